This is an optimization exercise on Yosys and OpenROAD, whose aim is small area, a short achievable clock period and few clock cycles per item, not a production implementation.
In this exercise RTL edits were held to simulation tests only and were not proved equivalent to the original.
The runs stand in the order in which they began. Some may have run side by side, so a run need not build on the results above it, and the first need not be the original design.
Not every run is shown, and edits may drop behaviour that the tests do not exercise.

--- flow/design.v ---
module JAM (
    input CLK,
    input RST,
    output reg [2:0] W,
    output reg [2:0] J,
    input [6:0] Cost,
    output reg [3:0] MatchCount,
    output reg [9:0] MinCost,
    output reg Valid );
reg [2:0]order[0:7];
reg [2:0]cs, ns;
reg [9:0]temp_min_cost;
reg [2:0]change_point;
reg [2:0]change_num;
reg [2:0]change_min_pointer;
reg [2:0]change_min_point;
reg [2:0]change_min_num;
reg [15:0]counter;
integer i;
parameter IDLE = 3'd0,
          GET_DATA = 3'd1,
          COMPARE = 3'd2,
          CHANGE = 3'd3,
          INVERSE = 3'd4;
always@(posedge CLK or posedge RST)begin
  if(RST)begin
    cs <= IDLE;
  end
  else begin
    cs <= ns;
  end
end
always@(*)begin
  case(cs)
    IDLE: ns = GET_DATA;
    GET_DATA: begin
      if(W < 3'd7)begin
        ns = GET_DATA;
      end
      else begin
        ns = COMPARE;
      end
    end
    COMPARE: begin
      if(change_min_pointer == 3'd7)begin
        ns = CHANGE;
      end
      else begin
        ns = COMPARE;
      end
    end
    CHANGE: ns = INVERSE;
    INVERSE: ns = GET_DATA;
    default: ns = IDLE;
  endcase
end
always@(posedge CLK or posedge RST)begin
  if(RST)begin
    for(i=0;i<8;i=i+1)begin
      order[i] <= i;
    end
  end
  else if(cs == CHANGE)begin
    order[change_point] <= change_min_num;
    order[change_min_point] <= change_num;
  end
  else if(cs == INVERSE)begin
    case(change_point)
      3'd5: begin
        order[6] <= order[7];
        order[7] <= order[6];
      end
      3'd4: begin
        order[5] <= order[7];
        order[7] <= order[5];
      end
      3'd3: begin
        order[4] <= order[7];
        order[7] <= order[4];
        order[5] <= order[6];
        order[6] <= order[5];
      end
      3'd2: begin
        order[3] <= order[7];
        order[7] <= order[3];
        order[4] <= order[6];
        order[6] <= order[4];
      end
      3'd1 :begin
        order[2] <= order[7];
        order[7] <= order[2];
        order[3] <= order[6];
        order[6] <= order[3];
        order[5] <= order[4];
        order[4] <= order[5];
      end
      3'd0: begin
        order[1] <= order[7];
        order[7] <= order[1];
        order[2] <= order[6];
        order[6] <= order[2];
        order[5] <= order[3];
        order[3] <= order[5];
      end
    endcase
  end
end
always@(posedge CLK or posedge RST)begin
  if(RST)begin
    W <= 3'd0;
  end
  else if(cs == GET_DATA)begin
    W <= W + 3'd1;
  end
end
always@(*)begin
  J = order[W];
end
always@(posedge CLK or posedge RST)begin
  if(RST)begin
    temp_min_cost <= 10'd0; 
  end
  else if(cs == GET_DATA)begin
    temp_min_cost <= temp_min_cost + {3'd0, Cost}; 
  end
  else if(cs == INVERSE)begin
    temp_min_cost <= 10'd0;
  end
end
always@(posedge CLK or posedge RST)begin
  if(RST)begin
    MatchCount <= 4'd0;
  end
  else if(cs == CHANGE && temp_min_cost < MinCost)begin
    MatchCount <= 4'd1;
  end
  else if(cs == CHANGE && temp_min_cost == MinCost)begin
    MatchCount <= MatchCount + 4'd1;
  end
end
always@(posedge CLK or posedge RST)begin
  if(RST)begin
    counter <= 16'd0;
  end
  else if(cs == INVERSE) begin
    counter <= counter + 16'd1;
  end
end
always@(posedge CLK or posedge RST)begin
  if(RST)begin
    MinCost <= 10'd1023; 
  end
  else if(cs == CHANGE && temp_min_cost < MinCost)begin
    MinCost <= temp_min_cost;
  end
end
always@(posedge CLK or posedge RST)begin
  if(RST)begin
    change_point <= 3'd0;
  end
  else if(cs == GET_DATA && W <= 3'd6 && order[W] < order[W+1])begin
    change_point <= W; 
  end
end
always@(posedge CLK or posedge RST)begin
  if(RST)begin
    change_num <= 3'd0;
    change_min_pointer <= 3'd0; 
  end	
  else if(W == 3'd7)begin
    change_num <= order[change_point];
    change_min_pointer <= change_point + 3'd1;
  end
  else if(cs == COMPARE && change_min_pointer < 3'd7)begin				
    change_min_pointer <= change_min_pointer + 3'd1;
  end
  else if(cs == INVERSE)begin
    change_min_pointer <= 3'd0;
  end
end
always@(posedge CLK or posedge RST)begin
  if(RST)begin
    change_min_point <= 3'd0;
    change_min_num <= 3'd7;
  end
  else if(cs == COMPARE && order[change_min_pointer] > change_num && order[change_min_pointer] <= change_min_num)begin
    change_min_point <= change_min_pointer;
    change_min_num <= order[change_min_pointer]; 
  end
  else if(cs == INVERSE)begin
    change_min_num <= 3'd7;
  end
end
always@(*)begin
  if(counter == 16'd40320)begin
    Valid = 1'b1;
  end
  else begin
    Valid = 1'b0;
  end
end
endmodule
--- flow/run.sh ---
#!/bin/bash
# synth_recipe.tcl (not shown) runs the flow's synth.tcl, then flattens the netlist and writes it again
# the make line also repeats each setting of config.mk as NAME=value (left out here)
make -C /OpenROAD-flow-scripts/flow DESIGN_CONFIG=/design/flow/config.mk WORK_HOME=/design/flow/orfs CLKGATE_MAP_FILE= SYNTH_SCRIPT=/design/flow/synth_recipe.tcl finish
--- flow/config.mk ---
export PLATFORM = sky130hd
export DESIGN_NAME = JAM
export DESIGN_NICKNAME = JAM
export VERILOG_FILES = /design/flow/design.v
export SDC_FILE = /design/flow/constraint.sdc
export NUM_CORES = 4
export LEC_CHECK = 0
export CAP_MARGIN = 20
export CORE_MARGIN = 2
export CORE_UTILIZATION = 40
export SLEW_MARGIN = 20
--- flow/constraint.sdc ---
create_clock -name core_clock -period 4.0 [get_ports {CLK}]
set_input_delay 0.8000 -clock core_clock [delete_from_list [all_inputs] [get_ports {CLK}]]
set_output_delay 0.8000 -clock core_clock [all_outputs]
set_load 0.01 [all_outputs]
==> notes.md, run 1 <==
Synthesized Nets 732; Fillers 1,451; DP HPWL between 10,000 and 15,000 um; PortBufs 29; Design Area, Final 6850 um^2; critical path class flop to output pin; final WL 18,200 um; Syn Area/Cell 9.10 um^2; Final period util between 80% and 90%; DR WL/cell 21.0 um; clock latency (worst-skew pair) roughly 0.35 ns; Hold Path Origin counter[12]$_DFFE_PP0P_; final clock skew 0.00719 ns; area of placed instances 6560 um^2; Post-Syn Instances 676; largest net degree at the start of global routing 39; Worst Path Max Fanout 16; residual DRC count 0; Final setup viols 0; setup TNS 0 ns; deepest clock path buffer count 2; initial core utilization 40.8%; Vias ~5,400; Critical R2R Capture change_min_point[0]$_DFFE_PP0P_; Slew HR 37.2%; slew of the pin with the lowest slew margin 0.942 ns; GP Congestion 0.917; DR iter-0 viols 511; RSZ-0062 raised after global routing no; Die W 128 um; Worst-path clk slew about 0.070 ns; clock buffer count from CTS 9; initial antenna violation count 0; mapped cell area 6150 um^2; Final Net Count 732; largest cells by area after synthesis dfrtp_1, dfstp_2, ha_1, mux2_2, a21oi_1; Critical Path Source Type flop; synth unique cells 58; register area share after synthesis about a third; Die Y 128 um; vias in the first global route 5,291; area grow syn2layout 11.4%; first-pass detailed-route iteration total 6; Register Area 2160 um^2; Critical Path Sink Type output pin; Synth area leader dfrtp_1; Final Hold Viols 0; EDFF count, synth 0; Overflow after GRT 0; final max-slew violation count 0; most frequent cell after synthesis dfrtp_1; Fmax roughly 280 MHz; first-pass GRT wire length 29,000 um; ys flop type dfrtp_1; worst endpoint required time roughly 3.2 ns; Setup Buffers After CTS 0; Reg2Reg Depth 11; hold depth 1; die area around 16,000 um^2; type of the worst min-delay path flop to flop; clock root buffer clkbuf_16; H-tree depth 3; area share of the largest cell type after synthesis 24.4%; # IOs 30; Placement Rows 45; Total GRT Usage 23.1%; status timing/DRC/antenna clean; post-route antenna net violation count 0; vias per std cell 6.25; Hold Buf Count CTS 0; CTS sink cnt 85; TritonCTS clock tree done; Yosys warnings 2; post-synthesis async set-or-reset flop share 100%; ratio of cells with drive above 1 in the final layout around 15%; r2r setup slk about 0.6 ns; arrival time at the worst endpoint 2.80 ns; Hold Crit Endpoint counter[12]$_DFFE_PP0P_; Commonest cells post-synth dfrtp_1, a21oi_1, nand2_1, nor2_1, ha_1; Antenna Cells 0; Synth Register Bits 85; Max Cap Violations 0; min Tclk post-route ~3.6 ns; core area 15,100 um^2; multi-input combinational cell area 3670 um^2; RR Startpoint change_min_pointer[1]$_DFFE_PP0P_; post-CTS sizing 0
## worst max path at each step
| stage | cells after the start | to | from |
|---|---|---|---|
| finish | 5 | J[0] | W[2]$_DFFE_PP0P_ |
| global route | 5 | J[0] | W[2]$_DFFE_PP0P_ |
| CTS | 5 | J[0] | W[2]$_DFFE_PP0P_ |
| detailed placement | 11 | change_min_point[0]$_DFFE_PP0P_ | change_min_pointer[1]$_DFFE_PP0P_ |
| global placement | 11 | change_point[0]$_DFFE_PP0P_ | W[2]$_DFFE_PP0P_ |
| floorplan | 13 | change_point[0]$_DFFE_PP0P_ | W[2]$_DFFE_PP0P_ |
## critical path: stages, from the launching register on
cell	delay [ns]
dfrtp_1	0.63
ha_1	0.63
a21oi_1	0.12
nand2_1	0.20
a2bb2oi_1	0.28
clkdlybuf4s50_1	0.59
## logic make-up after synthesis
kind of cell             synth area share (%)
AO/OA/AOI/OAI                            23.8
AND/OR/NAND/NOR                          13.9
buffers and inverters                    5.27
flip-flops                               35.1
multiplexers                             9.03
adder cells (fa/ha/maj)                  9.68
XOR/XNOR                                 3.27
## sequential cells by signal (all words and copies together) (netlist names)
register and cells:
MatchCount 4, MinCost 10, W 3, change_min_num 3
change_min_point 3, change_min_pointer 3, change_num 3, change_point 3
counter 16, cs 3, order 24, temp_min_cost 10
## cell type report
type	count	area share, %
clock buffer	9	3.29
clock inverter	7	1.08
inverter	37	2.04
multi-input combinational	506	53.6
sequential	85	31.5
tap	188	3.43
timing repair buffer	37	5.11
## layer usage
metal	global-route usage, %	routed length [um]
met1	30.3	7820
met2	35.5	8090
met3	5.18	1410
met4	12.8	920
met5	0	0
## stage by stage
| step | utilization [%] | hold WS (ns) | setup WS, ns | cells |
|---|---|---|---|---|
| final | 45.4 | 0.486 | 0.401 | 869 |
| after global placement | 43.4 | 0.463 | 0.687 | 853 |
| after floorplan | - | 0.441 | 0.802 | 676 |
| after CTS | 45.4 | 0.494 | 0.401 | 869 |
| after detailed placement | 43.4 | 0.481 | 0.618 | 853 |
| after global routing | 45.4 | 0.498 | 0.205 | 869 |
## cell usage in the layout (no fill, tap or decap), drive strengths merged, types with 6 or more instances in the layout
master / netlist / final
clkbuf: 43 / 9
nand2: 48 / 48
xor2: 9 / 9
clkinv: 2 / 7
inv: 35 / 35
a22oi: 18 / 18
mux2i: 15 / 15
dfstp: 25 / 25
a222oi: 13 / 13
o22ai: 6 / 6
nand2b: 7 / 7
a211oi: 11 / 11
o211ai: 9 / 9
nand3: 11 / 11
nand3b: 7 / 7
nor2b: 9 / 9
nor2: 48 / 48
nor3: 10 / 10
dfrtp: 60 / 60
a22o: 14 / 14
a21oi: 57 / 57
a21o: 6 / 6
buf: 5 / 8
o21ai: 37 / 37
ha: 46 / 46
mux2: 36 / 36
xnor2: 14 / 14
nand4: 10 / 10
a221oi: 12 / 12
clkdlybuf4s50: 0 / 29
Testbench counts, summed over its fixed seeds: cycles 8,504,568, tables 18.
Power of run 1 is not shown: the default activity estimate is doubtful for this run.
==> run 2: changes to the inputs <==
==> flow/design.v (replaced) <==
module JAM (
    input CLK,
    input RST,
    output reg [2:0] W,
    output reg [2:0] J,
    input [6:0] Cost,
    output reg [3:0] MatchCount,
    output reg [9:0] MinCost,
    output reg Valid );
localparam [2:0] S_SCAN = 3'd0,   
                 S_WAIT = 3'd1,   
                 S_DEC  = 3'd2,   
                 S_A0   = 3'd3,   
                 S_AUG  = 3'd4,   
                 S_ADJ  = 3'd5,   
                 S_DFS  = 3'd6,   
                 S_DONE = 3'd7;
localparam [1:0] T_NONE = 2'd0, T_A0 = 2'd1, T_SCAN = 2'd2, T_ADJ = 2'd3;
reg [2:0] cs;
reg [9:0]  wv   [0:7];    
reg [7:0]  mv   [0:7];    
reg [3:0]  way  [0:7];    
reg [2:0]  p    [0:7];    
reg [7:0]  mt;            
reg [7:0]  used;
reg [2:0]  row;           
reg [2:0]  i0;
reg [3:0]  j0;            
reg [6:0]  dl;            
reg [11:0] K;
reg [7:0]  best;
reg [2:0]  j1;
reg [2:0]  jj;            
reg [6:0]  creg;
reg [1:0]  ctag;
reg [2:0]  ccol;
reg        cend;          
reg [2:0]  crow;
reg        adj_end;
reg [7:0]  A [0:7];
reg [10:0] rmin;
reg [7:0]  arow;
reg [2:0]  lvl;
reg [7:0]  dused;
reg [3:0]  lb;
reg [2:0]  cst [0:4];
integer q;
function [3:0] next_free;
  input [7:0] u;
  input [3:0] from;
  integer n;
  begin
    next_free = 4'd8;
    for (n = 7; n >= 0; n = n - 1)
      if (!u[n] && n >= from) next_free = n;
  end
endfunction
function [3:0] lowest;
  input [7:0] m;
  integer n;
  begin
    lowest = 4'd8;
    for (n = 7; n >= 0; n = n - 1)
      if (m[n]) lowest = n;
  end
endfunction
function [2:0] perm3;
  input [7:0] r5, r6, r7, f;
  reg [7:0] e1, e3, e2;
  reg a1, a2, a3, b1, b2, b3, c1, c2, c3;
  integer n;
  begin
    e1 = f & (~f + 8'd1);
    e3 = 8'd0;
    for (n = 0; n < 8; n = n + 1)
      if (f[n]) e3 = 8'd1 << n;
    e2 = f & ~e1 & ~e3;
    a1 = |(r5 & e1); a2 = |(r5 & e2); a3 = |(r5 & e3);
    b1 = |(r6 & e1); b2 = |(r6 & e2); b3 = |(r6 & e3);
    c1 = |(r7 & e1); c2 = |(r7 & e2); c3 = |(r7 & e3);
    perm3 = {2'b00, a1 & b2 & c3} + {2'b00, a1 & b3 & c2} + {2'b00, a2 & b1 & c3}
          + {2'b00, a2 & b3 & c1} + {2'b00, a3 & b1 & c2} + {2'b00, a3 & b2 & c1};
  end
endfunction
wire [3:0]  nf_scan  = next_free(used, {1'b0, J} + 4'd1);
wire [3:0]  nf_first = next_free(used, 4'd0);
wire [3:0]  nf_after = next_free(used | (8'd1 << j1), 4'd0);
wire [11:0] xs   = {5'd0, creg} + K + {2'd0, wv[ccol]};
wire [7:0]  xsat = (|xs[10:7]) ? 8'hff : {1'b0, xs[6:0]};
wire        xlt  = xsat < mv[ccol];
wire [7:0]  nmv  = xlt ? xsat : mv[ccol];
wire        blt  = nmv < best;
wire [10:0] xa   = {4'd0, creg} + {1'b0, wv[ccol]};
wire [7:0]  cand  = A[lvl] & ~dused & (8'hff << lb);
wire [3:0]  cj    = lowest(cand);
wire [2:0]  pm3   = perm3(A[5], A[6], A[7], ~dused);
always @(posedge CLK or posedge RST) begin
  if (RST) begin
    cs <= S_SCAN;
    W <= 3'd0;
    J <= 3'd0;
    row <= 3'd0;
    i0 <= 3'd0;
    j0 <= 4'd8;
    used <= 8'd0;
    mt <= 8'd0;
    dl <= 7'd0;
    K <= 12'd0;
    best <= 8'hff;
    ctag <= T_NONE;
    adj_end <= 1'b0;
    MinCost <= 10'd0;
    MatchCount <= 4'd0;
    Valid <= 1'b0;
    for (q = 0; q < 8; q = q + 1) begin
      wv[q] <= 10'd0;
      mv[q] <= 8'hff;
    end
  end else begin
    case (ctag)
      T_A0: K <= {5'd0, dl} - {5'd0, creg} - {2'd0, wv[j0[2:0]]};
      T_SCAN: begin
        if (xlt) begin
          mv[ccol] <= xsat;
          way[ccol] <= j0;
        end
        if (blt) begin
          best <= nmv;
          j1 <= ccol;
        end
      end
      T_ADJ: begin
        if (ccol == 3'd0 || xa < rmin) begin
          rmin <= xa;
          arow <= 8'd1 << ccol;
        end else if (xa == rmin)
          arow <= arow | (8'd1 << ccol);
        if (cend)
          A[crow] <= (xa < rmin) ? (8'd1 << ccol) :
                         (xa == rmin) ? (arow | (8'd1 << ccol)) : arow;
      end
      default: ;
    endcase
    creg <= Cost;
    ccol <= J;
    crow <= W;
    cend <= (J == 3'd7);
    ctag <= T_NONE;
    case (cs)
      S_SCAN: begin
        ctag <= T_SCAN;
        if (nf_scan[3]) cs <= S_WAIT;
        else J <= nf_scan[2:0];
      end
      S_WAIT: begin
        if (adj_end) begin
          lvl <= 3'd0;
          dused <= 8'd0;
          lb <= 4'd0;
          MatchCount <= 4'd0;
          cs <= S_DFS;
        end else
          cs <= S_DEC;
      end
      S_DEC: begin
        dl <= best[6:0];
        used <= used | (8'd1 << j1);
        best <= 8'hff;
        if (mt[j1]) begin
          i0 <= p[j1];
          j0 <= {1'b0, j1};
          W <= p[j1];
          J <= j1;
          cs <= S_A0;
        end else begin
          MinCost <= MinCost + {3'd0, best[6:0]};
          for (q = 0; q < 8; q = q + 1) begin
            if (used[q]) wv[q] <= wv[q] + {3'd0, best[6:0]} - {3'd0, mv[q][6:0]};
            mv[q] <= 8'hff;
          end
          jj <= j1;
          mt[j1] <= 1'b1;
          cs <= S_AUG;
        end
      end
      S_A0: begin
        ctag <= T_A0;
        J <= nf_first[2:0];
        cs <= S_SCAN;
      end
      S_AUG: begin
        if (way[jj][3]) begin
          p[jj] <= row;
          used <= 8'd0;
          dl <= 7'd0;
          K <= 12'd0;
          j0 <= 4'd8;
          J <= 3'd0;
          if (row == 3'd7) begin
            W <= 3'd0;
            cs <= S_ADJ;
          end else begin
            row <= row + 3'd1;
            i0 <= row + 3'd1;
            W <= row + 3'd1;
            cs <= S_SCAN;
          end
        end else begin
          p[jj] <= p[way[jj][2:0]];
          jj <= way[jj][2:0];
        end
      end
      S_ADJ: begin
        ctag <= T_ADJ;
        J <= J + 3'd1;
        if (J == 3'd7) begin
          W <= W + 3'd1;
          if (W == 3'd7) begin
            adj_end <= 1'b1;
            cs <= S_WAIT;
          end
        end
      end
      S_DFS: begin
        if (lvl != 3'd5 && !cj[3]) begin
          cst[lvl] <= cj[2:0];
          dused <= dused | (8'd1 << cj[2:0]);
          lvl <= lvl + 3'd1;
          lb <= 4'd0;
        end else begin
          if (lvl == 3'd5) MatchCount <= MatchCount + {1'b0, pm3};
          if (lvl == 3'd0) begin
            Valid <= 1'b1;
            cs <= S_DONE;
          end else begin
            lvl <= lvl - 3'd1;
            dused <= dused & ~(8'd1 << cst[lvl - 3'd1]);
            lb <= {1'b0, cst[lvl - 3'd1]} + 4'd1;
          end
        end
      end
      default: ;
    endcase
  end
end
endmodule
==> run 2 against run 1 <==
  * Now fails the layout checks on negative setup slack
  * Cell count grew to 4.8 times the previous value
  * Global-route usage is 1.7 points higher
  * Synthesized cell count grew to 4.1 times the previous value
  * First-iteration DRC count grew to 3.8 times the previous value
  * Utilization is 4.8 points higher
  * Fmax is 54% lower
  * Area after synthesis grew to 4.5 times the previous value
  * Critical path type is now flop to flop
==> notes.md, run 2 <==
Synthesized Nets a little over 3,000; Crit-path slowest cell edfxtp_1; DR WL/cell 21.2 um; TritonCTS clock tree done; first-pass detailed-route iteration total 5; Total GRT Usage 24.8%; Final Hold Viols 0; Synth Register Bits 409; CTS sink cnt around 400; # IOs 30; core area roughly 68,000 um^2; biggest regs wv: 80 flops, A: 64 flops, mv: 64 flops; Die W 266 um; min Tclk post-route 7.79 ns; die area 70,700 um^2; Fillers just over 6,000; CP peak stage delay between 0.4 and 0.5 ns; cell mode on critical path buf_4; final clock skew 0.0253 ns; Final WS setup -3.79 ns; Overflow after GRT 0; Worst Path Max Fanout 5; most common cell after layout, fill and taps aside buf_4; Synth area leader edfxtp_1; clock root buffer clkbuf_16; Critical Path Sink Type flop; clock buffer count from CTS 48; Worst-path clk slew about 0.060 ns; ratio of cells with drive above 1 in the final layout 25.2%; largest cells by area after synthesis edfxtp_1, dfrtp_1, ha_1, dfstp_2, fa_1; Slew HR 34.2%; largest net degree at the start of global routing roughly 120; post-route antenna net violation count 0; Commonest cells post-synth inv_1, nand2_1, nor2_1, edfxtp_1, ha_1; Fail Reasons negative setup slack; synth unique cells 85; Register Area 11,300 um^2; Placement Rows 96; vias per std cell 5.61; Final Net Count 3,482; deepest clock path buffer count 3; Final period util 195%; H-tree depth 2; type of the worst min-delay path flop to flop; Max Cap Violations 0; DP HPWL 68,500 um; final WL 87,700 um; slew of the pin with the lowest slew margin 0.985 ns; GP Congestion 0.939; EDFF count, synth 189; mapped cell area 27,400 um^2; DR iter-0 viols 1,932; clock latency (worst-skew pair) around 0.60 ns; register area share after synthesis 41.1%; first-pass GRT wire length 135,000 um; area grow syn2layout 24.9%; critical path class flop to flop; residual DRC count 0; Final Core Density 50.2%; status failed layout checks; max FFs per register 80; initial core utilization 40.2%; Post-Syn Instances roughly 2,800; CP top delay family buffers and inverters; final max-slew violation count 0; vias in the first global route 23,395; Hold Buf Count CTS 0; most frequent cells in the layout buf_4, inv_1, nand2_1; Final setup viols 198; arrival time at the worst endpoint 8.10 ns; worst endpoint required time 4.31 ns; post-synthesis async set-or-reset flop share 53.8%; RSZ-0062 raised after global routing yes; area share of the largest cell type after synthesis about a fifth; Yosys warnings 7; PortBufs 29; Fmax 128 MHz; ys flop type edfxtp_1; multi-input combinational cell area 14,900 um^2; largest reg by FF count wv; most frequent cell after synthesis inv_1; Syn Area/Cell 9.83 um^2; Antenna Cells 0; Worst Path Buf+Inv 30; initial antenna violation count 2; Vias between 20,000 and 25,000; Critical Path Source Type flop; Die Y 266 um
## run 2: area by class of cell
type / count / share of cell area, %
Multi-Input combinational cell: 1901 / 43.6
Sequential cell: 409 / 32.9
Timing Repair Buffer: 506 / 12.0
Inverter: 351 / 3.86
Clock buffer: 64 / 3.80
Tap cell: 882 / 3.22
Clock inverter: 25 / 0.665
## run 2: repair_timing
item	in CTS	in global routing
pin swaps	39	30
setup buffers	45	11
gates cloned	1	1
hold endpoints to repair	0	0
setup endpoints to repair	192	201
resized for setup	78	37
## run 2: path summary, 6_finish.rpt
| check | from | to | slack (ns) | cells after the start |
|---|---|---|---|---|
| setup / recovery | ccol[0]$_DFFE_PN_ | rmin[8]$_DFFE_PP_ | -3.79 | 50 |
| setup reg to reg | ccol[0]$_DFFE_PN_ | rmin[8]$_DFFE_PP_ | -3.79 | 50 |
| hold / removal | mt[7]$_DFFE_PP0P_ | mt[7]$_DFFE_PP0P_ | 0.45 | 1 |
| max in group asynchronous | RST | used[4]$_DFFE_PP0P_ | 1.90 | 4 |
| hold reg to reg | mt[7]$_DFFE_PP0P_ | mt[7]$_DFFE_PP0P_ | 0.45 | 1 |
| min in group asynchronous | RST | Valid$_DFFE_PP0P_ | 0.81 | 3 |
## run 2: logic make-up after synthesis
| group | after synthesis | share of synthesized area, % |
|---|---|---|
| simple gates | 731 | 12.5 |
| compound gates | 678 | 16.3 |
| buf+inv | 480 | 6.66 |
| flops | 409 | 41.1 |
| fa+ha+maj | 256 | 13.6 |
| mux | 172 | 7.73 |
| xor+xnor | 64 | 2.04 |
## run 2: stage by stage
stage / setup TNS [ns] / setup slack (ns) / instances / hold slack [ns] / area (um^2)
4_1_cts: -558.35 / -3.84 / 4129 / 0.457 / 34000
3_3_place_gp: -389.81 / -4.11 / 3995 / 0.444 / 31800
5_1_grt: -638.97 / -4.05 / 4138 / 0.473 / 34300
2_1_floorplan: -433.26 / -4.03 / 2790 / 0.423 / 27800
3_5_place_dp: -414.33 / -4.32 / 3995 / 0.444 / 31800
6_report: -591.36 / -3.79 / 4138 / 0.452 / 34300
## run 2: routing by layer
layer / routed length (um) / track usage (%) / up-vias
met5: 11 / 0 / -
met4: 2450 / 7.21 / 2
met3: 6790 / 5.27 / 142
met2: 40800 / 40.6 / 814
met1: 37600 / 33.1 / 11502
li1: - / - / 10767
Testbench counts for the RTL of run 2, summed over its fixed seeds: cycles 5,697, tables 18.
Power of run 2 is not shown: the default activity estimate is doubtful for this run.
==> run 3: changes to the inputs <==
==> flow/design.v (replaced) <==
module JAM (
    input CLK,
    input RST,
    output reg [2:0] W,
    output reg [2:0] J,
    input [6:0] Cost,
    output reg [3:0] MatchCount,
    output reg [9:0] MinCost,
    output reg Valid );
localparam [2:0] S_SCAN = 3'd0,   
                 S_W1   = 3'd1,   
                 S_DEC  = 3'd2,   
                 S_A0   = 3'd3,   
                 S_AUG  = 3'd4,   
                 S_ADJ  = 3'd5,   
                 S_DFS  = 3'd6,   
                 S_DONE = 3'd7;
localparam [1:0] T_NONE = 2'd0, T_SCAN = 2'd1, T_ADJ = 2'd2;
reg [2:0]  cs;
reg        adj_end;
reg [7:0]  wv   [0:7];    
reg [7:0]  mv   [0:7];    
reg [3:0]  way  [0:7];    
reg [2:0]  p    [0:7];    
reg [7:0]  mt;            
reg [7:0]  used;
reg [2:0]  row;           
reg [3:0]  j0;            
reg [6:0]  dl;            
reg [9:0]  base;          
reg [7:0]  best;
reg [2:0]  j1;
reg [2:0]  jj;            
reg [1:0]  ctag;
reg [6:0]  creg;
reg [9:0]  kw;
reg [7:0]  msel;
reg [2:0]  ccol;
reg [2:0]  crow;
reg        nval;
reg [7:0]  nmv;
reg [2:0]  ncol;
reg [9:0]  rmin;
reg [7:0]  arow;
reg [2:0]  lvl;
reg [7:0]  dused;
reg [7:0]  rem;
reg [2:0]  cst [0:4];
reg [2:0]  pm;
reg        pmv;
integer q;
function [3:0] next_free;
  input [7:0] u;
  input [3:0] from;
  integer n;
  begin
    next_free = 4'd8;
    for (n = 7; n >= 0; n = n - 1)
      if (!u[n] && n >= from) next_free = n;
  end
endfunction
function [2:0] lowest;
  input [7:0] m;
  integer n;
  begin
    lowest = 3'd0;
    for (n = 7; n >= 0; n = n - 1)
      if (m[n]) lowest = n;
  end
endfunction
function [2:0] perm3;
  input [7:0] r5, r6, r7, f;
  reg [7:0] e1, e3, e2;
  reg a1, a2, a3, b1, b2, b3, c1, c2, c3;
  integer n;
  begin
    e1 = f & (~f + 8'd1);
    e3 = 8'd0;
    for (n = 0; n < 8; n = n + 1)
      if (f[n]) e3 = 8'd1 << n;
    e2 = f & ~e1 & ~e3;
    a1 = |(r5 & e1); a2 = |(r5 & e2); a3 = |(r5 & e3);
    b1 = |(r6 & e1); b2 = |(r6 & e2); b3 = |(r6 & e3);
    c1 = |(r7 & e1); c2 = |(r7 & e2); c3 = |(r7 & e3);
    perm3 = {2'b00, a1 & b2 & c3} + {2'b00, a1 & b3 & c2} + {2'b00, a2 & b1 & c3}
          + {2'b00, a2 & b3 & c1} + {2'b00, a3 & b1 & c2} + {2'b00, a3 & b2 & c1};
  end
endfunction
wire [3:0]  nf_scan  = next_free(used, {1'b0, J} + 4'd1);
wire [3:0]  nf_first = next_free(used, 4'd0);
wire [9:0]  xs   = {3'd0, creg} + kw;
wire [7:0]  xsat = (|xs[9:7]) ? 8'hff : {1'b0, xs[6:0]};
wire        xlt  = j0[3] | (xsat < msel);
wire        nlt  = nval & (nmv < best);
wire [7:0]  bestf = nlt ? nmv : best;
wire [2:0]  j1f   = nlt ? ncol : j1;
wire [9:0]  base_a0 = {3'd0, dl} - {2'd0, wv[j0[2:0]]} - {3'd0, Cost};
wire [2:0]  dj      = lowest(rem);
wire [7:0]  dused_d = dused | (8'd1 << dj);
wire [2:0]  cprev   = cst[lvl - 3'd1];
wire [7:0]  dused_b = dused & ~(8'd1 << cprev);
wire [7:0]  gtmask  = 8'hfe << cprev;
always @(posedge CLK or posedge RST) begin
  if (RST) begin
    cs <= S_SCAN;
    W <= 3'd0;
    J <= 3'd0;
    row <= 3'd0;
    j0 <= 4'd8;
    used <= 8'd0;
    mt <= 8'd0;
    dl <= 7'd0;
    base <= 10'd0;
    best <= 8'hff;
    ctag <= T_NONE;
    nval <= 1'b0;
    pmv <= 1'b0;
    adj_end <= 1'b0;
    MinCost <= 10'd0;
    MatchCount <= 4'd0;
    Valid <= 1'b0;
    for (q = 0; q < 8; q = q + 1)
      wv[q] <= 8'd0;
  end else begin
    creg <= Cost;
    kw <= {2'd0, wv[J]} + base;
    msel <= mv[J];
    ccol <= J;
    crow <= W;
    ctag <= T_NONE;
    nval <= 1'b0;
    nmv <= xlt ? xsat : msel;
    ncol <= ccol;
    if (ctag == T_SCAN) begin
      nval <= 1'b1;
      if (xlt) begin
        mv[ccol] <= xsat;
        way[ccol] <= j0;
      end
    end
    if (ctag == T_ADJ) begin
      if (ccol == 3'd0 || xs < rmin) begin
        rmin <= xs;
        arow <= 8'd1 << ccol;
      end else if (xs == rmin)
        arow <= arow | (8'd1 << ccol);
      if (ccol == 3'd7)
        mv[crow] <= (xs < rmin) ? (8'd1 << ccol) :
                    (xs == rmin) ? (arow | (8'd1 << ccol)) : arow;
    end
    if (nlt) begin
      best <= nmv;
      j1 <= ncol;
    end
    pmv <= 1'b0;
    if (pmv) MatchCount <= MatchCount + {1'b0, pm};
    case (cs)
      S_SCAN: begin
        ctag <= T_SCAN;
        if (nf_scan[3]) cs <= S_W1;
        else J <= nf_scan[2:0];
      end
      S_W1: begin
        if (adj_end) begin
          lvl <= 3'd0;
          dused <= 8'd0;
          rem <= mv[0];
          MatchCount <= 4'd0;
          cs <= S_DFS;
        end else
          cs <= S_DEC;
      end
      S_DEC: begin
        best <= 8'hff;
        dl <= bestf[6:0];
        if (mt[j1f]) begin
          used <= used | (8'd1 << j1f);
          j0 <= {1'b0, j1f};
          W <= p[j1f];
          J <= j1f;
          cs <= S_A0;
        end else begin
          mt[j1f] <= 1'b1;
          jj <= j1f;
          cs <= S_AUG;
        end
      end
      S_A0: begin
        base <= base_a0;
        J <= nf_first[2:0];
        cs <= S_SCAN;
      end
      S_AUG: begin
        if (way[jj][3]) begin
          p[jj] <= row;
          MinCost <= MinCost + {3'd0, dl};
          for (q = 0; q < 8; q = q + 1)
            if (used[q]) wv[q] <= wv[q] + {1'b0, dl} - mv[q];
          used <= 8'd0;
          dl <= 7'd0;
          base <= 10'd0;
          j0 <= 4'd8;
          J <= 3'd0;
          if (row == 3'd7) begin
            W <= 3'd0;
            cs <= S_ADJ;
          end else begin
            row <= row + 3'd1;
            W <= row + 3'd1;
            cs <= S_SCAN;
          end
        end else begin
          p[jj] <= p[way[jj][2:0]];
          jj <= way[jj][2:0];
        end
      end
      S_ADJ: begin
        ctag <= T_ADJ;
        J <= J + 3'd1;
        if (J == 3'd7) begin
          W <= W + 3'd1;
          if (W == 3'd7) begin
            adj_end <= 1'b1;
            cs <= S_W1;
          end
        end
      end
      S_DFS: begin
        if (lvl == 3'd5) begin
          pm <= perm3(mv[5], mv[6], mv[7], ~dused);
          pmv <= 1'b1;
        end
        if (lvl != 3'd5 && rem != 8'd0) begin
          cst[lvl] <= dj;
          dused <= dused_d;
          rem <= mv[lvl + 3'd1] & ~dused_d;
          lvl <= lvl + 3'd1;
        end else if (lvl == 3'd0) begin
          Valid <= 1'b1;
          cs <= S_DONE;
        end else begin
          dused <= dused_b;
          rem <= mv[lvl - 3'd1] & ~dused_b & gtmask;
          lvl <= lvl - 3'd1;
        end
      end
      default: ;
    endcase
  end
end
endmodule
==> run 3 against run 2 <==
  * The layout still fails its checks (negative setup slack)
  * Utilization shrank 2.0 points
  * Global-route usage grew 2.1 points
  * Fmax grew 88%
  * Non-clock buffer count shrank 272
  * Flip-flop and latch count shrank 45
  * Critical endpoint is now mv[0][5]$_DFFE_PN_
  * Highest routed layer unchanged
==> notes.md, run 3 <==
Synthesized Nets around 2,900; RSZ-0062 raised after global routing yes; non-filler instance count after layout 3,675; Slew HR 29.3%; clock latency (worst-skew pair) 0.60 ns; most frequent cell after synthesis inv_1; Worst-path clk slew roughly 0.06 ns; Final Core Density 48.2%; Yosys warnings 6; first-pass detailed-route iteration total 9; DR iter-0 viols ~3,000; largest cells by area after synthesis edfxtp_1, dfrtp_1, ha_1, fa_1, inv_1; mapped cell area 25,300 um^2; Final period util 104%; XOR/XNOR Fraction of Synth Area 3.60%; Placement Rows roughly 90; arrival time at the worst endpoint about 4.5 ns; initial core utilization 40.3%; DR WL/cell 24.1 um; Critical R2R Capture mv[0][5]$_DFFE_PN_; Fail Reasons negative setup slack; post-synthesis simple-gate area fraction between 10% and 20%; Critical Path Sink Type flop; PortBufs 29; Antenna Cells 0; area fraction in compound gates after synthesis 20.3%; worst slack at placement -0.248 ns; EDFF count, synth 223; # IOs 30; Commonest cells post-synth inv_1, nand2_1, edfxtp_1, o21ai_0, a21oi_1; Fmax 241 MHz; area of placed instances 28,100 um^2; area share of the largest cell type after synthesis 26.5%; Hold Buf Count CTS 0; Synth Register Bits 364; Final Net Count 3,023; type of the worst min-delay path flop to flop; clock buffer count from CTS 44; final clock skew 0.0174 ns; vias in the first global route 21,813; CTS sink cnt roughly 360; Max Cap Violations 0; initial antenna violation count 1; Syn Area/Cell 9.59 um^2; die area 65,200 um^2; ys flop type edfxtp_1; vias per std cell 5.95; deepest clock path buffer count 3; r2r setup slk -0.14 ns; Worst Path Max Fanout 7; status failed layout checks; core area between 60,000 and 70,000 um^2; first-pass GRT wire length 135,000 um; Hold Path Origin mt[7]$_DFFE_PP0P_; worst endpoint required time 4.33 ns; Synth Area in Adders 12.8%; biggest regs mv: 64 flops, wv: 64 flops, way: 32 flops; Inst Count DP 3,578; area grow syn2layout 19.5%; clock root buffer clkbuf_16; Critical Path Source Type flop; post-route antenna net violation count 0; Hold Crit Endpoint mt[7]$_DFFE_PP0P_; Die W 255 um; H-tree depth 2; largest family of logic cells by synthesized area compound AO/OA/AOI/OAI gates; register area share after synthesis 40.5%; residual DRC count 0; most frequent cells in the layout inv_1, nand2_1, edfxtp_1; synth unique cells roughly 80; critical path class flop to flop; Post-Syn Instances 2,638; Design Area, Final roughly 30,000 um^2; post-synthesis async set-or-reset flop share 38.7%; multiplexer share of the synthesized area under 10%; largest net degree at the start of global routing 125; RR Startpoint kw[1]$_DFFE_PN_; Die Y between 200 and 300 um; Final Hold Viols 0; Vias 21,850; final max-slew violation count 0; most common cell after layout, fill and taps aside inv_1; DP HPWL 66,400 um; final WL 88,700 um; Reg2Reg Depth 17; Synth area leader edfxtp_1; GP Congestion around 0.96; ratio of cells with drive above 1 in the final layout 16.9%; min Tclk post-route 4.14 ns; Final WS setup -0.143 ns; Total GRT Usage 26.9%; Overflow after GRT 0; TritonCTS clock tree done; hold depth 1; slew of the pin with the lowest slew margin roughly 1.1 ns; Final setup viols 65
==> run 3: final cells by class <==
| cell class | instances | area [um^2] |
|---|---|---|
| well taps | 846 | 1060 |
| multi-input cells | 1853 | 14100 |
| clock inverters | 22 | 288 |
| clock buffers | 59 | 1270 |
| repair buffers | 234 | 2100 |
| fillers | 5781 | 32500 |
| inverters | 297 | 1120 |
| flip-flops and latches | 364 | 10200 |
==> run 3: worst max-delay path by stage <==
| stage | startpoint | to | depth (start not counted) |
|---|---|---|---|
| floorplan | RST | p[6][0]$_DFFE_PP_ | 3 |
| global placement | creg[1]$_DFFE_PN_ | mv[5][0]$_DFFE_PN_ | 16 |
| detailed placement | creg[1]$_DFFE_PN_ | mv[5][7]$_DFFE_PN_ | 16 |
| CTS | kw[1]$_DFFE_PN_ | mv[2][1]$_DFFE_PN_ | 19 |
| global route | creg[0]$_DFFE_PN_ | mv[0][5]$_DFFE_PN_ | 19 |
| finish | kw[1]$_DFFE_PN_ | mv[0][5]$_DFFE_PN_ | 17 |
==> run 3: worst max-delay path, stage by stage, from the launching register on <==
cell	delay, ns
edfxtp_1	0.39
ha_1	0.31
a21o_1	0.19
a211oi_2	0.24
o21ai_2	0.09
a211o_1	0.35
a21oi_4	0.17
buf_12	0.15
nand2_1	0.09
ha_1	0.19
a211o_1	0.28
nand3b_1	0.23
a2111oi_4	0.36
clkbuf_16	0.23
buf_4	0.12
o21ai_4	0.09
o21ai_0	0.27
o21ai_1	0.13
==> run 3: through the flow <==
step           hold slack (ns)  TNS, ns
6_report                 0.463    -3.07
5_1_grt                  0.491   -18.01
4_1_cts                  0.466    -4.20
3_5_place_dp             0.452   -14.96
3_3_place_gp             0.450    -4.76
2_1_floorplan            0.424  -173.33
==> run 3: routing by layer <==
metal	global-route usage, %	up-vias	share of wire [%]	wire length, um
met2	42.6	1072	46	40400
met4	11.7	2	4.5	3990
met5	0	-	0.015	13
met1	36.0	10710	41	36600
met3	5.01	230	8.7	7740
li1	-	9836	-	-
==> run 3: what timing repair did <==
| item | 4_1_cts | 5_1_grt |
|---|---|---|
| buffers inserted | 8 | 7 |
| endpoints found under the hold margin | 0 | 0 |
| pin swaps | 20 | 43 |
| resized for setup | 29 | 91 |
| cloned | 2 | 1 |
| endpoints found under the setup margin | 96 | 115 |
==> run 3: kinds of logic after synthesis <==
kind of cell / after synthesis
flip-flops: 364
AND/OR/NAND/NOR: 597
buffers and inverters: 421
multiplexers: 131
AO/OA/AOI/OAI: 801
XOR/XNOR: 104
adder cells (fa/ha/maj): 220
Testbench counts for the RTL of run 3, summed over its fixed seeds: cycles 5,697, tables 18.
Power of run 3 is not shown: the default activity estimate is doubtful for this run.
==> run 4: changes to the inputs <==
--- a/flow/design.v
+++ b/flow/design.v
@@ -7,16 +7,18 @@
     output reg [3:0] MatchCount,
     output reg [9:0] MinCost,
     output reg Valid );
-localparam [2:0] S_SCAN = 3'd0,   
-                 S_W1   = 3'd1,   
-                 S_DEC  = 3'd2,   
-                 S_A0   = 3'd3,   
-                 S_AUG  = 3'd4,   
-                 S_ADJ  = 3'd5,   
-                 S_DFS  = 3'd6,   
-                 S_DONE = 3'd7;
+localparam [3:0] S_SCAN = 4'd0,   
+                 S_W1   = 4'd1,   
+                 S_W2   = 4'd8,   
+                 S_DEC  = 4'd2,   
+                 S_A0   = 4'd3,   
+                 S_AUG  = 4'd4,   
+                 S_ADJ  = 4'd5,   
+                 S_DFS  = 4'd6,   
+                 S_DONE = 4'd7;
 localparam [1:0] T_NONE = 2'd0, T_SCAN = 2'd1, T_ADJ = 2'd2;
-reg [2:0]  cs;
+reg [3:0]  cs;
+reg        fix;           
 reg        adj_end;
 reg [7:0]  wv   [0:7];    
 reg [7:0]  mv   [0:7];    
@@ -37,6 +39,11 @@
 reg [7:0]  msel;
 reg [2:0]  ccol;
 reg [2:0]  crow;
+reg [1:0]  xtag;
+reg [9:0]  xr;
+reg [7:0]  msel2;
+reg [2:0]  xcol;
+reg [2:0]  xrow;
 reg        nval;
 reg [7:0]  nmv;
 reg [2:0]  ncol;
@@ -86,11 +93,12 @@
           + {2'b00, a2 & b3 & c1} + {2'b00, a3 & b1 & c2} + {2'b00, a3 & b2 & c1};
   end
 endfunction
-wire [3:0]  nf_scan  = next_free(used, {1'b0, J} + 4'd1);
+wire [3:0]  nf_scan  = next_free(fix ? 8'd0 : used, {1'b0, J} + 4'd1);
 wire [3:0]  nf_first = next_free(used, 4'd0);
+wire [7:0]  wcur = (fix && used[J]) ? wv[J] + {1'b0, dl} - mv[J] : wv[J];
 wire [9:0]  xs   = {3'd0, creg} + kw;
-wire [7:0]  xsat = (|xs[9:7]) ? 8'hff : {1'b0, xs[6:0]};
-wire        xlt  = j0[3] | (xsat < msel);
+wire [7:0]  xsat = (|xr[9:7]) ? 8'hff : {1'b0, xr[6:0]};
+wire        xlt  = j0[3] | (xsat < msel2);
 wire        nlt  = nval & (nmv < best);
 wire [7:0]  bestf = nlt ? nmv : best;
 wire [2:0]  j1f   = nlt ? ncol : j1;
@@ -116,6 +124,8 @@
     nval <= 1'b0;
     pmv <= 1'b0;
     adj_end <= 1'b0;
+    fix <= 1'b0;
+    xtag <= T_NONE;
     MinCost <= 10'd0;
     MatchCount <= 4'd0;
     Valid <= 1'b0;
@@ -123,30 +133,36 @@
       wv[q] <= 8'd0;
   end else begin
     creg <= Cost;
-    kw <= {2'd0, wv[J]} + base;
+    kw <= {2'd0, wcur} + base;
+    if (fix && (cs == S_SCAN || cs == S_ADJ)) wv[J] <= wcur;
     msel <= mv[J];
     ccol <= J;
     crow <= W;
     ctag <= T_NONE;
+    xtag <= ctag;
+    xr <= xs;
+    msel2 <= msel;
+    xcol <= ccol;
+    xrow <= crow;
     nval <= 1'b0;
-    nmv <= xlt ? xsat : msel;
-    ncol <= ccol;
-    if (ctag == T_SCAN) begin
+    nmv <= xlt ? xsat : msel2;
+    ncol <= xcol;
+    if (xtag == T_SCAN) begin
       nval <= 1'b1;
       if (xlt) begin
-        mv[ccol] <= xsat;
-        way[ccol] <= j0;
+        mv[xcol] <= xsat;
+        way[xcol] <= j0;
       end
     end
-    if (ctag == T_ADJ) begin
-      if (ccol == 3'd0 || xs < rmin) begin
-        rmin <= xs;
-        arow <= 8'd1 << ccol;
-      end else if (xs == rmin)
-        arow <= arow | (8'd1 << ccol);
-      if (ccol == 3'd7)
-        mv[crow] <= (xs < rmin) ? (8'd1 << ccol) :
-                    (xs == rmin) ? (arow | (8'd1 << ccol)) : arow;
+    if (xtag == T_ADJ) begin
+      if (xcol == 3'd0 || xr < rmin) begin
+        rmin <= xr;
+        arow <= 8'd1 << xcol;
+      end else if (xr == rmin)
+        arow <= arow | (8'd1 << xcol);
+      if (xcol == 3'd7)
+        mv[xrow] <= (xr < rmin) ? (8'd1 << xcol) :
+                    (xr == rmin) ? (arow | (8'd1 << xcol)) : arow;
     end
     if (nlt) begin
       best <= nmv;
@@ -160,7 +176,8 @@
         if (nf_scan[3]) cs <= S_W1;
         else J <= nf_scan[2:0];
       end
-      S_W1: begin
+      S_W1: cs <= S_W2;
+      S_W2: begin
         if (adj_end) begin
           lvl <= 3'd0;
           dused <= 8'd0;
@@ -173,8 +190,10 @@
       S_DEC: begin
         best <= 8'hff;
         dl <= bestf[6:0];
+        fix <= 1'b0;
+        if (fix) used <= 8'd0;
         if (mt[j1f]) begin
-          used <= used | (8'd1 << j1f);
+          used <= (fix ? 8'd0 : used) | (8'd1 << j1f);
           j0 <= {1'b0, j1f};
           W <= p[j1f];
           J <= j1f;
@@ -194,10 +213,7 @@
         if (way[jj][3]) begin
           p[jj] <= row;
           MinCost <= MinCost + {3'd0, dl};
-          for (q = 0; q < 8; q = q + 1)
-            if (used[q]) wv[q] <= wv[q] + {1'b0, dl} - mv[q];
-          used <= 8'd0;
-          dl <= 7'd0;
+          fix <= 1'b1;
           base <= 10'd0;
           j0 <= 4'd8;
           J <= 3'd0;
@@ -219,6 +235,7 @@
         J <= J + 3'd1;
         if (J == 3'd7) begin
           W <= W + 3'd1;
+          fix <= 1'b0;
           if (W == 3'd7) begin
             adj_end <= 1'b1;
             cs <= S_W1;
==> run 4 against run 3 <==
  * Die area is 9.2% lower
  * Synthesized cell count decreased by 15%
  * Still fails the layout checks on negative setup slack
  * Hold slack got worse by 0.11 ns
  * Clock skew increased by 0.0059 ns
  * Highest routed layer is now met4
  * Critical path type unchanged
  * Non-clock buffer count is 78 higher
  * Final area down 7.0%
  * First-iteration DRC count fell by 31%
  * Via count is 13% lower
  * Register-to-register slack worse by 0.54 ns
==> notes.md, run 4 <==
PortBufs 29; Worst Path Buf+Inv 6; CP cell instances ha_4 > ha_4 > nor4_4 > nand2b_4 > buf_6 > buf_6 > a41oi_4 > inv_2 > fa_1 > inv_1 > ha_1 > inv_2 > nor2_1 > nor2_1 > xnor2_1 > nor2_1 > a21oi_2 > inv_2 > ha_4 > a21oi_2 > nor2b_4 > o21a_1 > o31a_1 > xor2_1; Crit path depth 24; most frequent cell after synthesis nand2_1; type of the worst min-delay path flop to flop; RR Startpoint J[1]$_DFFE_PP0P_; final WL ~73,000 um; RSZ-0062 raised after global routing yes; Reg2Reg Depth 24; worst endpoint required time 4.32 ns; Placement Rows 87; EDFF count, synth approximately 250; post-synthesis async set-or-reset flop share 37.0%; Final WS setup -0.685 ns; initial antenna violation count 0; Worst-path clk slew roughly 0.06 ns; DR iter-0 viols 2,063; Slew HR 27.8%; setup TNS -3.42 ns; synth unique cells 79; Final Hold Viols 0; Critical R2R Capture kw[9]$_DFFE_PN_; ratio of cells with drive above 1 in the final layout 21.6%; Crit-path slowest cell fa_1; Synth Register Bits 392; arrival time at the worst endpoint 5.01 ns; area grow syn2layout 22.6%; ys flop type edfxtp_1; Max Cap Violations 0; critical path class flop to flop; slew of the pin with the lowest slew margin roughly 1.1 ns; vias per std cell between 5 and 6; area share of the largest cell type after synthesis between 30% and 40%; Syn Area/Cell 10.2 um^2; # IOs 30; multi-input combinational cell area 11,500 um^2; Die W 243 um; Fail Reasons negative setup slack; Hold Path Origin ctag[1]$_DFF_PP0_; DR WL/cell around 22 um; Die Y 243 um; H-tree depth 2; Synthesized Nets 2,372; vias in the first global route between 15,000 and 20,000; Vias 19,052; die area 59,200 um^2; status failed layout checks; TritonCTS clock tree done; post-route antenna net violation count 0; most frequent cells in the layout nand2_1, buf_4, edfxtp_1; Final Core Density 49.7%; residual DRC count 0; CTS sink cnt 392; min Tclk post-route 4.68 ns; biggest regs mv: 64 flops, wv: 64 flops, way: 32 flops; Hold Buf Count CTS 0; final max-slew violation count 0; r2r setup slk -0.68 ns; deepest clock path buffer count 3; first-pass detailed-route iteration total 6; mapped cell area 22,900 um^2; final clock skew 0.0233 ns; Post-Syn Instances 2,248; clock root buffer clkbuf_16; largest cells by area after synthesis edfxtp_1, dfrtp_1, ha_1, nand2_1, mux2i_1; largest net degree at the start of global routing 120; Fillers 5,098; GP Congestion between 0.9 and 1; Total GRT Usage 24.2%; core area ~56,000 um^2; clock latency (worst-skew pair) ~0.59 ns; most common cell after layout, fill and taps aside nand2_1; Final Net Count 2,608; DP HPWL 54,000 um; Register Area around 11,000 um^2; Hold Crit Endpoint xtag[1]$_DFF_PP0_; initial core utilization roughly two fifths; Yosys warnings 6; Commonest cells post-synth nand2_1, edfxtp_1, o21ai_0, nor2_1, inv_1; Synth area leader edfxtp_1; Critical Path Source Type flop; Overflow after GRT 0; hold depth 0; first-pass GRT wire length 111,000 um; Worst Path Max Fanout 7; clock buffer count from CTS 46; CP top delay family adder cells; Final setup viols 16; Critical Path Sink Type flop; Final period util 117%; CP peak stage delay between 0.5 and 0.6 ns; register area share after synthesis 48.2%; Fmax 213 MHz
==> run 4: changes by cell type in the layout (fill, tap and decap cells not counted), moves of 19 or more <==
cell,change
inv_1,-160
buf_4,+77
ha_1,-64
a21oi_1,-50
fa_1,-50
o21ai_1,-47
xor2_1,-38
o211ai_1,+29
o22ai_1,-28
edfxtp_1,+24
xnor2_1,-22
o21bai_1,-20
o21ai_0,+19
==> run 4: repair_timing <==
item	4_1_cts	5_1_grt
setup buffers	20	11
pin swaps	43	28
endpoints found under the setup margin	36	60
gates resized for setup	75	75
==> run 4: how the worst max path moves through the flow <==
stage	start	endpoint	slack [ns]
3_3_place_gp	J[0]$_DFFE_PP0P_	kw[9]$_DFFE_PN_	-0.89
3_5_place_dp	J[0]$_DFFE_PP0P_	kw[9]$_DFFE_PN_	-0.95
4_1_cts	J[0]$_DFFE_PP0P_	kw[9]$_DFFE_PN_	-0.61
5_1_grt	J[1]$_DFFE_PP0P_	kw[9]$_DFFE_PN_	-0.94
2_1_floorplan	RST	p[1][0]$_DFFE_PP_	-1.62
6_report	J[1]$_DFFE_PP0P_	kw[9]$_DFFE_PN_	-0.68
==> run 4: metal layers <==
metal  share of wire [%]  wire [um]  global-route usage (%)
met1                  43      31900                    32.6
met2                  47      34400                    39.8
met3                 6.2       4520                    3.39
met4                 3.5       2590                    8.53
met5                   0          0                       0
==> run 4: logic make-up (layout without fill, tap and decap cells) <==
kind of cell,Yosys count,in the layout,share of synthesized area [%]
compound gates,643,643,18.5
xor+xnor,48,48,1.83
fa+ha+maj,115,115,6.80
buf+inv,266,540,4.48
flops,392,392,48.2
mux,158,158,7.74
other cells,0,1,0
simple gates,626,626,12.4
==> run 4: per-stage QoR <==
| step | worst slack, ns | hold slack, ns | std cells | area, um^2 |
|---|---|---|---|---|
| finish | -0.685 | 0.356 | 3279 | 28100 |
| global route | -0.935 | 0.368 | 3278 | 28100 |
| CTS | -0.609 | 0.364 | 3270 | 27700 |
| detailed placement | -0.954 | 0.341 | 3165 | 25700 |
| global placement | -0.888 | 0.331 | 3165 | 25700 |
| floorplan | -1.62 | 0.331 | 2248 | 23000 |
==> run 4: worst reg2reg max path: stages, from the launching register on <==
cell	delay (ns)
dfrtp_2	0.44
ha_4	0.20
ha_4	0.17
nor4_4	0.31
nand2b_4	0.12
buf_6	0.14
buf_6	0.13
a41oi_4	0.21
inv_2	0.06
fa_1	0.53
inv_1	0.05
ha_1	0.31
inv_2	0.08
nor2_1	0.05
nor2_1	0.16
xnor2_1	0.14
nor2_1	0.07
a21oi_2	0.14
inv_2	0.06
ha_4	0.24
a21oi_2	0.21
nor2b_4	0.06
o21a_1	0.18
o31a_1	0.24
xor2_1	0.14
==> run 4: final cells by class <==
type | count | area share, %
antenna | 1 | 0.00891
clock buffer | 60 | 4.58
clock inverter | 26 | 0.828
inverter | 142 | 1.92
multi-input combinational | 1590 | 40.8
sequential | 392 | 39.4
tap | 756 | 3.37
timing repair buffer | 312 | 9.12
Testbench counts for the RTL of run 4, summed over its fixed seeds: cycles 6,053, tables 18.
Power of run 4 is not shown: the default activity estimate is doubtful for this run.
==> run 5: changes to the inputs <==
==> flow/design.v (replaced) <==
module JAM (
    input CLK,
    input RST,
    output reg [2:0] W,
    output reg [2:0] J,
    input [6:0] Cost,
    output reg [3:0] MatchCount,
    output reg [9:0] MinCost,
    output reg Valid );
localparam [2:0] S_SCAN = 3'd0,   
                 S_WAIT = 3'd1,   
                 S_DEC  = 3'd2,   
                 S_A0   = 3'd3,   
                 S_ADJ  = 3'd4,   
                 S_DFS  = 3'd5,   
                 S_DONE = 3'd6;
localparam [1:0] T_NONE = 2'd0, T_SCAN = 2'd1, T_ADJ = 2'd2, T_A0 = 2'd3;
reg [2:0]  cs;
reg [1:0]  dcnt;
reg        fix;           
reg        adj_end;
reg        aug;           
reg [7:0]  wv   [0:7];    
reg [7:0]  mv   [0:7];    
reg [3:0]  way  [0:7];    
reg [2:0]  p    [0:7];    
reg [7:0]  mt;            
reg [7:0]  used;
reg [2:0]  row;           
reg [3:0]  j0;            
reg [6:0]  dl;            
reg [9:0]  pre;           
reg [9:0]  base;          
reg [7:0]  best;
reg [2:0]  j1;
reg [2:0]  jj;            
reg [1:0]  r_tag;
reg [6:0]  r_cost;
reg [7:0]  r_w;
reg [7:0]  r_m;
reg        r_u;
reg [2:0]  r_col;
reg [2:0]  r_row;
reg [1:0]  s1_tag;
reg [9:0]  s1_cb;
reg [7:0]  s1_w;
reg [7:0]  s1_m;
reg [2:0]  s1_col;
reg [2:0]  s1_row;
reg [1:0]  s2_tag;
reg [9:0]  s2_x;
reg [7:0]  s2_m;
reg [2:0]  s2_col;
reg [2:0]  s2_row;
reg        n_val;
reg [7:0]  nmv;
reg [2:0]  n_col;
reg [9:0]  rmin;
reg [7:0]  arow;
reg [2:0]  lvl;
reg [7:0]  dused;
reg [7:0]  rem;
reg [2:0]  cst [0:4];
reg [2:0]  pm;
reg        pmv;
integer q;
function [3:0] next_free;
  input [7:0] u;
  input [3:0] from;
  integer n;
  begin
    next_free = 4'd8;
    for (n = 7; n >= 0; n = n - 1)
      if (!u[n] && n >= from) next_free = n;
  end
endfunction
function [2:0] lowest;
  input [7:0] m;
  integer n;
  begin
    lowest = 3'd0;
    for (n = 7; n >= 0; n = n - 1)
      if (m[n]) lowest = n;
  end
endfunction
function [2:0] perm3;
  input [7:0] r5, r6, r7, f;
  reg [7:0] e1, e3, e2;
  reg a1, a2, a3, b1, b2, b3, c1, c2, c3;
  integer n;
  begin
    e1 = f & (~f + 8'd1);
    e3 = 8'd0;
    for (n = 0; n < 8; n = n + 1)
      if (f[n]) e3 = 8'd1 << n;
    e2 = f & ~e1 & ~e3;
    a1 = |(r5 & e1); a2 = |(r5 & e2); a3 = |(r5 & e3);
    b1 = |(r6 & e1); b2 = |(r6 & e2); b3 = |(r6 & e3);
    c1 = |(r7 & e1); c2 = |(r7 & e2); c3 = |(r7 & e3);
    perm3 = {2'b00, a1 & b2 & c3} + {2'b00, a1 & b3 & c2} + {2'b00, a2 & b1 & c3}
          + {2'b00, a2 & b3 & c1} + {2'b00, a3 & b1 & c2} + {2'b00, a3 & b2 & c1};
  end
endfunction
wire [3:0]  nf_scan  = next_free(fix ? 8'd0 : used, {1'b0, J} + 4'd1);
wire [3:0]  nf_first = next_free(used, 4'd0);
wire [7:0]  wnew = r_u ? r_w + {1'b0, dl} - r_m : r_w;
wire [7:0]  xsat = (|s2_x[9:7]) ? 8'hff : {1'b0, s2_x[6:0]};
wire        xlt  = j0[3] | (xsat < s2_m);
wire [2:0]  dj      = lowest(rem);
wire [7:0]  dused_d = dused | (8'd1 << dj);
wire [2:0]  cprev   = cst[lvl - 3'd1];
wire [7:0]  dused_b = dused & ~(8'd1 << cprev);
wire [7:0]  gtmask  = 8'hfe << cprev;
always @(posedge CLK or posedge RST) begin
  if (RST) begin
    cs <= S_SCAN;
    dcnt <= 2'd0;
    W <= 3'd0;
    J <= 3'd0;
    row <= 3'd0;
    j0 <= 4'd8;
    used <= 8'd0;
    mt <= 8'd0;
    dl <= 7'd0;
    base <= 10'd0;
    best <= 8'hff;
    fix <= 1'b1;
    aug <= 1'b0;
    adj_end <= 1'b0;
    r_tag <= T_NONE;
    s1_tag <= T_NONE;
    s2_tag <= T_NONE;
    n_val <= 1'b0;
    pmv <= 1'b0;
    MinCost <= 10'd0;
    MatchCount <= 4'd0;
    Valid <= 1'b0;
    for (q = 0; q < 8; q = q + 1)
      wv[q] <= 8'd0;
  end else begin
    r_tag <= T_NONE;
    r_cost <= Cost;
    r_w <= wv[J];
    r_m <= mv[J];
    r_u <= fix & used[J];
    r_col <= J;
    r_row <= W;
    s1_tag <= r_tag;
    s1_cb <= {3'd0, r_cost} + base;
    s1_w <= wnew;
    s1_m <= r_m;
    s1_col <= r_col;
    s1_row <= r_row;
    if (r_tag != T_NONE && r_u) wv[r_col] <= wnew;
    if (r_tag == T_A0) base <= pre - {3'd0, r_cost};
    s2_tag <= s1_tag;
    s2_x <= s1_cb + {2'd0, s1_w};
    s2_m <= s1_m;
    s2_col <= s1_col;
    s2_row <= s1_row;
    n_val <= 1'b0;
    nmv <= xlt ? xsat : s2_m;
    n_col <= s2_col;
    if (s2_tag == T_SCAN) begin
      n_val <= 1'b1;
      if (xlt) mv[s2_col] <= xsat;
      if (!j0[3] && xlt) way[s2_col] <= j0;
    end
    if (s2_tag == T_ADJ) begin
      if (s2_col == 3'd0 || s2_x < rmin) begin
        rmin <= s2_x;
        arow <= 8'd1 << s2_col;
      end else if (s2_x == rmin)
        arow <= arow | (8'd1 << s2_col);
      if (s2_col == 3'd7)
        mv[s2_row] <= (s2_x < rmin) ? (8'd1 << s2_col) :
                      (s2_x == rmin) ? (arow | (8'd1 << s2_col)) : arow;
    end
    if (n_val && nmv < best) begin
      best <= nmv;
      j1 <= n_col;
    end
    if (aug) begin
      if (way[jj][3]) begin
        p[jj] <= row;
        row <= row + 3'd1;
        MinCost <= MinCost + {3'd0, dl};
        aug <= 1'b0;
      end else begin
        p[jj] <= p[way[jj][2:0]];
        jj <= way[jj][2:0];
      end
    end
    pmv <= 1'b0;
    if (pmv) MatchCount <= MatchCount + {1'b0, pm};
    case (cs)
      S_SCAN: begin
        r_tag <= T_SCAN;
        if (nf_scan[3]) begin
          dcnt <= 2'd0;
          cs <= S_WAIT;
        end else
          J <= nf_scan[2:0];
      end
      S_WAIT: begin
        dcnt <= dcnt + 2'd1;
        if (dcnt == 2'd3) begin
          if (adj_end) begin
            lvl <= 3'd0;
            dused <= 8'd0;
            rem <= mv[0];
            MatchCount <= 4'd0;
            cs <= S_DFS;
          end else
            cs <= S_DEC;
        end
      end
      S_DEC: begin
        best <= 8'hff;
        dl <= best[6:0];
        fix <= 1'b0;
        if (j0[3]) begin
          for (q = 0; q < 8; q = q + 1)
            way[q] <= 4'd8;
        end
        if (mt[j1]) begin
          used <= (fix ? 8'd0 : used) | (8'd1 << j1);
          j0 <= {1'b0, j1};
          W <= p[j1];
          J <= j1;
          cs <= S_A0;
        end else begin
          if (fix) used <= 8'd0;
          mt[j1] <= 1'b1;
          jj <= j1;
          aug <= 1'b1;
          fix <= 1'b1;
          j0 <= 4'd8;
          base <= 10'd0;
          J <= 3'd0;
          if (row == 3'd7) begin
            W <= 3'd0;
            cs <= S_ADJ;
          end else begin
            W <= row + 3'd1;
            cs <= S_SCAN;
          end
        end
      end
      S_A0: begin
        r_tag <= T_A0;
        pre <= {3'd0, dl} - {2'd0, wv[j0[2:0]]};
        J <= nf_first[2:0];
        cs <= S_SCAN;
      end
      S_ADJ: begin
        r_tag <= T_ADJ;
        J <= J + 3'd1;
        if (J == 3'd7) begin
          W <= W + 3'd1;
          fix <= 1'b0;
          if (W == 3'd7) begin
            adj_end <= 1'b1;
            dcnt <= 2'd0;
            cs <= S_WAIT;
          end
        end
      end
      S_DFS: begin
        if (lvl == 3'd5) begin
          pm <= perm3(mv[5], mv[6], mv[7], ~dused);
          pmv <= 1'b1;
        end
        if (lvl != 3'd5 && rem != 8'd0) begin
          cst[lvl] <= dj;
          dused <= dused_d;
          rem <= mv[lvl + 3'd1] & ~dused_d;
          lvl <= lvl + 3'd1;
        end else if (lvl == 3'd0) begin
          Valid <= 1'b1;
          cs <= S_DONE;
        end else begin
          dused <= dused_b;
          rem <= mv[lvl - 3'd1] & ~dused_b & gtmask;
          lvl <= lvl - 3'd1;
        end
      end
      default: ;
    endcase
  end
end
endmodule
==> run 5 against run 4 <==
  * The run now finishes clean
  * Wire length down 1.1%
  * First-iteration DRC count is 2.9% higher
  * Synthesized cell count up 6.7%
  * Flip-flop and latch count up 44
  * Critical path depth decreased by 13
  * Hold slack better by 0.0053 ns
  * Via count increased by 3.7%
  * Global-route usage fell by 1.5 points
  * Worst setup slack improved by 0.89 ns
  * Critical path type unchanged
==> notes.md, run 5 <==
slew of the pin with the lowest slew margin roughly 1.0 ns; Synth Register Bits roughly 440; biggest regs mv: 64 flops, wv: 64 flops, way: 32 flops; arrival time at the worst endpoint 4.14 ns; Post-Syn Instances 2,399; Final Core Density 45.4%; first-pass detailed-route iteration total 7; Vias approximately 20,000; Hold Buf Count CTS 0; Die Y 253 um; worst slack at placement 0.201 ns; DR WL/cell 21.9 um; post-synthesis async set-or-reset flop share 34.2%; H-tree depth 2; largest cells by area after synthesis edfxtp_1, dfrtp_1, ha_1, a21oi_1, nand2_1; Final Net Count 2,555; # IOs 30; deepest clock path buffer count 3; Yosys warnings 6; Fmax about 260 MHz; most frequent cells in the layout edfxtp_1, nand2_1, nor2_1; area grow syn2layout 12.6%; residual DRC count 0; synth unique cells 89; CTS sink cnt 436; post-route antenna net violation count 0; Slew HR between 30% and 40%; clock latency (worst-skew pair) 0.60 ns; final max-slew violation count 0; Final WS setup 0.208 ns; Reg2Reg Depth 11; initial antenna violation count 2; largest net degree at the start of global routing between 80 and 90; status timing/DRC/antenna clean; hold depth 0; register area share after synthesis 49.8%; initial core utilization 40.3%; Final Hold Viols 0; Synth area leader edfxtp_1; Die W 253 um; ratio of cells with drive above 1 in the final layout around 12%; Synthesized Nets 2,522; worst endpoint required time 4.35 ns; Placement Rows 91; Critical Path Sink Type flop; Syn Area/Cell slightly above 10 um^2; Fillers 5,710; Commonest cells post-synth edfxtp_1, nand2_1, nor2_1, a21oi_1, nor3_1; TritonCTS clock tree done; Final setup viols 0; most frequent cell after synthesis edfxtp_1; ys flop type edfxtp_1; DR iter-0 viols ~2,100; Overflow after GRT 0; first-pass GRT wire length 113,000 um; clock buffer count from CTS just under 50; die area approximately 64,000 um^2; type of the worst min-delay path flop to flop; area share of the largest cell type after synthesis 34.7%; min Tclk post-route 3.79 ns; vias per std cell 5.97; RSZ-0062 raised after global routing no; GP Congestion about 0.9; Final period util 94.8%; DP HPWL approximately 52,000 um; Worst-path clk slew 0.06 ns; multi-input combinational cell area between 10,000 and 15,000 um^2; mapped cell area 24,800 um^2; CP peak stage delay 0.49 ns; clock root buffer clkbuf_16; Worst Path Max Fanout 5; core area around 62,000 um^2; EDFF count, synth approximately 290; vias in the first global route 19,189; Register Area 12,400 um^2; Critical Path Source Type flop; final clock skew 0.0293 ns; most common cell after layout, fill and taps aside edfxtp_1; Crit-path slowest cell fa_1; cell mode on critical path fa_1; PortBufs 29; final WL 72,600 um; CP cell instances and3_1 > and3_1 > a211oi_1 > a221oi_1 > o21ai_0 > a21oi_1 > nor3_1 > fa_1 > fa_1 > ha_1 > fa_1; Max Cap Violations 0; Total GRT Usage 22.6%; critical path class flop to flop
-- run 5: worst paths after layout --
kind                                         from                    to  slack [ns]
hold reg to reg               s1_tag[1]$_DFF_PP0_   s2_tag[1]$_DFF_PP0_        0.36
hold / removal                s1_tag[1]$_DFF_PP0_   s2_tag[1]$_DFF_PP0_        0.36
setup / recovery           dused[0]$_SDFFCE_PN0P_       pm[1]$_DFFE_PP_        0.21
max in group asynchronous                     RST  wv[7][5]$_DFFE_PP0P_        1.98
setup reg to reg           dused[0]$_SDFFCE_PN0P_       pm[1]$_DFFE_PP_        0.21
min in group asynchronous                     RST         pmv$_DFF_PP0_        0.95
-- run 5: area by class of cell --
type	count	area share [%]
antenna	1	0.00895
timing repair buffer	127	3.76
multi-input combinational	1692	40.9
clock buffer	66	4.91
inverter	126	1.71
sequential	436	44.2
clock inverter	23	0.770
tap	837	3.75
-- run 5: cell families after synthesis --
kind of cell             Yosys count  synth area share [%]
AO/OA/AOI/OAI                    675                  18.5
buffers and inverters            271                  4.31
XOR/XNOR                          48                  1.75
adder cells (fa/ha/maj)          114                  6.23
multiplexers                     108                  5.37
flip-flops                       436                  49.8
AND/OR/NAND/NOR                  747                  14.0
-- run 5: timing repair --
item	CTS	global route
buffers inserted	0	0
gates resized for setup	0	1
endpoints found under the setup margin	0	2
-- run 5: metrics by stage --
step                      std cells  cell area, um^2  hold WS, ns  setup TNS [ns]
final                          3308            28000        0.362               0
after global routing           3307            28000        0.380               0
after CTS                      3307            27900        0.366               0
after detailed placement       3218            26400        0.337               0
after global placement         3218            26400        0.333               0
after floorplan                2399            24800        0.331         -713.04
-- run 5: metal layers --
layer  GRT usage (%)  wire length [um]  up-vias
met4            8.32              2310        2
met1            31.4             31700     9675
met2            35.8             33100      828
met5               0                10        -
li1                -                 -     9087
met3            3.69              5450      165
-- run 5: critical path, delay by kind of cell (launching register included) --
family / cells / cell delay (ns)
compound gates: 4 / 0.77
flops: 1 / 0.38
fa+ha+maj: 4 / 1.62
simple gates: 3 / 0.77
Testbench counts for the RTL of run 5, summed over its fixed seeds: cycles 6,555, tables 18.
Power of run 5 is not shown: the default activity estimate is doubtful for this run.
==> run 6: changes to the inputs <==
--- a/flow/config.mk
+++ b/flow/config.mk
@@ -5,7 +5,9 @@
 export SDC_FILE = /design/flow/constraint.sdc
 export NUM_CORES = 4
 export LEC_CHECK = 0
+export ABC_CLOCK_PERIOD_IN_PS = 2500
 export CAP_MARGIN = 20
 export CORE_MARGIN = 2
 export CORE_UTILIZATION = 40
+export SETUP_SLACK_MARGIN = 1.0
 export SLEW_MARGIN = 20
==> run 6 against run 5 <==
  * Utilization up 4.4 points
  * Cell count up 3.0%
  * Register-to-register slack better by 0.37 ns
  * Area after synthesis unchanged
  * Worst setup slack better by 0.37 ns
  * Critical path depth unchanged
  * Non-clock buffer count up 96
  * Critical path type unchanged
  * Largest cell class is now multi-input combinational cells
==> notes.md, run 6 <==
largest cells by area after synthesis edfxtp_1, dfrtp_1, ha_1, a21oi_1, nand2_1; DP HPWL 52,600 um; first-pass detailed-route iteration total 9; GP Congestion 0.915; r2r setup slk around 0.58 ns; initial antenna violation count 0; DR iter-0 viols 2,432; area share of the largest cell type after synthesis 34.7%; most frequent cell after synthesis edfxtp_1; CTS sink cnt 436; area grow syn2layout 23.4%; Syn Area/Cell slightly above 10 um^2; Yosys warnings 6; biggest regs mv: 64 flops, wv: 64 flops, way: 32 flops; ys flop type edfxtp_1; initial core utilization about two fifths; TritonCTS clock tree done; Worst Setup SP dused[3]$_SDFFCE_PN0P_; slew of the pin with the lowest slew margin 1.11 ns; worst slack at placement 0.435 ns; first-pass GRT wire length roughly 120,000 um; register area share after synthesis 49.8%; Critical R2R Capture pm[1]$_DFFE_PP_; Fillers between 5,000 and 6,000; Slew HR 23.6%; # IOs 30; Final Hold Viols 0; final clock skew around 0.032 ns; Hold Path Origin s1_tag[1]$_DFF_PP0_; die area 64,100 um^2; Antenna Cells 0; PortBufs 29; most frequent cells in the layout edfxtp_1, nor2_1, nand2_1; vias per std cell between 6 and 7; synth unique cells slightly below 90; Synthesized Nets 2,522; Fmax between 200 and 300 MHz; final max-slew violation count 0; Post-Syn Instances between 2,000 and 2,500; Commonest cells post-synth edfxtp_1, nand2_1, nor2_1, a21oi_1, nor3_1; mapped cell area 24,800 um^2; ratio of cells with drive above 1 in the final layout 25.0%; most common cell after layout, fill and taps aside edfxtp_1; Total GRT Usage 23.5%; Die Y 253 um; Synth area leader edfxtp_1; post-route antenna net violation count 0; RR Startpoint dused[3]$_SDFFCE_PN0P_; H-tree depth 2; EDFF count, synth 287; core area 61,600 um^2; Placement Rows 91; Synth Register Bits 436; DR WL/cell between 20 and 25 um; Reg2Reg Depth 11; Register Area 12,400 um^2; Final WS setup 0.577 ns; multi-input combinational cell area 13,000 um^2; Max Cap Violations 0; Overflow after GRT 0; clock latency (worst-skew pair) 0.62 ns; status timing/DRC/antenna clean; clock root buffer clkbuf_16; clock buffer count from CTS 49; worst endpoint required time ~4.3 ns; Critical Path Sink Type flop; residual DRC count 0; Vias 20,532; post-synthesis async set-or-reset flop share 34.2%; min Tclk post-route 3.42 ns; Final setup viols 0; final WL 77,500 um; deepest clock path buffer count 3; Critical Path End pm[1]$_DFFE_PP_; arrival time at the worst endpoint 3.77 ns; RSZ-0062 raised after global routing yes; Critical Path Source Type flop; type of the worst min-delay path flop to flop; largest net degree at the start of global routing 109; vias in the first global route ~20,000; Final period util 85.6%; Die W about 250 um; Worst-path clk slew 0.06 ns; Worst Path Max Fanout 6; critical path class flop to flop; Final Net Count 2,653
run 6: worst max-delay path, cell delays in order (launching register included):
cell	delay (ns)
edfxtp_1	0.46
and3_4	0.23
a211oi_4	0.06
a22o_1	0.23
a221oi_1	0.23
o21ai_1	0.13
a21oi_2	0.16
nor3_2	0.07
fa_1	0.56
fa_1	0.45
ha_4	0.18
fa_2	0.41
run 6: cell families after synthesis:
family	after synthesis	share of synthesized area (%)
simple gates	747	14.0
compound gates	675	18.5
flops	436	49.8
buf+inv	271	4.31
fa+ha+maj	114	6.23
mux	108	5.37
xor+xnor	48	1.75
run 6: layout make-up:
cell class                 instances  share of cell area, %
tap                              837                   3.42
clock buffer                      60                   4.37
sequential                       436                   40.3
inverter                         126                   1.62
timing repair buffer             223                   6.79
multi-input combinational       1694                   42.5
clock inverter                    31                  0.971
run 6: worst min path at each step:
stage,endpoint,cells past startpoint
global placement,s2_tag[1]$_DFF_PP0_,0
CTS,s2_tag[1]$_DFF_PP0_,0
detailed placement,s2_tag[1]$_DFF_PP0_,0
finish,s2_tag[1]$_DFF_PP0_,0
global route,s2_tag[1]$_DFF_PP0_,0
floorplan,s2_tag[0]$_DFF_PP0_,0
run 6: stage by stage:
stage | hold WS (ns) | area [um^2] | instances | util (%) | TNS (ns)
finish | 0.349 | 30700 | 3407 | 49.8 | 0
CTS | 0.349 | 28900 | 3360 | 47.0 | 0
detailed placement | 0.335 | 26400 | 3211 | 42.9 | 0
global placement | 0.332 | 26400 | 3211 | 42.9 | 0
floorplan | 0.331 | 25000 | 2399 | - | -713.04
global route | 0.351 | 30700 | 3407 | 49.8 | 0
run 6: timing repair:
action / in CTS / in global routing
buffers inserted: 55 / 44
pin swaps: 23 / 112
hold buffers: 0 / 0
gates resized for setup: 96 / 280
endpoints found under the setup margin: 137 / 168
gates cloned: 3 / 3
run 6: per-layer routing:
metal / share of wire, % / up-vias / track usage, % / routed length (um)
li1: - / 9293 / - / -
met1: 42 / 10080 / 32.6 / 32600
met2: 46 / 955 / 37.8 / 36000
met3: 8.0 / 204 / 3.29 / 6210
met4: 3.5 / 0 / 8.49 / 2690
met5: 0 / - / 0 / 0
Power of run 6 is not shown: the default activity estimate is doubtful for this run.
==> run 7: changes to the inputs <==
==> flow/config.mk (replaced) <==
export PLATFORM = sky130hd
export DESIGN_NAME = JAM
export DESIGN_NICKNAME = JAM
export VERILOG_FILES = /design/flow/design.v
export SDC_FILE = /design/flow/constraint.sdc
export NUM_CORES = 4
export LEC_CHECK = 0
export CAP_MARGIN = 20
export CORE_MARGIN = 2
export CORE_UTILIZATION = 40
export SETUP_SLACK_MARGIN = 1.5
export SLEW_MARGIN = 20
==> run 7 against run 6 <==
  * Critical path depth stayed put
  * Cell count is 3.4% higher
  * Die area stayed put
  * Sequential share of layout area is 3.1 points lower
  * Critical endpoint unchanged
  * Hold slack better by 0.012 ns
  * Global-route usage is 1.6 points higher
==> notes.md, run 7 <==
post-route antenna net violation count 0; clock buffer count from CTS 50; ratio of cells with drive above 1 in the final layout 34.3%; multi-input combinational cell area 14,300 um^2; first-pass GRT wire length 124,000 um; largest net degree at the start of global routing 79; synth unique cells just under 90; Final Hold Viols 0; Overflow after GRT 0; Slew HR 26.5%; final max-slew violation count 0; Synthesized Nets between 2,000 and 3,000; Worst Path Max Fanout 4; Antenna Cells 0; Worst-path clk slew approximately 0.06 ns; Syn Area/Cell 10.4 um^2; DR iter-0 viols 2,396; deepest clock path buffer count 3; mapped cell area 24,800 um^2; core area 61,600 um^2; type of the worst min-delay path flop to flop; largest cells by area after synthesis edfxtp_1, dfrtp_1, ha_1, a21oi_1, nand2_1; final WL 83,600 um; status timing/DRC/antenna clean; Die W 253 um; slew of the pin with the lowest slew margin 1.07 ns; worst endpoint required time 4.35 ns; Hold Buf Count CTS 0; Total GRT Usage 25.2%; residual DRC count 0; ys flop type edfxtp_1; Critical Path Sink Type flop; Post-Syn Instances 2,399; Final setup viols 0; die area around 64,000 um^2; RSZ-0062 raised after global routing yes; # IOs 30; most frequent cells in the layout edfxtp_1, buf_4, nor2_1; Placement Rows between 90 and 100; arrival time at the worst endpoint ~3.8 ns; GP Congestion 0.916; Synth area leader edfxtp_1; vias in the first global route 20,637; area grow syn2layout 34.0%; Synth Register Bits 436; initial core utilization about two fifths; DP HPWL 53,700 um; most frequent cell after synthesis edfxtp_1; clock root buffer clkbuf_16; Final Net Count about 2,800; Fmax just under 300 MHz; Hold Slack 0.361 ns; vias per std cell roughly 6; PortBufs 29; area share of the largest cell type after synthesis 34.7%; Reg2Reg Depth 11; Max Cap Violations 0; Vias approximately 22,000; clock latency (worst-skew pair) 0.62 ns; Fillers 5,056; register area share after synthesis 49.8%; H-tree depth 2; Hold Crit Endpoint s2_tag[1]$_DFF_PP0_; RR Startpoint dused[7]$_SDFFCE_PN0P_; Yosys warnings 6; Design Area, Final 33,300 um^2; Final WS setup 0.547 ns; min Tclk post-route 3.45 ns; Final period util 86.3%; Die Y between 200 and 300 um; area of placed instances 27,100 um^2; biggest regs mv: 64 flops, wv: 64 flops, way: 32 flops; Critical R2R Capture pm[1]$_DFFE_PP_; first-pass detailed-route iteration total 9; initial antenna violation count 0; final clock skew 0.0354 ns; Register Area around 12,000 um^2; EDFF count, synth 287; r2r setup slk 0.55 ns; critical path class flop to flop; Hold Path Origin s1_tag[1]$_DFF_PP0_; DR WL/cell 23.7 um; TritonCTS clock tree done; hold depth 0; worst slack at placement between 0.3 and 0.4 ns; most common cell after layout, fill and taps aside edfxtp_1; post-synthesis async set-or-reset flop share 34.2%; Commonest cells post-synth edfxtp_1, nand2_1, nor2_1, a21oi_1, nor3_1; Critical Path Source Type flop; CTS sink cnt 436
[run 7: cells by family (layout without fill, tap and decap cells)]
kind of cell | count (synthesis) | after routing | synth area share (%)
AO/OA/AOI/OAI | 675 | 675 | 18.5
XOR/XNOR | 48 | 48 | 1.75
adder cells (fa/ha/maj) | 114 | 114 | 6.23
buffers and inverters | 271 | 553 | 4.31
flip-flops | 436 | 436 | 49.8
multiplexers | 108 | 108 | 5.37
AND/OR/NAND/NOR | 747 | 752 | 14.0
[run 7: final cells by class]
cell class | instances | area share [%]
Clock inverter | 29 | 0.951
Clock buffer | 65 | 4.08
Timing Repair Buffer | 333 | 10.1
Sequential cell | 436 | 37.2
Tap cell | 837 | 3.15
Inverter | 126 | 1.55
Multi-Input combinational cell | 1697 | 43.0
[run 7: per-stage QoR]
step,std cells,util [%],TNS (ns)
finish,3523,54.0,0
global route,3523,54.0,0
CTS,3450,51.1,0
detailed placement,3217,44.0,0
global placement,3217,44.0,0
floorplan,2399,-,-713.04
[run 7: worst max path at each step]
stage | start | endpoint | cells after the start
2_1_floorplan | RST | jj[0]$_DFFE_PN_ | 1
3_3_place_gp | dused[3]$_SDFFCE_PN0P_ | pm[1]$_DFFE_PP_ | 11
3_5_place_dp | dused[3]$_SDFFCE_PN0P_ | pm[1]$_DFFE_PP_ | 11
4_1_cts | dused[7]$_SDFFCE_PN0P_ | pm[1]$_DFFE_PP_ | 11
5_1_grt | dused[7]$_SDFFCE_PN0P_ | pm[1]$_DFFE_PP_ | 11
6_report | dused[7]$_SDFFCE_PN0P_ | pm[1]$_DFFE_PP_ | 11
[run 7: what timing repair did]
item | 4_1_cts | 5_1_grt
buffers inserted | 129 | 67
gates resized for setup | 324 | 270
pin swaps | 97 | 100
endpoints found under the setup margin | 260 | 279
cloned | 10 | 6
[run 7: routing by layer]
layer,GRT usage [%],share of wire [%],up-vias
met4,8.45,3.6,0
met1,34.9,42,10711
met5,0,0,-
met3,3.97,8.0,234
li1,-,-,9511
met2,40.2,47,1088
[run 7: critical path, cell delays in order (launching register included)]
cell and delay, ns:
edfxtp_1 0.45, and3_4 0.23, and3_4 0.20, a211oi_4 0.24, a221oi_2 0.10, o21ai_1 0.12
a21oi_2 0.06, nor3_2 0.25, fa_1 0.45, fa_1 0.54, ha_4 0.13, fa_2 0.42
Power of run 7 is not shown: the default activity estimate is doubtful for this run.
==> run 8: changes to the inputs <==
--- a/flow/design.v
+++ b/flow/design.v
@@ -7,15 +7,20 @@
     output reg [3:0] MatchCount,
     output reg [9:0] MinCost,
     output reg Valid );
-localparam [2:0] S_SCAN = 3'd0,   
-                 S_WAIT = 3'd1,   
-                 S_DEC  = 3'd2,   
-                 S_A0   = 3'd3,   
-                 S_ADJ  = 3'd4,   
-                 S_DFS  = 3'd5,   
-                 S_DONE = 3'd6;
+localparam [3:0] S_SCAN = 4'd0,   
+                 S_WAIT = 4'd1,   
+                 S_DEC  = 4'd2,   
+                 S_A0   = 4'd3,   
+                 S_ADJ  = 4'd4,   
+                 S_PRU  = 4'd6,   
+                 S_DINI = 4'd7,   
+                 S_DFS  = 4'd8,   
+                 S_FIN  = 4'd9,   
+                 S_FIN1 = 4'd12,
+                 S_FIN2 = 4'd11,
+                 S_DONE = 4'd10;
 localparam [1:0] T_NONE = 2'd0, T_SCAN = 2'd1, T_ADJ = 2'd2, T_A0 = 2'd3;
-reg [2:0]  cs;
+reg [3:0]  cs;
 reg [1:0]  dcnt;
 reg        fix;           
 reg        adj_end;
@@ -40,18 +45,16 @@
 reg [7:0]  r_m;
 reg        r_u;
 reg [2:0]  r_col;
-reg [2:0]  r_row;
 reg [1:0]  s1_tag;
 reg [9:0]  s1_cb;
 reg [7:0]  s1_w;
 reg [7:0]  s1_m;
 reg [2:0]  s1_col;
-reg [2:0]  s1_row;
 reg [1:0]  s2_tag;
 reg [9:0]  s2_x;
+reg [7:0]  s2_sat;
 reg [7:0]  s2_m;
 reg [2:0]  s2_col;
-reg [2:0]  s2_row;
 reg        n_val;
 reg [7:0]  nmv;
 reg [2:0]  n_col;
@@ -61,8 +64,13 @@
 reg [7:0]  dused;
 reg [7:0]  rem;
 reg [2:0]  cst [0:4];
-reg [2:0]  pm;
+reg [4:0]  nf;            
+reg [8:0]  pm;
 reg        pmv;
+reg [7:0]  le1, le3, lf;
+reg        lv;
+reg [2:0]  pc;
+reg        pcv;
 integer q;
 function [3:0] next_free;
   input [7:0] u;
@@ -83,32 +91,87 @@
       if (m[n]) lowest = n;
   end
 endfunction
-function [2:0] perm3;
-  input [7:0] r5, r6, r7, f;
-  reg [7:0] e1, e3, e2;
-  reg a1, a2, a3, b1, b2, b3, c1, c2, c3;
+function [8:0] sel3;
+  input [7:0] r5, r6, r7, e1, e3, f;
+  reg [7:0] e2;
+  begin
+    e2 = f & ~e1 & ~e3;
+    sel3 = {|(r7 & e3), |(r7 & e2), |(r7 & e1),
+            |(r6 & e3), |(r6 & e2), |(r6 & e1),
+            |(r5 & e3), |(r5 & e2), |(r5 & e1)};
+  end
+endfunction
+function [7:0] hibit;
+  input [7:0] f;
   integer n;
   begin
-    e1 = f & (~f + 8'd1);
-    e3 = 8'd0;
+    hibit = 8'd0;
     for (n = 0; n < 8; n = n + 1)
-      if (f[n]) e3 = 8'd1 << n;
-    e2 = f & ~e1 & ~e3;
-    a1 = |(r5 & e1); a2 = |(r5 & e2); a3 = |(r5 & e3);
-    b1 = |(r6 & e1); b2 = |(r6 & e2); b3 = |(r6 & e3);
-    c1 = |(r7 & e1); c2 = |(r7 & e2); c3 = |(r7 & e3);
-    perm3 = {2'b00, a1 & b2 & c3} + {2'b00, a1 & b3 & c2} + {2'b00, a2 & b1 & c3}
-          + {2'b00, a2 & b3 & c1} + {2'b00, a3 & b1 & c2} + {2'b00, a3 & b2 & c1};
+      if (f[n]) hibit = 8'd1 << n;
+  end
+endfunction
+function [2:0] perm3;
+  input [8:0] m;
+  begin
+    perm3 = {2'b00, m[0] & m[4] & m[8]} + {2'b00, m[0] & m[5] & m[7]}
+          + {2'b00, m[1] & m[3] & m[8]} + {2'b00, m[1] & m[5] & m[6]}
+          + {2'b00, m[2] & m[3] & m[7]} + {2'b00, m[2] & m[4] & m[6]};
   end
 endfunction
 wire [3:0]  nf_scan  = next_free(fix ? 8'd0 : used, {1'b0, J} + 4'd1);
 wire [3:0]  nf_first = next_free(used, 4'd0);
 wire [7:0]  wnew = r_u ? r_w + {1'b0, dl} - r_m : r_w;
-wire [7:0]  xsat = (|s2_x[9:7]) ? 8'hff : {1'b0, s2_x[6:0]};
+wire [9:0]  x2   = s1_cb + {2'd0, s1_w};
+wire [7:0]  xsat = s2_sat;
 wire        xlt  = j0[3] | (xsat < s2_m);
+wire [7:0]  nmv3 = xlt ? xsat : s2_m;
+wire [7:0]  pbit = 8'd1 << p[s2_col];
+function [2:0] nf_next;
+  input [4:0] m;
+  input [2:0] a;
+  integer n;
+  begin
+    nf_next = 3'd5;
+    for (n = 4; n >= 0; n = n - 1)
+      if (m[n] && n > a) nf_next = n;
+  end
+endfunction
+function [2:0] nf_prev;
+  input [4:0] m;
+  input [2:0] a;
+  integer n;
+  begin
+    nf_prev = 3'd7;
+    for (n = 0; n < 5; n = n + 1)
+      if (m[n] && n < a) nf_prev = n;
+  end
+endfunction
+reg  [7:0]  pru  [0:7];
+reg  [7:0]  outd, ind;
+reg  [4:0]  nfc;
+reg         pchg;
+integer a, b;
+always @(*) begin
+  for (a = 0; a < 8; a = a + 1) begin
+    outd[a] = |(mv[a] & ~(8'd1 << a));
+    ind[a] = 1'b0;
+    for (b = 0; b < 8; b = b + 1)
+      if (b != a) ind[a] = ind[a] | mv[b][a];
+  end
+  pchg = 1'b0;
+  for (a = 0; a < 8; a = a + 1)
+    for (b = 0; b < 8; b = b + 1) begin
+      pru[a][b] = mv[a][b] & ((a == b) | (outd[b] & ind[a]));
+      pchg = pchg | (mv[a][b] & ~pru[a][b]);
+    end
+  nfc = outd[4:0];
+end
 wire [2:0]  dj      = lowest(rem);
 wire [7:0]  dused_d = dused | (8'd1 << dj);
-wire [2:0]  cprev   = cst[lvl - 3'd1];
+wire [2:0]  lnext   = nf_next(nf, lvl);
+wire [2:0]  nf_lo   = nf[0] ? 3'd0 : nf_next(nf, 3'd0);
+wire [2:0]  lprev   = nf_prev(nf, lvl);
+wire [2:0]  cprev   = cst[lprev];
 wire [7:0]  dused_b = dused & ~(8'd1 << cprev);
 wire [7:0]  gtmask  = 8'hfe << cprev;
 always @(posedge CLK or posedge RST) begin
@@ -132,6 +195,8 @@
     s2_tag <= T_NONE;
     n_val <= 1'b0;
     pmv <= 1'b0;
+    pcv <= 1'b0;
+    lv <= 1'b0;
     MinCost <= 10'd0;
     MatchCount <= 4'd0;
     Valid <= 1'b0;
@@ -144,37 +209,37 @@
     r_m <= mv[J];
     r_u <= fix & used[J];
     r_col <= J;
-    r_row <= W;
     s1_tag <= r_tag;
     s1_cb <= {3'd0, r_cost} + base;
     s1_w <= wnew;
     s1_m <= r_m;
     s1_col <= r_col;
-    s1_row <= r_row;
     if (r_tag != T_NONE && r_u) wv[r_col] <= wnew;
     if (r_tag == T_A0) base <= pre - {3'd0, r_cost};
     s2_tag <= s1_tag;
-    s2_x <= s1_cb + {2'd0, s1_w};
+    s2_x <= x2;
+    s2_sat <= (|x2[9:7]) ? 8'hff : {1'b0, x2[6:0]};
     s2_m <= s1_m;
     s2_col <= s1_col;
-    s2_row <= s1_row;
     n_val <= 1'b0;
-    nmv <= xlt ? xsat : s2_m;
+    nmv <= nmv3;
     n_col <= s2_col;
     if (s2_tag == T_SCAN) begin
       n_val <= 1'b1;
-      if (xlt) mv[s2_col] <= xsat;
+      mv[s2_col] <= nmv3;
       if (!j0[3] && xlt) way[s2_col] <= j0;
     end
     if (s2_tag == T_ADJ) begin
       if (s2_col == 3'd0 || s2_x < rmin) begin
         rmin <= s2_x;
-        arow <= 8'd1 << s2_col;
+        arow <= pbit;
       end else if (s2_x == rmin)
-        arow <= arow | (8'd1 << s2_col);
-      if (s2_col == 3'd7)
-        mv[s2_row] <= (s2_x < rmin) ? (8'd1 << s2_col) :
-                      (s2_x == rmin) ? (arow | (8'd1 << s2_col)) : arow;
+        arow <= arow | pbit;
+      if (s2_col == 3'd7) begin
+        mv[row] <= (s2_x < rmin) ? pbit :
+                   (s2_x == rmin) ? (arow | pbit) : arow;
+        row <= row + 3'd1;
+      end
     end
     if (n_val && nmv < best) begin
       best <= nmv;
@@ -191,8 +256,12 @@
         jj <= way[jj][2:0];
       end
     end
-    pmv <= 1'b0;
-    if (pmv) MatchCount <= MatchCount + {1'b0, pm};
+    lv <= 1'b0;
+    pmv <= lv;
+    pm <= sel3(mv[5], mv[6], mv[7], le1, le3, lf);
+    pcv <= pmv;
+    pc <= perm3(pm);
+    if (pcv) MatchCount <= MatchCount + {1'b0, pc};
     case (cs)
       S_SCAN: begin
         r_tag <= T_SCAN;
@@ -206,11 +275,7 @@
         dcnt <= dcnt + 2'd1;
         if (dcnt == 2'd3) begin
           if (adj_end) begin
-            lvl <= 3'd0;
-            dused <= 8'd0;
-            rem <= mv[0];
-            MatchCount <= 4'd0;
-            cs <= S_DFS;
+            cs <= S_PRU;
           end else
             cs <= S_DEC;
         end
@@ -253,7 +318,7 @@
         J <= nf_first[2:0];
         cs <= S_SCAN;
       end
-      S_ADJ: begin
+      S_ADJ: if (!aug) begin
         r_tag <= T_ADJ;
         J <= J + 3'd1;
         if (J == 3'd7) begin
@@ -266,25 +331,45 @@
           end
         end
       end
+      S_PRU: begin
+        for (q = 0; q < 8; q = q + 1)
+          mv[q] <= pru[q];
+        nf <= nfc;
+        dused <= {3'd0, ~nfc};
+        MatchCount <= 4'd0;
+        if (!pchg) cs <= S_DINI;
+      end
+      S_DINI: begin
+        lvl <= nf_lo;
+        rem <= mv[nf_lo] & ~dused;
+        cs <= S_DFS;
+      end
       S_DFS: begin
         if (lvl == 3'd5) begin
-          pm <= perm3(mv[5], mv[6], mv[7], ~dused);
-          pmv <= 1'b1;
+          lf <= ~dused;
+          le1 <= ~dused & (dused + 8'd1);
+          le3 <= hibit(~dused);
+          lv <= 1'b1;
         end
         if (lvl != 3'd5 && rem != 8'd0) begin
           cst[lvl] <= dj;
           dused <= dused_d;
-          rem <= mv[lvl + 3'd1] & ~dused_d;
-          lvl <= lvl + 3'd1;
-        end else if (lvl == 3'd0) begin
-          Valid <= 1'b1;
-          cs <= S_DONE;
+          rem <= mv[lnext] & ~dused_d;
+          lvl <= lnext;
+        end else if (lprev == 3'd7) begin
+          cs <= S_FIN;
         end else begin
           dused <= dused_b;
-          rem <= mv[lvl - 3'd1] & ~dused_b & gtmask;
-          lvl <= lvl - 3'd1;
+          rem <= mv[lprev] & ~dused_b & gtmask;
+          lvl <= lprev;
         end
       end
+      S_FIN: cs <= S_FIN1;
+      S_FIN1: cs <= S_FIN2;
+      S_FIN2: begin
+        Valid <= 1'b1;
+        cs <= S_DONE;
+      end
       default: ;
     endcase
   end
--- a/flow/config.mk
+++ b/flow/config.mk
@@ -8,5 +8,4 @@
 export CAP_MARGIN = 20
 export CORE_MARGIN = 2
 export CORE_UTILIZATION = 40
-export SETUP_SLACK_MARGIN = 1.5
 export SLEW_MARGIN = 20
==> run 8 against run 7 <==
  * First-iteration DRC count grew 23%
  * Utilization shrank 8.7 points
  * Global-route usage shrank 0.20 points
  * Non-clock buffer count shrank 227
  * Flip-flop and latch count grew 39
  * Hold slack lost 0.012 ns
  * Critical path type unchanged
  * Largest cell class is now registers
==> notes.md, run 8 <==
GR Util met1 35.3%; Worst Path Max Fanout 19; RSZ-0062 raised after global routing no; first-pass detailed-route iteration total 6; # IOs 30; largest net degree at the start of global routing 109; area grow syn2layout 12.3%; Commonest cells post-synth edfxtp_1, nor2_1, nand2_1, o21ai_0, inv_1; Synthesized Nets 2,831; RR Startpoint j0[1]$_DFFE_PP0P_; GRT Max-Usage Layer met2; Hold Crit Endpoint s2_tag[0]$_DFF_PP0_; critical path class flop to flop; ratio of cells with drive above 1 in the final layout 11.4%; ys flop type edfxtp_1; core area around 70,000 um^2; vias per std cell about 6.3; met2 track demand over resource 38.2%; post-route antenna net violation count 0; Yosys warnings 7; most common cell after layout, fill and taps aside edfxtp_1; post-synthesis async set-or-reset flop share 32.0%; final clock skew roughly 0.036 ns; Final Hold Viols 0; synth unique cells 98; Final WS setup 0.414 ns; arrival time at the worst endpoint around 3.9 ns; min Tclk post-route between 3 and 4 ns; Max Cap Violations 0; Hold Buf Count CTS 0; status timing/DRC/antenna clean; residual DRC count 0; final max-slew violation count 0; Total GRT Usage 25.0%; Fmax 279 MHz; die area around 70,000 um^2; first-pass GRT wire length 136,000 um; Vias 22,950; Synth Register Bits 475; PortBufs 29; biggest regs mv: 64 flops, wv: 64 flops, way: 32 flops; area share of the largest cell type after synthesis 35.1%; vias in the first global route 22,090; initial core utilization 40.4%; Hold Path Origin s1_tag[0]$_DFF_PP0_; EDFF count, synth ~320; Reg2Reg Depth 12; DR WL/cell 24.4 um; area of placed instances roughly 29,000 um^2; worst slack at placement 0.560 ns; most frequent cells in the layout edfxtp_1, nor2_1, nand2_1; largest cells by area after synthesis edfxtp_1, dfrtp_1, o21ai_0, ha_1, nor2_1; Final period util 89.7%; Final Net Count 2,853; Overflow after GRT 0; Slew HR 19.4%; slew of the pin with the lowest slew margin between 1 and 1.5 ns; Synth area leader edfxtp_1; Placement Rows 96; Post-Syn Instances 2,712; Die Y 267 um; Critical Path Source Type flop; register area share after synthesis 48.9%; Design Area, Final 31,000 um^2; Die W about 270 um; H-tree depth 2; Critical R2R Capture pre[7]$_DFFE_PP_; DP HPWL 63,100 um; final WL 89,400 um; GP Congestion 0.975; TritonCTS clock tree done; r2r setup slk 0.41 ns; Final setup viols 0; clock latency (worst-skew pair) approximately 0.64 ns; Setup Buffers After CTS 0; worst endpoint required time roughly 4.4 ns; clock root buffer clkbuf_16; met3 usage 3.90%; mapped cell area 27,600 um^2; post-CTS sizing 0; type of the worst min-delay path flop to flop; Final Core Density 45.3%; Syn Area/Cell 10.2 um^2; clock buffer count from CTS 52; initial antenna violation count 0; Critical Path Sink Type flop; CTS sink cnt between 400 and 500; most frequent cell after synthesis edfxtp_1; deepest clock path buffer count 3; Worst-path clk slew 0.06 ns; hold depth 0; Antenna Cells 0; DR iter-0 viols 2,957
==> run 8: cells by family after synthesis <==
group | Yosys count | share of synthesized area, %
simple gates | 874 | 15.3
compound gates | 774 | 18.7
buf+inv | 296 | 4.26
flops | 475 | 48.9
mux | 146 | 6.21
fa+ha+maj | 110 | 5.42
xor+xnor | 37 | 1.17
==> run 8: stage by stage <==
| stage | setup TNS [ns] | instances | hold slack (ns) |
|---|---|---|---|
| 3_5_place_dp | 0 | 3562 | 0.335 |
| 6_report | 0 | 3658 | 0.349 |
| 2_1_floorplan | -992.97 | 2712 | 0.331 |
| 4_1_cts | 0 | 3658 | 0.350 |
| 5_1_grt | 0 | 3658 | 0.363 |
| 3_3_place_gp | 0 | 3562 | 0.333 |
==> run 8: worst max path at each step <==
stage | from | to | slack [ns] | cells after the start
4_1_cts | j0[1]$_DFFE_PP0P_ | pre[7]$_DFFE_PP_ | 0.51 | 12
6_report | j0[1]$_DFFE_PP0P_ | pre[7]$_DFFE_PP_ | 0.41 | 12
2_1_floorplan | RST | le1[0]$_DFFE_PP_ | -3.04 | 4
5_1_grt | j0[1]$_DFFE_PP0P_ | pre[8]$_DFFE_PP_ | 0.26 | 15
3_3_place_gp | j0[1]$_DFFE_PP0P_ | pre[7]$_DFFE_PP_ | 0.67 | 12
3_5_place_dp | j0[1]$_DFFE_PP0P_ | pre[7]$_DFFE_PP_ | 0.56 | 12
==> run 8: metal layers <==
metal | up-vias | share of wire (%) | wire length, um
li1 | 10227 | - | -
met2 | 1302 | 44 | 39200
met5 | - | 0 | 0
met4 | 0 | 4.3 | 3820
met1 | 11175 | 43 | 38000
met3 | 246 | 9.3 | 8340
==> run 8: layout make-up <==
cell class	count	area (um^2)
Multi-Input combinational cell	1941	13000
Timing Repair Buffer	106	906
Clock inverter	35	518
Sequential cell	475	13500
Tap cell	882	1100
Fill cell	6294	37400
Clock buffer	61	1390
Inverter	158	597
==> run 8: worst max-delay path, stage by stage, from the launching register on <==
cell and delay (ns):
dfrtp_1 0.57, buf_4 0.33, nor2_1 0.14, a22oi_1 0.27, o221ai_1 0.15, o22ai_1 0.41, ha_1 0.33, a21o_1 0.18
a21o_1 0.21, a21o_1 0.18, a21oi_1 0.22, o21ai_0 0.14, xor2_1 0.16
Testbench counts for the RTL of run 8, summed over its fixed seeds: cycles 5,644, tables 18.
Power of run 8 is not shown: the default activity estimate is doubtful for this run.
==> run 9: changes to the inputs <==
--- a/flow/config.mk
+++ b/flow/config.mk
@@ -7,5 +7,6 @@
 export LEC_CHECK = 0
 export CAP_MARGIN = 20
 export CORE_MARGIN = 2
-export CORE_UTILIZATION = 40
+export CORE_UTILIZATION = 65
+export PLACE_DENSITY = 0.75
 export SLEW_MARGIN = 20
==> run 9 against run 8 <==
  * Worst setup slack better by 0.060 ns
  * Critical endpoint unchanged
  * First-iteration DRC count is 25% higher
  * Cell count is 9.6% lower
  * Area after synthesis stayed put
  * Largest cell class unchanged
  * Synthesized cell count stayed put
  * Count of clock-buffer cells in the layout is 15 higher
  * Hold slack better by 0.00096 ns
==> notes.md, run 9 <==
CP peak stage delay just over 0.5 ns; largest net degree at the start of global routing 80; H-tree depth 2; Final period util 88.2%; min Tclk post-route 3.53 ns; Die Y roughly 210 um; Crit-path slowest cell dfrtp_1; residual DRC count 0; clock buffer count from CTS 50; setup TNS 0 ns; core area 41,900 um^2; CTS sink cnt 475; # IOs 30; Final Net Count 2,847; CP cell instances inv_1 > nor2_1 > a22oi_1 > o221ai_1 > o22ai_1 > ha_1 > a21o_1 > a21o_1 > a21o_1 > a21oi_1 > o21ai_0 > xor2_1; Final setup viols 0; vias per std cell 7.22; worst endpoint required time between 4 and 5 ns; register area share after synthesis 48.9%; slew of the pin with the lowest slew margin 1.11 ns; Hold Buf Count CTS 0; die area 44,200 um^2; DP HPWL 61,500 um; synth unique cells 98; Placement Rows 75; type of the worst min-delay path flop to flop; DR WL/cell 26.7 um; deepest clock path buffer count 3; Final Hold Viols 0; clock latency (worst-skew pair) 0.62 ns; post-synthesis async set-or-reset flop share 32.0%; TritonCTS clock tree done; Critical Path Source Type flop; Final Core Density ~72%; final max-slew violation count 0; initial core utilization 65.9%; most common cell after layout, fill and taps aside edfxtp_1; vias in the first global route 22,733; Post-Syn Instances between 2,000 and 3,000; PortBufs 29; mapped cell area 27,600 um^2; most frequent cells in the layout edfxtp_1, nor2_1, nand2_1; Critical Path Sink Type flop; Vias roughly 24,000; ratio of cells with drive above 1 in the final layout 10.8%; Yosys warnings 7; final clock skew ~0.022 ns; RSZ-0062 raised after global routing no; Setup Buffers After CTS 0; Worst-path clk slew 0.06 ns; clock root buffer clkbuf_16; area grow syn2layout 9.69%; status timing/DRC/antenna clean; Worst Path Max Fanout 12; EDFF count, synth 323; GP Congestion 1.01; most frequent cell after synthesis edfxtp_1; first-pass GRT wire length 135,000 um; Max Cap Violations 0; cell mode on critical path a21o_1; initial antenna violation count 1; final WL 88,300 um; Overflow after GRT 0; Syn Area/Cell 10.2 um^2; Die W 210 um; largest cells by area after synthesis edfxtp_1, dfrtp_1, o21ai_0, ha_1, nor2_1; DR iter-0 viols 3,702; Slew HR 26.2%; Total GRT Usage approximately two fifths; Synthesized Nets ~2,800; critical path class flop to flop; biggest regs mv: 64 flops, wv: 64 flops, way: 32 flops; post-CTS sizing 0; Synth area leader edfxtp_1; area share of the largest cell type after synthesis 35.1%; Commonest cells post-synth edfxtp_1, nor2_1, nand2_1, o21ai_0, inv_1; ys flop type edfxtp_1; first-pass detailed-route iteration total 9; arrival time at the worst endpoint 3.88 ns; post-route antenna net violation count 0; Fmax 284 MHz; Synth Register Bits 475
==> run 9: logic make-up (layout without fill, tap and decap cells) <==
kind of cell               Yosys count  in the layout  synth area share (%)
and+or+nand+nor                    874            874                  15.3
AOI/OAI and AO/OA                  774            774                  18.7
DFF                                475            475                  48.9
buffers and inverters              296            352                  4.26
muxes                              146            146                  6.21
adders and majority gates          110            110                  5.42
xor gates and xnor gates            37             37                  1.17
other                                0              1                     0
==> run 9: through the flow <==
stage / area (um^2) / cells / hold slack (ns) / setup WS [ns]
2_1_floorplan: 27700 / 2712 / 0.331 / -3.04
3_3_place_gp: 28700 / 3215 / 0.331 / 0.740
3_5_place_dp: 28700 / 3215 / 0.336 / 0.559
4_1_cts: 30300 / 3307 / 0.350 / 0.559
5_1_grt: 30300 / 3307 / 0.358 / 0.266
6_report: 30300 / 3308 / 0.350 / 0.474
==> run 9: worst max-delay path, delay by kind of cell (launching register included) <==
kind            cells  cell delay, ns
xor+xnor            1            0.16
buf+inv             1            0.34
fa+ha+maj           1            0.34
compound gates      8            1.74
flops               1            0.51
simple gates        1            0.18
==> run 9: final timing paths <==
check	slack (ns)	start	depth (start not counted)	end
worst max register to register	0.47	j0[1]$_DFFE_PP0P_	12	pre[7]$_DFFE_PP_
max in group asynchronous	1.63	RST	6	wv[7][0]$_DFFE_PP0P_
min in group asynchronous	0.76	RST	3	lv$_DFF_PP0_
worst min-delay path	0.35	s1_tag[1]$_DFF_PP0_	0	s2_tag[1]$_DFF_PP0_
worst min register to register	0.35	s1_tag[1]$_DFF_PP0_	0	s2_tag[1]$_DFF_PP0_
worst max-delay path	0.47	j0[1]$_DFFE_PP0P_	12	pre[7]$_DFFE_PP_
==> run 9: cell type report <==
class	instances	area, um^2
sequential	475	13500
multi-input combinational	1941	13000
fill	2960	11600
clock buffer	76	1440
timing repair buffer	102	901
tap	539	674
inverter	158	597
clock inverter	16	161
antenna	1	2.50
==> run 9: metal layers <==
metal / vias to the layer above / global-route usage (%) / wire, um
met2: 1793 / 60.1 / 38500
li1: 10189 / - / -
met4: 0 / 22.0 / 5650
met1: 11458 / 54.2 / 33100
met5: - / 0 / 0
met3: 448 / 9.70 / 11100
Power of run 9 is not shown: the default activity estimate is doubtful for this run.
==> run 10: changes to the inputs <==
--- a/flow/config.mk
+++ b/flow/config.mk
@@ -5,8 +5,8 @@
 export SDC_FILE = /design/flow/constraint.sdc
 export NUM_CORES = 4
 export LEC_CHECK = 0
+export ABC_AREA = 1
 export CAP_MARGIN = 20
 export CORE_MARGIN = 2
-export CORE_UTILIZATION = 65
-export PLACE_DENSITY = 0.75
+export CORE_UTILIZATION = 40
 export SLEW_MARGIN = 20
==> run 10 against run 9 <==
  * First-iteration DRC count down 9.6%
  * Critical endpoint unchanged
  * Non-clock buffer count unchanged
  * Global-route usage down 14 points
  * Area after synthesis up 3.4%
  * Highest routed layer unchanged
  * Still clean
  * Worst setup slack worse by 0.0051 ns
  * Clock skew up 0.0054 ns
  * Cell count up 37%
==> notes.md, run 10 <==
status timing/DRC/antenna clean; Commonest cells post-synth nand2_1, inv_1, edfxtp_1, nor2_1, o21ai_0; Inst Count DP ~4,400; final clock skew ~0.027 ns; min Tclk post-route 3.53 ns; first-pass GRT wire length 148,000 um; area grow syn2layout 12.9%; area share of the largest cell type after synthesis 33.9%; Design Area, Final around 32,000 um^2; deepest clock path buffer count 3; slew of the pin with the lowest slew margin 1.14 ns; Crit-path slowest cell dfrtp_1; area of placed instances 30,300 um^2; DR WL/cell approximately 21 um; initial core utilization just over 40%; Vias 25,889; clock latency (worst-skew pair) 0.64 ns; most frequent cell after synthesis nand2_1; Final setup viols 0; Slew HR 23.7%; Final period util between 80% and 90%; Synth Register Bits 475; post-CTS sizing 0; Placement Rows 97; core area 70,400 um^2; CP cell instances inv_1 > nand3_1 > o22ai_1 > a221oi_1 > o2111ai_1 > o21ai_0 > ha_1 > a21oi_1 > nand2_1 > a21oi_1 > o21ai_0 > a21o_1 > a21oi_1 > xnor2_1; register area share after synthesis between 40% and 50%; ratio of cells with drive above 1 in the final layout approximately 7%; type of the worst min-delay path flop to flop; Post-Syn Instances 3,487; Total GRT Usage a little over a quarter; Critical Path Sink Type flop; Die W between 200 and 300 um; largest net degree at the start of global routing between 60 and 70; Yosys warnings 7; Worst-path clk slew 0.06 ns; Overflow after GRT 0; initial antenna violation count 1; Final Hold Viols 0; non-filler instance count after layout approximately 4,500; vias per std cell 5.70; vias in the first global route 24,270; Synth area leader edfxtp_1; Setup Buffers After CTS 0; arrival time at the worst endpoint 3.90 ns; Hold Buf Count CTS 0; first-pass detailed-route iteration total 6; final WL 97,300 um; clock root buffer clkbuf_16; CTS sink cnt 475; worst endpoint required time 4.36 ns; Fmax about 280 MHz; Fillers between 6,000 and 7,000; die area 73,600 um^2; Worst Path Buf+Inv 1; largest cells by area after synthesis edfxtp_1, dfrtp_1, nand2_1, inv_1, o21ai_0; # IOs 30; most frequent cells in the layout nand2_1, inv_1, edfxtp_1; ys flop type edfxtp_1; Hold Slack 0.348 ns; Final Net Count 3,676; Syn Area/Cell approximately 8.2 um^2; residual DRC count 0; most common cell after layout, fill and taps aside nand2_1; post-synthesis async set-or-reset flop share 32.0%; Critical Path Source Type flop; post-route antenna net violation count 0; synth unique cells 66; GP Congestion 1.00; RSZ-0062 raised after global routing no; final max-slew violation count 0; Die Y 271 um; clock buffer count from CTS 55; DP HPWL 70,900 um; DR iter-0 viols approximately 3,300; Synthesized Nets 3,606; EDFF count, synth 323; cell mode on critical path a21oi_1; critical path class flop to flop; CP top delay family compound AO/OA/AOI/OAI gates; mapped cell area 28,600 um^2; CP peak stage delay 0.61 ns; Worst Path Max Fanout 13; biggest regs mv: 64 flops, wv: 64 flops, way: 32 flops; PortBufs 29; Max Cap Violations 0; TritonCTS clock tree done; H-tree depth 2
run 10: logic make-up after synthesis:
| kind of cell | Yosys count | share of synthesized area, % |
|---|---|---|
| buf+inv | 630 | 8.54 |
| flops | 475 | 47.3 |
| compound gates | 687 | 14.1 |
| fa+ha+maj | 110 | 5.24 |
| simple gates | 1547 | 23.6 |
| xor+xnor | 37 | 1.13 |
| mux | 1 | 0.0350 |
run 10: routing by layer:
| metal | routed length (um) | up-vias | track usage [%] |
|---|---|---|---|
| li1 | - | 12033 | - |
| met1 | 41100 | 12182 | 36.8 |
| met2 | 42100 | 1398 | 39.3 |
| met3 | 9920 | 276 | 5.02 |
| met4 | 4090 | 0 | 10.1 |
| met5 | 0 | - | 0 |
run 10: stage by stage:
step                      utilization [%]  setup WS (ns)  TNS, ns
after floorplan                         -          -2.97  -815.17
after global placement               43.0          0.652        0
after detailed placement             43.0          0.511        0
after CTS                            45.8          0.475        0
after global routing                 45.8          0.122        0
final                                45.8          0.469        0
run 10: area by class of cell:
type / count / area (um^2) / area share, %
timing repair buffer: 102 / 901 / 2.79
clock buffer: 73 / 1520 / 4.70
clock inverter: 29 / 447 / 1.38
antenna: 1 / 2.50 / 0.00776
sequential: 475 / 13500 / 41.9
inverter: 541 / 2040 / 6.31
tap: 940 / 1180 / 3.65
multi-input combinational: 2382 / 12700 / 39.3
run 10: final timing paths:
kind | startpoint | endpoint | slack (ns) | depth (start not counted)
min | pmv$_DFF_PP0_ | pcv$_DFF_PP0_ | 0.35 | 0
min reg2reg | pmv$_DFF_PP0_ | pcv$_DFF_PP0_ | 0.35 | 0
max reg2reg | j0[0]$_DFFE_PP0P_ | pre[7]$_DFFE_PP_ | 0.47 | 14
max | j0[0]$_DFFE_PP0P_ | pre[7]$_DFFE_PP_ | 0.47 | 14
min in group asynchronous | RST | dcnt[1]$_DFFE_PP0P_ | 0.62 | 2
max in group asynchronous | RST | wv[4][4]$_DFFE_PP0P_ | 2.12 | 5
run 10: worst register-to-register path: cells and delay by family, from the launching register on:
family                   cells  cell delay (ns)
AND/OR/NAND/NOR              2             0.44
XOR/XNOR                     1             0.09
buffers and inverters        1             0.21
AO/OA/AOI/OAI                9             1.57
flip-flops                   1             0.61
adder cells (fa/ha/maj)      1             0.36
Power of run 10 is not shown: the default activity estimate is doubtful for this run.
==> run 11: changes to the inputs <==
==> flow/design.v (replaced) <==
module JAM (
    input CLK,
    input RST,
    output reg [2:0] W,
    output reg [2:0] J,
    input [6:0] Cost,
    output reg [3:0] MatchCount,
    output reg [9:0] MinCost,
    output reg Valid );
localparam [3:0] S_SCAN = 4'd0,   
                 S_WAIT = 4'd1,   
                 S_DEC  = 4'd2,   
                 S_A0   = 4'd3,   
                 S_ADJ  = 4'd4,   
                 S_PRU  = 4'd5,   
                 S_DINI = 4'd6,   
                 S_DFS  = 4'd7,   
                 S_DONE = 4'd8;
localparam [1:0] T_NONE = 2'd0, T_SCAN = 2'd1, T_ADJ = 2'd2, T_A0 = 2'd3;
reg [3:0]  cs;
reg [1:0]  dcnt;
reg        fix;           
reg        wz;            
reg        adj_end;
reg        aug;           
reg [7:0]  wv   [0:7];    
reg [7:0]  mv   [0:7];    
reg [3:0]  way  [0:7];    
reg [2:0]  p    [0:7];    
reg [7:0]  mt;            
reg [7:0]  used;
reg [2:0]  row;           
reg [3:0]  j0;            
reg [6:0]  dl;            
reg [9:0]  pre;           
reg [9:0]  base;          
reg [7:0]  best;
reg [2:0]  j1;
reg [2:0]  jj;            
reg [1:0]  r_tag;
reg [6:0]  r_cost;
reg [7:0]  r_w;
reg [7:0]  r_m;
reg        r_cor;
reg        r_wb;
reg [2:0]  r_col;
reg [1:0]  s1_tag;
reg [9:0]  s1_cb;
reg [7:0]  s1_w;
reg [2:0]  s1_col;
reg [1:0]  s2_tag;
reg [7:0]  s2_x;          
reg [7:0]  s2_m;
reg [2:0]  s2_col;
reg [7:0]  rmin;
reg [7:0]  arow;
reg [2:0]  lvl;
reg [7:0]  dused;
reg [7:0]  rem;
reg [2:0]  cst [0:6];
reg [7:0]  nf;            
integer q;
function [3:0] next_free;
  input [7:0] u;
  input [3:0] from;
  integer n;
  begin
    next_free = 4'd8;
    for (n = 7; n >= 0; n = n - 1)
      if (!u[n] && n >= from) next_free = n;
  end
endfunction
function [2:0] lowest;
  input [7:0] m;
  integer n;
  begin
    lowest = 3'd0;
    for (n = 7; n >= 0; n = n - 1)
      if (m[n]) lowest = n;
  end
endfunction
function [3:0] nf_next;
  input [7:0] m;
  input [2:0] a;
  integer n;
  begin
    nf_next = 4'd8;
    for (n = 7; n >= 0; n = n - 1)
      if (m[n] && n > a) nf_next = n;
  end
endfunction
function [3:0] nf_prev;
  input [7:0] m;
  input [2:0] a;
  integer n;
  begin
    nf_prev = 4'd8;
    for (n = 0; n < 8; n = n + 1)
      if (m[n] && n < a) nf_prev = n;
  end
endfunction
wire [3:0]  nf_scan  = next_free(fix ? 8'd0 : used, {1'b0, J} + 4'd1);
wire [3:0]  nf_first = next_free(used, 4'd0);
wire [7:0]  wnew = r_cor ? r_w + {1'b0, dl} - r_m : r_w;
wire [9:0]  x2   = s1_cb + {2'd0, s1_w};
wire [7:0]  xsat = s2_x[7] ? 8'hff : s2_x;
wire        xlt  = j0[3] | (xsat < s2_m);
wire        xb   = xsat < best;
wire        mb   = s2_m < best;
wire [7:0]  nmv3 = xlt ? xsat : s2_m;
wire        nbst = xlt ? xb : mb;
wire [7:0]  pbit = 8'd1 << p[s2_col];
reg  [7:0]  pru  [0:7];
reg  [7:0]  outd, ind;
reg         pchg;
integer a, b;
always @(*) begin
  for (a = 0; a < 8; a = a + 1) begin
    outd[a] = |(mv[a] & ~(8'd1 << a));
    ind[a] = 1'b0;
    for (b = 0; b < 8; b = b + 1)
      if (b != a) ind[a] = ind[a] | mv[b][a];
  end
  pchg = 1'b0;
  for (a = 0; a < 8; a = a + 1)
    for (b = 0; b < 8; b = b + 1) begin
      pru[a][b] = mv[a][b] & ((a == b) | (outd[b] & ind[a]));
      pchg = pchg | (mv[a][b] & ~pru[a][b]);
    end
end
wire [2:0]  dj      = lowest(rem);
wire [7:0]  dused_d = dused | (8'd1 << dj);
wire [3:0]  lnext   = nf_next(nf, lvl);
wire [2:0]  nf_lo   = lowest(nf);
wire [3:0]  lprev   = nf_prev(nf, lvl);
wire [2:0]  cprev   = cst[lprev[2:0]];
wire [7:0]  dused_b = dused & ~(8'd1 << cprev);
wire [7:0]  gtmask  = 8'hfe << cprev;
always @(posedge CLK) begin
  if (r_tag != T_NONE && r_wb) wv[r_col] <= wnew;
end
always @(posedge CLK or posedge RST) begin
  if (RST) begin
    cs <= S_SCAN;
    dcnt <= 2'd0;
    W <= 3'd0;
    J <= 3'd0;
    row <= 3'd0;
    j0 <= 4'd8;
    used <= 8'd0;
    mt <= 8'd0;
    dl <= 7'd0;
    base <= 10'd0;
    best <= 8'hff;
    fix <= 1'b1;
    wz <= 1'b1;
    aug <= 1'b0;
    adj_end <= 1'b0;
    r_tag <= T_NONE;
    s1_tag <= T_NONE;
    s2_tag <= T_NONE;
    MinCost <= 10'd0;
    MatchCount <= 4'd0;
    Valid <= 1'b0;
  end else begin
    r_tag <= T_NONE;
    r_cost <= Cost;
    r_w <= wz ? 8'd0 : wv[J];
    r_m <= mv[J];
    r_cor <= fix & used[J];
    r_wb <= (fix & used[J]) | wz;
    r_col <= J;
    s1_tag <= r_tag;
    s1_cb <= {3'd0, r_cost} + base;
    s1_w <= wnew;
    s1_col <= r_col;
    if (r_tag == T_A0) base <= pre - {3'd0, r_cost};
    s2_tag <= s1_tag;
    s2_x <= (|x2[9:8]) ? 8'hff : x2[7:0];
    s2_m <= mv[s1_col];
    s2_col <= s1_col;
    if (s2_tag == T_SCAN) begin
      mv[s2_col] <= nmv3;
      if (!j0[3] && xlt) way[s2_col] <= j0;
      if (nbst) begin
        best <= nmv3;
        j1 <= s2_col;
      end
    end
    if (s2_tag == T_ADJ) begin
      if (s2_col == 3'd0 || s2_x < rmin) begin
        rmin <= s2_x;
        arow <= pbit;
      end else if (s2_x == rmin)
        arow <= arow | pbit;
      if (s2_col == 3'd7) begin
        mv[row] <= (s2_x < rmin) ? pbit :
                   (s2_x == rmin) ? (arow | pbit) : arow;
        row <= row + 3'd1;
      end
    end
    if (aug) begin
      if (way[jj][3]) begin
        p[jj] <= row;
        row <= row + 3'd1;
        MinCost <= MinCost + {3'd0, dl};
        aug <= 1'b0;
      end else begin
        p[jj] <= p[way[jj][2:0]];
        jj <= way[jj][2:0];
      end
    end
    case (cs)
      S_SCAN: begin
        r_tag <= T_SCAN;
        if (nf_scan[3]) begin
          dcnt <= 2'd0;
          cs <= S_WAIT;
        end else
          J <= nf_scan[2:0];
      end
      S_WAIT: begin
        dcnt <= dcnt + 2'd1;
        if (dcnt == 2'd2)
          cs <= adj_end ? S_PRU : S_DEC;
      end
      S_DEC: begin
        best <= 8'hff;
        dl <= best[6:0];
        fix <= 1'b0;
        wz <= 1'b0;
        if (j0[3]) begin
          for (q = 0; q < 8; q = q + 1)
            way[q] <= 4'd8;
        end
        if (mt[j1]) begin
          used <= (fix ? 8'd0 : used) | (8'd1 << j1);
          j0 <= {1'b0, j1};
          W <= p[j1];
          J <= j1;
          cs <= S_A0;
        end else begin
          if (fix) used <= 8'd0;
          mt[j1] <= 1'b1;
          jj <= j1;
          aug <= 1'b1;
          fix <= 1'b1;
          j0 <= 4'd8;
          base <= 10'd0;
          J <= 3'd0;
          if (row == 3'd7) begin
            W <= 3'd0;
            cs <= S_ADJ;
          end else begin
            W <= row + 3'd1;
            cs <= S_SCAN;
          end
        end
      end
      S_A0: begin
        r_tag <= T_A0;
        pre <= {3'd0, dl} - {2'd0, wv[j0[2:0]]};
        J <= nf_first[2:0];
        cs <= S_SCAN;
      end
      S_ADJ: if (!aug) begin
        r_tag <= T_ADJ;
        J <= J + 3'd1;
        if (J == 3'd7) begin
          W <= W + 3'd1;
          fix <= 1'b0;
          if (W == 3'd7) begin
            adj_end <= 1'b1;
            dcnt <= 2'd0;
            cs <= S_WAIT;
          end
        end
      end
      S_PRU: begin
        for (q = 0; q < 8; q = q + 1)
          mv[q] <= pru[q];
        nf <= outd;
        dused <= ~outd;
        if (!pchg) cs <= S_DINI;
      end
      S_DINI: begin
        lvl <= nf_lo;
        rem <= mv[nf_lo] & ~dused;
        MatchCount <= (nf == 8'd0) ? 4'd1 : 4'd0;
        if (nf == 8'd0) begin
          Valid <= 1'b1;
          cs <= S_DONE;
        end else
          cs <= S_DFS;
      end
      S_DFS: begin
        if (!lnext[3] && rem != 8'd0) begin
          cst[lvl] <= dj;
          dused <= dused_d;
          rem <= mv[lnext[2:0]] & ~dused_d;
          lvl <= lnext[2:0];
        end else begin
          if (lnext[3] && rem != 8'd0) MatchCount <= MatchCount + 4'd1;
          if (lprev[3]) begin
            Valid <= 1'b1;
            cs <= S_DONE;
          end else begin
            dused <= dused_b;
            rem <= mv[lprev[2:0]] & ~dused_b & gtmask;
            lvl <= lprev[2:0];
          end
        end
      end
      default: ;
    endcase
  end
end
endmodule
--- a/flow/config.mk
+++ b/flow/config.mk
@@ -5,7 +5,6 @@
 export SDC_FILE = /design/flow/constraint.sdc
 export NUM_CORES = 4
 export LEC_CHECK = 0
-export ABC_AREA = 1
 export CAP_MARGIN = 20
 export CORE_MARGIN = 2
 export CORE_UTILIZATION = 40
==> run 11 against run 10 <==
  * Wire length fell by 3.7%
  * Non-clock buffer count rose by 49
  * Critical path depth fell by 4
  * Clock skew fell by 0.00067 ns
==> notes.md, run 11 <==
slew of the pin with the lowest slew margin 1.05 ns; Commonest cells post-synth edfxtp_1, nand2_1, o21ai_0, nor2_1, inv_1; most frequent cell after synthesis edfxtp_1; CP peak stage delay 0.58 ns; ys flop type edfxtp_1; Critical Path Sink Type flop; Die Y 260 um; worst endpoint required time approximately 4.3 ns; GP Congestion 0.968; Total GRT Usage ~28%; vias in the first global route about 22,000; Max Cap Violations 0; Inst Count DP 3,426; Worst Path Buf+Inv 1; arrival time at the worst endpoint ~3.9 ns; Critical Path Source Type flop; clock root buffer clkbuf_16; biggest regs mv: 64 flops, wv: 64 flops, way: 32 flops; Die W 260 um; RSZ-0062 raised after global routing no; PortBufs 29; ratio of cells with drive above 1 in the final layout a little over an eighth; H-tree depth 2; EDFF count, synth 331; CTS sink cnt 416; area of placed instances 28,000 um^2; Post-Syn Instances 2,562; final clock skew 0.0268 ns; vias per std cell 6.32; # IOs 30; Design Area, Final 29,800 um^2; TritonCTS clock tree done; post-synthesis async set-or-reset flop share 20.4%; post-route antenna net violation count 0; min Tclk post-route 3.60 ns; Final period util between 80% and 90%; initial core utilization 40.5%; deepest clock path buffer count 3; Synthesized Nets ~2,700; CP top delay family simple AND/OR/NAND/NOR gates; first-pass GRT wire length 140,000 um; setup TNS 0 ns; critical path class flop to flop; mapped cell area 26,200 um^2; DP HPWL 66,800 um; register area share after synthesis between 40% and 50%; Final setup viols 0; most common cell after layout, fill and taps aside edfxtp_1; residual DRC count 0; Yosys warnings 6; type of the worst min-delay path flop to flop; area share of the largest cell type after synthesis between 30% and 40%; Syn Area/Cell 10.2 um^2; Final Hold Viols 0; Fmax 278 MHz; first-pass detailed-route iteration total 8; largest cells by area after synthesis edfxtp_1, dfrtp_1, mux4_2, ha_1, o21ai_0; Final Net Count 2,740; DR iter-0 viols approximately 2,700; final WL 93,600 um; Placement Rows 93; Worst-path clk slew 0.06 ns; most frequent cells in the layout edfxtp_1, nand2_1, nor2_1, o21ai_0, inv_1; Synth area leader edfxtp_1; die area about 68,000 um^2; clock buffer count from CTS 49; status timing/DRC/antenna clean; Crit-path slowest cell edfxtp_1; Vias 22,229; non-filler instance count after layout 3,519; Fillers roughly 6,000; Synth Register Bits 416; largest net degree at the start of global routing 145; Setup Buffers After CTS 0; Worst Path Max Fanout 13; synth unique cells 99; area grow syn2layout 13.7%; initial antenna violation count 3; Slew HR 30.1%; DR WL/cell approximately 27 um; core area 64,600 um^2; final max-slew violation count 0; CP cell instances nor2_1 > inv_1 > ha_1 > a211o_1 > o221ai_1 > o21ai_2 > and2_2 > o2111a_1 > nand2b_4 > and2_1; clock latency (worst-skew pair) 0.61 ns; Overflow after GRT 0
run 11: cell count changes in the layout (fill, tap and decap cells not counted), moves of 37 or more:
cell / before / now
dfrtp_1: 142 / 74
mux2i_1: 1 / 68
nand3_1: 258 / 59
a21o_1: 3 / 45
nor2b_1: 0 / 37
nor2_1: 275 / 237
inv_1: 519 / 134
nand2b_1: 0 / 37
nand4_1: 84 / 25
mux4_2: 0 / 57
buf_4: 68 / 120
nand2_1: 789 / 277
o22ai_1: 111 / 19
o21ai_0: 274 / 237
run 11: worst paths after layout:
kind	slack [ns]	startpoint	endpoint	depth (start not counted)
setup / recovery	0.40	s2_x[7]$_SDFFCE_PP1N_	j1[1]$_DFFE_PP_	10
setup reg to reg	0.40	s2_x[7]$_SDFFCE_PP1N_	j1[1]$_DFFE_PP_	10
min in group asynchronous	0.97	RST	used[0]$_DFFE_PP0P_	3
max in group asynchronous	2.26	RST	base[2]$_DFF_PP0_	3
hold / removal	0.35	s1_tag[1]$_DFF_PP0_	s2_tag[1]$_DFF_PP0_	0
hold reg to reg	0.35	s1_tag[1]$_DFF_PP0_	s2_tag[1]$_DFF_PP0_	0
run 11: routing by layer:
metal	global-route usage (%)	wire length (um)	share of wire, %	vias up
li1	-	-	-	9792
met1	36.9	38100	41	10877
met2	42.6	41400	44	1230
met3	5.37	8880	9.5	324
met4	13.7	5220	5.6	6
met5	0	36	0.038	-
run 11: metrics by stage:
stage | util [%] | hold WS [ns] | setup WS (ns)
finish | 46.1 | 0.350 | 0.404
global route | 46.1 | 0.379 | 0.130
CTS | 46.1 | 0.350 | 0.292
detailed placement | 43.3 | 0.335 | 0.318
global placement | 43.3 | 0.334 | 0.395
floorplan | - | 0.331 | -1.45
run 11: what timing repair did:
item / in CTS / in global routing
gates resized for setup: 0 / 1
endpoints found under the setup margin: 0 / 3
hold buffers: 0 / 0
run 11: kinds of logic after synthesis:
kind of cell	Yosys count	share of synthesized area [%]
compound gates	743	19.2
xor+xnor	41	1.37
fa+ha+maj	109	5.55
buf+inv	279	4.32
flops	416	46.1
mux	154	8.76
simple gates	820	14.7
run 11: cell type report:
type	count	area (um^2)	area share, %
Inverter	137	518	1.74
Tap cell	855	1070	3.59
Sequential cell	416	12100	40.6
Multi-Input combinational cell	1867	13100	44.0
Antenna cell	1	2.50	0.00840
Timing Repair Buffer	151	1230	4.13
Clock buffer	61	1310	4.41
Clock inverter	31	474	1.59
run 11: worst reg2reg max path, stage by stage, from the launching register on:
cell      delay, ns
edfxtp_1       0.58
nor2_1         0.25
inv_1          0.10
ha_1           0.31
a211o_1        0.15
o221ai_1       0.16
o21ai_2        0.35
and2_2         0.37
o2111a_1       0.44
nand2b_4       0.30
and2_1         0.25
Testbench counts for the RTL of run 11, summed over its fixed seeds: cycles 5,265, tables 18.
Power of run 11 is not shown: the default activity estimate is doubtful for this run.
==> run 12: changes to the inputs <==
--- a/flow/design.v
+++ b/flow/design.v
@@ -9,7 +9,6 @@
     output reg Valid );
 localparam [3:0] S_SCAN = 4'd0,   
                  S_WAIT = 4'd1,   
-                 S_DEC  = 4'd2,   
                  S_A0   = 4'd3,   
                  S_ADJ  = 4'd4,   
                  S_PRU  = 4'd5,   
@@ -110,6 +109,9 @@
 wire [7:0]  nmv3 = xlt ? xsat : s2_m;
 wire        nbst = xlt ? xb : mb;
 wire [7:0]  pbit = 8'd1 << p[s2_col];
+wire        nlast = (s2_tag == T_SCAN) & nbst;
+wire [7:0]  bestf = nlast ? nmv3 : best;
+wire [2:0]  j1f   = nlast ? s2_col : j1;
 reg  [7:0]  pru  [0:7];
 reg  [7:0]  outd, ind;
 reg         pchg;
@@ -221,39 +223,39 @@
       end
       S_WAIT: begin
         dcnt <= dcnt + 2'd1;
-        if (dcnt == 2'd2)
-          cs <= adj_end ? S_PRU : S_DEC;
-      end
-      S_DEC: begin
-        best <= 8'hff;
-        dl <= best[6:0];
-        fix <= 1'b0;
-        wz <= 1'b0;
-        if (j0[3]) begin
-          for (q = 0; q < 8; q = q + 1)
-            way[q] <= 4'd8;
-        end
-        if (mt[j1]) begin
-          used <= (fix ? 8'd0 : used) | (8'd1 << j1);
-          j0 <= {1'b0, j1};
-          W <= p[j1];
-          J <= j1;
-          cs <= S_A0;
-        end else begin
-          if (fix) used <= 8'd0;
-          mt[j1] <= 1'b1;
-          jj <= j1;
-          aug <= 1'b1;
-          fix <= 1'b1;
-          j0 <= 4'd8;
-          base <= 10'd0;
-          J <= 3'd0;
-          if (row == 3'd7) begin
-            W <= 3'd0;
-            cs <= S_ADJ;
+        if (dcnt == 2'd2 && adj_end)
+          cs <= S_PRU;
+        else if (dcnt == 2'd2) begin
+          best <= 8'hff;
+          dl <= bestf[6:0];
+          fix <= 1'b0;
+          wz <= 1'b0;
+          if (j0[3]) begin
+            for (q = 0; q < 8; q = q + 1)
+              way[q] <= 4'd8;
+          end
+          if (mt[j1f]) begin
+            used <= (fix ? 8'd0 : used) | (8'd1 << j1f);
+            j0 <= {1'b0, j1f};
+            W <= p[j1f];
+            J <= j1f;
+            cs <= S_A0;
           end else begin
-            W <= row + 3'd1;
-            cs <= S_SCAN;
+            if (fix) used <= 8'd0;
+            mt[j1f] <= 1'b1;
+            jj <= j1f;
+            aug <= 1'b1;
+            fix <= 1'b1;
+            j0 <= 4'd8;
+            base <= 10'd0;
+            J <= 3'd0;
+            if (row == 3'd7) begin
+              W <= 3'd0;
+              cs <= S_ADJ;
+            end else begin
+              W <= row + 3'd1;
+              cs <= S_SCAN;
+            end
           end
         end
       end
==> run 12 against run 11 <==
  * Still clean
  * Cell count is 2.6% higher
  * Die area increased by 1.4%
  * Global-route usage shrank 1.3 points
  * Sequential share of layout area decreased by 1.2 points
  * Area after synthesis rose by 1.4%
  * Flip-flop and latch count unchanged
  * Synthesized cell count rose by 3.9%
  * Count of clock-buffer cells in the layout grew 4
  * Worst setup slack worse by 0.30 ns
  * Utilization grew 0.56 points
  * Register-to-register slack worse by 0.30 ns
  * Critical endpoint is now W[0]$_DFFE_PP0P_
  * Largest cell class unchanged
==> notes.md, run 12 <==
status timing/DRC/antenna clean; Fmax 257 MHz; Vias 22,378; vias per std cell 6.20; die area approximately 70,000 um^2; Design Area, Final 30,700 um^2; deepest clock path buffer count 3; Synth Register Bits between 400 and 500; Die W 262 um; worst endpoint required time 4.49 ns; clock root buffer clkbuf_16; mapped cell area 26,600 um^2; Critical Path Source Type flop; Overflow after GRT 0; critical path class flop to flop; area share of the largest cell type after synthesis 37.4%; min Tclk post-route 3.89 ns; Yosys warnings 6; first-pass GRT wire length 136,000 um; most frequent cell after synthesis edfxtp_1; final clock skew between 0.015 and 0.02 ns; Hold Buf Count CTS 0; CTS sink cnt 416; slew of the pin with the lowest slew margin 1.02 ns; final max-slew violation count 0; Syn Area/Cell 9.98 um^2; Placement Rows 94; EDFF count, synth roughly 330; clock buffer count from CTS 48; Critical Path Sink Type flop; Worst Path Max Fanout 7; DR iter-0 viols between 2,000 and 3,000; Antenna Cells 0; Total GRT Usage 26.2%; Commonest cells post-synth edfxtp_1, nand2_1, o21ai_0, nor2_1, clkbuf_1; initial antenna violation count 1; H-tree depth 2; post-synthesis async set-or-reset flop share 20.4%; # IOs 30; Slew HR 31.3%; Final period util between 90% and 100%; biggest regs mv: 64 flops, wv: 64 flops, way: 32 flops; type of the worst min-delay path flop to flop; arrival time at the worst endpoint 4.38 ns; DP HPWL 65,200 um; ys flop type edfxtp_1; largest cells by area after synthesis edfxtp_1, dfrtp_1, mux2i_1, o21ai_0, mux4_2; area grow syn2layout 15.6%; Final setup viols 0; GP Congestion 0.986; register area share after synthesis 45.5%; Synthesized Nets 2,779; largest net degree at the start of global routing 92; final WL 89,900 um; core area 65,700 um^2; first-pass detailed-route iteration total 6; Synth area leader edfxtp_1; r2r setup slk between 0.1 and 0.15 ns; most common cell after layout, fill and taps aside edfxtp_1; DR WL/cell 24.9 um; Max Cap Violations 0; Worst-path clk slew 0.06 ns; TritonCTS clock tree done; Die Y about 260 um; initial core utilization 40.4%; Final Net Count 2,826; synth unique cells between 80 and 90; post-route antenna net violation count 0; area of placed instances 28,600 um^2; residual DRC count 0; RSZ-0062 raised after global routing yes; vias in the first global route 21,877; ratio of cells with drive above 1 in the final layout 15.2%; most frequent cells in the layout edfxtp_1, nand2_1, o21ai_0; clock latency (worst-skew pair) 0.62 ns; Post-Syn Instances 2,661; Final Hold Viols 0; PortBufs 29
run 12: what timing repair did:
item,4_1_cts,5_1_grt
resized for setup,6,34
setup endpoints to repair,3,15
pin swaps,2,6
buffers inserted,1,9
run 12: logic make-up after synthesis:
family	share of synthesized area, %
mux	11.7
simple gates	13.6
fa+ha+maj	5.48
buf+inv	4.80
flops	45.5
compound gates	17.6
xor+xnor	1.29
run 12: final cells by class:
| class | instances | area (um^2) |
|---|---|---|
| flip-flops and latches | 416 | 12100 |
| clock inverters | 25 | 494 |
| clock buffers | 65 | 1340 |
| fillers | 6060 | 35100 |
| well taps | 864 | 1080 |
| inverters | 138 | 524 |
| repair buffers | 193 | 1610 |
| multi-input cells | 1911 | 13600 |
run 12: final timing paths:
path,start,end,depth (start not counted)
setup reg to reg,s2_x[7]$_SDFFCE_PP1N_,W[0]$_DFFE_PP0P_,15
min in group asynchronous,RST,J[0]$_DFFE_PP0P_,3
max in group asynchronous,RST,mt[4]$_DFFE_PP0P_,4
hold reg to reg,s1_tag[0]$_DFF_PP0_,s2_tag[0]$_DFF_PP0_,0
hold / removal,s1_tag[0]$_DFF_PP0_,s2_tag[0]$_DFF_PP0_,0
setup / recovery,s2_x[7]$_SDFFCE_PP1N_,W[0]$_DFFE_PP0P_,15
run 12: critical path, stage by stage (launching register included):
cell	delay, ns
edfxtp_1	0.47
or2_4	0.29
ha_4	0.26
a2111oi_4	0.30
o21ai_2	0.13
a31oi_4	0.20
mux2i_4	0.30
buf_12	0.16
mux2i_4	0.31
inv_2	0.12
ha_4	0.18
or3_4	0.37
o211ai_1	0.18
o21ai_1	0.10
o211a_1	0.11
or3_1	0.30
run 12: layer usage:
| metal | up-vias | global-route usage [%] | wire [um] |
|---|---|---|---|
| met1 | 11011 | 36.1 | 37800 |
| li1 | 10015 | - | - |
| met2 | 1120 | 41.4 | 41200 |
| met3 | 230 | 4.97 | 7810 |
| met4 | 2 | 8.87 | 3090 |
| met5 | - | 0.208 | 55 |
run 12: stage by stage:
stage	TNS (ns)	util, %	hold WS [ns]	worst slack [ns]	std cells
floorplan	-158.38	-	0.331	-0.930	2661
global placement	0	43.5	0.335	0.0258	3513
detailed placement	-0.0245	43.5	0.339	-0.0245	3513
CTS	-0.000794	46.3	0.334	-0.000794	3604
global route	-0.0669	46.7	0.357	-0.0505	3612
finish	0	46.7	0.341	0.109	3612
Testbench counts for the RTL of run 12, summed over its fixed seeds: cycles 4,927, tables 18.
Power of run 12 is not shown: the default activity estimate is doubtful for this run.
==> run 13: changes to the inputs <==
--- a/flow/design.v
+++ b/flow/design.v
@@ -31,7 +31,6 @@
 reg [2:0]  row;           
 reg [3:0]  j0;            
 reg [6:0]  dl;            
-reg [9:0]  pre;           
 reg [9:0]  base;          
 reg [7:0]  best;
 reg [2:0]  j1;
@@ -138,6 +137,9 @@
 wire [2:0]  cprev   = cst[lprev[2:0]];
 wire [7:0]  dused_b = dused & ~(8'd1 << cprev);
 wire [7:0]  gtmask  = 8'hfe << cprev;
+wire        ddesc   = !lnext[3] && rem != 8'd0;
+wire [2:0]  ridx    = (cs == S_DINI) ? nf_lo : ddesc ? lnext[2:0] : lprev[2:0];
+wire [7:0]  rrow    = mv[ridx];
 always @(posedge CLK) begin
   if (r_tag != T_NONE && r_wb) wv[r_col] <= wnew;
 end
@@ -176,7 +178,7 @@
     s1_cb <= {3'd0, r_cost} + base;
     s1_w <= wnew;
     s1_col <= r_col;
-    if (r_tag == T_A0) base <= pre - {3'd0, r_cost};
+    if (r_tag == T_A0) base <= {3'd0, dl} - {2'd0, r_w} - {3'd0, r_cost};
     s2_tag <= s1_tag;
     s2_x <= (|x2[9:8]) ? 8'hff : x2[7:0];
     s2_m <= mv[s1_col];
@@ -261,7 +263,6 @@
       end
       S_A0: begin
         r_tag <= T_A0;
-        pre <= {3'd0, dl} - {2'd0, wv[j0[2:0]]};
         J <= nf_first[2:0];
         cs <= S_SCAN;
       end
@@ -287,7 +288,7 @@
       end
       S_DINI: begin
         lvl <= nf_lo;
-        rem <= mv[nf_lo] & ~dused;
+        rem <= rrow & ~dused;
         MatchCount <= (nf == 8'd0) ? 4'd1 : 4'd0;
         if (nf == 8'd0) begin
           Valid <= 1'b1;
@@ -299,7 +300,7 @@
         if (!lnext[3] && rem != 8'd0) begin
           cst[lvl] <= dj;
           dused <= dused_d;
-          rem <= mv[lnext[2:0]] & ~dused_d;
+          rem <= rrow & ~dused_d;
           lvl <= lnext[2:0];
         end else begin
           if (lnext[3] && rem != 8'd0) MatchCount <= MatchCount + 4'd1;
@@ -308,7 +309,7 @@
             cs <= S_DONE;
           end else begin
             dused <= dused_b;
-            rem <= mv[lprev[2:0]] & ~dused_b & gtmask;
+            rem <= rrow & ~dused_b & gtmask;
             lvl <= lprev[2:0];
           end
         end
==> run 13 against run 12 <==
  * Register-to-register slack about the same
  * Wire length down 7.8%
  * Clock skew up 0.018 ns
  * Die area down 5.9%
  * Via count down 7.2%
  * Cell count down 3.5%
  * Fmax up 0.36%
  * Worst setup slack better by 0.014 ns
  * Critical path depth up 1
  * First-iteration DRC count down 14%
  * Area after synthesis down 6.0%
  * Highest routed layer is now met4
==> notes.md, run 13 <==
Slew HR 20.1%; register area share after synthesis 47.3%; Overflow after GRT 0; largest cells by area after synthesis edfxtp_1, dfrtp_1, nand2_1, ha_1, mux2i_1; area share of the largest cell type after synthesis between 30% and 40%; post-synthesis async set-or-reset flop share 20.9%; Yosys warnings 6; type of the worst min-delay path flop to flop; Final setup viols 0; Critical Path Sink Type flop; Worst-path clk slew 0.06 ns; DR WL/cell 23.8 um; non-filler instance count after layout 3,487; clock latency (worst-skew pair) between 0.6 and 0.7 ns; arrival time at the worst endpoint 4.36 ns; DP HPWL 61,000 um; min Tclk post-route 3.88 ns; Total GRT Usage 25.8%; Critical R2R Capture J[0]$_DFFE_PP0P_; Final Net Count between 2,000 and 3,000; Crit path depth 16; initial antenna violation count 0; first-pass detailed-route iteration total 8; deepest clock path buffer count 3; Final period util a little over nine tenths; vias per std cell 5.95; final WL 82,900 um; die area 64,400 um^2; mapped cell area around 25,000 um^2; worst endpoint required time 4.48 ns; most common cell after layout, fill and taps aside nand2_1; Synthesized Nets 2,630; Die W 254 um; critical path class flop to flop; Placement Rows 91; RR Startpoint s2_x[7]$_SDFFCE_PP1N_; post-route antenna net violation count 0; H-tree depth 2; Inst Count DP between 3,000 and 4,000; clock root buffer clkbuf_16; final clock skew 0.0377 ns; Hold Buf Count CTS 0; Antenna Cells 0; EDFF count, synth 322; Worst Path Max Fanout 7; final max-slew violation count 0; GP Congestion 0.998; Fmax between 200 and 300 MHz; RSZ-0062 raised after global routing yes; biggest regs mv: 64 flops, wv: 64 flops, way: 32 flops; CP cell instances buf_6 > buf_4 > or2_4 > ha_1 > o211ai_1 > nor3_1 > nand2_1 > and3_4 > buf_4 > o211a_1 > a311o_1 > o221ai_2 > buf_4 > a21oi_1 > a211o_1 > mux2_2; ys flop type edfxtp_1; slew of the pin with the lowest slew margin 1.19 ns; Critical Path End J[0]$_DFFE_PP0P_; Max Cap Violations 0; most frequent cell after synthesis nand2_1; Critical Path Source Type flop; TritonCTS clock tree done; Syn Area/Cell 9.94 um^2; ratio of cells with drive above 1 in the final layout 15.2%; most frequent cells in the layout nand2_1, edfxtp_1, nor2_1; Die Y 254 um; r2r setup slk 0.12 ns; residual DRC count 0; Worst Path Buf+Inv 4; Reg2Reg Depth 16; PortBufs 29; first-pass GRT wire length approximately 130,000 um; Vias 20,765; vias in the first global route 20,346; DR iter-0 viols 2,234; Post-Syn Instances approximately 2,500; CP top delay family compound AO/OA/AOI/OAI gates; initial core utilization 40.5%; Final Hold Viols 0; status timing/DRC/antenna clean; Commonest cells post-synth nand2_1, edfxtp_1, nor2_1, a21oi_1, o21ai_0; largest net degree at the start of global routing 71; Synth Register Bits 407; synth unique cells 85; clock buffer count from CTS 49; Crit-path slowest cell edfxtp_1; CTS sink cnt between 400 and 500; area grow syn2layout 15.9%; CP peak stage delay 0.50 ns; # IOs 30; core area 61,700 um^2; cell mode on critical path buf_4; Worst Setup SP s2_x[7]$_SDFFCE_PP1N_; Synth area leader edfxtp_1
==> run 13: cell types whose count changed after synthesis, moves of 21 or more <==
| cell | before | now |
|---|---|---|
| nand2_1 | 272 | 375 |
| nor2_1 | 225 | 202 |
| o21ai_0 | 261 | 145 |
| mux2i_1 | 154 | 87 |
| nand3_1 | 79 | 39 |
| mux4_2 | 56 | 35 |
| o22ai_1 | 12 | 66 |
| clkbuf_1 | 166 | 117 |
==> run 13: worst min-delay path by stage <==
stage,from,to,slack (ns),depth (start not counted)
global route,s1_tag[1]$_DFF_PP0_,s2_tag[1]$_DFF_PP0_,0.34,0
floorplan,s1_tag[0]$_DFF_PP0_,s2_tag[0]$_DFF_PP0_,0.33,0
detailed placement,s1_tag[1]$_DFF_PP0_,s2_tag[1]$_DFF_PP0_,0.34,0
finish,s1_tag[1]$_DFF_PP0_,s2_tag[1]$_DFF_PP0_,0.34,0
CTS,s1_tag[1]$_DFF_PP0_,s2_tag[1]$_DFF_PP0_,0.34,0
global placement,s1_tag[1]$_DFF_PP0_,s2_tag[1]$_DFF_PP0_,0.33,0
==> run 13: cell type report <==
class,count,area (um^2)
tap,837,1050
multi-input combinational,1818,12300
sequential,407,11800
fill,5832,32800
clock buffer,55,1260
timing repair buffer,195,1600
inverter,139,528
clock inverter,36,385
==> run 13: kinds of logic (layout without fill, tap and decap cells) <==
family	count (synthesis)	in the layout	synth area share, %
AOI/OAI and AO/OA	689	689	18.1
xor gates and xnor gates	39	39	1.37
adders and majority gates	109	109	5.82
buffers and inverters	287	425	4.47
DFF	407	407	47.3
muxes	161	161	8.42
and+or+nand+nor	820	820	14.6
==> run 13: what timing repair did <==
item,CTS,global route
setup buffers,1,5
pin swaps,1,15
resized for setup,8,38
endpoints found under the setup margin,5,35
==> run 13: worst register-to-register path: cells and delay by family, from the launching register on <==
family,cells,cell delay (ns)
buf+inv,4,0.65
flops,1,0.50
simple gates,4,0.73
fa+ha+maj,1,0.27
mux,1,0.26
compound gates,6,1.34
==> run 13: routing by layer <==
layer / up-vias / global-route usage (%) / part of all wire [%]
met1: 10161 / 35.2 / 43
met5: - / 0 / 0
met4: 0 / 11.1 / 4.3
met2: 917 / 41.4 / 46
met3: 205 / 3.17 / 6.8
li1: 9482 / - / -
==> run 13: stage by stage <==
stage,hold WS [ns],util [%],setup TNS (ns),setup WS (ns),instance area (um^2)
final,0.336,46.9,0,0.123,28900
after global routing,0.344,46.9,-0.0414,-0.0414,28900
after CTS,0.336,46.5,0,0.0109,28700
after detailed placement,0.336,43.8,-0.296,-0.182,27000
after global placement,0.334,43.8,-0.152,-0.0995,27000
after floorplan,0.331,-,-232.73,-1.77,25000
Testbench counts for the RTL of run 13, summed over its fixed seeds: cycles 4,927, tables 18.
Power of run 13 is not shown: the default activity estimate is doubtful for this run.
==> run 14: changes to the inputs <==
--- a/flow/design.v
+++ b/flow/design.v
@@ -35,16 +35,11 @@
 reg [7:0]  best;
 reg [2:0]  j1;
 reg [2:0]  jj;            
-reg [1:0]  r_tag;
-reg [6:0]  r_cost;
-reg [7:0]  r_w;
-reg [7:0]  r_m;
-reg        r_cor;
-reg        r_wb;
-reg [2:0]  r_col;
 reg [1:0]  s1_tag;
-reg [9:0]  s1_cb;
-reg [7:0]  s1_w;
+reg [9:0]  s1_cb;         
+reg [7:0]  s1_w;          
+reg [7:0]  s1_corr;       
+reg        s1_wb;
 reg [2:0]  s1_col;
 reg [1:0]  s2_tag;
 reg [7:0]  s2_x;          
@@ -99,8 +94,8 @@
 endfunction
 wire [3:0]  nf_scan  = next_free(fix ? 8'd0 : used, {1'b0, J} + 4'd1);
 wire [3:0]  nf_first = next_free(used, 4'd0);
-wire [7:0]  wnew = r_cor ? r_w + {1'b0, dl} - r_m : r_w;
-wire [9:0]  x2   = s1_cb + {2'd0, s1_w};
+wire [7:0]  wnew = s1_w + s1_corr;
+wire [9:0]  x2   = s1_cb + {2'd0, wnew};
 wire [7:0]  xsat = s2_x[7] ? 8'hff : s2_x;
 wire        xlt  = j0[3] | (xsat < s2_m);
 wire        xb   = xsat < best;
@@ -141,7 +136,7 @@
 wire [2:0]  ridx    = (cs == S_DINI) ? nf_lo : ddesc ? lnext[2:0] : lprev[2:0];
 wire [7:0]  rrow    = mv[ridx];
 always @(posedge CLK) begin
-  if (r_tag != T_NONE && r_wb) wv[r_col] <= wnew;
+  if (s1_tag != T_NONE && s1_wb) wv[s1_col] <= wnew;
 end
 always @(posedge CLK or posedge RST) begin
   if (RST) begin
@@ -160,25 +155,18 @@
     wz <= 1'b1;
     aug <= 1'b0;
     adj_end <= 1'b0;
-    r_tag <= T_NONE;
     s1_tag <= T_NONE;
     s2_tag <= T_NONE;
     MinCost <= 10'd0;
     MatchCount <= 4'd0;
     Valid <= 1'b0;
   end else begin
-    r_tag <= T_NONE;
-    r_cost <= Cost;
-    r_w <= wz ? 8'd0 : wv[J];
-    r_m <= mv[J];
-    r_cor <= fix & used[J];
-    r_wb <= (fix & used[J]) | wz;
-    r_col <= J;
-    s1_tag <= r_tag;
-    s1_cb <= {3'd0, r_cost} + base;
-    s1_w <= wnew;
-    s1_col <= r_col;
-    if (r_tag == T_A0) base <= {3'd0, dl} - {2'd0, r_w} - {3'd0, r_cost};
+    s1_tag <= T_NONE;
+    s1_cb <= {3'd0, Cost} + base;
+    s1_w <= wz ? 8'd0 : wv[J];
+    s1_corr <= (fix & used[J]) ? {1'b0, dl} - mv[J] : 8'd0;
+    s1_wb <= (fix & used[J]) | wz;
+    s1_col <= J;
     s2_tag <= s1_tag;
     s2_x <= (|x2[9:8]) ? 8'hff : x2[7:0];
     s2_m <= mv[s1_col];
@@ -216,7 +204,7 @@
     end
     case (cs)
       S_SCAN: begin
-        r_tag <= T_SCAN;
+        s1_tag <= T_SCAN;
         if (nf_scan[3]) begin
           dcnt <= 2'd0;
           cs <= S_WAIT;
@@ -225,9 +213,9 @@
       end
       S_WAIT: begin
         dcnt <= dcnt + 2'd1;
-        if (dcnt == 2'd2 && adj_end)
+        if (dcnt == 2'd1 && adj_end)
           cs <= S_PRU;
-        else if (dcnt == 2'd2) begin
+        else if (dcnt == 2'd1) begin
           best <= 8'hff;
           dl <= bestf[6:0];
           fix <= 1'b0;
@@ -262,12 +250,12 @@
         end
       end
       S_A0: begin
-        r_tag <= T_A0;
+        base <= {3'd0, dl} - {2'd0, wv[J]} - {3'd0, Cost};
         J <= nf_first[2:0];
         cs <= S_SCAN;
       end
       S_ADJ: if (!aug) begin
-        r_tag <= T_ADJ;
+        s1_tag <= T_ADJ;
         J <= J + 3'd1;
         if (J == 3'd7) begin
           W <= W + 3'd1;
==> run 14 against run 13 <==
  * The layout now fails its checks (negative setup slack)
  * Critical endpoint is now W[0]$_DFFE_PP0P_
  * Utilization shrank 0.29 points
  * Count of clock-buffer cells in the layout increased by 3
  * Critical path depth decreased by 2
  * Global-route usage is 0.20 points higher
  * Highest routed layer unchanged
==> notes.md, run 14 <==
area grow syn2layout 15.7%; Die W 250 um; largest cells by area after synthesis edfxtp_1, dfrtp_1, nand2_1, ha_1, mux2i_1; vias per std cell 6.13; slew of the pin with the lowest slew margin 1.07 ns; CP peak stage delay 0.47 ns; PortBufs 29; DR WL/cell between 20 and 25 um; Commonest cells post-synth nand2_1, edfxtp_1, nor2_1, a21oi_1, o21ai_0; initial antenna violation count 0; multiplexer share of the synthesized area 8.99%; EDFF count, synth just over 300; post-synthesis async set-or-reset flop share 21.5%; Final Hold Viols 0; arrival time at the worst endpoint 4.53 ns; most frequent cells in the layout nand2_1, edfxtp_1, nor2_1; largest net degree at the start of global routing roughly 110; final max-slew violation count 0; Die Y around 250 um; residual DRC count 0; Worst Path Buf+Inv 2; Final Net Count 2,664; first-pass GRT wire length approximately 130,000 um; die area 62,400 um^2; first-pass detailed-route iteration total 9; Hold Path Origin s1_tag[1]$_DFF_PP0_; Crit-path slowest cell edfxtp_1; core area approximately 60,000 um^2; Vias 20,623; DP HPWL 59,200 um; Final WS setup -0.00678 ns; RSZ-0062 raised after global routing yes; setup TNS -0.00678 ns; worst endpoint required time 4.53 ns; Yosys warnings 6; clock latency (worst-skew pair) roughly 0.60 ns; Synthesized Nets about 2,600; most frequent cell after synthesis nand2_1; Synth Register Bits between 300 and 400; deepest clock path buffer count 3; H-tree depth 2; post-route antenna net violation count 0; CTS sink cnt 386; Fail Reasons negative setup slack; synth unique cells 83; status failed layout checks; mapped cell area 24,200 um^2; type of the worst min-delay path flop to flop; min Tclk post-route 4.01 ns; final clock skew 0.0293 ns; critical path class flop to flop; clock root buffer clkbuf_16; largest family of logic cells by synthesized area compound AO/OA/AOI/OAI gates; Worst Setup SP s2_x[7]$_SDFFCE_PP1N_; ratio of cells with drive above 1 in the final layout between 10% and 20%; area share of the largest cell type after synthesis around 38%; Critical Path Source Type flop; Critical Path Sink Type flop; most common cell after layout, fill and taps aside nand2_1; Synth area leader edfxtp_1; RR Startpoint s2_x[7]$_SDFFCE_PP1N_; Slew HR 28.5%; XOR/XNOR Fraction of Synth Area 1.67%; CP cell instances or2_4 > ha_4 > a2111oi_4 > o21ai_2 > a31oi_4 > mux2i_4 > buf_6 > mux2_4 > mux4_2 > nand2_2 > o21ai_4 > buf_6 > or4_1 > nand3_1; post-synthesis simple-gate area fraction about 15%; Synth Area in Adders 5.91%; final WL 82,300 um; Worst-path clk slew 0.06 ns; Final period util 100%; GP Congestion 1.06; initial core utilization between 40% and 50%; worst slack at placement -0.0578 ns; CP top delay family multiplexers; Final Core Density 46.6%; # IOs 30; Design Area, Final 28,000 um^2; Total GRT Usage 26.0%; ys flop type edfxtp_1; biggest regs mv: 64 flops, wv: 64 flops, way: 32 flops; Final setup viols 1; clock buffer count from CTS 46; Fmax about 250 MHz; register area share after synthesis a little under half; cell mode on critical path buf_6; Max Cap Violations 0; DR iter-0 viols 2,620; Syn Area/Cell 9.84 um^2; Worst Path Max Fanout 7; Placement Rows 90; vias in the first global route 20,092; Post-Syn Instances 2,456; area fraction in compound gates after synthesis around 18%; area of placed instances 26,200 um^2; TritonCTS clock tree done; Overflow after GRT 0
run 14: final timing paths:
check                                            end  slack [ns]  cells past startpoint
setup / recovery                    W[0]$_DFFE_PP0P_      -0.007                     14
hold / removal                   s2_tag[1]$_DFF_PP0_        0.42                      0
setup reg to reg                    W[0]$_DFFE_PP0P_      -0.007                     14
hold reg to reg                  s2_tag[1]$_DFF_PP0_        0.42                      0
max in group asynchronous          Valid$_DFFE_PP0P_        2.12                      4
min in group asynchronous  MatchCount[3]$_DFFE_PP0P_        0.72                      3
run 14: repair_timing:
action	4_1_cts	5_1_grt
setup buffers	4	9
resized for setup	7	23
setup endpoints to repair	12	41
gates cloned	0	2
pin swaps	0	15
hold buffers	0	0
run 14: routing by layer:
metal	GRT usage [%]	share of wire (%)
met1	35.4	42
met2	40.0	44
met3	5.13	9.2
met4	11.9	5.1
met5	0	0
run 14: cells by family (layout without fill, tap and decap cells):
family                     count (synthesis)  in the layout
AOI/OAI and AO/OA                        672            673
DFF                                      386            386
muxes                                    177            177
and+or+nand+nor                          802            802
adders and majority gates                110            110
buffers and inverters                    263            388
other                                      0              1
xor gates and xnor gates                  46             46
run 14: final cells by class:
type	count	area, um^2
Sequential cell	386	11200
Multi-Input combinational cell	1808	12200
Fill cell	5586	32100
Inverter	103	393
Clock buffer	58	1200
Clock inverter	27	365
Antenna cell	1	2.50
Timing Repair Buffer	200	1630
Tap cell	782	978
run 14: per-stage QoR:
step / hold WS (ns) / cells
final: 0.416 / 3365
after global routing: 0.443 / 3364
after CTS: 0.421 / 3353
after detailed placement: 0.406 / 3264
after global placement: 0.400 / 3264
after floorplan: 0.369 / 2456
Testbench counts for the RTL of run 14, summed over its fixed seeds: cycles 4,571, tables 18.
Power of run 14 is not shown: the default activity estimate is doubtful for this run.
==> run 15: changes to the inputs <==
--- a/flow/design.v
+++ b/flow/design.v
@@ -92,14 +92,64 @@
       if (m[n] && n < a) nf_prev = n;
   end
 endfunction
+function [9:0] add10c;
+  input [9:0] a, b;
+  input       cin;
+  reg [9:0] p, g, pp, gg, p2, g2;
+  integer i, d;
+  begin
+    p = a ^ b;
+    g = a & b;
+    g[0] = g[0] | (p[0] & cin);
+    pp = p;
+    gg = g;
+    for (d = 1; d < 10; d = d * 2) begin
+      p2 = pp;
+      g2 = gg;
+      for (i = 0; i < 10; i = i + 1)
+        if (i >= d) begin
+          g2[i] = gg[i] | (pp[i] & gg[i - d]);
+          p2[i] = pp[i] & pp[i - d];
+        end
+      pp = p2;
+      gg = g2;
+    end
+    add10c = p ^ {gg[8:0], cin};
+  end
+endfunction
+function [9:0] add3c;
+  input [9:0] a, b, c;
+  input       cin1, cin2;
+  begin
+    add3c = add10c(a ^ b ^ c, {(a[8:0] & b[8:0]) | (a[8:0] & c[8:0]) | (b[8:0] & c[8:0]), cin1}, cin2);
+  end
+endfunction
+function lt8;
+  input [7:0] a, b;
+  reg r, e;
+  integer i;
+  begin
+    r = 1'b0;
+    e = 1'b1;
+    for (i = 7; i >= 0; i = i - 1) begin
+      r = r | (e & ~a[i] & b[i]);
+      e = e & ~(a[i] ^ b[i]);
+    end
+    lt8 = r;
+  end
+endfunction
 wire [3:0]  nf_scan  = next_free(fix ? 8'd0 : used, {1'b0, J} + 4'd1);
 wire [3:0]  nf_first = next_free(used, 4'd0);
-wire [7:0]  wnew = s1_w + s1_corr;
-wire [9:0]  x2   = s1_cb + {2'd0, wnew};
+wire [9:0]  corr10 = add10c({3'd0, dl}, {2'b11, ~mv[J]}, 1'b1);
+wire [9:0]  base_a0 = add3c({3'd0, dl}, {2'b11, ~wv[J]}, {3'b111, ~Cost}, 1'b1, 1'b1);
+wire [9:0]  wnew10 = add10c({2'd0, s1_w}, {2'd0, s1_corr}, 1'b0);
+wire [7:0]  wnew = wnew10[7:0];
+wire [9:0]  x2   = add3c(s1_cb, {2'd0, s1_w}, {2'd0, s1_corr}, 1'b0, 1'b0);
 wire [7:0]  xsat = s2_x[7] ? 8'hff : s2_x;
-wire        xlt  = j0[3] | (xsat < s2_m);
-wire        xb   = xsat < best;
-wire        mb   = s2_m < best;
+wire        xlt  = j0[3] | lt8(xsat, s2_m);
+wire        xb   = lt8(xsat, best);
+wire        mb   = lt8(s2_m, best);
+wire        alt  = lt8(s2_x, rmin);
 wire [7:0]  nmv3 = xlt ? xsat : s2_m;
 wire        nbst = xlt ? xb : mb;
 wire [7:0]  pbit = 8'd1 << p[s2_col];
@@ -162,9 +212,9 @@
     Valid <= 1'b0;
   end else begin
     s1_tag <= T_NONE;
-    s1_cb <= {3'd0, Cost} + base;
+    s1_cb <= add10c({3'd0, Cost}, base, 1'b0);
     s1_w <= wz ? 8'd0 : wv[J];
-    s1_corr <= (fix & used[J]) ? {1'b0, dl} - mv[J] : 8'd0;
+    s1_corr <= (fix & used[J]) ? corr10[7:0] : 8'd0;
     s1_wb <= (fix & used[J]) | wz;
     s1_col <= J;
     s2_tag <= s1_tag;
@@ -180,13 +230,13 @@
       end
     end
     if (s2_tag == T_ADJ) begin
-      if (s2_col == 3'd0 || s2_x < rmin) begin
+      if (s2_col == 3'd0 || alt) begin
         rmin <= s2_x;
         arow <= pbit;
       end else if (s2_x == rmin)
         arow <= arow | pbit;
       if (s2_col == 3'd7) begin
-        mv[row] <= (s2_x < rmin) ? pbit :
+        mv[row] <= alt ? pbit :
                    (s2_x == rmin) ? (arow | pbit) : arow;
         row <= row + 3'd1;
       end
@@ -250,7 +300,7 @@
         end
       end
       S_A0: begin
-        base <= {3'd0, dl} - {2'd0, wv[J]} - {3'd0, Cost};
+        base <= base_a0;
         J <= nf_first[2:0];
         cs <= S_SCAN;
       end
==> run 15 against run 14 <==
  * Worst setup slack better by 0.15 ns
  * Now clean on timing, DRC and antenna
  * First-iteration DRC count down 4.7%
  * Clock skew grew 0.011 ns
  * Non-clock buffer count is 46 lower
  * Critical path depth decreased by 2
  * Global-route usage is 0.097 points higher
  * Utilization decreased by 0.32 points
  * Cell count shrank 3.3%
==> notes.md, run 15 <==
Reg2Reg Depth 12; Synth Register Bits slightly below 400; arrival time at the worst endpoint 4.15 ns; XOR/XNOR Fraction of Synth Area 1.70%; die area 61,100 um^2; r2r setup slk 0.14 ns; worst endpoint required time 4.29 ns; Final Net Count roughly 2,500; EDFF count, synth 303; largest cells by area after synthesis edfxtp_1, dfrtp_1, o21ai_0, ha_1, nand2_1; area grow syn2layout 15.0%; Syn Area/Cell 10.1 um^2; residual DRC count 0; min Tclk post-route ~3.9 ns; critical path class flop to flop; multi-input combinational cell area 11,700 um^2; Hold Slack 0.413 ns; mapped cell area 23,700 um^2; Placement Rows 89; vias per std cell 6.28; H-tree depth 2; cell mode on critical path maj3_2; ys flop type edfxtp_1; multiplexer share of the synthesized area under 10%; most common cell after layout, fill and taps aside edfxtp_1; Slew HR between 20 and 25%; CTS sink cnt around 390; synth unique cells 89; core area ~60,000 um^2; final max-slew violation count 0; GP Congestion between 1 and 1.5; post-route antenna net violation count 0; largest family of logic cells by synthesized area compound AO/OA/AOI/OAI gates; final clock skew between 0.03 and 0.04 ns; DR iter-0 viols roughly 2,500; TritonCTS clock tree done; slew of the pin with the lowest slew margin 1.12 ns; initial core utilization 40.3%; Die Y approximately 250 um; final WL 79,900 um; Commonest cells post-synth edfxtp_1, o21ai_0, nand2_1, nor2_1, a21oi_1; DP HPWL 57,200 um; Max Cap Violations 0; Synthesized Nets 2,445; Register Area 11,200 um^2; Hold Buf Count CTS 0; PortBufs 29; Hold Crit Endpoint s2_tag[1]$_DFF_PP0_; most frequent cell after synthesis edfxtp_1; Post-Syn Instances 2,342; Final Hold Viols 0; hold depth 0; post-synthesis simple-gate area fraction between 10% and 20%; Final setup viols 0; Critical Path Source Type flop; Hold Path Origin s1_tag[1]$_DFF_PP0_; area fraction in compound gates after synthesis 20.3%; Worst Path Max Fanout 8; clock root buffer clkbuf_16; CP peak stage delay 0.43 ns; Total GRT Usage between 20% and 30%; vias in the first global route 19,391; Vias 20,428; clock latency (worst-skew pair) roughly 0.61 ns; Yosys warnings 6; RR Startpoint s2_x[0]$_SDFFCE_PP1N_; deepest clock path buffer count 3; Crit-path slowest cell edfxtp_1; Final Core Density between 40 and 50%; register area share after synthesis 47.3%; Critical Path Sink Type flop; area share of the largest cell type after synthesis 38.4%; Worst-path clk slew 0.07 ns; post-synthesis async set-or-reset flop share between 20% and 30%; clock buffer count from CTS between 40 and 50; Synth area leader edfxtp_1; ratio of cells with drive above 1 in the final layout 13.2%; status timing/DRC/antenna clean; largest net degree at the start of global routing 100; DR WL/cell between 20 and 25 um; type of the worst min-delay path flop to flop; initial antenna violation count 2; Design Area, Final 27,200 um^2; CP cell instances buf_4 > nor2b_1 > maj3_2 > maj3_2 > maj3_2 > maj3_2 > maj3_2 > maj3_2 > a21oi_4 > a21oi_4 > a22oi_4 > o221ai_1; first-pass GRT wire length 121,000 um; Fillers 5,484; Fmax approximately 260 MHz; Synth Area in Adders 6.02%; most frequent cells in the layout edfxtp_1, o21ai_0, nand2_1; Final period util a little over nine tenths; # IOs 30; Die W roughly 250 um; biggest regs mv: 64 flops, wv: 64 flops, way: 32 flops; Critical R2R Capture mv[7][0]$_DFFE_PN_; area of placed instances 25,500 um^2; Overflow after GRT 0; first-pass detailed-route iteration total 6
==> run 15: layout make-up <==
cell class / count / share of cell area (%)
multi-input combinational: 1734 / 43.1
sequential: 386 / 41.1
timing repair buffer: 154 / 4.67
clock buffer: 48 / 4.22
tap: 773 / 3.55
inverter: 120 / 1.68
clock inverter: 36 / 1.64
antenna: 4 / 0.0368
==> run 15: worst max path at each step <==
stage / to / slack [ns] / from / cells after the start
CTS: W[2]$_DFFE_PP0P_ / 0.01 / s2_x[7]$_SDFFCE_PP1N_ / 16
global placement: W[2]$_DFFE_PP0P_ / 0.11 / s2_x[0]$_SDFFCE_PP1N_ / 16
finish: mv[7][0]$_DFFE_PN_ / 0.14 / s2_x[0]$_SDFFCE_PP1N_ / 12
global route: mv[7][0]$_DFFE_PN_ / -0.004 / s2_x[0]$_SDFFCE_PP1N_ / 12
floorplan: lvl[0]$_DFFE_PP_ / -1.12 / RST / 4
detailed placement: W[2]$_DFFE_PP0P_ / 0.02 / s2_m[3]$_DFFE_PN_ / 16
==> run 15: worst max-delay path, delay by kind of cell (launching register included) <==
family | cells | cell delay [ns]
fa+ha+maj | 6 | 1.90
buf+inv | 1 | 0.14
compound gates | 4 | 1.03
simple gates | 1 | 0.04
flops | 1 | 0.43
==> run 15: timing repair <==
action | in CTS | in global routing
pin swaps | 1 | 6
resized for setup | 0 | 20
setup buffers | 2 | 10
endpoints found under the hold margin | 0 | 0
gates cloned | 0 | 0
setup endpoints to repair | 1 | 18
==> run 15: logic make-up after synthesis <==
family / count (synthesis)
muxes: 111
xor gates and xnor gates: 46
DFF: 386
and+or+nand+nor: 753
buffers and inverters: 222
adders and majority gates: 103
AOI/OAI and AO/OA: 721
==> run 15: routing by layer <==
metal  routed length, um  track usage, %  up-vias
met1               33300            36.2     9949
li1                    -               -     9096
met5                   0               0        -
met4                3620            11.1        0
met2               35400            40.0     1136
met3                7630            4.80      247
==> run 15: metrics by stage <==
step,setup TNS [ns],std cells,setup WS [ns]
after floorplan,-137.19,2342,-1.12
after global placement,0,3155,0.114
after detailed placement,0,3155,0.0166
after CTS,0,3241,0.0106
after global routing,-0.00509,3251,-0.00398
final,0,3255,0.140
Testbench counts for the RTL of run 15, summed over its fixed seeds: cycles 4,571, tables 18.
Power of run 15 is not shown: the default activity estimate is doubtful for this run.
==> run 16: changes to the inputs <==
--- a/flow/design.v
+++ b/flow/design.v
@@ -45,6 +45,10 @@
 reg [7:0]  s2_x;          
 reg [7:0]  s2_m;
 reg [2:0]  s2_col;
+reg [2:0]  s2_p;          
+reg        s2_mt;         
+reg [2:0]  j1_p;          
+reg        j1_mt;         
 reg [7:0]  rmin;
 reg [7:0]  arow;
 reg [2:0]  lvl;
@@ -156,6 +160,12 @@
 wire        nlast = (s2_tag == T_SCAN) & nbst;
 wire [7:0]  bestf = nlast ? nmv3 : best;
 wire [2:0]  j1f   = nlast ? s2_col : j1;
+wire [2:0]  j1pf  = nlast ? s2_p : j1_p;
+wire        j1mtf = nlast ? s2_mt : j1_mt;
+wire [2:0]  augv  = way[jj][3] ? row : p[way[jj][2:0]];
+wire [2:0]  p_s1  = (aug && jj == s1_col) ? augv : p[s1_col];
+wire [2:0]  p_s2  = (aug && jj == s2_col) ? augv : s2_p;
+wire [2:0]  p_j1  = (aug && jj == j1) ? augv : j1_p;
 reg  [7:0]  pru  [0:7];
 reg  [7:0]  outd, ind;
 reg         pchg;
@@ -221,12 +231,17 @@
     s2_x <= (|x2[9:8]) ? 8'hff : x2[7:0];
     s2_m <= mv[s1_col];
     s2_col <= s1_col;
+    s2_p <= p_s1;
+    s2_mt <= mt[s1_col];
+    j1_p <= p_j1;
     if (s2_tag == T_SCAN) begin
       mv[s2_col] <= nmv3;
       if (!j0[3] && xlt) way[s2_col] <= j0;
       if (nbst) begin
         best <= nmv3;
         j1 <= s2_col;
+        j1_p <= p_s2;
+        j1_mt <= s2_mt;
       end
     end
     if (s2_tag == T_ADJ) begin
@@ -243,12 +258,12 @@
     end
     if (aug) begin
       if (way[jj][3]) begin
-        p[jj] <= row;
+        p[jj] <= augv;
         row <= row + 3'd1;
         MinCost <= MinCost + {3'd0, dl};
         aug <= 1'b0;
       end else begin
-        p[jj] <= p[way[jj][2:0]];
+        p[jj] <= augv;
         jj <= way[jj][2:0];
       end
     end
@@ -274,10 +289,10 @@
             for (q = 0; q < 8; q = q + 1)
               way[q] <= 4'd8;
           end
-          if (mt[j1f]) begin
+          if (j1mtf) begin
             used <= (fix ? 8'd0 : used) | (8'd1 << j1f);
             j0 <= {1'b0, j1f};
-            W <= p[j1f];
+            W <= j1pf;
             J <= j1f;
             cs <= S_A0;
           end else begin
==> run 16 against run 15 <==
  * Still clean on timing, DRC and antenna
  * Via count rose by 2.7%
  * Synthesized cell count is 3.3% higher
  * Count of clock-buffer cells in the layout rose by 16
  * Clock skew down 0.0013 ns
  * Sequential share of layout area is 0.60 points lower
  * Fmax is 1.8% higher
  * Non-clock buffer count increased by 4
  * Worst setup slack gained 0.067 ns
  * Utilization is 0.48 points lower
  * Critical endpoint is now base[5]$_DFFE_PP0P_
  * Largest cell class unchanged
==> notes.md, run 16 <==
CTS sink cnt 394; hold depth 0; Synth area leader edfxtp_1; clock buffer count from CTS 46; biggest regs mv: 64 flops, wv: 64 flops, way: 32 flops; non-filler instance count after layout 3,370; Final WS setup roughly 0.21 ns; Register Area between 10,000 and 15,000 um^2; Die W approximately 250 um; ratio of cells with drive above 1 in the final layout 12.1%; Placement Rows approximately 90; Hold Buf Count CTS 0; Max Cap Violations 0; Final Hold Viols 0; core area 61,600 um^2; first-pass GRT wire length 130,000 um; GR Util met1 35.5%; met2 track demand over resource 42.7%; deepest clock path buffer count 3; ys flop type edfxtp_1; Slew HR 24.0%; synth unique cells 91; vias in the first global route 20,477; post-CTS sizing 0; Overflow after GRT 0; clock latency (worst-skew pair) 0.60 ns; Critical Path Sink Type flop; r2r setup slk 0.21 ns; GRT Max-Usage Layer met2; Final setup viols 0; Synth Register Bits 394; arrival time at the worst endpoint between 4 and 5 ns; Fmax 264 MHz; vias per std cell 6.23; area grow syn2layout 13.5%; most frequent cells in the layout edfxtp_1, nand2_1, nor2_1; Hold Crit Endpoint s2_tag[1]$_DFF_PP0_; min Tclk post-route roughly 3.8 ns; largest cells by area after synthesis edfxtp_1, dfrtp_1, mux2i_1, ha_1, o21ai_0; slew of the pin with the lowest slew margin 1.13 ns; PortBufs 29; residual DRC count 0; Syn Area/Cell 10.3 um^2; Commonest cells post-synth edfxtp_1, nand2_1, nor2_1, o21ai_0, mux2i_1; most common cell after layout, fill and taps aside edfxtp_1; Final Core Density 45.8%; status timing/DRC/antenna clean; post-route antenna net violation count 0; most frequent cell after synthesis edfxtp_1; Inst Count DP 3,285; Vias around 21,000; initial core utilization 40.3%; # IOs 30; initial antenna violation count 2; register area share after synthesis 46.0%; Reg2Reg Depth 12; multi-input combinational cell area 12,500 um^2; largest net degree at the start of global routing between 50 and 60; Total GRT Usage 26.7%; EDFF count, synth 311; Worst-path clk slew approximately 0.060 ns; RSZ-0062 raised after global routing no; first-pass detailed-route iteration total 8; GP Congestion approximately 1; Synthesized Nets about 2,500; post-synthesis async set-or-reset flop share between 20% and 30%; setup TNS 0 ns; Hold Path Origin s1_tag[1]$_DFF_PP0_; Setup Buffers After CTS 0; Fillers between 5,000 and 6,000; TritonCTS clock tree done; Post-Syn Instances 2,420; final WL 85,700 um; die area 64,100 um^2; met3 usage 5.46%; area share of the largest cell type after synthesis approximately 38%; Yosys warnings 6; worst slack at placement 0.109 ns; critical path class flop to flop; RR Startpoint s2_m[7]$_DFFE_PN_; DP HPWL 61,400 um; mapped cell area 24,900 um^2; Final Net Count 2,599; DR iter-0 viols between 2,000 and 2,500; clock root buffer clkbuf_16; Final period util 94.8%; H-tree depth 2; type of the worst min-delay path flop to flop; Critical Path Source Type flop; final clock skew 0.0385 ns; worst endpoint required time around 4.4 ns; Worst Path Max Fanout 11; DR WL/cell 25.4 um; Critical R2R Capture base[5]$_DFFE_PP0P_; final max-slew violation count 0; Die Y around 250 um
==> run 16: cell count changes after synthesis, moves of 16 or more <==
| cell | previous run | this run |
|---|---|---|
| mux2i_1 | 66 | 154 |
| o221ai_1 | 59 | 8 |
| a32o_1 | 9 | 56 |
| a211oi_1 | 10 | 53 |
| buf_2 | 2 | 18 |
| nor2_1 | 225 | 190 |
| o21ai_0 | 252 | 182 |
| nand2_1 | 235 | 199 |
| a21oi_1 | 125 | 145 |
| nor2b_1 | 26 | 64 |
| nor3_1 | 24 | 42 |
==> run 16: cells by family (layout without fill, tap and decap cells) <==
logic type	Yosys count	after routing	share of synthesized area, %
compound gates	685	685	18.6
flops	394	394	46.0
xor+xnor	58	58	2.04
other cells	0	1	0
mux	207	207	9.75
buf+inv	253	365	3.96
simple gates	725	725	14.2
fa+ha+maj	98	98	5.50
==> run 16: metal layers <==
layer,up-vias,part of all wire (%)
li1,9322,-
met1,10441,42
met2,986,46
met3,236,7.9
met4,2,4.6
met5,-,0.011
==> run 16: worst max-delay path by stage <==
stage | startpoint | end | depth (start not counted)
2_1_floorplan | RST | cst[5][0]$_DFFE_PP_ | 4
3_3_place_gp | s1_w[1]$_SDFFCE_PP0N_ | s2_x[7]$_SDFFCE_PP1N_ | 13
5_1_grt | s2_x[7]$_SDFFCE_PP1N_ | base[5]$_DFFE_PP0P_ | 13
3_5_place_dp | s1_w[1]$_SDFFCE_PP0N_ | s2_x[7]$_SDFFCE_PP1N_ | 13
4_1_cts | s1_cb[1]$_DFFE_PN_ | s2_x[7]$_SDFFCE_PP1N_ | 13
6_report | s2_m[7]$_DFFE_PN_ | base[5]$_DFFE_PP0P_ | 12
==> run 16: cell type report <==
class                           instances  share of cell area [%]
Antenna cell                            1                 0.00887
Clock buffer                           64                    4.65
Clock inverter                         20                   0.656
Inverter                              123                    1.65
Multi-Input combinational cell       1773                    44.2
Sequential cell                       394                    40.5
Tap cell                              837                    3.71
Timing Repair Buffer                  158                    4.61
==> run 16: critical path, stage by stage (launching register included) <==
cell	delay, ns
edfxtp_1	0.40
ha_1	0.29
nor2b_1	0.16
o21ai_0	0.10
or4_1	0.47
o21ai_2	0.31
a311oi_2	0.13
nor3_4	0.45
buf_4	0.27
mux2_4	0.35
nor2_4	0.27
buf_4	0.26
o22ai_1	0.13
==> run 16: per-stage QoR <==
stage / hold WS, ns / instance area, um^2
floorplan: 0.349 / 24900
global placement: 0.399 / 26700
detailed placement: 0.400 / 26700
CTS: 0.416 / 28200
global route: 0.428 / 28200
finish: 0.417 / 28200
Testbench counts for the RTL of run 16, summed over its fixed seeds: cycles 4,571, tables 18.
Power of run 16 is not shown: the default activity estimate is doubtful for this run.
==> run 17: changes to the inputs <==
--- a/flow/design.v
+++ b/flow/design.v
@@ -38,7 +38,8 @@
 reg [1:0]  s1_tag;
 reg [9:0]  s1_cb;         
 reg [7:0]  s1_w;          
-reg [7:0]  s1_corr;       
+reg [7:0]  s1_m;          
+reg        s1_cor;        
 reg        s1_wb;
 reg [2:0]  s1_col;
 reg [1:0]  s2_tag;
@@ -128,27 +129,44 @@
     add3c = add10c(a ^ b ^ c, {(a[8:0] & b[8:0]) | (a[8:0] & c[8:0]) | (b[8:0] & c[8:0]), cin1}, cin2);
   end
 endfunction
+function [9:0] add4c;
+  input [9:0] a, b, c, d;
+  input       cin1;
+  reg [9:0] s1, c1, s2, c2;
+  begin
+    s1 = a ^ b ^ c;
+    c1 = {(a[8:0] & b[8:0]) | (a[8:0] & c[8:0]) | (b[8:0] & c[8:0]), cin1};
+    s2 = s1 ^ c1 ^ d;
+    c2 = {(s1[8:0] & c1[8:0]) | (s1[8:0] & d[8:0]) | (c1[8:0] & d[8:0]), 1'b0};
+    add4c = add10c(s2, c2, 1'b0);
+  end
+endfunction
 function lt8;
   input [7:0] a, b;
-  reg r, e;
+  reg [7:0] g, e;
+  reg [3:0] g1, e1;
+  reg [1:0] g2, e2;
   integer i;
   begin
-    r = 1'b0;
-    e = 1'b1;
-    for (i = 7; i >= 0; i = i - 1) begin
-      r = r | (e & ~a[i] & b[i]);
-      e = e & ~(a[i] ^ b[i]);
+    g = ~a & b;
+    e = ~(a ^ b);
+    for (i = 0; i < 4; i = i + 1) begin
+      g1[i] = g[2*i+1] | (e[2*i+1] & g[2*i]);
+      e1[i] = e[2*i+1] & e[2*i];
+    end
+    for (i = 0; i < 2; i = i + 1) begin
+      g2[i] = g1[2*i+1] | (e1[2*i+1] & g1[2*i]);
+      e2[i] = e1[2*i+1] & e1[2*i];
     end
-    lt8 = r;
+    lt8 = g2[1] | (e2[1] & g2[0]);
   end
 endfunction
 wire [3:0]  nf_scan  = next_free(fix ? 8'd0 : used, {1'b0, J} + 4'd1);
 wire [3:0]  nf_first = next_free(used, 4'd0);
-wire [9:0]  corr10 = add10c({3'd0, dl}, {2'b11, ~mv[J]}, 1'b1);
 wire [9:0]  base_a0 = add3c({3'd0, dl}, {2'b11, ~wv[J]}, {3'b111, ~Cost}, 1'b1, 1'b1);
-wire [9:0]  wnew10 = add10c({2'd0, s1_w}, {2'd0, s1_corr}, 1'b0);
+wire [9:0]  wnew10 = add3c({2'd0, s1_w}, s1_cor ? {3'd0, dl} : 10'd0, s1_cor ? {2'b11, ~s1_m} : 10'd0, s1_cor, 1'b0);
 wire [7:0]  wnew = wnew10[7:0];
-wire [9:0]  x2   = add3c(s1_cb, {2'd0, s1_w}, {2'd0, s1_corr}, 1'b0, 1'b0);
+wire [9:0]  x2   = add4c(s1_cb, {2'd0, s1_w}, s1_cor ? {3'd0, dl} : 10'd0, s1_cor ? {2'b11, ~s1_m} : 10'd0, s1_cor);
 wire [7:0]  xsat = s2_x[7] ? 8'hff : s2_x;
 wire        xlt  = j0[3] | lt8(xsat, s2_m);
 wire        xb   = lt8(xsat, best);
@@ -224,7 +242,8 @@
     s1_tag <= T_NONE;
     s1_cb <= add10c({3'd0, Cost}, base, 1'b0);
     s1_w <= wz ? 8'd0 : wv[J];
-    s1_corr <= (fix & used[J]) ? corr10[7:0] : 8'd0;
+    s1_m <= mv[J];
+    s1_cor <= fix & used[J];
     s1_wb <= (fix & used[J]) | wz;
     s1_col <= J;
     s2_tag <= s1_tag;
==> run 17 against run 16 <==
  * Utilization is 0.21 points higher
  * Highest routed layer unchanged
  * Wire length is 5.6% lower
  * Area after synthesis is 0.89% higher
  * Worst setup slack better by 0.0078 ns
  * Critical endpoint is now cs[2]$_DFFE_PP0P_
  * Fmax is 0.21% higher
  * Clock skew is 0.019 ns lower
  * Non-clock buffer count is 16 lower
  * Count of clock-buffer cells in the layout is 9 lower
  * Synthesized cell count is 0.62% lower
  * Critical path type unchanged
==> notes.md, run 17 <==
status timing/DRC/antenna clean; CTS sink cnt slightly below 400; area fraction in compound gates after synthesis 16.4%; DP HPWL 57,600 um; Slew HR 24.3%; largest cells by area after synthesis edfxtp_1, dfrtp_1, mux2i_1, ha_1, o21ai_0; slew of the pin with the lowest slew margin 1.13 ns; Die Y 254 um; ys flop type edfxtp_1; final clock skew between 0.015 and 0.02 ns; ratio of cells with drive above 1 in the final layout ~13%; Crit-path slowest cell or4_4; most frequent cell after synthesis edfxtp_1; Final setup viols 0; register area share after synthesis a little under half; Post-Syn Instances 2,405; most frequent cells in the layout edfxtp_1, nand2_1, o21ai_0; final WL 80,900 um; DR WL/cell 24.2 um; Total GRT Usage 25.0%; EDFF count, synth 312; initial core utilization 40.6%; first-pass GRT wire length 123,000 um; Die W between 200 and 300 um; r2r setup slk 0.22 ns; critical path class flop to flop; Max Cap Violations 0; biggest regs mv: 64 flops, wv: 64 flops, way: 32 flops; clock root buffer clkbuf_16; Worst Path Max Fanout 16; Worst-path clk slew 0.06 ns; TritonCTS clock tree done; post-synthesis simple-gate area fraction 14.2%; Critical R2R Capture cs[2]$_DFFE_PP0P_; Worst Setup SP J[0]$_DFFE_PP0P_; RR Startpoint J[0]$_DFFE_PP0P_; Placement Rows 91; Final period util 94.6%; deepest clock path buffer count 3; synth unique cells about 110; worst endpoint required time 4.49 ns; GP Congestion 0.967; Synthesized Nets roughly 2,500; Commonest cells post-synth edfxtp_1, nand2_1, o21ai_0, nor2_1, mux2i_1; cell mode on critical path ha_1; arrival time at the worst endpoint 4.27 ns; DR iter-0 viols 2,203; initial antenna violation count 1; Reg2Reg Depth 11; vias per std cell 6.08; multiplexer share of the synthesized area 11.1%; non-filler instance count after layout 3,349; min Tclk post-route 3.78 ns; Critical Path Sink Type flop; final max-slew violation count 0; Yosys warnings 6; die area 64,700 um^2; Vias between 20,000 and 25,000; Critical Path Source Type flop; PortBufs 29; CP cell instances buf_4 > ha_1 > ha_1 > nor3b_1 > o21a_1 > a31oi_1 > o31a_1 > o21bai_1 > or4_4 > a21oi_4 > mux2_4; mapped cell area around 25,000 um^2; post-synthesis async set-or-reset flop share 21.0%; Synth Area in Adders 7.28%; Final Net Count between 2,000 and 3,000; Syn Area/Cell 10.4 um^2; vias in the first global route approximately 20,000; post-route antenna net violation count 0; clock buffer count from CTS 46; area grow syn2layout 13.5%; Inst Count DP approximately 3,300; first-pass detailed-route iteration total 9; Synth area leader edfxtp_1; Critical Path End cs[2]$_DFFE_PP0P_; core area 61,800 um^2; Synth Register Bits 395; most common cell after layout, fill and taps aside edfxtp_1; area share of the largest cell type after synthesis 37.4%; # IOs 30; Fillers 5,654; Final Hold Viols 0; H-tree depth 2; CP peak stage delay 0.54 ns; largest net degree at the start of global routing between 70 and 80; Fmax 264 MHz; RSZ-0062 raised after global routing no; XOR/XNOR Fraction of Synth Area 1.57%; Hold Path Origin s1_tag[1]$_DFF_PP0_; type of the worst min-delay path flop to flop; residual DRC count 0; Overflow after GRT 0; clock latency (worst-skew pair) 0.61 ns; largest family of logic cells by synthesized area compound AO/OA/AOI/OAI gates
## run 17: changes by cell type in the layout (fill, tap and decap cells not counted), moves of 19 or more
cell      delta
nand3_1     +48
a32o_1      -54
o21ai_0     +23
ha_1        +19
buf_4       -19
a211oi_1    -38
nor2b_1     -28
## run 17: final cells by class
class	instances	area, um^2	area share [%]
diodes	1	2.50	0.00880
clock buffers	55	1270	4.46
clock inverters	29	280	0.985
inverters	111	420	1.48
multi-input cells	1779	12700	44.8
flip-flops and latches	395	11500	40.3
well taps	837	1050	3.68
repair buffers	142	1230	4.31
## run 17: logic make-up (layout without fill, tap and decap cells)
family          Yosys count  after routing
other cells               0              1
xor+xnor                 45             45
fa+ha+maj               126            126
mux                     235            235
buf+inv                 231            337
simple gates            744            744
compound gates          629            629
flops                   395            395
## run 17: layer usage
layer	vias up	share of wire, %	track usage, %
li1	9187	-	-
met3	250	8.5	4.67
met5	-	0.016	0
met4	2	5.0	11.5
met1	9918	41	33.4
met2	1010	45	39.5
## run 17: timing repair
item / CTS / global route
hold buffers: 0 / 0
setup endpoints to repair: 0 / 17
gates resized for setup: 0 / 7
buffers inserted: 0 / 3
## run 17: how the worst min path moves through the flow
stage	to	slack, ns	cells after the start
floorplan	s2_tag[0]$_DFF_PP0_	0.35	0
global placement	s2_tag[0]$_DFF_PP0_	0.38	0
detailed placement	s2_tag[0]$_DFF_PP0_	0.39	0
CTS	s2_tag[1]$_DFF_PP0_	0.41	0
global route	s2_tag[1]$_DFF_PP0_	0.42	0
finish	s2_tag[1]$_DFF_PP0_	0.42	0
## run 17: worst max-delay path: cells and delay by family, from the launching register on
family                   cells  cell delay, ns
AO/OA/AOI/OAI                5            1.04
adder cells (fa/ha/maj)      2            0.64
buffers and inverters        1            0.30
flip-flops                   1            0.46
multiplexers                 1            0.31
AND/OR/NAND/NOR              2            0.91
## run 17: stage by stage
step                      utilization (%)  instance area, um^2  setup TNS [ns]  hold slack [ns]  worst slack, ns
after floorplan                         -                25100         -158.13            0.349            -1.04
after global placement               43.4                26900               0            0.379            0.221
after detailed placement             43.4                26900               0            0.388            0.137
after CTS                            45.9                28400               0            0.415           0.0888
after global routing                 46.0                28400               0            0.423          0.00611
final                                46.0                28400               0            0.415            0.215
Testbench counts for the RTL of run 17, summed over its fixed seeds: cycles 4,571, tables 18.
Power of run 17 is not shown: the default activity estimate is doubtful for this run.
==> run 18: changes to the inputs <==
--- a/flow/config.mk
+++ b/flow/config.mk
@@ -5,6 +5,7 @@
 export SDC_FILE = /design/flow/constraint.sdc
 export NUM_CORES = 4
 export LEC_CHECK = 0
+export ABC_CLOCK_PERIOD_IN_PS = 2800
 export CAP_MARGIN = 20
 export CORE_MARGIN = 2
 export CORE_UTILIZATION = 40
==> run 18 against run 17 <==
  * Still clean
  * Via count unchanged
  * Global-route usage stayed put
  * Count of clock-buffer cells in the layout unchanged
  * Non-clock buffer count unchanged
  * First-iteration DRC count did not move
  * Highest routed layer unchanged
==> notes.md, run 18 <==
final max-slew violation count 0; final WL between 80,000 and 90,000 um; vias per std cell 6.08; initial core utilization 40.6%; H-tree depth 2; RR Startpoint J[0]$_DFFE_PP0P_; Critical Path Sink Type flop; ratio of cells with drive above 1 in the final layout 12.8%; post-synthesis async set-or-reset flop share 21.0%; Post-Syn Instances 2,405; final clock skew 0.0198 ns; initial antenna violation count 1; Total GRT Usage 25.0%; Synth Register Bits 395; Syn Area/Cell 10.4 um^2; Die W roughly 250 um; ys flop type edfxtp_1; largest net degree at the start of global routing 71; Final WS setup between 0.2 and 0.25 ns; GP Congestion 0.967; core area 61,800 um^2; Synth area leader edfxtp_1; Synthesized Nets 2,540; clock buffer count from CTS 46; Max Cap Violations 0; DR WL/cell about 24 um; most frequent cells in the layout edfxtp_1, nand2_1, o21ai_0; residual DRC count 0; Placement Rows 91; worst endpoint required time ~4.5 ns; Final period util 94.6%; Final Hold Viols 0; first-pass detailed-route iteration total 9; synth unique cells 108; RSZ-0062 raised after global routing no; type of the worst min-delay path flop to flop; Die Y 254 um; status timing/DRC/antenna clean; EDFF count, synth 312; r2r setup slk 0.22 ns; Slew HR 24.3%; most common cell after layout, fill and taps aside edfxtp_1; hold depth 0; Fmax ~260 MHz; area share of the largest cell type after synthesis 37.4%; Hold Crit Endpoint s2_tag[1]$_DFF_PP0_; arrival time at the worst endpoint around 4.3 ns; biggest regs mv: 64 flops, wv: 64 flops, way: 32 flops; slew of the pin with the lowest slew margin 1.13 ns; Overflow after GRT 0; post-route antenna net violation count 0; vias in the first global route 19,892; register area share after synthesis 45.7%; Final Net Count 2,610; clock latency (worst-skew pair) 0.61 ns; deepest clock path buffer count 3; Critical R2R Capture cs[2]$_DFFE_PP0P_; Yosys warnings 6; Hold Path Origin s1_tag[1]$_DFF_PP0_; Critical Path Source Type flop; most frequent cell after synthesis edfxtp_1; DP HPWL 57,600 um; first-pass GRT wire length 123,000 um; non-filler instance count after layout 3,349; CTS sink cnt 395; Worst-path clk slew 0.06 ns; Commonest cells post-synth edfxtp_1, nand2_1, o21ai_0, nor2_1, mux2i_1; DR iter-0 viols 2,203; die area between 60,000 and 70,000 um^2; # IOs 30; TritonCTS clock tree done; mapped cell area 25,100 um^2; Hold Buf Count CTS 0; Inst Count DP 3,261; PortBufs 29; Hold Slack 0.415 ns; Reg2Reg Depth 11; largest cells by area after synthesis edfxtp_1, dfrtp_1, mux2i_1, ha_1, o21ai_0; area grow syn2layout 13.5%; critical path class flop to flop; clock root buffer clkbuf_16; Worst Path Max Fanout 16; Vias between 20,000 and 25,000; worst slack at placement 0.137 ns; min Tclk post-route approximately 3.8 ns; Final setup viols 0
run 18: layout make-up:
| type | instances | area, um^2 |
|---|---|---|
| antenna | 1 | 2.50 |
| fill | 5654 | 33400 |
| clock inverter | 29 | 280 |
| sequential | 395 | 11500 |
| inverter | 111 | 420 |
| timing repair buffer | 142 | 1230 |
| clock buffer | 55 | 1270 |
| tap | 837 | 1050 |
| multi-input combinational | 1779 | 12700 |
run 18: how the worst max path moves through the flow:
stage | startpoint | slack [ns] | endpoint
floorplan | RST | -1.04 | cst[1][0]$_DFFE_PP_
global placement | J[1]$_DFFE_PP0P_ | 0.22 | base[9]$_DFFE_PP0P_
detailed placement | J[0]$_DFFE_PP0P_ | 0.14 | cs[2]$_DFFE_PP0P_
CTS | J[0]$_DFFE_PP0P_ | 0.09 | cs[2]$_DFFE_PP0P_
global route | s1_cor$_DFFE_PN_ | 0.006 | s2_x[5]$_SDFFCE_PP1N_
finish | J[0]$_DFFE_PP0P_ | 0.22 | cs[2]$_DFFE_PP0P_
run 18: timing repair:
| action | 4_1_cts | 5_1_grt |
|---|---|---|
| setup buffers | 0 | 3 |
| gates resized for setup | 0 | 7 |
| setup endpoints to repair | 0 | 17 |
run 18: worst max-delay path, cell delays in order, from the launching register on:
cell      delay [ns]
dfrtp_2         0.46
buf_4           0.30
ha_1            0.30
ha_1            0.34
nor3b_1         0.37
o21a_1          0.16
a31oi_1         0.09
o31a_1          0.37
o21bai_1        0.22
or4_4           0.54
a21oi_4         0.20
mux2_4          0.31
run 18: cell families after synthesis:
group,count (synthesis),synth area share (%)
multiplexers,235,11.1
XOR/XNOR,45,1.57
flip-flops,395,45.7
AO/OA/AOI/OAI,629,16.4
adder cells (fa/ha/maj),126,7.28
buffers and inverters,231,3.72
AND/OR/NAND/NOR,744,14.2
run 18: stage by stage:
step	cell area, um^2	utilization (%)	TNS [ns]
final	28400	46.0	0
after global routing	28400	46.0	0
after CTS	28400	45.9	0
after detailed placement	26900	43.4	0
after global placement	26900	43.4	0
after floorplan	25100	-	-158.13
run 18: routing by layer:
layer  global-route usage [%]  share of wire (%)
met5                        0              0.016
met3                     4.67                8.5
met4                     11.5                5.0
met2                     39.5                 45
met1                     33.4                 41
Power of run 18 is not shown: the default activity estimate is doubtful for this run.
==> run 19: changes to the inputs <==
--- a/flow/config.mk
+++ b/flow/config.mk
@@ -9,4 +9,5 @@
 export CAP_MARGIN = 20
 export CORE_MARGIN = 2
 export CORE_UTILIZATION = 40
+export SETUP_SLACK_MARGIN = 0.6
 export SLEW_MARGIN = 20
==> run 19 against run 18 <==
  * Via count increased by 3.1%
  * Largest cell class unchanged
  * Final area is 4.2% higher
  * Cell count up 2.3%
  * Critical path depth is 1 higher
  * Die area is the same
  * Critical endpoint is now s2_x[3]$_SDFFCE_PP1N_
==> notes.md, run 19 <==
status timing/DRC/antenna clean; CP cell instances and2_4 > fa_1 > fa_1 > ha_1 > a21o_1 > a21oi_2 > o21ai_1 > a21oi_1 > o21ai_1 > xor2_1 > nor3b_4 > o21ai_1; slew of the pin with the lowest slew margin between 1 and 1.5 ns; Critical Path Sink Type flop; DP HPWL 58,600 um; ys flop type edfxtp_1; final WL 84,700 um; Final setup viols 0; Yosys warnings 6; CP peak stage delay 0.60 ns; r2r setup slk between 0.2 and 0.3 ns; register area share after synthesis ~46%; residual DRC count 0; Final Hold Viols 0; vias per std cell 6.13; Final period util 92.9%; core area 61,800 um^2; DR iter-0 viols 2,408; biggest regs mv: 64 flops, wv: 64 flops, way: 32 flops; Fmax about 270 MHz; vias in the first global route 20,277; Max Cap Violations 0; arrival time at the worst endpoint 4.05 ns; H-tree depth 2; area share of the largest cell type after synthesis 37.4%; deepest clock path buffer count 3; Final Net Count 2,684; cell mode on critical path o21ai_1; Worst Path Max Fanout 8; Die Y 254 um; largest net degree at the start of global routing 98; Crit-path slowest cell fa_1; PortBufs 29; initial antenna violation count 1; Synth Register Bits 395; post-synthesis simple-gate area fraction 14.2%; Synth Area in Adders 7.28%; TritonCTS clock tree done; Inst Count DP 3,270; Total GRT Usage between 20% and 30%; Slew HR a little under a third; area fraction in compound gates after synthesis 16.4%; Synthesized Nets around 2,500; initial core utilization 40.6%; area of placed instances about 27,000 um^2; Commonest cells post-synth edfxtp_1, nand2_1, o21ai_0, nor2_1, mux2i_1; Placement Rows 91; most frequent cell after synthesis edfxtp_1; Post-Syn Instances 2,405; area grow syn2layout 18.2%; Worst-path clk slew 0.07 ns; CTS sink cnt 395; GP Congestion 0.967; min Tclk post-route approximately 3.7 ns; final clock skew around 0.024 ns; clock root buffer clkbuf_16; largest cells by area after synthesis edfxtp_1, dfrtp_1, mux2i_1, ha_1, o21ai_0; worst endpoint required time 4.33 ns; XOR/XNOR Fraction of Synth Area 1.57%; EDFF count, synth roughly 310; # IOs 30; Critical Path Source Type flop; first-pass detailed-route iteration total 10; first-pass GRT wire length 126,000 um; post-route antenna net violation count 0; final max-slew violation count 0; largest family of logic cells by synthesized area compound AO/OA/AOI/OAI gates; type of the worst min-delay path flop to flop; RSZ-0062 raised after global routing yes; Hold Buf Count CTS 0; most frequent cells in the layout edfxtp_1, nand2_1, o21ai_0; Synth area leader edfxtp_1; die area 64,700 um^2; clock buffer count from CTS 46; Overflow after GRT 0; Syn Area/Cell 10.4 um^2; critical path class flop to flop; Design Area, Final approximately 30,000 um^2; Fillers 5,578; clock latency (worst-skew pair) about 0.60 ns; most common cell after layout, fill and taps aside edfxtp_1; Die W 254 um; synth unique cells 108; DR WL/cell 24.7 um; mapped cell area between 20,000 and 30,000 um^2; ratio of cells with drive above 1 in the final layout 17.8%; multiplexer share of the synthesized area around 11%; non-filler instance count after layout 3,425; Vias between 20,000 and 25,000; post-synthesis async set-or-reset flop share 21.0%
run 19: final cells by class:
cell class / instances / area, um^2 / area share [%]
antenna: 1 / 2.50 / 0.00844
inverter: 111 / 424 / 1.43
multi-input combinational: 1779 / 13200 / 44.4
clock buffer: 55 / 1230 / 4.14
clock inverter: 31 / 325 / 1.10
tap: 837 / 1050 / 3.53
sequential: 395 / 11500 / 38.7
timing repair buffer: 216 / 1980 / 6.67
run 19: metal layers:
layer	vias up	GRT usage (%)	part of all wire [%]	routed length [um]
li1	9333	-	-	-
met1	10339	34.5	41	34700
met2	1045	40.2	46	38800
met3	272	4.62	8.2	6940
met4	2	11.5	4.9	4160
met5	-	0	0.015	13
run 19: logic make-up (layout without fill, tap and decap cells):
logic type / Yosys count / count (layout)
simple gates: 744 / 744
mux: 235 / 235
fa+ha+maj: 126 / 126
flops: 395 / 395
buf+inv: 231 / 413
xor+xnor: 45 / 45
other cells: 0 / 1
compound gates: 629 / 629
run 19: path summary, 6_finish.rpt:
check                                     from                        end  cells after the start
setup / recovery             dl[2]$_DFFE_PP0P_      s2_x[3]$_SDFFCE_PP1N_                     12
hold / removal             s1_tag[0]$_DFF_PP0_        s2_tag[0]$_DFF_PP0_                      0
setup reg to reg             dl[2]$_DFFE_PP0P_      s2_x[3]$_SDFFCE_PP1N_                     12
hold reg to reg            s1_tag[0]$_DFF_PP0_        s2_tag[0]$_DFF_PP0_                      0
max in group asynchronous                  RST          dl[0]$_DFFE_PP0P_                      4
min in group asynchronous                  RST  MatchCount[1]$_DFFE_PP0P_                      4
run 19: through the flow:
step,hold WS [ns],util (%),setup slack (ns),setup TNS (ns)
2_1_floorplan,0.349,-,-0.970,-157.56
3_3_place_gp,0.358,43.6,0.275,0
3_5_place_dp,0.358,43.6,0.204,0
4_1_cts,0.372,46.7,0.376,0
5_1_grt,0.389,47.9,0.165,0
6_report,0.376,47.9,0.283,0
run 19: critical path: cells and delay by family, from the launching register on:
| kind | cells | cell delay [ns] |
|---|---|---|
| fa+ha+maj | 3 | 1.31 |
| xor+xnor | 1 | 0.18 |
| compound gates | 6 | 0.96 |
| simple gates | 2 | 0.54 |
| flops | 1 | 0.46 |
run 19: timing repair:
| action | in CTS | in global routing |
|---|---|---|
| resized for setup | 30 | 90 |
| cloned | 0 | 3 |
| pin swaps | 25 | 49 |
| setup buffers | 30 | 34 |
| setup endpoints to repair | 70 | 115 |
Power of run 19 is not shown: the default activity estimate is doubtful for this run.
==> run 20: changes to the inputs <==
--- a/flow/design.v
+++ b/flow/design.v
@@ -24,39 +24,27 @@
 reg        aug;           
 reg [7:0]  wv   [0:7];    
 reg [7:0]  mv   [0:7];    
-reg [3:0]  way  [0:7];    
+reg [2:0]  way  [0:7];    
 reg [2:0]  p    [0:7];    
 reg [7:0]  mt;            
-reg [7:0]  used;
+reg [7:0]  used;          
 reg [2:0]  row;           
 reg [3:0]  j0;            
 reg [6:0]  dl;            
 reg [9:0]  base;          
-reg [7:0]  best;
-reg [2:0]  j1;
+reg [7:0]  best;          
+reg [2:0]  j1;            
 reg [2:0]  jj;            
 reg [1:0]  s1_tag;
 reg [9:0]  s1_cb;         
 reg [7:0]  s1_w;          
-reg [7:0]  s1_m;          
-reg        s1_cor;        
+reg [7:0]  s1_corr;       
 reg        s1_wb;
 reg [2:0]  s1_col;
 reg [1:0]  s2_tag;
 reg [7:0]  s2_x;          
 reg [7:0]  s2_m;
 reg [2:0]  s2_col;
-reg [2:0]  s2_p;          
-reg        s2_mt;         
-reg [2:0]  j1_p;          
-reg        j1_mt;         
-reg [7:0]  rmin;
-reg [7:0]  arow;
-reg [2:0]  lvl;
-reg [7:0]  dused;
-reg [7:0]  rem;
-reg [2:0]  cst [0:6];
-reg [7:0]  nf;            
 integer q;
 function [3:0] next_free;
   input [7:0] u;
@@ -129,61 +117,38 @@
     add3c = add10c(a ^ b ^ c, {(a[8:0] & b[8:0]) | (a[8:0] & c[8:0]) | (b[8:0] & c[8:0]), cin1}, cin2);
   end
 endfunction
-function [9:0] add4c;
-  input [9:0] a, b, c, d;
-  input       cin1;
-  reg [9:0] s1, c1, s2, c2;
-  begin
-    s1 = a ^ b ^ c;
-    c1 = {(a[8:0] & b[8:0]) | (a[8:0] & c[8:0]) | (b[8:0] & c[8:0]), cin1};
-    s2 = s1 ^ c1 ^ d;
-    c2 = {(s1[8:0] & c1[8:0]) | (s1[8:0] & d[8:0]) | (c1[8:0] & d[8:0]), 1'b0};
-    add4c = add10c(s2, c2, 1'b0);
-  end
-endfunction
 function lt8;
   input [7:0] a, b;
-  reg [7:0] g, e;
-  reg [3:0] g1, e1;
-  reg [1:0] g2, e2;
+  reg r, e;
   integer i;
   begin
-    g = ~a & b;
-    e = ~(a ^ b);
-    for (i = 0; i < 4; i = i + 1) begin
-      g1[i] = g[2*i+1] | (e[2*i+1] & g[2*i]);
-      e1[i] = e[2*i+1] & e[2*i];
-    end
-    for (i = 0; i < 2; i = i + 1) begin
-      g2[i] = g1[2*i+1] | (e1[2*i+1] & g1[2*i]);
-      e2[i] = e1[2*i+1] & e1[2*i];
+    r = 1'b0;
+    e = 1'b1;
+    for (i = 7; i >= 0; i = i - 1) begin
+      r = r | (e & ~a[i] & b[i]);
+      e = e & ~(a[i] ^ b[i]);
     end
-    lt8 = g2[1] | (e2[1] & g2[0]);
+    lt8 = r;
   end
 endfunction
 wire [3:0]  nf_scan  = next_free(fix ? 8'd0 : used, {1'b0, J} + 4'd1);
 wire [3:0]  nf_first = next_free(used, 4'd0);
+wire [9:0]  corr10 = add10c({3'd0, dl}, {2'b11, ~mv[J]}, 1'b1);
 wire [9:0]  base_a0 = add3c({3'd0, dl}, {2'b11, ~wv[J]}, {3'b111, ~Cost}, 1'b1, 1'b1);
-wire [9:0]  wnew10 = add3c({2'd0, s1_w}, s1_cor ? {3'd0, dl} : 10'd0, s1_cor ? {2'b11, ~s1_m} : 10'd0, s1_cor, 1'b0);
+wire [9:0]  wnew10 = add10c({2'd0, s1_w}, {2'd0, s1_corr}, 1'b0);
 wire [7:0]  wnew = wnew10[7:0];
-wire [9:0]  x2   = add4c(s1_cb, {2'd0, s1_w}, s1_cor ? {3'd0, dl} : 10'd0, s1_cor ? {2'b11, ~s1_m} : 10'd0, s1_cor);
+wire [9:0]  x2   = add3c(s1_cb, {2'd0, s1_w}, {2'd0, s1_corr}, 1'b0, 1'b0);
 wire [7:0]  xsat = s2_x[7] ? 8'hff : s2_x;
 wire        xlt  = j0[3] | lt8(xsat, s2_m);
 wire        xb   = lt8(xsat, best);
 wire        mb   = lt8(s2_m, best);
-wire        alt  = lt8(s2_x, rmin);
+wire        alt  = lt8(s2_x, best);
 wire [7:0]  nmv3 = xlt ? xsat : s2_m;
 wire        nbst = xlt ? xb : mb;
 wire [7:0]  pbit = 8'd1 << p[s2_col];
 wire        nlast = (s2_tag == T_SCAN) & nbst;
 wire [7:0]  bestf = nlast ? nmv3 : best;
 wire [2:0]  j1f   = nlast ? s2_col : j1;
-wire [2:0]  j1pf  = nlast ? s2_p : j1_p;
-wire        j1mtf = nlast ? s2_mt : j1_mt;
-wire [2:0]  augv  = way[jj][3] ? row : p[way[jj][2:0]];
-wire [2:0]  p_s1  = (aug && jj == s1_col) ? augv : p[s1_col];
-wire [2:0]  p_s2  = (aug && jj == s2_col) ? augv : s2_p;
-wire [2:0]  p_j1  = (aug && jj == j1) ? augv : j1_p;
 reg  [7:0]  pru  [0:7];
 reg  [7:0]  outd, ind;
 reg         pchg;
@@ -202,15 +167,15 @@
       pchg = pchg | (mv[a][b] & ~pru[a][b]);
     end
 end
-wire [2:0]  dj      = lowest(rem);
-wire [7:0]  dused_d = dused | (8'd1 << dj);
-wire [3:0]  lnext   = nf_next(nf, lvl);
-wire [2:0]  nf_lo   = lowest(nf);
-wire [3:0]  lprev   = nf_prev(nf, lvl);
-wire [2:0]  cprev   = cst[lprev[2:0]];
-wire [7:0]  dused_b = dused & ~(8'd1 << cprev);
+wire [2:0]  dj      = lowest(best);
+wire [7:0]  dused_d = used | (8'd1 << dj);
+wire [3:0]  lnext   = nf_next(mt, j1);
+wire [2:0]  nf_lo   = lowest(mt);
+wire [3:0]  lprev   = nf_prev(mt, j1);
+wire [2:0]  cprev   = way[lprev[2:0]];
+wire [7:0]  dused_b = used & ~(8'd1 << cprev);
 wire [7:0]  gtmask  = 8'hfe << cprev;
-wire        ddesc   = !lnext[3] && rem != 8'd0;
+wire        ddesc   = !lnext[3] && best != 8'd0;
 wire [2:0]  ridx    = (cs == S_DINI) ? nf_lo : ddesc ? lnext[2:0] : lprev[2:0];
 wire [7:0]  rrow    = mv[ridx];
 always @(posedge CLK) begin
@@ -242,48 +207,42 @@
     s1_tag <= T_NONE;
     s1_cb <= add10c({3'd0, Cost}, base, 1'b0);
     s1_w <= wz ? 8'd0 : wv[J];
-    s1_m <= mv[J];
-    s1_cor <= fix & used[J];
+    s1_corr <= (fix & used[J]) ? corr10[7:0] : 8'd0;
     s1_wb <= (fix & used[J]) | wz;
     s1_col <= J;
     s2_tag <= s1_tag;
     s2_x <= (|x2[9:8]) ? 8'hff : x2[7:0];
     s2_m <= mv[s1_col];
     s2_col <= s1_col;
-    s2_p <= p_s1;
-    s2_mt <= mt[s1_col];
-    j1_p <= p_j1;
     if (s2_tag == T_SCAN) begin
       mv[s2_col] <= nmv3;
-      if (!j0[3] && xlt) way[s2_col] <= j0;
+      if (!j0[3] && xlt) way[s2_col] <= j0[2:0];
       if (nbst) begin
         best <= nmv3;
         j1 <= s2_col;
-        j1_p <= p_s2;
-        j1_mt <= s2_mt;
       end
     end
     if (s2_tag == T_ADJ) begin
       if (s2_col == 3'd0 || alt) begin
-        rmin <= s2_x;
-        arow <= pbit;
-      end else if (s2_x == rmin)
-        arow <= arow | pbit;
+        best <= s2_x;
+        mt <= pbit;
+      end else if (s2_x == best)
+        mt <= mt | pbit;
       if (s2_col == 3'd7) begin
         mv[row] <= alt ? pbit :
-                   (s2_x == rmin) ? (arow | pbit) : arow;
+                   (s2_x == best) ? (mt | pbit) : mt;
         row <= row + 3'd1;
       end
     end
     if (aug) begin
-      if (way[jj][3]) begin
-        p[jj] <= augv;
+      if (way[jj] == jj) begin
+        p[jj] <= row;
         row <= row + 3'd1;
         MinCost <= MinCost + {3'd0, dl};
         aug <= 1'b0;
       end else begin
-        p[jj] <= augv;
-        jj <= way[jj][2:0];
+        p[jj] <= p[way[jj]];
+        jj <= way[jj];
       end
     end
     case (cs)
@@ -306,12 +265,12 @@
           wz <= 1'b0;
           if (j0[3]) begin
             for (q = 0; q < 8; q = q + 1)
-              way[q] <= 4'd8;
+              way[q] <= q;
           end
-          if (j1mtf) begin
+          if (mt[j1f]) begin
             used <= (fix ? 8'd0 : used) | (8'd1 << j1f);
             j0 <= {1'b0, j1f};
-            W <= j1pf;
+            W <= p[j1f];
             J <= j1f;
             cs <= S_A0;
           end else begin
@@ -354,35 +313,35 @@
       S_PRU: begin
         for (q = 0; q < 8; q = q + 1)
           mv[q] <= pru[q];
-        nf <= outd;
-        dused <= ~outd;
+        mt <= outd;
+        used <= ~outd;
         if (!pchg) cs <= S_DINI;
       end
       S_DINI: begin
-        lvl <= nf_lo;
-        rem <= rrow & ~dused;
-        MatchCount <= (nf == 8'd0) ? 4'd1 : 4'd0;
-        if (nf == 8'd0) begin
+        j1 <= nf_lo;
+        best <= rrow & ~used;
+        MatchCount <= (mt == 8'd0) ? 4'd1 : 4'd0;
+        if (mt == 8'd0) begin
           Valid <= 1'b1;
           cs <= S_DONE;
         end else
           cs <= S_DFS;
       end
       S_DFS: begin
-        if (!lnext[3] && rem != 8'd0) begin
-          cst[lvl] <= dj;
-          dused <= dused_d;
-          rem <= rrow & ~dused_d;
-          lvl <= lnext[2:0];
+        if (!lnext[3] && best != 8'd0) begin
+          way[j1] <= dj;
+          used <= dused_d;
+          best <= rrow & ~dused_d;
+          j1 <= lnext[2:0];
         end else begin
-          if (lnext[3] && rem != 8'd0) MatchCount <= MatchCount + 4'd1;
+          if (lnext[3] && best != 8'd0) MatchCount <= MatchCount + 4'd1;
           if (lprev[3]) begin
             Valid <= 1'b1;
             cs <= S_DONE;
           end else begin
-            dused <= dused_b;
-            rem <= rrow & ~dused_b & gtmask;
-            lvl <= lprev[2:0];
+            used <= dused_b;
+            best <= rrow & ~dused_b & gtmask;
+            j1 <= lprev[2:0];
           end
         end
       end
==> flow/config.mk (replaced) <==
export PLATFORM = sky130hd
export DESIGN_NAME = JAM
export DESIGN_NICKNAME = JAM
export VERILOG_FILES = /design/flow/design.v
export SDC_FILE = /design/flow/constraint.sdc
export NUM_CORES = 4
export LEC_CHECK = 0
export CAP_MARGIN = 20
export CORE_MARGIN = 2
export CORE_UTILIZATION = 40
export SLEW_MARGIN = 20
==> run 20 against run 19 <==
  * Hold slack better by 0.095 ns
  * Cell count fell by 3.9%
  * Sequential share of layout area down 3.7 points
  * Utilization is 1.2 points lower
  * Final area shrank 13%
  * Wire length increased by 6.2%
  * Count of clock-buffer cells in the layout is 3 lower
  * First-iteration DRC count grew 5.0%
  * Fmax fell by 2.7%
==> notes.md, run 20 <==
Inst Count DP 3,218; CP cell instances inv_1 > ha_1 > nand2_1 > a2111oi_2 > a311oi_2 > nor2b_1 > buf_4 > a211oi_4 > or2_4 > buf_4 > mux2_4 > ha_1 > a222oi_1 > mux2i_1 > o311ai_1 > a21oi_1; CP peak stage delay 0.36 ns; ratio of cells with drive above 1 in the final layout roughly 14%; worst endpoint required time 4.45 ns; Final setup viols 0; Design Area, Final 25,800 um^2; initial core utilization around 41%; area of placed instances ~24,000 um^2; Final Net Count roughly 2,600; area share of the largest cell type after synthesis between 30% and 40%; Critical Path Source Type flop; Max Cap Violations 0; biggest regs mv: 64 flops, wv: 64 flops; post-synthesis async set-or-reset flop share 26.4%; area grow syn2layout 15.1%; mapped cell area 22,400 um^2; slew of the pin with the lowest slew margin between 0.9 and 1 ns; vias per std cell 6.35; Hold Slack roughly 0.47 ns; Total GRT Usage a little under a third; Final Hold Viols 0; Die W 241 um; PortBufs 29; TritonCTS clock tree done; Yosys warnings 5; Placement Rows 86; status timing/DRC/antenna clean; hold depth 1; die area 57,900 um^2; setup TNS 0 ns; critical path class flop to flop; RR Startpoint s2_x[7]$_SDFFCE_PP1N_; Final period util 95.5%; H-tree depth 2; Overflow after GRT 0; min Tclk post-route 3.82 ns; clock buffer count from CTS 39; Slew HR a little over a third; ys flop type edfxtp_1; final WL 89,900 um; most frequent cell after synthesis nand2_1; r2r setup slk 0.18 ns; Critical R2R Capture W[2]$_DFFE_PP0P_; Hold Crit Endpoint Valid$_DFFE_PP0P_; register area share after synthesis 40.3%; deepest clock path buffer count 3; Syn Area/Cell 9.15 um^2; CTS sink cnt 314; Worst-path clk slew 0.07 ns; Synth area leader edfxtp_1; Register Area 9030 um^2; Synthesized Nets 2,550; DR WL/cell between 20 and 30 um; most frequent cells in the layout nand2_1, edfxtp_1, o21ai_0; Worst Path Max Fanout 6; Commonest cells post-synth nand2_1, edfxtp_1, o21ai_0, nor2_1, a21oi_1; initial antenna violation count 1; GP Congestion 1.11; final clock skew 0.0222 ns; DP HPWL around 67,000 um; arrival time at the worst endpoint 4.27 ns; synth unique cells between 80 and 90; core area 55,200 um^2; Crit-path slowest cell edfxtp_1; RSZ-0062 raised after global routing no; Reg2Reg Depth 16; Synth Register Bits 314; first-pass GRT wire length 133,000 um; Fmax between 200 and 300 MHz; clock latency (worst-skew pair) 0.59 ns; largest net degree at the start of global routing 88; Hold Path Origin Valid$_DFFE_PP0P_; final max-slew violation count 0; vias in the first global route 20,151; Vias between 20,000 and 25,000; Post-Syn Instances 2,448; type of the worst min-delay path flop to flop; largest cells by area after synthesis edfxtp_1, dfrtp_1, nand2_1, mux2i_1, o21ai_0; Critical Path Sink Type flop; # IOs 30; multi-input combinational cell area around 12,000 um^2; EDFF count, synth 231; clock root buffer clkbuf_16; Antenna Cells 0; first-pass detailed-route iteration total 8; non-filler instance count after layout 3,292; post-route antenna net violation count 0; most common cell after layout, fill and taps aside nand2_1; Fillers 5,235; residual DRC count 0; DR iter-0 viols 2,528; Die Y 241 um
run 20: repair_timing:
item | in CTS | in global routing
buffers inserted | 0 | 2
hold buffers | 0 | 0
setup endpoints to repair | 0 | 11
resized for setup | 0 | 11
endpoints found under the hold margin | 0 | 0
run 20: through the flow:
stage / utilization, % / worst slack [ns]
2_1_floorplan: - / -0.548
4_1_cts: 46.6 / 0.0436
5_1_grt: 46.7 / 0.0153
3_3_place_gp: 44.0 / 0.0730
3_5_place_dp: 44.0 / 0.0842
6_report: 46.7 / 0.179
run 20: worst max path at each step:
stage / slack, ns / cells past startpoint / start / end
2_1_floorplan: -0.55 / 1 / RST / j1[0]$_DFFE_PN_
3_3_place_gp: 0.07 / 15 / J[0]$_DFFE_PP0P_ / base[8]$_DFFE_PP0P_
3_5_place_dp: 0.08 / 15 / J[0]$_DFFE_PP0P_ / base[8]$_DFFE_PP0P_
4_1_cts: 0.04 / 13 / J[0]$_DFFE_PP0P_ / base[9]$_DFFE_PP0P_
5_1_grt: 0.02 / 17 / s2_x[7]$_SDFFCE_PP1N_ / W[2]$_DFFE_PP0P_
6_report: 0.18 / 16 / s2_x[7]$_SDFFCE_PP1N_ / W[2]$_DFFE_PP0P_
run 20: worst max-delay path: cells and delay by family, from the launching register on:
family	cells	cell delay, ns
buf+inv	3	0.41
simple gates	3	0.43
mux	2	0.45
compound gates	6	1.48
fa+ha+maj	2	0.54
flops	1	0.36
run 20: final cells by class:
type                    instances  area share (%)
inverters                      98            1.45
well taps                     748            3.63
clock inverters                20            1.17
multi-input cells            1856            47.8
clock buffers                  52            4.37
flip-flops and latches        314            35.0
repair buffers                204            6.56
run 20: logic make-up after synthesis:
logic type	share of synthesized area, %
AND/OR/NAND/NOR	16.4
AO/OA/AOI/OAI	19.9
flip-flops	40.3
buffers and inverters	4.93
multiplexers	10.4
adder cells (fa/ha/maj)	6.10
XOR/XNOR	1.92
run 20: per-layer routing:
layer	global-route usage (%)	up-vias	part of all wire [%]	wire length, um
met4	17.3	2	6.3	5670
li1	-	9220	-	-
met3	7.08	276	9.0	8060
met2	48.4	1159	45	40300
met1	39.9	10245	40	35900
met5	0	-	0.014	13
Testbench counts for the RTL of run 20, summed over its fixed seeds: cycles 4,571, tables 18.
Power of run 20 is not shown: the default activity estimate is doubtful for this run.
==> run 21: changes to the inputs <==
--- a/flow/design.v
+++ b/flow/design.v
@@ -45,6 +45,10 @@
 reg [7:0]  s2_x;          
 reg [7:0]  s2_m;
 reg [2:0]  s2_col;
+reg [2:0]  s2_p;          
+reg        s2_mt;         
+reg [2:0]  j1_p;          
+reg        j1_mt;         
 integer q;
 function [3:0] next_free;
   input [7:0] u;
@@ -149,6 +153,12 @@
 wire        nlast = (s2_tag == T_SCAN) & nbst;
 wire [7:0]  bestf = nlast ? nmv3 : best;
 wire [2:0]  j1f   = nlast ? s2_col : j1;
+wire [2:0]  j1pf  = nlast ? s2_p : j1_p;
+wire        j1mtf = nlast ? s2_mt : j1_mt;
+wire [2:0]  augv  = (way[jj] == jj) ? row : p[way[jj]];
+wire [2:0]  p_s1  = (aug && jj == s1_col) ? augv : p[s1_col];
+wire [2:0]  p_s2  = (aug && jj == s2_col) ? augv : s2_p;
+wire [2:0]  p_j1  = (aug && jj == j1) ? augv : j1_p;
 reg  [7:0]  pru  [0:7];
 reg  [7:0]  outd, ind;
 reg         pchg;
@@ -214,12 +224,17 @@
     s2_x <= (|x2[9:8]) ? 8'hff : x2[7:0];
     s2_m <= mv[s1_col];
     s2_col <= s1_col;
+    s2_p <= p_s1;
+    s2_mt <= mt[s1_col];
+    j1_p <= p_j1;
     if (s2_tag == T_SCAN) begin
       mv[s2_col] <= nmv3;
       if (!j0[3] && xlt) way[s2_col] <= j0[2:0];
       if (nbst) begin
         best <= nmv3;
         j1 <= s2_col;
+        j1_p <= p_s2;
+        j1_mt <= s2_mt;
       end
     end
     if (s2_tag == T_ADJ) begin
@@ -236,12 +251,12 @@
     end
     if (aug) begin
       if (way[jj] == jj) begin
-        p[jj] <= row;
+        p[jj] <= augv;
         row <= row + 3'd1;
         MinCost <= MinCost + {3'd0, dl};
         aug <= 1'b0;
       end else begin
-        p[jj] <= p[way[jj]];
+        p[jj] <= augv;
         jj <= way[jj];
       end
     end
@@ -267,10 +282,10 @@
             for (q = 0; q < 8; q = q + 1)
               way[q] <= q;
           end
-          if (mt[j1f]) begin
+          if (j1mtf) begin
             used <= (fix ? 8'd0 : used) | (8'd1 << j1f);
             j0 <= {1'b0, j1f};
-            W <= p[j1f];
+            W <= j1pf;
             J <= j1f;
             cs <= S_A0;
           end else begin
==> run 21 against run 20 <==
  * Wire length shrank 0.75%
  * Register-to-register slack improved by 0.04 ns
  * Area after synthesis up 3.3%
  * Critical endpoint is now mv[4][5]$_DFFE_PN_
  * Largest cell class unchanged
  * Highest routed layer unchanged
==> notes.md, run 21 <==
status timing/DRC/antenna clean; residual DRC count 0; Final Hold Viols 0; core area 57,500 um^2; clock latency (worst-skew pair) 0.58 ns; Synth Area in Adders 6.04%; Critical Path Sink Type flop; Max Cap Violations 0; RR Startpoint s2_x[5]$_SDFFCE_PP1N_; r2r setup slk 0.22 ns; deepest clock path buffer count 3; Final period util 94.6%; worst endpoint required time 4.41 ns; synth unique cells 110; area share of the largest cell type after synthesis 31.0%; Hold Slack between 0.4 and 0.5 ns; Die Y 245 um; die area 59,800 um^2; most common cell after layout, fill and taps aside edfxtp_1; Vias 20,901; Crit-path slowest cell mux2i_1; clock root buffer clkbuf_16; slew of the pin with the lowest slew margin between 1 and 1.5 ns; final clock skew 0.0221 ns; XOR/XNOR Fraction of Synth Area 2.01%; DP HPWL 65,400 um; Syn Area/Cell around 9.7 um^2; Hold Path Origin s1_tag[1]$_DFF_PP0_; RSZ-0062 raised after global routing no; ratio of cells with drive above 1 in the final layout 15.1%; Fillers 5,512; Final setup viols 0; EDFF count, synth 239; Critical Path Source Type flop; post-synthesis simple-gate area fraction about 16%; post-route antenna net violation count 0; Total GRT Usage 29.5%; Post-Syn Instances 2,388; largest cells by area after synthesis edfxtp_1, dfrtp_1, mux2i_1, o21ai_0, mux2_2; cell mode on critical path a21oi_1; Die W ~240 um; Synthesized Nets 2,491; first-pass detailed-route iteration total 12; Fmax 264 MHz; vias per std cell 6.42; Synth Register Bits between 300 and 400; PortBufs 29; Hold Crit Endpoint s2_tag[1]$_DFF_PP0_; Final Net Count 2,562; H-tree depth 2; Critical R2R Capture mv[4][5]$_DFFE_PN_; vias in the first global route roughly 20,000; register area share after synthesis between 40% and 50%; TritonCTS clock tree done; Yosys warnings 5; critical path class flop to flop; Slew HR 19.6%; area fraction in compound gates after synthesis between 10% and 20%; DR iter-0 viols 2,900; mapped cell area 23,100 um^2; Synth area leader edfxtp_1; Placement Rows 88; most frequent cells in the layout edfxtp_1, nor2_1, o21ai_0; clock buffer count from CTS 40; Worst-path clk slew 0.06 ns; area grow syn2layout 13.0%; largest family of logic cells by synthesized area compound AO/OA/AOI/OAI gates; initial antenna violation count 3; initial core utilization 40.3%; CTS sink cnt 322; Worst Path Max Fanout 10; GP Congestion ~1; arrival time at the worst endpoint 4.19 ns; Overflow after GRT 0; largest net degree at the start of global routing slightly above 100; final max-slew violation count 0; most frequent cell after synthesis edfxtp_1; Antenna Cells 0; first-pass GRT wire length approximately 130,000 um; CP peak stage delay 0.97 ns; min Tclk post-route around 3.8 ns; type of the worst min-delay path flop to flop; Commonest cells post-synth edfxtp_1, nor2_1, o21ai_0, nand2_1, a21oi_1; Reg2Reg Depth 10; multiplexer share of the synthesized area 12.6%; DR WL/cell 27.4 um; post-synthesis async set-or-reset flop share 25.8%; CP cell instances and2_1 > o21ai_1 > a21oi_1 > o221a_2 > nor4_2 > buf_4 > mux2i_1 > mux2_2 > a21oi_1 > o21ai_0; final WL ~89,000 um; hold depth 0; ys flop type edfxtp_1; Hold Buf Count CTS 0; Final Core Density 45.5%; # IOs 30; biggest regs mv: 64 flops, wv: 64 flops
[run 21: repair_timing]
action,in CTS,in global routing
gates resized for setup,0,3
setup buffers,0,3
setup endpoints to repair,0,4
[run 21: cells by family after synthesis]
| logic type | Yosys count |
|---|---|
| AOI/OAI and AO/OA | 691 |
| xor gates and xnor gates | 53 |
| adders and majority gates | 101 |
| buffers and inverters | 236 |
| DFF | 322 |
| muxes | 237 |
| and+or+nand+nor | 748 |
[run 21: layout make-up]
class	instances	area (um^2)	area share (%)
well taps	765	957	3.66
repair buffers	162	1360	5.21
clock buffers	54	1080	4.15
flip-flops and latches	322	9270	35.4
clock inverters	20	213	0.813
multi-input cells	1830	12900	49.2
inverters	103	390	1.49
[run 21: worst max-delay path by stage]
stage                          startpoint  depth (start not counted)                       end
floorplan                             RST                          3         p[1][0]$_DFFE_PP_
global placement         J[0]$_DFFE_PP0P_                         12       base[9]$_DFFE_PP0P_
detailed placement       J[0]$_DFFE_PP0P_                         12       base[9]$_DFFE_PP0P_
CTS                      J[0]$_DFFE_PP0P_                         12       base[9]$_DFFE_PP0P_
global route             J[0]$_DFFE_PP0P_                         17  s1_corr[7]$_SDFFCE_PN0N_
finish              s2_x[5]$_SDFFCE_PP1N_                         10        mv[4][5]$_DFFE_PN_
[run 21: per-layer routing]
metal / vias up / part of all wire, % / global-route usage, %
met5: - / 0.053 / 0
met4: 6 / 5.3 / 14.6
met3: 287 / 9.2 / 5.27
met2: 1218 / 43 / 44.2
met1: 10223 / 42 / 41.1
li1: 9167 / - / -
[run 21: per-stage QoR]
stage / cells / worst slack (ns) / setup TNS, ns / instance area (um^2)
final: 3256 / 0.218 / 0 / 26200
after global routing: 3256 / 0.000548 / 0 / 26200
after CTS: 3253 / 0.121 / 0 / 26100
after detailed placement: 3179 / 0.186 / 0 / 24800
after global placement: 3179 / 0.254 / 0 / 24800
after floorplan: 2388 / -0.683 / -99.01 / 23100
[run 21: worst max-delay path: cells and delay by family (launching register included)]
kind	cells	cell delay, ns
muxes	2	1.28
AOI/OAI and AO/OA	5	0.83
and+or+nand+nor	2	0.65
DFF	1	0.57
buffers and inverters	1	0.29
Testbench counts for the RTL of run 21, summed over its fixed seeds: cycles 4,571, tables 18.
Power of run 21 is not shown: the default activity estimate is doubtful for this run.
==> run 22: changes to the inputs <==
--- a/flow/design.v
+++ b/flow/design.v
@@ -17,7 +17,6 @@
                  S_DONE = 4'd8;
 localparam [1:0] T_NONE = 2'd0, T_SCAN = 2'd1, T_ADJ = 2'd2, T_A0 = 2'd3;
 reg [3:0]  cs;
-reg [1:0]  dcnt;
 reg        fix;           
 reg        wz;            
 reg        adj_end;
@@ -45,10 +44,6 @@
 reg [7:0]  s2_x;          
 reg [7:0]  s2_m;
 reg [2:0]  s2_col;
-reg [2:0]  s2_p;          
-reg        s2_mt;         
-reg [2:0]  j1_p;          
-reg        j1_mt;         
 integer q;
 function [3:0] next_free;
   input [7:0] u;
@@ -153,12 +148,6 @@
 wire        nlast = (s2_tag == T_SCAN) & nbst;
 wire [7:0]  bestf = nlast ? nmv3 : best;
 wire [2:0]  j1f   = nlast ? s2_col : j1;
-wire [2:0]  j1pf  = nlast ? s2_p : j1_p;
-wire        j1mtf = nlast ? s2_mt : j1_mt;
-wire [2:0]  augv  = (way[jj] == jj) ? row : p[way[jj]];
-wire [2:0]  p_s1  = (aug && jj == s1_col) ? augv : p[s1_col];
-wire [2:0]  p_s2  = (aug && jj == s2_col) ? augv : s2_p;
-wire [2:0]  p_j1  = (aug && jj == j1) ? augv : j1_p;
 reg  [7:0]  pru  [0:7];
 reg  [7:0]  outd, ind;
 reg         pchg;
@@ -194,7 +183,6 @@
 always @(posedge CLK or posedge RST) begin
   if (RST) begin
     cs <= S_SCAN;
-    dcnt <= 2'd0;
     W <= 3'd0;
     J <= 3'd0;
     row <= 3'd0;
@@ -224,17 +212,12 @@
     s2_x <= (|x2[9:8]) ? 8'hff : x2[7:0];
     s2_m <= mv[s1_col];
     s2_col <= s1_col;
-    s2_p <= p_s1;
-    s2_mt <= mt[s1_col];
-    j1_p <= p_j1;
     if (s2_tag == T_SCAN) begin
       mv[s2_col] <= nmv3;
       if (!j0[3] && xlt) way[s2_col] <= j0[2:0];
       if (nbst) begin
         best <= nmv3;
         j1 <= s2_col;
-        j1_p <= p_s2;
-        j1_mt <= s2_mt;
       end
     end
     if (s2_tag == T_ADJ) begin
@@ -251,12 +234,12 @@
     end
     if (aug) begin
       if (way[jj] == jj) begin
-        p[jj] <= augv;
+        p[jj] <= row;
         row <= row + 3'd1;
         MinCost <= MinCost + {3'd0, dl};
         aug <= 1'b0;
       end else begin
-        p[jj] <= augv;
+        p[jj] <= p[way[jj]];
         jj <= way[jj];
       end
     end
@@ -264,16 +247,14 @@
       S_SCAN: begin
         s1_tag <= T_SCAN;
         if (nf_scan[3]) begin
-          dcnt <= 2'd0;
-          cs <= S_WAIT;
+                cs <= S_WAIT;
         end else
           J <= nf_scan[2:0];
       end
       S_WAIT: begin
-        dcnt <= dcnt + 2'd1;
-        if (dcnt == 2'd1 && adj_end)
+        if (s1_tag == T_NONE && adj_end)
           cs <= S_PRU;
-        else if (dcnt == 2'd1) begin
+        else if (s1_tag == T_NONE) begin
           best <= 8'hff;
           dl <= bestf[6:0];
           fix <= 1'b0;
@@ -282,10 +263,10 @@
             for (q = 0; q < 8; q = q + 1)
               way[q] <= q;
           end
-          if (j1mtf) begin
+          if (mt[j1f]) begin
             used <= (fix ? 8'd0 : used) | (8'd1 << j1f);
             j0 <= {1'b0, j1f};
-            W <= j1pf;
+            W <= p[j1f];
             J <= j1f;
             cs <= S_A0;
           end else begin
@@ -320,8 +301,7 @@
           fix <= 1'b0;
           if (W == 3'd7) begin
             adj_end <= 1'b1;
-            dcnt <= 2'd0;
-            cs <= S_WAIT;
+                    cs <= S_WAIT;
           end
         end
       end
@@ -330,17 +310,20 @@
           mv[q] <= pru[q];
         mt <= outd;
         used <= ~outd;
-        if (!pchg) cs <= S_DINI;
+        if (!pchg) begin
+          MatchCount <= 4'd1;
+          if (outd == 8'd0) begin
+            Valid <= 1'b1;
+            cs <= S_DONE;
+          end else
+            cs <= S_DINI;
+        end
       end
       S_DINI: begin
         j1 <= nf_lo;
         best <= rrow & ~used;
-        MatchCount <= (mt == 8'd0) ? 4'd1 : 4'd0;
-        if (mt == 8'd0) begin
-          Valid <= 1'b1;
-          cs <= S_DONE;
-        end else
-          cs <= S_DFS;
+        MatchCount <= 4'd0;
+        cs <= S_DFS;
       end
       S_DFS: begin
         if (!lnext[3] && best != 8'd0) begin
==> run 22 against run 21 <==
  * Fmax is 1.9% lower
  * Utilization is 1.2 points higher
  * Worst setup slack worse by 0.073 ns
  * Cell count is 1.1% higher
  * Register-to-register slack worse by 0.07 ns
  * Count of clock-buffer cells in the layout is 7 lower
  * Wire length is 1.7% lower
  * Global-route usage is 0.73 points higher
  * Non-clock buffer count is 43 higher
  * Synthesized cell count is 2.2% higher
  * Critical endpoint is now mt[4]$_DFF_PP0_
  * Highest routed layer unchanged
==> notes.md, run 22 <==
status timing/DRC/antenna clean; most frequent cell after synthesis nand2_1; Synthesized Nets around 2,500; vias per std cell about 6.4; min Tclk post-route roughly 3.9 ns; Fmax 259 MHz; ys flop type edfxtp_1; PortBufs 29; cell mode on critical path buf_4; DR iter-0 viols 2,677; final clock skew 0.0370 ns; post-route antenna net violation count 0; Total GRT Usage a little under a third; type of the worst min-delay path flop to flop; largest net degree at the start of global routing roughly 130; TritonCTS clock tree done; Final Net Count between 2,000 and 3,000; Worst Path Buf+Inv 4; Syn Area/Cell 9.17 um^2; Final Hold Viols 0; Final period util between 90 and 100%; Die Y 241 um; CTS sink cnt roughly 310; mapped cell area about 22,000 um^2; clock root buffer clkbuf_16; CP top delay family compound AO/OA/AOI/OAI gates; largest cells by area after synthesis edfxtp_1, dfrtp_1, nand2_1, mux2i_1, ha_1; area share of the largest cell type after synthesis 31.0%; Post-Syn Instances 2,441; core area 55,200 um^2; ratio of cells with drive above 1 in the final layout 14.1%; synth unique cells 96; initial antenna violation count 1; Overflow after GRT 0; DRT met1 WL 34,500 um; CP peak stage delay 0.48 ns; Worst Path Max Fanout 8; GP Congestion 1.07; vias in the first global route 19,838; area grow syn2layout 15.1%; arrival time at the worst endpoint 4.36 ns; most frequent cells in the layout nand2_1, edfxtp_1, nor2_1; die area a little under 60,000 um^2; Die W 241 um; EDFF count, synth 231; # IOs 30; Critical Path Sink Type flop; Synth Register Bits 312; critical path class flop to flop; final WL 87,700 um; residual DRC count 0; first-pass GRT wire length 130,000 um; Placement Rows 86; Slew HR between 30 and 40%; met2 WL 38,500 um; Yosys warnings 5; most common cell after layout, fill and taps aside nand2_1; Max Cap Violations 0; Critical Path Source Type flop; Worst-path clk slew ~0.070 ns; top layer in use met5; biggest regs mv: 64 flops, wv: 64 flops; Commonest cells post-synth nand2_1, edfxtp_1, nor2_1, o21ai_0, a21oi_1; Vias 21,008; first-pass detailed-route iteration total 9; Crit-path slowest cell edfxtp_1; final max-slew violation count 0; slew of the pin with the lowest slew margin 1.04 ns; RSZ-0062 raised after global routing no; H-tree depth 2; post-synthesis async set-or-reset flop share 26.0%; Antenna Cells 0; clock buffer count from CTS around 40; CP cell instances buf_4 > buf_4 > nor2_1 > nand3_1 > a211o_4 > and3_1 > buf_4 > nor4b_1 > a21oi_1 > o221ai_2 > a21boi_4 > buf_4 > nand3b_2 > o22ai_2; deepest clock path buffer count 3; DR WL/cell 26.6 um; clock latency (worst-skew pair) 0.61 ns; register area share after synthesis 40.1%; met3 WL 8890 um; initial core utilization 40.6%; Final setup viols 0; setup TNS 0 ns; DP HPWL 65,200 um; worst endpoint required time 4.50 ns; Synth area leader edfxtp_1
[run 22: changes by cell type after synthesis, moves of 17 or more]
cell | before | now
o22ai_1 | 39 | 92
clkbuf_1 | 85 | 135
nor2_1 | 213 | 177
o21ai_0 | 210 | 168
nand3_1 | 102 | 39
nand2_1 | 182 | 368
nor3_1 | 37 | 54
nand4_1 | 33 | 12
mux2_2 | 85 | 29
a22oi_1 | 14 | 35
a22o_1 | 5 | 32
[run 22: logic make-up (layout without fill, tap and decap cells)]
kind of cell             count (synthesis)  in the layout  synth area share (%)
AND/OR/NAND/NOR                        819            819                  16.5
AO/OA/AOI/OAI                          712            712                  21.1
flip-flops                             312            312                  40.1
buffers and inverters                  276            380                  4.83
multiplexers                           179            179                  9.56
adder cells (fa/ha/maj)                 97             97                  6.04
XOR/XNOR                                46             46                  1.80
[run 22: what timing repair did]
item / CTS / global route
setup endpoints to repair: 0 / 27
hold buffers: 0 / 0
gates resized for setup: 0 / 10
endpoints found under the hold margin: 0 / 0
buffers inserted: 0 / 3
[run 22: worst paths after layout]
path	start	end	slack [ns]	depth (start not counted)
min in group asynchronous	RST	W[0]$_DFFE_PP0P_	1.11	3
min	Valid$_DFFE_PP0P_	Valid$_DFFE_PP0P_	0.47	1
max reg2reg	s2_x[7]$_SDFFCE_PP1N_	mt[4]$_DFF_PP0_	0.14	14
min reg2reg	Valid$_DFFE_PP0P_	Valid$_DFFE_PP0P_	0.47	1
max	s2_x[7]$_SDFFCE_PP1N_	mt[4]$_DFF_PP0_	0.14	14
max in group asynchronous	RST	fix$_DFFE_PP1P_	2.02	4
[run 22: cell type report]
class | count | area [um^2]
repair buffers | 205 | 1660
clock inverters | 28 | 359
multi-input cells | 1853 | 12400
flip-flops and latches | 312 | 8980
well taps | 748 | 936
fillers | 5222 | 29400
inverters | 100 | 379
clock buffers | 47 | 1060
[run 22: metal layers]
metal,global-route usage (%),vias to the layer above
met4,17.3,2
li1,-,9196
met1,39.7,10152
met2,46.6,1337
met5,0,-
met3,6.10,321
[run 22: metrics by stage]
stage	utilization (%)	std cells	hold WS, ns	setup slack (ns)	area (um^2)
CTS	46.6	3290	0.471	0.109	25700
floorplan	-	2441	0.404	-0.618	22400
finish	46.7	3293	0.466	0.145	25800
global route	46.7	3293	0.488	0.00611	25800
detailed placement	44.0	3215	0.452	0.140	24300
global placement	44.0	3215	0.449	0.201	24300
Testbench counts for the RTL of run 22, summed over its fixed seeds: cycles 4,558, tables 18.
Power of run 22 is not shown: the default activity estimate is doubtful for this run.
==> run 23: changes to the inputs <==
--- a/flow/design.v
+++ b/flow/design.v
@@ -17,6 +17,7 @@
                  S_DONE = 4'd8;
 localparam [1:0] T_NONE = 2'd0, T_SCAN = 2'd1, T_ADJ = 2'd2, T_A0 = 2'd3;
 reg [3:0]  cs;
+reg [1:0]  dcnt;
 reg        fix;           
 reg        wz;            
 reg        adj_end;
@@ -183,6 +184,7 @@
 always @(posedge CLK or posedge RST) begin
   if (RST) begin
     cs <= S_SCAN;
+    dcnt <= 2'd0;
     W <= 3'd0;
     J <= 3'd0;
     row <= 3'd0;
@@ -247,14 +249,16 @@
       S_SCAN: begin
         s1_tag <= T_SCAN;
         if (nf_scan[3]) begin
-                cs <= S_WAIT;
+          dcnt <= 2'd0;
+          cs <= S_WAIT;
         end else
           J <= nf_scan[2:0];
       end
       S_WAIT: begin
-        if (s1_tag == T_NONE && adj_end)
+        dcnt <= dcnt + 2'd1;
+        if (dcnt == 2'd1 && adj_end)
           cs <= S_PRU;
-        else if (s1_tag == T_NONE) begin
+        else if (dcnt == 2'd1) begin
           best <= 8'hff;
           dl <= bestf[6:0];
           fix <= 1'b0;
@@ -301,7 +305,8 @@
           fix <= 1'b0;
           if (W == 3'd7) begin
             adj_end <= 1'b1;
-                    cs <= S_WAIT;
+            dcnt <= 2'd0;
+            cs <= S_WAIT;
           end
         end
       end
@@ -310,20 +315,17 @@
           mv[q] <= pru[q];
         mt <= outd;
         used <= ~outd;
-        if (!pchg) begin
-          MatchCount <= 4'd1;
-          if (outd == 8'd0) begin
-            Valid <= 1'b1;
-            cs <= S_DONE;
-          end else
-            cs <= S_DINI;
-        end
+        if (!pchg) cs <= S_DINI;
       end
       S_DINI: begin
         j1 <= nf_lo;
         best <= rrow & ~used;
-        MatchCount <= 4'd0;
-        cs <= S_DFS;
+        MatchCount <= (mt == 8'd0) ? 4'd1 : 4'd0;
+        if (mt == 8'd0) begin
+          Valid <= 1'b1;
+          cs <= S_DONE;
+        end else
+          cs <= S_DFS;
       end
       S_DFS: begin
         if (!lnext[3] && best != 8'd0) begin
--- a/flow/config.mk
+++ b/flow/config.mk
@@ -8,4 +8,6 @@
 export CAP_MARGIN = 20
 export CORE_MARGIN = 2
 export CORE_UTILIZATION = 40
+export CTS_CLUSTER_DIAMETER = 80
+export CTS_CLUSTER_SIZE = 30
 export SLEW_MARGIN = 20
==> run 23 against run 22 <==
  * Hold slack gained 0.010 ns
  * Critical path depth shrank 4
  * Synthesized cell count grew 0.29%
  * Area after synthesis is the same
==> notes.md, run 23 <==
clock buffer count from CTS 25; H-tree depth 1; Setup Buffers After CTS 0; DR WL/cell 27.4 um; Synth area leader edfxtp_1; TritonCTS clock tree done; register area share after synthesis between 40% and 50%; Hold Slack 0.477 ns; Total GRT Usage between 30% and 40%; core area 55,200 um^2; Fillers 5,289; final WL ~89,000 um; Syn Area/Cell 9.15 um^2; Register Area 9030 um^2; Slew HR about a third; multi-input combinational cell area about 12,000 um^2; Final period util 96.8%; critical path class flop to flop; mapped cell area 22,400 um^2; Overflow after GRT 0; Commonest cells post-synth nand2_1, edfxtp_1, o21ai_0, nor2_1, a21oi_1; slew of the pin with the lowest slew margin 0.973 ns; Final Hold Viols 0; Yosys warnings 5; EDFF count, synth 231; Final setup viols 0; post-synthesis async set-or-reset flop share 26.4%; most common cell after layout, fill and taps aside nand2_1; Max Cap Violations 0; deepest clock path buffer count 3; largest cells by area after synthesis edfxtp_1, dfrtp_1, nand2_1, mux2i_1, o21ai_0; die area 57,900 um^2; vias in the first global route 19,901; first-pass GRT wire length 132,000 um; synth unique cells 88; initial core utilization 40.6%; DR iter-0 viols around 2,600; ys flop type edfxtp_1; # IOs 30; Placement Rows 86; clock root buffer clkbuf_16; CTS sink cnt approximately 310; Worst-path clk slew 0.08 ns; Synthesized Nets 2,550; vias per std cell 6.38; final max-slew violation count 0; PortBufs 29; min Tclk post-route just under 4 ns; Design Area, Final 25,200 um^2; biggest regs mv: 64 flops, wv: 64 flops; area grow syn2layout 12.7%; Fmax 258 MHz; post-route antenna net violation count 0; Worst Path Max Fanout 8; status timing/DRC/antenna clean; Die Y 241 um; GP Congestion 1.11; Final Net Count 2,599; Synth Register Bits around 310; largest net degree at the start of global routing between 80 and 90; most frequent cell after synthesis nand2_1; Critical Path Source Type flop; Die W ~240 um; first-pass detailed-route iteration total 8; initial antenna violation count 1; area share of the largest cell type after synthesis 31.0%; final clock skew just under 0.04 ns; arrival time at the worst endpoint roughly 4.4 ns; residual DRC count 0; DP HPWL 66,900 um; Antenna Cells 0; RSZ-0062 raised after global routing yes; most frequent cells in the layout nand2_1, edfxtp_1, o21ai_0; ratio of cells with drive above 1 in the final layout 13.2%; Critical Path Sink Type flop; worst endpoint required time 4.49 ns; clock latency (worst-skew pair) 0.61 ns; type of the worst min-delay path flop to flop; Post-Syn Instances 2,448; area of placed instances 24,300 um^2; Vias 20,807
-- run 23: path summary, 6_finish.rpt --
path | cells after the start | from | slack [ns] | endpoint
setup / recovery | 10 | mv[0][1]$_DFFE_PN_ | 0.13 | W[0]$_DFFE_PP0P_
hold / removal | 1 | Valid$_DFFE_PP0P_ | 0.48 | Valid$_DFFE_PP0P_
setup reg to reg | 10 | mv[0][1]$_DFFE_PN_ | 0.13 | W[0]$_DFFE_PP0P_
hold reg to reg | 1 | Valid$_DFFE_PP0P_ | 0.48 | Valid$_DFFE_PP0P_
max in group asynchronous | 4 | RST | 1.92 | MinCost[4]$_DFFE_PP0P_
min in group asynchronous | 2 | RST | 0.88 | aug$_DFF_PP0_
-- run 23: metrics by stage --
stage / setup slack [ns] / utilization (%) / instances / TNS [ns]
global placement: 0.0730 / 44.0 / 3218 / 0
global route: 0.000434 / 45.7 / 3263 / 0
floorplan: -0.548 / - / 2448 / -82.33
finish: 0.129 / 45.7 / 3263 / 0
detailed placement: 0.0842 / 44.0 / 3218 / 0
CTS: 0.0648 / 45.6 / 3263 / 0
-- run 23: critical path: stages, from the launching register on --
cell and delay (ns):
edfxtp_1 0.77, nor4_1 0.14, nand2_1 0.44, nand2_1 0.15, a22oi_1 0.31, nand4_1 0.18, nor3_1 0.49, a21oi_1 0.39
nor2_1 0.32, o2111ai_1 0.27, o32ai_1 0.33
-- run 23: metal layers --
layer	global-route usage, %	vias up	part of all wire [%]
li1	-	9173	-
met1	39.6	10130	39
met2	48.9	1234	45
met3	6.51	270	9.7
met4	15.2	0	6.0
met5	0	-	0
-- run 23: final cells by class --
type                       count  area share (%)
clock buffer                  26            2.49
clock inverter                19            1.09
inverter                      98            1.48
multi-input combinational   1856            48.8
sequential                   314            35.8
tap                          748            3.71
timing repair buffer         202            6.65
-- run 23: what timing repair did --
action | in CTS | in global routing
endpoints found under the setup margin | 0 | 13
resized for setup | 0 | 10
hold endpoints to repair | 0 | 0
hold buffers | 0 | 0
-- run 23: logic make-up after synthesis --
logic type      after synthesis  share of synthesized area [%]
flops                       314                           40.3
xor+xnor                     49                           1.92
mux                         181                           10.4
simple gates                826                           16.4
compound gates              702                           19.9
fa+ha+maj                    98                           6.10
buf+inv                     278                           4.93
Testbench counts for the RTL of run 23, summed over its fixed seeds: cycles 4,571, tables 18.
Power of run 23 is not shown: the default activity estimate is doubtful for this run.
==> run 24: changes to the inputs <==
--- a/flow/config.mk
+++ b/flow/config.mk
@@ -8,6 +8,6 @@
 export CAP_MARGIN = 20
 export CORE_MARGIN = 2
 export CORE_UTILIZATION = 40
-export CTS_CLUSTER_DIAMETER = 80
+export CTS_CLUSTER_DIAMETER = 100
 export CTS_CLUSTER_SIZE = 30
 export SLEW_MARGIN = 20
==> run 24 against run 23 <==
  * Synthesized cell count unchanged
  * Critical path type unchanged
  * Register-to-register slack better by 0.08 ns
  * Final area down 0.86%
  * Cell count down 0.31%
  * Still clean on timing, DRC and antenna
  * Count of clock-buffer cells in the layout down 6
  * Largest cell class unchanged
  * Critical path depth up 7
==> notes.md, run 24 <==
H-tree depth 1; first-pass GRT wire length 132,000 um; Worst-path clk slew about 0.11 ns; Critical Path Sink Type flop; Max Cap Violations 0; Hold Buf Count CTS 0; worst endpoint required time between 4 and 5 ns; largest cells by area after synthesis edfxtp_1, dfrtp_1, nand2_1, mux2i_1, o21ai_0; RR Startpoint s2_x[7]$_SDFFCE_PP1N_; non-filler instance count after layout 3,253; GP Congestion 1.11; Fmax 264 MHz; critical path class flop to flop; most frequent cell after synthesis nand2_1; Syn Area/Cell 9.15 um^2; first-pass detailed-route iteration total 8; DR WL/cell 27.4 um; clock latency (worst-skew pair) 0.61 ns; Die W 241 um; arrival time at the worst endpoint 4.28 ns; hold depth 1; Slew HR 35.0%; Setup Buffers After CTS 0; Synthesized Nets 2,550; final max-slew violation count 0; Hold Slack just under 0.5 ns; ys flop type edfxtp_1; Placement Rows 86; PortBufs 29; vias in the first global route 19,878; Commonest cells post-synth nand2_1, edfxtp_1, o21ai_0, nor2_1, a21oi_1; slew of the pin with the lowest slew margin 0.972 ns; Fillers 5,302; Hold Path Origin Valid$_DFFE_PP0P_; Final Hold Viols 0; type of the worst min-delay path flop to flop; Critical R2R Capture W[2]$_DFFE_PP0P_; Worst Path Max Fanout 7; core area 55,200 um^2; post-route antenna net violation count 0; synth unique cells 88; TritonCTS clock tree done; ratio of cells with drive above 1 in the final layout 12.7%; Critical Path Source Type flop; Final Core Density between 40 and 50%; final clock skew 0.0661 ns; Synth area leader edfxtp_1; Final period util ~95%; Overflow after GRT 0; Final setup viols 0; largest net degree at the start of global routing around 90; Synth Register Bits 314; initial core utilization slightly above 40%; deepest clock path buffer count 3; clock root buffer clkbuf_16; register area share after synthesis between 40% and 50%; area of placed instances 24,300 um^2; Yosys warnings 5; final WL 89,100 um; area grow syn2layout 11.7%; clock buffer count from CTS 20; die area 57,900 um^2; post-synthesis async set-or-reset flop share between 20% and 30%; Final Net Count between 2,000 and 3,000; Total GRT Usage 30.7%; mapped cell area about 22,000 um^2; most common cell after layout, fill and taps aside nand2_1; vias per std cell 6.37; Reg2Reg Depth 17; Hold Crit Endpoint Valid$_DFFE_PP0P_; EDFF count, synth about 230; DR iter-0 viols 2,643; Post-Syn Instances 2,448; # IOs 30; DP HPWL between 60,000 and 70,000 um; initial antenna violation count 1; Die Y about 240 um; biggest regs mv: 64 flops, wv: 64 flops; Inst Count DP 3,218; CTS sink cnt 314; Vias 20,723; most frequent cells in the layout nand2_1, edfxtp_1, o21ai_0; r2r setup slk 0.21 ns; residual DRC count 0; status timing/DRC/antenna clean; area share of the largest cell type after synthesis between 30% and 40%; min Tclk post-route approximately 3.8 ns; Design Area, Final 25,000 um^2; RSZ-0062 raised after global routing no
==> run 24: cell counts after synthesis <==
Identical to the previous run, type by type.
==> run 24: through the flow <==
step	setup slack, ns	TNS, ns
5_1_grt	0.00345	0
3_3_place_gp	0.0730	0
6_report	0.213	0
4_1_cts	0.0641	0
3_5_place_dp	0.0842	0
2_1_floorplan	-0.548	-82.33
==> run 24: worst max path at each step <==
stage,cells after the start,start,slack [ns],end
final,17,s2_x[7]$_SDFFCE_PP1N_,0.21,W[2]$_DFFE_PP0P_
after global routing,18,s2_x[7]$_SDFFCE_PP1N_,0.003,W[0]$_DFFE_PP0P_
after CTS,13,J[0]$_DFFE_PP0P_,0.06,base[9]$_DFFE_PP0P_
after detailed placement,15,J[0]$_DFFE_PP0P_,0.08,base[8]$_DFFE_PP0P_
after global placement,15,J[0]$_DFFE_PP0P_,0.07,base[8]$_DFFE_PP0P_
after floorplan,1,RST,-0.55,j1[0]$_DFFE_PN_
==> run 24: area by class of cell <==
type,count,area (um^2),share of cell area [%]
multi-input combinational,1856,12300,49.2
sequential,314,9030,36.1
timing repair buffer,202,1680,6.70
tap,748,936,3.74
clock buffer,20,500,2.00
inverter,98,374,1.50
clock inverter,14,180,0.720
antenna,1,2.50,0.0100
==> run 24: repair_timing <==
item / 4_1_cts / 5_1_grt
resized for setup: 0 / 10
endpoints found under the setup margin: 0 / 10
endpoints found under the hold margin: 0 / 0
==> run 24: kinds of logic (layout without fill, tap and decap cells) <==
family,after synthesis,after routing,synth area share (%)
flops,314,314,40.3
other cells,0,1,0
buf+inv,278,334,4.93
simple gates,826,826,16.4
fa+ha+maj,98,98,6.10
mux,181,181,10.4
xor+xnor,49,49,1.92
compound gates,702,702,19.9
==> run 24: worst max-delay path: stages (launching register included) <==
cell       delay (ns)
edfxtp_1         0.38
inv_1            0.09
ha_1             0.33
nand2_1          0.07
a2111oi_2        0.33
a311oi_2         0.09
nor2b_1          0.17
buf_4            0.16
a211oi_4         0.28
buf_4            0.20
o21ai_0          0.09
o21a_1           0.12
ha_1             0.22
ha_1             0.25
a222oi_1         0.33
mux2i_1          0.13
o311ai_1         0.32
a21oi_1          0.11
==> run 24: per-layer routing <==
| layer | vias to the layer above | track usage, % | part of all wire [%] |
|---|---|---|---|
| met2 | 1191 | 48.8 | 45 |
| li1 | 9164 | - | - |
| met4 | 0 | 15.2 | 5.8 |
| met5 | - | 0 | 0 |
| met1 | 10111 | 39.7 | 40 |
| met3 | 257 | 6.36 | 9.4 |
Power of run 24 is not shown: the default activity estimate is doubtful for this run.
==> run 25: changes to the inputs <==
--- a/flow/design.v
+++ b/flow/design.v
@@ -17,7 +17,6 @@
                  S_DONE = 4'd8;
 localparam [1:0] T_NONE = 2'd0, T_SCAN = 2'd1, T_ADJ = 2'd2, T_A0 = 2'd3;
 reg [3:0]  cs;
-reg [1:0]  dcnt;
 reg        fix;           
 reg        wz;            
 reg        adj_end;
@@ -184,7 +183,6 @@
 always @(posedge CLK or posedge RST) begin
   if (RST) begin
     cs <= S_SCAN;
-    dcnt <= 2'd0;
     W <= 3'd0;
     J <= 3'd0;
     row <= 3'd0;
@@ -249,16 +247,14 @@
       S_SCAN: begin
         s1_tag <= T_SCAN;
         if (nf_scan[3]) begin
-          dcnt <= 2'd0;
-          cs <= S_WAIT;
+                cs <= S_WAIT;
         end else
           J <= nf_scan[2:0];
       end
       S_WAIT: begin
-        dcnt <= dcnt + 2'd1;
-        if (dcnt == 2'd1 && adj_end)
+        if (s1_tag == T_NONE && adj_end)
           cs <= S_PRU;
-        else if (dcnt == 2'd1) begin
+        else if (s1_tag == T_NONE) begin
           best <= 8'hff;
           dl <= bestf[6:0];
           fix <= 1'b0;
@@ -305,8 +301,7 @@
           fix <= 1'b0;
           if (W == 3'd7) begin
             adj_end <= 1'b1;
-            dcnt <= 2'd0;
-            cs <= S_WAIT;
+                    cs <= S_WAIT;
           end
         end
       end
@@ -315,17 +310,20 @@
           mv[q] <= pru[q];
         mt <= outd;
         used <= ~outd;
-        if (!pchg) cs <= S_DINI;
+        if (!pchg) begin
+          MatchCount <= 4'd1;
+          if (outd == 8'd0) begin
+            Valid <= 1'b1;
+            cs <= S_DONE;
+          end else
+            cs <= S_DINI;
+        end
       end
       S_DINI: begin
         j1 <= nf_lo;
         best <= rrow & ~used;
-        MatchCount <= (mt == 8'd0) ? 4'd1 : 4'd0;
-        if (mt == 8'd0) begin
-          Valid <= 1'b1;
-          cs <= S_DONE;
-        end else
-          cs <= S_DFS;
+        MatchCount <= 4'd0;
+        cs <= S_DFS;
       end
       S_DFS: begin
         if (!lnext[3] && best != 8'd0) begin
==> run 25 against run 24 <==
  * Still clean on timing, DRC and antenna
  * Flip-flop and latch count decreased by 2
  * Utilization increased by 0.077 points
  * Hold slack got worse by 0.0034 ns
  * Synthesized cell count decreased by 0.29%
  * Via count increased by 0.31%
  * Critical path type unchanged
==> notes.md, run 25 <==
Critical Path Sink Type flop; CTS sink cnt approximately 310; Syn Area/Cell 9.17 um^2; post-route antenna net violation count 0; ys flop type edfxtp_1; Final period util 95.4%; DR iter-0 viols 2,943; Post-Syn Instances 2,441; critical path class flop to flop; Yosys warnings 5; EDFF count, synth 231; type of the worst min-delay path flop to flop; Die W 241 um; Total GRT Usage 29.9%; Vias 20,788; TritonCTS clock tree done; Critical Path Source Type flop; largest net degree at the start of global routing 126; DR WL/cell 26.7 um; register area share after synthesis 40.1%; Placement Rows 86; most frequent cells in the layout nand2_1, edfxtp_1, nor2_1; Worst Path Max Fanout 7; post-synthesis async set-or-reset flop share 26.0%; PortBufs 29; worst endpoint required time 4.49 ns; post-synthesis simple-gate area fraction 16.5%; Final Hold Viols 0; GP Congestion 1.07; # IOs 30; most frequent cell after synthesis nand2_1; area grow syn2layout 11.9%; Slew HR between 20 and 30%; most common cell after layout, fill and taps aside nand2_1; Hold Buf Count CTS 0; synth unique cells 96; final WL around 87,000 um; final max-slew violation count 0; first-pass GRT wire length approximately 130,000 um; final clock skew 0.0276 ns; Fillers 5,284; Synth Register Bits about 310; Commonest cells post-synth nand2_1, edfxtp_1, nor2_1, o21ai_0, a21oi_1; initial antenna violation count 1; Max Cap Violations 0; Die Y 241 um; vias per std cell 6.39; status timing/DRC/antenna clean; first-pass detailed-route iteration total 9; Worst-path clk slew 0.12 ns; r2r setup slk 0.18 ns; H-tree depth 1; initial core utilization 40.6%; area fraction in compound gates after synthesis 21.1%; core area 55,200 um^2; Synth area leader edfxtp_1; slew of the pin with the lowest slew margin 1.05 ns; deepest clock path buffer count 3; largest cells by area after synthesis edfxtp_1, dfrtp_1, nand2_1, mux2i_1, ha_1; Final Net Count 2,592; Hold Slack around 0.48 ns; min Tclk post-route between 3 and 4 ns; area share of the largest cell type after synthesis 31.0%; biggest regs mv: 64 flops, wv: 64 flops; clock buffer count from CTS 19; vias in the first global route 19,666; clock latency (worst-skew pair) ~0.60 ns; XOR/XNOR Fraction of Synth Area 1.80%; Register Area 8980 um^2; ratio of cells with drive above 1 in the final layout 13.0%; residual DRC count 0; clock root buffer clkbuf_16; Fmax 262 MHz; die area 57,900 um^2; multi-input combinational cell area 12,400 um^2; Synthesized Nets about 2,500; largest family of logic cells by synthesized area compound AO/OA/AOI/OAI gates; Synth Area in Adders slightly above 6%; DP HPWL 65,200 um; arrival time at the worst endpoint 4.30 ns; Final setup viols 0; Overflow after GRT 0; mapped cell area about 22,000 um^2; multiplexer share of the synthesized area 9.56%
run 25: changes by cell type after synthesis, moves of 12 or more:
cell	change
a22o_1	+21
o22ai_1	+16
nand3_1	-28
o211ai_1	-12
mux4_2	-13
nor2_1	+23
nand2_1	-24
nand2b_1	+12
o21ai_0	-26
run 25: metal layers:
metal | track usage (%) | share of wire, % | vias up
met5 | 0 | 0.0092 | -
met4 | 16.6 | 7.0 | 2
met3 | 5.25 | 9.2 | 298
met2 | 46.1 | 44 | 1243
met1 | 39.8 | 40 | 10115
li1 | - | - | 9130
run 25: logic make-up after synthesis:
| logic type | Yosys count |
|---|---|
| and+or+nand+nor | 819 |
| adders and majority gates | 97 |
| muxes | 179 |
| DFF | 312 |
| AOI/OAI and AO/OA | 712 |
| buffers and inverters | 276 |
| xor gates and xnor gates | 46 |
run 25: worst max-delay path, cell delays in order, from the launching register on:
cell      delay, ns
edfxtp_1       0.48
buf_4          0.20
buf_4          0.16
nor2_1         0.18
nand3_1        0.17
a211o_4        0.43
and3_1         0.23
nor2_4         0.21
mux2_2         0.37
buf_4          0.16
ha_1           0.26
a221o_1        0.32
a222oi_1       0.27
a211o_1        0.19
a31oi_1        0.07
run 25: area by class of cell:
type / instances / share of cell area (%)
antenna: 1 / 0.00999
timing repair buffer: 205 / 6.63
clock buffer: 19 / 1.90
tap: 748 / 3.74
clock inverter: 14 / 0.884
multi-input combinational: 1853 / 49.5
sequential: 312 / 35.8
inverter: 100 / 1.51
run 25: what timing repair did:
action                     4_1_cts  5_1_grt
gates resized for setup          0        8
buffers inserted                 0        3
setup endpoints to repair        0       27
run 25: final timing paths:
kind	depth (start not counted)	from	endpoint
max	14	s2_x[7]$_SDFFCE_PP1N_	W[1]$_DFFE_PP0P_
min	1	MinCost[9]$_DFFE_PP0P_	MinCost[9]$_DFFE_PP0P_
max reg2reg	14	s2_x[7]$_SDFFCE_PP1N_	W[1]$_DFFE_PP0P_
min reg2reg	1	MinCost[9]$_DFFE_PP0P_	MinCost[9]$_DFFE_PP0P_
max in group asynchronous	4	RST	fix$_DFFE_PP1P_
min in group asynchronous	3	RST	used[6]$_DFFE_PP0P_
run 25: through the flow:
stage / setup TNS (ns) / utilization, % / instance area [um^2] / setup WS [ns] / cells
after floorplan: -78.96 / - / 22400 / -0.618 / 2441
after global placement: 0 / 44.0 / 24300 / 0.201 / 3215
after detailed placement: 0 / 44.0 / 24300 / 0.140 / 3215
after CTS: 0 / 45.3 / 25000 / 0.117 / 3248
after global routing: -0.000270 / 45.4 / 25100 / -0.000270 / 3251
final: 0 / 45.4 / 25100 / 0.184 / 3252
Testbench counts for the RTL of run 25, summed over its fixed seeds: cycles 4,558, tables 18.
Power of run 25 is not shown: the default activity estimate is doubtful for this run.
==> run 26: changes to the inputs <==
--- a/flow/design.v
+++ b/flow/design.v
@@ -17,6 +17,7 @@
                  S_DONE = 4'd8;
 localparam [1:0] T_NONE = 2'd0, T_SCAN = 2'd1, T_ADJ = 2'd2, T_A0 = 2'd3;
 reg [3:0]  cs;
+reg [1:0]  dcnt;
 reg        fix;           
 reg        wz;            
 reg        adj_end;
@@ -183,6 +184,7 @@
 always @(posedge CLK or posedge RST) begin
   if (RST) begin
     cs <= S_SCAN;
+    dcnt <= 2'd0;
     W <= 3'd0;
     J <= 3'd0;
     row <= 3'd0;
@@ -247,14 +249,16 @@
       S_SCAN: begin
         s1_tag <= T_SCAN;
         if (nf_scan[3]) begin
-                cs <= S_WAIT;
+          dcnt <= 2'd0;
+          cs <= S_WAIT;
         end else
           J <= nf_scan[2:0];
       end
       S_WAIT: begin
-        if (s1_tag == T_NONE && adj_end)
+        dcnt <= dcnt + 2'd1;
+        if (dcnt == 2'd1 && adj_end)
           cs <= S_PRU;
-        else if (s1_tag == T_NONE) begin
+        else if (dcnt == 2'd1) begin
           best <= 8'hff;
           dl <= bestf[6:0];
           fix <= 1'b0;
@@ -301,7 +305,8 @@
           fix <= 1'b0;
           if (W == 3'd7) begin
             adj_end <= 1'b1;
-                    cs <= S_WAIT;
+            dcnt <= 2'd0;
+            cs <= S_WAIT;
           end
         end
       end
@@ -310,20 +315,17 @@
           mv[q] <= pru[q];
         mt <= outd;
         used <= ~outd;
-        if (!pchg) begin
-          MatchCount <= 4'd1;
-          if (outd == 8'd0) begin
-            Valid <= 1'b1;
-            cs <= S_DONE;
-          end else
-            cs <= S_DINI;
-        end
+        if (!pchg) cs <= S_DINI;
       end
       S_DINI: begin
         j1 <= nf_lo;
         best <= rrow & ~used;
-        MatchCount <= 4'd0;
-        cs <= S_DFS;
+        MatchCount <= (mt == 8'd0) ? 4'd1 : 4'd0;
+        if (mt == 8'd0) begin
+          Valid <= 1'b1;
+          cs <= S_DONE;
+        end else
+          cs <= S_DFS;
       end
       S_DFS: begin
         if (!lnext[3] && best != 8'd0) begin
--- a/flow/config.mk
+++ b/flow/config.mk
@@ -10,4 +10,5 @@
 export CORE_UTILIZATION = 40
 export CTS_CLUSTER_DIAMETER = 100
 export CTS_CLUSTER_SIZE = 30
+export GPL_TIMING_DRIVEN = 0
 export SLEW_MARGIN = 20
==> run 26 against run 25 <==
  * Now fails the layout checks on negative setup slack
  * Fmax shrank 7.7%
  * Count of clock-buffer cells in the layout grew 5
  * First-iteration DRC count shrank 2.9%
  * Critical path type unchanged
  * Highest routed layer is now met4
==> notes.md, run 26 <==
Synth Register Bits 314; area grow syn2layout 14.2%; RR Startpoint mv[2][0]$_DFFE_PN_; largest net degree at the start of global routing 33; Slew HR 26.1%; Critical Path Source Type flop; residual DRC count 0; DR iter-0 viols 2,858; Commonest cells post-synth nand2_1, edfxtp_1, o21ai_0, nor2_1, a21oi_1; clock latency (worst-skew pair) 0.59 ns; die area ~58,000 um^2; mapped cell area 22,400 um^2; Vias between 20,000 and 25,000; Critical R2R Capture W[0]$_DFFE_PP0P_; most common cell after layout, fill and taps aside nand2_1; Synthesized Nets 2,550; slew of the pin with the lowest slew margin 1.11 ns; Placement Rows 86; RSZ-0062 raised after global routing yes; biggest regs mv: 64 flops, wv: 64 flops; DR WL/cell 28.6 um; Critical Path Sink Type flop; Final setup viols 1; Syn Area/Cell just over 9 um^2; vias in the first global route 20,222; PortBufs 29; hold depth 0; Fail Reasons negative setup slack; Reg2Reg Depth 11; Worst-path clk slew between 0.1 and 0.15 ns; most frequent cell after synthesis nand2_1; arrival time at the worst endpoint 4.62 ns; Hold Path Origin s1_col[2]$_DFFE_PN_; H-tree depth 1; register area share after synthesis about two fifths; TritonCTS clock tree done; final clock skew between 0.02 and 0.03 ns; Worst Path Max Fanout 8; Final Core Density between 40% and 50%; Max Cap Violations 0; non-filler instance count after layout ~3,300; synth unique cells 88; largest cells by area after synthesis edfxtp_1, dfrtp_1, nand2_1, mux2i_1, o21ai_0; initial core utilization around two fifths; ys flop type edfxtp_1; EDFF count, synth 231; Die W 241 um; Synth area leader edfxtp_1; r2r setup slk -0.13 ns; Final period util 103%; Yosys warnings 5; most frequent cells in the layout nand2_1, edfxtp_1, o21ai_0; clock root buffer clkbuf_16; critical path class flop to flop; final max-slew violation count 0; first-pass detailed-route iteration total 7; Final WS setup -0.134 ns; GP Congestion 1.05; Overflow after GRT 0; Final Net Count 2,645; Total GRT Usage 32.5%; ratio of cells with drive above 1 in the final layout about 12%; # IOs 30; Final Hold Viols 0; first-pass GRT wire length between 100,000 and 150,000 um; CTS sink cnt 314; DP HPWL 70,500 um; status failed layout checks; deepest clock path buffer count 3; core area 55,200 um^2; Fmax approximately 240 MHz; post-synthesis async set-or-reset flop share 26.4%; min Tclk post-route between 4 and 5 ns; type of the worst min-delay path flop to flop; Die Y 241 um; vias per std cell roughly 6.4; final WL 94,800 um; initial antenna violation count 3; worst endpoint required time 4.48 ns; Inst Count DP about 3,200; clock buffer count from CTS 22; Post-Syn Instances 2,448; area share of the largest cell type after synthesis 31.0%; Hold Crit Endpoint s2_col[2]$_DFFE_PN_; post-route antenna net violation count 0
## run 26: worst max-delay path by stage
stage                    endpoint  cells past startpoint             startpoint
3_3_place_gp   mv[3][1]$_DFFE_PN_                      2                    RST
6_report         W[0]$_DFFE_PP0P_                     11     mv[2][0]$_DFFE_PN_
3_5_place_dp     W[1]$_DFFE_PP0P_                     19  s2_x[7]$_SDFFCE_PP1N_
2_1_floorplan     j1[0]$_DFFE_PN_                      1                    RST
5_1_grt           jj[1]$_DFFE_PN_                     16  s2_x[7]$_SDFFCE_PP1N_
4_1_cts           mt[0]$_DFF_PP0_                     16  s2_x[7]$_SDFFCE_PP1N_
## run 26: per-stage QoR
step	worst slack, ns	instance area (um^2)	setup TNS [ns]	hold WS [ns]
after floorplan	-0.548	22400	-82.33	0.369
after global placement	-3.53	23600	-773.94	0.440
final	-0.134	25600	-0.134	0.453
after detailed placement	-1.62	23900	-50.53	0.438
after CTS	-0.00199	25200	-0.00199	0.453
after global routing	-0.0305	25600	-0.0529	0.463
## run 26: layout make-up
type / instances / area [um^2]
Multi-Input combinational cell: 1856 / 12700
Inverter: 98 / 388
Antenna cell: 3 / 7.51
Buffer: 152 / 701
Timing Repair Buffer: 99 / 972
Sequential cell: 314 / 9030
Tap cell: 748 / 936
Fill cell: 5293 / 29600
Clock buffer: 24 / 601
Clock inverter: 15 / 259
## run 26: what timing repair did
| action | 4_1_cts | 5_1_grt |
|---|---|---|
| setup buffers | 24 | 31 |
| hold endpoints to repair | 0 | 0 |
| pin swaps | 5 | 20 |
| hold buffers | 0 | 0 |
| resized for setup | 75 | 48 |
| endpoints found under the setup margin | 119 | 88 |
## run 26: logic make-up after synthesis
family	Yosys count	share of synthesized area, %
buffers and inverters	278	4.93
AO/OA/AOI/OAI	702	19.9
multiplexers	181	10.4
XOR/XNOR	49	1.92
flip-flops	314	40.3
AND/OR/NAND/NOR	826	16.4
adder cells (fa/ha/maj)	98	6.10
## run 26: routing by layer
| metal | up-vias | part of all wire [%] | GRT usage [%] |
|---|---|---|---|
| li1 | 9267 | - | - |
| met1 | 10325 | 39 | 42.0 |
| met2 | 1298 | 44 | 50.6 |
| met3 | 303 | 10 | 6.85 |
| met4 | 0 | 6.6 | 18.4 |
| met5 | - | 0 | 0 |
## run 26: worst max-delay path: stages (launching register included)
cell,delay (ns)
edfxtp_1,0.33
clkbuf_1,0.66
nor4_1,0.15
nand2_1,0.42
nand2_1,0.27
a22oi_1,0.23
nand4_1,0.13
nor3_1,0.54
a21oi_1,0.40
nor2_2,0.26
o2111ai_2,0.26
o32ai_2,0.38
Testbench counts for the RTL of run 26, summed over its fixed seeds: cycles 4,571, tables 18.
Power of run 26 is not shown: the default activity estimate is doubtful for this run.
==> run 27: changes to the inputs <==
--- a/flow/config.mk
+++ b/flow/config.mk
@@ -10,5 +10,5 @@
 export CORE_UTILIZATION = 40
 export CTS_CLUSTER_DIAMETER = 100
 export CTS_CLUSTER_SIZE = 30
-export GPL_TIMING_DRIVEN = 0
+export PLACE_DENSITY = 0.7
 export SLEW_MARGIN = 20
==> run 27 against run 26 <==
  * The run now finishes clean
  * Final area decreased by 3.2%
  * Worst setup slack improved by 0.22 ns
  * Flip-flop and latch count unchanged
  * Count of clock-buffer cells in the layout decreased by 4
  * Utilization decreased by 1.5 points
==> notes.md, run 27 <==
Final setup viols 0; most frequent cells in the layout nand2_1, edfxtp_1, o21ai_0; status timing/DRC/antenna clean; vias in the first global route 20,047; Synthesized Nets ~2,600; DR WL/cell between 20 and 30 um; critical path class flop to flop; mapped cell area roughly 22,000 um^2; residual DRC count 0; non-filler instance count after layout 3,219; min Tclk post-route a little under 4 ns; first-pass detailed-route iteration total 6; deepest clock path buffer count 3; worst endpoint required time 4.48 ns; Hold Buf Count CTS 0; ys flop type edfxtp_1; largest net degree at the start of global routing 75; area grow syn2layout 10.5%; Critical Path Source Type flop; Synth area leader edfxtp_1; CTS sink cnt 314; post-route antenna net violation count 0; Yosys warnings 5; core area ~55,000 um^2; r2r setup slk 0.08 ns; GP Congestion 1.05; Syn Area/Cell 9.15 um^2; initial core utilization around two fifths; die area between 50,000 and 60,000 um^2; clock buffer count from CTS 19; Worst Path Max Fanout 8; Overflow after GRT 0; Slew HR 36.5%; final clock skew 0.0467 ns; DR iter-0 viols 3,085; Final Hold Viols 0; largest cells by area after synthesis edfxtp_1, dfrtp_1, nand2_1, mux2i_1, o21ai_0; synth unique cells 88; clock root buffer clkbuf_16; Placement Rows 86; vias per std cell 6.51; initial antenna violation count 2; Inst Count DP 3,185; Die Y about 240 um; most common cell after layout, fill and taps aside nand2_1; Max Cap Violations 0; multi-input combinational cell area 12,300 um^2; arrival time at the worst endpoint 4.39 ns; biggest regs mv: 64 flops, wv: 64 flops; Final Core Density 44.8%; post-synthesis async set-or-reset flop share a little over a quarter; Fillers 5,244; first-pass GRT wire length 129,000 um; Vias approximately 21,000; Synth Register Bits 314; # IOs 30; Fmax around 260 MHz; Worst-path clk slew 0.12 ns; Commonest cells post-synth nand2_1, edfxtp_1, o21ai_0, nor2_1, a21oi_1; Register Area 9030 um^2; final max-slew violation count 0; Post-Syn Instances 2,448; Antenna Cells 0; register area share after synthesis 40.3%; Critical Path Sink Type flop; ratio of cells with drive above 1 in the final layout 11.5%; Final WS setup approximately 0.085 ns; Final Net Count roughly 2,600; Die W 241 um; H-tree depth 1; slew of the pin with the lowest slew margin 0.944 ns; most frequent cell after synthesis nand2_1; type of the worst min-delay path flop to flop; PortBufs 29; final WL 86,900 um; Total GRT Usage 29.7%; TritonCTS clock tree done; area share of the largest cell type after synthesis 31.0%; EDFF count, synth 231; worst slack at placement 0.0896 ns; clock latency (worst-skew pair) just under 0.6 ns; DP HPWL 64,500 um; Final period util a little over nine tenths
run 27: cell counts after synthesis:
Identical to the previous run, type by type.
run 27: path summary, 6_finish.rpt:
path	startpoint	to	cells past startpoint
worst min-delay path	MinCost[9]$_DFFE_PP0P_	MinCost[9]$_DFFE_PP0P_	1
worst max register to register	mv[0][3]$_DFFE_PN_	W[0]$_DFFE_PP0P_	10
min in group asynchronous	RST	cs[0]$_DFFE_PP0P_	2
worst max-delay path	mv[0][3]$_DFFE_PN_	W[0]$_DFFE_PP0P_	10
worst min register to register	MinCost[9]$_DFFE_PP0P_	MinCost[9]$_DFFE_PP0P_	1
max in group asynchronous	RST	fix$_DFFE_PP1P_	4
run 27: final cells by class:
class | instances | area share (%)
Sequential cell | 314 | 36.5
Multi-Input combinational cell | 1856 | 49.7
Clock inverter | 13 | 0.875
Inverter | 98 | 1.51
Timing Repair Buffer | 170 | 5.67
Tap cell | 748 | 3.78
Clock buffer | 20 | 1.94
run 27: repair_timing:
item / in CTS / in global routing
gates resized for setup: 0 / 12
setup buffers: 0 / 1
endpoints found under the hold margin: 0 / 0
endpoints found under the setup margin: 0 / 15
run 27: metrics by stage:
step           hold slack [ns]  setup TNS, ns  area, um^2
5_1_grt                  0.520        -0.0249       24800
6_report                 0.484              0       24800
2_1_floorplan            0.369         -82.33       22400
3_5_place_dp             0.466              0       24000
3_3_place_gp             0.454              0       24000
4_1_cts                  0.491              0       24700
run 27: kinds of logic (layout without fill, tap and decap cells):
logic type	Yosys count	in the layout	share of synthesized area (%)
AND/OR/NAND/NOR	826	826	16.4
AO/OA/AOI/OAI	702	702	19.9
flip-flops	314	314	40.3
buffers and inverters	278	301	4.93
multiplexers	181	181	10.4
adder cells (fa/ha/maj)	98	98	6.10
XOR/XNOR	49	49	1.92
run 27: worst max-delay path, cell delays in order (launching register included):
cell       delay [ns]
edfxtp_1         0.71
nor3_1           0.10
nand2_1          0.51
nand2_1          0.18
a22oi_1          0.42
nand4_1          0.14
nor4_1           0.53
a21oi_1          0.38
nor2_1           0.30
o2111ai_1        0.24
o32ai_1          0.30
run 27: layer usage:
metal,GRT usage [%],share of wire (%),up-vias
li1,-,-,9079
met1,38.5,38,10157
met2,46.6,45,1405
met3,6.54,11,324
met4,15.8,6.3,2
met5,0,0.0058,-
Power of run 27 is not shown: the default activity estimate is doubtful for this run.
==> run 28: changes to the inputs <==
--- a/flow/design.v
+++ b/flow/design.v
@@ -17,7 +17,6 @@
                  S_DONE = 4'd8;
 localparam [1:0] T_NONE = 2'd0, T_SCAN = 2'd1, T_ADJ = 2'd2, T_A0 = 2'd3;
 reg [3:0]  cs;
-reg [1:0]  dcnt;
 reg        fix;           
 reg        wz;            
 reg        adj_end;
@@ -31,7 +30,9 @@
 reg [2:0]  row;           
 reg [3:0]  j0;            
 reg [6:0]  dl;            
-reg [9:0]  base;          
+reg [9:0]  bneg;          
+reg        spec_v;        
+reg [2:0]  spec_c;
 reg [7:0]  best;          
 reg [2:0]  j1;            
 reg [2:0]  jj;            
@@ -134,7 +135,8 @@
 wire [3:0]  nf_scan  = next_free(fix ? 8'd0 : used, {1'b0, J} + 4'd1);
 wire [3:0]  nf_first = next_free(used, 4'd0);
 wire [9:0]  corr10 = add10c({3'd0, dl}, {2'b11, ~mv[J]}, 1'b1);
-wire [9:0]  base_a0 = add3c({3'd0, dl}, {2'b11, ~wv[J]}, {3'b111, ~Cost}, 1'b1, 1'b1);
+wire [9:0]  bneg_a0 = add3c(10'd0, {2'b11, ~wv[J]}, {3'b111, ~Cost}, 1'b1, 1'b1);
+wire [3:0]  nf_spec = next_free((fix ? 8'd0 : used) | (8'd1 << spec_c), 4'd0);
 wire [9:0]  wnew10 = add10c({2'd0, s1_w}, {2'd0, s1_corr}, 1'b0);
 wire [7:0]  wnew = wnew10[7:0];
 wire [9:0]  x2   = add3c(s1_cb, {2'd0, s1_w}, {2'd0, s1_corr}, 1'b0, 1'b0);
@@ -184,7 +186,6 @@
 always @(posedge CLK or posedge RST) begin
   if (RST) begin
     cs <= S_SCAN;
-    dcnt <= 2'd0;
     W <= 3'd0;
     J <= 3'd0;
     row <= 3'd0;
@@ -192,7 +193,8 @@
     used <= 8'd0;
     mt <= 8'd0;
     dl <= 7'd0;
-    base <= 10'd0;
+    bneg <= 10'd0;
+    spec_v <= 1'b0;
     best <= 8'hff;
     fix <= 1'b1;
     wz <= 1'b1;
@@ -205,7 +207,7 @@
     Valid <= 1'b0;
   end else begin
     s1_tag <= T_NONE;
-    s1_cb <= add10c({3'd0, Cost}, base, 1'b0);
+    s1_cb <= add3c({3'd0, Cost}, j0[3] ? 10'd0 : {3'd0, dl}, bneg, 1'b0, 1'b0);
     s1_w <= wz ? 8'd0 : wv[J];
     s1_corr <= (fix & used[J]) ? corr10[7:0] : 8'd0;
     s1_wb <= (fix & used[J]) | wz;
@@ -249,16 +251,21 @@
       S_SCAN: begin
         s1_tag <= T_SCAN;
         if (nf_scan[3]) begin
-          dcnt <= 2'd0;
+          spec_v <= mt[j1f];
+          spec_c <= j1f;
+          if (mt[j1f]) begin
+            W <= p[j1f];
+            J <= j1f;
+          end
           cs <= S_WAIT;
         end else
           J <= nf_scan[2:0];
       end
       S_WAIT: begin
-        dcnt <= dcnt + 2'd1;
-        if (dcnt == 2'd1 && adj_end)
+        if (spec_v && s1_tag == T_SCAN) bneg <= bneg_a0;
+        if (s1_tag == T_NONE && adj_end)
           cs <= S_PRU;
-        else if (dcnt == 2'd1) begin
+        else if (s1_tag == T_NONE) begin
           best <= 8'hff;
           dl <= bestf[6:0];
           fix <= 1'b0;
@@ -270,9 +277,14 @@
           if (mt[j1f]) begin
             used <= (fix ? 8'd0 : used) | (8'd1 << j1f);
             j0 <= {1'b0, j1f};
-            W <= p[j1f];
-            J <= j1f;
-            cs <= S_A0;
+            if (spec_v && j1f == spec_c) begin
+              J <= nf_spec[2:0];
+              cs <= S_SCAN;
+            end else begin
+              W <= p[j1f];
+              J <= j1f;
+              cs <= S_A0;
+            end
           end else begin
             if (fix) used <= 8'd0;
             mt[j1f] <= 1'b1;
@@ -280,7 +292,7 @@
             aug <= 1'b1;
             fix <= 1'b1;
             j0 <= 4'd8;
-            base <= 10'd0;
+            bneg <= 10'd0;
             J <= 3'd0;
             if (row == 3'd7) begin
               W <= 3'd0;
@@ -293,7 +305,7 @@
         end
       end
       S_A0: begin
-        base <= base_a0;
+        bneg <= bneg_a0;
         J <= nf_first[2:0];
         cs <= S_SCAN;
       end
@@ -305,8 +317,7 @@
           fix <= 1'b0;
           if (W == 3'd7) begin
             adj_end <= 1'b1;
-            dcnt <= 2'd0;
-            cs <= S_WAIT;
+                    cs <= S_WAIT;
           end
         end
       end
@@ -315,17 +326,20 @@
           mv[q] <= pru[q];
         mt <= outd;
         used <= ~outd;
-        if (!pchg) cs <= S_DINI;
+        if (!pchg) begin
+          MatchCount <= 4'd1;
+          if (outd == 8'd0) begin
+            Valid <= 1'b1;
+            cs <= S_DONE;
+          end else
+            cs <= S_DINI;
+        end
       end
       S_DINI: begin
         j1 <= nf_lo;
         best <= rrow & ~used;
-        MatchCount <= (mt == 8'd0) ? 4'd1 : 4'd0;
-        if (mt == 8'd0) begin
-          Valid <= 1'b1;
-          cs <= S_DONE;
-        end else
-          cs <= S_DFS;
+        MatchCount <= 4'd0;
+        cs <= S_DFS;
       end
       S_DFS: begin
         if (!lnext[3] && best != 8'd0) begin
--- a/flow/config.mk
+++ b/flow/config.mk
@@ -10,5 +10,4 @@
 export CORE_UTILIZATION = 40
 export CTS_CLUSTER_DIAMETER = 100
 export CTS_CLUSTER_SIZE = 30
-export PLACE_DENSITY = 0.7
 export SLEW_MARGIN = 20
==> run 28 against run 27 <==
  * Count of clock-buffer cells in the layout rose by 2
  * Largest cell class unchanged
  * Global-route usage rose by 0.60 points
  * First-iteration DRC count decreased by 7.0%
==> notes.md, run 28 <==
Reg2Reg Depth 14; final max-slew violation count 0; Register Area roughly 9100 um^2; status timing/DRC/antenna clean; largest cells by area after synthesis edfxtp_1, dfrtp_1, o21ai_0, mux2i_1, nand2_1; GP Congestion roughly 1.1; first-pass GRT wire length 136,000 um; vias per std cell 6.39; Syn Area/Cell 9.28 um^2; Synth area leader edfxtp_1; Yosys warnings 5; arrival time at the worst endpoint 4.38 ns; Placement Rows 88; largest net degree at the start of global routing 76; Die Y 245 um; Final Net Count 2,731; Overflow after GRT 0; non-filler instance count after layout 3,401; clock buffer count from CTS 19; final WL 92,600 um; min Tclk post-route 3.85 ns; hold depth 1; deepest clock path buffer count 3; Max Cap Violations 0; Final setup viols 0; Commonest cells post-synth nand2_1, o21ai_0, edfxtp_1, nor2_1, a21oi_1; Vias roughly 22,000; most frequent cell after synthesis nand2_1; DR WL/cell between 20 and 30 um; Final Hold Viols 0; first-pass detailed-route iteration total 6; Worst-path clk slew 0.10 ns; synth unique cells 100; RSZ-0062 raised after global routing no; Slew HR 37.5%; # IOs 30; Hold Buf Count CTS 0; die area 59,900 um^2; H-tree depth 1; type of the worst min-delay path flop to flop; most common cell after layout, fill and taps aside nand2_1; ratio of cells with drive above 1 in the final layout 15.4%; initial core utilization a little over 40%; Fmax 259 MHz; TritonCTS clock tree done; Critical R2R Capture mt[0]$_DFF_PP0_; clock latency (worst-skew pair) 0.59 ns; Antenna Cells 0; most frequent cells in the layout nand2_1, o21ai_0, edfxtp_1; ys flop type edfxtp_1; vias in the first global route 20,735; area grow syn2layout 13.3%; Post-Syn Instances 2,499; multi-input combinational cell area 13,200 um^2; initial antenna violation count 2; worst endpoint required time 4.52 ns; r2r setup slk 0.15 ns; post-synthesis async set-or-reset flop share 25.9%; mapped cell area ~23,000 um^2; DP HPWL 69,500 um; Inst Count DP 3,361; Hold Path Origin MinCost[9]$_DFFE_PP0P_; Critical Path Source Type flop; RR Startpoint s2_x[2]$_SDFFCE_PP1N_; slew of the pin with the lowest slew margin about 0.94 ns; Critical Path Sink Type flop; Hold Crit Endpoint MinCost[9]$_DFFE_PP0P_; clock root buffer clkbuf_16; Worst Path Max Fanout 6; residual DRC count 0; Synth Register Bits between 300 and 400; core area between 50,000 and 60,000 um^2; CTS sink cnt ~320; post-route antenna net violation count 0; critical path class flop to flop; area share of the largest cell type after synthesis between 30 and 40%; Fillers ~5,600; biggest regs mv: 64 flops, wv: 64 flops; PortBufs 29; Final period util between 90% and 100%; final clock skew around 0.036 ns; Synthesized Nets 2,607; Total GRT Usage 30.3%; DR iter-0 viols 2,868; EDFF count, synth 234; register area share after synthesis 39.2%; Die W 245 um
run 28: cell count changes after synthesis, moves of 10 or more:
cell and delta:
mux2_2 +27, a21o_1 +10, o22ai_1 -31, clkbuf_1 -23, o21ai_0 +47, nand3_1 +25, a21oi_1 +13, nand2_1 -109
a22oi_1 -14, a221oi_1 -12, buf_1 -12, nor2_1 +52, nor3_1 -14
run 28: per-stage QoR:
step	util (%)	cell area [um^2]	hold WS (ns)	worst slack, ns	setup TNS (ns)
global placement	44.4	25500	0.445	0.215	0
CTS	45.6	26200	0.475	0.158	0
finish	45.7	26300	0.476	0.146	0
detailed placement	44.4	25500	0.449	0.151	0
floorplan	-	23200	0.401	-0.644	-86.36
global route	45.7	26300	0.493	0.0195	0
run 28: layer usage:
metal | part of all wire, % | wire length (um) | vias to the layer above | global-route usage, %
met3 | 9.7 | 9020 | 257 | 6.12
met4 | 6.6 | 6150 | 0 | 16.5
met1 | 41 | 38300 | 10638 | 41.4
li1 | - | - | 9611 | -
met5 | 0 | 0 | - | 0
met2 | 42 | 39200 | 1239 | 45.2
run 28: cell families after synthesis:
| kind of cell | Yosys count | synth area share (%) |
|---|---|---|
| buffers and inverters | 245 | 4.16 |
| DFF | 316 | 39.2 |
| and+or+nand+nor | 828 | 16.7 |
| xor gates and xnor gates | 46 | 1.74 |
| adders and majority gates | 100 | 6.04 |
| AOI/OAI and AO/OA | 759 | 21.1 |
| muxes | 205 | 11.0 |
run 28: critical path, stage by stage (launching register included):
cell and delay [ns]:
edfxtp_1 0.45, nor2b_1 0.25, nor3_1 0.10, o41ai_1 0.48
a31oi_2 0.22, and3b_2 0.35, o21ai_1 0.12, nand2_1 0.12
inv_1 0.09, ha_1 0.24, ha_1 0.35, nand2_1 0.10
or4_1 0.42, nor4_1 0.32, o22a_1 0.20
run 28: area by class of cell:
cell class / count / area share, %
Multi-Input combinational cell: 1938 / 50.2
Sequential cell: 316 / 34.6
Timing Repair Buffer: 247 / 7.58
Tap cell: 765 / 3.64
Clock buffer: 22 / 1.85
Inverter: 101 / 1.47
Clock inverter: 12 / 0.638
run 28: worst max-delay path by stage:
| stage | to | start | slack [ns] | cells after the start |
|---|---|---|---|---|
| floorplan | p[0][0]$_DFFE_PP_ | RST | -0.64 | 3 |
| global placement | W[2]$_DFFE_PP0P_ | s2_m[5]$_DFFE_PN_ | 0.22 | 15 |
| detailed placement | W[2]$_DFFE_PP0P_ | s2_m[5]$_DFFE_PN_ | 0.15 | 15 |
| CTS | W[2]$_DFFE_PP0P_ | s2_m[5]$_DFFE_PN_ | 0.16 | 15 |
| global route | mt[0]$_DFF_PP0_ | s2_x[0]$_SDFFCE_PP1N_ | 0.02 | 15 |
| finish | mt[0]$_DFF_PP0_ | s2_x[2]$_SDFFCE_PP1N_ | 0.15 | 14 |
run 28: repair_timing:
action | in CTS | in global routing
endpoints found under the hold margin | 0 | 0
resized for setup | 0 | 6
setup endpoints to repair | 0 | 5
setup buffers | 0 | 6
Testbench counts for the RTL of run 28, summed over its fixed seeds: cycles 4,403, tables 18.
Power of run 28 is not shown: the default activity estimate is doubtful for this run.
==> run 29: changes to the inputs <==
--- a/flow/design.v
+++ b/flow/design.v
@@ -30,9 +30,7 @@
 reg [2:0]  row;           
 reg [3:0]  j0;            
 reg [6:0]  dl;            
-reg [9:0]  bneg;          
-reg        spec_v;        
-reg [2:0]  spec_c;
+reg [9:0]  base;          
 reg [7:0]  best;          
 reg [2:0]  j1;            
 reg [2:0]  jj;            
@@ -135,8 +133,7 @@
 wire [3:0]  nf_scan  = next_free(fix ? 8'd0 : used, {1'b0, J} + 4'd1);
 wire [3:0]  nf_first = next_free(used, 4'd0);
 wire [9:0]  corr10 = add10c({3'd0, dl}, {2'b11, ~mv[J]}, 1'b1);
-wire [9:0]  bneg_a0 = add3c(10'd0, {2'b11, ~wv[J]}, {3'b111, ~Cost}, 1'b1, 1'b1);
-wire [3:0]  nf_spec = next_free((fix ? 8'd0 : used) | (8'd1 << spec_c), 4'd0);
+wire [9:0]  base_a0 = add3c({3'd0, dl}, {2'b11, ~wv[J]}, {3'b111, ~Cost}, 1'b1, 1'b1);
 wire [9:0]  wnew10 = add10c({2'd0, s1_w}, {2'd0, s1_corr}, 1'b0);
 wire [7:0]  wnew = wnew10[7:0];
 wire [9:0]  x2   = add3c(s1_cb, {2'd0, s1_w}, {2'd0, s1_corr}, 1'b0, 1'b0);
@@ -151,23 +148,15 @@
 wire        nlast = (s2_tag == T_SCAN) & nbst;
 wire [7:0]  bestf = nlast ? nmv3 : best;
 wire [2:0]  j1f   = nlast ? s2_col : j1;
-reg  [7:0]  pru  [0:7];
-reg  [7:0]  outd, ind;
-reg         pchg;
+reg  [7:0]  alive, ina;
 integer a, b;
 always @(*) begin
   for (a = 0; a < 8; a = a + 1) begin
-    outd[a] = |(mv[a] & ~(8'd1 << a));
-    ind[a] = 1'b0;
+    ina[a] = 1'b0;
     for (b = 0; b < 8; b = b + 1)
-      if (b != a) ind[a] = ind[a] | mv[b][a];
+      if (b != a) ina[a] = ina[a] | (mv[b][a] & mt[b]);
+    alive[a] = mt[a] & ina[a] & |(mv[a] & mt & ~(8'd1 << a));
   end
-  pchg = 1'b0;
-  for (a = 0; a < 8; a = a + 1)
-    for (b = 0; b < 8; b = b + 1) begin
-      pru[a][b] = mv[a][b] & ((a == b) | (outd[b] & ind[a]));
-      pchg = pchg | (mv[a][b] & ~pru[a][b]);
-    end
 end
 wire [2:0]  dj      = lowest(best);
 wire [7:0]  dused_d = used | (8'd1 << dj);
@@ -193,8 +182,7 @@
     used <= 8'd0;
     mt <= 8'd0;
     dl <= 7'd0;
-    bneg <= 10'd0;
-    spec_v <= 1'b0;
+    base <= 10'd0;
     best <= 8'hff;
     fix <= 1'b1;
     wz <= 1'b1;
@@ -207,7 +195,7 @@
     Valid <= 1'b0;
   end else begin
     s1_tag <= T_NONE;
-    s1_cb <= add3c({3'd0, Cost}, j0[3] ? 10'd0 : {3'd0, dl}, bneg, 1'b0, 1'b0);
+    s1_cb <= add10c({3'd0, Cost}, base, 1'b0);
     s1_w <= wz ? 8'd0 : wv[J];
     s1_corr <= (fix & used[J]) ? corr10[7:0] : 8'd0;
     s1_wb <= (fix & used[J]) | wz;
@@ -251,20 +239,15 @@
       S_SCAN: begin
         s1_tag <= T_SCAN;
         if (nf_scan[3]) begin
-          spec_v <= mt[j1f];
-          spec_c <= j1f;
-          if (mt[j1f]) begin
-            W <= p[j1f];
-            J <= j1f;
-          end
-          cs <= S_WAIT;
+                cs <= S_WAIT;
         end else
           J <= nf_scan[2:0];
       end
       S_WAIT: begin
-        if (spec_v && s1_tag == T_SCAN) bneg <= bneg_a0;
-        if (s1_tag == T_NONE && adj_end)
+        if (s1_tag == T_NONE && adj_end) begin
+          mt <= 8'hff;
           cs <= S_PRU;
+        end
         else if (s1_tag == T_NONE) begin
           best <= 8'hff;
           dl <= bestf[6:0];
@@ -277,14 +260,9 @@
           if (mt[j1f]) begin
             used <= (fix ? 8'd0 : used) | (8'd1 << j1f);
             j0 <= {1'b0, j1f};
-            if (spec_v && j1f == spec_c) begin
-              J <= nf_spec[2:0];
-              cs <= S_SCAN;
-            end else begin
-              W <= p[j1f];
-              J <= j1f;
-              cs <= S_A0;
-            end
+            W <= p[j1f];
+            J <= j1f;
+            cs <= S_A0;
           end else begin
             if (fix) used <= 8'd0;
             mt[j1f] <= 1'b1;
@@ -292,7 +270,7 @@
             aug <= 1'b1;
             fix <= 1'b1;
             j0 <= 4'd8;
-            bneg <= 10'd0;
+            base <= 10'd0;
             J <= 3'd0;
             if (row == 3'd7) begin
               W <= 3'd0;
@@ -305,7 +283,7 @@
         end
       end
       S_A0: begin
-        bneg <= bneg_a0;
+        base <= base_a0;
         J <= nf_first[2:0];
         cs <= S_SCAN;
       end
@@ -322,13 +300,11 @@
         end
       end
       S_PRU: begin
-        for (q = 0; q < 8; q = q + 1)
-          mv[q] <= pru[q];
-        mt <= outd;
-        used <= ~outd;
-        if (!pchg) begin
+        mt <= alive;
+        used <= ~alive;
+        if (alive == mt) begin
           MatchCount <= 4'd1;
-          if (outd == 8'd0) begin
+          if (alive == 8'd0) begin
             Valid <= 1'b1;
             cs <= S_DONE;
           end else
--- a/flow/config.mk
+++ b/flow/config.mk
@@ -8,6 +8,6 @@
 export CAP_MARGIN = 20
 export CORE_MARGIN = 2
 export CORE_UTILIZATION = 40
-export CTS_CLUSTER_DIAMETER = 100
-export CTS_CLUSTER_SIZE = 30
+export CTS_CLUSTER_DIAMETER = 90
+export CTS_CLUSTER_SIZE = 35
 export SLEW_MARGIN = 20
==> run 29 against run 28 <==
  * Still clean on timing, DRC and antenna
  * Critical path depth unchanged
  * Wire length down 14%
  * Utilization up 1.1 points
  * Sequential share of layout area up 1.8 points
  * Area after synthesis down 7.6%
  * Global-route usage down 2.2 points
  * Die area down 7.5%
  * Count of clock-buffer cells in the layout down 1
  * Critical endpoint is now cs[2]$_DFFE_PP0P_
  * Largest cell class unchanged
==> notes.md, run 29 <==
Fillers roughly 5,000; initial antenna violation count 2; post-route antenna net violation count 0; most common cell after layout, fill and taps aside nand2_1; Worst Path Max Fanout 4; residual DRC count 0; post-synthesis async set-or-reset flop share 26.0%; most frequent cell after synthesis nand2_1; H-tree depth 1; setup TNS 0 ns; first-pass GRT wire length around 120,000 um; register area share after synthesis 41.9%; core area 52,800 um^2; area grow syn2layout 15.3%; DP HPWL 60,500 um; Final period util between 90 and 100%; Antenna Cells 0; PortBufs 29; clock latency (worst-skew pair) about 0.58 ns; Final setup viols 0; clock buffer count from CTS 20; largest net degree at the start of global routing 46; Hold Buf Count CTS 0; Synthesized Nets 2,287; Die W 235 um; worst endpoint required time 4.50 ns; clock root buffer clkbuf_16; arrival time at the worst endpoint 4.34 ns; Max Cap Violations 0; most frequent cells in the layout nand2_1, edfxtp_1, o21ai_0; Synth Register Bits 312; TritonCTS clock tree done; slew of the pin with the lowest slew margin 1.05 ns; type of the worst min-delay path flop to flop; initial core utilization 40.6%; Final Net Count approximately 2,400; CTS sink cnt 312; Syn Area/Cell between 9 and 10 um^2; Fmax 260 MHz; ys flop type edfxtp_1; Final Core Density between 40% and 50%; Synth area leader edfxtp_1; final clock skew approximately 0.043 ns; Die Y 235 um; Post-Syn Instances 2,186; largest cells by area after synthesis edfxtp_1, dfrtp_1, o21ai_0, nand2_1, ha_1; DR WL/cell approximately 26 um; Total GRT Usage approximately 28%; final max-slew violation count 0; first-pass detailed-route iteration total 10; die area 55,400 um^2; GP Congestion 1.06; Critical Path Sink Type flop; mapped cell area 21,400 um^2; critical path class flop to flop; # IOs 30; Overflow after GRT 0; EDFF count, synth 231; final WL 79,900 um; ratio of cells with drive above 1 in the final layout 17.9%; Commonest cells post-synth nand2_1, edfxtp_1, o21ai_0, nor2_1, a21oi_1; Vias 19,070; synth unique cells 97; status timing/DRC/antenna clean; Critical Path Source Type flop; vias per std cell 6.32; Placement Rows 84; biggest regs mv: 64 flops, wv: 64 flops; area share of the largest cell type after synthesis 32.4%; DR iter-0 viols 2,662; Yosys warnings 4; vias in the first global route 18,137; min Tclk post-route approximately 3.8 ns; Final Hold Viols 0; Worst-path clk slew 0.12 ns; deepest clock path buffer count 3; Slew HR roughly 30%
==> run 29: cells by family (layout without fill, tap and decap cells) <==
logic type	Yosys count	in the layout	share of synthesized area (%)
AO/OA/AOI/OAI	698	698	21.8
AND/OR/NAND/NOR	626	626	13.2
flip-flops	312	312	41.9
buffers and inverters	229	373	4.13
multiplexers	178	178	10.7
adder cells (fa/ha/maj)	98	98	6.37
XOR/XNOR	45	45	1.84
==> run 29: layout make-up <==
| cell class | count | area (um^2) | share of cell area, % |
|---|---|---|---|
| clock buffers | 21 | 526 | 2.13 |
| clock inverters | 15 | 307 | 1.24 |
| inverters | 109 | 413 | 1.67 |
| multi-input cells | 1645 | 11700 | 47.2 |
| flip-flops and latches | 312 | 8980 | 36.4 |
| well taps | 688 | 861 | 3.49 |
| repair buffers | 228 | 1930 | 7.82 |
==> run 29: path summary, 6_finish.rpt <==
check / end / depth (start not counted) / start / slack (ns)
worst min-delay path: s2_tag[1]$_DFF_PP0_ / 0 / s1_tag[1]$_DFF_PP0_ / 0.42
min in group asynchronous: row[1]$_DFF_PP0_ / 3 / RST / 1.11
worst min register to register: s2_tag[1]$_DFF_PP0_ / 0 / s1_tag[1]$_DFF_PP0_ / 0.42
worst max register to register: cs[2]$_DFFE_PP0P_ / 14 / best[0]$_DFF_PP1_ / 0.16
max in group asynchronous: fix$_DFFE_PP1P_ / 5 / RST / 1.99
worst max-delay path: cs[2]$_DFFE_PP0P_ / 14 / best[0]$_DFF_PP1_ / 0.16
==> run 29: through the flow <==
| stage | hold WS [ns] | instance area (um^2) | setup WS (ns) | instances |
|---|---|---|---|---|
| floorplan | 0.367 | 21500 | -0.623 | 2186 |
| global placement | 0.390 | 23700 | -0.147 | 2976 |
| detailed placement | 0.386 | 23700 | -0.0581 | 2976 |
| CTS | 0.421 | 24500 | 0.0673 | 3012 |
| global route | 0.437 | 24700 | -0.00475 | 3018 |
| finish | 0.419 | 24700 | 0.159 | 3018 |
==> run 29: critical path: stages (launching register included) <==
cell       delay, ns
dfstp_2         0.38
nor2b_4         0.11
maj3_2          0.35
a2111oi_4       0.42
a2111oi_4       0.11
buf_4           0.15
o311a_4         0.36
nor3_4          0.23
a21oi_4         0.06
buf_4           0.18
mux4_2          0.49
a211oi_4        0.44
buf_4           0.21
nand2_1         0.06
a32oi_1         0.22
==> run 29: routing by layer <==
metal,GRT usage (%),vias up,wire [um]
met3,3.90,201,6650
met4,11.4,4,3650
met1,39.8,9342,34500
met2,43.4,1022,35100
met5,0,-,21
li1,-,8501,-
==> run 29: timing repair <==
item	4_1_cts	5_1_grt
endpoints found under the setup margin	1	18
gates cloned	0	1
pin swaps	0	5
buffers inserted	0	5
resized for setup	1	17
Power of run 29 is not shown: the default activity estimate is doubtful for this run.
==> run 30: changes to the inputs <==
--- a/flow/config.mk
+++ b/flow/config.mk
@@ -8,6 +8,6 @@
 export CAP_MARGIN = 20
 export CORE_MARGIN = 2
 export CORE_UTILIZATION = 40
-export CTS_CLUSTER_DIAMETER = 90
-export CTS_CLUSTER_SIZE = 35
+export CTS_CLUSTER_DIAMETER = 100
+export CTS_CLUSTER_SIZE = 25
 export SLEW_MARGIN = 20
==> run 30 against run 29 <==
  * Die area stayed put
  * Synthesized cell count did not move
  * Register-to-register slack lost 0.03 ns
  * First-iteration DRC count shrank 3.2%
  * Area after synthesis unchanged
  * Hold slack worse by 0.0058 ns
  * Via count barely moved
  * Final area decreased by 0.82%
  * Critical path type unchanged
  * Critical endpoint is now cs[0]$_DFFE_PP0P_
  * Largest cell class unchanged
==> notes.md, run 30 <==
Hold Buf Count CTS 0; first-pass GRT wire length 119,000 um; largest net degree at the start of global routing 46; Critical Path End cs[0]$_DFFE_PP0P_; ratio of cells with drive above 1 in the final layout 17.6%; area grow syn2layout 14.3%; H-tree depth 1; EDFF count, synth 231; Vias around 19,000; GP Congestion ~1.1; Die Y 235 um; type of the worst min-delay path flop to flop; core area roughly 53,000 um^2; clock root buffer clkbuf_16; register area share after synthesis 41.9%; residual DRC count 0; post-route antenna net violation count 0; clock buffer count from CTS 19; CTS sink cnt 312; first-pass detailed-route iteration total 12; deepest clock path buffer count 3; Total GRT Usage between 20 and 30%; Die W 235 um; DR iter-0 viols 2,578; final max-slew violation count 0; XOR/XNOR Fraction of Synth Area 1.84%; final clock skew 0.0332 ns; post-synthesis async set-or-reset flop share 26.0%; Final Net Count around 2,400; Overflow after GRT 0; Final setup viols 0; largest family of logic cells by synthesized area compound AO/OA/AOI/OAI gates; final WL 79,900 um; most common cell after layout, fill and taps aside nand2_1; RR Startpoint mt[6]$_DFF_PP0_; mapped cell area 21,400 um^2; arrival time at the worst endpoint 4.33 ns; area share of the largest cell type after synthesis 32.4%; biggest regs mv: 64 flops, wv: 64 flops; Critical Path Source Type flop; Synthesized Nets 2,287; Slew HR a little over a quarter; status timing/DRC/antenna clean; Critical R2R Capture cs[0]$_DFFE_PP0P_; worst endpoint required time 4.46 ns; critical path class flop to flop; synth unique cells a little under 100; die area 55,400 um^2; initial antenna violation count 1; vias in the first global route between 15,000 and 20,000; slew of the pin with the lowest slew margin 1.09 ns; TritonCTS clock tree done; PortBufs 29; Antenna Cells 0; vias per std cell 6.33; Critical Path Sink Type flop; multiplexer share of the synthesized area 10.7%; RSZ-0062 raised after global routing yes; Hold Slack around 0.41 ns; Commonest cells post-synth nand2_1, edfxtp_1, o21ai_0, nor2_1, a21oi_1; Placement Rows 84; area fraction in compound gates after synthesis approximately 22%; Final period util 96.8%; clock latency (worst-skew pair) 0.56 ns; Yosys warnings 4; Fmax 258 MHz; Synth Register Bits 312; Final WS setup about 0.13 ns; most frequent cells in the layout nand2_1, edfxtp_1, o21ai_0; worst slack at placement -0.0581 ns; DP HPWL about 60,000 um; Worst Setup SP mt[6]$_DFF_PP0_; non-filler instance count after layout roughly 3,000; largest cells by area after synthesis edfxtp_1, dfrtp_1, o21ai_0, nand2_1, ha_1; ys flop type edfxtp_1; Syn Area/Cell 9.79 um^2; initial core utilization 40.6%; Post-Syn Instances 2,186; min Tclk post-route 3.87 ns; Inst Count DP 2,976; Max Cap Violations 0; Worst-path clk slew approximately 0.10 ns; Synth area leader edfxtp_1; r2r setup slk approximately 0.13 ns; post-synthesis simple-gate area fraction between 10% and 20%; most frequent cell after synthesis nand2_1; Worst Path Max Fanout 12; Final Hold Viols 0; DR WL/cell 26.5 um; setup TNS 0 ns; Reg2Reg Depth 12; # IOs 30; Synth Area in Adders 6.37%
run 30: cells by family (layout without fill, tap and decap cells):
logic type / Yosys count / after routing
flops: 312 / 312
compound gates: 698 / 698
fa+ha+maj: 98 / 98
buf+inv: 229 / 370
mux: 178 / 178
xor+xnor: 45 / 45
simple gates: 626 / 626
run 30: cell type report:
type	instances	area, um^2
Tap cell	688	861
Clock buffer	25	508
Clock inverter	7	105
Fill cell	4933	28300
Inverter	109	413
Multi-Input combinational cell	1645	11700
Sequential cell	312	8980
Timing Repair Buffer	229	1940
run 30: worst min-delay path by stage:
| stage | slack (ns) | endpoint | start | cells past startpoint |
|---|---|---|---|---|
| after floorplan | 0.37 | s2_tag[0]$_DFF_PP0_ | s1_tag[0]$_DFF_PP0_ | 0 |
| after global placement | 0.39 | s2_tag[1]$_DFF_PP0_ | s1_tag[1]$_DFF_PP0_ | 0 |
| after detailed placement | 0.39 | s2_tag[1]$_DFF_PP0_ | s1_tag[1]$_DFF_PP0_ | 0 |
| after CTS | 0.42 | s2_tag[1]$_DFF_PP0_ | s1_tag[1]$_DFF_PP0_ | 0 |
| after global routing | 0.43 | s2_tag[1]$_DFF_PP0_ | s1_tag[1]$_DFF_PP0_ | 0 |
| final | 0.41 | s2_tag[1]$_DFF_PP0_ | s1_tag[1]$_DFF_PP0_ | 0 |
run 30: per-layer routing:
metal	vias to the layer above	part of all wire [%]	GRT usage, %	routed length, um
met3	172	9.2	3.93	7340
met4	2	4.0	10.7	3220
met5	-	0.014	0	11
met1	9313	42	39.7	33800
li1	8504	-	-	-
met2	1086	44	43.8	35500
run 30: per-stage QoR:
stage | utilization, % | instance area [um^2]
2_1_floorplan | - | 21500
3_3_place_gp | 44.9 | 23700
3_5_place_dp | 44.9 | 23700
4_1_cts | 46.1 | 24300
5_1_grt | 46.4 | 24500
6_report | 46.4 | 24500
run 30: timing repair:
action                                  in CTS  in global routing
gates cloned                                 0                  1
endpoints found under the setup margin       2                 20
pin swaps                                    0                  9
setup buffers                                0                  6
resized for setup                            1                 20
endpoints found under the hold margin        0                  0
run 30: critical path: stages, from the launching register on:
cell and delay (ns):
dfrtp_1 0.77, buf_4 0.27, a22oi_1 0.08, and3_1 0.19
a31oi_1 0.34, buf_4 0.22, o21ai_0 0.07, nor4_1 0.46
o21ai_0 0.19, o21bai_1 0.27, or3_1 0.41, or2_2 0.33
o21a_1 0.17
Power of run 30 is not shown: the default activity estimate is doubtful for this run.
==> run 31: changes to the inputs <==
--- a/flow/design.v
+++ b/flow/design.v
@@ -149,6 +149,7 @@
 wire [7:0]  bestf = nlast ? nmv3 : best;
 wire [2:0]  j1f   = nlast ? s2_col : j1;
 reg  [7:0]  alive, ina;
+reg         pchg;         
 integer a, b;
 always @(*) begin
   for (a = 0; a < 8; a = a + 1) begin
@@ -246,6 +247,7 @@
       S_WAIT: begin
         if (s1_tag == T_NONE && adj_end) begin
           mt <= 8'hff;
+          pchg <= 1'b1;
           cs <= S_PRU;
         end
         else if (s1_tag == T_NONE) begin
@@ -302,9 +304,10 @@
       S_PRU: begin
         mt <= alive;
         used <= ~alive;
-        if (alive == mt) begin
+        pchg <= |(mt & ~alive);
+        if (!pchg) begin
           MatchCount <= 4'd1;
-          if (alive == 8'd0) begin
+          if (mt == 8'd0) begin
             Valid <= 1'b1;
             cs <= S_DONE;
           end else
--- a/flow/config.mk
+++ b/flow/config.mk
@@ -8,6 +8,4 @@
 export CAP_MARGIN = 20
 export CORE_MARGIN = 2
 export CORE_UTILIZATION = 40
-export CTS_CLUSTER_DIAMETER = 100
-export CTS_CLUSTER_SIZE = 25
 export SLEW_MARGIN = 20
==> run 31 against run 30 <==
  * Area after synthesis grew 1.1%
  * Clock skew shrank 0.016 ns
  * Worst setup slack is essentially flat
  * Hold slack gained 0.018 ns
  * Die area grew 1.1%
  * Utilization grew 0.40 points
  * Register-to-register slack is essentially flat
  * Via count grew 3.9%
  * First-iteration DRC count grew 14%
  * Count of clock-buffer cells in the layout grew 30
  * Sequential share of layout area shrank 0.77 points
  * Final area grew 2.5%
==> notes.md, run 31 <==
most common cell after layout, fill and taps aside nand2_1; multi-input combinational cell area 11,800 um^2; RR Startpoint best[4]$_DFF_PP1_; r2r setup slk approximately 0.13 ns; vias per std cell between 6 and 7; Placement Rows 85; CP cell instances clkinvlp_4 > o2111ai_1 > a21oi_1 > o41ai_2 > buf_4 > mux2_4 > a21oi_1 > a21o_1 > buf_4 > ha_1 > buf_4 > a222oi_1 > a21boi_2 > o221ai_1 > o311ai_1 > o211ai_1; final max-slew violation count 0; deepest clock path buffer count 3; Critical R2R Capture W[1]$_DFFE_PP0P_; H-tree depth 2; synth unique cells 73; Synthesized Nets 2,374; status timing/DRC/antenna clean; DR WL/cell between 20 and 30 um; most frequent cell after synthesis nand2_1; PortBufs 29; Fillers 5,114; Yosys warnings 4; Synth Register Bits between 300 and 400; core area 53,600 um^2; # IOs 30; Total GRT Usage between 30% and 40%; clock latency (worst-skew pair) 0.58 ns; Final Net Count 2,491; type of the worst min-delay path flop to flop; Die W 237 um; area fraction in compound gates after synthesis 21.3%; Crit-path slowest cell dfstp_2; post-synthesis simple-gate area fraction roughly 14%; die area 56,000 um^2; Die Y around 240 um; Commonest cells post-synth nand2_1, edfxtp_1, o21ai_0, nor2_1, a21oi_1; cell mode on critical path buf_4; Critical Path End W[1]$_DFFE_PP0P_; TritonCTS clock tree done; clock buffer count from CTS 39; post-synthesis async set-or-reset flop share approximately a quarter; Post-Syn Instances 2,273; Hold Path Origin s1_tag[1]$_DFF_PP0_; first-pass GRT wire length 126,000 um; initial antenna violation count 7; DP HPWL 63,800 um; EDFF count, synth 232; Hold Slack 0.431 ns; ys flop type edfxtp_1; Slew HR 27.9%; most frequent cells in the layout nand2_1, edfxtp_1, o21ai_0; Final period util 96.9%; min Tclk post-route 3.87 ns; arrival time at the worst endpoint approximately 4.3 ns; biggest regs mv: 64 flops, wv: 64 flops; mapped cell area 21,600 um^2; largest cells by area after synthesis edfxtp_1, dfrtp_1, o21ai_0, nand2_1, mux2_2; ratio of cells with drive above 1 in the final layout 16.3%; largest net degree at the start of global routing 63; slew of the pin with the lowest slew margin around 1.1 ns; XOR/XNOR Fraction of Synth Area 1.90%; Critical Path Sink Type flop; Reg2Reg Depth 16; final WL 85,800 um; clock root buffer clkbuf_16; Design Area, Final about 25,000 um^2; first-pass detailed-route iteration total 9; CP peak stage delay ~0.62 ns; final clock skew 0.0175 ns; Critical Path Source Type flop; critical path class flop to flop; post-route antenna net violation count 0; Fmax 258 MHz; Worst-path clk slew 0.06 ns; Register Area 9010 um^2; worst endpoint required time 4.43 ns; register area share after synthesis 41.6%; Worst Path Max Fanout 9; Synth area leader edfxtp_1; Synth Area in Adders 6.24%; Final WS setup 0.126 ns; area of placed instances 23,700 um^2; multiplexer share of the synthesized area 10.3%; Final Core Density 46.8%; area grow syn2layout 15.9%; worst slack at placement 0.00205 ns; largest family of logic cells by synthesized area compound AO/OA/AOI/OAI gates; Syn Area/Cell 9.52 um^2; CTS sink cnt between 300 and 400; DR iter-0 viols ~2,900; area share of the largest cell type after synthesis 32.2%; Overflow after GRT 0; Vias 19,824; Max Cap Violations 0; vias in the first global route 18,793; residual DRC count 0; initial core utilization 40.4%; Hold Buf Count CTS 0; Final setup viols 0; Final Hold Viols 0; GP Congestion 0.998; Worst Setup SP best[4]$_DFF_PP1_
-- run 31: cell types whose count changed after synthesis, sizes merged, moves of 8 or more --
| cell | previous run | this run |
|---|---|---|
| a21oi | 115 | 136 |
| nor3 | 36 | 44 |
| o211ai | 14 | 31 |
| a22oi | 74 | 62 |
| nand4 | 4 | 14 |
| mux2 | 77 | 86 |
| a221oi | 21 | 31 |
| clkbuf | 95 | 105 |
| nand3 | 50 | 75 |
| nand2b | 20 | 29 |
| o221ai | 18 | 9 |
-- run 31: final cells by class --
type | count | area share [%]
multi-input combinational | 1716 | 46.9
sequential | 313 | 35.9
clock buffer | 55 | 4.38
timing repair buffer | 207 | 6.86
inverter | 113 | 1.72
clock inverter | 16 | 0.714
antenna | 2 | 0.0200
tap | 696 | 3.47
-- run 31: metal layers --
layer / wire (um) / GRT usage (%) / vias to the layer above / part of all wire [%]
li1: - / - / 8819 / -
met1: 38300 / 44.2 / 9797 / 45
met2: 36500 / 44.3 / 1002 / 42
met3: 8170 / 6.81 / 202 / 9.5
met4: 2930 / 9.92 / 4 / 3.4
met5: 27 / 0 / - / 0.031
-- run 31: cell families after synthesis --
logic type	count (synthesis)
XOR/XNOR	47
buffers and inverters	244
flip-flops	313
adder cells (fa/ha/maj)	97
AO/OA/AOI/OAI	709
AND/OR/NAND/NOR	684
multiplexers	179
-- run 31: critical path, delay by kind of cell (launching register included) --
family / cells / cell delay [ns]
DFF: 1 / 0.62
buffers and inverters: 4 / 0.71
muxes: 1 / 0.21
adders and majority gates: 1 / 0.22
AOI/OAI and AO/OA: 10 / 1.96
-- run 31: through the flow --
step                std cells  setup TNS (ns)
global placement         3039               0
CTS                      3110               0
detailed placement       3039               0
global route             3116         -0.0200
finish                   3118               0
floorplan                2273          -96.78
-- run 31: worst min-delay path by stage --
| stage | depth (start not counted) | slack (ns) | to |
|---|---|---|---|
| global route | 0 | 0.44 | s2_tag[1]$_DFF_PP0_ |
| CTS | 0 | 0.43 | s2_tag[1]$_DFF_PP0_ |
| global placement | 0 | 0.41 | s2_tag[1]$_DFF_PP0_ |
| detailed placement | 0 | 0.40 | s2_tag[1]$_DFF_PP0_ |
| floorplan | 0 | 0.37 | s2_tag[0]$_DFF_PP0_ |
| finish | 0 | 0.43 | s2_tag[1]$_DFF_PP0_ |
-- run 31: repair_timing --
item / CTS / global route
resized for setup: 1 / 17
cloned: 0 / 1
buffers inserted: 0 / 5
pin swaps: 0 / 3
setup endpoints to repair: 2 / 18
Testbench counts for the RTL of run 31, summed over its fixed seeds: cycles 4,584, tables 18.
Power of run 31 is not shown: the default activity estimate is doubtful for this run.
==> run 32: changes to the inputs <==
--- a/flow/design.v
+++ b/flow/design.v
@@ -44,6 +44,8 @@
 reg [7:0]  s2_x;          
 reg [7:0]  s2_m;
 reg [2:0]  s2_col;
+reg        s2_mt;         
+reg        j1_mt;         
 integer q;
 function [3:0] next_free;
   input [7:0] u;
@@ -148,6 +150,7 @@
 wire        nlast = (s2_tag == T_SCAN) & nbst;
 wire [7:0]  bestf = nlast ? nmv3 : best;
 wire [2:0]  j1f   = nlast ? s2_col : j1;
+wire        j1mtf = nlast ? s2_mt : j1_mt;
 reg  [7:0]  alive, ina;
 reg         pchg;         
 integer a, b;
@@ -205,12 +208,14 @@
     s2_x <= (|x2[9:8]) ? 8'hff : x2[7:0];
     s2_m <= mv[s1_col];
     s2_col <= s1_col;
+    s2_mt <= mt[s1_col];
     if (s2_tag == T_SCAN) begin
       mv[s2_col] <= nmv3;
       if (!j0[3] && xlt) way[s2_col] <= j0[2:0];
       if (nbst) begin
         best <= nmv3;
         j1 <= s2_col;
+        j1_mt <= s2_mt;
       end
     end
     if (s2_tag == T_ADJ) begin
@@ -259,7 +264,7 @@
             for (q = 0; q < 8; q = q + 1)
               way[q] <= q;
           end
-          if (mt[j1f]) begin
+          if (j1mtf) begin
             used <= (fix ? 8'd0 : used) | (8'd1 << j1f);
             j0 <= {1'b0, j1f};
             W <= p[j1f];
--- a/flow/config.mk
+++ b/flow/config.mk
@@ -8,4 +8,6 @@
 export CAP_MARGIN = 20
 export CORE_MARGIN = 2
 export CORE_UTILIZATION = 40
+export CTS_CLUSTER_DIAMETER = 100
+export CTS_CLUSTER_SIZE = 25
 export SLEW_MARGIN = 20
==> run 32 against run 31 <==
  * Fmax grew 1.1%
  * Hold slack better by 0.016 ns
  * Critical endpoint is now best[4]$_DFF_PP1_
  * Final area is 3.6% lower
  * Area after synthesis increased by 0.46%
==> notes.md, run 32 <==
CP cell instances nor2b_1 > o21ai_0 > a31oi_2 > o221ai_1 > and2_1 > buf_4 > mux2i_1 > o221ai_1 > nand3b_1 > o211ai_1; critical path class flop to flop; biggest regs mv: 64 flops, wv: 64 flops; Post-Syn Instances 2,220; Total GRT Usage 28.3%; deepest clock path buffer count 3; setup TNS 0 ns; Worst-path clk slew around 0.10 ns; area of placed instances 23,400 um^2; final clock skew 0.0561 ns; Synthesized Nets ~2,300; Fillers 5,099; met3 usage 3.81%; Crit path depth 10; residual DRC count 0; # IOs 30; arrival time at the worst endpoint 4.28 ns; initial core utilization 40.4%; Yosys warnings 4; most common cell after layout, fill and taps aside nand2_1; Vias a little under 20,000; vias in the first global route 18,075; Placement Rows 85; Slew HR 15.5%; Worst Path Buf+Inv 1; Synth Register Bits 315; min Tclk post-route ~3.8 ns; Final setup viols 0; final max-slew violation count 0; H-tree depth 1; final WL 81,000 um; die area 56,200 um^2; DP HPWL 61,000 um; most frequent cells in the layout nand2_1, edfxtp_1, o21ai_0; Design Area, Final 24,200 um^2; largest net degree at the start of global routing 101; DR WL/cell 27.0 um; Worst Path Max Fanout 15; Final Net Count approximately 2,400; r2r setup slk 0.17 ns; clock latency (worst-skew pair) a little under 0.6 ns; Final Hold Viols 0; status timing/DRC/antenna clean; slew of the pin with the lowest slew margin 1.27 ns; Critical R2R Capture best[4]$_DFF_PP1_; area share of the largest cell type after synthesis about a third; Overflow after GRT 0; post-route antenna net violation count 0; Commonest cells post-synth nand2_1, edfxtp_1, o21ai_0, nor2_1, a21oi_1; TritonCTS clock tree done; Critical Path Source Type flop; most frequent cell after synthesis nand2_1; worst endpoint required time 4.45 ns; Reg2Reg Depth 10; clock buffer count from CTS 20; CP top delay family compound AO/OA/AOI/OAI gates; Syn Area/Cell 9.79 um^2; DR iter-0 viols 2,671; Max Cap Violations 0; Hold Crit Endpoint s2_tag[0]$_DFF_PP0_; post-synthesis async set-or-reset flop share 25.7%; PortBufs 29; largest cells by area after synthesis edfxtp_1, dfrtp_1, mux2_2, nand2_1, ha_1; ratio of cells with drive above 1 in the final layout 14.5%; register area share after synthesis 41.7%; clock root buffer clkbuf_16; first-pass GRT wire length approximately 120,000 um; initial antenna violation count 6; area grow syn2layout 11.2%; GRT Max-Usage Layer met1; met2 track demand over resource 42.1%; Final period util 95.8%; CP peak stage delay 0.64 ns; synth unique cells 98; type of the worst min-delay path flop to flop; core area 53,800 um^2; EDFF count, synth 234; Hold Path Origin s1_tag[0]$_DFF_PP0_; cell mode on critical path o221ai_1; Fmax 261 MHz; hold depth 0; RR Startpoint j1[1]$_DFFE_PN_; Synth area leader edfxtp_1; ys flop type edfxtp_1; CTS sink cnt 315; Die Y 237 um; vias per std cell 6.42; Die W 237 um; Critical Path Sink Type flop; Crit-path slowest cell edfxtp_1; GP Congestion 1.05; mapped cell area 21,700 um^2; Hold Buf Count CTS 0; first-pass detailed-route iteration total 9; GR Util met1 42.1%
==> run 32: changes by cell type after synthesis, sizes merged, moves of 16 or more <==
cell,before,now
o21ai,221,186
nor2,158,132
mux2i,67,86
clkbuf,105,87
a21oi,136,119
buf,26,42
nand2,266,250
==> run 32: area by class of cell <==
type | count | area [um^2] | share of cell area, %
Inverter | 113 | 428 | 1.77
Clock inverter | 10 | 131 | 0.544
Tap cell | 696 | 871 | 3.60
Timing Repair Buffer | 170 | 1390 | 5.75
Antenna cell | 1 | 2.50 | 0.0104
Clock buffer | 26 | 564 | 2.34
Sequential cell | 315 | 9070 | 37.5
Multi-Input combinational cell | 1663 | 11700 | 48.5
==> run 32: worst register-to-register path, cell delays in order (launching register included) <==
cell      delay (ns)
edfxtp_1        0.64
nor2b_1         0.12
o21ai_0         0.49
a31oi_2         0.18
o221ai_1        0.61
and2_1          0.40
buf_4           0.19
mux2i_1         0.37
o221ai_1        0.22
nand3b_1        0.30
o211ai_1        0.20
==> run 32: worst max path at each step <==
| stage | startpoint | end | slack, ns |
|---|---|---|---|
| detailed placement | J[0]$_DFFE_PP0P_ | s1_corr[7]$_SDFFCE_PN0N_ | 0.20 |
| global placement | s2_x[0]$_SDFFCE_PP1N_ | W[0]$_DFFE_PP0P_ | 0.27 |
| finish | j1[1]$_DFFE_PN_ | best[4]$_DFF_PP1_ | 0.17 |
| floorplan | RST | p[0][0]$_DFFE_PP_ | -0.75 |
| global route | s2_x[5]$_SDFFCE_PP1N_ | W[2]$_DFFE_PP0P_ | -0.006 |
| CTS | J[0]$_DFFE_PP0P_ | s1_corr[7]$_SDFFCE_PN0N_ | 0.20 |
==> run 32: through the flow <==
step	std cells	worst slack, ns	util [%]	hold slack [ns]
final	2994	0.169	44.9	0.447
after global routing	2993	-0.00599	44.9	0.445
after CTS	2992	0.196	44.9	0.434
after detailed placement	2956	0.205	43.6	0.405
after global placement	2956	0.274	43.6	0.400
after floorplan	2220	-0.746	-	0.367
==> run 32: logic make-up (layout without fill, tap and decap cells) <==
logic type      count (synthesis)  in the layout  synth area share (%)
buf+inv                       242            319                  4.52
flops                         315            315                  41.7
fa+ha+maj                     100            100                  6.37
simple gates                  643            643                  13.8
other cells                     0              1                     0
compound gates                679            679                  20.8
mux                           197            197                  11.0
xor+xnor                       44             44                  1.77
==> run 32: repair_timing <==
item,4_1_cts,5_1_grt
gates resized for setup,0,4
setup endpoints to repair,0,4
buffers inserted,0,1
==> run 32: layer usage <==
metal,vias up,share of wire [%]
li1,8506,-
met1,9436,44
met2,1094,43
met3,177,9.5
met4,0,3.7
met5,-,0
Testbench counts for the RTL of run 32, summed over its fixed seeds: cycles 4,584, tables 18.
Power of run 32 is not shown: the default activity estimate is doubtful for this run.
==> run 33: changes to the inputs <==
--- a/flow/config.mk
+++ b/flow/config.mk
@@ -10,4 +10,5 @@
 export CORE_UTILIZATION = 40
 export CTS_CLUSTER_DIAMETER = 100
 export CTS_CLUSTER_SIZE = 25
+export PLACE_DENSITY = 0.65
 export SLEW_MARGIN = 20
==> run 33 against run 32 <==
  * Utilization up 0.63 points
  * Critical path depth up 5
  * Flip-flop and latch count unchanged
  * Synthesized cell count unchanged
  * Critical path type unchanged
==> notes.md, run 33 <==
Critical Path Source Type flop; RSZ-0062 raised after global routing no; final clock skew 0.0330 ns; vias per std cell 6.46; Critical Path Sink Type flop; Overflow after GRT 0; Placement Rows 85; ratio of cells with drive above 1 in the final layout 15.6%; first-pass GRT wire length 122,000 um; Final Net Count 2,410; most frequent cell after synthesis nand2_1; Antenna Cells 0; Commonest cells post-synth nand2_1, edfxtp_1, o21ai_0, nor2_1, a21oi_1; final max-slew violation count 0; setup TNS 0 ns; area share of the largest cell type after synthesis 32.3%; DR iter-0 viols roughly 2,800; Final Hold Viols 0; Syn Area/Cell 9.79 um^2; arrival time at the worst endpoint around 4.4 ns; Worst-path clk slew 0.10 ns; Synthesized Nets approximately 2,300; Vias 19,506; min Tclk post-route 3.91 ns; Max Cap Violations 0; Die W ~240 um; Worst Path Max Fanout 8; Hold Buf Count CTS 0; cell mode on critical path ha_1; initial core utilization 40.4%; Total GRT Usage between 20% and 30%; most frequent cells in the layout nand2_1, edfxtp_1, o21ai_0; clock buffer count from CTS 22; synth unique cells 98; critical path class flop to flop; clock root buffer clkbuf_16; largest net degree at the start of global routing 78; CTS sink cnt ~320; Synth area leader edfxtp_1; Yosys warnings 4; status timing/DRC/antenna clean; residual DRC count 0; worst endpoint required time 4.45 ns; first-pass detailed-route iteration total 9; biggest regs mv: 64 flops, wv: 64 flops; type of the worst min-delay path flop to flop; post-route antenna net violation count 0; Final setup viols 0; initial antenna violation count 1; Final period util 97.9%; final WL 82,700 um; ys flop type edfxtp_1; H-tree depth 1; Hold Slack ~0.43 ns; non-filler instance count after layout 3,020; EDFF count, synth 234; die area approximately 56,000 um^2; register area share after synthesis 41.7%; DR WL/cell 27.4 um; GP Congestion 1.05; vias in the first global route 18,403; most common cell after layout, fill and taps aside nand2_1; Synth Register Bits 315; Slew HR 31.2%; slew of the pin with the lowest slew margin 1.03 ns; Crit-path slowest cell a2111oi_0; r2r setup slk 0.09 ns; area grow syn2layout 12.7%; Die Y ~240 um; TritonCTS clock tree done; Fmax between 200 and 300 MHz; Fillers 5,083; PortBufs 29; core area 53,800 um^2; Post-Syn Instances ~2,200; deepest clock path buffer count 3; clock latency (worst-skew pair) between 0.5 and 0.6 ns; Inst Count DP 2,980; CP peak stage delay 0.41 ns; largest cells by area after synthesis edfxtp_1, dfrtp_1, mux2_2, nand2_1, ha_1; mapped cell area 21,700 um^2; CP cell instances clkinv_1 > buf_4 > ha_1 > a2111oi_0 > o21ai_0 > and3_1 > nor3_1 > a21oi_1 > buf_4 > ha_1 > ha_1 > a22o_1 > a221oi_1 > mux2_2 > o21ai_1; post-synthesis async set-or-reset flop share 25.7%; DP HPWL 61,900 um; # IOs 30
[run 33: cell type report]
| class | instances | area (um^2) | area share, % |
|---|---|---|---|
| well taps | 696 | 871 | 3.55 |
| clock inverters | 15 | 259 | 1.06 |
| flip-flops and latches | 315 | 9070 | 37.0 |
| multi-input cells | 1663 | 11700 | 47.8 |
| inverters | 113 | 428 | 1.75 |
| clock buffers | 25 | 562 | 2.29 |
| repair buffers | 193 | 1600 | 6.52 |
[run 33: kinds of logic after synthesis]
| kind of cell | after synthesis | share of synthesized area, % |
|---|---|---|
| buffers and inverters | 242 | 4.52 |
| and+or+nand+nor | 643 | 13.8 |
| AOI/OAI and AO/OA | 679 | 20.8 |
| xor gates and xnor gates | 44 | 1.77 |
| adders and majority gates | 100 | 6.37 |
| muxes | 197 | 11.0 |
| DFF | 315 | 41.7 |
[run 33: per-stage QoR]
| stage | util (%) | worst slack (ns) | area, um^2 |
|---|---|---|---|
| 6_report | 45.5 | 0.0855 | 24500 |
| 5_1_grt | 45.5 | 0.00611 | 24500 |
| 4_1_cts | 45.5 | 0.125 | 24500 |
| 3_5_place_dp | 44.0 | 0.147 | 23700 |
| 3_3_place_gp | 44.0 | 0.237 | 23700 |
| 2_1_floorplan | - | -0.746 | 21700 |
[run 33: routing by layer]
| layer | global-route usage, % | up-vias | routed length [um] |
|---|---|---|---|
| met1 | 41.8 | 9590 | 35700 |
| met3 | 4.42 | 210 | 7850 |
| met2 | 43.9 | 1157 | 35700 |
| li1 | - | 8549 | - |
| met5 | 0 | - | 0 |
| met4 | 10.8 | 0 | 3490 |
[run 33: path summary, 6_finish.rpt]
check | start | endpoint | cells past startpoint
worst min-delay path | s1_tag[1]$_DFF_PP0_ | s2_tag[1]$_DFF_PP0_ | 0
max in group asynchronous | RST | wz$_DFFE_PP1P_ | 3
min in group asynchronous | RST | aug$_DFF_PP0_ | 2
worst max-delay path | s2_x[7]$_SDFFCE_PP1N_ | W[0]$_DFFE_PP0P_ | 15
worst max register to register | s2_x[7]$_SDFFCE_PP1N_ | W[0]$_DFFE_PP0P_ | 15
worst min register to register | s1_tag[1]$_DFF_PP0_ | s2_tag[1]$_DFF_PP0_ | 0
[run 33: worst max-delay path, delay by kind of cell, from the launching register on]
kind	cells	cell delay [ns]
flip-flops	1	0.36
multiplexers	1	0.19
AO/OA/AOI/OAI	6	1.44
buffers and inverters	3	0.45
adder cells (fa/ha/maj)	3	0.78
AND/OR/NAND/NOR	2	0.56
[run 33: timing repair]
item | CTS | global route
buffers inserted | 0 | 0
setup endpoints to repair | 0 | 7
resized for setup | 0 | 7
Power of run 33 is not shown: the default activity estimate is doubtful for this run.
==> run 34: changes to the inputs <==
--- a/flow/config.mk
+++ b/flow/config.mk
@@ -9,6 +9,5 @@
 export CORE_MARGIN = 2
 export CORE_UTILIZATION = 40
 export CTS_CLUSTER_DIAMETER = 100
-export CTS_CLUSTER_SIZE = 25
-export PLACE_DENSITY = 0.65
+export CTS_CLUSTER_SIZE = 20
 export SLEW_MARGIN = 20
==> run 34 against run 33 <==
  * Critical path depth up 3
  * Still clean on timing, DRC and antenna
  * Cell count down 0.70%
  * Wire length down 1.7%
  * Register-to-register slack improved by 0.12 ns
  * Via count fell by 0.72%
==> notes.md, run 34 <==
Reg2Reg Depth 18; Synthesized Nets 2,322; Synth area leader edfxtp_1; initial antenna violation count 6; H-tree depth 1; worst endpoint required time 4.30 ns; DR WL/cell 27.1 um; clock latency (worst-skew pair) 0.57 ns; ratio of cells with drive above 1 in the final layout between 10 and 15%; type of the worst min-delay path flop to flop; status timing/DRC/antenna clean; Final setup viols 0; GP Congestion between 1 and 1.5; deepest clock path buffer count 3; Final Net Count 2,390; area share of the largest cell type after synthesis approximately a third; Critical R2R Capture s1_corr[7]$_SDFFCE_PN0N_; Die Y 237 um; clock root buffer clkbuf_16; PortBufs 29; ys flop type edfxtp_1; largest net degree at the start of global routing roughly 100; CTS sink cnt 315; DP HPWL a little over 60,000 um; Synth Register Bits 315; r2r setup slk ~0.20 ns; Worst Path Max Fanout 14; residual DRC count 0; RSZ-0062 raised after global routing no; EDFF count, synth 234; Final period util 95.0%; hold depth 1; min Tclk post-route 3.80 ns; Hold Crit Endpoint MinCost[9]$_DFFE_PP0P_; clock buffer count from CTS 21; first-pass GRT wire length between 100,000 and 150,000 um; Hold Buf Count CTS 0; Die W between 200 and 250 um; die area 56,200 um^2; initial core utilization between 40% and 50%; Fmax 263 MHz; Hold Path Origin MinCost[9]$_DFFE_PP0P_; most common cell after layout, fill and taps aside nand2_1; slew of the pin with the lowest slew margin 1.17 ns; largest cells by area after synthesis edfxtp_1, dfrtp_1, mux2_2, nand2_1, ha_1; final max-slew violation count 0; most frequent cell after synthesis nand2_1; critical path class flop to flop; vias in the first global route 18,153; Critical Path Sink Type flop; Overflow after GRT 0; first-pass detailed-route iteration total 12; setup TNS 0 ns; final clock skew 0.0423 ns; core area 53,800 um^2; Total GRT Usage roughly 28%; Worst-path clk slew 0.09 ns; Final Hold Viols 0; arrival time at the worst endpoint 4.10 ns; biggest regs mv: 64 flops, wv: 64 flops; vias per std cell 6.46; RR Startpoint J[0]$_DFFE_PP0P_; register area share after synthesis a little over two fifths; Post-Syn Instances 2,220; area grow syn2layout 11.1%; Yosys warnings 4; Critical Path Source Type flop; Slew HR 22.2%; DR iter-0 viols roughly 2,800; final WL 81,300 um; synth unique cells 98; Commonest cells post-synth nand2_1, edfxtp_1, o21ai_0, nor2_1, a21oi_1; Placement Rows 85; # IOs 30; Syn Area/Cell 9.79 um^2; Max Cap Violations 0; post-synthesis async set-or-reset flop share 25.7%; mapped cell area 21,700 um^2; Vias 19,365; post-route antenna net violation count 0; TritonCTS clock tree done; most frequent cells in the layout nand2_1, edfxtp_1, o21ai_0
## run 34: cell counts after synthesis
No cell type changed its count.
## run 34: stage by stage
step | setup WS, ns | area, um^2 | hold WS, ns | utilization [%] | std cells
final | 0.202 | 24100 | 0.473 | 44.9 | 2999
after global routing | 0.0232 | 24100 | 0.472 | 44.9 | 2999
after CTS | 0.197 | 24100 | 0.458 | 44.8 | 2993
after detailed placement | 0.205 | 23400 | 0.405 | 43.6 | 2956
after global placement | 0.274 | 23400 | 0.400 | 43.6 | 2956
after floorplan | -0.746 | 21700 | 0.367 | - | 2220
## run 34: logic make-up after synthesis
group,Yosys count,synth area share [%]
compound gates,679,20.8
simple gates,643,13.8
flops,315,41.7
buf+inv,242,4.52
mux,197,11.0
fa+ha+maj,100,6.37
xor+xnor,44,1.77
## run 34: layout make-up
cell class	instances	area, um^2
fillers	5119	29700
inverters	113	428
repair buffers	174	1420
multi-input cells	1663	11700
diodes	1	2.50
clock inverters	5	51.3
well taps	696	871
clock buffers	32	587
flip-flops and latches	315	9070
## run 34: what timing repair did
action	CTS	global route
setup buffers	0	4
endpoints found under the setup margin	0	4
resized for setup	0	7
## run 34: how the worst max path moves through the flow
stage	from	slack, ns	to
floorplan	RST	-0.75	p[0][0]$_DFFE_PP_
global placement	s2_x[0]$_SDFFCE_PP1N_	0.27	W[0]$_DFFE_PP0P_
detailed placement	J[0]$_DFFE_PP0P_	0.20	s1_corr[7]$_SDFFCE_PN0N_
CTS	s2_x[0]$_SDFFCE_PP1N_	0.20	W[2]$_DFFE_PP0P_
global route	J[0]$_DFFE_PP0P_	0.02	base[8]$_DFFE_PP0P_
finish	J[0]$_DFFE_PP0P_	0.20	s1_corr[7]$_SDFFCE_PN0N_
## run 34: per-layer routing
layer  global-route usage (%)  share of wire [%]
met5                        0                  0
met1                     41.8                 44
met3                     4.36                9.9
met2                     42.1                 42
met4                     10.4                4.1
## run 34: worst max-delay path: stages (launching register included)
cell      delay [ns]
dfrtp_1         0.41
buf_6           0.19
inv_1           0.12
ha_1            0.23
buf_4           0.19
a221oi_1        0.33
a21oi_1         0.08
a221oi_1        0.26
nand2_1         0.08
o21ai_0         0.15
ha_1            0.31
a21o_1          0.15
a21o_1          0.19
a21oi_1         0.16
o21bai_1        0.11
a21o_1          0.20
a21oi_1         0.17
xnor2_1         0.14
nor2_1          0.06
Power of run 34 is not shown: the default activity estimate is doubtful for this run.
==> run 35: changes to the inputs <==
--- a/flow/config.mk
+++ b/flow/config.mk
@@ -9,5 +9,5 @@
 export CORE_MARGIN = 2
 export CORE_UTILIZATION = 40
 export CTS_CLUSTER_DIAMETER = 100
-export CTS_CLUSTER_SIZE = 20
+export CTS_CLUSTER_SIZE = 15
 export SLEW_MARGIN = 20
==> run 35 against run 34 <==
  * Via count shrank 0.42%
  * Wire length is essentially flat
  * Utilization grew 0.28 points
  * Synthesized cell count is the same
  * Critical path depth shrank 8
  * Worst setup slack lost 0.028 ns
  * Non-clock buffer count shrank 4
  * Clock skew shrank 0.018 ns
  * Count of clock-buffer cells in the layout grew 12
  * Highest routed layer is now met5
==> notes.md, run 35 <==
status timing/DRC/antenna clean; largest cells by area after synthesis edfxtp_1, dfrtp_1, mux2_2, nand2_1, ha_1; Total GRT Usage 28.5%; most frequent cells in the layout nand2_1, edfxtp_1, o21ai_0; DP HPWL 61,000 um; clock latency (worst-skew pair) around 0.58 ns; clock buffer count from CTS 27; Final setup viols 0; Final Net Count 2,392; Max Cap Violations 0; Hold Slack 0.443 ns; final clock skew about 0.024 ns; Critical R2R Capture best[4]$_DFF_PP1_; vias per std cell 6.42; first-pass detailed-route iteration total 10; Fillers 5,095; Die W 237 um; initial antenna violation count 6; Post-Syn Instances approximately 2,200; Reg2Reg Depth 10; first-pass GRT wire length 121,000 um; r2r setup slk roughly 0.17 ns; Critical Path Source Type flop; Final Core Density 45.1%; initial core utilization 40.4%; post-synthesis async set-or-reset flop share 25.7%; Overflow after GRT 0; min Tclk post-route 3.83 ns; Synth area leader edfxtp_1; multi-input combinational cell area 11,700 um^2; DR WL/cell between 20 and 30 um; Slew HR 20.4%; critical path class flop to flop; deepest clock path buffer count 3; Final Hold Viols 0; Register Area between 9000 and 10,000 um^2; Synthesized Nets 2,322; Placement Rows between 80 and 90; synth unique cells 98; TritonCTS clock tree done; worst endpoint required time around 4.5 ns; H-tree depth 1; # IOs 30; area grow syn2layout 11.8%; vias in the first global route approximately 18,000; Hold Crit Endpoint s2_tag[1]$_DFF_PP0_; biggest regs mv: 64 flops, wv: 64 flops; RR Startpoint j1[1]$_DFFE_PN_; Critical Path Sink Type flop; Yosys warnings 4; EDFF count, synth approximately 230; setup TNS 0 ns; slew of the pin with the lowest slew margin 1.19 ns; core area 53,800 um^2; CTS sink cnt ~320; Die Y 237 um; mapped cell area 21,700 um^2; Syn Area/Cell 9.79 um^2; Final period util 95.7%; PortBufs 29; Worst-path clk slew 0.08 ns; arrival time at the worst endpoint 4.30 ns; hold depth 0; Hold Buf Count CTS 0; clock root buffer clkbuf_16; Commonest cells post-synth nand2_1, edfxtp_1, o21ai_0, nor2_1, a21oi_1; die area between 50,000 and 60,000 um^2; type of the worst min-delay path flop to flop; largest net degree at the start of global routing about 100; residual DRC count 0; Hold Path Origin s1_tag[1]$_DFF_PP0_; RSZ-0062 raised after global routing no; final WL 81,300 um; GP Congestion 1.05; Antenna Cells 0; Final WS setup 0.173 ns; Synth Register Bits between 300 and 400; post-route antenna net violation count 0; most frequent cell after synthesis nand2_1; register area share after synthesis about two fifths; final max-slew violation count 0; Vias 19,284; DR iter-0 viols 2,933; ratio of cells with drive above 1 in the final layout roughly 15%; ys flop type edfxtp_1; most common cell after layout, fill and taps aside nand2_1; Worst Setup SP j1[1]$_DFFE_PN_; Worst Path Max Fanout 15; area share of the largest cell type after synthesis around a third; worst slack at placement slightly above 0.2 ns; Fmax 261 MHz
run 35: cell counts after synthesis:
No cell type changed its count.
run 35: worst max-delay path: stages (launching register included):
cell and delay, ns:
edfxtp_1 0.65, nor2b_1 0.11, o21ai_0 0.50, a31oi_2 0.18, o221ai_1 0.59, and2_1 0.39
buf_4 0.19, mux2i_1 0.39, o221ai_1 0.22, nand3b_1 0.30, o211ai_1 0.20
run 35: final cells by class:
cell class | instances | share of cell area, %
multi-input combinational | 1663 | 48.2
tap | 696 | 3.58
clock buffer | 44 | 3.17
clock inverter | 5 | 0.191
timing repair buffer | 170 | 5.72
sequential | 315 | 37.3
inverter | 113 | 1.76
run 35: layer usage:
metal	part of all wire, %	global-route usage, %	wire [um]	vias to the layer above
met5	0.011	0	9	-
li1	-	-	-	8517
met1	44	41.8	35600	9395
met4	3.9	9.41	3200	2
met3	9.8	4.73	7930	205
met2	42	42.5	34500	1165
run 35: how the worst max path moves through the flow:
stage                          endpoint
4_1_cts        s1_corr[7]$_SDFFCE_PN0N_
3_5_place_dp   s1_corr[7]$_SDFFCE_PN0N_
5_1_grt             base[8]$_DFFE_PP0P_
3_3_place_gp           W[0]$_DFFE_PP0P_
2_1_floorplan         p[0][0]$_DFFE_PP_
6_report              best[4]$_DFF_PP1_
run 35: cell families (layout without fill, tap and decap cells):
| group | count (synthesis) | after routing | synth area share, % |
|---|---|---|---|
| compound gates | 679 | 679 | 20.8 |
| mux | 197 | 197 | 11.0 |
| flops | 315 | 315 | 41.7 |
| buf+inv | 242 | 332 | 4.52 |
| simple gates | 643 | 643 | 13.8 |
| fa+ha+maj | 100 | 100 | 6.37 |
| xor+xnor | 44 | 44 | 1.77 |
run 35: per-stage QoR:
stage | cells | cell area [um^2]
floorplan | 2220 | 21700
global placement | 2956 | 23400
detailed placement | 2956 | 23400
CTS | 3005 | 24300
global route | 3006 | 24300
finish | 3006 | 24300
run 35: timing repair:
action,in CTS,in global routing
setup endpoints to repair,0,4
gates resized for setup,0,7
buffers inserted,0,1
Power of run 35 is not shown: the default activity estimate is doubtful for this run.
==> run 36: changes to the inputs <==
--- a/flow/config.mk
+++ b/flow/config.mk
@@ -8,6 +8,6 @@
 export CAP_MARGIN = 20
 export CORE_MARGIN = 2
 export CORE_UTILIZATION = 40
-export CTS_CLUSTER_DIAMETER = 100
-export CTS_CLUSTER_SIZE = 15
+export CTS_CLUSTER_DIAMETER = 140
+export CTS_CLUSTER_SIZE = 20
 export SLEW_MARGIN = 20
==> run 36 against run 35 <==
  * Critical endpoint unchanged
  * Synthesized cell count did not move
  * Hold slack got worse by 0.017 ns
  * Cell count fell by 0.43%
  * Still clean
  * Highest routed layer is now met4
  * Utilization fell by 0.51 points
  * Area after synthesis did not move
==> notes.md, run 36 <==
area grow syn2layout 10.5%; Critical Path End best[4]$_DFF_PP1_; Critical Path Sink Type flop; CP peak stage delay 0.65 ns; initial core utilization 40.4%; H-tree depth 1; synth unique cells slightly below 100; Hold Path Origin s1_tag[1]$_DFF_PP0_; Worst Path Max Fanout 15; CP top delay family compound AO/OA/AOI/OAI gates; first-pass detailed-route iteration total 9; Post-Syn Instances 2,220; largest cells by area after synthesis edfxtp_1, dfrtp_1, mux2_2, nand2_1, ha_1; Fmax 262 MHz; Commonest cells post-synth nand2_1, edfxtp_1, o21ai_0, nor2_1, a21oi_1; Hold Buf Count CTS 0; Reg2Reg Depth 10; Design Area, Final between 20,000 and 25,000 um^2; largest net degree at the start of global routing 101; Max Cap Violations 0; clock buffer count from CTS 19; EDFF count, synth roughly 230; most frequent cell after synthesis nand2_1; cell mode on critical path o221ai_1; residual DRC count 0; Fillers 5,116; register area share after synthesis a little over two fifths; min Tclk post-route 3.81 ns; biggest regs mv: 64 flops, wv: 64 flops; Synthesized Nets around 2,300; RR Startpoint j1[1]$_DFFE_PN_; PortBufs 29; status timing/DRC/antenna clean; vias in the first global route about 18,000; TritonCTS clock tree done; Total GRT Usage 28.3%; Hold Slack 0.426 ns; Worst Path Buf+Inv 1; Slew HR around 15%; die area 56,200 um^2; # IOs 30; Vias 19,361; area of placed instances 23,400 um^2; final max-slew violation count 0; clock root buffer clkbuf_16; Die Y 237 um; type of the worst min-delay path flop to flop; Yosys warnings 4; arrival time at the worst endpoint 4.27 ns; first-pass GRT wire length approximately 120,000 um; Critical Path Source Type flop; DP HPWL 61,000 um; slew of the pin with the lowest slew margin between 1 and 1.5 ns; ys flop type edfxtp_1; Synth Register Bits 315; Final Core Density 44.6%; vias per std cell 6.47; most frequent cells in the layout nand2_1, edfxtp_1, o21ai_0; initial antenna violation count 8; CP cell instances nor2b_1 > o21ai_0 > a31oi_2 > o221ai_1 > and2_1 > buf_4 > mux2i_1 > o221ai_1 > nand3b_1 > o211ai_1; critical path class flop to flop; Die W 237 um; mapped cell area 21,700 um^2; Crit path depth 10; Syn Area/Cell 9.79 um^2; Critical R2R Capture best[4]$_DFF_PP1_; ratio of cells with drive above 1 in the final layout 14.1%; Worst Setup SP j1[1]$_DFFE_PN_; final WL a little over 80,000 um; DR iter-0 viols 2,801; area share of the largest cell type after synthesis about a third; setup TNS 0 ns; CTS sink cnt 315; post-synthesis async set-or-reset flop share 25.7%; Final Net Count between 2,000 and 2,500; r2r setup slk 0.19 ns; final clock skew 0.0347 ns; RSZ-0062 raised after global routing no; most common cell after layout, fill and taps aside nand2_1; Final period util 95.3%; deepest clock path buffer count 3; Placement Rows 85; GP Congestion 1.05; Worst-path clk slew 0.11 ns; core area 53,800 um^2; Synth area leader edfxtp_1; Crit-path slowest cell edfxtp_1; post-route antenna net violation count 0; worst endpoint required time about 4.5 ns; Overflow after GRT 0; DR WL/cell 27.1 um; clock latency (worst-skew pair) 0.56 ns; Final setup viols 0; Final Hold Viols 0
==> run 36: cell count changes in the layout (fill, tap and decap cells not counted) <==
cell and delta:
clkinv_4 -1, clkbuf_16 -9, diode_2 +2, inv_8 -2, clkbuf_1 -2, clkbuf_8 -1
==> run 36: layout make-up <==
type | count | area, um^2 | share of cell area (%)
repair buffers | 170 | 1390 | 5.79
flip-flops and latches | 315 | 9070 | 37.7
well taps | 696 | 871 | 3.63
inverters | 113 | 428 | 1.78
multi-input cells | 1663 | 11700 | 48.8
clock buffers | 32 | 524 | 2.18
diodes | 2 | 5.00 | 0.0208
clock inverters | 2 | 15.0 | 0.0625
==> run 36: repair_timing <==
item	4_1_cts	5_1_grt
resized for setup	0	7
endpoints found under the setup margin	0	4
buffers inserted	0	1
==> run 36: per-stage QoR <==
stage,cells,setup WS [ns]
after detailed placement,2956,0.205
after global placement,2956,0.274
after global routing,2992,0.0161
after CTS,2990,0.181
after floorplan,2220,-0.746
final,2993,0.186
==> run 36: worst min-delay path by stage <==
stage          slack, ns  cells after the start                   to
2_1_floorplan       0.37                      0  s2_tag[0]$_DFF_PP0_
3_3_place_gp        0.40                      0  s2_tag[1]$_DFF_PP0_
3_5_place_dp        0.41                      0  s2_tag[1]$_DFF_PP0_
4_1_cts             0.43                      0  s2_tag[1]$_DFF_PP0_
5_1_grt             0.46                      0  s2_tag[1]$_DFF_PP0_
6_report            0.43                      0  s2_tag[1]$_DFF_PP0_
==> run 36: kinds of logic (layout without fill, tap and decap cells) <==
family          count (synthesis)  in the layout  synth area share, %
compound gates                679            679                 20.8
xor+xnor                       44             44                 1.77
fa+ha+maj                     100            100                 6.37
buf+inv                       242            317                 4.52
flops                         315            315                 41.7
mux                           197            197                 11.0
other cells                     0              2                    0
simple gates                  643            643                 13.8
==> run 36: layer usage <==
layer  up-vias  part of all wire (%)  GRT usage, %
met4         0                   4.4          10.9
li1       8507                     -             -
met5         -                     0             0
met3       212                   9.4          4.22
met2      1140                    42          41.9
met1      9502                    44          41.7
Power of run 36 is not shown: the default activity estimate is doubtful for this run.
==> run 37: changes to the inputs <==
--- a/flow/config.mk
+++ b/flow/config.mk
@@ -7,7 +7,7 @@
 export LEC_CHECK = 0
 export CAP_MARGIN = 20
 export CORE_MARGIN = 2
-export CORE_UTILIZATION = 40
-export CTS_CLUSTER_DIAMETER = 140
+export CORE_UTILIZATION = 45
+export CTS_CLUSTER_DIAMETER = 100
 export CTS_CLUSTER_SIZE = 20
 export SLEW_MARGIN = 20
==> run 37 against run 36 <==
  * Count of clock-buffer cells in the layout increased by 1
  * Critical path depth increased by 7
  * Final area increased by 0.48%
  * Clock skew decreased by 0.0079 ns
  * Die area decreased by 11%
  * Utilization increased by 5.9 points
  * Critical path type unchanged
  * Global-route usage increased by 4.3 points
  * Non-clock buffer count increased by 7
  * Worst setup slack improved by 0.038 ns
  * Flip-flop and latch count unchanged
==> notes.md, run 37 <==
Synth area leader edfxtp_1; CTS sink cnt roughly 320; Commonest cells post-synth nand2_1, edfxtp_1, o21ai_0, nor2_1, a21oi_1; slew of the pin with the lowest slew margin 0.962 ns; TritonCTS clock tree done; initial antenna violation count 10; core area 47,700 um^2; Worst Path Max Fanout 12; area grow syn2layout 11.0%; vias per std cell 6.56; die area 50,100 um^2; final max-slew violation count 0; Final period util a little over nine tenths; EDFF count, synth 234; DR iter-0 viols 2,735; critical path class flop to flop; Max Cap Violations 0; Setup Buffers After CTS 0; mapped cell area 21,700 um^2; arrival time at the worst endpoint 4.10 ns; Overflow after GRT 0; largest net degree at the start of global routing 126; r2r setup slk 0.22 ns; Hold Path Origin s1_tag[1]$_DFF_PP0_; register area share after synthesis about two fifths; worst endpoint required time 4.32 ns; Critical Path Source Type flop; PortBufs 29; clock root buffer clkbuf_16; H-tree depth 1; Critical Path Sink Type flop; Final Hold Viols 0; clock latency (worst-skew pair) 0.58 ns; worst slack at placement 0.0877 ns; first-pass GRT wire length 122,000 um; vias in the first global route ~18,000; post-synthesis async set-or-reset flop share 25.7%; post-CTS sizing 0; Fmax 265 MHz; Worst-path clk slew 0.09 ns; post-route antenna net violation count 0; CP cell instances buf_4 > ha_1 > buf_4 > a222oi_1 > a21oi_1 > a221oi_1 > a21oi_1 > ha_1 > inv_1 > a21o_1 > a21o_1 > a21oi_1 > o21bai_1 > a21o_1 > a21oi_1 > xnor2_1 > nor2_1; cell mode on critical path a21oi_1; biggest regs mv: 64 flops, wv: 64 flops; initial core utilization between 40 and 50%; final clock skew 0.0268 ns; Fillers between 4,000 and 5,000; Yosys warnings 4; Reg2Reg Depth 17; RR Startpoint J[0]$_DFFE_PP0P_; Hold Buf Count CTS 0; ys flop type edfxtp_1; Syn Area/Cell 9.79 um^2; most frequent cells in the layout nand2_1, edfxtp_1, o21ai_0; Final Net Count 2,394; largest cells by area after synthesis edfxtp_1, dfrtp_1, mux2_2, nand2_1, ha_1; area share of the largest cell type after synthesis around a third; Placement Rows 80; area of placed instances 23,400 um^2; Post-Syn Instances ~2,200; Die Y roughly 220 um; most common cell after layout, fill and taps aside nand2_1; Inst Count DP just under 3,000; GP Congestion around 1; Critical R2R Capture s1_corr[7]$_SDFFCE_PN0N_; min Tclk post-route between 3 and 4 ns; final WL approximately 82,000 um; hold depth 0; synth unique cells ~100; DP HPWL 61,300 um; type of the worst min-delay path flop to flop; Slew HR 35.6%; Final setup viols 0; Worst Path Buf+Inv 3; first-pass detailed-route iteration total 8; CP top delay family compound AO/OA/AOI/OAI gates; non-filler instance count after layout 2,924; status timing/DRC/antenna clean; CP peak stage delay 0.51 ns; clock buffer count from CTS 22; Vias 19,168; DR WL/cell 28.0 um; Final WS setup 0.224 ns; most frequent cell after synthesis nand2_1; ratio of cells with drive above 1 in the final layout 14.7%; Design Area, Final around 24,000 um^2; Crit-path slowest cell a221oi_1; setup TNS 0 ns; deepest clock path buffer count 3; Synth Register Bits roughly 320; Die W 224 um; RSZ-0062 raised after global routing no; Hold Crit Endpoint s2_tag[1]$_DFF_PP0_; residual DRC count 0; Synthesized Nets 2,322; Total GRT Usage 32.6%; # IOs 30
run 37: cell counts after synthesis:
No cell type changed its count.
run 37: area by class of cell:
class | count | area, um^2 | share of cell area, %
Multi-Input combinational cell | 1663 | 11700 | 48.6
Sequential cell | 315 | 9070 | 37.6
Timing Repair Buffer | 177 | 1450 | 6.01
Tap cell | 615 | 769 | 3.19
Clock buffer | 33 | 623 | 2.58
Inverter | 113 | 428 | 1.77
Clock inverter | 7 | 76.3 | 0.316
Antenna cell | 1 | 2.50 | 0.0104
run 37: cells by family after synthesis:
kind of cell,Yosys count,synth area share [%]
AO/OA/AOI/OAI,679,20.8
XOR/XNOR,44,1.77
adder cells (fa/ha/maj),100,6.37
buffers and inverters,242,4.52
flip-flops,315,41.7
multiplexers,197,11.0
AND/OR/NAND/NOR,643,13.8
run 37: how the worst max path moves through the flow:
stage / start / cells past startpoint / end / slack [ns]
6_report: J[0]$_DFFE_PP0P_ / 17 / s1_corr[7]$_SDFFCE_PN0N_ / 0.22
5_1_grt: s2_x[0]$_SDFFCE_PP1N_ / 16 / W[2]$_DFFE_PP0P_ / 0.01
4_1_cts: best[0]$_DFF_PP1_ / 9 / mv[0][6]$_DFFE_PN_ / 0.05
3_5_place_dp: best[0]$_DFF_PP1_ / 9 / mv[0][6]$_DFFE_PN_ / 0.09
3_3_place_gp: best[0]$_DFF_PP1_ / 9 / mv[1][6]$_DFFE_PN_ / 0.16
2_1_floorplan: RST / 3 / p[0][0]$_DFFE_PP_ / -0.75
run 37: per-layer routing:
layer  wire (um)  part of all wire (%)  global-route usage (%)
met1       35500                    43                    47.3
met2       34900                    43                    48.7
met3        8340                    10                    6.82
met4        3030                   3.7                    10.5
met5          45                 0.055                       0
run 37: metrics by stage:
step / util [%] / hold slack [ns]
floorplan: - / 0.367
global placement: 49.0 / 0.395
detailed placement: 49.0 / 0.385
CTS: 50.5 / 0.401
global route: 50.5 / 0.408
finish: 50.6 / 0.412
run 37: worst reg2reg max path: cells and delay by family, from the launching register on:
kind	cells	cell delay, ns
AND/OR/NAND/NOR	1	0.05
AO/OA/AOI/OAI	10	1.91
adder cells (fa/ha/maj)	2	0.49
XOR/XNOR	1	0.15
buffers and inverters	3	0.50
flip-flops	1	0.43
Power of run 37 is not shown: the default activity estimate is doubtful for this run.
==> run 38: changes to the inputs <==
--- a/flow/config.mk
+++ b/flow/config.mk
@@ -7,7 +7,7 @@
 export LEC_CHECK = 0
 export CAP_MARGIN = 20
 export CORE_MARGIN = 2
-export CORE_UTILIZATION = 45
+export CORE_UTILIZATION = 50
 export CTS_CLUSTER_DIAMETER = 100
 export CTS_CLUSTER_SIZE = 20
 export SLEW_MARGIN = 20
==> run 38 against run 37 <==
  * Count of clock-buffer cells in the layout is the same
  * Utilization up 5.8 points
  * Global-route usage grew 4.2 points
  * Final area rose by 0.40%
  * Flip-flop and latch count unchanged
  * Clock skew is 0.0072 ns higher
  * Via count up 1.8%
  * First-iteration DRC count is 15% higher
  * Wire length is 1.7% higher
  * Non-clock buffer count is 29 higher
  * Die area shrank 9.8%
  * Worst setup slack better by 0.035 ns
  * Critical endpoint is now base[8]$_DFFE_PP0P_
==> notes.md, run 38 <==
initial core utilization 50.6%; most common cell after layout, fill and taps aside nand2_1; initial antenna violation count 3; clock root buffer clkbuf_16; largest net degree at the start of global routing 94; PortBufs 29; Final Net Count 2,421; post-synthesis async set-or-reset flop share 25.7%; Critical Path Sink Type flop; DR iter-0 viols 3,132; final WL between 80,000 and 90,000 um; H-tree depth 1; mapped cell area 21,700 um^2; Worst-path clk slew 0.09 ns; vias in the first global route about 18,000; post-route antenna net violation count 0; status timing/DRC/antenna clean; Worst Path Max Fanout 8; arrival time at the worst endpoint 4.19 ns; Placement Rows between 70 and 80; area share of the largest cell type after synthesis 32.3%; area grow syn2layout 11.5%; Slew HR a little over a third; ratio of cells with drive above 1 in the final layout 15.5%; first-pass GRT wire length 122,000 um; DR WL/cell 28.5 um; largest cells by area after synthesis edfxtp_1, dfrtp_1, mux2_2, nand2_1, ha_1; critical path class flop to flop; Synthesized Nets 2,322; Total GRT Usage 36.8%; final clock skew 0.0340 ns; Overflow after GRT 0; core area 43,000 um^2; Hold Slack 0.406 ns; Yosys warnings 4; ys flop type edfxtp_1; slew of the pin with the lowest slew margin 0.925 ns; first-pass detailed-route iteration total 9; worst endpoint required time 4.45 ns; register area share after synthesis 41.7%; residual DRC count 0; synth unique cells 98; Vias 19,505; Fmax 267 MHz; Critical Path Source Type flop; type of the worst min-delay path flop to flop; clock latency (worst-skew pair) 0.58 ns; Commonest cells post-synth nand2_1, edfxtp_1, o21ai_0, nor2_1, a21oi_1; Final Hold Viols 0; Post-Syn Instances 2,220; Max Cap Violations 0; Design Area, Final 24,200 um^2; deepest clock path buffer count 3; EDFF count, synth 234; Final setup viols 0; Synth area leader edfxtp_1; Die Y 213 um; vias per std cell 6.68; area of placed instances roughly 24,000 um^2; TritonCTS clock tree done; most frequent cell after synthesis nand2_1; Die W 213 um; # IOs 30; biggest regs mv: 64 flops, wv: 64 flops; Final period util 93.5%; GP Congestion 1.03; Hold Buf Count CTS 0; DP HPWL 63,500 um; final max-slew violation count 0; setup TNS 0 ns; Synth Register Bits 315; clock buffer count from CTS 20; CTS sink cnt 315; most frequent cells in the layout nand2_1, edfxtp_1, o21ai_0; RSZ-0062 raised after global routing no; Fillers 3,798; die area 45,200 um^2; min Tclk post-route 3.74 ns; Syn Area/Cell ~9.8 um^2
-- run 38: changes by cell type in the layout (fill, tap and decap cells not counted), moves of 2 or more --
cell / change
inv_8: -3
clkbuf_1: +2
clkbuf_16: -2
clkinv_8: +2
buf_4: +29
inv_6: -2
-- run 38: logic make-up after synthesis --
kind of cell	count (synthesis)	share of synthesized area, %
AO/OA/AOI/OAI	679	20.8
AND/OR/NAND/NOR	643	13.8
flip-flops	315	41.7
buffers and inverters	242	4.52
multiplexers	197	11.0
adder cells (fa/ha/maj)	100	6.37
XOR/XNOR	44	1.77
-- run 38: repair_timing --
item                                    in CTS  in global routing
endpoints found under the setup margin       0                  7
setup buffers                                0                  2
resized for setup                            0                  6
-- run 38: cell type report --
type / instances / area, um^2 / share of cell area (%)
Antenna cell: 1 / 2.50 / 0.0103
Sequential cell: 315 / 9070 / 37.4
Timing Repair Buffer: 206 / 1670 / 6.89
Tap cell: 585 / 732 / 3.02
Inverter: 113 / 428 / 1.77
Multi-Input combinational cell: 1663 / 11700 / 48.3
Clock buffer: 33 / 581 / 2.40
Clock inverter: 3 / 41.3 / 0.170
-- run 38: stage by stage --
step | setup WS, ns | util, % | std cells
after floorplan | -0.746 | - | 2220
after global placement | 0.170 | 54.9 | 2880
after detailed placement | 0.128 | 54.9 | 2880
after CTS | 0.0703 | 56.3 | 2916
after global routing | 0.0388 | 56.4 | 2919
final | 0.259 | 56.4 | 2919
-- run 38: final timing paths --
| check | to | start | cells after the start | slack, ns |
|---|---|---|---|---|
| worst max-delay path | base[8]$_DFFE_PP0P_ | J[0]$_DFFE_PP0P_ | 15 | 0.26 |
| worst min-delay path | s2_tag[1]$_DFF_PP0_ | s1_tag[1]$_DFF_PP0_ | 0 | 0.41 |
| worst max register to register | base[8]$_DFFE_PP0P_ | J[0]$_DFFE_PP0P_ | 15 | 0.26 |
| worst min register to register | s2_tag[1]$_DFF_PP0_ | s1_tag[1]$_DFF_PP0_ | 0 | 0.41 |
| max in group asynchronous | used[6]$_DFFE_PP0P_ | RST | 4 | 2.15 |
| min in group asynchronous | used[3]$_DFFE_PP0P_ | RST | 3 | 1.01 |
-- run 38: worst max-delay path, cell delays in order, from the launching register on --
cell	delay (ns)
dfrtp_2	0.48
buf_4	0.24
mux4_2	0.51
mux2i_1	0.50
fa_1	0.34
inv_1	0.06
ha_1	0.21
nor2b_1	0.12
o21ai_1	0.09
a21boi_0	0.25
o21a_1	0.16
o21ai_0	0.11
a21oi_1	0.16
nor2_1	0.06
xnor2_1	0.12
a22o_1	0.20
-- run 38: per-layer routing --
metal / GRT usage, % / routed length [um]
met3: 6.10 / 7710
met5: 0 / 11
met2: 56.0 / 36600
met1: 52.9 / 35500
met4: 13.4 / 3470
Power of run 38 is not shown: the default activity estimate is doubtful for this run.
==> run 39: changes to the inputs <==
--- a/flow/config.mk
+++ b/flow/config.mk
@@ -7,7 +7,7 @@
 export LEC_CHECK = 0
 export CAP_MARGIN = 20
 export CORE_MARGIN = 2
-export CORE_UTILIZATION = 50
+export CORE_UTILIZATION = 55
 export CTS_CLUSTER_DIAMETER = 100
 export CTS_CLUSTER_SIZE = 20
 export SLEW_MARGIN = 20
==> run 39 against run 38 <==
  * Fmax down 3.1%
  * Utilization up 5.2 points
  * First-iteration DRC count down 13%
  * Non-clock buffer count down 27
  * Global-route usage up 1.1 points
  * Cell count down 3.3%
==> notes.md, run 39 <==
clock latency (worst-skew pair) between 0.5 and 0.6 ns; DP HPWL 58,800 um; Overflow after GRT 0; H-tree depth 1; area grow syn2layout 10.0%; GP Congestion approximately 1.1; Critical Path Sink Type flop; type of the worst min-delay path flop to flop; Commonest cells post-synth nand2_1, edfxtp_1, o21ai_0, nor2_1, a21oi_1; Die W 203 um; Max Cap Violations 0; Synth Register Bits 315; DR WL/cell around 28 um; final clock skew 0.0370 ns; met3 WL approximately 9000 um; Die Y 203 um; Final setup viols 0; worst slack at placement 0.0557 ns; Final WS setup 0.137 ns; Post-Syn Instances 2,220; status timing/DRC/antenna clean; vias in the first global route 18,142; initial antenna violation count 2; Syn Area/Cell between 9 and 10 um^2; Yosys warnings 4; post-route antenna net violation count 0; Vias 19,474; hold depth 0; Fmax 259 MHz; Placement Rows 72; core area 38,800 um^2; first-pass GRT wire length 117,000 um; mapped cell area 21,700 um^2; most frequent cell after synthesis nand2_1; final WL 78,700 um; ratio of cells with drive above 1 in the final layout around 15%; Hold Slack 0.421 ns; met2 WL 33,900 um; TritonCTS clock tree done; DRT met1 WL 32,000 um; clock root buffer clkbuf_16; synth unique cells 98; Final Hold Viols 0; largest cells by area after synthesis edfxtp_1, dfrtp_1, mux2_2, nand2_1, ha_1; arrival time at the worst endpoint approximately 4.3 ns; Slew HR 23.9%; area share of the largest cell type after synthesis between 30% and 40%; biggest regs mv: 64 flops, wv: 64 flops; # IOs 30; Synthesized Nets ~2,300; first-pass detailed-route iteration total 7; EDFF count, synth 234; Design Area, Final 23,900 um^2; Synth area leader edfxtp_1; CTS sink cnt 315; post-synthesis async set-or-reset flop share 25.7%; min Tclk post-route 3.86 ns; vias per std cell roughly 6.9; critical path class flop to flop; most frequent cells in the layout nand2_1, edfxtp_1, o21ai_0; area of placed instances 23,300 um^2; deepest clock path buffer count 3; top layer in use met5; register area share after synthesis 41.7%; Final Net Count 2,394; Reg2Reg Depth 17; largest net degree at the start of global routing 84; Total GRT Usage 37.9%; Final Core Density between 60% and 70%; Worst Path Max Fanout 9; clock buffer count from CTS 20; die area 41,100 um^2; most common cell after layout, fill and taps aside nand2_1; worst endpoint required time 4.44 ns; DR iter-0 viols roughly 2,700; residual DRC count 0; Worst-path clk slew 0.10 ns; slew of the pin with the lowest slew margin 1.14 ns; PortBufs 29; ys flop type edfxtp_1; Critical Path Source Type flop; Final period util 96.6%; Setup Buffers After CTS 0; Antenna Cells 0; initial core utilization around 56%; final max-slew violation count 0
## run 39: worst max-delay path, stage by stage, from the launching register on
cell and delay, ns:
dfstp_2 0.55, buf_4 0.18, nor2b_1 0.16, maj3_1 0.20, a21oi_1 0.08, o21ai_0 0.46, nand3_1 0.33, nand2_4 0.19
mux2i_4 0.32, inv_1 0.13, ha_1 0.21, buf_4 0.17, a22oi_1 0.20, nand4_1 0.13, o21ai_0 0.11, nand3_1 0.11
o211ai_1 0.12, a21oi_1 0.09
## run 39: cells by family after synthesis
group,after synthesis,share of synthesized area [%]
AOI/OAI and AO/OA,679,20.8
and+or+nand+nor,643,13.8
DFF,315,41.7
buffers and inverters,242,4.52
muxes,197,11.0
adders and majority gates,100,6.37
xor gates and xnor gates,44,1.77
## run 39: path summary, 6_finish.rpt
| check | start | to | slack (ns) |
|---|---|---|---|
| min reg2reg | s1_tag[1]$_DFF_PP0_ | s2_tag[1]$_DFF_PP0_ | 0.42 |
| max reg2reg | best[0]$_DFF_PP1_ | W[1]$_DFFE_PP0P_ | 0.14 |
| max | best[0]$_DFF_PP1_ | W[1]$_DFFE_PP0P_ | 0.14 |
| min in group asynchronous | RST | aug$_DFF_PP0_ | 0.93 |
| max in group asynchronous | RST | best[5]$_DFF_PP1_ | 1.78 |
| min | s1_tag[1]$_DFF_PP0_ | s2_tag[1]$_DFF_PP0_ | 0.42 |
## run 39: final cells by class
| cell class | count | area [um^2] |
|---|---|---|
| Clock buffer | 34 | 574 |
| Clock inverter | 2 | 27.5 |
| Fill cell | 3291 | 14900 |
| Inverter | 113 | 428 |
| Multi-Input combinational cell | 1663 | 11700 |
| Sequential cell | 315 | 9070 |
| Tap cell | 518 | 648 |
| Timing Repair Buffer | 179 | 1440 |
## run 39: repair_timing
| action | CTS | global route |
|---|---|---|
| setup endpoints to repair | 0 | 9 |
| hold buffers | 0 | 0 |
| gates resized for setup | 0 | 7 |
## run 39: per-layer routing
metal,up-vias,GRT usage (%)
met2,1297,56.3
met4,2,15.7
li1,8526,-
met1,9444,54.6
met5,-,0
met3,205,7.43
## run 39: through the flow
step,TNS (ns),instances
finish,0,2824
global placement,0,2788
floorplan,-102.34,2220
global route,-0.0514,2824
CTS,0,2824
detailed placement,0,2788
Power of run 39 is not shown: the default activity estimate is doubtful for this run.
==> run 40: changes to the inputs <==
--- a/flow/config.mk
+++ b/flow/config.mk
@@ -7,7 +7,8 @@
 export LEC_CHECK = 0
 export CAP_MARGIN = 20
 export CORE_MARGIN = 2
-export CORE_UTILIZATION = 55
+export CORE_UTILIZATION = 50
 export CTS_CLUSTER_DIAMETER = 100
 export CTS_CLUSTER_SIZE = 20
+export PLACE_DENSITY = 0.65
 export SLEW_MARGIN = 20
==> run 40 against run 39 <==
  * Fmax increased by 2.6%
  * Wire length increased by 3.3%
  * Flip-flop and latch count unchanged
  * Largest cell class unchanged
==> notes.md, run 40 <==
final max-slew violation count 0; vias per std cell 6.59; Placement Rows 76; area grow syn2layout 10.8%; Synth Area in Adders 6.37%; non-filler instance count after layout between 2,000 and 3,000; die area 45,200 um^2; Fmax roughly 270 MHz; first-pass GRT wire length 120,000 um; Antenna Cells 0; Worst Path Max Fanout 8; first-pass detailed-route iteration total 9; Synthesized Nets around 2,300; most common cell after layout, fill and taps aside nand2_1; CP top delay family compound AO/OA/AOI/OAI gates; XOR/XNOR Fraction of Synth Area 1.77%; Final Net Count 2,403; area fraction in compound gates after synthesis between 20% and 30%; Die Y 213 um; Synth Register Bits 315; # IOs 30; slew of the pin with the lowest slew margin just under 1 ns; most frequent cells in the layout nand2_1, edfxtp_1, o21ai_0; Slew HR between 30% and 40%; clock buffer count from CTS 20; Final period util 94.2%; TritonCTS clock tree done; Final Hold Viols 0; Worst-path clk slew 0.10 ns; biggest regs mv: 64 flops, wv: 64 flops; DR WL/cell 28.0 um; final WL between 80,000 and 90,000 um; Syn Area/Cell 9.79 um^2; GP Congestion 1.01; met2 track demand over resource a little over half; Vias 19,113; GRT Max-Usage Layer met2; ys flop type edfxtp_1; Critical Path Sink Type flop; largest cells by area after synthesis edfxtp_1, dfrtp_1, mux2_2, nand2_1, ha_1; critical path class flop to flop; CTS sink cnt 315; synth unique cells 98; Post-Syn Instances 2,220; most frequent cell after synthesis nand2_1; Total GRT Usage between 30% and 40%; Worst Path Buf+Inv 1; GR Util met1 52.0%; largest net degree at the start of global routing 113; Max Cap Violations 0; post-synthesis async set-or-reset flop share 25.7%; H-tree depth 1; PortBufs 29; register area share after synthesis 41.7%; met3 usage 7.70%; clock latency (worst-skew pair) 0.58 ns; multiplexer share of the synthesized area a little over a tenth; largest family of logic cells by synthesized area compound AO/OA/AOI/OAI gates; mapped cell area 21,700 um^2; status timing/DRC/antenna clean; clock root buffer clkbuf_16; Commonest cells post-synth nand2_1, edfxtp_1, o21ai_0, nor2_1, a21oi_1; RSZ-0062 raised after global routing no; Inst Count DP about 2,900; type of the worst min-delay path flop to flop; CP peak stage delay between 0.4 and 0.5 ns; Yosys warnings 4; CP cell instances inv_1 > ha_1 > a222oi_1 > a21oi_1 > a221oi_1 > nand2_1 > o21ai_0 > ha_1 > a21o_1 > a21o_1 > a21oi_1 > o21bai_1 > a21o_1 > a21oi_1 > xnor2_1 > nor2_1; vias in the first global route 18,129; post-route antenna net violation count 0; min Tclk post-route 3.77 ns; final clock skew 0.0278 ns; Crit-path slowest cell dfrtp_2; DR iter-0 viols 2,827; core area approximately 43,000 um^2; post-synthesis simple-gate area fraction 13.8%; worst endpoint required time 4.32 ns; Final setup viols 0; residual DRC count 0; initial core utilization about 51%; arrival time at the worst endpoint 4.08 ns; Critical Path Source Type flop; ratio of cells with drive above 1 in the final layout between 10% and 20%; Die W 213 um; Overflow after GRT 0; Synth area leader edfxtp_1; deepest clock path buffer count 3; EDFF count, synth approximately 230; area share of the largest cell type after synthesis 32.3%; initial antenna violation count 4; DP HPWL 61,500 um
run 40: final cells by class:
cell class	count	area (um^2)
fillers	3851	18900
inverters	113	428
flip-flops and latches	315	9070
repair buffers	188	1520
clock buffers	31	562
clock inverters	4	41.3
multi-input cells	1663	11700
well taps	585	732
run 40: cells by family (layout without fill, tap and decap cells):
group,Yosys count,in the layout
AOI/OAI and AO/OA,679,679
xor gates and xnor gates,44,44
adders and majority gates,100,100
buffers and inverters,242,336
DFF,315,315
muxes,197,197
and+or+nand+nor,643,643
run 40: metal layers:
layer	part of all wire [%]	vias up	wire length, um
met4	4.7	2	3790
met1	43	9230	34700
li1	-	8526	-
met5	0.071	-	58
met3	11	211	8630
met2	42	1144	34100
run 40: stage by stage:
step	hold slack (ns)	util, %	area (um^2)	setup TNS, ns	worst slack (ns)
after detailed placement	0.393	54.6	23500	0	0.197
after CTS	0.417	56.0	24100	0	0.175
after global routing	0.437	56.0	24100	0	0.0147
after global placement	0.385	54.6	23500	0	0.250
after floorplan	0.367	-	21700	-102.34	-0.746
final	0.432	56.0	24100	0	0.234
run 40: final timing paths:
| path | endpoint | depth (start not counted) | from | slack, ns |
|---|---|---|---|---|
| hold reg to reg | s2_tag[1]$_DFF_PP0_ | 0 | s1_tag[1]$_DFF_PP0_ | 0.43 |
| min in group asynchronous | W[0]$_DFFE_PP0P_ | 3 | RST | 1.20 |
| max in group asynchronous | best[6]$_DFF_PP1_ | 4 | RST | 1.91 |
| setup reg to reg | s1_corr[7]$_SDFFCE_PN0N_ | 16 | J[1]$_DFFE_PP0P_ | 0.23 |
| hold / removal | s2_tag[1]$_DFF_PP0_ | 0 | s1_tag[1]$_DFF_PP0_ | 0.43 |
| setup / recovery | s1_corr[7]$_SDFFCE_PN0N_ | 16 | J[1]$_DFFE_PP0P_ | 0.23 |
run 40: repair_timing:
item	4_1_cts	5_1_grt
hold buffers	0	0
setup endpoints to repair	0	6
gates resized for setup	0	7
buffers inserted	0	0
Power of run 40 is not shown: the default activity estimate is doubtful for this run.

## separate check: timing with driven ports
No port has a modelled driver above. Below, the same layouts with a new extraction and two added sets of constraints.
Step 1 (the two cells are an assumption about what drives the block):
set clk [get_ports {CLK}]
set_driving_cell -lib_cell sky130_fd_sc_hd__clkbuf_16 $clk
set_driving_cell -lib_cell sky130_fd_sc_hd__buf_2 [delete_from_list [all_inputs] $clk]
Step 2, shift: input delay + t, output delay - t, t = (earliest + latest rising clock arrival at the registers) / 2. This alone moves slack from input paths to output paths.
Slacks: ideal / step 1 / step 2; pairs: ideal / step 1.
run	t (ns)	slack for setup (ns)	worst setup path after step 2	clock arrival spread, ns
run 1	0.386	0.401 / 0.361 / 0.586	register to register	0.007 / 0.007
run 2	0.651	-3.788 / -3.788 / -3.788	register to register	0.026 / 0.025
run 3	0.653	-0.143 / -0.143 / -0.143	register to register	0.018 / 0.019
run 4	0.637	-0.685 / -0.685 / -0.685	register to register	0.024 / 0.023
run 5	0.649	0.208 / 0.208 / 0.208	register to register	0.033 / 0.033
run 6	0.658	0.577 / 0.577 / 0.577	register to register	0.034 / 0.034
run 7	0.657	0.547 / 0.547 / 0.547	register to register	0.036 / 0.037
run 8	0.681	0.414 / 0.414 / 0.414	register to register	0.037 / 0.036
run 9	0.667	0.474 / 0.474 / 0.474	register to register	0.025 / 0.025
run 10	0.691	0.469 / 0.469 / 0.469	register to register	0.028 / 0.027
run 11	0.661	0.404 / 0.404 / 0.404	register to register	0.029 / 0.030
run 12	0.675	0.109 / 0.109 / 0.109	register to register	0.019 / 0.020
run 13	0.666	0.123 / 0.123 / 0.123	register to register	0.038 / 0.038
run 14	0.643	-0.007 / -0.007 / -0.007	register to register	0.030 / 0.030
run 15	0.648	0.140 / 0.140 / 0.131	input to register	0.040 / 0.040
run 16	0.641	0.207 / 0.207 / 0.166	input to register	0.039 / 0.039
run 17	0.657	0.215 / 0.215 / 0.215	register to register	0.022 / 0.022
run 18	0.657	0.215 / 0.215 / 0.215	register to register	0.022 / 0.022
run 19	0.647	0.283 / 0.283 / 0.283	register to register	0.024 / 0.024
run 20	0.641	0.179 / 0.179 / 0.179	register to register	0.025 / 0.025
run 21	0.633	0.218 / 0.218 / 0.218	register to register	0.024 / 0.025
run 22	0.649	0.145 / 0.145 / 0.145	register to register	0.037 / 0.037
run 23	0.646	0.129 / 0.129 / 0.129	register to register	0.040 / 0.040
run 24	0.636	0.213 / 0.213 / 0.213	register to register	0.067 / 0.068
run 25	0.640	0.184 / 0.184 / 0.184	register to register	0.031 / 0.030
run 26	0.637	-0.134 / -0.134 / -0.134	register to register	0.027 / 0.026
run 27	0.627	0.085 / 0.085 / 0.085	register to register	0.047 / 0.047
run 28	0.631	0.146 / 0.146 / 0.146	register to register	0.036 / 0.037
run 29	0.615	0.159 / 0.159 / 0.159	register to register	0.044 / 0.043
run 30	0.598	0.126 / 0.126 / 0.126	register to register	0.033 / 0.034
run 31	0.627	0.126 / 0.126 / 0.126	register to register	0.018 / 0.018
run 32	0.612	0.169 / 0.169 / 0.169	register to register	0.056 / 0.056
run 33	0.624	0.085 / 0.085 / 0.085	register to register	0.033 / 0.034
run 34	0.611	0.202 / 0.202 / 0.202	register to register	0.043 / 0.043
run 35	0.624	0.173 / 0.173 / 0.173	register to register	0.026 / 0.026
run 36	0.607	0.186 / 0.186 / 0.186	register to register	0.035 / 0.035
run 37	0.622	0.224 / 0.224 / 0.224	register to register	0.027 / 0.028
run 38	0.617	0.259 / 0.259 / 0.259	register to register	0.034 / 0.034
run 39	0.599	0.137 / 0.137 / 0.137	register to register	0.037 / 0.037
run 40	0.622	0.234 / 0.234 / 0.230	input to register	0.028 / 0.028
The setup slack of run 16, which loses most, moves by 0.000 ns with the drivers and by -0.041 ns with both steps.
